This is an optimization exercise on Yosys and OpenROAD, whose aim is small area and a short achievable clock period, not a production implementation.
RTL that was checked went through simulation tests only; none was proved equivalent to the original.
The runs stand in the order in which they began. Some may have run side by side, so a run need not build on the results above it, and the first need not be the original design.
Not every run is shown, and edits may drop behaviour that the tests do not exercise.
Function not checked in runs 3 to 5, 8 to 11 and 31 to 33: the RTL went through the layout flow alone.
In runs 19 to 33 the design's own scripts or RTL, not TritonCTS, make the clock network.
No driver is modelled on the clock port, so clock power and skew are understated where the tree is cut down; a real chip needs a root buffer or a tree.
No activity file was given, so power comes from the tool's default toggle rates.

### design.v
module pg_bit(x, y, p, g);
	input x, y;
	output p, g;
	xor pblock (p, x, y);
	and gblock (g, x, y);
endmodule
module black_cell(g_ik, p_ik, g_k1j, p_k1j, Gij, Pij);
	input g_ik, p_ik, g_k1j, p_k1j;
	output Gij, Pij;
	wire w1;
	and g1 (w1, p_ik, g_k1j);
	or g2 (Gij, g_ik, w1);
	and g3 (Pij, p_ik, p_k1j);
endmodule
module gray_cell(g_ik, p_ik, g_k1j, Gij);
	input g_ik, p_ik, g_k1j;
	output Gij;
	wire w1;
	or g1 (Gij, g_ik, w1);
	and g2 (w1, p_ik, g_k1j);
endmodule
module KS_ADDER(clk, rst_n, a, b, c_in, sum, cout);
input clk, rst_n, c_in;
input [31:0]a;
input [31:0]b;
output reg [31:0]sum;
output reg cout;
reg [31:0]a_reg;  
reg [31:0]b_reg;   
reg c_in_reg;     
wire [31:0]Yout;  
wire cout_p;  
wire [32:0]bitwise_p;
wire [32:0]bitwise_g;
assign bitwise_p[0] = 0;
assign bitwise_g[0] = c_in_reg;
genvar i;
generate for(i = 1; i <= 32; i = i+1) begin : pg_bit_wise
	pg_bit pg_generation (a_reg[i-1], b_reg[i-1], bitwise_p[i], bitwise_g[i]);
	end
endgenerate
wire [31:0]l1p;
wire [31:0]l1g;
genvar l1;
generate for(l1 = 2; l1 <= 31; l1 = l1 + 1) begin : l1b
		black_cell l1bcs (bitwise_g[l1], bitwise_p[l1], bitwise_g[l1-1], bitwise_p[l1-1], l1g[l1], l1p[l1]);
	end
endgenerate 
assign l1p[1] = 1'b0;
assign l1p[0] = 1'b0;
gray_cell l1gray1 (bitwise_g[1], bitwise_p[1], bitwise_g[0], l1g[1]);
buf l1buffer1 (l1g[0], bitwise_g[0]);
wire [31:0]l2p;
wire [31:0]l2g;
genvar l2;
generate for(l2 = 4; l2 <= 31; l2 = l2 + 1) begin : l2b
	black_cell l2bcs (l1g[l2], l1p[l2], l1g[l2-2], l1p[l2-2], l2g[l2], l2p[l2]);
	end
endgenerate
gray_cell l2gray1 (l1g[3], l1p[3], l1g[1], l2g[3]);
gray_cell l2gray2 (l1g[2], l1p[2], l1g[0], l2g[2]);
assign l2p[3] = 1'b0;
assign l2p[2] = 1'b0;
assign l2p[1] = 1'b0;
assign l2p[0] = 1'b0;
assign l2g[0] = l1g[0];
buf l2buffer (l2g[1], l1g[1]);
wire [31:0]l3g;
wire [31:0]l3p;
genvar l3;
generate for(l3 = 8; l3 <= 31; l3 = l3 + 1) begin : l3b
		black_cell l3bcs (l2g[l3], l2p[l3], l2g[l3-4], l2p[l3-4], l3g[l3], l3p[l3]);
	end
endgenerate 
gray_cell l3gray1 (l2g[7], l2p[7], l2g[3], l3g[7]);
gray_cell l3gray2 (l2g[6], l2p[6], l2g[2], l3g[6]);
gray_cell l3gray3 (l2g[5], l2p[5], l2g[1], l3g[5]);
gray_cell l3gray4 (l2g[4], l2p[4], l2g[0], l3g[4]);
assign l3p[7] = 1'b0;
assign l3p[6] = 1'b0;
assign l3p[5] = 1'b0;
assign l3p[4] = 1'b0;
buf l3buffer1 (l3g[3], l2g[3]);
buf l3buffer2 (l3g[2], l2g[2]);
assign l3p[3] = 1'b0;
assign l3p[2] = 1'b0;
assign l3g[1] = l2g[1];
assign l3p[1] = 1'b0;
assign l3g[0] = l2g[0];
assign l3p[0] = 1'b0;
wire [31:0]l4g;
wire [31:0]l4p;
genvar l4;
generate for(l4 = 16; l4 <= 31; l4 = l4 + 1) begin : l4b
		black_cell l4bcs (l3g[l4], l3p[l4], l3g[l4-8], l3p[l4-8], l4g[l4], l4p[l4]);
	end
endgenerate
genvar l4gc;
generate for(l4gc = 8; l4gc <= 15; l4gc = l4gc + 1) begin : l4gcell
		gray_cell l4gcs (l3g[l4gc], l3p[l4gc], l3g[l4gc - 8], l4g[l4gc]);
	end
endgenerate
genvar l4bf;
generate for(l4bf = 4; l4bf <= 7; l4bf = l4bf + 1) begin : buffersl4
		buf l4buffer (l4g[l4bf], l3g[l4bf]);
	end
endgenerate
assign l4g[3] = l3g[3];
assign l4g[2] = l3g[2];
assign l4g[1] = l3g[1];
assign l4g[0] = l3g[0];
assign l4p[15:0] = 16'b0;
wire [31:0]l5g;
genvar l5;
generate for(l5 = 16; l5 <= 31; l5 = l5 + 1) begin : gcs
		gray_cell l5gcs (l4g[l5], l4p[l5], l4g[l5-16], l5g[l5]);
	end
endgenerate
genvar l5bf;
generate for(l5bf = 8; l5bf <= 15; l5bf = l5bf + 1) begin : buffersl5
		buf l5buffer (l5g[l5bf], l4g[l5bf]);
	end
endgenerate
assign l5g[7] = l4g[7];
assign l5g[6] = l4g[6];
assign l5g[5] = l4g[5];
assign l5g[4] = l4g[4];
assign l5g[3] = l4g[3];
assign l5g[2] = l4g[2];
assign l5g[1] = l4g[1];
assign l5g[0] = l4g[0];
wire last1;
and coutG1 (last1, bitwise_p[32], l5g[31]);
or coutG2 (cout_p, bitwise_g[32], last1);
genvar s_out;
generate for(s_out = 0; s_out <=  31; s_out = s_out + 1) begin : summing 
	xor sumready (Yout[s_out], bitwise_p[s_out+1], l5g[s_out]);
	end
endgenerate
always @(posedge clk or negedge rst_n) begin
	if(!rst_n) begin
		a_reg <= 32'b0;
		b_reg <= 32'b0;
		c_in_reg <= 1'b0;
		sum <= 32'b0;
		cout <= 1'b0;
	end
	else begin
		a_reg <= a;
		b_reg <= b;
		c_in_reg <= c_in;
		sum <= Yout;
		cout <= cout_p;
	end
end
endmodule
module multipler(
input clk,
input rst,
input [7:0] A,
input [7:0] B,
output [15:0] Product
    );
wire [3:0]  A_low,A_high,B_low,B_high;
assign A_low = A[3:0];
assign A_high = A[7:4];
assign B_low = B[3:0];
assign B_high = B[7:4];
wire [7:0] Product1,Product2,Product3,Product4;
assign Product1 = A_low * B_low;
assign Product2 = A_high * B_low;
assign Product3 = A_low * B_high;
assign Product4 = A_high * B_high;
reg[7:0] reg_Product1,reg_Product2,reg_Product3,reg_Product4;
wire[8:0] Sum1 = reg_Product2 + reg_Product3;
wire[12:0] Sum1_shift = {Sum1,4'b0};
wire[15:0] Product1_shift,Product4_shift;
assign Product1_shift = {8'b0,reg_Product1};
assign Product4_shift = {reg_Product4,8'b0};
reg[12:0] reg_Sum1_shift;
reg[15:0] reg_Product1_shift,reg_Product4_shift;
wire[15:0] PP1,PP2,PP3;
assign PP1 =reg_Product1_shift;
assign PP2 ={3'b0,reg_Sum1_shift};
assign PP3 =reg_Product4_shift;
wire [15:0] result = PP1 + PP2 + PP3;
reg[15:0] reg_Product;
always @(posedge clk) begin
        if (rst) begin
            reg_Product1        <= 8'b0;
            reg_Product2        <= 8'b0;
            reg_Product3        <= 8'b0;
            reg_Product4        <= 8'b0;
            reg_Sum1_shift  <= 13'b0;
            reg_Product1_shift <= 16'b0;
            reg_Product4_shift    <= 16'b0;
            reg_Product    <= 16'b0;
        end else begin
            reg_Product1 <= Product1;
            reg_Product2 <= Product2;
            reg_Product3 <= Product3;
            reg_Product4 <= Product4;
            reg_Sum1_shift  <= Sum1_shift;
            reg_Product1_shift <= Product1_shift;
            reg_Product4_shift    <= Product4_shift;
            reg_Product <= result;
        end
    end
    assign Product =reg_Product;
endmodule
module MAC(
    input  [7:0]  in1,
    input  [7:0]  h,
    input  [31:0] in2,
    input         rst_n,
    input         clk,
    output [31:0] z_out
);
    wire [15:0] mul_out;
    multipler u_mul (
        .clk(clk),
        .rst(~rst_n),    
        .A(in1),
        .B(h),
        .Product(mul_out)
    );
    wire [31:0] mul_ext = {16'b0, mul_out};
    wire [31:0] sum_wire;
    wire        cout_wire;
    KS_ADDER u_adder (
        .clk(clk),
        .rst_n(rst_n),
        .a(mul_ext),
        .b(in2),
        .c_in(1'b0),
        .sum(sum_wire),
        .cout(cout_wire)
    );
    assign z_out = sum_wire;
endmodule
module dff_c #(
parameter integer N = 8
) (
input clk,
input en,     
input rst_n,  
input [N-1:0] d,
output reg [N-1:0] q
);
always @(posedge clk) begin
	if (!rst_n)	q <= {N{1'b0}};
	else if (en)	q <= d;
end
endmodule
module modified_MAC(
    input  [7:0]  in1,
    input  [7:0]  h,
    input  [31:0] in2,
    input         rst_n,
    input         clk,
    input         slow_en,
    output [31:0] z_out
);
	wire [7:0]in1_wire;
	wire [31:0]z_out_wire;
	dff_c #(.N(8)) d1 (
		.clk(clk),
		.en(slow_en),
		.rst_n(rst_n), 
		.d(in1),
		.q(in1_wire)
	);
	MAC original (
		.in1(in1_wire),
		.h(h),
		.in2(in2),
		.rst_n(rst_n),
		.clk(clk),
		.z_out(z_out_wire)
	);
	dff_c #(.N(32)) d2 (
		.clk(clk),
		.en(slow_en),
		.rst_n(rst_n), 
		.d(z_out_wire),
		.q(z_out)
	);
endmodule
module clk_div6(
    input  clk,
    input  rst_n,
    output reg slow_clk,
    output slow_en       
);
    reg [2:0] cnt;
    assign slow_en = (cnt == 3'd2) && !slow_clk;
    always @(posedge clk or negedge rst_n) begin
        if (!rst_n) begin
            cnt      <= 3'd0;
            slow_clk <= 1'b0;
        end
        else begin
            if (cnt == 3'd2) begin
                cnt      <= 3'd0;
                slow_clk <= ~slow_clk;    
            end
            else begin
                cnt <= cnt + 1'b1;
            end
        end
    end
endmodule
module Kernel(
    input  [7:0] pixel_in,
    input        clk,
    input        rst_n,
    input 	 rst_clk,
    output [31:0] z_out,
    output        slow_clk_out      
);
    wire slow_clk;
    wire slow_en;
    clk_div6 u_div6 (
        .clk(clk),
        .rst_n(rst_clk),
        .slow_clk(slow_clk),
        .slow_en(slow_en)
    );
    assign slow_clk_out = slow_clk;
wire [7:0]h_in[0:8];
	assign h_in[0] = 8'd2;
	assign h_in[1] = 8'd1;
	assign h_in[2] = 8'd2;
	assign h_in[3] = 8'd1;
	assign h_in[4] = 8'd2;
	assign h_in[5] = 8'd1;
	assign h_in[6] = 8'd2;
	assign h_in[7] = 8'd1;
	assign h_in[8] = 8'd2;
wire [31:0]mid_val[0:9];
modified_MAC M1 (
	.in1(pixel_in),
	.h(h_in[0]),
	.in2(32'b0),
	.rst_n(rst_n),
	.clk(clk),
	.slow_en(slow_en),
	.z_out(mid_val[0])
);
genvar m_gen;
generate for(m_gen = 1; m_gen <= 2; m_gen = m_gen + 1) begin : Munits
	 	modified_MAC Mxs (
			.in1(pixel_in),
			.h(h_in[m_gen]),
			.in2(mid_val[m_gen - 1]),
			.rst_n(rst_n),
			.clk(clk),
			.slow_en(slow_en),
			.z_out(mid_val[m_gen])
		);
	end
endgenerate
	wire [31:0]l1b[0:2]; 
	dff_c #(.N(32)) b1l1 (
		.clk(clk),
		.en(slow_en),
		.rst_n(rst_n), 
		.d(mid_val[2]),
		.q(l1b[0])
	);
	dff_c #(.N(32)) b2l1 (
		.clk(clk),
		.en(slow_en),
		.rst_n(rst_n), 
		.d(l1b[0]),
		.q(l1b[1])
	);
	dff_c #(.N(32)) b3l1 (
		.clk(clk),
		.en(slow_en),
		.rst_n(rst_n), 
		.d(l1b[1]),
		.q(l1b[2])
	);	
modified_MAC M4 (
	.in1(pixel_in),
	.h(h_in[3]),
	.in2(l1b[2]),
	.rst_n(rst_n),
	.clk(clk),
	.slow_en(slow_en),
	.z_out(mid_val[3])
);
modified_MAC M5 (
	.in1(pixel_in),
	.h(h_in[4]),
	.in2(mid_val[3]),
	.rst_n(rst_n),
	.clk(clk),
	.slow_en(slow_en),
	.z_out(mid_val[4])
);
modified_MAC M6 (
	.in1(pixel_in),
	.h(h_in[5]),
	.in2(mid_val[4]),
	.rst_n(rst_n),
	.clk(clk),
	.slow_en(slow_en),
	.z_out(mid_val[5])
);
	wire [31:0]l2b[0:2];
	dff_c #(.N(32)) b1l2 (
		.clk(clk),
		.en(slow_en),
		.rst_n(rst_n), 
		.d(mid_val[5]),
		.q(l2b[0])
	);
	dff_c #(.N(32)) b2l2 (
		.clk(clk),
		.en(slow_en),
		.rst_n(rst_n), 
		.d(l2b[0]),
		.q(l2b[1])
	);
	dff_c #(.N(32)) b3l2 (
		.clk(clk),
		.en(slow_en),
		.rst_n(rst_n), 
		.d(l2b[1]),
		.q(l2b[2])
	);
modified_MAC M7 (
	.in1(pixel_in),
	.h(h_in[6]),
	.in2(l2b[2]),
	.rst_n(rst_n),
	.clk(clk),
	.slow_en(slow_en),
	.z_out(mid_val[6])
);
modified_MAC M8 (
	.in1(pixel_in),
	.h(h_in[7]),
	.in2(mid_val[6]),
	.rst_n(rst_n),
	.clk(clk),
	.slow_en(slow_en),
	.z_out(mid_val[7])
);
modified_MAC M9 (
	.in1(pixel_in),
	.h(h_in[8]),
	.in2(mid_val[7]),
	.rst_n(rst_n),
	.clk(clk),
	.slow_en(slow_en),
	.z_out(mid_val[8])
);
assign z_out = mid_val[8];
endmodule
### run.sh
#!/bin/bash
# synth_recipe.tcl (not shown) runs the flow's synth.tcl, then flattens the netlist and writes it again
# the make line also repeats each setting of config.mk as NAME=value (left out here)
make -C /OpenROAD-flow-scripts/flow DESIGN_CONFIG=/design/flow/config.mk WORK_HOME=/design/flow/orfs CLKGATE_MAP_FILE= SYNTH_SCRIPT=/design/flow/synth_recipe.tcl finish
### config.mk
export PLATFORM = sky130hd
export DESIGN_NAME = Kernel
export DESIGN_NICKNAME = Kernel
export VERILOG_FILES = /design/flow/design.v
export SDC_FILE = /design/flow/constraint.sdc
export NUM_CORES = 4
export LEC_CHECK = 0
export CAP_MARGIN = 20
export CORE_MARGIN = 2
export CORE_UTILIZATION = 40
export SLEW_MARGIN = 20
### constraint.sdc
create_clock -name core_clock -period 3.0 [get_ports {clk}]
set_input_delay 0.6000 -clock core_clock [delete_from_list [all_inputs] [get_ports {clk}]]
set_output_delay 0.6000 -clock core_clock [all_outputs]
set_load 0.01 [all_outputs]
==> key figures, run 1 <==
Timing
  – RSZ-0062 raised after global routing: false
  – Final Setup Violations: 0
  – Total Neg Setup Slack: 0 ps
  – Peak Freq: 0.391 GHz
  – Fin worst setup slack: 439 ps
  – Worst Max-Slew Pin Slew: 828 ps
  – Fin. Hold Viols: 0
  – Tcrit/Tclk final: 85.4%
  – Slew HR: 44.6%
  – Final hold slack: 249 ps
  – Pins over their slew limit: 0
  – Crit path time final: 2560 ps
  – Final clock skew: 9.99 ps

Setup path
  – Setup crit start kind: flop
  – Worst setup path endpoint: M7.original.u_adder.sum[13]$_DFF_PN0_
  – CP Max Fanout: 9
  – CP Launch Point: M8.original.u_adder.a_reg[1]$_DFF_PN0_
  – Critical Path AT: 2990 ps
  – R2r startpoint: M8.original.u_adder.a_reg[1]$_DFF_PN0_
  – Crit. End Element: flop
  – Worst reg2reg setup slack: 440 ps
  – Crit path kind: reg2reg
  – Worst endpoint required time: 3430 ps
  – Reg2reg end: M7.original.u_adder.sum[13]$_DFF_PN0_
  – Worst Reg-to-Reg Cells: 6

GRT
  – Pin count of the biggest net entering global routing: 104
  – Initial antenna violation count: 0
  – Global-route wire length before repair: 53500 um
  – Number of global-route vias before repair: 10800
  – Total GRT Usage: 15.1%
  – Grt ovf: 0

Placed design
  – DP Wirelength: 20000 um
  – Setup WS pre-CTS: 462 ps
  – GPL Wtd Cong: 0.811
  – Placed Instances: 2098
  – Port bufs: 28
  – Area after DPL: 0.0177 mm2

Power
  – Net switching fraction of the power: 20.1%
  – Combinational share of power: 1.7%
  – Sequential share of power: 49.4%
  – Peak supply drop: 0.000369 V
  – Switch Pwr: 2.44 mW
  – Internal power: 9.72 mW
  – Power density cells: 628 mW/mm2
  – Tot Pwr: 12.2 mW
  – Clock share of power: 48.9%
  – Leakage: 8.42 nW

Floorplan
  – Die span in y: 210 um
  – Row cnt: 75
  – Starting density of the core: 40.5%
  – Die Area: 0.0440 mm2
  – Core area: 0.0419 mm2
  – Die X: 210 um
  – IO Pins: 44

Route
  – Initial DRC Count: 590
  – First-pass detailed-route iteration total: 4
  – Via density: 4.89
  – DRC viols: 0
  – DR vias: 10700
  – Post-Route WL: 31700 um
  – DRT antenna net count: 0
  – Wire length per cell: 14.5 um

Cells and area
  – Final net count: 1690
  – Layout Utilization: 46.3%
  – Post-Layout Inst Area: 0.0194 mm2
  – Layout cell share with drive strength beyond 1: 6.68%
  – Area grow syn2layout: 14.4%
  – Largest regs: Munits.Mxs.d2.q: 20 flops, Munits.Mxs.original.u_adder.sum: 20 flops
  – Antenna cells: 0
  – Final non-filler cell total: 2185

Clock network
  – Reg clk slew, reported paths: 60 ps
  – Cts repair resizes: 0
  – Clock sink total: 447
  – Clock Latency Late Sink: 560 ps
  – Postcts setup bufs: 0
  – CTS Buf Count: 46
  – H-Tree Depth: 2
  – Cts hold-fix bufs: 1
  – Worst-case clock buffer depth: 3
  – CTS tree: built
  – Root buffer cell: clkbuf_16

Synth
  – Sequential fraction of the synthesis area: 59.5%
  – Asr flop ratio synth: 50.3%
  – Distinct cells, synth: 58
  – Cell with the most instances after synthesis: nand2_1
  – Synth top area cells: dfrtp_1, dfxtp_1, nand2_1, a21boi_1, ha_1
  – Post-synth EDFFs: 0
  – Syn. warnings: 6
  – Commonest cells post-synth: nand2_1, dfrtp_1, dfxtp_1
  – Gate Count Post-Synth: 1580
  – Synthesized area: 0.0169 mm2
  – Syn avg cell area: 10.7 um2
  – Post-synth top area share: 33.3%
  – Largest area contributor in the netlist: dfrtp_1
  – Commonest register cell after synthesis: dfrtp_1
  – #FFs+latches synth: 447

Hold path
  – Hold Crit Class: in2async

Outcome
  – Run status: finished clean

Flow run
  – Max-cap check violation count: 0
==> how the worst min path moves through the flow <==
stage | from | endpoint | depth (start not counted)
after global routing | rst_clk | u_div6.cnt[2]$_DFF_PN0_ | 1
final | rst_clk | u_div6.cnt[2]$_DFF_PN0_ | 1
after global placement | M9.original.u_mul.reg_Product[8]$_SDFF_PN0_ | M8.original.u_adder.a_reg[7]$_DFF_PN0_ | 0
after CTS | rst_clk | u_div6.cnt[2]$_DFF_PN0_ | 1
after detailed placement | M9.original.u_mul.reg_Product[6]$_SDFF_PN0_ | M8.original.u_adder.a_reg[5]$_DFF_PN0_ | 0
after floorplan | rst_n | M1.original.u_adder.sum[1]$_DFF_PN0_ | 0
==> cell type report <==
cell class	count	area, um2
inverters	10	37.5
flip-flops and latches	447	10100
well taps	539	674
repair buffers	54	583
clock inverters	12	141
clock buffers	74	1480
fillers	3888	22500
multi-input cells	1049	6370
==> layer usage <==
layer	part of all wire, %	global-route usage, %
met1	46	18.9
met2	48	25.7
met3	3.6	3.25
met4	2.9	5.40
met5	0	0
==> kinds of logic (layout without fill, tap and decap cells) <==
family	Yosys count	count (layout)	synth area share, %
flip-flops	447	447	59.5
AO/OA/AOI/OAI	351	351	14.9
other	1	15	0.0221
XOR/XNOR	65	65	3.36
buffers and inverters	98	150	3.19
multiplexers	1	1	0.0591
adder cells (fa/ha/maj)	71	71	5.60
AND/OR/NAND/NOR	546	546	13.3
==> layout by cell type (no fill, tap or decap), types with 18 or more instances in the layout <==
cell type and n:
nand2_1 420, dfrtp_1 225, dfxtp_1 222, a21boi_1 120
a21boi_0 83, ha_1 63, clkbuf_16 52, nor2_1 46
xnor2_1 40, a21oi_1 30, o21ai_0 27, clkdlybuf4s50_1 27
xor2_1 25, and2_1 25, a21o_1 20, a211oi_1 18
==> worst max-delay path, cell delays in order (launching register included) <==
cell	delay [ps]
dfrtp_1	580
fa_1	550
a211oi_1	350
o21ai_0	200
a211oi_1	450
nor3_1	140
xor2_1	160
==> power groups by stage <==
stage | combinational (mW) | clock [mW] | sequential [mW]
after floorplan | 0.116 | 0 | 6.12
after global placement | 0.209 | 0 | 6.13
after detailed placement | 0.212 | 0 | 6.13
after CTS | 0.214 | 6.12 | 6.01
after global routing | 0.235 | 6.39 | 6.00
final | 0.207 | 5.95 | 6.01
==> run 2, diff against run 1 <==
==> design.v (replaced) <==
module fa(input a, input b, input c, output s, output co);
    assign s  = a ^ b ^ c;
    assign co = (a & b) | (c & (a ^ b));
endmodule
module Kernel(
    input  [7:0]  pixel_in,
    input         clk,
    input         rst_n,
    input         rst_clk,
    output [31:0] z_out,
    output        slow_clk_out
);
    reg [1:0] cnt;
    reg       s;
    always @(posedge clk or negedge rst_clk) begin
        if (!rst_clk) begin
            cnt <= 2'd0;
            s   <= 1'b0;
        end else if (cnt == 2'd2) begin
            cnt <= 2'd0;
            s   <= ~s;
        end else begin
            cnt <= cnt + 2'd1;
        end
    end
    assign slow_clk_out = s;
    wire slot = (cnt == 2'd2) & ~s;    
    reg rst_seen, rst_prev;
    always @(posedge clk) begin
        rst_seen <= ~rst_n | (rst_seen & ~slot);
        if (slot) rst_prev <= rst_seen | ~rst_n;
    end
    wire kill = rst_seen | rst_prev;
    reg [7:0] px;
    reg       px_lo;   
    always @(posedge clk) begin
        if (slot) px <= pixel_in;
        else      px <= {2'b00, px[7:2]};
        px_lo <= px[1] & ~slot;
    end
    wire [1:0] x1 = {px[1], px[0]} & {2{~rst_seen}};    
    wire [1:0] x2 = {px[0], px_lo} & {2{~rst_seen}};    
    wire [1:0] out [1:15];
    assign out[15] = x2;
    genvar k;
    generate
        for (k = 14; k >= 1; k = k - 1) begin : tap
            reg  [11:0] dl;
            always @(posedge clk) dl <= {dl[9:0], out[k+1]};
            wire [1:0] din = dl[11:10] & {2{~kill}};
            wire co;
            if (k == 1 || k == 3 || k == 8 || k == 13) begin : w2
                reg cy;
                wire c0;
                fa f0 (.a(din[0]), .b(x2[0]), .c(cy), .s(out[k][0]), .co(c0));
                fa f1 (.a(din[1]), .b(x2[1]), .c(c0), .s(out[k][1]), .co(co));
                always @(posedge clk) cy <= co;
            end else if (k == 2 || k == 7 || k == 9 || k == 14) begin : w1
                reg cy;
                wire c0;
                fa f0 (.a(din[0]), .b(x1[0]), .c(cy), .s(out[k][0]), .co(c0));
                fa f1 (.a(din[1]), .b(x1[1]), .c(c0), .s(out[k][1]), .co(co));
                always @(posedge clk) cy <= co;
            end else begin : w0
                assign out[k] = din;
            end
        end
    endgenerate
    reg [9:0]  zs;      
    reg [11:0] zr;
    always @(posedge clk) begin
        zs <= {out[1], zs[9:2]};
        if (!rst_n)    zr <= 12'd0;
        else if (slot) zr <= rst_seen ? 12'd0 : {out[1], zs};
    end
    assign z_out = {20'd0, zr};
endmodule
==> run 2 against run 1 <==
Net effect:
- worst hold slack gained 55 ps
- total power shrank 56%
- via count shrank 78%
- wire length shrank 80%
- fmax grew 16%
- die area shrank 67%
- count of clock-buffer cells in the layout shrank 46
- critical path depth grew 2
- clock skew shrank 1.9 ps
- critical path type unchanged
- critical endpoint is now zr[11]$_SDFFE_PN0P_
==> key figures, run 2 <==
Clock network
  – Clock sink total: 212 (was 447)
  – Cts repair resizes: 0 (unchanged)
  – Postcts setup bufs: 0 (unchanged)
  – Reg clk slew, reported paths: 60 ps (about the same)
  – CTS Buf Count: 21 (was 46)
  – Cts hold-fix bufs: 0 (was 1)
  – H-Tree Depth: 1 (was 2)
  – Clock Latency Late Sink: 480 ps (was 560 ps)
  – CTS tree: built (unchanged)
  – Root buffer cell: clkbuf_16 (unchanged)
  – Worst-case clock buffer depth: 3 (unchanged)

Synth
  – Post-synth EDFFs: 1 (was 0)
  – Distinct cells, synth: 26 (was 58)
  – Xor/xnor cell area share of the yosys netlist: 0.160% (was 3.36%)
  – Gate Count Post-Synth: 366 (was 1580)
  – Syn. warnings: 1 (was 6)
  – #FFs+latches synth: 212 (was 447)
  – Synth Area in Adders: 5.84% (was 5.60%)
  – Cell with the most instances after synthesis: dfxtp_1 (was nand2_1)
  – Largest area contributor in the netlist: dfxtp_1 (was dfrtp_1)
  – Simple-gate share of the synthesized area: 6.92% (was 13.3%)
  – Share of synthesized area spent on multiplexers: 3.63% (was 0.0591%)
  – Post-synth top area share: 76.0% (was 33.3%)
  – Synth top area cells: dfxtp_1, fa_1, buf_4, and2_1, mux2i_1 (was dfrtp_1, dfxtp_1, nand2_1, a21boi_1, ha_1)
  – Asr flop ratio synth: 1.42% (was 50.3%)
  – Commonest cells post-synth: dfxtp_1, inv_1, and2_1 (was nand2_1, dfrtp_1, dfxtp_1)
  – Compound-Gate Fraction of Synth Area: 0.0913% (was 14.9%)
  – Synthesized area: 0.00548 mm2 (was 0.0169 mm2)
  – Syn avg cell area: 15.0 um2 (was 10.7 um2)
  – Commonest register cell after synthesis: dfxtp_1 (was dfrtp_1)
  – Sequential fraction of the synthesis area: 77.9% (was 59.5%)
  – Largest family of logic cells by synthesized area: simple AND/OR/NAND/NOR gates (was compound AO/OA/AOI/OAI gates)

GRT
  – Total GRT Usage: 9.63% (was 15.1%)
  – Grt ovf: 0 (unchanged)
  – Pin count of the biggest net entering global routing: 29 (was 104)
  – Global-route wire length before repair: 11200 um (was 53500 um)
  – Initial antenna violation count: 0 (unchanged)
  – Number of global-route vias before repair: 2317 (was 10800)

Route
  – DR vias: 2311 (was 10700)
  – Wire length per cell: 10.7 um (was 14.5 um)
  – DRC viols: 0 (unchanged)
  – First-pass detailed-route iteration total: 2 (was 4)
  – Post-Route WL: 6420 um (was 31700 um)
  – Via density: 3.86 (was 4.89)
  – Initial DRC Count: 93 (was 590)
  – DRT antenna net count: 0 (unchanged)

Setup path
  – Worst endpoint required time: 3360 ps (was 3430 ps)
  – CP bufs+invs: 2 (was 0)
  – Setup crit start kind: flop (unchanged)
  – CP dominant cell by count: fa_1 (was a211oi_1)
  – Max incr delay on CP: 470 ps (was 580 ps)
  – Crit. End Element: flop (unchanged)
  – CP Max Fanout: 28 (was 9)
  – Crit-path cells: nor2_2, buf_4, nand2_1, fa_1, inv_1, fa_1, nand3b_1, mux2i_1 (was fa_1, a211oi_1, o21ai_0, a211oi_1, nor3_1, xor2_1)
  – Critical Path AT: 2570 ps (was 2990 ps)
  – Crit path kind: reg2reg (unchanged)
  – Critical-path top delay cell: dfxtp_1 (was dfrtp_1)
  – Delay-heaviest family, CP: adder cells (was compound AO/OA/AOI/OAI gates)

Cells and area
  – Filler Cell Count: 1123 (was 3888)
  – Largest register FFs: 168
  – Most frequent cells in the layout: dfxtp_1, inv_1, and2_1, clkdlybuf4s50_1, clkbuf_16 (was nand2_1, dfrtp_1, dfxtp_1)
  – Multi-input logic area: 987 um2 (was 0.00637 mm2)
  – FF/Latch Area: 0.00427 mm2 (was 0.0101 mm2)
  – Antenna cells: 0 (unchanged)
  – Largest regs: tap.dl: 168 flops, zr: 12 flops, zs: 10 flops (was Munits.Mxs.d2.q: 20 flops, Munits.Mxs.original.u_adder.sum: 20 flops)
  – Layout cell share with drive strength beyond 1: 11.8% (was 6.68%)
  – Layout Utilization: 48.9% (was 46.3%)
  – Final net count: 434 (was 1690)
  – Final non-filler cell total: 598 (was 2185)
  – Biggest register: tap.dl
  – Area grow syn2layout: 18.7% (was 14.4%)
  – Commonest non-fill, non-tap cell in the layout: dfxtp_1 (was nand2_1)
  – Post-Layout Inst Area: 0.00651 mm2 (was 0.0194 mm2)

Power
  – Tot Pwr: 5.33 mW (was 12.2 mW)
  – Leakage: 2.67 nW (was 8.42 nW)
  – Power density cells: 819 mW/mm2 (was 628 mW/mm2)
  – Peak supply drop: 0.000378 V (was 0.000369 V)

Timing
  – RSZ-0062 raised after global routing: false (unchanged)
  – Fin. Hold Viols: 0 (unchanged)
  – Final Setup Violations: 0 (unchanged)
  – Total Neg Setup Slack: 0 ps (unchanged)
  – Crit path time final: 2210 ps (was 2560 ps)
  – Final hold slack: 304 ps (was 249 ps)
  – Slew HR: 63.5% (was 44.6%)
  – Final clock skew: 8.10 ps (was 9.99 ps)
  – Fin worst setup slack: 794 ps (was 439 ps)
  – Worst Max-Slew Pin Slew: 548 ps (was 828 ps)
  – Peak Freq: 0.453 GHz (was 0.391 GHz)
  – Pins over their slew limit: 0 (unchanged)
  – Tcrit/Tclk final: 73.5% (was 85.4%)

Floorplan
  – Core area: 0.0133 mm2 (was 0.0419 mm2)
  – IO Pins: 44 (unchanged)
  – Die X: 121 um (was 210 um)
  – Row cnt: 42 (was 75)
  – Die Area: 0.0147 mm2 (was 0.0440 mm2)
  – Starting density of the core: 41.2% (was 40.5%)
  – Die span in y: 121 um (was 210 um)

Placed design
  – DP Wirelength: 3740 um (was 20000 um)
  – Port bufs: 23 (was 28)
  – GPL Wtd Cong: 0.679 (was 0.811)
  – Area after DPL: 0.00583 mm2 (was 0.0177 mm2)
  – Placed Instances: 560 (was 2098)
  – Setup WS pre-CTS: 780 ps (was 462 ps)

Hold path
  – Hold Crit Class: in2async (unchanged)

Flow run
  – Max-cap check violation count: 0 (unchanged)

Outcome
  – Run status: finished clean (unchanged)
-- run 2: cell count changes after synthesis, moves of 26 or more --
cell      previous run  this run
a21boi_0            83         0
a21boi_1           120         0
a21oi_1             30         0
clkbuf_1            35         3
dfrtp_1            225         3
ha_1                63         0
nand2_1            420        20
nor2_1              46         1
o21ai_0             27         1
xnor2_1             40         1
-- run 2: cells by family after synthesis --
family	count (synthesis)
compound gates	1
xor+xnor	1
fa+ha+maj	16
buf+inv	53
flops	212
mux	18
other cells	1
simple gates	64
-- run 2: final timing paths --
kind | startpoint | to | slack [ps] | depth (start not counted)
worst max-delay path | rst_seen$_DFF_P_ | zr[11]$_SDFFE_PN0P_ | 790 | 8
worst min-delay path | rst_clk | s$_DFFE_PN0N_ | 300 | 1
worst max register to register | rst_seen$_DFF_P_ | zr[11]$_SDFFE_PN0P_ | 790 | 8
worst min register to register | tap[3].dl[0]$_DFF_P_ | tap[3].dl[2]$_DFF_P_ | 320 | 0
max in group asynchronous | rst_clk | cnt[1]$_DFF_PN0_ | 2550 | 1
min in group core_clock | tap[3].dl[0]$_DFF_P_ | tap[3].dl[2]$_DFF_P_ | 320 | 0
-- run 2: final cells by class --
type	instances	share of cell area [%]
clock buffers	28	9.40
clock inverters	10	0.981
inverters	25	1.44
multi-input cells	120	15.2
flip-flops and latches	212	65.6
well taps	176	3.38
repair buffers	27	4.00
-- run 2: report_power, final --
| part | total, mW | switching [mW] | internal [mW] |
|---|---|---|---|
| combinational | 0.0334 | 0.0196 | 0.0138 |
| sequential | 2.86 | 0.00819 | 2.85 |
| clock | 2.43 | 0.996 | 1.44 |
-- run 2: worst reg2reg max path, stage by stage (launching register included) --
cell and delay (ps):
dfxtp_1 470, nor2_2 170, buf_4 270, nand2_1 120, fa_1 390, inv_1 80
fa_1 440, nand3b_1 100, mux2i_1 70
-- run 2: routing by layer --
| metal | wire length, um | vias up | track usage, % |
|---|---|---|---|
| li1 | - | 1157 | - |
| met1 | 3300 | 1099 | 13.9 |
| met2 | 2580 | 36 | 13.1 |
| met3 | 276 | 19 | 2.77 |
| met4 | 261 | 0 | 4.87 |
| met5 | 0 | - | 0 |
==> run 3, diff against run 2 <==
--- a/design.v
+++ b/design.v
@@ -12,23 +12,17 @@
 );
-    reg [1:0] cnt;
-    reg       s;
+    reg [2:0] j;
     always @(posedge clk or negedge rst_clk) begin
-        if (!rst_clk) begin
-            cnt <= 2'd0;
-            s   <= 1'b0;
-        end else if (cnt == 2'd2) begin
-            cnt <= 2'd0;
-            s   <= ~s;
-        end else begin
-            cnt <= cnt + 2'd1;
-        end
+        if (!rst_clk) j <= 3'b000;
+        else          j <= {j[1], j[0], ~j[2]};
     end
-    assign slow_clk_out = s;
-    wire slot = (cnt == 2'd2) & ~s;    
+    assign slow_clk_out = j[2];
+    reg slot;                        
+    always @(posedge clk) slot <= j[0] & ~j[1];
     reg rst_seen, rst_prev;
+    wire seen_nx = ~rst_n | (rst_seen & ~slot);
+    wire kill_nx = ~rst_n | rst_seen | (rst_prev & ~slot);    
     always @(posedge clk) begin
-        rst_seen <= ~rst_n | (rst_seen & ~slot);
+        rst_seen <= seen_nx;
         if (slot) rst_prev <= rst_seen | ~rst_n;
     end
-    wire kill = rst_seen | rst_prev;
     reg [7:0] px;
@@ -36,8 +30,8 @@
     always @(posedge clk) begin
-        if (slot) px <= pixel_in;
-        else      px <= {2'b00, px[7:2]};
-        px_lo <= px[1] & ~slot;
+        px[7:2] <= slot ? pixel_in[7:2] : {2'b00, px[7:4]};
+        px[1:0] <= (slot ? pixel_in[1:0] : px[3:2]) & {2{~seen_nx}};
+        px_lo   <= px[1] & ~slot & ~seen_nx;
     end
-    wire [1:0] x1 = {px[1], px[0]} & {2{~rst_seen}};    
-    wire [1:0] x2 = {px[0], px_lo} & {2{~rst_seen}};    
+    wire [1:0] x1 = {px[1], px[0]};    
+    wire [1:0] x2 = {px[0], px_lo};    
     wire [1:0] out [1:15];
@@ -48,4 +42,7 @@
             reg  [11:0] dl;
-            always @(posedge clk) dl <= {dl[9:0], out[k+1]};
-            wire [1:0] din = dl[11:10] & {2{~kill}};
+            always @(posedge clk) begin
+                dl[9:0]   <= {dl[7:0], out[k+1]};
+                dl[11:10] <= dl[9:8] & {2{~kill_nx}};
+            end
+            wire [1:0] din = dl[11:10];
             wire co;
==> run 3 against run 2 <==
Net effect:
- still clean on timing, DRC and antenna
- sequential share of layout area is 1.9 points lower
- synthesized cell count grew 6.8%
- area after synthesis is 4.3% higher
- critical path type is now reg2out
- wire length rose by 12%
- highest routed layer unchanged
- via count rose by 8.3%
- sequential cell count up 1
==> key figures, run 3 <==
GRT
  – Total GRT Usage: 10.3% (was 9.63%)
  – Grt ovf: 0 (unchanged)
  – Number of global-route vias before repair: 2646 (was 2317)
  – Pin count of the biggest net entering global routing: 29 (unchanged)
  – Initial antenna violation count: 0 (unchanged)
  – Global-route wire length before repair: 12400 um (was 11200 um)

Synth
  – Sequential fraction of the synthesis area: 75.0% (was 77.9%)
  – Synth top area cells: dfxtp_1, fa_1, nor3b_2, inv_1, buf_4 (was dfxtp_1, fa_1, buf_4, and2_1, mux2i_1)
  – Syn. warnings: 1 (unchanged)
  – Post-synth EDFFs: 1 (unchanged)
  – Distinct cells, synth: 27 (was 26)
  – Gate Count Post-Synth: 391 (was 366)
  – Commonest cells post-synth: dfxtp_1, inv_1, buf_4 (was dfxtp_1, inv_1, and2_1)
  – Cell with the most instances after synthesis: dfxtp_1 (unchanged)
  – Synthesized area: 0.00572 mm2 (was 0.00548 mm2)
  – Largest area contributor in the netlist: dfxtp_1 (unchanged)
  – Asr flop ratio synth: 1.41% (was 1.42%)
  – Syn avg cell area: 14.6 um2 (was 15.0 um2)
  – Post-synth top area share: 73.2% (was 76.0%)
  – #FFs+latches synth: 213 (was 212)
  – Commonest register cell after synthesis: dfxtp_1 (unchanged)

Hold path
  – Hold Crit Class: in2async (unchanged)

Floorplan
  – Row cnt: 43 (was 42)
  – Starting density of the core: 41.0% (was 41.2%)
  – Die Area: 0.0153 mm2 (was 0.0147 mm2)
  – Die X: 124 um (was 121 um)
  – Die span in y: 124 um (was 121 um)
  – IO Pins: 44 (unchanged)
  – Core area: 0.0139 mm2 (was 0.0133 mm2)

Setup path
  – Worst endpoint required time: 2400 ps (was 3360 ps)
  – Critical Path AT: 1380 ps (was 2570 ps)
  – Setup crit start kind: flop (unchanged)
  – Worst reg2reg setup slack: 1220 ps (was 790 ps)
  – R2r startpoint: px[0]$_DFF_P_ (was rst_seen$_DFF_P_)
  – Critical-path top delay cell: clkdlybuf4s50_1 (was dfxtp_1)
  – Crit path kind: reg2out (was reg2reg)
  – Max incr delay on CP: 560 ps (was 470 ps)
  – Delay-heaviest family, CP: buffers and inverters (was adder cells)
  – CP bufs+invs: 1 (was 2)
  – Crit-path cells: clkdlybuf4s50_1 (was nor2_2, buf_4, nand2_1, fa_1, inv_1, fa_1, nand3b_1, mux2i_1)
  – Crit. End Element: output pin (was flop)
  – CP Max Fanout: 2 (was 28)
  – Reg2reg end: tap[1].dl[1]$_DFF_P_ (was zr[11]$_SDFFE_PN0P_)
  – Worst Reg-to-Reg Cells: 4 (was 8)

Route
  – Initial DRC Count: 119 (was 93)
  – DR vias: 2502 (was 2311)
  – Via density: 4.03 (was 3.86)
  – First-pass detailed-route iteration total: 4 (was 2)
  – Wire length per cell: 11.6 um (was 10.7 um)
  – DRC viols: 0 (unchanged)
  – Post-Route WL: 7200 um (was 6420 um)
  – DRT antenna net count: 0 (unchanged)

Clock network
  – Clock sink total: 213 (was 212)
  – Worst-case clock buffer depth: 3 (unchanged)
  – Clock Latency Late Sink: 480 ps (about the same)
  – Cts hold-fix bufs: 0 (unchanged)
  – CTS Buf Count: 21 (unchanged)
  – Cts repair resizes: 0 (unchanged)
  – Root buffer cell: clkbuf_16 (unchanged)
  – H-Tree Depth: 1 (unchanged)
  – Reg clk slew, reported paths: 60 ps (about the same)
  – CTS tree: built (unchanged)
  – Postcts setup bufs: 0 (unchanged)

Timing
  – Tcrit/Tclk final: 65.9% (was 73.5%)
  – Final hold slack: 304 ps (about the same)
  – Total Neg Setup Slack: 0 ps (unchanged)
  – Final clock skew: 12.3 ps (was 8.10 ps)
  – Crit path time final: 1980 ps (was 2210 ps)
  – Fin worst setup slack: 1020 ps (was 794 ps)
  – Peak Freq: 0.506 GHz (was 0.453 GHz)
  – Final Setup Violations: 0 (unchanged)
  – Fin. Hold Viols: 0 (unchanged)
  – Pins over their slew limit: 0 (unchanged)
  – RSZ-0062 raised after global routing: false (unchanged)

Placed design
  – Port bufs: 23 (unchanged)
  – GPL Wtd Cong: 0.712 (was 0.679)
  – Setup WS pre-CTS: 1050 ps (was 780 ps)
  – DP Wirelength: 4370 um (was 3740 um)

Power
  – Peak supply drop: 0.000372 V (was 0.000378 V)
  – Power density cells: 822 mW/mm2 (was 819 mW/mm2)
  – Leakage: 2.64 nW (was 2.67 nW)

Cells and area
  – Antenna cells: 0 (unchanged)
  – Final net count: 455 (was 434)
  – Commonest non-fill, non-tap cell in the layout: dfxtp_1 (unchanged)
  – Most frequent cells in the layout: dfxtp_1, inv_1, clkdlybuf4s50_1 (was dfxtp_1, inv_1, and2_1, clkdlybuf4s50_1, clkbuf_16)
  – Largest register FFs: 168 (unchanged)
  – Largest regs: tap.dl: 168 flops, zr: 12 flops, zs: 10 flops (unchanged)
  – Biggest register: tap.dl (unchanged)
  – Layout cell share with drive strength beyond 1: 15.0% (was 11.8%)
  – Area grow syn2layout: 17.8% (was 18.7%)

Flow run
  – Max-cap check violation count: 0 (unchanged)

Outcome
  – Run status: finished clean (unchanged)
run 3: cell count changes after synthesis, sizes merged, moves of 13 or more:
cell	delta
and2	-21
inv	+22
nand2	-19
nand2b	+14
nor3b	+27
o21ai	+13
run 3: final cells by class:
| cell class | instances | area (um2) |
|---|---|---|
| clock buffers | 28 | 592 |
| clock inverters | 8 | 121 |
| fillers | 1185 | 7200 |
| inverters | 47 | 176 |
| multi-input cells | 117 | 1060 |
| flip-flops and latches | 213 | 4290 |
| well taps | 180 | 225 |
| repair buffers | 28 | 268 |
run 3: logic make-up (layout without fill, tap and decap cells):
| family | Yosys count | count (layout) | share of synthesized area [%] |
|---|---|---|---|
| DFF | 213 | 213 | 75.0 |
| buffers and inverters | 80 | 111 | 7.70 |
| and+or+nand+nor | 62 | 62 | 9.47 |
| adders and majority gates | 16 | 16 | 5.60 |
| AOI/OAI and AO/OA | 15 | 15 | 1.38 |
| muxes | 4 | 4 | 0.788 |
| other | 1 | 20 | 0.0656 |
run 3: stage by stage:
step / instances / total power [mW] / cell area (um2) / util (%)
2_1_floorplan: 410 / 2.96 / 5790 / -
4_1_cts: 621 / 5.60 / 6740 / 48.3
5_1_grt: 621 / 5.73 / 6740 / 48.3
3_3_place_gp: 585 / 2.96 / 6020 / 43.2
3_5_place_dp: 585 / 2.96 / 6020 / 43.2
6_report: 621 / 5.54 / 6740 / 48.3
run 3: worst max path at each step:
stage | startpoint | to | slack, ps | depth (start not counted)
floorplan | px[0]$_DFF_P_ | tap[1].dl[1]$_DFF_P_ | 1350 | 4
detailed placement | rst_n | tap[4].dl[10]$_DFF_P_ | 1050 | 4
global placement | rst_n | tap[7].dl[10]$_DFF_P_ | 1100 | 4
global route | zr[1]$_SDFFE_PN0P_ | z_out[1] | 990 | 1
CTS | zr[2]$_SDFFE_PN0P_ | z_out[2] | 1000 | 1
finish | zr[2]$_SDFFE_PN0P_ | z_out[2] | 1020 | 1
run 3: power breakdown:
| group | switching (mW) | leakage [nW] | internal (mW) |
|---|---|---|---|
| clock | 0.999 | 0.350 | 1.64 |
| sequential | 0.00724 | 1.74 | 2.86 |
| combinational | 0.0189 | 0.548 | 0.0136 |
run 3: metal layers:
| metal | vias to the layer above | wire (um) | track usage [%] | share of wire [%] |
|---|---|---|---|---|
| li1 | 1230 | - | - | - |
| met4 | 0 | 176 | 3.98 | 2.4 |
| met5 | - | 0 | 0 | 0 |
| met1 | 1218 | 3460 | 13.6 | 48 |
| met2 | 34 | 3240 | 16.1 | 45 |
| met3 | 20 | 326 | 2.79 | 4.5 |
==> run 4, diff against run 3 <==
==> flow/run.sh (new file) <==
#!/bin/bash
set -euo pipefail
bash standard.sh \
  "CTS_ARGS=-sink_clustering_enable -repair_clock_nets -dont_use_dummy_load -buf_list sky130_fd_sc_hd__clkbuf_8" \
  "BUFFER_PORTS_ARGS=-buffer_cell sky130_fd_sc_hd__buf_2" \
  SKIP_REPAIR_TIE_FANOUT=1 \
  finish > flow.log 2>&1
==> standard.sh (new file) <==
#!/bin/bash
# synth_recipe.tcl (not shown) runs the flow's synth.tcl, then flattens the netlist and writes it again
# the make line also repeats each setting of config.mk as NAME=value (left out here)
make -C /OpenROAD-flow-scripts/flow DESIGN_CONFIG=/design/flow/config.mk WORK_HOME=/design/flow/orfs CLKGATE_MAP_FILE= SYNTH_SCRIPT=/design/flow/synth_recipe.tcl "${@:-finish}"
--- a/config.mk
+++ b/config.mk
@@ -10,2 +10,3 @@
 export CORE_UTILIZATION = 40
+export SETUP_SLACK_MARGIN = 1.5
 export SLEW_MARGIN = 20
removed: run.sh
==> run 4 against run 3 <==
Net effect:
- area after synthesis did not move
- non-clock buffer count did not move
- synthesized cell count did not move
- global-route usage fell by 0.34 points
- clock skew rose by 6.0 ps
- first-iteration DRC count fell by 46%
- critical path depth did not move
- worst setup slack improved by 370 ps
- total power fell by 16%
- sequential power barely moved
- final cell count fell by 3.9%
- highest routed layer unchanged
==> key figures, run 4 <==
Cells and area
  – Multi-input logic area: 0.00102 mm2 (was 0.00106 mm2)
  – Most frequent cells in the layout: dfxtp_1, inv_1, clkbuf_8 (was dfxtp_1, inv_1, clkdlybuf4s50_1)
  – Biggest register: tap.dl (unchanged)
  – Final net count: 446 (was 455)
  – Commonest non-fill, non-tap cell in the layout: dfxtp_1 (unchanged)
  – Largest regs: tap.dl: 168 flops, zr: 12 flops, zs: 10 flops (unchanged)
  – Area grow syn2layout: 11.9% (was 17.8%)
  – Antenna cells: 0 (unchanged)
  – FF/Latch Area: 0.00431 mm2 (was 0.00429 mm2)
  – Largest register FFs: 168 (unchanged)
  – Filler Cell Count: 1201 (was 1185)
  – Layout cell share with drive strength beyond 1: 26.6% (was 15.0%)

Timing
  – RSZ-0062 raised after global routing: true (was false)
  – Worst Max-Slew Pin Slew: 503 ps
  – Final clock skew: 18.3 ps (was 12.3 ps)
  – Peak Freq: 0.621 GHz (was 0.506 GHz)
  – Slew HR: 66.5%
  – Pins over their slew limit: 0 (unchanged)
  – Total Neg Setup Slack: 0 ps (unchanged)
  – Crit path time final: 1610 ps (was 1980 ps)
  – Final Setup Violations: 0 (unchanged)
  – Tcrit/Tclk final: 53.7% (was 65.9%)
  – Fin. Hold Viols: 0 (unchanged)

Placed design
  – Port bufs: 23 (unchanged)
  – GPL Wtd Cong: 0.716 (was 0.712)
  – DP Wirelength: 4010 um (was 4370 um)

Synth
  – Commonest register cell after synthesis: dfxtp_1 (unchanged)
  – Commonest cells post-synth: dfxtp_1, inv_1, buf_4 (unchanged)
  – Asr flop ratio synth: 1.41% (unchanged)
  – #FFs+latches synth: 213 (unchanged)
  – Post-synth EDFFs: 1 (unchanged)
  – Synthesized area: 0.00572 mm2 (unchanged)
  – Syn avg cell area: 14.6 um2 (unchanged)
  – Syn. warnings: 1 (unchanged)
  – Sequential fraction of the synthesis area: 75.0% (unchanged)
  – Cell with the most instances after synthesis: dfxtp_1 (unchanged)
  – Synth top area cells: dfxtp_1, fa_1, nor3b_2, inv_1, buf_4 (unchanged)
  – Post-synth top area share: 73.2% (unchanged)
  – Distinct cells, synth: 27 (unchanged)
  – Gate Count Post-Synth: 391 (unchanged)
  – Largest area contributor in the netlist: dfxtp_1 (unchanged)

Floorplan
  – Die Area: 0.0153 mm2 (unchanged)
  – Row cnt: 43 (unchanged)
  – Die X: 124 um (unchanged)
  – Die span in y: 124 um (unchanged)
  – IO Pins: 44 (unchanged)
  – Starting density of the core: 41.0% (unchanged)
  – Core area: 0.0139 mm2 (unchanged)

Setup path
  – Worst Reg-to-Reg Cells: 4 (unchanged)
  – Reg2reg end: tap[7].dl[1]$_DFF_P_ (was tap[1].dl[1]$_DFF_P_)
  – Worst reg2reg setup slack: 1530 ps (was 1220 ps)
  – Crit path kind: reg2out (unchanged)
  – Worst endpoint required time: 2400 ps (about the same)
  – Crit-path cells: buf_2 (was clkdlybuf4s50_1)
  – Delay-heaviest family, CP: flip-flops (was buffers and inverters)
  – CP Max Fanout: 2 (unchanged)
  – CP bufs+invs: 1 (unchanged)
  – Setup crit start kind: flop (unchanged)
  – Critical Path AT: 1010 ps (was 1380 ps)
  – Crit. End Element: output pin (unchanged)
  – R2r startpoint: px_lo$_DFF_P_ (was px[0]$_DFF_P_)
  – Critical-path top delay cell: dfrtp_1 (was clkdlybuf4s50_1)
  – Max incr delay on CP: 380 ps (was 560 ps)

Power
  – Power density cells: 727 mW/mm2 (was 822 mW/mm2)
  – Sequential share of power: 61.6% (was 51.7%)
  – Internal power: 3.77 mW (was 4.51 mW)
  – Switch Pwr: 882 uW (was 1.03 mW)
  – Combinational share of power: 0.5% (was 0.6%)
  – Tot Pwr: 4.65 mW (was 5.54 mW)
  – Clock share of power: 37.9% (was 47.7%)
  – Net switching fraction of the power: 19.0% (was 18.5%)
  – Peak supply drop: 0.000392 V (was 0.000372 V)
  – Leakage: 2.51 nW (was 2.64 nW)

Clock network
  – Clock sink total: 213 (unchanged)
  – Reg clk slew, reported paths: 50 ps (was 60 ps)
  – Root buffer cell: clkbuf_8 (was clkbuf_16)
  – CTS tree: built (unchanged)
  – CTS Buf Count: 31 (was 21)
  – Clock Latency Late Sink: 510 ps (was 480 ps)
  – H-Tree Depth: 1 (unchanged)
  – Worst-case clock buffer depth: 3 (unchanged)

Hold path
  – Hold depth: 2
  – Hold EP: px[6]$_SDFF_PN0_
  – Hold Crit Class: in2reg (was in2async)
  – HP Start: pixel_in[6]

Route
  – DRT antenna net count: 0 (unchanged)
  – DR vias: 2461 (was 2502)
  – Post-Route WL: 6880 um (was 7200 um)
  – First-pass detailed-route iteration total: 4 (unchanged)
  – DRC viols: 0 (unchanged)
  – Initial DRC Count: 64 (was 119)
  – Wire length per cell: 11.5 um (was 11.6 um)
  – Via density: 4.12 (was 4.03)

GRT
  – Pin count of the biggest net entering global routing: 32 (was 29)
  – Number of global-route vias before repair: 2604 (was 2646)
  – Grt ovf: 0 (unchanged)
  – Initial antenna violation count: 0 (unchanged)
  – Total GRT Usage: 9.91% (was 10.3%)
  – Global-route wire length before repair: 12000 um (was 12400 um)

Outcome
  – Run status: finished clean (unchanged)

Flow run
  – Max-cap check violation count: 0 (unchanged)
-- run 4: cell counts after synthesis --
Identical to the previous run, type by type.
-- run 4: worst max path at each step --
stage	from	endpoint	slack, ps	cells past startpoint
after floorplan	px_lo$_DFF_P_	tap[12].dl[1]$_DFF_P_	1480	4
after global placement	rst_n	rst_prev$_DFFE_PP_	1100	2
after detailed placement	rst_n	tap[7].dl[10]$_DFF_P_	1040	3
after CTS	j[2]$_DFF_PN0_	slow_clk_out	1350	1
after global routing	j[2]$_DFF_PN0_	slow_clk_out	1330	1
final	j[2]$_DFF_PN0_	slow_clk_out	1390	1
-- run 4: per-layer routing --
metal / routed length (um) / part of all wire [%] / global-route usage, % / vias up
met5: 0 / 0 / 0 / -
met2: 3260 / 47 / 16.1 / 35
met3: 276 / 4.0 / 2.66 / 18
li1: - / - / - / 1214
met1: 3150 / 46 / 12.3 / 1194
met4: 186 / 2.7 / 4.69 / 0
-- run 4: per-stage QoR --
stage | instance area [um2] | hold WS (ps) | setup slack (ps) | instances | utilization, %
finish | 6400 | 305 | 1390 | 597 | 45.9
global route | 6400 | 283 | 1330 | 597 | 45.9
CTS | 6390 | 277 | 1350 | 597 | 45.9
detailed placement | 5830 | 312 | 1040 | 563 | 41.8
global placement | 5830 | 310 | 1100 | 563 | 41.8
floorplan | 5730 | 304 | 1480 | 391 | -
-- run 4: kinds of logic (layout without fill, tap and decap cells) --
family / count (synthesis) / count (layout) / share of synthesized area, %
AOI/OAI and AO/OA: 15 / 15 / 1.38
adders and majority gates: 16 / 16 / 5.60
buffers and inverters: 80 / 106 / 7.70
DFF: 213 / 213 / 75.0
muxes: 4 / 4 / 0.788
other: 1 / 1 / 0.0656
and+or+nand+nor: 62 / 62 / 9.47
-- run 4: cell type report --
| cell class | instances | area share [%] |
|---|---|---|
| Tap cell | 180 | 3.52 |
| Sequential cell | 213 | 67.4 |
| Timing Repair Buffer | 28 | 3.60 |
| Multi-Input combinational cell | 98 | 15.9 |
| Inverter | 47 | 2.91 |
| Clock buffer | 31 | 6.67 |
-- run 4: timing repair --
item | in CTS | in global routing
resized for setup | 35 | 2
hold buffers | 1 | 0
setup endpoints to repair | 52 | 18
setup buffers | 2 | 0
hold endpoints to repair | 3 | 0
pin swaps | 8 | 8
-- run 4: power by group through the flow --
stage | sequential (mW) | combinational, mW | clock, mW
global route | 2.87 | 0.0278 | 1.97
floorplan | 2.92 | 0.0371 | 0
global placement | 2.93 | 0.0235 | 0
CTS | 2.87 | 0.0255 | 1.84
finish | 2.87 | 0.0254 | 1.76
detailed placement | 2.93 | 0.0241 | 0
-- run 4: worst register-to-register path, stage by stage, from the launching register on --
cell and delay, ps:
dfxtp_4 380, inv_4 60, fa_2 340, fa_1 550, inv_1 50
==> run 5, diff against run 4 <==
--- a/flow/run.sh
+++ b/flow/run.sh
@@ -5,3 +5,2 @@
   "BUFFER_PORTS_ARGS=-buffer_cell sky130_fd_sc_hd__buf_2" \
-  SKIP_REPAIR_TIE_FANOUT=1 \
   finish > flow.log 2>&1
==> run 5 against run 4 <==
Net effect:
- critical path depth did not move
- critical path type unchanged
- final cell count rose by 3.7%
- first-iteration DRC count fell by 14%
- die area did not move
- total power barely moved
- final area rose by 1.6%
- clock skew fell by 4.4 ps
- sequential share of layout area fell by 1.1 points
- critical endpoint unchanged
- register-to-register slack got worse by 20 ps
==> key figures, run 5 <==
Synth
  – Synth top area cells: dfxtp_1, fa_1, nor3b_2, inv_1, buf_4 (unchanged)
  – Syn. warnings: 1 (unchanged)
  – Gate Count Post-Synth: 391 (unchanged)
  – Synthesized area: 0.00572 mm2 (unchanged)
  – #FFs+latches synth: 213 (unchanged)
  – Asr flop ratio synth: 1.41% (unchanged)
  – Post-synth top area share: 73.2% (unchanged)
  – Commonest register cell after synthesis: dfxtp_1 (unchanged)
  – Syn avg cell area: 14.6 um2 (unchanged)
  – Post-synth EDFFs: 1 (unchanged)
  – Distinct cells, synth: 27 (unchanged)
  – Cell with the most instances after synthesis: dfxtp_1 (unchanged)
  – Commonest cells post-synth: dfxtp_1, inv_1, buf_4 (unchanged)
  – Sequential fraction of the synthesis area: 75.0% (unchanged)
  – Largest area contributor in the netlist: dfxtp_1 (unchanged)

Cells and area
  – Layout cell share with drive strength beyond 1: 26.0% (was 26.6%)
  – Biggest register: tap.dl (unchanged)
  – Post-Layout Inst Area: 0.00650 mm2 (was 0.00640 mm2)
  – Commonest non-fill, non-tap cell in the layout: dfxtp_1 (unchanged)
  – Most frequent cells in the layout: dfxtp_1, inv_1, clkbuf_8 (unchanged)
  – Antenna cells: 0 (unchanged)
  – Final net count: 468 (was 446)
  – Largest regs: tap.dl: 168 flops, zr: 12 flops, zs: 10 flops (unchanged)
  – Final non-filler cell total: 619 (was 597)
  – Largest register FFs: 168 (unchanged)
  – Area grow syn2layout: 13.7% (was 11.9%)

Clock network
  – Reg clk slew, reported paths: 50 ps (about the same)
  – CTS Buf Count: 31 (unchanged)
  – Clock sink total: 213 (unchanged)
  – Clock Latency Late Sink: 500 ps (was 510 ps)
  – Root buffer cell: clkbuf_8 (unchanged)
  – Worst-case clock buffer depth: 3 (unchanged)
  – CTS tree: built (unchanged)
  – H-Tree Depth: 1 (unchanged)

Floorplan
  – Starting density of the core: 41.0% (unchanged)
  – Core area: 0.0139 mm2 (unchanged)
  – IO Pins: 44 (unchanged)
  – Die span in y: 124 um (unchanged)
  – Row cnt: 43 (unchanged)
  – Die X: 124 um (unchanged)
  – Die Area: 0.0153 mm2 (unchanged)

Placed design
  – Area after DPL: 0.00590 mm2 (was 0.00583 mm2)
  – Port bufs: 23 (unchanged)
  – DP Wirelength: 3990 um (was 4010 um)
  – Setup WS pre-CTS: 1070 ps (was 1040 ps)
  – GPL Wtd Cong: 0.719 (was 0.716)
  – Placed Instances: 582 (was 563)

Setup path
  – Setup crit start kind: flop (unchanged)
  – CP Max Fanout: 2 (unchanged)
  – Worst Reg-to-Reg Cells: 4 (unchanged)
  – Delay-heaviest family, CP: flip-flops (unchanged)
  – Crit. End Element: output pin (unchanged)
  – Worst path depth: 1 (unchanged)
  – Critical-path top delay cell: dfrtp_1 (unchanged)
  – Critical Path AT: 1020 ps (was 1010 ps)
  – Reg2reg end: tap[8].dl[1]$_DFF_P_ (was tap[7].dl[1]$_DFF_P_)
  – R2r startpoint: px[0]$_DFF_P_ (was px_lo$_DFF_P_)
  – Crit path kind: reg2out (unchanged)
  – Worst reg2reg setup slack: 1510 ps (was 1530 ps)
  – Crit-path cells: buf_2 (unchanged)
  – Max incr delay on CP: 380 ps (about the same)
  – Worst endpoint required time: 2400 ps (about the same)
  – CP bufs+invs: 1 (unchanged)

Timing
  – Slew HR: 66.4% (was 66.5%)
  – RSZ-0062 raised after global routing: true (unchanged)
  – Final clock skew: 13.9 ps (was 18.3 ps)
  – Tcrit/Tclk final: 53.9% (was 53.7%)
  – Fin worst setup slack: 1380 ps (was 1390 ps)
  – Worst Max-Slew Pin Slew: 505 ps (was 503 ps)
  – Peak Freq: 0.618 GHz (was 0.621 GHz)
  – Crit path time final: 1620 ps (was 1610 ps)
  – Pins over their slew limit: 0 (unchanged)
  – Fin. Hold Viols: 0 (unchanged)
  – Final Setup Violations: 0 (unchanged)
  – Total Neg Setup Slack: 0 ps (unchanged)

Power
  – Peak supply drop: 0.000291 V (was 0.000392 V)
  – Leakage: 2.59 nW (was 2.51 nW)
  – Combinational share of power: 0.6% (was 0.5%)
  – Power density cells: 715 mW/mm2 (was 727 mW/mm2)
  – Net switching fraction of the power: 18.9% (was 19.0%)
  – Clock share of power: 37.8% (was 37.9%)
  – Sequential share of power: 61.6% (about the same)
  – Internal power: 3.77 mW (about the same)
  – Switch Pwr: 878 uW (was 882 uW)

Hold path
  – HP Start: pixel_in[6] (unchanged)
  – Hold Crit Class: in2reg (unchanged)
  – Hold EP: px[6]$_SDFF_PN0_ (unchanged)
  – Hold depth: 2 (unchanged)

Route
  – DRC viols: 0 (unchanged)
  – First-pass detailed-route iteration total: 3 (was 4)
  – DR vias: 2495 (was 2461)
  – Initial DRC Count: 55 (was 64)
  – Post-Route WL: 6780 um (was 6880 um)
  – Wire length per cell: 10.9 um (was 11.5 um)
  – DRT antenna net count: 0 (unchanged)
  – Via density: 4.03 (was 4.12)

Outcome
  – Run status: finished clean (unchanged)

GRT
  – Initial antenna violation count: 0 (unchanged)
  – Number of global-route vias before repair: 2646 (was 2604)
  – Pin count of the biggest net entering global routing: 32 (unchanged)
  – Grt ovf: 0 (unchanged)
  – Global-route wire length before repair: 11700 um (was 12000 um)
  – Total GRT Usage: 9.64% (was 9.91%)

Flow run
  – Max-cap check violation count: 0 (unchanged)
-- run 5: cell count changes in the layout (fill, tap and decap cells not counted), sizes merged --
cell    delta
conb      +19
inv        -1
clkinv     +1
buf        +3
-- run 5: routing by layer --
metal	GRT usage, %	up-vias	part of all wire (%)
met4	4.33	0	1.9
li1	-	1243	-
met3	2.84	15	5.2
met2	15.4	42	47
met1	12.1	1195	46
met5	0	-	0
-- run 5: cell families after synthesis --
family,synth area share (%)
buffers and inverters,7.70
AO/OA/AOI/OAI,1.38
multiplexers,0.788
other,0.0656
adder cells (fa/ha/maj),5.60
flip-flops,75.0
AND/OR/NAND/NOR,9.47
-- run 5: layout make-up --
class	count	area [um2]
Fill cell	1232	7430
Timing Repair Buffer	31	253
Clock buffer	31	427
Tap cell	180	225
Multi-Input combinational cell	117	1090
Sequential cell	213	4310
Inverter	47	194
-- run 5: what timing repair did --
action	4_1_cts	5_1_grt
buffers inserted	2	3
hold endpoints to repair	3	0
hold buffers	1	0
pin swaps	8	10
endpoints found under the setup margin	53	20
gates resized for setup	36	3
-- run 5: power groups by stage --
stage	Clock, mW	Sequential, mW	Combinational, mW
6_report	1.76	2.87	0.0257
5_1_grt	1.96	2.87	0.0290
4_1_cts	1.84	2.87	0.0255
3_5_place_dp	0	2.93	0.0241
3_3_place_gp	0	2.93	0.0233
2_1_floorplan	0	2.92	0.0371
-- run 5: stage by stage --
| step | total power [mW] | hold slack [ps] | util (%) |
|---|---|---|---|
| after global routing | 4.86 | 277 | 46.6 |
| final | 4.65 | 306 | 46.6 |
| after CTS | 4.73 | 270 | 46.4 |
| after floorplan | 2.96 | 304 | - |
| after global placement | 2.95 | 310 | 42.3 |
| after detailed placement | 2.95 | 312 | 42.3 |
-- run 5: worst max path at each step --
stage | slack, ps | end | startpoint
after floorplan | 1480 | tap[12].dl[1]$_DFF_P_ | px_lo$_DFF_P_
after global placement | 1110 | rst_prev$_DFFE_PP_ | rst_n
after detailed placement | 1070 | px[1]$_DFF_P_ | rst_n
after CTS | 1340 | slow_clk_out | j[2]$_DFF_PN0_
after global routing | 1330 | slow_clk_out | j[2]$_DFF_PN0_
final | 1380 | slow_clk_out | j[2]$_DFF_PN0_
==> run 6, diff against run 5 <==
==> design.v (replaced) <==
module fa(input a, input b, input c, output s, output co);
    assign s  = a ^ b ^ c;
    assign co = (a & b) | (c & (a ^ b));
endmodule
module add2(input [1:0] a, input [1:0] b, input ci, output [1:0] s, output co);
    wire c0;
    fa f0 (.a(a[0]), .b(b[0]), .c(ci), .s(s[0]), .co(c0));
    fa f1 (.a(a[1]), .b(b[1]), .c(c0), .s(s[1]), .co(co));
endmodule
module Kernel(
    input  [7:0]  pixel_in,
    input         clk,
    input         rst_n,
    input         rst_clk,
    output [31:0] z_out,
    output        slow_clk_out
);
    reg [2:0] j;
    always @(posedge clk or negedge rst_clk) begin
        if (!rst_clk) j <= 3'b000;
        else          j <= {j[1], j[0], ~j[2]};
    end
    assign slow_clk_out = j[2];
    wire c5_nx = j[0] & ~j[1];       
    reg  slot;                       
    always @(posedge clk) slot <= c5_nx;
    wire c3 = ~j[2] & ~j[0];         
    reg rst_seen, rst_prev;
    wire seen_nx = ~rst_n | (rst_seen & ~slot);
    wire prev_nx = slot ? (rst_seen | ~rst_n) : rst_prev;
    wire kill_nx = seen_nx | (prev_nx & ~c5_nx);
    always @(posedge clk) begin
        rst_seen <= seen_nx;
        rst_prev <= prev_nx;
    end
    reg [3:0] n;                     
    always @(posedge clk) begin
        if (!rst_n)                  n <= 4'd0;
        else if (slot && n != 4'd13) n <= n + 4'd1;
    end
    reg v_lane, v_reg, w_lane, w_reg;
    always @(posedge clk) begin
        v_lane <= rst_n & ~j[2] & (n >= 4'd6);
        v_reg  <= rst_n & j[2] & j[0] & (n >= 4'd7);
        w_lane <= rst_n & ~j[2] & (n >= 4'd12);
        w_reg  <= rst_n & j[2] & j[0] & (n >= 4'd13);
    end
    reg [3:0] ev;
    reg [6:0] od;
    reg       x_lo;                  
    always @(posedge clk) begin
        if (slot) begin
            ev[3:1] <= {pixel_in[6], pixel_in[4], pixel_in[2]};
            od[6:4] <= {pixel_in[7], pixel_in[5], pixel_in[3]};
            od[2:0] <= 3'b000;
        end else begin
            ev[3:1] <= {1'b0, ev[3:2]};
            od[6:4] <= {1'b0, od[6:5]};
            od[2:0] <= od[3:1];
        end
        ev[0] <= (slot ? pixel_in[0] : ev[1]) & ~seen_nx;
        od[3] <= (slot ? pixel_in[1] : od[4]) & ~seen_nx;
        x_lo  <= od[3] & ~slot & ~seen_nx;
    end
    wire [1:0] x1 = {od[3], ev[0]};      
    wire [1:0] x2 = {ev[0], x_lo};       
    reg [70:1] lane;
    always @(posedge clk) lane <= {lane[69:1], j[2] ? ev[0] : od[0]};
    reg [1:0] hb [1:12];                 
    integer k;
    always @(posedge clk) begin
        if (c3) begin
            hb[1] <= x1;
            for (k = 2; k <= 12; k = k + 1) hb[k] <= hb[k-1];
        end
    end
    wire [1:0] v = ({2{v_lane}} & {lane[31], lane[34]}) | ({2{v_reg}} & hb[6]);    
    wire [1:0] w = ({2{w_lane}} & {lane[67], lane[70]}) | ({2{w_reg}} & hb[12]);   
    reg v_lo, w_lo;
    wire [1:0] v2 = {v[0], v_lo};
    wire [1:0] w2 = {w[0], w_lo};
    wire [1:0] r, s, q, s1, c1, t2in, z;
    wire       r_co, s_co, q_co, s1_co, c1_co, t2_co, z_co;
    reg        r_cy, s_cy, q_cy, s1_cy, c1_cy, t2_cy, z_cy;
    reg  [1:0] r_q, r_qq, s_q, q_q, s1_q;
    reg  [9:0] t3, t2;               
    add2 a_r  (.a(v),    .b(w2),   .ci(r_cy),  .s(r),    .co(r_co));
    add2 a_s  (.a(v2),   .b(w),    .ci(s_cy),  .s(s),    .co(s_co));
    add2 a_q  (.a(r_q),  .b(t2[9:8]), .ci(q_cy),  .s(q),    .co(q_co));
    add2 a_s1 (.a(s_q),  .b(t3[9:8]), .ci(s1_cy), .s(s1),   .co(s1_co));
    add2 a_c1 (.a(x2),   .b(r_qq), .ci(c1_cy), .s(c1),   .co(c1_co));
    add2 a_t2 (.a(x1),   .b(s1_q), .ci(t2_cy), .s(t2in), .co(t2_co));
    add2 a_z  (.a(x2),   .b(q_q),  .ci(z_cy),  .s(z),    .co(z_co));
    always @(posedge clk) begin
        if (!rst_n) begin
            v_lo <= 1'b0;  w_lo <= 1'b0;
            r_cy <= 1'b0;  s_cy <= 1'b0;  q_cy <= 1'b0;  s1_cy <= 1'b0;
            r_q  <= 2'b00; r_qq <= 2'b00; s_q <= 2'b00; q_q <= 2'b00; s1_q <= 2'b00;
        end else begin
            v_lo <= v[1];  w_lo <= w[1];
            r_cy <= r_co;  s_cy <= s_co;  q_cy <= q_co;  s1_cy <= s1_co;
            r_q  <= r;     r_qq <= r_q;   s_q <= s;      q_q <= q;      s1_q <= s1;
        end
        c1_cy <= c1_co;  t2_cy <= t2_co;  z_cy <= z_co;
        t3[7:0] <= {t3[5:0], c1};
        t3[9:8] <= t3[7:6] & {2{~kill_nx}};
        t2[7:0] <= {t2[5:0], t2in};
        t2[9:8] <= t2[7:6] & {2{~kill_nx}};
    end
    reg [9:0]  zs;      
    reg [11:0] zr;
    always @(posedge clk) begin
        zs <= {z, zs[9:2]};
        if (!rst_n)    zr <= 12'd0;
        else if (slot) zr <= rst_seen ? 12'd0 : {z, zs};
    end
    assign z_out = {20'd0, zr};
endmodule
--- a/flow/run.sh
+++ b/flow/run.sh
@@ -5,2 +5,3 @@
   "BUFFER_PORTS_ARGS=-buffer_cell sky130_fd_sc_hd__buf_2" \
+  SKIP_REPAIR_TIE_FANOUT=1 \
   finish > flow.log 2>&1
--- a/config.mk
+++ b/config.mk
@@ -10,3 +10,3 @@
 export CORE_UTILIZATION = 40
-export SETUP_SLACK_MARGIN = 1.5
+export SETUP_SLACK_MARGIN = 1.6
 export SLEW_MARGIN = 20
==> run 6 against run 5 <==
Net effect:
- register-to-register slack worse by 110 ps
- final cell count fell by 7.9%
- clock power decreased by 33%
- sequential share of layout area about the same
- fmax is 1.4% higher
- die area down 8.6%
- worst hold slack got worse by 1.6 ps
- largest power group unchanged
==> key figures, run 6 <==
Outcome
  – Run status: finished clean (unchanged)

Setup path
  – Max incr delay on CP: 510 ps (was 380 ps)
  – CP bufs+invs: 0 (was 1)
  – Critical Path AT: 1950 ps (was 1020 ps)
  – Crit path kind: reg2reg (was reg2out)
  – CP dominant cell by count: fa_2
  – Worst path depth: 4 (was 1)
  – Reg2reg end: s_q[1]$_SDFF_PN0_ (was tap[8].dl[1]$_DFF_P_)
  – Worst setup path endpoint: s_q[1]$_SDFF_PN0_ (was slow_clk_out)
  – Delay-heaviest family, CP: adder cells (was flip-flops)
  – Critical-path top delay cell: fa_2 (was dfrtp_1)
  – CP Max Fanout: 2 (unchanged)
  – R2r startpoint: w_reg$_DFF_P_ (was px[0]$_DFF_P_)
  – Setup crit start kind: flop (unchanged)
  – Worst reg2reg setup slack: 1400 ps (was 1510 ps)
  – Crit. End Element: flop (was output pin)
  – Crit-path cells: a22o_1, fa_2, fa_2, and2_1 (was buf_2)
  – CP Launch Point: w_reg$_DFF_P_ (was j[2]$_DFF_PN0_)
  – Worst endpoint required time: 3350 ps (was 2400 ps)
  – Worst Reg-to-Reg Cells: 4 (unchanged)

Synth
  – Gate Count Post-Synth: 371 (was 391)
  – Syn avg cell area: 14.0 um2 (was 14.6 um2)
  – Commonest cells post-synth: dfxtp_1, inv_1, edfxtp_1 (was dfxtp_1, inv_1, buf_4)
  – Synth top area cells: dfxtp_1, edfxtp_1, fa_1, buf_4, inv_1 (was dfxtp_1, fa_1, nor3b_2, inv_1, buf_4)
  – Post-synth EDFFs: 24 (was 1)
  – Cell with the most instances after synthesis: dfxtp_1 (unchanged)
  – Sequential fraction of the synthesis area: 74.5% (was 75.0%)
  – Asr flop ratio synth: 1.66% (was 1.41%)
  – Commonest register cell after synthesis: dfxtp_1 (unchanged)
  – Largest area contributor in the netlist: dfxtp_1 (unchanged)
  – Synthesized area: 0.00521 mm2 (was 0.00572 mm2)
  – Post-synth top area share: 59.2% (was 73.2%)
  – Syn. warnings: 2 (was 1)
  – #FFs+latches synth: 181 (was 213)
  – Distinct cells, synth: 32 (was 27)

Route
  – Wire length per cell: 12.3 um (was 10.9 um)
  – Post-Route WL: 7040 um (was 6780 um)
  – DRC viols: 0 (unchanged)
  – Initial DRC Count: 153 (was 55)
  – DRT antenna net count: 0 (unchanged)
  – DR vias: 2432 (was 2495)
  – First-pass detailed-route iteration total: 4 (was 3)
  – Via density: 4.27 (was 4.03)

Floorplan
  – Row cnt: 41 (was 43)
  – Die span in y: 118 um (was 124 um)
  – Die Area: 0.0140 mm2 (was 0.0153 mm2)
  – Core area: 0.0127 mm2 (was 0.0139 mm2)
  – IO Pins: 44 (unchanged)
  – Starting density of the core: 41.1% (was 41.0%)
  – Die X: 118 um (was 124 um)

Placed design
  – GPL Wtd Cong: 0.800 (was 0.719)
  – DP Wirelength: 4210 um (was 3990 um)
  – Port bufs: 23 (unchanged)

Timing
  – Fin. Hold Viols: 0 (unchanged)
  – Final clock skew: 39.1 ps (was 13.9 ps)
  – Peak Freq: 0.627 GHz (was 0.618 GHz)
  – Pins over their slew limit: 0 (unchanged)
  – Total Neg Setup Slack: 0 ps (unchanged)
  – Worst Max-Slew Pin Slew: 635 ps (was 505 ps)
  – Tcrit/Tclk final: 53.2% (was 53.9%)
  – Final Setup Violations: 0 (unchanged)
  – RSZ-0062 raised after global routing: true (unchanged)
  – Slew HR: 57.6% (was 66.4%)
  – Crit path time final: 1600 ps (was 1620 ps)

Power
  – Peak supply drop: 0.000385 V (was 0.000291 V)
  – Leakage: 2.28 nW (was 2.59 nW)
  – Tot Pwr: 3.70 mW (was 4.65 mW)
  – Power density cells: 629 mW/mm2 (was 715 mW/mm2)

Clock network
  – Worst-case clock buffer depth: 2 (was 3)
  – Reg clk slew, reported paths: 80 ps (was 50 ps)
  – Clock sink total: 181 (was 213)
  – CTS tree: built (unchanged)
  – H-Tree Depth: 4 (was 1)
  – Root buffer cell: clkbuf_8 (unchanged)
  – Clock Latency Late Sink: 440 ps (was 500 ps)
  – CTS Buf Count: 17 (was 31)

Cells and area
  – Layout cell share with drive strength beyond 1: 26.1% (was 26.0%)
  – Layout Utilization: 46.5% (was 46.6%)
  – Largest regs: lane: 70 flops, hb: 24 flops, zr: 12 flops (was tap.dl: 168 flops, zr: 12 flops, zs: 10 flops)
  – Antenna cells: 0 (unchanged)
  – Area grow syn2layout: 13.1% (was 13.7%)
  – Biggest register: lane (was tap.dl)
  – Filler Cell Count: 1164 (was 1232)
  – Commonest non-fill, non-tap cell in the layout: dfxtp_1 (unchanged)
  – Largest register FFs: 70 (was 168)
  – Most frequent cells in the layout: dfxtp_1, inv_1, edfxtp_1 (was dfxtp_1, inv_1, clkbuf_8)
  – Final net count: 429 (was 468)

Hold path
  – Hold Crit Class: reg2reg (was in2reg)
  – Hold depth: 0 (was 2)

GRT
  – Grt ovf: 0 (unchanged)
  – Initial antenna violation count: 0 (unchanged)
  – Total GRT Usage: 10.9% (was 9.64%)
  – Number of global-route vias before repair: 2401 (was 2646)
  – Pin count of the biggest net entering global routing: 45 (was 32)
  – Global-route wire length before repair: 11600 um (was 11700 um)

Flow run
  – Max-cap check violation count: 0 (unchanged)
-- run 6: cell types whose count changed after synthesis, sizes merged, moves of 11 or more --
cell / before / now
o21ai: 14 / 3
a22oi: 0 / 12
edfxtp: 1 / 24
nand3b: 12 / 0
nand2b: 14 / 0
nand2: 1 / 14
dfxtp: 209 / 154
nor2b: 2 / 22
nor3b: 28 / 0
-- run 6: final cells by class --
type                    instances  area (um2)  area share, %
flip-flops and latches        181        3910           66.4
multi-input cells             122        1050           17.8
repair buffers                 38         332           5.63
clock buffers                  17         234           3.97
well taps                     172         215           3.65
inverters                      40         154           2.61
-- run 6: cells by family (layout without fill, tap and decap cells) --
family / after synthesis / in the layout / synth area share [%]
DFF: 181 / 181 / 74.5
muxes: 9 / 9 / 1.85
adders and majority gates: 18 / 18 / 6.34
other: 1 / 1 / 0.0720
AOI/OAI and AO/OA: 29 / 29 / 3.94
buffers and inverters: 69 / 95 / 6.65
and+or+nand+nor: 64 / 65 / 6.68
-- run 6: stage by stage --
stage	std cells	setup slack [ps]	area, um2	hold WS (ps)
final	570	1400	5890	304
after CTS	565	1400	5810	311
after global placement	538	1380	5380	310
after global routing	570	1330	5890	317
after detailed placement	538	1370	5380	312
after floorplan	371	1410	5240	304
-- run 6: how the worst min path moves through the flow --
stage          slack, ps               to             from
6_report             300    t3[2]$_DFF_P_    t3[0]$_DFF_P_
5_1_grt              320    t3[2]$_DFF_P_    t3[0]$_DFF_P_
2_1_floorplan        300   j[0]$_DFF_PN0_          rst_clk
4_1_cts              310    t3[2]$_DFF_P_    t3[0]$_DFF_P_
3_5_place_dp         310  lane[6]$_DFF_P_  lane[5]$_DFF_P_
3_3_place_gp         310    t3[5]$_DFF_P_    t3[3]$_DFF_P_
-- run 6: where the power goes --
part	internal (mW)	total, mW	switching (mW)
sequential	2.48	2.49	0.0100
clock	0.502	1.18	0.677
combinational	0.0111	0.0341	0.0230
total	2.99	3.70	0.710
-- run 6: what timing repair did --
item / in CTS / in global routing
setup endpoints to repair: 57 / 29
buffers inserted: 8 / 5
hold buffers: 1 / 0
resized for setup: 38 / 10
endpoints found under the hold margin: 3 / 0
pin swaps: 4 / 4
cloned: 1 / 0
-- run 6: per-layer routing --
layer  share of wire [%]  up-vias  routed length [um]  GRT usage, %
li1                    -     1197                   -             -
met1                  50     1181                3490          14.5
met2                  45       43                3140          15.5
met3                 3.8       11                 270          4.31
met4                 2.0        0                 144          5.27
met5                   0        -                   0             0
==> run 7, diff against run 6 <==
--- a/config.mk
+++ b/config.mk
@@ -10,3 +10,3 @@
 export CORE_UTILIZATION = 40
-export SETUP_SLACK_MARGIN = 1.6
+export SETUP_SLACK_MARGIN = 1.4
 export SLEW_MARGIN = 20
==> run 7 against run 6 <==
Net effect:
- sequential share of layout area up 2.3 points
- critical path type unchanged
- sequential cell count did not move
- synthesized cell count unchanged
- sequential power barely moved
==> key figures, run 7 <==
Setup path
  – Setup crit start kind: flop (unchanged)
  – Worst Reg-to-Reg Cells: 4 (unchanged)
  – Worst endpoint required time: 3360 ps (was 3350 ps)
  – Worst path depth: 4 (unchanged)
  – CP bufs+invs: 0 (unchanged)
  – Crit. End Element: flop (unchanged)
  – Reg2reg end: s_q[1]$_SDFF_PN0_ (unchanged)
  – R2r startpoint: w_lane$_DFF_P_ (was w_reg$_DFF_P_)
  – Critical-path top delay cell: fa_2 (unchanged)
  – Max incr delay on CP: 510 ps (about the same)
  – Crit-path cells: a22o_1, fa_2, fa_2, and2_1 (unchanged)
  – Critical Path AT: 1960 ps (was 1950 ps)
  – Worst reg2reg setup slack: 1400 ps (about the same)
  – CP dominant cell by count: fa_2 (unchanged)
  – CP Max Fanout: 2 (unchanged)
  – Crit path kind: reg2reg (unchanged)
  – Delay-heaviest family, CP: adder cells (unchanged)

Synth
  – Post-synth EDFFs: 24 (unchanged)
  – Sequential fraction of the synthesis area: 74.5% (unchanged)
  – #FFs+latches synth: 181 (unchanged)
  – Distinct cells, synth: 32 (unchanged)
  – Gate Count Post-Synth: 371 (unchanged)
  – Cell with the most instances after synthesis: dfxtp_1 (unchanged)
  – Synthesized area: 0.00521 mm2 (unchanged)
  – Syn. warnings: 2 (unchanged)
  – Asr flop ratio synth: 1.66% (unchanged)
  – Synth top area cells: dfxtp_1, edfxtp_1, fa_1, buf_4, inv_1 (unchanged)
  – Syn avg cell area: 14.0 um2 (unchanged)
  – Commonest register cell after synthesis: dfxtp_1 (unchanged)
  – Commonest cells post-synth: dfxtp_1, inv_1, edfxtp_1 (unchanged)
  – Largest area contributor in the netlist: dfxtp_1 (unchanged)
  – Post-synth top area share: 59.2% (unchanged)

Cells and area
  – Filler Cell Count: 1193 (was 1164)
  – Post-Layout Inst Area: 0.00565 mm2 (was 0.00589 mm2)
  – Commonest non-fill, non-tap cell in the layout: dfxtp_1 (unchanged)
  – Biggest register: lane (unchanged)
  – Layout cell share with drive strength beyond 1: 16.5% (was 26.1%)
  – Final net count: 419 (was 429)
  – Antenna cells: 0 (unchanged)
  – Largest register FFs: 70 (unchanged)
  – Area grow syn2layout: 8.55% (was 13.1%)
  – Most frequent cells in the layout: dfxtp_1, inv_1, edfxtp_1 (unchanged)
  – Largest regs: lane: 70 flops, hb: 24 flops, zr: 12 flops (unchanged)

Power
  – Power density cells: 654 mW/mm2 (was 629 mW/mm2)
  – Peak supply drop: 0.000463 V (was 0.000385 V)
  – Leakage: 2.20 nW (was 2.28 nW)

Timing
  – Fin. Hold Viols: 0 (unchanged)
  – Slew HR: 56.3% (was 57.6%)
  – Total Neg Setup Slack: 0 ps (unchanged)
  – Tcrit/Tclk final: 53.4% (was 53.2%)
  – Pins over their slew limit: 0 (unchanged)
  – Final Setup Violations: 0 (unchanged)
  – Final hold slack: 316 ps (was 304 ps)
  – Peak Freq: 0.624 GHz (was 0.627 GHz)
  – Crit path time final: 1600 ps (about the same)
  – RSZ-0062 raised after global routing: true (unchanged)
  – Worst Max-Slew Pin Slew: 655 ps (was 635 ps)
  – Final clock skew: 24.6 ps (was 39.1 ps)

Hold path
  – Hold depth: 0 (unchanged)
  – HP Start: t2[1]$_DFF_P_ (was t3[0]$_DFF_P_)
  – Hold EP: t2[3]$_DFF_P_ (was t3[2]$_DFF_P_)
  – Hold Crit Class: reg2reg (unchanged)

Floorplan
  – Die X: 118 um (unchanged)
  – Starting density of the core: 41.1% (unchanged)
  – IO Pins: 44 (unchanged)
  – Die Area: 0.0140 mm2 (unchanged)
  – Die span in y: 118 um (unchanged)
  – Row cnt: 41 (unchanged)
  – Core area: 0.0127 mm2 (unchanged)

Clock network
  – Root buffer cell: clkbuf_8 (unchanged)
  – Clock Latency Late Sink: 430 ps (was 440 ps)
  – Reg clk slew, reported paths: 80 ps (about the same)
  – H-Tree Depth: 4 (unchanged)
  – Clock sink total: 181 (unchanged)
  – CTS tree: built (unchanged)
  – Worst-case clock buffer depth: 2 (unchanged)
  – CTS Buf Count: 17 (unchanged)

Route
  – First-pass detailed-route iteration total: 4 (unchanged)
  – Via density: 4.21 (was 4.27)
  – Wire length per cell: 12.1 um (was 12.3 um)
  – Initial DRC Count: 118 (was 153)
  – DRT antenna net count: 0 (unchanged)
  – DR vias: 2359 (was 2432)
  – Post-Route WL: 6780 um (was 7040 um)
  – DRC viols: 0 (unchanged)

GRT
  – Global-route wire length before repair: 11800 um (was 11600 um)
  – Number of global-route vias before repair: 2517 (was 2401)
  – Grt ovf: 0 (unchanged)
  – Pin count of the biggest net entering global routing: 45 (unchanged)
  – Total GRT Usage: 11.1% (was 10.9%)
  – Initial antenna violation count: 0 (unchanged)

Placed design
  – GPL Wtd Cong: 0.749 (was 0.800)
  – Area after DPL: 0.00536 mm2 (was 0.00538 mm2)
  – DP Wirelength: 4380 um (was 4210 um)
  – Port bufs: 23 (unchanged)

Outcome
  – Run status: finished clean (unchanged)

Flow run
  – Max-cap check violation count: 0 (unchanged)
-- run 7: what timing repair did --
action | in CTS | in global routing
hold endpoints to repair | 3 | 0
pin swaps | 3 | 1
endpoints found under the setup margin | 5 | 14
resized for setup | 7 | 5
setup buffers | 3 | 0
hold buffers | 1 | 0
-- run 7: how the worst max path moves through the flow --
stage,slack (ps),start,endpoint
global route,1320,hb[12][0]$_DFFE_PP_,s_q[1]$_SDFF_PN0_
global placement,1370,x_lo$_DFF_P_,zr[11]$_SDFFE_PN0P_
detailed placement,1330,x_lo$_DFF_P_,zr[11]$_SDFFE_PN0P_
finish,1400,w_lane$_DFF_P_,s_q[1]$_SDFF_PN0_
floorplan,1400,x_lo$_DFF_P_,zr[11]$_SDFFE_PN0P_
CTS,1390,z_cy$_DFF_P_,zr[11]$_SDFFE_PN0P_
-- run 7: final cells by class --
type	count	area (um2)	area share, %
clock buffer	17	234	4.14
inverter	40	150	2.66
multi-input combinational	121	1000	17.7
sequential	181	3880	68.7
tap	172	215	3.81
timing repair buffer	29	169	2.99
-- run 7: logic make-up after synthesis --
kind of cell    after synthesis  synth area share [%]
flops                       181                  74.5
buf+inv                      69                  6.65
simple gates                 64                  6.68
compound gates               29                  3.94
fa+ha+maj                    18                  6.34
mux                           9                  1.85
other cells                   1                0.0720
-- run 7: per-stage QoR --
stage,total power [mW],worst slack [ps],instances,utilization [%]
6_report,3.70,1400,560,44.6
3_5_place_dp,2.58,1330,539,42.3
3_3_place_gp,2.58,1370,539,42.3
4_1_cts,3.75,1390,560,44.6
2_1_floorplan,2.59,1400,371,-
5_1_grt,3.85,1320,560,44.6
-- run 7: routing by layer --
metal	GRT usage, %	vias up	share of wire [%]
li1	-	1174	-
met1	14.6	1132	52
met2	15.6	40	42
met3	3.68	13	3.9
met4	6.85	0	2.2
met5	0	-	0
-- run 7: power by group --
group | switching, mW | internal (mW) | leakage (nW)
logic | 0.0235 | 0.0110 | 0.569
registers | 0.00940 | 2.48 | 1.51
clock network | 0.671 | 0.502 | 0.122
==> run 8, diff against run 7 <==
--- a/design.v
+++ b/design.v
@@ -18,6 +18,8 @@
     reg [2:0] j;
+    reg       j2;
     always @(posedge clk or negedge rst_clk) begin
         if (!rst_clk) j <= 3'b000;
-        else          j <= {j[1], j[0], ~j[2]};
+        else          j <= {j[1], j[0], ~j2};
     end
+    always @(posedge clk) j2 <= j[1] & rst_clk;
     assign slow_clk_out = j[2];
@@ -26,3 +28,3 @@
     always @(posedge clk) slot <= c5_nx;
-    wire c3 = ~j[2] & ~j[0];         
+    wire at_c1 = j[1] & ~j[0];       
     reg rst_seen, rst_prev;
@@ -40,9 +42,6 @@
     end
-    reg v_lane, v_reg, w_lane, w_reg;
-    always @(posedge clk) begin
-        v_lane <= rst_n & ~j[2] & (n >= 4'd6);
-        v_reg  <= rst_n & j[2] & j[0] & (n >= 4'd7);
-        w_lane <= rst_n & ~j[2] & (n >= 4'd12);
-        w_reg  <= rst_n & j[2] & j[0] & (n >= 4'd13);
-    end
+    wire v_lane = rst_n & ~j2 & (n >= 4'd6);
+    wire v_reg  = rst_n & j2 & j[0] & (n >= 4'd7);
+    wire w_lane = rst_n & ~j2 & (n >= 4'd12);
+    wire w_reg  = rst_n & j2 & j[0] & (n >= 4'd13);
     reg [3:0] ev;
@@ -67,3 +66,3 @@
     reg [70:1] lane;
-    always @(posedge clk) lane <= {lane[69:1], j[2] ? ev[0] : od[0]};
+    always @(posedge clk) lane <= {lane[69:1], j2 ? ev[0] : od[0]};
     reg [1:0] hb [1:12];                 
@@ -71,4 +70,4 @@
     always @(posedge clk) begin
-        if (c3) begin
-            hb[1] <= x1;
+        if (at_c1) begin
+            hb[1] <= {od[5], ev[2]};
             for (k = 2; k <= 12; k = k + 1) hb[k] <= hb[k-1];
@@ -76,4 +75,7 @@
     end
-    wire [1:0] v = ({2{v_lane}} & {lane[31], lane[34]}) | ({2{v_reg}} & hb[6]);    
-    wire [1:0] w = ({2{w_lane}} & {lane[67], lane[70]}) | ({2{w_reg}} & hb[12]);   
+    reg [1:0] v, w;
+    always @(posedge clk) begin
+        v <= ({2{v_lane}} & {lane[30], lane[33]}) | ({2{v_reg}} & hb[6]);
+        w <= ({2{w_lane}} & {lane[66], lane[69]}) | ({2{w_reg}} & hb[12]);
+    end
     reg v_lo, w_lo;
@@ -93,3 +95,3 @@
     add2 a_z  (.a(x2),   .b(q_q),  .ci(z_cy),  .s(z),    .co(z_co));
-    always @(posedge clk) begin
+    always @(posedge clk or negedge rst_n) begin
         if (!rst_n) begin
@@ -103,2 +105,4 @@
         end
+    end
+    always @(posedge clk) begin
         c1_cy <= c1_co;  t2_cy <= t2_co;  z_cy <= z_co;
==> flow/run.sh (replaced) <==
#!/bin/bash
set -euo pipefail
bash standard.sh \
  "CTS_ARGS=-sink_clustering_enable -repair_clock_nets -dont_use_dummy_load -buf_list sky130_fd_sc_hd__clkbuf_8 -root_buf sky130_fd_sc_hd__clkbuf_16" \
  "BUFFER_PORTS_ARGS=-buffer_cell sky130_fd_sc_hd__buf_2" \
  SKIP_REPAIR_TIE_FANOUT=1 \
  finish > flow.log 2>&1
==> run 8 against run 7 <==
Net effect:
- worst setup slack improved by 80 ps
- final cell count did not move
- worst hold slack got worse by 190 ps
==> key figures, run 8 <==
Synth
  – Commonest cells post-synth: dfxtp_1, inv_1, edfxtp_1 (unchanged)
  – Asr flop ratio synth: 10.5% (was 1.66%)
  – Sequential fraction of the synthesis area: 75.8% (was 74.5%)
  – Gate Count Post-Synth: 369 (was 371)
  – Cell with the most instances after synthesis: dfxtp_1 (unchanged)
  – Post-synth EDFFs: 24 (unchanged)
  – Largest area contributor in the netlist: dfxtp_1 (unchanged)
  – Syn avg cell area: 14.2 um2 (was 14.0 um2)
  – Post-synth top area share: 52.9% (was 59.2%)
  – Syn. warnings: 2 (unchanged)
  – Commonest register cell after synthesis: dfxtp_1 (unchanged)
  – #FFs+latches synth: 181 (unchanged)
  – Synthesized area: 0.00523 mm2 (was 0.00521 mm2)
  – Distinct cells, synth: 31 (was 32)
  – Synth top area cells: dfxtp_1, edfxtp_1, dfrtp_1, fa_1, inv_1 (was dfxtp_1, edfxtp_1, fa_1, buf_4, inv_1)

Clock network
  – Reg clk slew, reported paths: 80 ps (about the same)
  – H-Tree Depth: 4 (unchanged)
  – Clock sink total: 181 (unchanged)
  – CTS tree: built (unchanged)
  – CTS Buf Count: 17 (unchanged)
  – Root buffer cell: clkbuf_16 (was clkbuf_8)
  – Clock Latency Late Sink: 380 ps (was 430 ps)
  – Worst-case clock buffer depth: 2 (unchanged)

Floorplan
  – Die Area: 0.0140 mm2 (about the same)
  – IO Pins: 44 (unchanged)
  – Row cnt: 41 (unchanged)
  – Core area: 0.0127 mm2 (unchanged)
  – Die span in y: 118 um (about the same)
  – Die X: 118 um (about the same)
  – Starting density of the core: 41.2% (was 41.1%)

Timing
  – RSZ-0062 raised after global routing: true (unchanged)
  – Slew HR: 66.7% (was 56.3%)
  – Worst Max-Slew Pin Slew: 499 ps (was 655 ps)
  – Total Neg Setup Slack: 0 ps (unchanged)
  – Fin worst setup slack: 1480 ps (was 1400 ps)
  – Final clock skew: 28.2 ps (was 24.6 ps)
  – Crit path time final: 1520 ps (was 1600 ps)
  – Final Setup Violations: 0 (unchanged)
  – Tcrit/Tclk final: 50.8% (was 53.4%)
  – Peak Freq: 0.656 GHz (was 0.624 GHz)
  – Fin. Hold Viols: 0 (unchanged)
  – Pins over their slew limit: 0 (unchanged)

Route
  – Post-Route WL: 6650 um (was 6780 um)
  – DRC viols: 0 (unchanged)
  – Initial DRC Count: 81 (was 118)
  – Wire length per cell: 11.9 um (was 12.1 um)
  – First-pass detailed-route iteration total: 4 (unchanged)
  – DRT antenna net count: 0 (unchanged)
  – Via density: 4.14 (was 4.21)
  – DR vias: 2320 (was 2359)

Setup path
  – Crit path kind: reg2reg (unchanged)
  – Setup crit start kind: flop (unchanged)
  – CP Max Fanout: 2 (unchanged)
  – Critical Path AT: 1780 ps (was 1960 ps)
  – Worst endpoint required time: 3250 ps (was 3360 ps)
  – Crit. End Element: flop (unchanged)

GRT
  – Global-route wire length before repair: 11400 um (was 11800 um)
  – Grt ovf: 0 (unchanged)
  – Number of global-route vias before repair: 2414 (was 2517)
  – Pin count of the biggest net entering global routing: 25 (was 45)
  – Initial antenna violation count: 0 (unchanged)
  – Total GRT Usage: 10.7% (was 11.1%)

Placed design
  – Setup WS pre-CTS: 1400 ps (was 1330 ps)
  – Port bufs: 23 (unchanged)
  – DP Wirelength: 4320 um (was 4380 um)
  – GPL Wtd Cong: 0.713 (was 0.749)
  – Placed Instances: 541 (was 539)

Power
  – Peak supply drop: 0.000509 V (was 0.000463 V)
  – Leakage: 2.33 nW (was 2.20 nW)
  – Tot Pwr: 3.88 mW (was 3.70 mW)
  – Power density cells: 685 mW/mm2 (was 654 mW/mm2)

Cells and area
  – Area grow syn2layout: 8.29% (was 8.55%)
  – Layout cell share with drive strength beyond 1: 14.4% (was 16.5%)
  – Biggest register: lane (unchanged)
  – Largest register FFs: 69 (was 70)
  – Largest regs: lane: 69 flops, hb: 24 flops, zr: 12 flops (was lane: 70 flops, hb: 24 flops, zr: 12 flops)
  – Most frequent cells in the layout: dfxtp_1, inv_1, edfxtp_1 (unchanged)
  – Final non-filler cell total: 560 (unchanged)
  – Commonest non-fill, non-tap cell in the layout: dfxtp_1 (unchanged)
  – Antenna cells: 0 (unchanged)
  – Final net count: 419 (unchanged)

Outcome
  – Run status: finished clean (unchanged)

Flow run
  – Max-cap check violation count: 0 (unchanged)

Hold path
  – Hold Crit Class: in2async (was reg2reg)
run 8: layer usage:
metal,wire (um),vias to the layer above,GRT usage (%)
li1,-,1159,-
met1,3410,1126,14.3
met2,2870,29,14.7
met3,293,6,4.83
met4,83,0,5.42
met5,0,-,0
run 8: what timing repair did:
item	in CTS	in global routing
endpoints found under the hold margin	2	0
setup endpoints to repair	0	2
hold buffers	1	0
buffers inserted	0	1
gates resized for setup	0	3
run 8: critical path: stages (launching register included):
cell,delay [ps]
dfxtp_1,300
inv_1,70
fa_2,390
inv_2,60
fa_1,430
nand3_1,100
a21oi_1,60
run 8: cell type report:
type,count,area (um2)
fill,1171,7010
timing repair buffer,28,155
multi-input combinational,105,868
clock buffer,17,245
tap,172,215
sequential,181,3960
inverter,57,214
run 8: path summary, 6_finish.rpt:
| path | cells after the start | slack, ps | start | to |
|---|---|---|---|---|
| min in group core_clock | 0 | 320 | lane[10]$_DFF_P_ | lane[11]$_DFF_P_ |
| max reg2reg | 6 | 1480 | x_lo$_DFF_P_ | zr[11]$_SDFFE_PN0P_ |
| max in group asynchronous | 2 | 2310 | rst_clk | j[1]$_DFF_PN0_ |
| min | 1 | 120 | rst_n | s1_q[0]$_DFF_PN0_ |
| min reg2reg | 0 | 320 | lane[10]$_DFF_P_ | lane[11]$_DFF_P_ |
| max | 6 | 1480 | x_lo$_DFF_P_ | zr[11]$_SDFFE_PN0P_ |
run 8: stage by stage:
| stage | util (%) | hold WS, ps | area, um2 |
|---|---|---|---|
| after floorplan | - | 304 | 5230 |
| after global placement | 42.5 | 311 | 5390 |
| after detailed placement | 42.5 | 312 | 5390 |
| after CTS | 44.6 | 109 | 5650 |
| after global routing | 44.7 | 120 | 5660 |
| final | 44.7 | 124 | 5660 |
run 8: report_power, final:
group	leakage [nW]	switching [mW]	internal, mW
Combinational	0.599	0.0669	0.0325
Sequential	1.60	0.0280	2.53
Clock	0.127	0.679	0.536
run 8: cells by family after synthesis:
logic type	count (synthesis)	synth area share, %
AOI/OAI and AO/OA	31	4.14
adders and majority gates	18	6.32
buffers and inverters	83	7.71
DFF	181	75.8
muxes	9	1.84
other	1	0.0718
and+or+nand+nor	46	4.14
==> run 9, diff against run 8 <==
==> flow/run.sh (replaced) <==
#!/bin/bash
set -euo pipefail
bash standard.sh \
  "CTS_ARGS=-sink_clustering_enable -repair_clock_nets -dont_use_dummy_load -buf_list sky130_fd_sc_hd__clkbuf_16 -root_buf sky130_fd_sc_hd__clkbuf_16" \
  "BUFFER_PORTS_ARGS=-buffer_cell sky130_fd_sc_hd__buf_2" \
  SKIP_REPAIR_TIE_FANOUT=1 \
  finish > flow.log 2>&1
==> run 9 against run 8 <==
Net effect:
- sequential cell count did not move
- still clean
- non-clock buffer count did not move
- largest cell class unchanged
- total power rose by 14%
==> key figures, run 9 <==
Outcome
  – Run status: finished clean (unchanged)

Setup path
  – Worst reg2reg setup slack: 1470 ps (was 1480 ps)
  – Crit-path cells: inv_1, fa_1, fa_1, inv_1 (was inv_1, fa_2, inv_2, fa_1, nand3_1, a21oi_1)
  – Critical-path top delay cell: fa_1 (unchanged)
  – Worst endpoint required time: 3300 ps (was 3250 ps)
  – R2r startpoint: ev[0]$_DFF_P_ (was x_lo$_DFF_P_)
  – Delay-heaviest family, CP: adder cells (unchanged)
  – CP Max Fanout: 3 (was 2)
  – Reg2reg end: t2[1]$_DFF_P_ (was zr[11]$_SDFFE_PN0P_)
  – Crit path kind: reg2reg (unchanged)
  – Setup crit start kind: flop (unchanged)
  – CP bufs+invs: 2 (unchanged)
  – Crit. End Element: flop (unchanged)
  – Max incr delay on CP: 490 ps (was 430 ps)
  – Critical Path AT: 1830 ps (was 1780 ps)
  – Worst Reg-to-Reg Cells: 4 (was 6)

Floorplan
  – Die Area: 0.0140 mm2 (unchanged)
  – Die X: 118 um (unchanged)
  – Core area: 0.0127 mm2 (unchanged)
  – Row cnt: 41 (unchanged)
  – Die span in y: 118 um (unchanged)
  – Starting density of the core: 41.2% (unchanged)
  – IO Pins: 44 (unchanged)

Route
  – First-pass detailed-route iteration total: 4 (unchanged)
  – Top Metal Used: met4 (unchanged)
  – DRC viols: 0 (unchanged)
  – Metal3 WL: 284 um (was 293 um)
  – DR vias: 2334 (was 2320)
  – DRT antenna net count: 0 (unchanged)
  – Routed wl met2: 2960 um (was 2870 um)
  – Via density: 4.17 (was 4.14)
  – Routed length on met1: 3440 um (was 3410 um)
  – Wire length per cell: 12.2 um (was 11.9 um)
  – Post-Route WL: 6810 um (was 6650 um)
  – Initial DRC Count: 77 (was 81)

Timing
  – Tcrit/Tclk final: 50.9% (was 50.8%)
  – Fin worst setup slack: 1470 ps (was 1480 ps)
  – Peak Freq: 0.655 GHz (was 0.656 GHz)
  – Slew HR: 64.9% (was 66.7%)
  – Total Neg Setup Slack: 0 ps (unchanged)
  – Pins over their slew limit: 0 (unchanged)
  – RSZ-0062 raised after global routing: false (was true)
  – Crit path time final: 1530 ps (was 1520 ps)
  – Fin. Hold Viols: 0 (unchanged)
  – Final clock skew: 17.2 ps (was 28.2 ps)
  – Worst Max-Slew Pin Slew: 526 ps (was 499 ps)
  – Final Setup Violations: 0 (unchanged)

Power
  – Leakage: 2.41 nW (was 2.33 nW)
  – Switch Pwr: 856 uW (was 773 uW)
  – Power density cells: 755 mW/mm2 (was 685 mW/mm2)
  – Sequential share of power: 58.2% (was 66.1%)
  – Peak supply drop: 0.000468 V (was 0.000509 V)
  – Clock share of power: 39.5% (was 31.3%)
  – Net switching fraction of the power: 19.4% (was 19.9%)
  – Internal power: 3.55 mW (was 3.10 mW)
  – Combinational share of power: 2.3% (was 2.6%)

Placed design
  – Setup WS pre-CTS: 1400 ps (unchanged)
  – GPL Wtd Cong: 0.713 (unchanged)
  – Port bufs: 23 (unchanged)
  – DP Wirelength: 4320 um (unchanged)

Synth
  – Syn. warnings: 2 (unchanged)
  – Compound-Gate Fraction of Synth Area: 4.14% (unchanged)
  – Gate Count Post-Synth: 369 (unchanged)
  – Synth top area cells: dfxtp_1, edfxtp_1, dfrtp_1, fa_1, inv_1 (unchanged)
  – Xor/xnor cell area share of the yosys netlist: 0% (unchanged)
  – Synthesized area: 0.00523 mm2 (unchanged)
  – Sequential fraction of the synthesis area: 75.8% (unchanged)
  – Commonest register cell after synthesis: dfxtp_1 (unchanged)
  – Post-synth top area share: 52.9% (unchanged)
  – Largest family of logic cells by synthesized area: buffers and inverters (unchanged)
  – Commonest cells post-synth: dfxtp_1, inv_1, edfxtp_1 (unchanged)
  – Synth Area in Adders: 6.32% (unchanged)
  – Simple-gate share of the synthesized area: 4.14% (unchanged)
  – Syn avg cell area: 14.2 um2 (unchanged)
  – Distinct cells, synth: 31 (unchanged)
  – #FFs+latches synth: 181 (unchanged)
  – Largest area contributor in the netlist: dfxtp_1 (unchanged)
  – Post-synth EDFFs: 24 (unchanged)
  – Share of synthesized area spent on multiplexers: 1.84% (unchanged)
  – Cell with the most instances after synthesis: dfxtp_1 (unchanged)
  – Asr flop ratio synth: 10.5% (unchanged)

Cells and area
  – Largest register FFs: 69 (unchanged)
  – Commonest non-fill, non-tap cell in the layout: dfxtp_1 (unchanged)
  – Layout cell share with drive strength beyond 1: 15.2% (was 14.4%)
  – Multi-input logic area: 868 um2 (unchanged)
  – Biggest register: lane (unchanged)
  – Final net count: 419 (unchanged)
  – Area grow syn2layout: 11.8% (was 8.29%)
  – Most frequent cells in the layout: dfxtp_1, inv_1, edfxtp_1 (unchanged)
  – Filler Cell Count: 1157 (was 1171)
  – Largest regs: lane: 69 flops, hb: 24 flops, zr: 12 flops (unchanged)
  – Antenna cells: 0 (unchanged)
  – FF/Latch Area: 0.00396 mm2 (about the same)

Hold path
  – Hold Crit Class: in2async (unchanged)

GRT
  – Grt ovf: 0 (unchanged)
  – Pin count of the biggest net entering global routing: 25 (unchanged)
  – Global-route wire length before repair: 11700 um (was 11400 um)
  – Number of global-route vias before repair: 2441 (was 2414)
  – Total GRT Usage: 11.0% (was 10.7%)
  – Initial antenna violation count: 0 (unchanged)

Clock network
  – Root buffer cell: clkbuf_16 (unchanged)
  – Worst-case clock buffer depth: 2 (unchanged)
  – CTS tree: built (unchanged)
  – CTS Buf Count: 17 (unchanged)
  – Clock Latency Late Sink: 420 ps (was 380 ps)
  – H-Tree Depth: 4 (unchanged)
  – Reg clk slew, reported paths: 50 ps (was 80 ps)
  – Clock sink total: 181 (unchanged)

Flow run
  – Max-cap check violation count: 0 (unchanged)
run 9: changes by cell type in the layout (fill, tap and decap cells not counted):
| cell | previous run | this run |
|---|---|---|
| clkbuf_16 | 1 | 17 |
| inv_1 | 55 | 53 |
| dfxtp_2 | 1 | 2 |
| inv_2 | 2 | 4 |
| clkbuf_8 | 16 | 0 |
| dfxtp_1 | 137 | 136 |
run 9: per-stage QoR:
stage          cell area (um2)  std cells  hold slack (ps)  util, %  power (mW)
5_1_grt                   5840        560             77.2     46.1        4.57
4_1_cts                   5840        560             64.2     46.1        4.45
2_1_floorplan             5230        369              304        -        2.70
3_3_place_gp              5390        541              311     42.5        2.71
3_5_place_dp              5390        541              312     42.5        2.72
6_report                  5840        560             74.0     46.1        4.41
run 9: final cells by class:
class                           count  share of cell area, %
Inverter                           57                   3.66
Tap cell                          172                   3.69
Clock buffer                       17                   7.29
Sequential cell                   181                   67.8
Timing Repair Buffer               28                   2.66
Multi-Input combinational cell    105                   14.9
run 9: what timing repair did:
action | CTS | global route
pin swaps | 2 | 4
endpoints found under the setup margin | 2 | 2
gates resized for setup | 2 | 4
hold endpoints to repair | 3 | 0
cloned | 0 | 0
hold buffers | 1 | 0
buffers inserted | 1 | 0
run 9: how the worst max path moves through the flow:
stage,from,to,slack (ps),cells past startpoint
final,ev[0]$_DFF_P_,t2[1]$_DFF_P_,1470,4
after CTS,x_lo$_DFF_P_,zr[11]$_SDFFE_PN0P_,1440,6
after global placement,ev[0]$_DFF_P_,t2[1]$_DFF_P_,1450,4
after global routing,z_cy$_DFF_P_,zr[11]$_SDFFE_PN0P_,1400,6
after floorplan,x_lo$_DFF_P_,zr[11]$_SDFFE_PN0P_,1510,6
after detailed placement,x_lo$_DFF_P_,zr[11]$_SDFFE_PN0P_,1400,6
run 9: worst reg2reg max path: stages, from the launching register on:
cell and delay [ps]:
dfxtp_2 360, inv_1 100, fa_1 440, fa_1 490, inv_1 40
run 9: cells by family (layout without fill, tap and decap cells):
group           count (synthesis)  in the layout
buf+inv                        83            102
compound gates                 31             31
flops                         181            181
simple gates                   46             46
other cells                     1              1
mux                             9              9
fa+ha+maj                      18             18
run 9: per-layer routing:
layer	GRT usage, %	up-vias
met2	15.3	30
li1	-	1160
met5	0	-
met4	6.55	0
met3	4.25	13
met1	14.5	1131
run 9: power groups by stage:
stage / registers, mW / clock network, mW / logic [mW]
6_report: 2.57 / 1.74 / 0.100
5_1_grt: 2.57 / 1.88 / 0.116
4_1_cts: 2.57 / 1.78 / 0.102
3_5_place_dp: 2.62 / 0 / 0.0988
3_3_place_gp: 2.62 / 0 / 0.0967
2_1_floorplan: 2.61 / 0 / 0.0907
==> run 10, diff against run 9 <==
==> flow/run.sh (replaced) <==
#!/bin/bash
# The standard layout (standard.sh), with these changes:
#  - CTS arguments below (no dummy loads, chosen clock buffers);
#  - buf_2 port buffers; one tie cell for the constant outputs;
#  - after the standard synthesis, fixfa.py flips full adders that Yosys
#    built with inverted inputs and outputs back to true polarity (same
#    function, fewer inverters); registers are untouched.
# make's output goes to flow_*.log here; each step's log is under orfs/logs.
set -euo pipefail
ARGS=(
  "CTS_ARGS=-sink_clustering_enable -repair_clock_nets -dont_use_dummy_load -buf_list sky130_fd_sc_hd__clkbuf_8 -root_buf sky130_fd_sc_hd__clkbuf_16"
  "BUFFER_PORTS_ARGS=-buffer_cell sky130_fd_sc_hd__buf_2"
  SKIP_REPAIR_TIE_FANOUT=1
)
R=orfs/results/sky130hd/Kernel/base
bash standard.sh "${ARGS[@]}" synth > flow_synth.log 2>&1
python3 flow/fixfa.py $R/1_2_yosys.v $R/1_2_yosys_fixfa.v > fixfa.log 2>&1
cp $R/1_2_yosys.v $R/1_2_yosys_orig.v
mv $R/1_2_yosys_fixfa.v $R/1_2_yosys.v
bash standard.sh "${ARGS[@]}" finish > flow_finish.log 2>&1
==> flow/fixfa.py (new file) <==
#!/usr/bin/env python3
"""Polarity clean-up of a Yosys netlist: Yosys's extract_fa often builds a full
adder from inverted inputs with inverted outputs (FA(~a,~b,~c) = ~FA(a,b,c)),
adding inverters around the fa cell. This script flips such adders back to
true polarity (the function of the netlist does not change): inputs driven by
inverters are connected to the inverters' inputs, carries between flipped adders
keep their nets, and each output's former consumers get the inverse it had:
an inverter load is removed (its loads move to the true net), any other load
gets a new inverter. Inverters left without loads are removed.
usage: fixfa.py in.v out.v"""
import re, sys
from collections import defaultdict

src = open(sys.argv[1]).read()
OUTP = {'X', 'Y', 'Q', 'Q_N', 'SUM', 'COUT', 'HI', 'LO'}
inst_re = re.compile(r'^(\s*)(sky130_fd_sc_hd__\w+)\s+(\S+)\s*\((.*?)\);[ \t]*\n', re.S | re.M)
pin_re = re.compile(r'\.(\w+)\(([^()]*)\)')

insts = []           # [type, name, [[pin, net], ...], indent]
pieces = []          # text pieces between instances
pos = 0
for m in inst_re.finditer(src):
    pieces.append(src[pos:m.start()])
    pins = [[p, n.strip()] for p, n in pin_re.findall(m.group(4))]
    insts.append([m.group(2), m.group(3), pins, m.group(1)])
    pos = m.end()
tail = src[pos:]
head = ''.join(pieces)

# nets that appear outside instances (ports, assigns) are left alone
fixed = set()
for line in (head + tail).splitlines():
    s = line.strip()
    if s.startswith('assign') or s.startswith('input') or s.startswith('output'):
        for tok in re.findall(r'\\\S+|[A-Za-z_][\w$]*(?:\[\d+\])?', s):
            fixed.add(tok)
            fixed.add(tok.split('[')[0])

def build():
    drv, loads = {}, defaultdict(list)
    for i, (t, n, pins, _) in enumerate(insts):
        for k, (p, net) in enumerate(pins):
            if p in OUTP:
                drv[net] = (i, k)
            else:
                loads[net].append((i, k))
    return drv, loads

def is_inv(i):
    return re.match(r'sky130_fd_sc_hd__(clk)?inv_\d+$', insts[i][0]) is not None

def pin(i, name):
    for p, net in insts[i][2]:
        if p == name:
            return net
    return None

def setpin(i, name, net):
    for pp in insts[i][2]:
        if pp[0] == name:
            pp[1] = net

drv, loads = build()
fas = [i for i, x in enumerate(insts) if re.match(r'sky130_fd_sc_hd__fa_\d+$', x[0])]

def src_kind(net):
    d = drv.get(net)
    if d is None or net in fixed:
        return None
    i, k = d
    if is_inv(i) and pin(i, 'A') not in fixed:
        return ('inv', i)
    if i in fas and insts[i][2][k][0] == 'COUT':
        return ('fa', i)
    return None

cand = set()
for f in fas:
    ks = [src_kind(pin(f, p)) for p in ('A', 'B', 'CIN')]
    if all(ks) and pin(f, 'SUM') not in fixed and pin(f, 'COUT') not in fixed:
        cand.add(f)
changed = True
while changed:
    changed = False
    for f in list(cand):
        for p in ('A', 'B', 'CIN'):
            k = src_kind(pin(f, p))
            if k[0] == 'fa' and k[1] not in cand:
                cand.discard(f); changed = True; break
# a flipped adder's carry may only feed other flipped adders' CIN or anything
# else (handled below), so no further condition is needed.

newid = [0]
def fresh(base):
    newid[0] += 1
    return '_fixfa_%s%d_' % (base, newid[0])

new_insts = []
new_wires = []
dead = set()
for f in sorted(cand):
    for p in ('A', 'B', 'CIN'):
        k = src_kind(pin(f, p))
        if k[0] == 'inv':
            setpin(f, p, pin(k[1], 'A'))
drv, loads = build()
for f in sorted(cand):
    for p in ('SUM', 'COUT'):
        o = pin(f, p)
        for (i, k) in list(loads.get(o, [])):
            if i in cand and insts[i][2][k][0] == 'CIN':
                continue
            if is_inv(i) and i not in dead and pin(i, 'Y') not in fixed:
                y = pin(i, 'Y')
                for (i2, k2) in list(loads.get(y, [])):
                    insts[i2][2][k2][1] = o
                dead.add(i)
            else:
                nn = fresh('n')
                new_wires.append(nn)
                insts[i][2][k][1] = nn
                new_insts.append(['sky130_fd_sc_hd__inv_1', fresh('i'), [['A', o], ['Y', nn]], '  '])
drv, loads = build()
# remove inverters with no loads
for i, x in enumerate(insts):
    if is_inv(i) and not loads.get(pin(i, 'Y')) and pin(i, 'Y') not in fixed:
        dead.add(i)

def fmt(x):
    t, n, pins, ind = x
    body = ',\n'.join('%s  .%s(%s)' % (ind, p, net + ' ' if net.startswith('\\') else net)
                       for p, net in pins)
    return '%s%s %s (\n%s\n%s);\n' % (ind, t, n, body, ind)

out = [pieces[0]]
for idx, x in enumerate(insts):
    if idx not in dead:
        out.append(fmt(x))
    if idx + 1 < len(pieces):
        out.append(pieces[idx + 1])
for x in new_insts:
    out.append(fmt(x))
out.append(tail)
text = ''.join(out)
if new_wires:
    decl = ''.join('  wire %s;\n' % w for w in new_wires)
    text = re.sub(r'(module\s+\w+\s*\([^;]*\);\n)', lambda m: m.group(1) + decl, text, count=1)
open(sys.argv[2], 'w').write(text)
sys.stderr.write('fixfa: flipped %d of %d adders, removed %d inverters, added %d\n'
                 % (len(cand), len(fas), len(dead), len(new_insts)))
==> run 10 against run 9 <==
Net effect:
- still clean on timing, DRC and antenna
- non-clock buffer count is 2 lower
- die area is 3.3% lower
- final area is 6.4% lower
- sequential share of layout area is 4.7 points higher
- worst setup slack gained 0.54 ps
- final cell count decreased by 8.9%
- clock power down about 30%
- critical path type unchanged
==> key figures, run 10 <==
Outcome
  – Run status: finished clean (unchanged)

Setup path
  – Critical Path AT: 1820 ps (was 1830 ps)
  – Worst Reg-to-Reg Cells: 4 (unchanged)
  – Setup crit start kind: flop (unchanged)
  – Worst reg2reg setup slack: 1470 ps (about the same)
  – R2r startpoint: x_lo$_DFF_P_ (was ev[0]$_DFF_P_)
  – Worst endpoint required time: 3290 ps (was 3300 ps)
  – Crit. End Element: flop (unchanged)
  – CP Max Fanout: 2 (was 3)
  – Reg2reg end: zr[11]$_SDFFE_PN0P_ (was t2[1]$_DFF_P_)
  – Crit path kind: reg2reg (unchanged)

Timing
  – Final clock skew: 25.3 ps (was 17.2 ps)
  – Worst Max-Slew Pin Slew: 573 ps (was 526 ps)
  – RSZ-0062 raised after global routing: true (was false)
  – Pins over their slew limit: 0 (unchanged)
  – Fin. Hold Viols: 0 (unchanged)
  – Slew HR: 61.8% (was 64.9%)
  – Fin worst setup slack: 1470 ps (about the same)
  – Tcrit/Tclk final: 50.9% (about the same)
  – Total Neg Setup Slack: 0 ps (unchanged)
  – Peak Freq: 0.655 GHz (about the same)
  – Crit path time final: 1530 ps (about the same)
  – Final Setup Violations: 0 (unchanged)

Placed design
  – GPL Wtd Cong: 0.697 (was 0.713)
  – Setup WS pre-CTS: 1150 ps (was 1400 ps)
  – Area after DPL: 0.00520 mm2 (was 0.00539 mm2)
  – Port bufs: 23 (unchanged)
  – DP Wirelength: 4150 um (was 4320 um)

Cells and area
  – Largest regs: lane: 69 flops, hb: 24 flops, zr: 12 flops (unchanged)
  – Final net count: 369 (was 419)
  – Most frequent cells in the layout: dfxtp_1, edfxtp_1, buf_2 (was dfxtp_1, inv_1, edfxtp_1)
  – Area grow syn2layout: 8.28% (was 11.8%)
  – Layout cell share with drive strength beyond 1: 15.7% (was 15.2%)
  – Layout Utilization: 43.8% (was 46.1%)
  – Post-Layout Inst Area: 0.00546 mm2 (was 0.00584 mm2)
  – Antenna cells: 0 (unchanged)
  – Commonest non-fill, non-tap cell in the layout: dfxtp_1 (unchanged)
  – Biggest register: lane (unchanged)
  – Largest register FFs: 69 (unchanged)
  – Filler Cell Count: 1132 (was 1157)

Power
  – Power density cells: 709 mW/mm2 (was 755 mW/mm2)
  – Tot Pwr: 3.87 mW (was 4.41 mW)
  – Peak supply drop: 0.000474 V (was 0.000468 V)
  – Leakage: 2.24 nW (was 2.41 nW)

GRT
  – Pin count of the biggest net entering global routing: 29 (was 25)
  – Global-route wire length before repair: 11000 um (was 11700 um)
  – Initial antenna violation count: 0 (unchanged)
  – Number of global-route vias before repair: 2226 (was 2441)
  – Total GRT Usage: 11.1% (was 11.0%)
  – Grt ovf: 0 (unchanged)

Synth
  – Synthesized area: 0.00504 mm2 (was 0.00523 mm2)
  – Gate Count Post-Synth: 321 (was 369)
  – Syn. warnings: 2 (unchanged)
  – Syn avg cell area: 15.7 um2 (was 14.2 um2)

Floorplan
  – Starting density of the core: 40.5% (was 41.2%)
  – Die X: 116 um (was 118 um)
  – Die span in y: 116 um (was 118 um)
  – Die Area: 0.0135 mm2 (was 0.0140 mm2)
  – Core area: 0.0125 mm2 (was 0.0127 mm2)
  – Row cnt: 41 (unchanged)
  – IO Pins: 44 (unchanged)

Route
  – Initial DRC Count: 120 (was 77)
  – Post-Route WL: 6520 um (was 6810 um)
  – Via density: 4.30 (was 4.17)
  – First-pass detailed-route iteration total: 4 (unchanged)
  – DR vias: 2191 (was 2334)
  – DRT antenna net count: 0 (unchanged)
  – Wire length per cell: 12.8 um (was 12.2 um)
  – DRC viols: 0 (unchanged)

Clock network
  – Postcts setup bufs: 0 (was 1)
  – Reg clk slew, reported paths: 70 ps (was 50 ps)
  – Clock sink total: 181 (unchanged)
  – Worst-case clock buffer depth: 2 (unchanged)
  – Clock Latency Late Sink: 360 ps (was 420 ps)
  – CTS Buf Count: 17 (unchanged)
  – H-Tree Depth: 4 (unchanged)
  – CTS tree: built (unchanged)
  – Root buffer cell: clkbuf_16 (unchanged)

Flow run
  – Max-cap check violation count: 0 (unchanged)

Hold path
  – Hold Crit Class: in2async (unchanged)
==> run 10: cell types whose count changed in the layout (fill, tap and decap cells not counted) <==
cell / previous run / this run
clkbuf_8: 0 / 16
inv_1: 53 / 8
clkbuf_16: 17 / 1
dfxtp_1: 136 / 137
dfxtp_2: 2 / 1
buf_4: 4 / 2
inv_2: 4 / 1
==> run 10: power breakdown <==
group	switching [mW]	internal, mW
combinational	0.0655	0.0306
clock	0.673	0.536
sequential	0.0314	2.54
total	0.770	3.10
==> run 10: what timing repair did <==
item	CTS	global route
endpoints found under the hold margin	3	0
pin swaps	1	3
hold buffers	1	0
setup endpoints to repair	1	1
resized for setup	1	1
==> run 10: worst max-delay path by stage <==
stage | slack [ps] | cells after the start | end | startpoint
floorplan | 1490 | 4 | zr[11]$_SDFFE_PN0P_ | q_q[0]$_DFF_PN0_
global placement | 1210 | 4 | rst_prev$_DFF_P_ | rst_n
detailed placement | 1150 | 4 | rst_prev$_DFF_P_ | rst_n
CTS | 1400 | 4 | zr[11]$_SDFFE_PN0P_ | q_q[0]$_DFF_PN0_
global route | 1400 | 3 | x_lo$_DFF_P_ | rst_n
finish | 1470 | 4 | zr[11]$_SDFFE_PN0P_ | x_lo$_DFF_P_
==> run 10: per-layer routing <==
metal / wire, um / up-vias / track usage [%]
met2: 2790 / 44 / 15.1
met5: 0 / - / 0
li1: - / 1056 / -
met1: 3130 / 1078 / 14.9
met3: 409 / 13 / 4.46
met4: 185 / 0 / 6.90
==> run 10: critical path, cell delays in order (launching register included) <==
cell and delay (ps):
dfxtp_2 340, fa_2 380, fa_1 530, nand3_1 90, a21oi_1 130
==> run 10: final cells by class <==
| type | count | area, um2 | area share [%] |
|---|---|---|---|
| Clock buffer | 17 | 245 | 4.49 |
| Inverter | 9 | 33.8 | 0.618 |
| Multi-Input combinational cell | 105 | 868 | 15.9 |
| Sequential cell | 181 | 3960 | 72.5 |
| Tap cell | 172 | 215 | 3.94 |
| Timing Repair Buffer | 26 | 140 | 2.57 |
==> run 10: metrics by stage <==
| stage | hold slack (ps) | std cells |
|---|---|---|
| global route | 258 | 510 |
| global placement | 311 | 492 |
| detailed placement | 312 | 492 |
| CTS | 236 | 510 |
| finish | 231 | 510 |
| floorplan | 304 | 321 |
==> run 11, diff against run 10 <==
--- a/flow/run.sh
+++ b/flow/run.sh
@@ -10,3 +10,3 @@
 ARGS=(
-  "CTS_ARGS=-sink_clustering_enable -repair_clock_nets -dont_use_dummy_load -buf_list sky130_fd_sc_hd__clkbuf_8 -root_buf sky130_fd_sc_hd__clkbuf_16"
+  "CTS_ARGS=-sink_clustering_enable -repair_clock_nets -dont_use_dummy_load -buf_list sky130_fd_sc_hd__clkbuf_8 -root_buf sky130_fd_sc_hd__clkbuf_16 -sink_clustering_size 24 -sink_clustering_max_diameter 80"
   "BUFFER_PORTS_ARGS=-buffer_cell sky130_fd_sc_hd__buf_2"
==> run 11 against run 10 <==
Net effect:
- via count is the same
- combinational power is essentially flat
- final cell count is the same
- global-route usage is the same
- register-to-register slack is essentially flat
- die area is the same
- synthesized cell count is the same
- first-iteration DRC count is the same
- critical path depth is the same
- critical path type unchanged
- critical endpoint unchanged
- highest routed layer unchanged
==> key figures, run 11 <==
Synth
  – Syn avg cell area: 15.7 um2 (unchanged)
  – Syn. warnings: 2 (unchanged)
  – Gate Count Post-Synth: 321 (unchanged)
  – Synthesized area: 0.00504 mm2 (unchanged)

Clock network
  – H-Tree Depth: 4 (unchanged)
  – Reg clk slew, reported paths: 70 ps (about the same)
  – Postcts setup bufs: 0 (unchanged)
  – Root buffer cell: clkbuf_16 (unchanged)
  – Clock sink total: 181 (unchanged)
  – CTS tree: built (unchanged)
  – CTS Buf Count: 17 (unchanged)
  – Worst-case clock buffer depth: 2 (unchanged)
  – Clock Latency Late Sink: 360 ps (about the same)

Setup path
  – Crit. End Element: flop (unchanged)
  – Setup crit start kind: flop (unchanged)
  – CP Max Fanout: 2 (unchanged)
  – Crit path kind: reg2reg (unchanged)
  – Critical Path AT: 1820 ps (about the same)
  – Worst endpoint required time: 3290 ps (about the same)

Floorplan
  – Starting density of the core: 40.5% (unchanged)
  – Die Area: 0.0135 mm2 (unchanged)
  – Die X: 116 um (unchanged)
  – Die span in y: 116 um (unchanged)
  – Core area: 0.0125 mm2 (unchanged)
  – Row cnt: 41 (unchanged)
  – IO Pins: 44 (unchanged)

GRT
  – Global-route wire length before repair: 11000 um (unchanged)
  – Gr busiest metal: met2 (unchanged)
  – Met2 GRT Util: 15.1% (unchanged)
  – GR Layer Usage met3: 4.46% (unchanged)
  – Pin count of the biggest net entering global routing: 29 (unchanged)
  – Number of global-route vias before repair: 2226 (unchanged)
  – Total GRT Usage: 11.1% (unchanged)
  – Met1 Use GR: 14.9% (unchanged)
  – Grt ovf: 0 (unchanged)
  – Initial antenna violation count: 0 (unchanged)

Cells and area
  – Largest register FFs: 69 (unchanged)
  – Antenna cells: 0 (unchanged)
  – Multi-input logic area: 868 um2 (unchanged)
  – Commonest non-fill, non-tap cell in the layout: dfxtp_1 (unchanged)
  – Area grow syn2layout: 8.28% (unchanged)
  – Most frequent cells in the layout: dfxtp_1, edfxtp_1, buf_2 (unchanged)
  – Biggest register: lane (unchanged)
  – Filler Cell Count: 1132 (unchanged)
  – FF/Latch Area: 0.00396 mm2 (unchanged)
  – Post-Layout Inst Area: 0.00546 mm2 (unchanged)
  – Largest regs: lane: 69 flops, hb: 24 flops, zr: 12 flops (unchanged)
  – Layout cell share with drive strength beyond 1: 15.7% (unchanged)
  – Final net count: 369 (unchanged)

Power
  – Sequential share of power: 66.3% (about the same)
  – Leakage: 2.24 nW (unchanged)
  – Internal power: 3.10 mW (unchanged)
  – Power density cells: 709 mW/mm2 (unchanged)
  – Switch Pwr: 770 uW (unchanged)
  – Net switching fraction of the power: 19.9% (unchanged)
  – Peak supply drop: 0.000474 V (unchanged)
  – Clock share of power: 31.2% (about the same)
  – Combinational share of power: 2.5% (about the same)

Timing
  – Peak Freq: 0.655 GHz (unchanged)
  – Fin. Hold Viols: 0 (unchanged)
  – Final clock skew: 25.3 ps (unchanged)
  – Final Setup Violations: 0 (unchanged)
  – Worst Max-Slew Pin Slew: 573 ps (unchanged)
  – Pins over their slew limit: 0 (unchanged)
  – RSZ-0062 raised after global routing: true (unchanged)
  – Crit path time final: 1530 ps (unchanged)
  – Slew HR: 61.8% (unchanged)
  – Total Neg Setup Slack: 0 ps (unchanged)
  – Tcrit/Tclk final: 50.9% (unchanged)

Route
  – DRC viols: 0 (unchanged)
  – DR vias: 2191 (unchanged)
  – Post-Route WL: 6520 um (unchanged)
  – First-pass detailed-route iteration total: 4 (unchanged)
  – Wire length per cell: 12.8 um (unchanged)
  – DRT antenna net count: 0 (unchanged)
  – Via density: 4.30 (unchanged)
  – Initial DRC Count: 120 (unchanged)

Outcome
  – Run status: finished clean (unchanged)

Placed design
  – GPL Wtd Cong: 0.697 (unchanged)
  – Area after DPL: 0.00520 mm2 (unchanged)
  – DP Wirelength: 4150 um (unchanged)
  – Port bufs: 23 (unchanged)

Flow run
  – Max-cap check violation count: 0 (unchanged)

Hold path
  – Hold Crit Class: in2async (unchanged)
-- run 11: cell counts in the layout (fill, tap and decap cells not counted) --
No cell type changed its count.
-- run 11: cell type report --
cell class,instances,share of cell area (%)
clock buffers,17,4.49
inverters,9,0.618
multi-input cells,105,15.9
flip-flops and latches,181,72.5
well taps,172,3.94
repair buffers,26,2.57
-- run 11: per-stage QoR --
stage          power [mW]  setup slack [ps]  util (%)  instances  hold slack [ps]
6_report             3.87              1470      43.8        510              231
5_1_grt              4.04              1400      43.8        510              258
4_1_cts              3.92              1400      43.8        510              236
3_5_place_dp         2.72              1150      41.7        492              312
3_3_place_gp         2.71              1210      41.7        492              311
2_1_floorplan        2.70              1490         -        321              304
-- run 11: metal layers --
layer / vias to the layer above / routed length [um] / share of wire (%)
li1: 1056 / - / -
met4: 0 / 185 / 2.8
met1: 1078 / 3130 / 48
met2: 44 / 2790 / 43
met3: 13 / 409 / 6.3
met5: - / 0 / 0
-- run 11: repair_timing --
action / in CTS / in global routing
gates resized for setup: 1 / 1
hold buffers: 1 / 0
setup endpoints to repair: 1 / 1
hold endpoints to repair: 3 / 0
pin swaps: 1 / 3
gates cloned: 0 / 0
-- run 11: path summary, 6_finish.rpt --
path                       slack (ps)  cells after the start              from                  end
setup / recovery                 1470                      4      x_lo$_DFF_P_  zr[11]$_SDFFE_PN0P_
hold / removal                    230                      1             rst_n    r_qq[1]$_DFF_PN0_
setup reg to reg                 1470                      4      x_lo$_DFF_P_  zr[11]$_SDFFE_PN0P_
hold reg to reg                   300                      0  lane[24]$_DFF_P_     lane[25]$_DFF_P_
max in group asynchronous        2330                      2           rst_clk       j[2]$_DFF_PN0_
min in group core_clock           300                      0  lane[24]$_DFF_P_     lane[25]$_DFF_P_
-- run 11: power groups by stage --
| stage | clock [mW] | combinational (mW) | sequential (mW) |
|---|---|---|---|
| floorplan | 0 | 0.0884 | 2.61 |
| global placement | 0 | 0.0925 | 2.62 |
| detailed placement | 0 | 0.0956 | 2.62 |
| finish | 1.21 | 0.0961 | 2.57 |
| CTS | 1.26 | 0.0970 | 2.57 |
| global route | 1.36 | 0.110 | 2.57 |
-- run 11: critical path, stage by stage (launching register included) --
cell     delay (ps)
dfxtp_2         340
fa_2            380
fa_1            530
nand3_1          90
a21oi_1         130
==> run 12, diff against run 11 <==
--- a/design.v
+++ b/design.v
@@ -115,2 +115,3 @@
     reg [11:0] zr;
+    wire [1:0] ztop = {q_q[1] ^ (q_q[0] & z_cy), q_q[0] ^ z_cy};
     always @(posedge clk) begin
@@ -118,3 +119,3 @@
         if (!rst_n)    zr <= 12'd0;
-        else if (slot) zr <= rst_seen ? 12'd0 : {z, zs};
+        else if (slot) zr <= rst_seen ? 12'd0 : {ztop, zs};
     end
--- a/flow/run.sh
+++ b/flow/run.sh
@@ -10,3 +10,3 @@
 ARGS=(
-  "CTS_ARGS=-sink_clustering_enable -repair_clock_nets -dont_use_dummy_load -buf_list sky130_fd_sc_hd__clkbuf_8 -root_buf sky130_fd_sc_hd__clkbuf_16 -sink_clustering_size 24 -sink_clustering_max_diameter 80"
+  "CTS_ARGS=-sink_clustering_enable -repair_clock_nets -dont_use_dummy_load -buf_list sky130_fd_sc_hd__clkbuf_8 -root_buf sky130_fd_sc_hd__clkbuf_16"
   "BUFFER_PORTS_ARGS=-buffer_cell sky130_fd_sc_hd__buf_2"
==> run 12 against run 11 <==
Net effect:
- largest power group unchanged
- die area grew 0.50%
- clock skew grew 3.5 ps
- utilization shrank 0.060 points
==> key figures, run 12 <==
Outcome
  – Run status: finished clean (unchanged)

Timing
  – Slew HR: 60.9% (was 61.8%)
  – Final Setup Violations: 0 (unchanged)
  – Total Neg Setup Slack: 0 ps (unchanged)
  – Final clock skew: 28.8 ps (was 25.3 ps)
  – Tcrit/Tclk final: 48.6% (was 50.9%)
  – Worst Max-Slew Pin Slew: 586 ps (was 573 ps)
  – Fin. Hold Viols: 0 (unchanged)
  – Crit path time final: 1460 ps (was 1530 ps)
  – Peak Freq: 0.686 GHz (was 0.655 GHz)
  – Pins over their slew limit: 0 (unchanged)
  – RSZ-0062 raised after global routing: false (was true)

Floorplan
  – Starting density of the core: 40.5% (about the same)
  – Row cnt: 41 (unchanged)
  – Die span in y: 117 um (was 116 um)
  – Core area: 0.0125 mm2 (about the same)
  – IO Pins: 44 (unchanged)
  – Die Area: 0.0136 mm2 (was 0.0135 mm2)
  – Die X: 117 um (was 116 um)

Route
  – Wire length per cell: 12.8 um (about the same)
  – Post-Route WL: 6560 um (was 6520 um)
  – DRC viols: 0 (unchanged)
  – DR vias: 2186 (was 2191)
  – Initial DRC Count: 98 (was 120)
  – First-pass detailed-route iteration total: 4 (unchanged)
  – DRT antenna net count: 0 (unchanged)
  – Via density: 4.27 (was 4.30)

Setup path
  – Worst endpoint required time: 3240 ps (was 3290 ps)
  – CP Max Fanout: 4 (was 2)
  – CP Launch Point: ev[0]$_DFF_P_ (was x_lo$_DFF_P_)
  – Crit. End Element: flop (unchanged)
  – Worst reg2reg setup slack: 1540 ps (was 1470 ps)
  – CP bufs+invs: 0 (unchanged)
  – Setup crit start kind: flop (unchanged)
  – CP dominant cell by count: fa_1
  – Crit path kind: reg2reg (unchanged)
  – R2r startpoint: ev[0]$_DFF_P_ (was x_lo$_DFF_P_)
  – Critical Path AT: 1700 ps (was 1820 ps)
  – Crit-path cells: fa_1, fa_1 (was fa_2, fa_1, nand3_1, a21oi_1)
  – Max incr delay on CP: 480 ps (was 530 ps)
  – Delay-heaviest family, CP: adder cells (unchanged)
  – Critical-path top delay cell: fa_1 (unchanged)

Cells and area
  – Layout cell share with drive strength beyond 1: 15.0% (was 15.7%)
  – Layout Utilization: 43.8% (about the same)
  – Filler Cell Count: 1169 (was 1132)
  – Largest regs: lane: 69 flops, hb: 24 flops, zr: 12 flops (unchanged)
  – Biggest register: lane (unchanged)
  – Largest register FFs: 69 (unchanged)
  – Final non-filler cell total: 512 (was 510)
  – Commonest non-fill, non-tap cell in the layout: dfxtp_1 (unchanged)
  – Antenna cells: 0 (unchanged)
  – Area grow syn2layout: 8.02% (was 8.28%)
  – Final net count: 372 (was 369)
  – Most frequent cells in the layout: dfxtp_1, edfxtp_1, buf_2 (unchanged)

GRT
  – Pin count of the biggest net entering global routing: 29 (unchanged)
  – GR Layer Usage met3: 3.94% (was 4.46%)
  – Initial antenna violation count: 0 (unchanged)
  – Met1 Use GR: 14.0% (was 14.9%)
  – Number of global-route vias before repair: 2218 (was 2226)
  – Grt ovf: 0 (unchanged)
  – Met2 GRT Util: 15.2% (was 15.1%)
  – Gr busiest metal: met2 (unchanged)
  – Global-route wire length before repair: 10600 um (was 11000 um)
  – Total GRT Usage: 10.8% (was 11.1%)

Placed design
  – Placed Instances: 495 (was 492)
  – GPL Wtd Cong: 0.744 (was 0.697)
  – Port bufs: 23 (unchanged)
  – DP Wirelength: 4100 um (was 4150 um)

Power
  – Switch Pwr: 776 uW (was 770 uW)
  – Net switching fraction of the power: 20.0% (was 19.9%)
  – Combinational share of power: 2.5% (about the same)
  – Peak supply drop: 0.000381 V (was 0.000474 V)
  – Internal power: 3.10 mW (about the same)
  – Power density cells: 708 mW/mm2 (was 709 mW/mm2)
  – Sequential share of power: 66.2% (was 66.3%)
  – Clock share of power: 31.3% (was 31.2%)
  – Leakage: 2.26 nW (was 2.24 nW)

Hold path
  – Hold Crit Class: in2async (unchanged)

Clock network
  – H-Tree Depth: 4 (unchanged)
  – Clock Latency Late Sink: 380 ps (was 360 ps)
  – Clock sink total: 181 (unchanged)
  – CTS tree: built (unchanged)
  – Worst-case clock buffer depth: 2 (unchanged)
  – CTS Buf Count: 17 (unchanged)
  – Root buffer cell: clkbuf_16 (unchanged)
  – Postcts setup bufs: 0 (unchanged)
  – Reg clk slew, reported paths: 70 ps (about the same)

Synth
  – Gate Count Post-Synth: 324 (was 321)
  – Syn avg cell area: 15.7 um2 (about the same)
  – Synthesized area: 0.00507 mm2 (was 0.00504 mm2)
  – Syn. warnings: 2 (unchanged)

Flow run
  – Max-cap check violation count: 0 (unchanged)
run 12: power by group through the flow:
| stage | Sequential, mW | Combinational [mW] | Clock, mW |
|---|---|---|---|
| after global placement | 2.62 | 0.0932 | 0 |
| final | 2.57 | 0.0960 | 1.21 |
| after global routing | 2.57 | 0.110 | 1.35 |
| after CTS | 2.57 | 0.0972 | 1.27 |
| after floorplan | 2.61 | 0.0877 | 0 |
| after detailed placement | 2.62 | 0.0969 | 0 |
run 12: worst paths after layout:
path	depth (start not counted)	end
worst max register to register	2	t2[1]$_DFF_P_
worst min-delay path	1	j[2]$_DFF_PN0_
worst min register to register	0	lane[22]$_DFF_P_
max in group asynchronous	1	q_q[1]$_DFF_PN0_
worst max-delay path	2	t2[1]$_DFF_P_
min in group core_clock	0	lane[22]$_DFF_P_
run 12: per-stage QoR:
stage               total power [mW]  hold slack (ps)  instance area [um2]  setup slack, ps
detailed placement              2.72              312                 5230             1050
finish                          3.88             19.1                 5480             1540
global route                    4.03             8.02                 5480             1500
global placement                2.71              311                 5230             1080
floorplan                       2.70              304                 5070             1550
CTS                             3.93             1.23                 5470             1410
run 12: metal layers:
layer	part of all wire, %	vias to the layer above	wire (um)
met3	4.4	13	287
met4	2.6	0	168
li1	-	1064	-
met1	49	1078	3210
met5	0	-	0
met2	44	31	2890
run 12: area by class of cell:
cell class | instances | area, um2 | area share, %
inverters | 9 | 33.8 | 0.617
repair buffers | 25 | 133 | 2.42
clock buffers | 17 | 245 | 4.48
flip-flops and latches | 181 | 3960 | 72.3
well taps | 172 | 215 | 3.93
multi-input cells | 108 | 892 | 16.3
run 12: repair_timing:
item / 4_1_cts / 5_1_grt
setup endpoints to repair: 0 / 12
hold buffers: 0 / 0
endpoints found under the hold margin: 0 / 0
resized for setup: 0 / 2
==> run 13, diff against run 12 <==
--- a/config.mk
+++ b/config.mk
@@ -10,3 +10,3 @@
 export CORE_UTILIZATION = 40
-export SETUP_SLACK_MARGIN = 1.4
+export SETUP_SLACK_MARGIN = 1.55
 export SLEW_MARGIN = 20
==> run 13 against run 12 <==
Net effect:
- global-route usage is 0.090 points lower
- total power down 0.41%
- utilization up 0.54 points
- die area unchanged
- sequential power hardly changed
- critical endpoint is now slow_clk_out
==> key figures, run 13 <==
Floorplan
  – Starting density of the core: 40.5% (unchanged)
  – Die Area: 0.0136 mm2 (unchanged)
  – Core area: 0.0125 mm2 (unchanged)
  – Die X: 117 um (unchanged)
  – Row cnt: 41 (unchanged)
  – IO Pins: 44 (unchanged)
  – Die span in y: 117 um (unchanged)

Cells and area
  – Largest regs: lane: 69 flops, hb: 24 flops, zr: 12 flops (unchanged)
  – Commonest non-fill, non-tap cell in the layout: dfxtp_1 (unchanged)
  – Final net count: 375 (was 372)
  – Biggest register: lane (unchanged)
  – Largest register FFs: 69 (unchanged)
  – Antenna cells: 0 (unchanged)
  – Layout cell share with drive strength beyond 1: 18.4% (was 15.0%)
  – Area grow syn2layout: 9.35% (was 8.02%)
  – Most frequent cells in the layout: dfxtp_1, edfxtp_1, buf_2 (unchanged)

Synth
  – Gate Count Post-Synth: 324 (unchanged)
  – Syn. warnings: 2 (unchanged)
  – Synthesized area: 0.00507 mm2 (unchanged)
  – Syn avg cell area: 15.7 um2 (unchanged)

GRT
  – Initial antenna violation count: 0 (unchanged)
  – Number of global-route vias before repair: 2235 (was 2218)
  – Pin count of the biggest net entering global routing: 25 (was 29)
  – Grt ovf: 0 (unchanged)
  – Total GRT Usage: 10.7% (was 10.8%)
  – Global-route wire length before repair: 10600 um (about the same)

Clock network
  – Worst-case clock buffer depth: 2 (unchanged)
  – Root buffer cell: clkbuf_16 (unchanged)
  – Clock sink total: 181 (unchanged)
  – Reg clk slew, reported paths: 80 ps (was 70 ps)
  – CTS tree: built (unchanged)
  – H-Tree Depth: 4 (unchanged)
  – Clock Latency Late Sink: 370 ps (was 380 ps)
  – CTS Buf Count: 17 (unchanged)

Route
  – Post-Route WL: 6410 um (was 6560 um)
  – DR vias: 2205 (was 2186)
  – First-pass detailed-route iteration total: 4 (unchanged)
  – Wire length per cell: 12.4 um (was 12.8 um)
  – Initial DRC Count: 140 (was 98)
  – DRT antenna net count: 0 (unchanged)
  – DRC viols: 0 (unchanged)
  – Via density: 4.28 (was 4.27)

Power
  – Tot Pwr: 3.86 mW (was 3.88 mW)
  – Power density cells: 696 mW/mm2 (was 708 mW/mm2)
  – Leakage: 2.28 nW (was 2.26 nW)
  – Peak supply drop: 0.000432 V (was 0.000381 V)

Timing
  – Pins over their slew limit: 0 (unchanged)
  – Final hold slack: 119 ps (was 19.1 ps)
  – Slew HR: 60.1% (was 60.9%)
  – Crit path time final: 1450 ps (was 1460 ps)
  – Final clock skew: 35.1 ps (was 28.8 ps)
  – Final Setup Violations: 0 (unchanged)
  – Peak Freq: 0.691 GHz (was 0.686 GHz)
  – Worst Max-Slew Pin Slew: 592 ps (was 586 ps)
  – Tcrit/Tclk final: 48.3% (was 48.6%)
  – Fin. Hold Viols: 0 (unchanged)
  – RSZ-0062 raised after global routing: true (was false)
  – Total Neg Setup Slack: 0 ps (unchanged)

Setup path
  – Crit-path cells: buf_2 (was fa_1, fa_1)
  – Max incr delay on CP: 360 ps (was 480 ps)
  – Critical Path AT: 850 ps (was 1700 ps)
  – Setup crit start kind: flop (unchanged)
  – CP bufs+invs: 1 (was 0)
  – Crit path kind: reg2out (was reg2reg)
  – Delay-heaviest family, CP: flip-flops (was adder cells)
  – Worst endpoint required time: 2400 ps (was 3240 ps)
  – CP Max Fanout: 1 (was 4)
  – Crit. End Element: output pin (was flop)
  – Critical-path top delay cell: dfrtp_1 (was fa_1)

Placed design
  – DP Wirelength: 4050 um (was 4100 um)
  – GPL Wtd Cong: 0.785 (was 0.744)
  – Port bufs: 23 (unchanged)

Outcome
  – Run status: finished clean (unchanged)

Flow run
  – Max-cap check violation count: 0 (unchanged)

Hold path
  – Hold Crit Class: in2async (unchanged)
-- run 13: per-layer routing --
| layer | vias up | wire length [um] | track usage [%] |
|---|---|---|---|
| met5 | - | 0 | 0 |
| met4 | 0 | 91 | 5.88 |
| met3 | 10 | 304 | 4.20 |
| met2 | 39 | 2830 | 15.2 |
| met1 | 1080 | 3180 | 14.2 |
| li1 | 1076 | - | - |
-- run 13: final cells by class --
| cell class | count | area (um2) |
|---|---|---|
| Fill cell | 1135 | 6970 |
| Sequential cell | 181 | 3970 |
| Multi-Input combinational cell | 109 | 911 |
| Clock buffer | 17 | 245 |
| Tap cell | 172 | 215 |
| Timing Repair Buffer | 27 | 166 |
| Inverter | 9 | 37.5 |
-- run 13: repair_timing --
item	4_1_cts	5_1_grt
endpoints found under the setup margin	16	24
cloned	0	1
hold buffers	1	0
gates resized for setup	6	9
setup buffers	0	1
hold endpoints to repair	3	0
-- run 13: worst paths after layout --
path | startpoint | endpoint | slack (ps) | depth (start not counted)
worst max-delay path | j[2]$_DFF_PN0_ | slow_clk_out | 1550 | 1
max in group asynchronous | rst_clk | j[1]$_DFF_PN0_ | 2340 | 2
worst max register to register | r_q[0]$_DFF_PN0_ | q_q[1]$_DFF_PN0_ | 1590 | 2
min in group core_clock | lane[64]$_DFF_P_ | lane[65]$_DFF_P_ | 300 | 0
worst min-delay path | rst_n | r_qq[0]$_DFF_PN0_ | 120 | 1
worst min register to register | lane[64]$_DFF_P_ | lane[65]$_DFF_P_ | 300 | 0
-- run 13: metrics by stage --
step / instances / area [um2] / utilization (%) / setup WS, ps
2_1_floorplan: 324 / 5080 / - / 1640
3_3_place_gp: 495 / 5230 / 41.8 / 1450
3_5_place_dp: 495 / 5230 / 41.8 / 1450
4_1_cts: 513 / 5500 / 43.9 / 1520
5_1_grt: 515 / 5550 / 44.3 / 1490
6_report: 515 / 5550 / 44.3 / 1550
-- run 13: power breakdown --
part	internal, mW	leakage, nW	total [mW]	switching [mW]
clock network	0.536	0.127	1.19	0.658
registers	2.54	1.60	2.57	0.0315
logic	0.0330	0.553	0.0997	0.0667
total	3.11	2.28	3.86	0.756
==> run 14, diff against run 13 <==
--- a/config.mk
+++ b/config.mk
@@ -10,3 +10,3 @@
 export CORE_UTILIZATION = 40
-export SETUP_SLACK_MARGIN = 1.55
+export SETUP_SLACK_MARGIN = 1.62
 export SLEW_MARGIN = 20
==> run 14 against run 13 <==
Net effect:
- still clean on timing, DRC and antenna
- non-clock buffer count rose by 3
- first-iteration DRC count fell by 14%
- die area did not move
- sequential power barely moved
- worst hold slack improved by 2.2 ps
==> key figures, run 14 <==
Cells and area
  – Commonest non-fill, non-tap cell in the layout: dfxtp_1 (unchanged)
  – Area grow syn2layout: 11.8% (was 9.35%)
  – Antenna cells: 0 (unchanged)
  – Final net count: 378 (was 375)
  – Layout cell share with drive strength beyond 1: 24.0% (was 18.4%)
  – Largest regs: lane: 69 flops, hb: 24 flops, zr: 12 flops (unchanged)
  – Largest register FFs: 69 (unchanged)
  – Most frequent cells in the layout: dfxtp_1, edfxtp_1, dfrtp_1 (was dfxtp_1, edfxtp_1, buf_2)
  – Biggest register: lane (unchanged)

Clock network
  – CTS Buf Count: 17 (unchanged)
  – Reg clk slew, reported paths: 80 ps (about the same)
  – CTS tree: built (unchanged)
  – Root buffer cell: clkbuf_16 (unchanged)
  – Clock sink total: 181 (unchanged)
  – H-Tree Depth: 4 (unchanged)
  – Worst-case clock buffer depth: 2 (unchanged)
  – Clock Latency Late Sink: 370 ps (about the same)

GRT
  – Grt ovf: 0 (unchanged)
  – Number of global-route vias before repair: 2299 (was 2235)
  – Global-route wire length before repair: 11100 um (was 10600 um)
  – Pin count of the biggest net entering global routing: 24 (was 25)
  – Total GRT Usage: 11.2% (was 10.7%)
  – Initial antenna violation count: 0 (unchanged)

Timing
  – Peak Freq: 0.691 GHz (about the same)
  – Final hold slack: 121 ps (was 119 ps)
  – Fin. Hold Viols: 0 (unchanged)
  – RSZ-0062 raised after global routing: true (unchanged)
  – Final clock skew: 34.2 ps (was 35.1 ps)
  – Worst Max-Slew Pin Slew: 564 ps (was 592 ps)
  – Final Setup Violations: 0 (unchanged)
  – Pins over their slew limit: 0 (unchanged)
  – Slew HR: 62.0% (was 60.1%)
  – Crit path time final: 1450 ps (about the same)
  – Total Neg Setup Slack: 0 ps (unchanged)
  – Tcrit/Tclk final: 48.2% (was 48.3%)

Flow run
  – Max-cap check violation count: 0 (unchanged)

Placed design
  – GPL Wtd Cong: 0.785 (unchanged)
  – DP Wirelength: 4050 um (unchanged)
  – Port bufs: 23 (unchanged)

Synth
  – Gate Count Post-Synth: 324 (unchanged)
  – Syn avg cell area: 15.7 um2 (unchanged)
  – Syn. warnings: 2 (unchanged)
  – Synthesized area: 0.00507 mm2 (unchanged)

Floorplan
  – Die span in y: 117 um (unchanged)
  – Die Area: 0.0136 mm2 (unchanged)
  – Die X: 117 um (unchanged)
  – Row cnt: 41 (unchanged)
  – Starting density of the core: 40.5% (unchanged)
  – IO Pins: 44 (unchanged)
  – Core area: 0.0125 mm2 (unchanged)

Route
  – Wire length per cell: 12.7 um (was 12.4 um)
  – DRT antenna net count: 0 (unchanged)
  – Post-Route WL: 6560 um (was 6410 um)
  – First-pass detailed-route iteration total: 4 (unchanged)
  – Initial DRC Count: 121 (was 140)
  – DR vias: 2228 (was 2205)
  – DRC viols: 0 (unchanged)
  – Via density: 4.30 (was 4.28)

Power
  – Leakage: 2.30 nW (was 2.28 nW)
  – Tot Pwr: 3.86 mW (about the same)
  – Peak supply drop: 0.000431 V (was 0.000432 V)
  – Power density cells: 681 mW/mm2 (was 696 mW/mm2)

Setup path
  – Setup crit start kind: flop (unchanged)
  – R2r startpoint: q_cy$_DFF_PN0_ (was r_q[0]$_DFF_PN0_)
  – CP bufs+invs: 1 (unchanged)
  – Worst Reg-to-Reg Cells: 2 (unchanged)
  – Critical-path top delay cell: dfrtp_1 (unchanged)
  – CP Max Fanout: 1 (unchanged)
  – Worst endpoint required time: 2400 ps (about the same)
  – Reg2reg end: q_q[1]$_DFF_PN0_ (unchanged)
  – Crit-path cells: buf_2 (unchanged)
  – Max incr delay on CP: 360 ps (about the same)
  – Delay-heaviest family, CP: flip-flops (unchanged)
  – Worst reg2reg setup slack: 1660 ps (was 1590 ps)
  – Crit. End Element: output pin (unchanged)
  – Critical Path AT: 850 ps (about the same)
  – Crit path kind: reg2out (unchanged)

Outcome
  – Run status: finished clean (unchanged)

Hold path
  – Hold Crit Class: in2async (unchanged)
[run 14: worst max path at each step]
stage | startpoint | endpoint | slack (ps) | cells past startpoint
floorplan | r_q[0]$_DFF_PN0_ | q_q[1]$_DFF_PN0_ | 1640 | 2
finish | j[2]$_DFF_PN0_ | slow_clk_out | 1550 | 1
global placement | rst_n | rst_prev$_DFF_P_ | 1450 | 4
global route | j[2]$_DFF_PN0_ | slow_clk_out | 1490 | 1
detailed placement | rst_n | rst_prev$_DFF_P_ | 1450 | 4
CTS | j[2]$_DFF_PN0_ | slow_clk_out | 1520 | 1
[run 14: layout make-up]
type,instances,area (um2)
inverter,9,37.5
multi-input combinational,109,937
sequential,181,3990
clock buffer,17,245
tap,172,215
fill,1121,6850
timing repair buffer,30,249
[run 14: power by group]
group / leakage (nW) / internal (mW) / total (mW) / switching [mW]
sequential: 1.61 / 2.54 / 2.57 / 0.0316
combinational: 0.563 / 0.0359 / 0.105 / 0.0686
clock: 0.127 / 0.536 / 1.19 / 0.657
[run 14: metal layers]
metal	global-route usage [%]	wire, um
met5	0	0
met4	5.88	83
met3	4.20	289
met2	15.9	2950
met1	15.0	3240
[run 14: per-stage QoR]
step / util [%] / worst slack [ps] / std cells / area, um2
floorplan: - / 1640 / 324 / 5080
global placement: 41.8 / 1450 / 495 / 5230
detailed placement: 41.8 / 1450 / 495 / 5230
CTS: 45.0 / 1520 / 517 / 5630
global route: 45.3 / 1490 / 518 / 5670
finish: 45.3 / 1550 / 518 / 5670
[run 14: what timing repair did]
action / in CTS / in global routing
hold buffers: 1 / 0
pin swaps: 0 / 2
setup endpoints to repair: 53 / 47
setup buffers: 3 / 1
endpoints found under the hold margin: 3 / 0
gates cloned: 1 / 0
resized for setup: 33 / 12
==> run 15, diff against run 14 <==
--- a/flow/run.sh
+++ b/flow/run.sh
@@ -10,3 +10,3 @@
 ARGS=(
-  "CTS_ARGS=-sink_clustering_enable -repair_clock_nets -dont_use_dummy_load -buf_list sky130_fd_sc_hd__clkbuf_8 -root_buf sky130_fd_sc_hd__clkbuf_16"
+  "CTS_ARGS=-sink_clustering_enable -repair_clock_nets -dont_use_dummy_load -buf_list sky130_fd_sc_hd__clkbuf_8 -root_buf sky130_fd_sc_hd__clkbuf_16 -sink_clustering_size 20 -sink_clustering_max_diameter 50 -sink_clustering_buffer sky130_fd_sc_hd__clkbuf_16"
   "BUFFER_PORTS_ARGS=-buffer_cell sky130_fd_sc_hd__buf_2"
--- a/config.mk
+++ b/config.mk
@@ -10,3 +10,3 @@
 export CORE_UTILIZATION = 40
-export SETUP_SLACK_MARGIN = 1.62
+export SETUP_SLACK_MARGIN = 1.55
 export SLEW_MARGIN = 20
==> run 15 against run 14 <==
Net effect:
- total power barely moved
- register-to-register slack got worse by 70 ps
- final cell count fell by 0.58%
- via count fell by 1.0%
- global-route usage fell by 0.48 points
- sequential cell count did not move
- utilization fell by 1.0 points
- synthesized cell count did not move
- clock power barely moved
- critical endpoint unchanged
==> key figures, run 15 <==
Outcome
  – Run status: finished clean (unchanged)

Cells and area
  – Area grow syn2layout: 9.35% (was 11.8%)
  – Most frequent cells in the layout: dfxtp_1, edfxtp_1, buf_2 (was dfxtp_1, edfxtp_1, dfrtp_1)
  – Final net count: 375 (was 378)
  – Antenna cells: 0 (unchanged)
  – Biggest register: lane (unchanged)
  – Commonest non-fill, non-tap cell in the layout: dfxtp_1 (unchanged)
  – Layout cell share with drive strength beyond 1: 18.4% (was 24.0%)
  – Largest register FFs: 69 (unchanged)
  – Largest regs: lane: 69 flops, hb: 24 flops, zr: 12 flops (unchanged)

Hold path
  – Hold Crit Class: in2async (unchanged)

Clock network
  – Clock Latency Late Sink: 370 ps (about the same)
  – CTS Buf Count: 17 (unchanged)
  – H-Tree Depth: 4 (unchanged)
  – Root buffer cell: clkbuf_16 (unchanged)
  – Clock sink total: 181 (unchanged)
  – Worst-case clock buffer depth: 2 (unchanged)
  – CTS tree: built (unchanged)
  – Reg clk slew, reported paths: 80 ps (about the same)

GRT
  – Initial antenna violation count: 0 (unchanged)
  – Pin count of the biggest net entering global routing: 25 (was 24)
  – Grt ovf: 0 (unchanged)
  – Number of global-route vias before repair: 2235 (was 2299)
  – Global-route wire length before repair: 10600 um (was 11100 um)
  – Total GRT Usage: 10.7% (was 11.2%)

Route
  – Wire length per cell: 12.4 um (was 12.7 um)
  – First-pass detailed-route iteration total: 4 (unchanged)
  – Post-Route WL: 6410 um (was 6560 um)
  – Initial DRC Count: 140 (was 121)
  – DRC viols: 0 (unchanged)
  – DR vias: 2205 (was 2228)
  – DRT antenna net count: 0 (unchanged)
  – Via density: 4.28 (was 4.30)

Timing
  – Final Setup Violations: 0 (unchanged)
  – RSZ-0062 raised after global routing: true (unchanged)
  – Pins over their slew limit: 0 (unchanged)
  – Worst Max-Slew Pin Slew: 592 ps (was 564 ps)
  – Total Neg Setup Slack: 0 ps (unchanged)
  – Slew HR: 60.1% (was 62.0%)
  – Tcrit/Tclk final: 48.3% (was 48.2%)
  – Crit path time final: 1450 ps (about the same)
  – Final hold slack: 119 ps (was 121 ps)
  – Fin. Hold Viols: 0 (unchanged)
  – Peak Freq: 0.691 GHz (about the same)
  – Final clock skew: 35.1 ps (was 34.2 ps)

Setup path
  – Setup crit start kind: flop (unchanged)
  – Delay-heaviest family, CP: flip-flops (unchanged)
  – Worst Reg-to-Reg Cells: 2 (unchanged)
  – Crit-path cells: buf_2 (unchanged)
  – Critical Path AT: 850 ps (about the same)
  – Worst path depth: 1 (unchanged)
  – Critical-path top delay cell: dfrtp_1 (unchanged)
  – CP bufs+invs: 1 (unchanged)
  – Worst reg2reg setup slack: 1590 ps (was 1660 ps)
  – Worst endpoint required time: 2400 ps (about the same)
  – Max incr delay on CP: 360 ps (about the same)
  – Crit path kind: reg2out (unchanged)
  – Crit. End Element: output pin (unchanged)
  – CP Max Fanout: 1 (unchanged)

Floorplan
  – IO Pins: 44 (unchanged)
  – Core area: 0.0125 mm2 (unchanged)
  – Starting density of the core: 40.5% (unchanged)
  – Die Area: 0.0136 mm2 (unchanged)
  – Row cnt: 41 (unchanged)
  – Die span in y: 117 um (unchanged)
  – Die X: 117 um (unchanged)

Placed design
  – Port bufs: 23 (unchanged)
  – GPL Wtd Cong: 0.785 (unchanged)
  – DP Wirelength: 4050 um (unchanged)

Power
  – Power density cells: 696 mW/mm2 (was 681 mW/mm2)
  – Peak supply drop: 0.000432 V (was 0.000431 V)
  – Leakage: 2.28 nW (was 2.30 nW)

Synth
  – Gate Count Post-Synth: 324 (unchanged)
  – Synthesized area: 0.00507 mm2 (unchanged)
  – Syn avg cell area: 15.7 um2 (unchanged)
  – Syn. warnings: 2 (unchanged)

Flow run
  – Max-cap check violation count: 0 (unchanged)
[run 15: path summary, 6_finish.rpt]
| check | start | endpoint |
|---|---|---|
| setup / recovery | j[2]$_DFF_PN0_ | slow_clk_out |
| hold / removal | rst_n | r_qq[0]$_DFF_PN0_ |
| setup reg to reg | r_q[0]$_DFF_PN0_ | q_q[1]$_DFF_PN0_ |
| hold reg to reg | lane[64]$_DFF_P_ | lane[65]$_DFF_P_ |
| max in group asynchronous | rst_clk | j[1]$_DFF_PN0_ |
| min in group core_clock | lane[64]$_DFF_P_ | lane[65]$_DFF_P_ |
[run 15: area by class of cell]
type                    instances  area [um2]
inverters                       9        37.5
fillers                      1135        6970
flip-flops and latches        181        3970
repair buffers                 27         166
clock buffers                  17         245
well taps                     172         215
multi-input cells             109         911
[run 15: report_power, final]
group / total [mW] / internal (mW) / switching (mW)
logic: 0.0997 / 0.0330 / 0.0667
clock network: 1.19 / 0.536 / 0.658
registers: 2.57 / 2.54 / 0.0315
total: 3.86 / 3.11 / 0.756
[run 15: metal layers]
| layer | GRT usage (%) | routed length, um |
|---|---|---|
| met1 | 14.2 | 3180 |
| met2 | 15.2 | 2830 |
| met3 | 4.20 | 304 |
| met4 | 5.88 | 91 |
| met5 | 0 | 0 |
[run 15: repair_timing]
action	in CTS	in global routing
cloned	0	1
endpoints found under the hold margin	3	0
hold buffers	1	0
setup endpoints to repair	16	24
setup buffers	0	1
gates resized for setup	6	9
[run 15: through the flow]
step           power, mW  area [um2]  instances  setup slack [ps]  util (%)
2_1_floorplan       2.70        5080        324              1640         -
3_3_place_gp        2.71        5230        495              1450      41.8
3_5_place_dp        2.72        5230        495              1450      41.8
4_1_cts             3.91        5500        513              1520      43.9
5_1_grt             4.04        5550        515              1490      44.3
6_report            3.86        5550        515              1550      44.3
==> run 16, diff against run 15 <==
--- a/flow/run.sh
+++ b/flow/run.sh
@@ -10,3 +10,3 @@
 ARGS=(
-  "CTS_ARGS=-sink_clustering_enable -repair_clock_nets -dont_use_dummy_load -buf_list sky130_fd_sc_hd__clkbuf_8 -root_buf sky130_fd_sc_hd__clkbuf_16 -sink_clustering_size 20 -sink_clustering_max_diameter 50 -sink_clustering_buffer sky130_fd_sc_hd__clkbuf_16"
+  "CTS_ARGS=-sink_clustering_enable -repair_clock_nets -dont_use_dummy_load -buf_list sky130_fd_sc_hd__clkbuf_16 -root_buf sky130_fd_sc_hd__clkbuf_16 -sink_clustering_size 24 -sink_clustering_max_diameter 60"
   "BUFFER_PORTS_ARGS=-buffer_cell sky130_fd_sc_hd__buf_2"
==> run 16 against run 15 <==
Net effect:
- still clean
- critical path depth is the same
- final cell count unchanged
- first-iteration DRC count shrank 30%
- via count decreased by 0.45%
- clock power up 45%
- synthesized cell count is the same
- sequential cell count did not move
- combinational power is 1% lower
- worst hold slack worse by 62 ps
- sequential share of layout area fell by 2.9 points
- largest cell class unchanged
==> key figures, run 16 <==
Clock network
  – Worst-case clock buffer depth: 2 (unchanged)
  – Reg clk slew, reported paths: 60 ps (was 80 ps)
  – H-Tree Depth: 4 (unchanged)
  – Root buffer cell: clkbuf_16 (unchanged)
  – Clock sink total: 181 (unchanged)
  – Clock Latency Late Sink: 420 ps (was 370 ps)
  – CTS Buf Count: 17 (unchanged)
  – CTS tree: built (unchanged)

Power
  – Peak supply drop: 0.000640 V (was 0.000432 V)
  – Clock share of power: 39.2% (was 30.9%)
  – Switch Pwr: 834 uW (was 756 uW)
  – Sequential share of power: 58.6% (was 66.5%)
  – Internal power: 3.56 mW (was 3.11 mW)
  – Net switching fraction of the power: 19.0% (was 19.6%)
  – Leakage: 2.38 nW (was 2.28 nW)
  – Combinational share of power: 2.2% (was 2.6%)
  – Power density cells: 759 mW/mm2 (was 696 mW/mm2)

GRT
  – Total GRT Usage: 11.1% (was 10.7%)
  – Number of global-route vias before repair: 2309 (was 2235)
  – Pin count of the biggest net entering global routing: 25 (unchanged)
  – Grt ovf: 0 (unchanged)
  – Global-route wire length before repair: 10900 um (was 10600 um)
  – GR Layer Usage met3: 4.83% (was 4.20%)
  – Gr busiest metal: met2 (unchanged)
  – Met2 GRT Util: 15.8% (was 15.2%)
  – Met1 Use GR: 14.3% (was 14.2%)
  – Initial antenna violation count: 0 (unchanged)

Setup path
  – Crit. End Element: output pin (unchanged)
  – CP Max Fanout: 1 (unchanged)
  – Max incr delay on CP: 350 ps (was 360 ps)
  – Setup crit start kind: flop (unchanged)
  – CP bufs+invs: 1 (unchanged)
  – Worst endpoint required time: 2400 ps (about the same)
  – Crit path kind: reg2out (unchanged)
  – Critical Path AT: 890 ps (was 850 ps)
  – Delay-heaviest family, CP: flip-flops (unchanged)
  – Critical-path top delay cell: dfrtp_1 (unchanged)
  – Crit-path cells: buf_2 (unchanged)

Route
  – DR vias: 2195 (was 2205)
  – Post-Route WL: 6460 um (was 6410 um)
  – Initial DRC Count: 98 (was 140)
  – Via density: 4.26 (was 4.28)
  – First-pass detailed-route iteration total: 4 (unchanged)
  – DRT antenna net count: 0 (unchanged)
  – Wire length per cell: 12.5 um (was 12.4 um)
  – DRC viols: 0 (unchanged)

Cells and area
  – Largest register FFs: 69 (unchanged)
  – Most frequent cells in the layout: dfxtp_1, edfxtp_1, dfrtp_1 (was dfxtp_1, edfxtp_1, buf_2)
  – Final non-filler cell total: 515 (unchanged)
  – Layout Utilization: 46.2% (was 44.3%)
  – Largest regs: lane: 69 flops, hb: 24 flops, zr: 12 flops (unchanged)
  – Commonest non-fill, non-tap cell in the layout: dfxtp_1 (unchanged)
  – Antenna cells: 0 (unchanged)
  – Area grow syn2layout: 14.1% (was 9.35%)
  – Layout cell share with drive strength beyond 1: 19.8% (was 18.4%)
  – Biggest register: lane (unchanged)
  – Final net count: 375 (unchanged)

Placed design
  – Placed Instances: 495 (unchanged)
  – DP Wirelength: 4050 um (unchanged)
  – Setup WS pre-CTS: 1450 ps (unchanged)
  – GPL Wtd Cong: 0.785 (unchanged)
  – Port bufs: 23 (unchanged)

Timing
  – Peak Freq: 0.673 GHz (was 0.691 GHz)
  – Fin. Hold Viols: 0 (unchanged)
  – Worst Max-Slew Pin Slew: 632 ps (was 592 ps)
  – RSZ-0062 raised after global routing: true (unchanged)
  – Total Neg Setup Slack: 0 ps (unchanged)
  – Pins over their slew limit: 0 (unchanged)
  – Final clock skew: 22.8 ps (was 35.1 ps)
  – Tcrit/Tclk final: 49.5% (was 48.3%)
  – Fin worst setup slack: 1510 ps (was 1550 ps)
  – Crit path time final: 1490 ps (was 1450 ps)
  – Slew HR: 57.8% (was 60.1%)
  – Final Setup Violations: 0 (unchanged)

Flow run
  – Max-cap check violation count: 0 (unchanged)

Floorplan
  – Die Area: 0.0136 mm2 (unchanged)
  – Die span in y: 117 um (unchanged)
  – Starting density of the core: 40.5% (unchanged)
  – Die X: 117 um (unchanged)
  – IO Pins: 44 (unchanged)
  – Core area: 0.0125 mm2 (unchanged)
  – Row cnt: 41 (unchanged)

Hold path
  – Hold Crit Class: in2async (unchanged)

Synth
  – Syn. warnings: 2 (unchanged)
  – Synthesized area: 0.00507 mm2 (unchanged)
  – Gate Count Post-Synth: 324 (unchanged)
  – Syn avg cell area: 15.7 um2 (unchanged)

Outcome
  – Run status: finished clean (unchanged)
[run 16: routing by layer]
| metal | up-vias | share of wire [%] | routed length, um |
|---|---|---|---|
| met2 | 42 | 45 | 2910 |
| li1 | 1075 | - | - |
| met5 | - | 0 | 0 |
| met4 | 0 | 1.1 | 73 |
| met1 | 1072 | 48 | 3100 |
| met3 | 6 | 5.9 | 378 |
[run 16: per-stage QoR]
stage | cell area, um2 | total power [mW] | hold WS (ps)
2_1_floorplan | 5080 | 2.70 | 304
5_1_grt | 5790 | 4.56 | 58.1
3_5_place_dp | 5230 | 2.72 | 312
4_1_cts | 5770 | 4.44 | 44.9
6_report | 5790 | 4.39 | 57.0
3_3_place_gp | 5230 | 2.71 | 311
[run 16: path summary, 6_finish.rpt]
| kind | from | endpoint | slack, ps | cells after the start |
|---|---|---|---|---|
| max in group asynchronous | rst_clk | j[1]$_DFF_PN0_ | 2380 | 2 |
| min reg2reg | lane[28]$_DFF_P_ | lane[29]$_DFF_P_ | 310 | 0 |
| max | j[2]$_DFF_PN0_ | slow_clk_out | 1510 | 1 |
| min | rst_n | r_qq[0]$_DFF_PN0_ | 60 | 1 |
| max reg2reg | r_q[0]$_DFF_PN0_ | q_q[1]$_DFF_PN0_ | 1590 | 2 |
| min in group core_clock | lane[28]$_DFF_P_ | lane[29]$_DFF_P_ | 310 | 0 |
[run 16: cell type report]
type	instances	area (um2)
Timing Repair Buffer	28	230
Sequential cell	181	3980
Multi-Input combinational cell	108	902
Fill cell	1103	6730
Inverter	9	37.5
Clock buffer	17	425
Tap cell	172	215
[run 16: repair_timing]
item / 4_1_cts / 5_1_grt
hold buffers: 1 / 0
setup endpoints to repair: 24 / 22
hold endpoints to repair: 3 / 0
resized for setup: 26 / 3
gates cloned: 0 / 0
setup buffers: 1 / 1
[run 16: worst reg2reg max path: stages, from the launching register on]
cell and delay [ps]:
dfrtp_1 400, fa_1 440, fa_1 440
[run 16: power groups by stage]
stage	Combinational (mW)	Clock, mW	Sequential, mW
after floorplan	0.0884	0	2.61
final	0.0985	1.72	2.57
after global routing	0.113	1.87	2.58
after CTS	0.0978	1.77	2.57
after global placement	0.0935	0	2.62
after detailed placement	0.0956	0	2.62
==> run 17, diff against run 16 <==
--- a/flow/run.sh
+++ b/flow/run.sh
@@ -10,3 +10,3 @@
 ARGS=(
-  "CTS_ARGS=-sink_clustering_enable -repair_clock_nets -dont_use_dummy_load -buf_list sky130_fd_sc_hd__clkbuf_16 -root_buf sky130_fd_sc_hd__clkbuf_16 -sink_clustering_size 24 -sink_clustering_max_diameter 60"
+  "CTS_ARGS=-sink_clustering_enable -repair_clock_nets -dont_use_dummy_load -buf_list sky130_fd_sc_hd__clkbuf_8 -root_buf sky130_fd_sc_hd__clkbuf_16"
   "BUFFER_PORTS_ARGS=-buffer_cell sky130_fd_sc_hd__buf_2"
--- a/config.mk
+++ b/config.mk
@@ -9,3 +9,4 @@
 export CORE_MARGIN = 2
-export CORE_UTILIZATION = 40
+export CORE_UTILIZATION = 65
+export PLACE_DENSITY = 0.75
 export SETUP_SLACK_MARGIN = 1.55
==> run 17 against run 16 <==
Net effect:
- register-to-register slack improved by 20 ps
- utilization increased by 25 points
- sequential power about the same
- area after synthesis unchanged
- worst hold slack got worse by 30 ps
- wire length increased by 1.0%
- still clean
- clock skew about the same
- total power decreased by 12%
- fmax increased by 3.0%
- non-clock buffer count decreased by 4
==> key figures, run 17 <==
Power
  – Power density cells: 715 mW/mm2 (was 759 mW/mm2)
  – Leakage: 2.27 nW (was 2.38 nW)
  – Tot Pwr: 3.87 mW (was 4.39 mW)
  – Peak supply drop: 0.000555 V (was 0.000640 V)

Setup path
  – CP bufs+invs: 1 (unchanged)
  – Crit path kind: reg2out (unchanged)
  – Crit. End Element: output pin (unchanged)
  – Delay-heaviest family, CP: flip-flops (unchanged)
  – Crit-path cells: buf_2 (unchanged)
  – Max incr delay on CP: 350 ps (about the same)
  – Setup crit start kind: flop (unchanged)
  – CP Max Fanout: 1 (unchanged)
  – Critical-path top delay cell: dfrtp_1 (unchanged)
  – Critical Path AT: 840 ps (was 890 ps)
  – Worst endpoint required time: 2400 ps (about the same)

GRT
  – Grt ovf: 0 (unchanged)
  – Initial antenna violation count: 0 (unchanged)
  – Total GRT Usage: 17.3% (was 11.1%)
  – Number of global-route vias before repair: 2267 (was 2309)
  – Global-route wire length before repair: 10700 um (was 10900 um)
  – Pin count of the biggest net entering global routing: 29 (was 25)

Route
  – DRC viols: 0 (unchanged)
  – Wire length per cell: 14.8 um (was 12.5 um)
  – Via density: 5.03 (was 4.26)
  – DR vias: 2224 (was 2195)
  – First-pass detailed-route iteration total: 4 (unchanged)
  – DRT antenna net count: 0 (unchanged)
  – Initial DRC Count: 106 (was 98)
  – Post-Route WL: 6520 um (was 6460 um)

Clock network
  – CTS tree: built (unchanged)
  – Cts hold-fix bufs: 0 (was 1)
  – Worst-case clock buffer depth: 2 (unchanged)
  – H-Tree Depth: 4 (unchanged)
  – Reg clk slew, reported paths: 70 ps (was 60 ps)
  – CTS Buf Count: 17 (unchanged)
  – Root buffer cell: clkbuf_16 (unchanged)
  – Postcts setup bufs: 0 (was 1)
  – Clock sink total: 181 (unchanged)
  – Clock Latency Late Sink: 360 ps (was 420 ps)

Placed design
  – Port bufs: 23 (unchanged)
  – GPL Wtd Cong: 0.795 (was 0.785)
  – Placed Instances: 424 (was 495)
  – DP Wirelength: 4030 um (was 4050 um)

Synth
  – Syn. warnings: 2 (unchanged)
  – Gate Count Post-Synth: 324 (unchanged)
  – Syn avg cell area: 15.7 um2 (unchanged)
  – Synthesized area: 0.00507 mm2 (unchanged)

Timing
  – Crit path time final: 1440 ps (was 1490 ps)
  – Fin. Hold Viols: 0 (unchanged)
  – RSZ-0062 raised after global routing: true (unchanged)
  – Worst Max-Slew Pin Slew: 591 ps (was 632 ps)
  – Peak Freq: 0.693 GHz (was 0.673 GHz)
  – Final Setup Violations: 0 (unchanged)
  – Final clock skew: 23.3 ps (was 22.8 ps)
  – Slew HR: 60.4% (was 57.8%)
  – Total Neg Setup Slack: 0 ps (unchanged)
  – Pins over their slew limit: 0 (unchanged)
  – Tcrit/Tclk final: 48.1% (was 49.5%)

Floorplan
  – Row cnt: 32 (was 41)
  – Die Area: 0.00852 mm2 (was 0.0136 mm2)
  – Core area: 0.00765 mm2 (was 0.0125 mm2)
  – Die X: 92.3 um (was 117 um)
  – Starting density of the core: 66.3% (was 40.5%)
  – IO Pins: 44 (unchanged)
  – Die span in y: 92.3 um (was 117 um)

Cells and area
  – Commonest non-fill, non-tap cell in the layout: dfxtp_1 (unchanged)
  – Final non-filler cell total: 442 (was 515)
  – Area grow syn2layout: 6.83% (was 14.1%)
  – Layout cell share with drive strength beyond 1: 17.6% (was 19.8%)
  – Antenna cells: 0 (unchanged)
  – Largest register FFs: 69 (unchanged)
  – Biggest register: lane (unchanged)
  – Largest regs: lane: 69 flops, hb: 24 flops, zr: 12 flops (unchanged)
  – Filler Cell Count: 497 (was 1103)
  – Final net count: 372 (was 375)
  – Most frequent cells in the layout: dfxtp_1, edfxtp_1, buf_2 (was dfxtp_1, edfxtp_1, dfrtp_1)

Flow run
  – Max-cap check violation count: 0 (unchanged)

Outcome
  – Run status: finished clean (unchanged)

Hold path
  – Hold Crit Class: in2async (unchanged)
==> run 17: worst paths after layout <==
| path | from | end | slack [ps] | depth (start not counted) |
|---|---|---|---|---|
| hold / removal | rst_clk | j[1]$_DFF_PN0_ | 30 | 1 |
| hold reg to reg | lane[24]$_DFF_P_ | lane[25]$_DFF_P_ | 320 | 0 |
| setup / recovery | j[2]$_DFF_PN0_ | slow_clk_out | 1560 | 1 |
| setup reg to reg | s_q[0]$_DFF_PN0_ | s1_q[1]$_DFF_PN0_ | 1610 | 2 |
| max in group asynchronous | rst_n | r_cy$_DFF_PN0_ | 2600 | 1 |
| min in group core_clock | lane[24]$_DFF_P_ | lane[25]$_DFF_P_ | 320 | 0 |
==> run 17: timing repair <==
| action | CTS | global route |
|---|---|---|
| gates resized for setup | 4 | 9 |
| cloned | 0 | 1 |
| pin swaps | 0 | 1 |
| setup endpoints to repair | 7 | 23 |
| hold endpoints to repair | 0 | 0 |
==> run 17: cell type report <==
cell class / instances / area [um2] / area share, %
flip-flops and latches: 181 / 3970 / 73.3
multi-input cells: 109 / 908 / 16.8
clock buffers: 17 / 245 / 4.53
repair buffers: 24 / 131 / 2.42
well taps: 102 / 128 / 2.36
inverters: 9 / 33.8 / 0.624
==> run 17: where the power goes <==
| part | internal (mW) | switching (mW) |
|---|---|---|
| Sequential | 2.54 | 0.0334 |
| Combinational | 0.0299 | 0.0635 |
| Clock | 0.536 | 0.674 |
==> run 17: routing by layer <==
| layer | wire length [um] | GRT usage [%] | vias to the layer above | part of all wire (%) |
|---|---|---|---|---|
| met4 | 95 | 7.46 | 0 | 1.5 |
| met1 | 3020 | 22.0 | 1115 | 46 |
| li1 | - | - | 1068 | - |
| met3 | 249 | 6.59 | 9 | 3.8 |
| met5 | 0 | 0 | - | 0 |
| met2 | 3160 | 26.6 | 32 | 48 |
==> run 17: metrics by stage <==
step	hold slack [ps]	setup WS [ps]	utilization, %	cell area [um2]
6_report	26.6	1560	70.8	5420
5_1_grt	5.34	1500	70.8	5420
4_1_cts	11.7	1540	70.5	5390
3_5_place_dp	312	1090	67.2	5140
3_3_place_gp	311	1110	67.2	5140
2_1_floorplan	304	1640	-	5080
==> run 18, diff against run 17 <==
--- a/flow/run.sh
+++ b/flow/run.sh
@@ -10,3 +10,3 @@
 ARGS=(
-  "CTS_ARGS=-sink_clustering_enable -repair_clock_nets -dont_use_dummy_load -buf_list sky130_fd_sc_hd__clkbuf_8 -root_buf sky130_fd_sc_hd__clkbuf_16"
+  "CTS_ARGS=-sink_clustering_enable -repair_clock_nets -dont_use_dummy_load -buf_list sky130_fd_sc_hd__clkbuf_16 -root_buf sky130_fd_sc_hd__clkbuf_16 -sink_clustering_size 30 -sink_clustering_max_diameter 60"
   "BUFFER_PORTS_ARGS=-buffer_cell sky130_fd_sc_hd__buf_2"
--- a/config.mk
+++ b/config.mk
@@ -9,4 +9,3 @@
 export CORE_MARGIN = 2
-export CORE_UTILIZATION = 65
-export PLACE_DENSITY = 0.75
+export CORE_UTILIZATION = 40
 export SETUP_SLACK_MARGIN = 1.55
==> run 18 against run 17 <==
Net effect:
- worst hold slack improved by 30 ps
- area after synthesis is the same
- critical path depth did not move
- non-clock buffer count is 4 higher
- critical path type unchanged
- critical endpoint unchanged
- fmax decreased by 2.9%
==> key figures, run 18 <==
Clock network
  – H-Tree Depth: 4 (unchanged)
  – Clock sink total: 181 (unchanged)
  – CTS tree: built (unchanged)
  – Worst-case clock buffer depth: 2 (unchanged)
  – CTS Buf Count: 17 (unchanged)
  – Reg clk slew, reported paths: 60 ps (was 70 ps)
  – Root buffer cell: clkbuf_16 (unchanged)
  – Clock Latency Late Sink: 420 ps (was 360 ps)

Route
  – Via density: 4.26 (was 5.03)
  – DRT antenna net count: 0 (unchanged)
  – Post-Route WL: 6460 um (was 6520 um)
  – DRC viols: 0 (unchanged)
  – Initial DRC Count: 98 (was 106)
  – DR vias: 2195 (was 2224)
  – First-pass detailed-route iteration total: 4 (unchanged)
  – Wire length per cell: 12.5 um (was 14.8 um)

Timing
  – Fin. Hold Viols: 0 (unchanged)
  – Crit path time final: 1490 ps (was 1440 ps)
  – Total Neg Setup Slack: 0 ps (unchanged)
  – RSZ-0062 raised after global routing: true (unchanged)
  – Final Setup Violations: 0 (unchanged)
  – Pins over their slew limit: 0 (unchanged)
  – Tcrit/Tclk final: 49.5% (was 48.1%)
  – Slew HR: 57.8% (was 60.4%)
  – Final clock skew: 22.8 ps (was 23.3 ps)
  – Worst Max-Slew Pin Slew: 632 ps (was 591 ps)
  – Peak Freq: 0.673 GHz (was 0.693 GHz)

Power
  – Combinational share of power: 2.2% (was 2.4%)
  – Peak supply drop: 0.000640 V (was 0.000555 V)
  – Leakage: 2.38 nW (was 2.27 nW)
  – Switch Pwr: 834 uW (was 771 uW)
  – Sequential share of power: 58.6% (was 66.3%)
  – Power density cells: 759 mW/mm2 (was 715 mW/mm2)
  – Tot Pwr: 4.39 mW (was 3.87 mW)
  – Net switching fraction of the power: 19.0% (was 19.9%)
  – Internal power: 3.56 mW (was 3.10 mW)
  – Clock share of power: 39.2% (was 31.3%)

Hold path
  – Hold Crit Class: in2async (unchanged)

Setup path
  – Worst setup path endpoint: slow_clk_out (unchanged)
  – Setup crit start kind: flop (unchanged)
  – Critical Path AT: 890 ps (was 840 ps)
  – Max incr delay on CP: 350 ps (about the same)
  – CP Max Fanout: 1 (unchanged)
  – Delay-heaviest family, CP: flip-flops (unchanged)
  – Worst Reg-to-Reg Cells: 2 (unchanged)
  – Worst endpoint required time: 2400 ps (about the same)
  – Crit path kind: reg2out (unchanged)
  – R2r startpoint: r_q[0]$_DFF_PN0_ (was s_q[0]$_DFF_PN0_)
  – Crit. End Element: output pin (unchanged)
  – CP bufs+invs: 1 (unchanged)
  – Crit-path cells: buf_2 (unchanged)
  – Worst reg2reg setup slack: 1590 ps (was 1610 ps)
  – Worst path depth: 1 (unchanged)
  – Critical-path top delay cell: dfrtp_1 (unchanged)
  – Reg2reg end: q_q[1]$_DFF_PN0_ (was s1_q[1]$_DFF_PN0_)
  – CP Launch Point: j[2]$_DFF_PN0_ (unchanged)

GRT
  – Grt ovf: 0 (unchanged)
  – Total GRT Usage: 11.1% (was 17.3%)
  – Number of global-route vias before repair: 2309 (was 2267)
  – Initial antenna violation count: 0 (unchanged)
  – Pin count of the biggest net entering global routing: 25 (was 29)
  – Global-route wire length before repair: 10900 um (was 10700 um)

Placed design
  – GPL Wtd Cong: 0.785 (was 0.795)
  – Placed Instances: 495 (was 424)
  – Area after DPL: 0.00523 mm2 (was 0.00514 mm2)
  – Port bufs: 23 (unchanged)
  – DP Wirelength: 4050 um (was 4030 um)

Synth
  – Syn. warnings: 2 (unchanged)
  – Syn avg cell area: 15.7 um2 (unchanged)
  – Synthesized area: 0.00507 mm2 (unchanged)
  – Gate Count Post-Synth: 324 (unchanged)

Floorplan
  – Die span in y: 117 um (was 92.3 um)
  – Die Area: 0.0136 mm2 (was 0.00852 mm2)
  – IO Pins: 44 (unchanged)
  – Row cnt: 41 (was 32)
  – Starting density of the core: 40.5% (was 66.3%)
  – Die X: 117 um (was 92.3 um)
  – Core area: 0.0125 mm2 (was 0.00765 mm2)

Cells and area
  – Largest regs: lane: 69 flops, hb: 24 flops, zr: 12 flops (unchanged)
  – Final net count: 375 (was 372)
  – Commonest non-fill, non-tap cell in the layout: dfxtp_1 (unchanged)
  – Most frequent cells in the layout: dfxtp_1, edfxtp_1, dfrtp_1 (was dfxtp_1, edfxtp_1, buf_2)
  – Multi-input logic area: 902 um2 (was 908 um2)
  – Largest register FFs: 69 (unchanged)
  – FF/Latch Area: 0.00398 mm2 (was 0.00397 mm2)
  – Post-Layout Inst Area: 0.00579 mm2 (was 0.00542 mm2)
  – Biggest register: lane (unchanged)
  – Layout cell share with drive strength beyond 1: 19.8% (was 17.6%)
  – Final non-filler cell total: 515 (was 442)
  – Filler Cell Count: 1103 (was 497)
  – Area grow syn2layout: 14.1% (was 6.83%)
  – Antenna cells: 0 (unchanged)

Outcome
  – Run status: finished clean (unchanged)

Flow run
  – Max-cap check violation count: 0 (unchanged)
## run 18: worst min path at each step
stage,from,to,slack [ps],depth (start not counted)
floorplan,rst_clk,j[0]$_DFF_PN0_,300,0
global placement,t2[0]$_DFF_P_,t2[2]$_DFF_P_,310,0
detailed placement,lane[11]$_DFF_P_,lane[12]$_DFF_P_,310,0
CTS,rst_n,r_qq[0]$_DFF_PN0_,40,1
global route,rst_n,q_q[0]$_DFF_PN0_,60,1
finish,rst_n,r_qq[0]$_DFF_PN0_,60,1
## run 18: repair_timing
| item | in CTS | in global routing |
|---|---|---|
| setup buffers | 1 | 1 |
| gates resized for setup | 26 | 3 |
| hold endpoints to repair | 3 | 0 |
| endpoints found under the setup margin | 24 | 22 |
| hold buffers | 1 | 0 |
## run 18: power groups by stage
| stage | Clock, mW | Combinational (mW) | Sequential [mW] |
|---|---|---|---|
| after global placement | 0 | 0.0935 | 2.62 |
| after floorplan | 0 | 0.0884 | 2.61 |
| after CTS | 1.77 | 0.0978 | 2.57 |
| after detailed placement | 0 | 0.0956 | 2.62 |
| after global routing | 1.87 | 0.113 | 2.58 |
| final | 1.72 | 0.0985 | 2.57 |
## run 18: layout make-up
class | count | share of cell area, %
clock buffers | 17 | 7.35
inverters | 9 | 0.649
multi-input cells | 108 | 15.6
flip-flops and latches | 181 | 68.7
well taps | 172 | 3.72
repair buffers | 28 | 3.98
## run 18: per-layer routing
metal  GRT usage (%)  vias up  part of all wire [%]
met5               0        -                     0
li1                -     1075                     -
met4            5.65        0                   1.1
met3            4.83        6                   5.9
met1            14.3     1072                    48
met2            15.8       42                    45
## run 18: per-stage QoR
step | utilization, % | setup slack, ps | hold slack [ps]
after floorplan | - | 1640 | 304
after global placement | 41.8 | 1450 | 311
after detailed placement | 41.8 | 1450 | 312
after CTS | 46.1 | 1490 | 44.9
after global routing | 46.2 | 1460 | 58.1
final | 46.2 | 1510 | 57.0
## run 18: worst reg2reg max path: stages, from the launching register on
cell     delay, ps
dfrtp_1        400
fa_1           440
fa_1           440
==> run 19, diff against run 18 <==
--- a/flow/run.sh
+++ b/flow/run.sh
@@ -2,3 +2,3 @@
 # The standard layout (standard.sh), with these changes:
-#  - CTS arguments below (no dummy loads, chosen clock buffers);
+#  - clock tree: flow/cts8.tcl (PRE_CTS_TCL) replaces TritonCTS (see there);
 #  - buf_2 port buffers; one tie cell for the constant outputs;
@@ -10,3 +10,3 @@
 ARGS=(
-  "CTS_ARGS=-sink_clustering_enable -repair_clock_nets -dont_use_dummy_load -buf_list sky130_fd_sc_hd__clkbuf_16 -root_buf sky130_fd_sc_hd__clkbuf_16 -sink_clustering_size 30 -sink_clustering_max_diameter 60"
+  "PRE_CTS_TCL=$PWD/flow/cts8.tcl"
   "BUFFER_PORTS_ARGS=-buffer_cell sky130_fd_sc_hd__buf_2"
==> flow/cts8.tcl (new file) <==
# Clock tree for this design, in place of TritonCTS (sourced as PRE_CTS_TCL,
# it replaces the clock_tree_synthesis command that cts.tcl calls next).
# Two levels: the clock port drives four clkbuf_8 (one per quarter of the
# flip-flops, split at the median x, then at the median y of each half); each
# drives two clkbuf_16 (its quarter split again at the median of its longer
# side), and each of those drives its flip-flops. Buffers sit at the centroid
# of what they drive. Every flip-flop is two buffers from the port. cts.tcl
# then legalizes the placement and repairs timing as usual.
rename clock_tree_synthesis my_tritoncts
proc cts8_split { pts } {
  # split a list of {x y iterm} in two halves along its longer side
  set xs [lsort -integer [lmap p $pts { lindex $p 0 }]]
  set ys [lsort -integer [lmap p $pts { lindex $p 1 }]]
  set dx [expr { [lindex $xs end] - [lindex $xs 0] }]
  set dy [expr { [lindex $ys end] - [lindex $ys 0] }]
  set idx [expr { $dx >= $dy ? 0 : 1 }]
  set pts [lsort -integer -index $idx $pts]
  set h [expr { [llength $pts] / 2 }]
  return [list [lrange $pts 0 [expr { $h - 1 }]] [lrange $pts $h end]]
}
proc cts8_centroid { pts } {
  set sx 0
  set sy 0
  foreach p $pts {
    incr sx [lindex $p 0]
    incr sy [lindex $p 1]
  }
  set k [llength $pts]
  return [list [expr { $sx / $k }] [expr { $sy / $k }]]
}
proc cts8_buffer { block master name innet pts } {
  set inst [odb::dbInst_create $block $master $name]
  set net [odb::dbNet_create $block "${name}_net"]
  $net setSigType CLOCK
  [$inst findITerm A] connect $innet
  [$inst findITerm X] connect $net
  set c [cts8_centroid $pts]
  $inst setLocation [lindex $c 0] [lindex $c 1]
  $inst setPlacementStatus PLACED
  return $net
}
proc clock_tree_synthesis { args } {
  set block [ord::get_db_block]
  set db [ord::get_db]
  set clk [$block findNet clk]
  set pts {}
  foreach it [$clk getITerms] {
    set loc [[$it getInst] getLocation]
    lappend pts [list [lindex $loc 0] [lindex $loc 1] $it]
  }
  puts "cts8: [llength $pts] clock sinks"
  set quarters {}
  foreach half [cts8_split $pts] {
    foreach q [cts8_split $half] { lappend quarters $q }
  }
  set m1 [$db findMaster sky130_fd_sc_hd__clkbuf_8]
  set m2 [$db findMaster sky130_fd_sc_hd__clkbuf_16]
  set g 0
  foreach q $quarters {
    set n1 [cts8_buffer $block $m1 "clkbuf_r$g" $clk $q]
    set l 0
    foreach leaf [cts8_split $q] {
      set n2 [cts8_buffer $block $m2 "clkbuf_l${g}_$l" $n1 $leaf]
      foreach p $leaf {
        set it [lindex $p 2]
        $it disconnect
        $it connect $n2
      }
      puts "cts8: clkbuf_l${g}_$l drives [llength $leaf] sinks"
      incr l
    }
    incr g
  }
  $clk setSigType CLOCK
  global_connect
  set_propagated_clock [all_clocks]
}
--- a/config.mk
+++ b/config.mk
@@ -9,3 +9,4 @@
 export CORE_MARGIN = 2
-export CORE_UTILIZATION = 40
+export CORE_UTILIZATION = 65
+export PLACE_DENSITY = 0.75
 export SETUP_SLACK_MARGIN = 1.55
==> run 19 against run 18 <==
Net effect:
- highest routed layer unchanged
- critical path type is now reg2reg
- utilization increased by 25 points
- via count fell by 0.18%
- sequential share of layout area up 4.1 points
- die area fell by 37%
- largest cell class unchanged
- synthesized cell count did not move
- sequential cell count stayed put
- first-iteration DRC count down 6.1%
==> key figures, run 19 <==
Timing
  – Pins over their slew limit: 0 (unchanged)
  – Crit path time final: 1390 ps (was 1490 ps)
  – Slew HR: 62.2% (was 57.8%)
  – Total Neg Setup Slack: 0 ps (unchanged)
  – Fin. Hold Viols: 0 (unchanged)
  – Final hold slack: 98.2 ps (was 57.0 ps)
  – RSZ-0062 raised after global routing: false (was true)
  – Tcrit/Tclk final: 46.4% (was 49.5%)
  – Peak Freq: 0.719 GHz (was 0.673 GHz)
  – Worst Max-Slew Pin Slew: 565 ps (was 632 ps)
  – Final Setup Violations: 0 (unchanged)
  – Final clock skew: 7.71 ps (was 22.8 ps)

Hold path
  – Hold Crit Class: in2async (unchanged)

Floorplan
  – Die X: 92.3 um (was 117 um)
  – Die span in y: 92.3 um (was 117 um)
  – Die Area: 0.00852 mm2 (was 0.0136 mm2)
  – Row cnt: 32 (was 41)
  – IO Pins: 44 (unchanged)
  – Core area: 0.00765 mm2 (was 0.0125 mm2)
  – Starting density of the core: 66.3% (was 40.5%)

Route
  – DR vias: 2191 (was 2195)
  – Via density: 4.98 (was 4.26)
  – Wire length per cell: 14.4 um (was 12.5 um)
  – Initial DRC Count: 92 (was 98)
  – DRT antenna net count: 0 (unchanged)
  – First-pass detailed-route iteration total: 4 (unchanged)
  – Post-Route WL: 6350 um (was 6460 um)
  – DRC viols: 0 (unchanged)

Setup path
  – Worst Reg-to-Reg Cells: 2 (unchanged)
  – Crit. End Element: flop (was output pin)
  – Setup crit start kind: flop (unchanged)
  – Critical Path AT: 1540 ps (was 890 ps)
  – CP Max Fanout: 1 (unchanged)
  – Max incr delay on CP: 470 ps (was 350 ps)
  – Crit-path cells: fa_2, fa_1 (was buf_2)
  – Worst endpoint required time: 3150 ps (was 2400 ps)
  – Crit path kind: reg2reg (was reg2out)
  – Critical-path top delay cell: fa_1 (was dfrtp_1)

Synth
  – Gate Count Post-Synth: 324 (unchanged)
  – Syn. warnings: 2 (unchanged)
  – Synthesized area: 0.00507 mm2 (unchanged)
  – Syn avg cell area: 15.7 um2 (unchanged)

GRT
  – Total GRT Usage: 15.1% (was 11.1%)
  – GR Layer Usage met3: 1.06% (was 4.83%)
  – Grt ovf: 0 (unchanged)
  – Gr busiest metal: met2 (unchanged)
  – Met1 Use GR: 21.4% (was 14.3%)
  – Global-route wire length before repair: 10400 um (was 10900 um)
  – Initial antenna violation count: 0 (unchanged)
  – Number of global-route vias before repair: 2226 (was 2309)
  – Met2 GRT Util: 25.9% (was 15.8%)
  – Pin count of the biggest net entering global routing: 29 (was 25)

Flow run
  – Max-cap check violation count: 0 (unchanged)

Clock network
  – Reg clk slew, reported paths: 80 ps (was 60 ps)
  – Clock Latency Late Sink: 280 ps (was 420 ps)
  – Cts hold-fix bufs: 0 (was 1)

Cells and area
  – Largest register FFs: 69 (unchanged)
  – Area grow syn2layout: 7.20% (was 14.1%)
  – Multi-input logic area: 908 um2 (was 902 um2)
  – Antenna cells: 0 (unchanged)
  – Most frequent cells in the layout: dfxtp_1, edfxtp_1, buf_2 (was dfxtp_1, edfxtp_1, dfrtp_1)
  – Biggest register: lane (unchanged)
  – FF/Latch Area: 0.00396 mm2 (was 0.00398 mm2)
  – Post-Layout Inst Area: 0.00544 mm2 (was 0.00579 mm2)
  – Largest regs: lane: 69 flops, hb: 24 flops, zr: 12 flops (unchanged)
  – Layout cell share with drive strength beyond 1: 15.4% (was 19.8%)
  – Filler Cell Count: 494 (was 1103)
  – Commonest non-fill, non-tap cell in the layout: dfxtp_1 (unchanged)
  – Final non-filler cell total: 440 (was 515)
  – Final net count: 370 (was 375)

Power
  – Peak supply drop: 0.000522 V (was 0.000640 V)
  – Leakage: 2.27 nW (was 2.38 nW)
  – Power density cells: 716 mW/mm2 (was 759 mW/mm2)

Placed design
  – Placed Instances: 424 (was 495)
  – GPL Wtd Cong: 0.795 (was 0.785)
  – DP Wirelength: 4030 um (was 4050 um)
  – Area after DPL: 0.00514 mm2 (was 0.00523 mm2)
  – Port bufs: 23 (unchanged)

Outcome
  – Run status: finished clean (unchanged)
==> run 19: stage by stage <==
| stage | setup slack (ps) | power, mW | utilization (%) |
|---|---|---|---|
| CTS | 1550 | 3.92 | 70.5 |
| detailed placement | 1090 | 2.71 | 67.2 |
| floorplan | 1640 | 2.70 | - |
| finish | 1610 | 3.89 | 71.1 |
| global route | 1560 | 4.01 | 71.1 |
| global placement | 1110 | 2.71 | 67.2 |
==> run 19: final cells by class <==
class / instances / area share, %
Inverter: 9 / 0.690
Tap cell: 102 / 2.35
Sequential cell: 181 / 72.8
Buffer: 12 / 4.70
Multi-Input combinational cell: 109 / 16.7
Timing Repair Buffer: 27 / 2.72
==> run 19: routing by layer <==
| metal | up-vias | share of wire [%] |
|---|---|---|
| li1 | 1070 | - |
| met1 | 1087 | 48 |
| met2 | 25 | 47 |
| met3 | 9 | 2.6 |
| met4 | 0 | 2.1 |
| met5 | - | 0 |
==> run 19: final timing paths <==
path                                  start  slack, ps                 to
max                        s_q[0]$_DFF_PN0_       1610  s1_q[1]$_DFF_PN0_
min                                 rst_clk        100     j[0]$_DFF_PN0_
max reg2reg                s_q[0]$_DFF_PN0_       1610  s1_q[1]$_DFF_PN0_
min reg2reg                lane[24]$_DFF_P_        330   lane[25]$_DFF_P_
max in group asynchronous             rst_n       2530     r_cy$_DFF_PN0_
min in group core_clock    lane[24]$_DFF_P_        330   lane[25]$_DFF_P_
==> run 19: power breakdown <==
part / total (mW) / internal (mW) / leakage (nW) / switching [mW]
Sequential: 2.57 / 2.53 / 1.60 / 0.0338
Combinational: 0.0970 / 0.0324 / 0.546 / 0.0646
Clock: 1.23 / 0.600 / 0.127 / 0.626
==> run 19: critical path: cells and delay by family (launching register included) <==
kind | cells | cell delay, ps
fa+ha+maj | 2 | 860
flops | 1 | 400
==> run 19: timing repair <==
| item | in CTS | in global routing |
|---|---|---|
| gates cloned | 0 | 1 |
| pin swaps | 0 | 1 |
| resized for setup | 1 | 4 |
| endpoints found under the hold margin | 0 | 0 |
| setup buffers | 0 | 3 |
| setup endpoints to repair | 6 | 36 |
==> run 20, diff against run 19 <==
--- a/design.v
+++ b/design.v
@@ -31,3 +31,3 @@
     wire seen_nx = ~rst_n | (rst_seen & ~slot);
-    wire prev_nx = slot ? (rst_seen | ~rst_n) : rst_prev;
+    wire prev_nx = slot ? rst_seen : rst_prev;
     wire kill_nx = seen_nx | (prev_nx & ~c5_nx);
@@ -59,5 +59,5 @@
         end
-        ev[0] <= (slot ? pixel_in[0] : ev[1]) & ~seen_nx;
-        od[3] <= (slot ? pixel_in[1] : od[4]) & ~seen_nx;
-        x_lo  <= od[3] & ~slot & ~seen_nx;
+        ev[0] <= slot ? pixel_in[0] : ev[1];
+        od[3] <= slot ? pixel_in[1] : od[4];
+        x_lo  <= od[3] & ~slot;
     end
--- a/flow/run.sh
+++ b/flow/run.sh
@@ -6,3 +6,4 @@
 #    built with inverted inputs and outputs back to true polarity (same
-#    function, fewer inverters); registers are untouched.
+#    function, fewer inverters) and rebuilds each from two xor2 and a maj3,
+#    which are faster; registers are untouched.
 # make's output goes to flow_*.log here; each step's log is under orfs/logs.
@@ -16,3 +17,3 @@
 bash standard.sh "${ARGS[@]}" synth > flow_synth.log 2>&1
-python3 flow/fixfa.py $R/1_2_yosys.v $R/1_2_yosys_fixfa.v > fixfa.log 2>&1
+python3 flow/fixfa.py --split $R/1_2_yosys.v $R/1_2_yosys_fixfa.v > fixfa.log 2>&1
 cp $R/1_2_yosys.v $R/1_2_yosys_orig.v
--- a/flow/fixfa.py
+++ b/flow/fixfa.py
@@ -9,3 +9,5 @@
 gets a new inverter. Inverters left without loads are removed.
-usage: fixfa.py in.v out.v"""
+With --split, every full adder is then built from two xor2 and a maj3, which
+are faster than the fa cell (same function).
+usage: fixfa.py [--split] in.v out.v"""
 import re, sys
@@ -13,3 +15,5 @@
 
-src = open(sys.argv[1]).read()
+split = '--split' in sys.argv
+argv = [a for a in sys.argv if a != '--split']
+src = open(argv[1]).read()
 OUTP = {'X', 'Y', 'Q', 'Q_N', 'SUM', 'COUT', 'HI', 'LO'}
@@ -128,2 +132,14 @@
 
+if split:
+    for i, x in enumerate(insts):
+        if i in dead or not re.match(r'sky130_fd_sc_hd__fa_\d+$', x[0]):
+            continue
+        a, b, c, so, co = (pin(i, p) for p in ('A', 'B', 'CIN', 'SUM', 'COUT'))
+        p = fresh('p')
+        new_wires.append(p)
+        new_insts.append(['sky130_fd_sc_hd__xor2_1', fresh('x'), [['A', a], ['B', b], ['X', p]], x[3]])
+        new_insts.append(['sky130_fd_sc_hd__xor2_1', fresh('x'), [['A', p], ['B', c], ['X', so]], x[3]])
+        new_insts.append(['sky130_fd_sc_hd__maj3_1', fresh('m'), [['A', a], ['B', b], ['C', c], ['X', co]], x[3]])
+        dead.add(i)
+
 def fmt(x):
@@ -147,3 +163,3 @@
     text = re.sub(r'(module\s+\w+\s*\([^;]*\);\n)', lambda m: m.group(1) + decl, text, count=1)
-open(sys.argv[2], 'w').write(text)
+open(argv[2], 'w').write(text)
 sys.stderr.write('fixfa: flipped %d of %d adders, removed %d inverters, added %d\n'
--- a/config.mk
+++ b/config.mk
@@ -11,3 +11,3 @@
 export PLACE_DENSITY = 0.75
-export SETUP_SLACK_MARGIN = 1.55
+export SETUP_SLACK_MARGIN = 1.6
 export SLEW_MARGIN = 20
==> run 20 against run 19 <==
Net effect:
- largest power group unchanged
- critical path type is now reg2out
- critical path depth decreased by 1
- utilization is 0.79 points higher
- first-iteration DRC count up 21%
- sequential share of layout area shrank 1.4 points
- final cell count up 5.2%
- wire length is 4.5% higher
- via count up 6.2%
==> key figures, run 20 <==
GRT
  – Grt ovf: 0 (unchanged)
  – Number of global-route vias before repair: 2281 (was 2226)
  – Total GRT Usage: 15.6% (was 15.1%)
  – Pin count of the biggest net entering global routing: 24 (was 29)
  – Global-route wire length before repair: 11000 um (was 10400 um)
  – Initial antenna violation count: 0 (unchanged)

Cells and area
  – Biggest register: lane (unchanged)
  – Area grow syn2layout: 6.76% (was 7.20%)
  – Layout cell share with drive strength beyond 1: 16.3% (was 15.4%)
  – Most frequent cells in the layout: dfxtp_1, xor2_1, edfxtp_1 (was dfxtp_1, edfxtp_1, buf_2)
  – Largest register FFs: 69 (unchanged)
  – Post-Layout Inst Area: 0.00555 mm2 (was 0.00544 mm2)
  – Layout Utilization: 71.9% (was 71.1%)
  – Final non-filler cell total: 463 (was 440)
  – Antenna cells: 0 (unchanged)
  – Final net count: 379 (was 370)
  – Largest regs: lane: 69 flops, hb: 24 flops, zr: 12 flops (unchanged)
  – Commonest non-fill, non-tap cell in the layout: dfxtp_1 (unchanged)

Setup path
  – Critical Path AT: 820 ps (was 1540 ps)
  – Crit-path cells: buf_2 (was fa_2, fa_1)
  – Critical-path top delay cell: dfrtp_1 (was fa_1)
  – Crit. End Element: output pin (was flop)
  – Worst endpoint required time: 2400 ps (was 3150 ps)
  – Max incr delay on CP: 380 ps (was 470 ps)
  – CP Max Fanout: 1 (unchanged)
  – Crit path kind: reg2out (was reg2reg)
  – CP bufs+invs: 1 (was 0)
  – Delay-heaviest family, CP: flip-flops (was adder cells)
  – Setup crit start kind: flop (unchanged)

Power
  – Power density cells: 734 mW/mm2 (was 716 mW/mm2)
  – Peak supply drop: 0.000536 V (was 0.000522 V)
  – Tot Pwr: 4.08 mW (was 3.89 mW)
  – Leakage: 2.42 nW (was 2.27 nW)

Route
  – Post-Route WL: 6640 um (was 6350 um)
  – Via density: 5.03 (was 4.98)
  – Initial DRC Count: 111 (was 92)
  – DRC viols: 0 (unchanged)
  – Wire length per cell: 14.3 um (was 14.4 um)
  – First-pass detailed-route iteration total: 4 (unchanged)
  – DR vias: 2327 (was 2191)
  – DRT antenna net count: 0 (unchanged)

Timing
  – Fin worst setup slack: 1580 ps (was 1610 ps)
  – Final hold slack: 84.4 ps (was 98.2 ps)
  – Fin. Hold Viols: 0 (unchanged)
  – Peak Freq: 0.704 GHz (was 0.719 GHz)
  – Total Neg Setup Slack: 0 ps (unchanged)
  – Final Setup Violations: 0 (unchanged)
  – Pins over their slew limit: 0 (unchanged)
  – Crit path time final: 1420 ps (was 1390 ps)
  – Slew HR: 66.1% (was 62.2%)
  – RSZ-0062 raised after global routing: true (was false)
  – Tcrit/Tclk final: 47.3% (was 46.4%)
  – Final clock skew: 18.3 ps (was 7.71 ps)
  – Worst Max-Slew Pin Slew: 508 ps (was 565 ps)

Placed design
  – Setup WS pre-CTS: 1340 ps (was 1090 ps)
  – DP Wirelength: 4190 um (was 4030 um)
  – Area after DPL: 0.00527 mm2 (was 0.00514 mm2)
  – GPL Wtd Cong: 0.776 (was 0.795)
  – Port bufs: 23 (unchanged)
  – Placed Instances: 450 (was 424)

Synth
  – Syn. warnings: 2 (unchanged)
  – Syn avg cell area: 14.9 um2 (was 15.7 um2)
  – Synthesized area: 0.00520 mm2 (was 0.00507 mm2)
  – Gate Count Post-Synth: 349 (was 324)

Floorplan
  – Core area: 0.00773 mm2 (was 0.00765 mm2)
  – Die Area: 0.00874 mm2 (was 0.00852 mm2)
  – Die span in y: 93.5 um (was 92.3 um)
  – Die X: 93.5 um (was 92.3 um)
  – Starting density of the core: 67.3% (was 66.3%)
  – Row cnt: 32 (unchanged)
  – IO Pins: 44 (unchanged)

Outcome
  – Run status: finished clean (unchanged)

Hold path
  – Hold Crit Class: in2async (unchanged)

Flow run
  – Max-cap check violation count: 0 (unchanged)

Clock network
  – Reg clk slew, reported paths: 90 ps (was 80 ps)
  – Clock Latency Late Sink: 290 ps (was 280 ps)
  – Cts hold-fix bufs: 0 (unchanged)
## run 20: cell types whose count changed in the layout (fill, tap and decap cells not counted), sizes merged, moves of 3 or more
cell,before,now
fa,14,0
maj3,0,14
o21ai,5,2
xor2,1,29
## run 20: cell type report
type,count,area [um2]
Tap cell,102,128
Timing Repair Buffer,25,134
Fill cell,512,2170
Multi-Input combinational cell,135,1040
Sequential cell,181,3970
Inverter,8,30.0
Buffer,12,255
## run 20: worst paths after layout
kind / startpoint / end / slack, ps / cells after the start
worst max-delay path: j[2]$_DFF_PN0_ / slow_clk_out / 1580 / 1
worst min-delay path: rst_clk / j[0]$_DFF_PN0_ / 80 / 1
worst max register to register: ev[0]$_DFF_P_ / t2_cy$_DFF_P_ / 1650 / 2
worst min register to register: lane[18]$_DFF_P_ / lane[19]$_DFF_P_ / 330 / 0
max in group asynchronous: rst_n / s1_q[0]$_DFF_PN0_ / 2490 / 2
min in group core_clock: lane[18]$_DFF_P_ / lane[19]$_DFF_P_ / 330 / 0
## run 20: layer usage
| metal | up-vias | global-route usage (%) | share of wire, % |
|---|---|---|---|
| li1 | 1151 | - | - |
| met4 | 0 | 2.57 | 1.9 |
| met1 | 1124 | 23.7 | 50 |
| met3 | 11 | 2.10 | 4.9 |
| met5 | - | 0 | 0 |
| met2 | 41 | 24.6 | 44 |
## run 20: what timing repair did
action                     in CTS  in global routing
setup endpoints to repair      25                  8
cloned                          1                  0
resized for setup               1                  7
setup buffers                   0                  0
## run 20: where the power goes
part           internal, mW  switching (mW)  total, mW  leakage [nW]
combinational        0.0520          0.0763      0.128         0.671
clock                 0.600           0.637       1.24         0.127
sequential             2.64          0.0704       2.71          1.62
==> run 21, diff against run 20 <==
--- a/config.mk
+++ b/config.mk
@@ -11,3 +11,3 @@
 export PLACE_DENSITY = 0.75
-export SETUP_SLACK_MARGIN = 1.6
+export SETUP_SLACK_MARGIN = 1.7
 export SLEW_MARGIN = 20
==> run 21 against run 20 <==
Net effect:
- worst hold slack better by 0.51 ps
- register-to-register slack better by 90 ps
- sequential cell count unchanged
- clock power about the same
- final area up 3.5%
- utilization up 2.5 points
- first-iteration DRC count up 2.7%
- critical path depth unchanged
- still clean
- sequential power about the same
- final cell count up 2.2%
- worst setup slack better by 0.62 ps
==> key figures, run 21 <==
Setup path
  – Worst endpoint required time: 2400 ps (about the same)
  – Crit. End Element: output pin (unchanged)
  – CP bufs+invs: 1 (unchanged)
  – Critical-path top delay cell: dfrtp_1 (unchanged)
  – Delay-heaviest family, CP: flip-flops (unchanged)
  – Crit-path cells: buf_2 (unchanged)
  – Max incr delay on CP: 380 ps (about the same)
  – CP Max Fanout: 1 (unchanged)
  – Crit path kind: reg2out (unchanged)
  – Critical Path AT: 820 ps (about the same)
  – Setup crit start kind: flop (unchanged)

Floorplan
  – Core area: 0.00773 mm2 (unchanged)
  – Die span in y: 93.5 um (unchanged)
  – Die Area: 0.00874 mm2 (unchanged)
  – Starting density of the core: 67.3% (unchanged)
  – Row cnt: 32 (unchanged)
  – IO Pins: 44 (unchanged)
  – Die X: 93.5 um (unchanged)

Timing
  – Peak Freq: 0.705 GHz (was 0.704 GHz)
  – Tcrit/Tclk final: 47.3% (about the same)
  – Pins over their slew limit: 0 (unchanged)
  – RSZ-0062 raised after global routing: true (unchanged)
  – Crit path time final: 1420 ps (about the same)
  – Final Setup Violations: 0 (unchanged)
  – Final clock skew: 18.4 ps (was 18.3 ps)
  – Final hold slack: 84.9 ps (was 84.4 ps)
  – Fin. Hold Viols: 0 (unchanged)
  – Total Neg Setup Slack: 0 ps (unchanged)

Cells and area
  – Layout cell share with drive strength beyond 1: 23.2% (was 16.3%)
  – Multi-input logic area: 0.00106 mm2 (was 0.00104 mm2)
  – Final net count: 389 (was 379)
  – Most frequent cells in the layout: dfxtp_1, xor2_1, edfxtp_1 (unchanged)
  – Largest register FFs: 69 (unchanged)
  – Area grow syn2layout: 10.5% (was 6.76%)
  – FF/Latch Area: 0.00398 mm2 (was 0.00397 mm2)
  – Commonest non-fill, non-tap cell in the layout: dfxtp_1 (unchanged)
  – Biggest register: lane (unchanged)
  – Antenna cells: 0 (unchanged)
  – Largest regs: lane: 69 flops, hb: 24 flops, zr: 12 flops (unchanged)
  – Filler Cell Count: 494 (was 512)

Clock network
  – Clock Latency Late Sink: 290 ps (about the same)
  – Reg clk slew, reported paths: 90 ps (about the same)
  – Cts hold-fix bufs: 0 (unchanged)

Flow run
  – Max-cap check violation count: 0 (unchanged)

Power
  – Power density cells: 710 mW/mm2 (was 734 mW/mm2)
  – Internal power: 3.30 mW (was 3.29 mW)
  – Switch Pwr: 785 uW (was 783 uW)
  – Sequential share of power: 66.4% (was 66.5%)
  – Net switching fraction of the power: 19.2% (about the same)
  – Tot Pwr: 4.08 mW (about the same)
  – Leakage: 2.51 nW (was 2.42 nW)
  – Combinational share of power: 3.4% (was 3.1%)
  – Clock share of power: 30.3% (about the same)
  – Peak supply drop: 0.000506 V (was 0.000536 V)

GRT
  – Global-route wire length before repair: 11200 um (was 11000 um)
  – Total GRT Usage: 16.0% (was 15.6%)
  – Number of global-route vias before repair: 2340 (was 2281)
  – Initial antenna violation count: 0 (unchanged)
  – Pin count of the biggest net entering global routing: 24 (unchanged)
  – Grt ovf: 0 (unchanged)

Route
  – Via density: 5.01 (was 5.03)
  – Wire length per cell: 14.4 um (was 14.3 um)
  – First-pass detailed-route iteration total: 4 (unchanged)
  – DR vias: 2371 (was 2327)
  – DRT antenna net count: 0 (unchanged)
  – Post-Route WL: 6830 um (was 6640 um)
  – DRC viols: 0 (unchanged)
  – Initial DRC Count: 114 (was 111)

Synth
  – Gate Count Post-Synth: 349 (unchanged)
  – Syn avg cell area: 14.9 um2 (unchanged)
  – Syn. warnings: 2 (unchanged)
  – Synthesized area: 0.00520 mm2 (unchanged)

Placed design
  – GPL Wtd Cong: 0.776 (unchanged)
  – DP Wirelength: 4190 um (unchanged)
  – Port bufs: 23 (unchanged)

Outcome
  – Run status: finished clean (unchanged)

Hold path
  – Hold Crit Class: in2async (unchanged)
## run 21: worst paths after layout
path	start	end	slack, ps	cells after the start
max	j[2]$_DFF_PN0_	slow_clk_out	1580	1
min	rst_clk	j[0]$_DFF_PN0_	80	1
max reg2reg	x_lo$_DFF_P_	c1_cy$_DFF_P_	1740	2
min reg2reg	lane[18]$_DFF_P_	lane[19]$_DFF_P_	330	0
max in group asynchronous	rst_n	s1_q[0]$_DFF_PN0_	2560	2
min in group core_clock	lane[18]$_DFF_P_	lane[19]$_DFF_P_	330	0
## run 21: area by class of cell
| type | instances | area share (%) |
|---|---|---|
| buffer | 12 | 4.44 |
| multi-input combinational | 135 | 18.4 |
| tap | 102 | 2.22 |
| inverter | 8 | 0.522 |
| timing repair buffer | 35 | 5.13 |
| sequential | 181 | 69.3 |
## run 21: metal layers
layer  track usage (%)  wire (um)  vias up
met5                 0          0        -
met3              2.10        270       11
met4              2.57        123        0
li1                  -          -     1175
met2              26.1       3110       44
met1              23.6       3330     1141
## run 21: worst register-to-register path, delay by kind of cell, from the launching register on
| family | cells | cell delay [ps] |
|---|---|---|
| adder cells (fa/ha/maj) | 2 | 770 |
| flip-flops | 1 | 380 |
## run 21: power by group through the flow
stage,clock (mW),sequential [mW],combinational (mW)
after floorplan,0,2.74,0.117
after global placement,0,2.76,0.122
after detailed placement,0,2.77,0.126
after CTS,1.27,2.72,0.133
after global routing,1.35,2.73,0.155
final,1.24,2.71,0.137
## run 21: timing repair
action | 4_1_cts | 5_1_grt
setup endpoints to repair | 41 | 27
gates resized for setup | 29 | 14
pin swaps | 0 | 0
gates cloned | 1 | 0
setup buffers | 4 | 6
## run 21: through the flow
step	area, um2	worst slack (ps)	utilization [%]	std cells
after global placement	5270	1390	68.2	450
after floorplan	5210	1770	-	349
final	5750	1580	74.4	473
after CTS	5670	1570	73.4	467
after global routing	5750	1550	74.4	473
after detailed placement	5270	1340	68.2	450
==> run 22, diff against run 21 <==
==> flow/run.sh (replaced) <==
#!/bin/bash
# The standard layout (standard.sh), with these changes:
#  - clock tree: flow/cts8b.tcl (PRE_CTS_TCL) replaces TritonCTS (see there);
#  - buf_2 port buffers; one tie cell for the constant outputs;
#  - after the standard synthesis, fixfa.py flips full adders that Yosys
#    built with inverted inputs and outputs back to true polarity (same
#    function, fewer inverters); registers are untouched.
# make's output goes to flow_*.log here; each step's log is under orfs/logs.
set -euo pipefail
ARGS=(
  "PRE_CTS_TCL=$PWD/flow/cts8b.tcl"
  "BUFFER_PORTS_ARGS=-buffer_cell sky130_fd_sc_hd__buf_2"
  SKIP_REPAIR_TIE_FANOUT=1
)
R=orfs/results/sky130hd/Kernel/base
bash standard.sh "${ARGS[@]}" synth > flow_synth.log 2>&1
python3 flow/fixfa.py $R/1_2_yosys.v $R/1_2_yosys_fixfa.v > fixfa.log 2>&1
cp $R/1_2_yosys.v $R/1_2_yosys_orig.v
mv $R/1_2_yosys_fixfa.v $R/1_2_yosys.v
bash standard.sh "${ARGS[@]}" finish > flow_finish.log 2>&1
==> flow/cts8b.tcl (new file) <==
# Clock tree for this design, in place of TritonCTS (sourced as PRE_CTS_TCL,
# it replaces the clock_tree_synthesis command that cts.tcl calls next).
# Two levels: the clock port drives four clkbuf_16 (one per quarter of the
# flip-flops, split at the median x, then at the median y of each half); each
# drives two clkbuf_16 (its quarter split again at the median of its longer
# side), and each of those drives its flip-flops. Buffers sit at the centroid
# of what they drive. Every flip-flop is two buffers from the port. cts.tcl
# then legalizes the placement and repairs timing as usual.
rename clock_tree_synthesis my_tritoncts
proc cts8_split { pts } {
  # split a list of {x y iterm} in two halves along its longer side
  set xs [lsort -integer [lmap p $pts { lindex $p 0 }]]
  set ys [lsort -integer [lmap p $pts { lindex $p 1 }]]
  set dx [expr { [lindex $xs end] - [lindex $xs 0] }]
  set dy [expr { [lindex $ys end] - [lindex $ys 0] }]
  set idx [expr { $dx >= $dy ? 0 : 1 }]
  set pts [lsort -integer -index $idx $pts]
  set h [expr { [llength $pts] / 2 }]
  return [list [lrange $pts 0 [expr { $h - 1 }]] [lrange $pts $h end]]
}
proc cts8_centroid { pts } {
  set sx 0
  set sy 0
  foreach p $pts {
    incr sx [lindex $p 0]
    incr sy [lindex $p 1]
  }
  set k [llength $pts]
  return [list [expr { $sx / $k }] [expr { $sy / $k }]]
}
proc cts8_buffer { block master name innet pts } {
  set inst [odb::dbInst_create $block $master $name]
  set net [odb::dbNet_create $block "${name}_net"]
  $net setSigType CLOCK
  [$inst findITerm A] connect $innet
  [$inst findITerm X] connect $net
  set c [cts8_centroid $pts]
  $inst setLocation [lindex $c 0] [lindex $c 1]
  $inst setPlacementStatus PLACED
  return $net
}
proc clock_tree_synthesis { args } {
  set block [ord::get_db_block]
  set db [ord::get_db]
  set clk [$block findNet clk]
  set pts {}
  foreach it [$clk getITerms] {
    set loc [[$it getInst] getLocation]
    lappend pts [list [lindex $loc 0] [lindex $loc 1] $it]
  }
  puts "cts8: [llength $pts] clock sinks"
  set quarters {}
  foreach half [cts8_split $pts] {
    foreach q [cts8_split $half] { lappend quarters $q }
  }
  set m1 [$db findMaster sky130_fd_sc_hd__clkbuf_16]
  set m2 [$db findMaster sky130_fd_sc_hd__clkbuf_16]
  set g 0
  foreach q $quarters {
    set n1 [cts8_buffer $block $m1 "clkbuf_r$g" $clk $q]
    set l 0
    foreach leaf [cts8_split $q] {
      set n2 [cts8_buffer $block $m2 "clkbuf_l${g}_$l" $n1 $leaf]
      foreach p $leaf {
        set it [lindex $p 2]
        $it disconnect
        $it connect $n2
      }
      puts "cts8: clkbuf_l${g}_$l drives [llength $leaf] sinks"
      incr l
    }
    incr g
  }
  $clk setSigType CLOCK
  global_connect
  set_propagated_clock [all_clocks]
}
--- a/config.mk
+++ b/config.mk
@@ -11,3 +11,3 @@
 export PLACE_DENSITY = 0.75
-export SETUP_SLACK_MARGIN = 1.7
+export SETUP_SLACK_MARGIN = 1.6
 export SLEW_MARGIN = 20
removed: flow/cts8.tcl
==> run 22 against run 21 <==
Net effect:
- first-iteration DRC count fell by 25%
- register-to-register slack got worse by 90 ps
- final cell count fell by 8.0%
- critical path type unchanged
==> key figures, run 22 <==
Synth
  – Syn. warnings: 2 (unchanged)
  – Syn avg cell area: 15.9 um2 (was 14.9 um2)
  – Gate Count Post-Synth: 321 (was 349)
  – Synthesized area: 0.00510 mm2 (was 0.00520 mm2)

Setup path
  – R2r startpoint: r_q[0]$_DFF_PN0_ (was x_lo$_DFF_P_)
  – Critical-path top delay cell: dfrtp_1 (unchanged)
  – CP bufs+invs: 1 (unchanged)
  – Crit. End Element: output pin (unchanged)
  – Delay-heaviest family, CP: flip-flops (unchanged)
  – CP Launch Point: j[2]$_DFF_PN0_ (unchanged)
  – Max incr delay on CP: 360 ps (was 380 ps)
  – Setup crit start kind: flop (unchanged)
  – Worst endpoint required time: 2400 ps (about the same)
  – Crit-path cells: buf_2 (unchanged)
  – Crit path kind: reg2out (unchanged)
  – Critical Path AT: 760 ps (was 820 ps)
  – CP Max Fanout: 1 (unchanged)

Timing
  – Final Setup Violations: 0 (unchanged)
  – Fin. Hold Viols: 0 (unchanged)
  – RSZ-0062 raised after global routing: false (was true)
  – Total Neg Setup Slack: 0 ps (unchanged)
  – Fin worst setup slack: 1640 ps (was 1580 ps)
  – Tcrit/Tclk final: 45.2% (was 47.3%)
  – Peak Freq: 0.737 GHz (was 0.705 GHz)
  – Crit path time final: 1360 ps (was 1420 ps)
  – Final clock skew: 8.86 ps (was 18.4 ps)
  – Pins over their slew limit: 0 (unchanged)

Route
  – Via density: 4.96 (was 5.01)
  – DR vias: 2159 (was 2371)
  – Wire length per cell: 14.5 um (was 14.4 um)
  – DRC viols: 0 (unchanged)
  – Initial DRC Count: 86 (was 114)
  – Post-Route WL: 6310 um (was 6830 um)
  – First-pass detailed-route iteration total: 6 (was 4)
  – DRT antenna net count: 0 (unchanged)

Clock network
  – Clock Latency Late Sink: 280 ps (was 290 ps)
  – Cts hold-fix bufs: 0 (unchanged)
  – Reg clk slew, reported paths: 80 ps (was 90 ps)

GRT
  – Number of global-route vias before repair: 2220 (was 2340)
  – Initial antenna violation count: 0 (unchanged)
  – Global-route wire length before repair: 10500 um (was 11200 um)
  – Pin count of the biggest net entering global routing: 28 (was 24)
  – Grt ovf: 0 (unchanged)
  – Total GRT Usage: 15.1% (was 16.0%)

Power
  – Internal power: 3.40 mW (was 3.30 mW)
  – Tot Pwr: 4.17 mW (was 4.08 mW)
  – Peak supply drop: 0.000671 V (was 0.000506 V)
  – Switch Pwr: 775 uW (was 785 uW)
  – Net switching fraction of the power: 18.6% (was 19.2%)
  – Clock share of power: 32.1% (was 30.3%)
  – Combinational share of power: 2.7% (was 3.4%)
  – Leakage: 2.31 nW (was 2.51 nW)
  – Sequential share of power: 65.2% (was 66.4%)
  – Power density cells: 757 mW/mm2 (was 710 mW/mm2)

Outcome
  – Run status: finished clean (unchanged)

Cells and area
  – FF/Latch Area: 0.00397 mm2 (was 0.00398 mm2)
  – Most frequent cells in the layout: dfxtp_1, edfxtp_1, buf_2 (was dfxtp_1, xor2_1, edfxtp_1)
  – Biggest register: lane (unchanged)
  – Area grow syn2layout: 8.25% (was 10.5%)
  – Layout Utilization: 72.2% (was 74.4%)
  – Antenna cells: 0 (unchanged)
  – Largest regs: lane: 69 flops, hb: 24 flops, zr: 12 flops (unchanged)
  – Layout cell share with drive strength beyond 1: 19.2% (was 23.2%)
  – Largest register FFs: 69 (unchanged)
  – Multi-input logic area: 953 um2 (was 0.00106 mm2)
  – Commonest non-fill, non-tap cell in the layout: dfxtp_1 (unchanged)
  – Final net count: 365 (was 389)
  – Filler Cell Count: 476 (was 494)

Floorplan
  – IO Pins: 44 (unchanged)
  – Die Area: 0.00857 mm2 (was 0.00874 mm2)
  – Die span in y: 92.6 um (was 93.5 um)
  – Core area: 0.00765 mm2 (was 0.00773 mm2)
  – Starting density of the core: 66.7% (was 67.3%)
  – Die X: 92.6 um (was 93.5 um)
  – Row cnt: 32 (unchanged)

Flow run
  – Max-cap check violation count: 0 (unchanged)

Placed design
  – GPL Wtd Cong: 0.734 (was 0.776)
  – DP Wirelength: 3950 um (was 4190 um)
  – Port bufs: 23 (unchanged)
  – Setup WS pre-CTS: 1100 ps (was 1340 ps)

Hold path
  – Hold Crit Class: in2async (unchanged)
==> run 22: repair_timing <==
action / in CTS / in global routing
gates resized for setup: 5 / 11
cloned: 0 / 1
setup buffers: 0 / 2
endpoints found under the setup margin: 31 / 40
==> run 22: power groups by stage <==
stage	clock network, mW	registers [mW]	logic, mW
finish	1.34	2.72	0.112
global route	1.44	2.74	0.128
CTS	1.37	2.72	0.110
detailed placement	0	2.77	0.108
global placement	0	2.77	0.104
floorplan	0	2.74	0.104
==> run 22: worst register-to-register path: cells and delay by family, from the launching register on <==
family	cells	cell delay, ps
adder cells (fa/ha/maj)	2	830
flip-flops	1	410
==> run 22: path summary, 6_finish.rpt <==
kind,end,cells after the start,slack [ps]
worst max-delay path,slow_clk_out,1,1640
worst min-delay path,j[2]$_DFF_PN0_,1,110
worst max register to register,q_q[1]$_DFF_PN0_,2,1650
worst min register to register,lane[36]$_DFF_P_,0,330
max in group asynchronous,s_q[0]$_DFF_PN0_,1,2520
min in group core_clock,lane[36]$_DFF_P_,0,330
==> run 22: cell type report <==
class / instances / area share (%)
inverters: 8 / 0.612
plain buffers: 12 / 5.44
well taps: 102 / 2.31
flip-flops and latches: 181 / 72.0
multi-input cells: 107 / 17.3
repair buffers: 25 / 2.40
==> run 22: through the flow <==
step	hold WS [ps]	cell area, um2	instances
after floorplan	304	5100	321
after global placement	312	5150	420
after detailed placement	312	5150	420
after CTS	111	5470	432
after global routing	113	5520	435
final	113	5520	435
==> run 22: routing by layer <==
layer  vias to the layer above  track usage, %  share of wire [%]
met1                      1050            22.2                 47
met2                        36            24.9                 48
met5                         -               0                  0
met3                        11            1.46                3.7
met4                         0            3.23                2.0
li1                       1062               -                  -
==> run 23, diff against run 22 <==
--- a/flow/run.sh
+++ b/flow/run.sh
@@ -2,3 +2,3 @@
 # The standard layout (standard.sh), with these changes:
-#  - clock tree: flow/cts8b.tcl (PRE_CTS_TCL) replaces TritonCTS (see there);
+#  - clock tree: flow/cts8.tcl (PRE_CTS_TCL) replaces TritonCTS (see there);
 #  - buf_2 port buffers; one tie cell for the constant outputs;
@@ -10,3 +10,3 @@
 ARGS=(
-  "PRE_CTS_TCL=$PWD/flow/cts8b.tcl"
+  "PRE_CTS_TCL=$PWD/flow/cts8.tcl"
   "BUFFER_PORTS_ARGS=-buffer_cell sky130_fd_sc_hd__buf_2"
==> flow/cts8.tcl: back to that of run 19 <==
removed: flow/cts8b.tcl
==> run 23 against run 22 <==
Net effect:
- still clean on timing, DRC and antenna
- worst setup slack got worse by 5.8 ps
- register-to-register slack is essentially flat
- critical path depth stayed put
- area after synthesis is the same
- final cell count is the same
- wire length shrank 0.46%
- sequential share of layout area grew 0.59 points
- clock skew is 1.6 ps higher
- combinational power barely moved
- worst hold slack lost 6.2 ps
- via count is 0.19% lower
- sequential cell count is the same
- largest cell class unchanged
- largest power group unchanged
==> key figures, run 23 <==
Cells and area
  – Commonest non-fill, non-tap cell in the layout: dfxtp_1 (unchanged)
  – Biggest register: lane (unchanged)
  – Final net count: 365 (unchanged)
  – Layout Utilization: 71.6% (was 72.2%)
  – Multi-input logic area: 953 um2 (unchanged)
  – Most frequent cells in the layout: dfxtp_1, edfxtp_1, buf_2 (unchanged)
  – Post-Layout Inst Area: 0.00547 mm2 (was 0.00552 mm2)
  – Filler Cell Count: 475 (was 476)
  – Layout cell share with drive strength beyond 1: 19.2% (unchanged)
  – Antenna cells: 0 (unchanged)
  – Area grow syn2layout: 7.36% (was 8.25%)
  – Largest regs: lane: 69 flops, hb: 24 flops, zr: 12 flops (unchanged)
  – Final non-filler cell total: 435 (unchanged)
  – FF/Latch Area: 0.00397 mm2 (unchanged)
  – Largest register FFs: 69 (unchanged)

Placed design
  – Area after DPL: 0.00515 mm2 (unchanged)
  – Placed Instances: 420 (unchanged)
  – Setup WS pre-CTS: 1100 ps (unchanged)
  – Port bufs: 23 (unchanged)
  – GPL Wtd Cong: 0.734 (unchanged)
  – DP Wirelength: 3950 um (unchanged)

GRT
  – Initial antenna violation count: 0 (unchanged)
  – Pin count of the biggest net entering global routing: 28 (unchanged)
  – Number of global-route vias before repair: 2254 (was 2220)
  – Global-route wire length before repair: 10400 um (was 10500 um)
  – Grt ovf: 0 (unchanged)
  – Total GRT Usage: 15.0% (was 15.1%)

Hold path
  – Hold Crit Class: in2async (unchanged)

Power
  – Leakage: 2.29 nW (was 2.31 nW)
  – Tot Pwr: 4.05 mW (was 4.17 mW)
  – Peak supply drop: 0.000779 V (was 0.000671 V)
  – Power density cells: 741 mW/mm2 (was 757 mW/mm2)

Setup path
  – Worst path depth: 1 (unchanged)
  – CP Launch Point: j[2]$_DFF_PN0_ (unchanged)
  – Critical Path AT: 760 ps (about the same)
  – Crit. End Element: output pin (unchanged)
  – CP bufs+invs: 1 (unchanged)
  – Worst endpoint required time: 2400 ps (about the same)
  – Critical-path top delay cell: dfrtp_1 (unchanged)
  – Worst Reg-to-Reg Cells: 2 (unchanged)
  – Reg2reg end: q_q[1]$_DFF_PN0_ (unchanged)
  – Worst setup path endpoint: slow_clk_out (unchanged)
  – Worst reg2reg setup slack: 1640 ps (was 1650 ps)
  – Setup crit start kind: flop (unchanged)
  – Crit-path cells: buf_2 (unchanged)
  – Delay-heaviest family, CP: flip-flops (unchanged)
  – CP Max Fanout: 1 (unchanged)
  – Max incr delay on CP: 360 ps (about the same)
  – Crit path kind: reg2out (unchanged)
  – R2r startpoint: r_q[0]$_DFF_PN0_ (unchanged)

Synth
  – Synthesized area: 0.00510 mm2 (unchanged)
  – Gate Count Post-Synth: 321 (unchanged)
  – Syn avg cell area: 15.9 um2 (unchanged)
  – Syn. warnings: 2 (unchanged)

Timing
  – RSZ-0062 raised after global routing: false (unchanged)
  – Fin worst setup slack: 1640 ps (about the same)
  – Total Neg Setup Slack: 0 ps (unchanged)
  – Tcrit/Tclk final: 45.4% (was 45.2%)
  – Final hold slack: 107 ps (was 113 ps)
  – Fin. Hold Viols: 0 (unchanged)
  – Pins over their slew limit: 0 (unchanged)
  – Final Setup Violations: 0 (unchanged)
  – Final clock skew: 10.5 ps (was 8.86 ps)
  – Crit path time final: 1360 ps (about the same)
  – Peak Freq: 0.734 GHz (was 0.737 GHz)

Floorplan
  – Die Area: 0.00857 mm2 (unchanged)
  – Starting density of the core: 66.7% (unchanged)
  – Row cnt: 32 (unchanged)
  – Core area: 0.00765 mm2 (unchanged)
  – Die X: 92.6 um (unchanged)
  – Die span in y: 92.6 um (unchanged)
  – IO Pins: 44 (unchanged)

Route
  – Via density: 4.95 (was 4.96)
  – Post-Route WL: 6290 um (was 6310 um)
  – Initial DRC Count: 86 (unchanged)
  – DRC viols: 0 (unchanged)
  – First-pass detailed-route iteration total: 4 (was 6)
  – DR vias: 2155 (was 2159)
  – DRT antenna net count: 0 (unchanged)
  – Wire length per cell: 14.4 um (was 14.5 um)

Flow run
  – Max-cap check violation count: 0 (unchanged)

Clock network
  – Clock Latency Late Sink: 290 ps (was 280 ps)
  – Reg clk slew, reported paths: 80 ps (about the same)
  – Cts hold-fix bufs: 0 (unchanged)

Outcome
  – Run status: finished clean (unchanged)
-- run 23: changes by cell type in the layout (fill, tap and decap cells not counted) --
| cell | previous run | this run |
|---|---|---|
| clkbuf_16 | 12 | 8 |
| clkbuf_8 | 0 | 4 |
-- run 23: where the power goes --
| group | internal [mW] | switching (mW) | leakage (nW) | total [mW] |
|---|---|---|---|---|
| combinational | 0.0457 | 0.0673 | 0.544 | 0.113 |
| clock | 0.599 | 0.622 | 0.127 | 1.22 |
| sequential | 2.64 | 0.0799 | 1.62 | 2.72 |
-- run 23: area by class of cell --
type	count	share of cell area (%)
flip-flops and latches	181	72.5
plain buffers	12	4.66
well taps	102	2.33
inverters	8	0.617
multi-input cells	107	17.4
repair buffers	25	2.42
-- run 23: what timing repair did --
action | CTS | global route
cloned | 0 | 1
endpoints found under the setup margin | 31 | 40
setup buffers | 0 | 2
resized for setup | 5 | 11
endpoints found under the hold margin | 0 | 0
-- run 23: metal layers --
layer  wire length (um)  track usage [%]
met1               3010             22.0
met2               2940             24.5
met3                222             2.03
met4                115             3.23
met5                  0                0
-- run 23: how the worst min path moves through the flow --
stage	to	startpoint	depth (start not counted)
4_1_cts	j[2]$_DFF_PN0_	rst_clk	1
6_report	j[0]$_DFF_PN0_	rst_clk	1
3_5_place_dp	lane[61]$_DFF_P_	lane[60]$_DFF_P_	0
5_1_grt	j[2]$_DFF_PN0_	rst_clk	1
2_1_floorplan	j[0]$_DFF_PN0_	rst_clk	0
3_3_place_gp	lane[31]$_DFF_P_	lane[30]$_DFF_P_	0
==> run 24, diff against run 23 <==
--- a/config.mk
+++ b/config.mk
@@ -9,4 +9,4 @@
 export CORE_MARGIN = 2
-export CORE_UTILIZATION = 65
-export PLACE_DENSITY = 0.75
+export CORE_UTILIZATION = 78
+export PLACE_DENSITY = 0.88
 export SETUP_SLACK_MARGIN = 1.6
==> run 24 against run 23 <==
Net effect:
- critical path depth stayed put
- worst setup slack lost 32 ps
- register-to-register slack got worse by 20 ps
- wire length grew 24%
- sequential share of layout area is 0.45 points higher
- first-iteration DRC count fell by 3.5%
- global-route usage grew 7.1 points
- largest power group unchanged
==> key figures, run 24 <==
Outcome
  – Run status: finished clean (unchanged)

Cells and area
  – Biggest register: lane (unchanged)
  – Largest register FFs: 69 (unchanged)
  – Final net count: 365 (unchanged)
  – Filler Cell Count: 258 (was 475)
  – Largest regs: lane: 69 flops, hb: 24 flops, zr: 12 flops (unchanged)
  – Commonest non-fill, non-tap cell in the layout: dfxtp_1 (unchanged)
  – FF/Latch Area: 0.00397 mm2 (about the same)
  – Layout cell share with drive strength beyond 1: 18.6% (was 19.2%)
  – Layout Utilization: 85.6% (was 71.6%)
  – Antenna cells: 0 (unchanged)
  – Most frequent cells in the layout: dfxtp_1, edfxtp_1, buf_2 (unchanged)
  – Final non-filler cell total: 410 (was 435)
  – Multi-input logic area: 953 um2 (unchanged)
  – Area grow syn2layout: 6.60% (was 7.36%)

Floorplan
  – Die X: 84.8 um (was 92.6 um)
  – Row cnt: 29 (was 32)
  – Die Area: 0.00720 mm2 (was 0.00857 mm2)
  – Starting density of the core: 80.3% (was 66.7%)
  – Die span in y: 84.8 um (was 92.6 um)
  – IO Pins: 44 (unchanged)
  – Core area: 0.00635 mm2 (was 0.00765 mm2)

Setup path
  – R2r startpoint: q_q[0]$_DFF_PN0_ (was r_q[0]$_DFF_PN0_)
  – Crit path kind: reg2out (unchanged)
  – Delay-heaviest family, CP: flip-flops (unchanged)
  – Setup crit start kind: flop (unchanged)
  – Worst endpoint required time: 2400 ps (about the same)
  – Worst reg2reg setup slack: 1620 ps (was 1640 ps)
  – CP Max Fanout: 2 (was 1)
  – Critical Path AT: 800 ps (was 760 ps)
  – CP Launch Point: zr[1]$_SDFFE_PN0P_ (was j[2]$_DFF_PN0_)
  – Worst Reg-to-Reg Cells: 2 (unchanged)
  – Reg2reg end: zs[9]$_DFF_P_ (was q_q[1]$_DFF_PN0_)
  – Crit. End Element: output pin (unchanged)
  – Critical-path top delay cell: dfxtp_1 (was dfrtp_1)
  – Crit-path cells: buf_2 (unchanged)
  – CP bufs+invs: 1 (unchanged)
  – Max incr delay on CP: 360 ps (about the same)

Route
  – Post-Route WL: 7770 um (was 6290 um)
  – DRC viols: 0 (unchanged)
  – First-pass detailed-route iteration total: 4 (unchanged)
  – DRT antenna net count: 0 (unchanged)
  – DR vias: 2245 (was 2155)
  – Initial DRC Count: 83 (was 86)
  – Via density: 5.48 (was 4.95)
  – Wire length per cell: 19.0 um (was 14.4 um)

Timing
  – Tcrit/Tclk final: 46.5% (was 45.4%)
  – Crit path time final: 1400 ps (was 1360 ps)
  – Pins over their slew limit: 0 (unchanged)
  – RSZ-0062 raised after global routing: true (was false)
  – Final hold slack: 93.5 ps (was 107 ps)
  – Final Setup Violations: 0 (unchanged)
  – Total Neg Setup Slack: 0 ps (unchanged)
  – Fin. Hold Viols: 0 (unchanged)
  – Peak Freq: 0.717 GHz (was 0.734 GHz)
  – Final clock skew: 9.79 ps (was 10.5 ps)

GRT
  – Total GRT Usage: 22.1% (was 15.0%)
  – Grt ovf: 0 (unchanged)
  – Global-route wire length before repair: 12200 um (was 10400 um)
  – Initial antenna violation count: 0 (unchanged)
  – Pin count of the biggest net entering global routing: 28 (unchanged)
  – Number of global-route vias before repair: 2354 (was 2254)

Power
  – Power density cells: 755 mW/mm2 (was 741 mW/mm2)
  – Peak supply drop: 0.000749 V (was 0.000779 V)
  – Leakage: 2.29 nW (about the same)

Clock network
  – Reg clk slew, reported paths: 90 ps (was 80 ps)
  – Clock Latency Late Sink: 290 ps (about the same)

Hold path
  – Hold Crit Class: in2async (unchanged)

Synth
  – Syn avg cell area: 15.9 um2 (unchanged)
  – Syn. warnings: 2 (unchanged)
  – Synthesized area: 0.00510 mm2 (unchanged)
  – Gate Count Post-Synth: 321 (unchanged)

Placed design
  – DP Wirelength: 4200 um (was 3950 um)
  – Port bufs: 23 (unchanged)
  – GPL Wtd Cong: 0.755 (was 0.734)
  – Placed Instances: 396 (was 420)

Flow run
  – Max-cap check violation count: 0 (unchanged)
-- run 24: where the power goes --
group          switching (mW)  internal (mW)  total (mW)
Clock                   0.654          0.601        1.25
Sequential             0.0833           2.64        2.72
Combinational          0.0785         0.0465       0.125
Total                   0.816           3.29        4.10
-- run 24: area by class of cell --
cell class	instances	area share (%)
repair buffers	25	2.44
inverters	8	0.553
multi-input cells	107	17.5
well taps	77	1.77
flip-flops and latches	181	73.0
plain buffers	12	4.70
-- run 24: worst max-delay path by stage --
stage | cells past startpoint | slack [ps] | endpoint
after floorplan | 2 | 1640 | q_q[1]$_DFF_PN0_
after global placement | 3 | 1230 | rst_seen$_DFF_P_
after detailed placement | 3 | 1170 | n[3]$_SDFFE_PN0P_
after CTS | 2 | 1570 | zs[9]$_DFF_P_
after global routing | 1 | 1600 | slow_clk_out
final | 1 | 1600 | z_out[1]
-- run 24: metal layers --
metal	vias to the layer above	part of all wire [%]	GRT usage, %
met5	-	0	0
met1	1120	44	31.4
met2	50	49	37.4
li1	1056	-	-
met3	19	3.8	2.04
met4	0	3.4	6.64
-- run 24: repair_timing --
action | 4_1_cts | 5_1_grt
buffers inserted | 0 | 1
pin swaps | 3 | 2
hold buffers | 0 | 0
cloned | 1 | 0
setup endpoints to repair | 46 | 19
gates resized for setup | 6 | 7
-- run 24: through the flow --
stage | cell area [um2] | worst slack (ps) | total power [mW]
5_1_grt | 5430 | 1600 | 4.23
6_report | 5430 | 1600 | 4.10
4_1_cts | 5410 | 1570 | 4.11
2_1_floorplan | 5100 | 1640 | 2.84
3_3_place_gp | 5130 | 1230 | 2.87
3_5_place_dp | 5130 | 1170 | 2.88
==> run 25, diff against run 24 <==
--- a/config.mk
+++ b/config.mk
@@ -9,5 +9,5 @@
 export CORE_MARGIN = 2
-export CORE_UTILIZATION = 78
-export PLACE_DENSITY = 0.88
-export SETUP_SLACK_MARGIN = 1.6
+export CORE_UTILIZATION = 65
+export PLACE_DENSITY = 0.75
+export SETUP_SLACK_MARGIN = 1.5
 export SLEW_MARGIN = 20
==> run 25 against run 24 <==
Net effect:
- wire length fell by 21%
- die area rose by 19%
- final cell count grew 5.9%
- first-iteration DRC count increased by 3.6%
- critical endpoint is now s1_q[1]$_DFF_PN0_
- largest cell class unchanged
- sequential share of layout area is essentially flat
- final area decreased by 0.18%
- still clean on timing, DRC and antenna
- critical path depth rose by 1
- worst hold slack improved by 7.3 ps
- sequential power barely moved
- highest routed layer unchanged
- combinational power shrank 6%
- critical path type is now reg2reg
- global-route usage fell by 7.2 points
- register-to-register slack lost 40 ps
==> key figures, run 25 <==
Clock network
  – Clock Latency Late Sink: 290 ps (about the same)
  – Reg clk slew, reported paths: 80 ps (was 90 ps)

Setup path
  – CP Max Fanout: 1 (was 2)
  – Worst reg2reg setup slack: 1580 ps (was 1620 ps)
  – Crit-path cells: fa_2, fa_1 (was buf_2)
  – Crit path kind: reg2reg (was reg2out)
  – Setup crit start kind: flop (unchanged)
  – Crit. End Element: flop (was output pin)
  – Critical-path top delay cell: fa_1 (was dfxtp_1)
  – Worst endpoint required time: 3150 ps (was 2400 ps)
  – Critical Path AT: 1570 ps (was 800 ps)
  – Max incr delay on CP: 490 ps (was 360 ps)

Timing
  – Final Setup Violations: 0 (unchanged)
  – Crit path time final: 1420 ps (was 1400 ps)
  – RSZ-0062 raised after global routing: true (unchanged)
  – Pins over their slew limit: 0 (unchanged)
  – Fin. Hold Viols: 0 (unchanged)
  – Tcrit/Tclk final: 47.5% (was 46.5%)
  – Final hold slack: 101 ps (was 93.5 ps)
  – Final clock skew: 12.6 ps (was 9.79 ps)
  – Peak Freq: 0.702 GHz (was 0.717 GHz)
  – Total Neg Setup Slack: 0 ps (unchanged)

Cells and area
  – Final net count: 364 (was 365)
  – Final non-filler cell total: 434 (was 410)
  – Largest regs: lane: 69 flops, hb: 24 flops, zr: 12 flops (unchanged)
  – Most frequent cells in the layout: dfxtp_1, edfxtp_1, buf_2 (unchanged)
  – Post-Layout Inst Area: 0.00542 mm2 (was 0.00543 mm2)
  – Layout Utilization: 70.9% (was 85.6%)
  – Largest register FFs: 69 (unchanged)
  – Antenna cells: 0 (unchanged)
  – Biggest register: lane (unchanged)
  – Layout cell share with drive strength beyond 1: 16.0% (was 18.6%)
  – Area grow syn2layout: 6.41% (was 6.60%)
  – Commonest non-fill, non-tap cell in the layout: dfxtp_1 (unchanged)

Synth
  – Synthesized area: 0.00510 mm2 (unchanged)
  – Gate Count Post-Synth: 321 (unchanged)
  – Syn avg cell area: 15.9 um2 (unchanged)
  – Syn. warnings: 2 (unchanged)

GRT
  – Initial antenna violation count: 0 (unchanged)
  – Global-route wire length before repair: 10400 um (was 12200 um)
  – Total GRT Usage: 14.9% (was 22.1%)
  – Pin count of the biggest net entering global routing: 28 (unchanged)
  – Number of global-route vias before repair: 2159 (was 2354)
  – Grt ovf: 0 (unchanged)

Floorplan
  – Row cnt: 32 (was 29)
  – Die X: 92.6 um (was 84.8 um)
  – Starting density of the core: 66.7% (was 80.3%)
  – Die span in y: 92.6 um (was 84.8 um)
  – Core area: 0.00765 mm2 (was 0.00635 mm2)
  – IO Pins: 44 (unchanged)
  – Die Area: 0.00857 mm2 (was 0.00720 mm2)

Power
  – Power density cells: 746 mW/mm2 (was 755 mW/mm2)
  – Leakage: 2.29 nW (about the same)
  – Peak supply drop: 0.000548 V (was 0.000749 V)

Route
  – First-pass detailed-route iteration total: 4 (unchanged)
  – DRC viols: 0 (unchanged)
  – DRT antenna net count: 0 (unchanged)
  – Initial DRC Count: 86 (was 83)
  – Wire length per cell: 14.1 um (was 19.0 um)
  – Via density: 4.90 (was 5.48)
  – Post-Route WL: 6140 um (was 7770 um)
  – DR vias: 2128 (was 2245)

Placed design
  – Area after DPL: 0.00516 mm2 (was 0.00513 mm2)
  – GPL Wtd Cong: 0.779 (was 0.755)
  – DP Wirelength: 3990 um (was 4200 um)
  – Placed Instances: 422 (was 396)
  – Port bufs: 23 (unchanged)

Hold path
  – Hold Crit Class: in2async (unchanged)

Outcome
  – Run status: finished clean (unchanged)

Flow run
  – Max-cap check violation count: 0 (unchanged)
-- run 25: power breakdown --
part	total, mW	switching [mW]	internal (mW)
Sequential	2.71	0.0695	2.64
Combinational	0.118	0.0737	0.0439
Clock	1.22	0.622	0.599
-- run 25: worst paths after layout --
path,start,cells after the start,to
hold / removal,rst_clk,1,j[2]$_DFF_PN0_
setup / recovery,s1_cy$_DFF_PN0_,2,s1_q[1]$_DFF_PN0_
hold reg to reg,lane[41]$_DFF_P_,0,lane[42]$_DFF_P_
setup reg to reg,s1_cy$_DFF_PN0_,2,s1_q[1]$_DFF_PN0_
min in group core_clock,lane[41]$_DFF_P_,0,lane[42]$_DFF_P_
max in group asynchronous,rst_n,1,s1_q[1]$_DFF_PN0_
-- run 25: what timing repair did --
item | 4_1_cts | 5_1_grt
resized for setup | 1 | 1
hold buffers | 0 | 0
setup buffers | 0 | 0
pin swaps | 0 | 2
endpoints found under the setup margin | 1 | 1
gates cloned | 0 | 0
-- run 25: worst max-delay path, delay by kind of cell (launching register included) --
family	cells	cell delay, ps
fa+ha+maj	2	890
flops	1	400
-- run 25: per-stage QoR --
step                setup WS, ps  power (mW)
finish                      1580        4.05
global route                1500        4.21
CTS                         1560        4.09
detailed placement          1180        2.88
global placement            1220        2.87
floorplan                   1540        2.84
-- run 25: area by class of cell --
class,instances,area [um2]
fillers,508,2220
well taps,102,128
multi-input cells,106,920
flip-flops and latches,181,3960
plain buffers,12,255
inverters,8,30.0
repair buffers,25,133
-- run 25: layer usage --
metal  GRT usage (%)  part of all wire (%)  vias up
met3            1.06                   3.0       16
met5               0                     0        -
met4            3.73                   2.7        0
li1                -                     -     1055
met1            23.7                    50     1027
met2            22.9                    45       30
==> run 26, diff against run 25 <==
--- a/config.mk
+++ b/config.mk
@@ -9,5 +9,5 @@
 export CORE_MARGIN = 2
-export CORE_UTILIZATION = 65
-export PLACE_DENSITY = 0.75
-export SETUP_SLACK_MARGIN = 1.5
+export CORE_UTILIZATION = 55
+export PLACE_DENSITY = 0.65
+export SETUP_SLACK_MARGIN = 1.6
 export SLEW_MARGIN = 20
==> run 26 against run 25 <==
Net effect:
- still clean
- sequential share of layout area is 0.64 points lower
- clock skew grew 2.5 ps
- sequential cell count is the same
- critical path depth decreased by 1
- largest cell class unchanged
==> key figures, run 26 <==
Floorplan
  – Die span in y: 100 um (was 92.6 um)
  – Row cnt: 35 (was 32)
  – Starting density of the core: 56.0% (was 66.7%)
  – Die X: 100 um (was 92.6 um)
  – IO Pins: 44 (unchanged)
  – Die Area: 0.0101 mm2 (was 0.00857 mm2)
  – Core area: 0.00911 mm2 (was 0.00765 mm2)

Cells and area
  – Commonest non-fill, non-tap cell in the layout: dfxtp_1 (unchanged)
  – Biggest register: lane (unchanged)
  – Antenna cells: 0 (unchanged)
  – Largest register FFs: 69 (unchanged)
  – Layout cell share with drive strength beyond 1: 18.5% (was 16.0%)
  – Largest regs: lane: 69 flops, hb: 24 flops, zr: 12 flops (unchanged)
  – Filler Cell Count: 696 (was 508)
  – Final net count: 367 (was 364)
  – Area grow syn2layout: 7.58% (was 6.41%)
  – Most frequent cells in the layout: dfxtp_1, edfxtp_1, buf_2 (unchanged)

Setup path
  – Worst endpoint required time: 2400 ps (was 3150 ps)
  – R2r startpoint: s_q[0]$_DFF_PN0_ (was s1_cy$_DFF_PN0_)
  – CP Max Fanout: 1 (unchanged)
  – Worst Reg-to-Reg Cells: 2 (unchanged)
  – Crit. End Element: output pin (was flop)
  – Critical-path top delay cell: dfrtp_1 (was fa_1)
  – Setup crit start kind: flop (unchanged)
  – Crit path kind: reg2out (was reg2reg)
  – CP Launch Point: j[2]$_DFF_PN0_ (was s1_cy$_DFF_PN0_)
  – Worst reg2reg setup slack: 1630 ps (was 1580 ps)
  – Critical Path AT: 770 ps (was 1570 ps)
  – Crit-path cells: buf_2 (was fa_2, fa_1)
  – Reg2reg end: s1_q[1]$_DFF_PN0_ (unchanged)
  – Max incr delay on CP: 360 ps (was 490 ps)
  – Delay-heaviest family, CP: flip-flops (was adder cells)
  – CP bufs+invs: 1 (was 0)

Power
  – Net switching fraction of the power: 19.1% (was 18.9%)
  – Switch Pwr: 778 uW (was 765 uW)
  – Power density cells: 742 mW/mm2 (was 746 mW/mm2)
  – Sequential share of power: 66.7% (was 66.9%)
  – Internal power: 3.29 mW (was 3.28 mW)
  – Peak supply drop: 0.000713 V (was 0.000548 V)
  – Tot Pwr: 4.07 mW (was 4.05 mW)
  – Clock share of power: 30.2% (about the same)
  – Leakage: 2.31 nW (was 2.29 nW)
  – Combinational share of power: 3.0% (was 2.9%)

Route
  – DRC viols: 0 (unchanged)
  – DR vias: 2123 (was 2128)
  – Wire length per cell: 14.2 um (was 14.1 um)
  – First-pass detailed-route iteration total: 4 (unchanged)
  – Post-Route WL: 6330 um (was 6140 um)
  – Initial DRC Count: 47 (was 86)
  – DRT antenna net count: 0 (unchanged)
  – Via density: 4.76 (was 4.90)

Synth
  – Syn avg cell area: 15.9 um2 (unchanged)
  – Syn. warnings: 2 (unchanged)
  – Synthesized area: 0.00510 mm2 (unchanged)
  – Gate Count Post-Synth: 321 (unchanged)

Timing
  – Final clock skew: 15.1 ps (was 12.6 ps)
  – Fin. Hold Viols: 0 (unchanged)
  – RSZ-0062 raised after global routing: false (was true)
  – Tcrit/Tclk final: 45.7% (was 47.5%)
  – Peak Freq: 0.730 GHz (was 0.702 GHz)
  – Crit path time final: 1370 ps (was 1420 ps)
  – Final Setup Violations: 0 (unchanged)
  – Total Neg Setup Slack: 0 ps (unchanged)
  – Pins over their slew limit: 0 (unchanged)

Clock network
  – Reg clk slew, reported paths: 80 ps (about the same)
  – Cts hold-fix bufs: 0 (unchanged)
  – Clock Latency Late Sink: 290 ps (about the same)

Placed design
  – DP Wirelength: 3970 um (was 3990 um)
  – GPL Wtd Cong: 0.782 (was 0.779)
  – Port bufs: 23 (unchanged)

GRT
  – Grt ovf: 0 (unchanged)
  – Total GRT Usage: 12.7% (was 14.9%)
  – Global-route wire length before repair: 10400 um (about the same)
  – Initial antenna violation count: 0 (unchanged)
  – Pin count of the biggest net entering global routing: 28 (unchanged)
  – Number of global-route vias before repair: 2154 (was 2159)

Flow run
  – Max-cap check violation count: 0 (unchanged)

Outcome
  – Run status: finished clean (unchanged)

Hold path
  – Hold Crit Class: in2async (unchanged)
==> run 26: worst max-delay path by stage <==
stage | to | slack (ps) | cells after the start
floorplan | q_q[1]$_DFF_PN0_ | 1640 | 2
global placement | rst_seen$_DFF_P_ | 1220 | 3
detailed placement | n[2]$_SDFFE_PN0P_ | 1130 | 3
CTS | z_out[2] | 1600 | 1
global route | z_out[9] | 1600 | 1
finish | slow_clk_out | 1630 | 1
==> run 26: cell type report <==
class / instances / area, um2 / share of cell area (%)
Sequential cell: 181 / 3970 / 72.3
Buffer: 12 / 255 / 4.65
Inverter: 8 / 30.0 / 0.548
Tap cell: 111 / 139 / 2.53
Multi-Input combinational cell: 107 / 941 / 17.2
Timing Repair Buffer: 27 / 151 / 2.76
==> run 26: metrics by stage <==
stage	hold WS (ps)	instance area [um2]	cells	util (%)	setup slack, ps
CTS	93.4	5450	444	59.8	1600
floorplan	304	5100	321	-	1640
finish	96.6	5480	446	60.2	1630
global route	87.0	5480	446	60.2	1600
global placement	311	5170	430	56.8	1220
detailed placement	312	5170	430	56.8	1130
==> run 26: power groups by stage <==
stage          Sequential [mW]  Clock (mW)  Combinational [mW]
6_report                  2.71        1.23               0.124
5_1_grt                   2.73        1.36               0.142
4_1_cts                   2.72        1.26               0.118
3_5_place_dp              2.77           0               0.116
3_3_place_gp              2.77           0               0.112
2_1_floorplan             2.74           0               0.104
==> run 26: timing repair <==
item / 4_1_cts / 5_1_grt
endpoints found under the setup margin: 32 / 21
cloned: 1 / 0
buffers inserted: 1 / 2
gates resized for setup: 2 / 9
==> run 26: metal layers <==
metal	global-route usage, %	up-vias	share of wire, %
met5	0	-	0
met4	2.32	0	2.1
met3	1.67	11	3.7
met2	19.6	41	44
met1	19.5	1017	51
li1	-	1054	-
==> run 27, diff against run 26 <==
--- a/config.mk
+++ b/config.mk
@@ -9,5 +9,5 @@
 export CORE_MARGIN = 2
-export CORE_UTILIZATION = 55
-export PLACE_DENSITY = 0.65
-export SETUP_SLACK_MARGIN = 1.6
+export CORE_UTILIZATION = 65
+export PLACE_DENSITY = 0.75
+export SETUP_SLACK_MARGIN = 1.65
 export SLEW_MARGIN = 20
==> run 27 against run 26 <==
Net effect:
- worst setup slack lost 17 ps
- global-route usage grew 2.2 points
- utilization grew 13 points
- die area shrank 15%
- fmax shrank 1.2%
- total power is essentially flat
- final cell count shrank 2.0%
- wire length grew 2.0%
- combinational power is essentially flat
- sequential share of layout area shrank 0.95 points
==> key figures, run 27 <==
Outcome
  – Run status: finished clean (unchanged)

Synth
  – Syn avg cell area: 15.9 um2 (unchanged)
  – Gate Count Post-Synth: 321 (unchanged)
  – Syn. warnings: 2 (unchanged)
  – Synthesized area: 0.00510 mm2 (unchanged)

Timing
  – Total Neg Setup Slack: 0 ps (unchanged)
  – Peak Freq: 0.721 GHz (was 0.730 GHz)
  – Fin worst setup slack: 1610 ps (was 1630 ps)
  – Final Setup Violations: 0 (unchanged)
  – Final clock skew: 10.7 ps (was 15.1 ps)
  – RSZ-0062 raised after global routing: true (was false)
  – Final hold slack: 99.6 ps (was 96.6 ps)
  – Tcrit/Tclk final: 46.2% (was 45.7%)
  – Crit path time final: 1390 ps (was 1370 ps)
  – Pins over their slew limit: 0 (unchanged)
  – Fin. Hold Viols: 0 (unchanged)

Cells and area
  – Layout cell share with drive strength beyond 1: 23.6% (was 18.5%)
  – Filler Cell Count: 472 (was 696)
  – Commonest non-fill, non-tap cell in the layout: dfxtp_1 (unchanged)
  – Largest regs: lane: 69 flops, hb: 24 flops, zr: 12 flops (unchanged)
  – Most frequent cells in the layout: dfxtp_1, edfxtp_1, dfrtp_1 (was dfxtp_1, edfxtp_1, buf_2)
  – Area grow syn2layout: 9.40% (was 7.58%)
  – Biggest register: lane (unchanged)
  – Antenna cells: 0 (unchanged)
  – Final net count: 367 (unchanged)
  – Largest register FFs: 69 (unchanged)
  – Post-Layout Inst Area: 0.00558 mm2 (was 0.00548 mm2)

Placed design
  – Area after DPL: 0.00516 mm2 (was 0.00517 mm2)
  – DP Wirelength: 3990 um (was 3970 um)
  – Port bufs: 23 (unchanged)
  – Setup WS pre-CTS: 1180 ps (was 1130 ps)
  – GPL Wtd Cong: 0.744 (was 0.782)

Setup path
  – CP bufs+invs: 0 (was 1)
  – Crit-path cells: fa_2, fa_1 (was buf_2)
  – CP Max Fanout: 2 (was 1)
  – Delay-heaviest family, CP: adder cells (was flip-flops)
  – Max incr delay on CP: 460 ps (was 360 ps)
  – Critical Path AT: 1540 ps (was 770 ps)
  – Crit path kind: reg2reg (was reg2out)
  – Setup crit start kind: flop (unchanged)
  – Critical-path top delay cell: fa_1 (was dfrtp_1)
  – Worst endpoint required time: 3160 ps (was 2400 ps)
  – Crit. End Element: flop (was output pin)

Route
  – DR vias: 2180 (was 2123)
  – DRC viols: 0 (unchanged)
  – Wire length per cell: 14.8 um (was 14.2 um)
  – Initial DRC Count: 69 (was 47)
  – Via density: 4.99 (was 4.76)
  – DRT antenna net count: 0 (unchanged)
  – First-pass detailed-route iteration total: 4 (unchanged)
  – Post-Route WL: 6450 um (was 6330 um)

GRT
  – Total GRT Usage: 14.9% (was 12.7%)
  – Pin count of the biggest net entering global routing: 28 (unchanged)
  – Number of global-route vias before repair: 2106 (was 2154)
  – Grt ovf: 0 (unchanged)
  – Global-route wire length before repair: 10100 um (was 10400 um)
  – Initial antenna violation count: 0 (unchanged)

Power
  – Power density cells: 729 mW/mm2 (was 742 mW/mm2)
  – Peak supply drop: 0.000660 V (was 0.000713 V)
  – Tot Pwr: 4.07 mW (about the same)
  – Leakage: 2.31 nW (about the same)

Clock network
  – Reg clk slew, reported paths: 80 ps (about the same)
  – Clock Latency Late Sink: 290 ps (about the same)
  – Cts hold-fix bufs: 0 (unchanged)

Floorplan
  – Starting density of the core: 66.7% (was 56.0%)
  – Die span in y: 92.6 um (was 100 um)
  – Row cnt: 32 (was 35)
  – Die X: 92.6 um (was 100 um)
  – Die Area: 0.00857 mm2 (was 0.0101 mm2)
  – IO Pins: 44 (unchanged)
  – Core area: 0.00765 mm2 (was 0.00911 mm2)

Hold path
  – Hold Crit Class: in2async (unchanged)

Flow run
  – Max-cap check violation count: 0 (unchanged)
## run 27: worst reg2reg max path, cell delays in order (launching register included)
cell and delay, ps:
dfrtp_1 410, fa_2 390, fa_1 460
## run 27: worst paths after layout
kind | startpoint | endpoint | slack [ps] | cells past startpoint
min in group core_clock | lane[23]$_DFF_P_ | lane[24]$_DFF_P_ | 330 | 0
min | rst_clk | j[1]$_DFF_PN0_ | 100 | 1
max in group asynchronous | rst_n | r_cy$_DFF_PN0_ | 2570 | 1
max reg2reg | r_q[0]$_DFF_PN0_ | q_q[1]$_DFF_PN0_ | 1610 | 2
min reg2reg | lane[23]$_DFF_P_ | lane[24]$_DFF_P_ | 330 | 0
max | r_q[0]$_DFF_PN0_ | q_q[1]$_DFF_PN0_ | 1610 | 2
## run 27: metal layers
metal  up-vias  global-route usage [%]  wire length [um]
met5         -                       0                 0
met4         0                    2.86               126
met1      1074                    21.3              2930
li1       1061                       -                 -
met3        13                    1.95               284
met2        32                    24.9              3120
## run 27: power by group
part           leakage [nW]  switching (mW)  internal (mW)
logic                 0.563          0.0730         0.0486
registers              1.62          0.0734           2.64
clock network         0.127           0.630          0.600
## run 27: area by class of cell
class                      count  area (um2)  area share (%)
buffer                        12         255            4.58
inverter                       8        30.0           0.538
multi-input combinational    107         956            17.1
sequential                   181        3980            71.4
tap                          102         128            2.29
timing repair buffer          27         226            4.06
## run 27: what timing repair did
item	4_1_cts	5_1_grt
resized for setup	18	21
gates cloned	1	0
buffers inserted	1	2
pin swaps	1	3
endpoints found under the setup margin	55	26
## run 27: metrics by stage
stage                     utilization, %  cells
final                               72.9    437
after detailed placement            67.5    421
after CTS                           71.6    435
after floorplan                        -    321
after global placement              67.5    421
after global routing                72.9    437
==> run 28, diff against run 27 <==
--- a/flow/run.sh
+++ b/flow/run.sh
@@ -3,3 +3,3 @@
 #  - clock tree: flow/cts8.tcl (PRE_CTS_TCL) replaces TritonCTS (see there);
-#  - buf_2 port buffers; one tie cell for the constant outputs;
+#  - buf_1 port buffers; one tie cell for the constant outputs;
 #  - after the standard synthesis, fixfa.py flips full adders that Yosys
@@ -11,3 +11,3 @@
   "PRE_CTS_TCL=$PWD/flow/cts8.tcl"
-  "BUFFER_PORTS_ARGS=-buffer_cell sky130_fd_sc_hd__buf_2"
+  "BUFFER_PORTS_ARGS=-buffer_cell sky130_fd_sc_hd__buf_1"
   SKIP_REPAIR_TIE_FANOUT=1
--- a/config.mk
+++ b/config.mk
@@ -11,3 +11,3 @@
 export PLACE_DENSITY = 0.75
-export SETUP_SLACK_MARGIN = 1.65
+export SETUP_SLACK_MARGIN = 1.6
 export SLEW_MARGIN = 20
==> run 28 against run 27 <==
Net effect:
- first-iteration DRC count rose by 10%
- fmax grew 1.0%
- final area shrank 2.0%
- worst setup slack better by 14 ps
- largest cell class unchanged
==> key figures, run 28 <==
Setup path
  – Crit-path cells: buf_1 (was fa_2, fa_1)
  – Max incr delay on CP: 330 ps (was 460 ps)
  – Worst reg2reg setup slack: 1640 ps (was 1610 ps)
  – Crit. End Element: output pin (was flop)
  – Critical-path top delay cell: dfxtp_1 (was fa_1)
  – CP bufs+invs: 1 (was 0)
  – Worst Reg-to-Reg Cells: 2 (unchanged)
  – Critical Path AT: 770 ps (was 1540 ps)
  – Reg2reg end: zs[9]$_DFF_P_ (was q_q[1]$_DFF_PN0_)
  – Worst path depth: 1 (was 2)
  – R2r startpoint: q_q[0]$_DFF_PN0_ (was r_q[0]$_DFF_PN0_)
  – Worst setup path endpoint: z_out[11] (was q_q[1]$_DFF_PN0_)
  – Worst endpoint required time: 2400 ps (was 3160 ps)
  – CP Launch Point: zr[11]$_SDFFE_PN0P_ (was r_q[0]$_DFF_PN0_)
  – CP Max Fanout: 2 (unchanged)
  – Crit path kind: reg2out (was reg2reg)
  – Delay-heaviest family, CP: flip-flops (was adder cells)
  – Setup crit start kind: flop (unchanged)

Power
  – Leakage: 2.26 nW (was 2.31 nW)
  – Power density cells: 747 mW/mm2 (was 729 mW/mm2)
  – Peak supply drop: 0.000719 V (was 0.000660 V)

GRT
  – Grt ovf: 0 (unchanged)
  – Global-route wire length before repair: 10900 um (was 10100 um)
  – Number of global-route vias before repair: 2289 (was 2106)
  – Total GRT Usage: 15.8% (was 14.9%)
  – Initial antenna violation count: 0 (unchanged)
  – Pin count of the biggest net entering global routing: 25 (was 28)

Outcome
  – Run status: finished clean (unchanged)

Floorplan
  – IO Pins: 44 (unchanged)
  – Die X: 92.6 um (unchanged)
  – Row cnt: 32 (unchanged)
  – Starting density of the core: 66.7% (unchanged)
  – Die span in y: 92.6 um (unchanged)
  – Core area: 0.00765 mm2 (unchanged)
  – Die Area: 0.00857 mm2 (unchanged)

Timing
  – Final clock skew: 13.1 ps (was 10.7 ps)
  – Pins over their slew limit: 0 (unchanged)
  – Final Setup Violations: 0 (unchanged)
  – Peak Freq: 0.728 GHz (was 0.721 GHz)
  – Fin. Hold Viols: 0 (unchanged)
  – Crit path time final: 1370 ps (was 1390 ps)
  – RSZ-0062 raised after global routing: false (was true)
  – Total Neg Setup Slack: 0 ps (unchanged)
  – Fin worst setup slack: 1630 ps (was 1610 ps)
  – Tcrit/Tclk final: 45.8% (was 46.2%)

Route
  – Post-Route WL: 6600 um (was 6450 um)
  – Initial DRC Count: 76 (was 69)
  – Wire length per cell: 15.1 um (was 14.8 um)
  – DRC viols: 0 (unchanged)
  – DRT antenna net count: 0 (unchanged)
  – DR vias: 2166 (was 2180)
  – Via density: 4.96 (was 4.99)
  – First-pass detailed-route iteration total: 4 (unchanged)

Synth
  – Syn. warnings: 2 (unchanged)
  – Synthesized area: 0.00510 mm2 (unchanged)
  – Gate Count Post-Synth: 321 (unchanged)
  – Syn avg cell area: 15.9 um2 (unchanged)

Placed design
  – Setup WS pre-CTS: 1120 ps (was 1180 ps)
  – GPL Wtd Cong: 0.710 (was 0.744)
  – Port bufs: 23 (unchanged)
  – DP Wirelength: 4080 um (was 3990 um)

Clock network
  – Clock Latency Late Sink: 290 ps (about the same)
  – Cts hold-fix bufs: 0 (unchanged)
  – Reg clk slew, reported paths: 80 ps (about the same)

Cells and area
  – Largest register FFs: 69 (unchanged)
  – Commonest non-fill, non-tap cell in the layout: dfxtp_1 (unchanged)
  – Most frequent cells in the layout: dfxtp_1, edfxtp_1, dfrtp_1 (unchanged)
  – Area grow syn2layout: 7.17% (was 9.40%)
  – Largest regs: lane: 69 flops, hb: 24 flops, zr: 12 flops (unchanged)
  – Biggest register: lane (unchanged)
  – Layout Utilization: 71.4% (was 72.9%)
  – Filler Cell Count: 500 (was 472)
  – Antenna cells: 0 (unchanged)
  – Final net count: 367 (unchanged)
  – Layout cell share with drive strength beyond 1: 15.8% (was 23.6%)

Flow run
  – Max-cap check violation count: 0 (unchanged)

Hold path
  – Hold Crit Class: in2async (unchanged)
==> run 28: how the worst min path moves through the flow <==
stage	startpoint	end	slack (ps)
6_report	rst_clk	j[0]$_DFF_PN0_	110
5_1_grt	rst_clk	j[2]$_DFF_PN0_	130
4_1_cts	rst_clk	j[0]$_DFF_PN0_	120
3_5_place_dp	lane[16]$_DFF_P_	lane[17]$_DFF_P_	310
3_3_place_gp	t3[0]$_DFF_P_	t3[2]$_DFF_P_	310
2_1_floorplan	rst_clk	j[0]$_DFF_PN0_	300
==> run 28: area by class of cell <==
class	count	area, um2	area share [%]
sequential	181	3970	72.7
tap	102	128	2.34
inverter	8	30.0	0.550
multi-input combinational	107	951	17.4
buffer	12	255	4.67
timing repair buffer	27	130	2.38
==> run 28: through the flow <==
| stage | instance area, um2 | hold slack, ps | std cells | power (mW) |
|---|---|---|---|---|
| after floorplan | 5100 | 304 | 321 | 2.84 |
| after global placement | 5140 | 311 | 422 | 2.87 |
| after detailed placement | 5140 | 312 | 422 | 2.88 |
| after CTS | 5400 | 120 | 434 | 4.11 |
| after global routing | 5460 | 127 | 437 | 4.22 |
| final | 5460 | 114 | 437 | 4.08 |
==> run 28: repair_timing <==
item,in CTS,in global routing
buffers inserted,0,2
endpoints found under the hold margin,0,0
cloned,0,1
gates resized for setup,5,19
pin swaps,0,1
endpoints found under the setup margin,24,51
==> run 28: layer usage <==
| metal | vias up | track usage (%) | routed length (um) |
|---|---|---|---|
| met5 | - | 0 | 0 |
| met4 | 0 | 3.86 | 170 |
| met3 | 12 | 1.46 | 229 |
| met2 | 38 | 26.5 | 3140 |
| met1 | 1061 | 22.5 | 3060 |
| li1 | 1055 | - | - |
==> run 28: where the power goes <==
group | internal (mW) | switching, mW
sequential | 2.64 | 0.0725
clock | 0.600 | 0.642
combinational | 0.0484 | 0.0769
total | 3.29 | 0.791
==> run 29, diff against run 28 <==
--- a/flow/run.sh
+++ b/flow/run.sh
@@ -3,3 +3,3 @@
 #  - clock tree: flow/cts8.tcl (PRE_CTS_TCL) replaces TritonCTS (see there);
-#  - buf_1 port buffers; one tie cell for the constant outputs;
+#  - buf_2 port buffers; one tie cell for the constant outputs;
 #  - after the standard synthesis, fixfa.py flips full adders that Yosys
@@ -11,3 +11,3 @@
   "PRE_CTS_TCL=$PWD/flow/cts8.tcl"
-  "BUFFER_PORTS_ARGS=-buffer_cell sky130_fd_sc_hd__buf_1"
+  "BUFFER_PORTS_ARGS=-buffer_cell sky130_fd_sc_hd__buf_2"
   SKIP_REPAIR_TIE_FANOUT=1
--- a/config.mk
+++ b/config.mk
@@ -7,2 +7,3 @@
 export LEC_CHECK = 0
+export ABC_AREA = 1
 export CAP_MARGIN = 20
==> run 29 against run 28 <==
Net effect:
- wire length increased by 2.1%
- fmax fell by 2.0%
- register-to-register slack hardly changed
- largest power group unchanged
- final area grew 1.8%
- still clean on timing, DRC and antenna
==> key figures, run 29 <==
GRT
  – Number of global-route vias before repair: 2307 (was 2289)
  – Pin count of the biggest net entering global routing: 25 (unchanged)
  – Global-route wire length before repair: 11000 um (was 10900 um)
  – Grt ovf: 0 (unchanged)
  – Initial antenna violation count: 0 (unchanged)
  – Total GRT Usage: 15.6% (was 15.8%)

Timing
  – RSZ-0062 raised after global routing: true (was false)
  – Final clock skew: 10.5 ps (was 13.1 ps)
  – Pins over their slew limit: 0 (unchanged)
  – Peak Freq: 0.714 GHz (was 0.728 GHz)
  – Final Setup Violations: 0 (unchanged)
  – Fin. Hold Viols: 0 (unchanged)
  – Tcrit/Tclk final: 46.7% (was 45.8%)
  – Crit path time final: 1400 ps (was 1370 ps)
  – Total Neg Setup Slack: 0 ps (unchanged)

Setup path
  – Worst endpoint required time: 2400 ps (about the same)
  – Setup crit start kind: flop (unchanged)
  – Worst setup path endpoint: slow_clk_out (was z_out[11])
  – CP Max Fanout: 1 (was 2)
  – Reg2reg end: q_q[1]$_DFF_PN0_ (was zs[9]$_DFF_P_)
  – Max incr delay on CP: 380 ps (was 330 ps)
  – R2r startpoint: r_q[0]$_DFF_PN0_ (was q_q[0]$_DFF_PN0_)
  – Critical Path AT: 800 ps (was 770 ps)
  – Worst reg2reg setup slack: 1640 ps (about the same)
  – Delay-heaviest family, CP: flip-flops (unchanged)
  – Critical-path top delay cell: dfrtp_1 (was dfxtp_1)
  – CP Launch Point: j[2]$_DFF_PN0_ (was zr[11]$_SDFFE_PN0P_)
  – CP bufs+invs: 1 (unchanged)
  – Crit-path cells: buf_2 (was buf_1)
  – Worst Reg-to-Reg Cells: 2 (unchanged)
  – Crit path kind: reg2out (unchanged)
  – Crit. End Element: output pin (unchanged)
  – Worst path depth: 1 (unchanged)

Clock network
  – Clock Latency Late Sink: 290 ps (about the same)
  – Cts hold-fix bufs: 0 (unchanged)
  – Reg clk slew, reported paths: 80 ps (about the same)

Route
  – Top Metal Used: met4 (unchanged)
  – Post-Route WL: 6730 um (was 6600 um)
  – Via density: 4.76 (was 4.96)
  – Wire length per cell: 13.7 um (was 15.1 um)
  – Initial DRC Count: 95 (was 76)
  – DRT antenna net count: 0 (unchanged)
  – Routed length on met1: 3210 um (was 3060 um)
  – DR vias: 2330 (was 2166)
  – Routed wl met2: 3200 um (was 3140 um)
  – First-pass detailed-route iteration total: 4 (unchanged)
  – Metal3 WL: 241 um (was 229 um)
  – DRC viols: 0 (unchanged)

Cells and area
  – Area grow syn2layout: 7.29% (was 7.17%)
  – Filler Cell Count: 497 (was 500)
  – Final non-filler cell total: 490 (was 437)
  – Largest register FFs: 69 (unchanged)
  – Most frequent cells in the layout: dfxtp_1, nand2_1, inv_1 (was dfxtp_1, edfxtp_1, dfrtp_1)
  – Layout cell share with drive strength beyond 1: 20.9% (was 15.8%)
  – Largest regs: lane: 69 flops, hb: 24 flops, zr: 12 flops (unchanged)
  – Layout Utilization: 71.9% (was 71.4%)
  – Multi-input logic area: 941 um2 (was 951 um2)
  – Commonest non-fill, non-tap cell in the layout: dfxtp_1 (unchanged)
  – Biggest register: lane (unchanged)
  – Antenna cells: 0 (unchanged)
  – Final net count: 420 (was 367)
  – FF/Latch Area: 0.00397 mm2 (about the same)

Synth
  – Synthesized area: 0.00518 mm2 (was 0.00510 mm2)
  – Gate Count Post-Synth: 374 (was 321)
  – Syn avg cell area: 13.9 um2 (was 15.9 um2)
  – Syn. warnings: 2 (unchanged)

Power
  – Peak supply drop: 0.000741 V (was 0.000719 V)
  – Power density cells: 731 mW/mm2 (was 747 mW/mm2)
  – Leakage: 2.39 nW (was 2.26 nW)
  – Tot Pwr: 4.06 mW (was 4.08 mW)

Placed design
  – DP Wirelength: 4160 um (was 4080 um)
  – GPL Wtd Cong: 0.794 (was 0.710)
  – Placed Instances: 473 (was 422)
  – Port bufs: 23 (unchanged)

Floorplan
  – Die X: 93.3 um (was 92.6 um)
  – Starting density of the core: 67.0% (was 66.7%)
  – Die Area: 0.00870 mm2 (was 0.00857 mm2)
  – Die span in y: 93.3 um (was 92.6 um)
  – Core area: 0.00773 mm2 (was 0.00765 mm2)
  – Row cnt: 32 (unchanged)
  – IO Pins: 44 (unchanged)

Hold path
  – Hold Crit Class: in2async (unchanged)

Outcome
  – Run status: finished clean (unchanged)

Flow run
  – Max-cap check violation count: 0 (unchanged)
run 29: worst min path at each step:
stage,end,cells after the start,start
after global routing,j[0]$_DFF_PN0_,1,rst_clk
after floorplan,j[0]$_DFF_PN0_,0,rst_clk
after global placement,t3[4]$_DFF_P_,0,t3[2]$_DFF_P_
after CTS,j[0]$_DFF_PN0_,1,rst_clk
after detailed placement,lane[11]$_DFF_P_,0,lane[10]$_DFF_P_
final,j[0]$_DFF_PN0_,1,rst_clk
run 29: area by class of cell:
cell class,instances,area share [%]
buffer,12,4.59
inverter,30,2.12
multi-input combinational,138,16.9
sequential,181,71.4
tap,102,2.30
timing repair buffer,27,2.66
run 29: where the power goes:
part | switching (mW) | leakage (nW) | internal [mW]
clock | 0.637 | 0.127 | 0.600
combinational | 0.0825 | 0.648 | 0.0382
sequential | 0.0733 | 1.62 | 2.63
run 29: what timing repair did:
item,4_1_cts,5_1_grt
gates resized for setup,5,11
setup buffers,2,2
cloned,0,1
pin swaps,2,2
setup endpoints to repair,24,41
run 29: routing by layer:
layer  vias up  global-route usage, %
li1       1156                      -
met1      1120                   23.7
met2        46                   25.1
met5         -                      0
met4         0                   2.57
met3         8                   1.85
run 29: per-stage QoR:
| step | worst slack, ps | cell area (um2) | hold WS, ps |
|---|---|---|---|
| after global routing | 1560 | 5560 | 91.9 |
| after floorplan | 1640 | 5190 | 304 |
| after global placement | 1230 | 5230 | 311 |
| after CTS | 1580 | 5510 | 97.0 |
| after detailed placement | 1150 | 5230 | 312 |
| final | 1600 | 5560 | 100 |
==> run 30, diff against run 29 <==
--- a/flow/run.sh
+++ b/flow/run.sh
@@ -16,3 +16,3 @@
 bash standard.sh "${ARGS[@]}" synth > flow_synth.log 2>&1
-python3 flow/fixfa.py $R/1_2_yosys.v $R/1_2_yosys_fixfa.v > fixfa.log 2>&1
+python3 flow/fixfa.py --split $R/1_2_yosys.v $R/1_2_yosys_fixfa.v > fixfa.log 2>&1
 cp $R/1_2_yosys.v $R/1_2_yosys_orig.v
--- a/config.mk
+++ b/config.mk
@@ -7,3 +7,2 @@
 export LEC_CHECK = 0
-export ABC_AREA = 1
 export CAP_MARGIN = 20
==> run 30 against run 29 <==
Net effect:
- still clean on timing, DRC and antenna
- sequential share of layout area hardly changed
- fmax down 1.3%
- clock power about the same
- critical path depth unchanged
- largest cell class unchanged
==> key figures, run 30 <==
Timing
  – Crit path time final: 1420 ps (was 1400 ps)
  – Final clock skew: 18.3 ps (was 10.5 ps)
  – Worst Max-Slew Pin Slew: 508 ps
  – Pins over their slew limit: 0 (unchanged)
  – Tcrit/Tclk final: 47.3% (was 46.7%)
  – Peak Freq: 0.704 GHz (was 0.714 GHz)
  – RSZ-0062 raised after global routing: true (unchanged)
  – Final Setup Violations: 0 (unchanged)
  – Total Neg Setup Slack: 0 ps (unchanged)
  – Slew HR: 66.1%
  – Fin worst setup slack: 1580 ps (was 1600 ps)
  – Final hold slack: 84.4 ps (was 100 ps)
  – Fin. Hold Viols: 0 (unchanged)

Setup path
  – CP Max Fanout: 1 (unchanged)
  – Worst endpoint required time: 2400 ps (about the same)
  – Worst Reg-to-Reg Cells: 2 (unchanged)
  – Crit. End Element: output pin (unchanged)
  – Delay-heaviest family, CP: flip-flops (unchanged)
  – Critical Path AT: 820 ps (was 800 ps)
  – Crit path kind: reg2out (unchanged)
  – Crit-path cells: buf_2 (unchanged)
  – Worst path depth: 1 (unchanged)
  – CP bufs+invs: 1 (unchanged)
  – Critical-path top delay cell: dfrtp_1 (unchanged)
  – Setup crit start kind: flop (unchanged)
  – Max incr delay on CP: 380 ps (about the same)

Power
  – Tot Pwr: 4.08 mW (was 4.06 mW)
  – Power density cells: 734 mW/mm2 (was 731 mW/mm2)
  – Clock share of power: 30.3% (was 30.5%)
  – Net switching fraction of the power: 19.2% (was 19.5%)
  – Switch Pwr: 783 uW (was 793 uW)
  – Leakage: 2.42 nW (was 2.39 nW)
  – Combinational share of power: 3.1% (was 3.0%)
  – Sequential share of power: 66.5% (was 66.6%)
  – Internal power: 3.29 mW (was 3.27 mW)
  – Peak supply drop: 0.000536 V (was 0.000741 V)

Route
  – DRC viols: 0 (unchanged)
  – Wire length per cell: 14.3 um (was 13.7 um)
  – Via density: 5.03 (was 4.76)
  – Initial DRC Count: 111 (was 95)
  – Routed wl met2: 2900 um (was 3200 um)
  – DRT antenna net count: 0 (unchanged)
  – Top Metal Used: met4 (unchanged)
  – First-pass detailed-route iteration total: 4 (unchanged)
  – Routed length on met1: 3290 um (was 3210 um)
  – Metal3 WL: 327 um (was 241 um)
  – Post-Route WL: 6640 um (was 6730 um)
  – DR vias: 2327 (was 2330)

Floorplan
  – Die Area: 0.00874 mm2 (was 0.00870 mm2)
  – Row cnt: 32 (unchanged)
  – Core area: 0.00773 mm2 (unchanged)
  – IO Pins: 44 (unchanged)
  – Die X: 93.5 um (was 93.3 um)
  – Starting density of the core: 67.3% (was 67.0%)
  – Die span in y: 93.5 um (was 93.3 um)

Cells and area
  – Largest register FFs: 69 (unchanged)
  – Most frequent cells in the layout: dfxtp_1, xor2_1, edfxtp_1 (was dfxtp_1, nand2_1, inv_1)
  – Largest regs: lane: 69 flops, hb: 24 flops, zr: 12 flops (unchanged)
  – Area grow syn2layout: 6.76% (was 7.29%)
  – Final net count: 379 (was 420)
  – Layout cell share with drive strength beyond 1: 16.3% (was 20.9%)
  – Final non-filler cell total: 463 (was 490)
  – Biggest register: lane (unchanged)
  – Commonest non-fill, non-tap cell in the layout: dfxtp_1 (unchanged)
  – Antenna cells: 0 (unchanged)

GRT
  – Initial antenna violation count: 0 (unchanged)
  – Global-route wire length before repair: 11000 um (about the same)
  – Total GRT Usage: 15.6% (about the same)
  – Number of global-route vias before repair: 2281 (was 2307)
  – Pin count of the biggest net entering global routing: 24 (was 25)
  – Grt ovf: 0 (unchanged)

Synth
  – Syn. warnings: 2 (unchanged)
  – Syn avg cell area: 14.9 um2 (was 13.9 um2)
  – Synthesized area: 0.00520 mm2 (was 0.00518 mm2)
  – Gate Count Post-Synth: 349 (was 374)

Flow run
  – Max-cap check violation count: 0 (unchanged)

Clock network
  – Clock Latency Late Sink: 290 ps (about the same)
  – Cts hold-fix bufs: 0 (unchanged)
  – Postcts setup bufs: 0 (was 2)
  – Reg clk slew, reported paths: 90 ps (was 80 ps)

Outcome
  – Run status: finished clean (unchanged)

Placed design
  – GPL Wtd Cong: 0.776 (was 0.794)
  – Port bufs: 23 (unchanged)
  – Placed Instances: 450 (was 473)
  – Setup WS pre-CTS: 1340 ps (was 1150 ps)
  – DP Wirelength: 4190 um (was 4160 um)

Hold path
  – Hold Crit Class: in2async (unchanged)
-- run 30: path summary, 6_finish.rpt --
kind / slack, ps / endpoint / from
min in group core_clock: 330 / lane[19]$_DFF_P_ / lane[18]$_DFF_P_
max in group asynchronous: 2490 / s1_q[0]$_DFF_PN0_ / rst_n
min: 80 / j[0]$_DFF_PN0_ / rst_clk
max: 1580 / slow_clk_out / j[2]$_DFF_PN0_
max reg2reg: 1650 / t2_cy$_DFF_P_ / ev[0]$_DFF_P_
min reg2reg: 330 / lane[19]$_DFF_P_ / lane[18]$_DFF_P_
-- run 30: metrics by stage --
stage / util (%) / cell area, um2
2_1_floorplan: - / 5210
3_3_place_gp: 68.2 / 5270
3_5_place_dp: 68.2 / 5270
4_1_cts: 71.7 / 5540
5_1_grt: 71.9 / 5550
6_report: 71.9 / 5550
-- run 30: final cells by class --
cell class / count / area [um2]
Fill cell: 512 / 2170
Inverter: 8 / 30.0
Buffer: 12 / 255
Multi-Input combinational cell: 135 / 1040
Tap cell: 102 / 128
Sequential cell: 181 / 3970
Timing Repair Buffer: 25 / 134
-- run 30: power groups by stage --
stage | Combinational (mW) | Sequential, mW | Clock, mW
CTS | 0.129 | 2.71 | 1.27
detailed placement | 0.126 | 2.77 | 0
global placement | 0.122 | 2.76 | 0
finish | 0.128 | 2.71 | 1.24
floorplan | 0.117 | 2.74 | 0
global route | 0.145 | 2.73 | 1.35
-- run 30: layer usage --
metal / GRT usage [%] / up-vias
met2: 24.6 / 41
met3: 2.10 / 11
li1: - / 1151
met1: 23.7 / 1124
met5: 0 / -
met4: 2.57 / 0
-- run 30: what timing repair did --
action / CTS / global route
cloned: 1 / 0
resized for setup: 1 / 7
endpoints found under the setup margin: 25 / 8
==> run 31, diff against run 30 <==
--- a/design.v
+++ b/design.v
@@ -48,3 +48,2 @@
     reg [6:0] od;
-    reg       x_lo;                  
     always @(posedge clk) begin
@@ -61,6 +60,5 @@
         od[3] <= slot ? pixel_in[1] : od[4];
-        x_lo  <= od[3] & ~slot;
     end
     wire [1:0] x1 = {od[3], ev[0]};      
-    wire [1:0] x2 = {ev[0], x_lo};       
+    wire [1:0] x2 = {ev[0], od[2]};      
     reg [70:1] lane;
--- a/flow/run.sh
+++ b/flow/run.sh
@@ -16,3 +16,3 @@
 bash standard.sh "${ARGS[@]}" synth > flow_synth.log 2>&1
-python3 flow/fixfa.py --split $R/1_2_yosys.v $R/1_2_yosys_fixfa.v > fixfa.log 2>&1
+python3 flow/fixfa.py $R/1_2_yosys.v $R/1_2_yosys_fixfa.v > fixfa.log 2>&1
 cp $R/1_2_yosys.v $R/1_2_yosys_orig.v
==> run 31 against run 30 <==
Net effect:
- sequential share of layout area is 1.1 points higher
- via count is 7.9% lower
- sequential cell count is 1 lower
- final area is 2.1% lower
- worst setup slack better by 41 ps
==> key figures, run 31 <==
Timing
  – Fin worst setup slack: 1620 ps (was 1580 ps)
  – RSZ-0062 raised after global routing: false (was true)
  – Final clock skew: 15.0 ps (was 18.3 ps)
  – Total Neg Setup Slack: 0 ps (unchanged)
  – Pins over their slew limit: 0 (unchanged)
  – Tcrit/Tclk final: 46.0% (was 47.3%)
  – Fin. Hold Viols: 0 (unchanged)
  – Peak Freq: 0.725 GHz (was 0.704 GHz)
  – Final Setup Violations: 0 (unchanged)
  – Crit path time final: 1380 ps (was 1420 ps)

GRT
  – Initial antenna violation count: 0 (unchanged)
  – Number of global-route vias before repair: 2105 (was 2281)
  – Pin count of the biggest net entering global routing: 28 (was 24)
  – Total GRT Usage: 14.2% (was 15.6%)
  – Global-route wire length before repair: 9830 um (was 11000 um)
  – Grt ovf: 0 (unchanged)

Flow run
  – Max-cap check violation count: 0 (unchanged)

Setup path
  – Worst reg2reg setup slack: 1620 ps (was 1650 ps)
  – Worst setup path endpoint: t2[1]$_DFF_P_ (was slow_clk_out)
  – Worst Reg-to-Reg Cells: 2 (unchanged)
  – Crit. End Element: flop (was output pin)
  – CP Max Fanout: 4 (was 1)
  – CP Launch Point: ev[0]$_DFF_P_ (was j[2]$_DFF_PN0_)
  – Worst endpoint required time: 3170 ps (was 2400 ps)
  – Critical Path AT: 1540 ps (was 820 ps)
  – Reg2reg end: t2[1]$_DFF_P_ (was t2_cy$_DFF_P_)
  – R2r startpoint: ev[0]$_DFF_P_ (unchanged)
  – Setup crit start kind: flop (unchanged)
  – Crit path kind: reg2reg (was reg2out)

Placed design
  – DP Wirelength: 3830 um (was 4190 um)
  – Port bufs: 23 (unchanged)
  – Setup WS pre-CTS: 1190 ps (was 1340 ps)
  – Area after DPL: 0.00513 mm2 (was 0.00527 mm2)
  – GPL Wtd Cong: 0.759 (was 0.776)

Hold path
  – Hold Crit Class: in2async (unchanged)

Power
  – Power density cells: 742 mW/mm2 (was 734 mW/mm2)
  – Tot Pwr: 4.04 mW (was 4.08 mW)
  – Leakage: 2.28 nW (was 2.42 nW)
  – Peak supply drop: 0.000618 V (was 0.000536 V)

Synth
  – Gate Count Post-Synth: 320 (was 349)
  – Syn. warnings: 2 (unchanged)
  – Synthesized area: 0.00507 mm2 (was 0.00520 mm2)
  – Syn avg cell area: 15.8 um2 (was 14.9 um2)

Route
  – DRT antenna net count: 0 (unchanged)
  – Wire length per cell: 13.8 um (was 14.3 um)
  – DR vias: 2144 (was 2327)
  – Initial DRC Count: 78 (was 111)
  – Post-Route WL: 5990 um (was 6640 um)
  – Via density: 4.93 (was 5.03)
  – DRC viols: 0 (unchanged)
  – First-pass detailed-route iteration total: 4 (unchanged)

Cells and area
  – Layout Utilization: 71.1% (was 71.9%)
  – Commonest non-fill, non-tap cell in the layout: dfxtp_1 (unchanged)
  – Filler Cell Count: 509 (was 512)
  – Area grow syn2layout: 7.36% (was 6.76%)
  – Biggest register: lane (unchanged)
  – Antenna cells: 0 (unchanged)
  – Most frequent cells in the layout: dfxtp_1, edfxtp_1, buf_2 (was dfxtp_1, xor2_1, edfxtp_1)
  – Post-Layout Inst Area: 0.00544 mm2 (was 0.00555 mm2)
  – Largest regs: lane: 69 flops, hb: 24 flops, zr: 12 flops (unchanged)
  – Layout cell share with drive strength beyond 1: 19.2% (was 16.3%)
  – Final net count: 365 (was 379)
  – Largest register FFs: 69 (unchanged)

Floorplan
  – Row cnt: 32 (unchanged)
  – IO Pins: 44 (unchanged)
  – Die Area: 0.00852 mm2 (was 0.00874 mm2)
  – Die span in y: 92.3 um (was 93.5 um)
  – Core area: 0.00765 mm2 (was 0.00773 mm2)
  – Starting density of the core: 66.2% (was 67.3%)
  – Die X: 92.3 um (was 93.5 um)

Clock network
  – Reg clk slew, reported paths: 90 ps (about the same)
  – Cts hold-fix bufs: 0 (unchanged)
  – Clock Latency Late Sink: 290 ps (about the same)

Outcome
  – Run status: finished clean (unchanged)
## run 31: critical path, cell delays in order (launching register included)
cell and delay [ps]:
dfxtp_2 380, fa_1 440, fa_1 430
## run 31: per-stage QoR
step	hold slack [ps]	cells
floorplan	304	320
global placement	309	420
detailed placement	312	420
CTS	91.7	434
global route	88.0	435
finish	93.9	435
## run 31: power by group
part / internal [mW] / total (mW) / leakage (nW) / switching [mW]
sequential: 2.63 / 2.69 / 1.61 / 0.0665
combinational: 0.0459 / 0.116 / 0.540 / 0.0703
clock: 0.600 / 1.23 / 0.127 / 0.627
## run 31: worst min path at each step
stage / cells after the start / to / slack [ps]
2_1_floorplan: 0 / j[0]$_DFF_PN0_ / 300
3_3_place_gp: 0 / t3[6]$_DFF_P_ / 310
3_5_place_dp: 0 / lane[2]$_DFF_P_ / 310
4_1_cts: 1 / j[2]$_DFF_PN0_ / 90
5_1_grt: 1 / j[1]$_DFF_PN0_ / 90
6_report: 1 / j[2]$_DFF_PN0_ / 90
## run 31: timing repair
| action | CTS | global route |
|---|---|---|
| endpoints found under the setup margin | 19 | 36 |
| buffers inserted | 2 | 0 |
| gates cloned | 0 | 1 |
| gates resized for setup | 7 | 7 |
| pin swaps | 0 | 1 |
## run 31: layout make-up
cell class,count,area [um2],area share (%)
Multi-Input combinational cell,106,937,17.2
Tap cell,102,128,2.35
Timing Repair Buffer,26,140,2.58
Inverter,9,33.8,0.621
Buffer,12,255,4.69
Sequential cell,180,3950,72.5
## run 31: metal layers
layer | GRT usage [%] | wire [um]
met1 | 21.2 | 2930
met2 | 23.1 | 2700
met3 | 1.48 | 227
met4 | 3.36 | 125
met5 | 0 | 0
==> run 32, diff against run 31 <==
--- a/config.mk
+++ b/config.mk
@@ -9,5 +9,5 @@
 export CORE_MARGIN = 2
-export CORE_UTILIZATION = 65
-export PLACE_DENSITY = 0.75
-export SETUP_SLACK_MARGIN = 1.6
+export CORE_UTILIZATION = 62
+export PLACE_DENSITY = 0.72
+export SETUP_SLACK_MARGIN = 1.58
 export SLEW_MARGIN = 20
==> run 32 against run 31 <==
Net effect:
- wire length increased by 0.35%
- sequential cell count unchanged
- total power decreased by 0.10%
- sequential power about the same
- synthesized cell count stayed put
- fmax is 0.74% lower
- worst hold slack gained 5.2 ps
- final area is essentially flat
- die area increased by 4.6%
==> key figures, run 32 <==
GRT
  – Total GRT Usage: 13.9% (was 14.2%)
  – Initial antenna violation count: 0 (unchanged)
  – Number of global-route vias before repair: 1991 (was 2105)
  – Pin count of the biggest net entering global routing: 25 (was 28)
  – Grt ovf: 0 (unchanged)
  – Global-route wire length before repair: 9780 um (was 9830 um)

Cells and area
  – Commonest non-fill, non-tap cell in the layout: dfxtp_1 (unchanged)
  – FF/Latch Area: 0.00394 mm2 (was 0.00395 mm2)
  – Area grow syn2layout: 7.26% (was 7.36%)
  – Largest register FFs: 69 (unchanged)
  – Biggest register: lane (unchanged)
  – Most frequent cells in the layout: dfxtp_1, edfxtp_1, buf_2 (unchanged)
  – Multi-input logic area: 925 um2 (was 937 um2)
  – Largest regs: lane: 69 flops, hb: 24 flops, zr: 12 flops (unchanged)
  – Layout cell share with drive strength beyond 1: 17.7% (was 19.2%)
  – Antenna cells: 0 (unchanged)
  – Final net count: 366 (was 365)
  – Filler Cell Count: 520 (was 509)

Clock network
  – Clock Latency Late Sink: 280 ps (was 290 ps)
  – Reg clk slew, reported paths: 80 ps (was 90 ps)
  – Cts hold-fix bufs: 0 (unchanged)

Timing
  – Total Neg Setup Slack: 0 ps (unchanged)
  – Final clock skew: 8.01 ps (was 15.0 ps)
  – Crit path time final: 1390 ps (was 1380 ps)
  – Final Setup Violations: 0 (unchanged)
  – Worst Max-Slew Pin Slew: 602 ps
  – Pins over their slew limit: 0 (unchanged)
  – RSZ-0062 raised after global routing: true (was false)
  – Peak Freq: 0.720 GHz (was 0.725 GHz)
  – Tcrit/Tclk final: 46.3% (was 46.0%)
  – Slew HR: 59.7%
  – Fin. Hold Viols: 0 (unchanged)

Setup path
  – Crit. End Element: output pin (was flop)
  – Critical Path AT: 790 ps (was 1540 ps)
  – CP Max Fanout: 1 (was 4)
  – CP bufs+invs: 1 (was 0)
  – Critical-path top delay cell: dfrtp_1 (was fa_1)
  – Crit path kind: reg2out (was reg2reg)
  – Max incr delay on CP: 370 ps (was 440 ps)
  – Setup crit start kind: flop (unchanged)
  – Delay-heaviest family, CP: flip-flops (was adder cells)
  – Crit-path cells: buf_2 (was fa_1, fa_1)
  – Worst endpoint required time: 2400 ps (was 3170 ps)

Synth
  – Synthesized area: 0.00507 mm2 (unchanged)
  – Gate Count Post-Synth: 320 (unchanged)
  – Syn avg cell area: 15.8 um2 (unchanged)
  – Syn. warnings: 2 (unchanged)

Power
  – Tot Pwr: 4.03 mW (was 4.04 mW)
  – Peak supply drop: 0.000529 V (was 0.000618 V)
  – Power density cells: 742 mW/mm2 (about the same)
  – Leakage: 2.28 nW (about the same)

Route
  – DR vias: 2129 (was 2144)
  – Post-Route WL: 6010 um (was 5990 um)
  – First-pass detailed-route iteration total: 4 (unchanged)
  – DRT antenna net count: 0 (unchanged)
  – DRC viols: 0 (unchanged)
  – Via density: 4.88 (was 4.93)
  – Initial DRC Count: 69 (was 78)
  – Wire length per cell: 13.8 um (about the same)

Floorplan
  – IO Pins: 44 (unchanged)
  – Starting density of the core: 64.9% (was 66.2%)
  – Core area: 0.00781 mm2 (was 0.00765 mm2)
  – Die Area: 0.00891 mm2 (was 0.00852 mm2)
  – Die span in y: 94.4 um (was 92.3 um)
  – Row cnt: 32 (unchanged)
  – Die X: 94.4 um (was 92.3 um)

Flow run
  – Max-cap check violation count: 0 (unchanged)

Outcome
  – Run status: finished clean (unchanged)

Hold path
  – Hold Crit Class: in2async (unchanged)

Placed design
  – GPL Wtd Cong: 0.743 (was 0.759)
  – Port bufs: 23 (unchanged)
  – DP Wirelength: 3770 um (was 3830 um)
[run 32: final timing paths]
path,slack [ps],to,start,cells past startpoint
max,1610,slow_clk_out,j[2]$_DFF_PN0_,1
min,100,j[0]$_DFF_PN0_,rst_clk,1
max reg2reg,1630,t3[1]$_DFF_P_,r_qq[0]$_DFF_PN0_,2
min reg2reg,320,lane[20]$_DFF_P_,lane[19]$_DFF_P_,0
max in group asynchronous,2510,r_q[0]$_DFF_PN0_,rst_n,2
min in group core_clock,320,lane[20]$_DFF_P_,lane[19]$_DFF_P_,0
[run 32: through the flow]
step	setup WS (ps)	hold slack [ps]	cell area [um2]	std cells	utilization, %
finish	1610	99.1	5430	436	69.6
floorplan	1640	304	5070	320	-
global placement	1420	310	5130	421	65.8
CTS	1590	96.8	5400	434	69.2
detailed placement	1390	312	5130	421	65.8
global route	1580	95.0	5430	436	69.6
[run 32: layout make-up]
class / count / share of cell area [%]
inverters: 9 / 0.622
flip-flops and latches: 180 / 72.6
multi-input cells: 106 / 17.0
repair buffers: 27 / 2.74
well taps: 102 / 2.35
plain buffers: 12 / 4.70
[run 32: where the power goes]
| part | total [mW] | internal [mW] | switching [mW] |
|---|---|---|---|
| Sequential | 2.69 | 2.63 | 0.0637 |
| Combinational | 0.121 | 0.0469 | 0.0736 |
| Clock | 1.22 | 0.599 | 0.622 |
[run 32: timing repair]
action	in CTS	in global routing
gates resized for setup	3	5
cloned	0	1
setup endpoints to repair	13	36
setup buffers	1	1
endpoints found under the hold margin	0	0
[run 32: metal layers]
layer,up-vias,routed length (um),GRT usage [%]
met2,27,2650,20.8
met4,0,125,3.02
met3,7,230,1.60
li1,1056,-,-
met1,1039,3000,22.4
met5,-,0,0
==> run 33, diff against run 32 <==
--- a/config.mk
+++ b/config.mk
@@ -9,5 +9,5 @@
 export CORE_MARGIN = 2
-export CORE_UTILIZATION = 62
-export PLACE_DENSITY = 0.72
-export SETUP_SLACK_MARGIN = 1.58
+export CORE_UTILIZATION = 70
+export PLACE_DENSITY = 0.8
+export SETUP_SLACK_MARGIN = 1.62
 export SLEW_MARGIN = 20
==> run 33 against run 32 <==
Net effect:
- sequential share of layout area shrank 0.15 points
- clock skew grew 4.7 ps
- die area shrank 11%
- wire length grew 9.4%
- via count grew 3.1%
- critical endpoint is now s1_q[1]$_DFF_PN0_
- highest routed layer unchanged
==> key figures, run 33 <==
Placed design
  – Setup WS pre-CTS: 1170 ps (was 1390 ps)
  – Area after DPL: 0.00512 mm2 (was 0.00513 mm2)
  – GPL Wtd Cong: 0.794 (was 0.743)
  – Port bufs: 23 (unchanged)
  – DP Wirelength: 4000 um (was 3770 um)

Timing
  – Total Neg Setup Slack: 0 ps (unchanged)
  – RSZ-0062 raised after global routing: true (unchanged)
  – Fin. Hold Viols: 0 (unchanged)
  – Final Setup Violations: 0 (unchanged)
  – Tcrit/Tclk final: 45.8% (was 46.3%)
  – Pins over their slew limit: 0 (unchanged)
  – Final clock skew: 12.7 ps (was 8.01 ps)
  – Fin worst setup slack: 1630 ps (was 1610 ps)
  – Crit path time final: 1370 ps (was 1390 ps)
  – Final hold slack: 96.7 ps (was 99.1 ps)
  – Peak Freq: 0.728 GHz (was 0.720 GHz)

GRT
  – Total GRT Usage: 16.8% (was 13.9%)
  – Global-route wire length before repair: 10300 um (was 9780 um)
  – Number of global-route vias before repair: 2235 (was 1991)
  – Pin count of the biggest net entering global routing: 28 (was 25)
  – Grt ovf: 0 (unchanged)
  – Initial antenna violation count: 0 (unchanged)

Synth
  – Gate Count Post-Synth: 320 (unchanged)
  – Synthesized area: 0.00507 mm2 (unchanged)
  – Syn avg cell area: 15.8 um2 (unchanged)
  – Syn. warnings: 2 (unchanged)

Outcome
  – Run status: finished clean (unchanged)

Cells and area
  – Largest register FFs: 69 (unchanged)
  – Largest regs: lane: 69 flops, hb: 24 flops, zr: 12 flops (unchanged)
  – Post-Layout Inst Area: 0.00546 mm2 (was 0.00543 mm2)
  – Commonest non-fill, non-tap cell in the layout: dfxtp_1 (unchanged)
  – Antenna cells: 0 (unchanged)
  – Layout cell share with drive strength beyond 1: 22.5% (was 17.7%)
  – Area grow syn2layout: 7.83% (was 7.26%)
  – Final net count: 366 (unchanged)
  – Biggest register: lane (unchanged)
  – Most frequent cells in the layout: dfxtp_1, edfxtp_1, buf_2 (unchanged)

Setup path
  – R2r startpoint: s_q[0]$_DFF_PN0_ (was r_qq[0]$_DFF_PN0_)
  – CP Launch Point: s_q[0]$_DFF_PN0_ (was j[2]$_DFF_PN0_)
  – Crit. End Element: flop (was output pin)
  – Worst endpoint required time: 3150 ps (was 2400 ps)
  – CP Max Fanout: 1 (unchanged)
  – Crit path kind: reg2reg (was reg2out)
  – Critical Path AT: 1530 ps (was 790 ps)
  – Setup crit start kind: flop (unchanged)

Route
  – DRT antenna net count: 0 (unchanged)
  – Post-Route WL: 6570 um (was 6010 um)
  – First-pass detailed-route iteration total: 4 (unchanged)
  – Wire length per cell: 15.2 um (was 13.8 um)
  – DRC viols: 0 (unchanged)
  – DR vias: 2196 (was 2129)
  – Initial DRC Count: 97 (was 69)
  – Via density: 5.07 (was 4.88)

Clock network
  – Cts hold-fix bufs: 0 (unchanged)
  – Clock Latency Late Sink: 290 ps (was 280 ps)
  – Reg clk slew, reported paths: 90 ps (was 80 ps)

Power
  – Leakage: 2.28 nW (about the same)
  – Tot Pwr: 4.05 mW (was 4.03 mW)
  – Peak supply drop: 0.000581 V (was 0.000529 V)
  – Power density cells: 741 mW/mm2 (was 742 mW/mm2)

Floorplan
  – Row cnt: 31 (was 32)
  – Starting density of the core: 71.0% (was 64.9%)
  – Die X: 89.1 um (was 94.4 um)
  – IO Pins: 44 (unchanged)
  – Die Area: 0.00793 mm2 (was 0.00891 mm2)
  – Die span in y: 89.1 um (was 94.4 um)
  – Core area: 0.00714 mm2 (was 0.00781 mm2)

Hold path
  – Hold Crit Class: in2async (unchanged)

Flow run
  – Max-cap check violation count: 0 (unchanged)
[run 33: timing repair]
action / in CTS / in global routing
endpoints found under the hold margin: 0 / 0
pin swaps: 1 / 0
setup endpoints to repair: 51 / 23
resized for setup: 11 / 14
setup buffers: 1 / 2
gates cloned: 1 / 0
[run 33: routing by layer]
layer	global-route usage (%)	share of wire, %	vias to the layer above
met5	0	0	-
met4	4.88	2.4	0
met3	1.85	5.0	15
met2	28.5	48	47
met1	23.6	45	1079
li1	-	-	1055
[run 33: final timing paths]
| check | end | slack (ps) | cells past startpoint |
|---|---|---|---|
| setup / recovery | s1_q[1]$_DFF_PN0_ | 1630 | 2 |
| hold / removal | j[2]$_DFF_PN0_ | 100 | 1 |
| setup reg to reg | s1_q[1]$_DFF_PN0_ | 1630 | 2 |
| hold reg to reg | lane[65]$_DFF_P_ | 330 | 0 |
| max in group asynchronous | r_qq[1]$_DFF_PN0_ | 2550 | 1 |
| min in group core_clock | lane[65]$_DFF_P_ | 330 | 0 |
[run 33: cell type report]
type / instances / area [um2]
repair buffers: 27 / 148
plain buffers: 12 / 255
multi-input cells: 106 / 942
fillers: 445 / 1670
inverters: 9 / 37.5
flip-flops and latches: 180 / 3960
well taps: 99 / 124
[run 33: report_power, final]
part           internal, mW  switching (mW)  total [mW]
combinational        0.0468          0.0726       0.119
sequential             2.63          0.0710        2.70
clock                 0.600           0.634        1.23
total                  3.27           0.778        4.05
[run 33: stage by stage]
stage | cells | util [%]
3_3_place_gp | 417 | 71.8
3_5_place_dp | 417 | 71.8
5_1_grt | 433 | 76.5
2_1_floorplan | 320 | -
4_1_cts | 431 | 75.9
6_report | 433 | 76.5
[run 33: worst max-delay path, cell delays in order, from the launching register on]
cell and delay [ps]:
dfrtp_1 400, fa_2 390, fa_1 450

==> static timing again, ports no longer ideal <==
Ports are ideal in the flow. The routed layouts listed here were re-timed in OpenROAD. Step 1 assumes that a clkbuf_16 drives the clock port and a buf_2 every other input. Step 2 adds t to the input delays and takes it off the output delays; t is the mean of the earliest and latest rising clock arrival at the registers after step 1. Input paths then give back, and output paths get back, about the clock's delay inside the block. Three values: no drivers, after step 1, after step 2; two values: the first two.
run | t (ns) | setup slack, ns | worst hold slack (ns) | cell pins on the clock port's net
run 1 | 0.604 | 0.439 / 0.439 / 0.439 | 0.249 / 0.220 / 0.323 | 1
run 2 | 0.512 | 0.794 / 0.794 / 0.794 | 0.304 / 0.291 / 0.321 | 1
run 3 | 0.512 | 1.023 / 0.985 / 1.067 | 0.304 / 0.292 / 0.314 | 1
run 4 | 0.535 | 1.390 / 1.357 / 1.335 | 0.305 / 0.293 / 0.317 | 1
run 5 | 0.530 | 1.382 / 1.349 / 1.358 | 0.306 / 0.294 / 0.311 | 1
run 6 | 0.454 | 1.404 / 1.404 / 1.347 | 0.304 / 0.304 / 0.304 | 1
run 7 | 0.453 | 1.397 / 1.397 / 1.348 | 0.316 / 0.316 / 0.316 | 1
run 8 | 0.396 | 1.476 / 1.472 / 1.445 | 0.124 / 0.113 / 0.316 | 1
run 9 | 0.444 | 1.474 / 1.441 / 1.439 | 0.074 / 0.063 / 0.318 | 1
run 10 | 0.403 | 1.474 / 1.474 / 1.177 | 0.231 / 0.216 / 0.303 | 1
run 11 | 0.403 | 1.474 / 1.474 / 1.177 | 0.231 / 0.216 / 0.303 | 1
run 12 | 0.398 | 1.542 / 1.517 / 1.275 | 0.019 / 0.007 / 0.312 | 1
run 13 | 0.393 | 1.552 / 1.513 / 1.379 | 0.119 / 0.104 / 0.299 | 1
run 14 | 0.390 | 1.554 / 1.515 / 1.373 | 0.121 / 0.106 / 0.300 | 1
run 15 | 0.393 | 1.552 / 1.513 / 1.379 | 0.119 / 0.104 / 0.299 | 1
run 16 | 0.445 | 1.514 / 1.474 / 1.430 | 0.057 / 0.041 / 0.308 | 1
run 17 | 0.389 | 1.557 / 1.525 / 1.334 | 0.027 / 0.018 / 0.316 | 1
run 18 | 0.445 | 1.514 / 1.474 / 1.430 | 0.057 / 0.041 / 0.308 | 1
run 19 | 0.338 | 1.609 / 1.572 / 1.383 | 0.098 / 0.064 / 0.328 | 4
run 20 | 0.342 | 1.580 / 1.523 / 1.402 | 0.084 / 0.062 / 0.327 | 4
run 21 | 0.342 | 1.581 / 1.523 / 1.480 | 0.085 / 0.062 / 0.326 | 4
run 22 | 0.349 | 1.643 / 1.564 / 1.385 | 0.113 / 0.058 / 0.327 | 4
run 23 | 0.341 | 1.637 / 1.577 / 1.366 | 0.107 / 0.069 / 0.327 | 4
run 24 | 0.344 | 1.605 / 1.543 / 1.428 | 0.093 / 0.064 / 0.330 | 4
run 25 | 0.336 | 1.576 / 1.562 / 1.466 | 0.101 / 0.066 / 0.323 | 4
run 26 | 0.341 | 1.630 / 1.569 / 1.459 | 0.097 / 0.063 / 0.323 | 4
run 27 | 0.338 | 1.613 / 1.578 / 1.435 | 0.100 / 0.066 / 0.328 | 4
run 28 | 0.344 | 1.627 / 1.566 / 1.415 | 0.114 / 0.077 / 0.329 | 4
run 29 | 0.339 | 1.599 / 1.541 / 1.476 | 0.100 / 0.073 / 0.326 | 4
run 30 | 0.342 | 1.580 / 1.523 / 1.402 | 0.084 / 0.062 / 0.327 | 4
run 31 | 0.335 | 1.621 / 1.574 / 1.465 | 0.094 / 0.059 / 0.324 | 4
run 32 | 0.343 | 1.611 / 1.547 / 1.453 | 0.099 / 0.077 / 0.322 | 4
run 33 | 0.342 | 1.625 / 1.566 / 1.483 | 0.097 / 0.058 / 0.327 | 4
After both steps every run listed still meets setup and hold.
